Context: an optimization exercise on an open-source flow, tuned for small area, a short achievable clock period and few clock cycles per item. The choices shown serve that exercise and are no tape-out recipe.
At most, simulation tests tie the RTL to the original design; equivalence was not proved.
Order is by start time. A run may have started before the one above it ended, and the first run may already hold edits.
Some runs may be left out. An edit can pass the tests and still lose a function that they never use.
No functional check of the RTL was part of runs 2 to 8, 10, 12 to 19, 21, 29 to 38, 40, 52, 55, 56 and 59 to 72.
No activity file was given, so power comes from the tool's default toggle rates.

==> design.v <==
module CordicAccelerator(
  input         clock,
  input         reset,
  input         cmd_valid,
  output        cmd_ready,
  input  [6:0]  cmd_funct,
  input  [4:0]  cmd_rd,
  input  [63:0] cmd_rs1,
  input  [63:0] cmd_rs2,
  output        resp_valid,
  input         resp_ready,
  output [4:0]  resp_rd,
  output [63:0] resp_data,
  output        busy
);
  reg  [1:0]  state;
  reg  [31:0] x_reg;
  reg  [31:0] y_reg;
  reg  [31:0] z_reg;
  reg  [5:0]  cnt_reg;
  reg  [4:0]  rd_reg;
  reg         funct_reg;    
  reg  [16:0] atan_entry;
  always @(*) begin
    case (cnt_reg[4:0])
      5'd0:  atan_entry = 17'hC910;
      5'd1:  atan_entry = 17'h76B2;
      5'd2:  atan_entry = 17'h3EB7;
      5'd3:  atan_entry = 17'h1FD6;
      5'd4:  atan_entry = 17'hFFB;
      5'd5:  atan_entry = 17'h7FF;
      5'd6:  atan_entry = 17'h400;
      5'd7:  atan_entry = 17'h200;
      5'd8:  atan_entry = 17'h100;
      5'd9:  atan_entry = 17'h80;
      5'd10: atan_entry = 17'h40;
      5'd11: atan_entry = 17'h20;
      5'd12: atan_entry = 17'h10;
      5'd13: atan_entry = 17'h8;
      5'd14: atan_entry = 17'h4;
      5'd15: atan_entry = 17'h2;
      5'd16: atan_entry = 17'h1;
      default: atan_entry = 17'h0;
    endcase
  end
  wire        cmd_fire = ~(|state) & cmd_valid;
  wire        computing = state == 2'h1;
  assign resp_valid = state == 2'h2;
  wire [31:0] shamt = {26'h0, cnt_reg};
  wire [31:0] x_shift = $signed($signed(x_reg) >>> shamt);
  wire [31:0] y_shift = $signed($signed(y_reg) >>> shamt);
  wire        sign = $signed(z_reg) < 32'sh0;
  wire [31:0] atan_val = {{15{atan_entry[16]}}, atan_entry};
  always @(posedge clock) begin
    if (reset)
      state <= 2'h0;
    else begin
      if (|state) begin
        if (computing) begin
          if (cnt_reg == 6'h1F)
            state <= 2'h2;
        end
        else if (state == 2'h2 & resp_ready & resp_valid)
          state <= 2'h0;
      end
      else if (cmd_fire)
        state <= 2'h1;
    end
    if (|state) begin
      if (computing) begin
        x_reg <= sign ? x_reg + y_shift : x_reg - y_shift;
        y_reg <= sign ? y_reg - x_shift : y_reg + x_shift;
        z_reg <= sign ? z_reg + atan_val : z_reg - atan_val;
        cnt_reg <= cnt_reg + 6'h1;
      end
    end
    else if (cmd_fire) begin
      x_reg <= cmd_rs1[31:0];
      y_reg <= 32'h0;
      z_reg <= cmd_rs2[31:0];
      cnt_reg <= 6'h0;
    end
    if (cmd_fire) begin
      rd_reg <= cmd_rd;
      funct_reg <= cmd_funct[0];
    end
  end
  assign cmd_ready = ~(|state);
  assign resp_rd = rd_reg;
  assign resp_data = {32'h0, funct_reg ? y_reg : x_reg};
  assign busy = |state;
endmodule
==> run.sh <==
#!/bin/bash
# synth_recipe.tcl (not shown) runs the flow's synth.tcl, then flattens the netlist and writes it again
# the make line also repeats each setting of config.mk as NAME=value (left out here)
make -C /OpenROAD-flow-scripts/flow DESIGN_CONFIG=/design/flow/config.mk WORK_HOME=/design/flow/orfs CLKGATE_MAP_FILE= SYNTH_SCRIPT=/design/flow/synth_recipe.tcl finish
==> config.mk <==
export PLATFORM = sky130hd
export DESIGN_NAME = CordicAccelerator
export DESIGN_NICKNAME = CordicAccelerator
export VERILOG_FILES = /design/flow/design.v
export SDC_FILE = /design/flow/constraint.sdc
export NUM_CORES = 8
export LEC_CHECK = 0
export CAP_MARGIN = 20
export CORE_MARGIN = 2
export CORE_UTILIZATION = 40
export SLEW_MARGIN = 20
==> constraint.sdc <==
create_clock -name core_clock -period 6.0 [get_ports {clock}]
set_input_delay 1.2000 -clock core_clock [delete_from_list [all_inputs] [get_ports {clock}]]
set_output_delay 1.2000 -clock core_clock [all_outputs]
set_load 0.01 [all_outputs]
==> run notes, run 1 <==
- TritonCTS clock tree: yes
- Final Skew: 0.0192 ns
- Routed vias/inst: 6.12
- Seq/Total Area, Yosys: 21.6%
- Max Buffers Root-to-Sink: 2
- Max_cap viols: 0
- H-tree level count: 4
- Die width: 208 µm
- Final worst path period share: 96.9%
- Share of cells above drive strength 1: 22.4%
- Most used cell, CP: buf_4
- Vias: 16,800
- CTS Hold Bufs: 0
- Clk sinks: 126
- Largest net degree at the start of global routing: 91
- Clock buffer count from CTS: 17
- Final count of hold timing violations: 0
- CTS root buf: clkbuf_16
- Remaining DRCs: 0
- Clk latency of the worst-skew pair: 0.51 ns
- Overall Global Routing Usage: 29.8%
- Max frequency: 0.172 GHz
- R2r setup slk: 0.19 ns
- Cell Rows: 74
- Hold Path Class: flip-flop to flip-flop
- Ys flop type: edfxtp_1
- Post-Place Cells: 2,698
- DP HPWL: 49,900 µm
- Final #Nets: 2,459
- Die Y: 208 µm
- Worst Tran Pin Value: 0.952 ns
- Initial Util: 40.6%
- Post-Route Utilization: 50.7%
- Startpoint types: flip-flop
- Outcome: complete, no violations
- Data arrival time of the worst path: 6.03 ns
- Non-filler cells, final: 2,746
- Commonest non-fill, non-tap cells in the layout: buf_4 (255), a21oi_1 (193), nor2_1 (183)
- Final setup vio count: 0
- Peak supply drop: 0.000246 V
- Mapped Area: 16,700 µm²
- Crit-path slowest cell: mux4_2
- Commonest non-fill, non-tap cell in the layout: buf_4
- CP Capture Type: flip-flop
- GPL Wtd Cong: 1.02
- Routed WL per cell: 24.0 µm
- Vias in the first global route: 16,100
- Post-synth EDFFs: 108
- Async set or reset register ratio after synthesis: 0%
- Critical Path RT: 6.21 ns
- First-pass GRT wire length: 97,800 µm
- Slew margin rel.: 36.5%
- I/O Buffers: 113
- Pleak: 8.62 nW
- # IOs: 216
- Die area: 43,300 µm²
- Ys Warns: 1
- GRT overflow: 0
- Library cells used by synthesis: 96
- RSZ-0062 raised after global routing: true
- P&R area growth vs syn: 24.8%
- Initial antenna violation count: 0
- DRT Pass-1 Iters: 6
- Power Density: 560 nW/µm²
- Max incr delay on CP: 0.60 ns
- Syn Area/Cell: 8.73 µm²
- Floorplan Core Area: 41,000 µm²
- Drt first-iter violations: 1,558
- CP max FO: 7
- Total inserted antenna cells: 0
- Routed Antenna Nets: 0
- DRT Wirelength: 65,800 µm
- CP Class: flip-flop to flip-flop
- Tmin final: 5.81 ns
- Synth Register Bits: 126
- Clock transition at path regs: 0.07 ns
- Max-slew violation count: 0
- Fillers: 3,938
- Post-Synthesis Cells: 1,910
==> through the flow <==
stage          hold slack, ns  setup WS, ns  cell area, µm²  power [mW]  setup TNS (ns)
3_5_place_dp            0.535        -0.179           19800        10.1          -0.403
2_1_floorplan           0.481         0.550           16800        6.94               0
3_3_place_gp            0.524        -0.161           19800        10.0          -0.238
4_1_cts                 0.546        0.0498           20500        11.4               0
6_report                0.545         0.185           20800        11.6               0
5_1_grt                 0.595       -0.0760           20800        12.5          -0.403
==> area by class of cell <==
type	instances	area, µm²	share of cell area (%)
Multi-Input combinational cell	1627	12400	59.5
Sequential cell	126	3600	17.3
Timing Repair Buffer	385	3370	16.2
Tap cell	532	666	3.20
Clock buffer	17	425	2.04
Clock inverter	15	198	0.950
Inverter	44	170	0.818
==> worst paths after layout <==
path,startpoint,to,cells past startpoint
hold reg to reg,state[0],state[0],2
setup / recovery,cnt_reg[0],y_reg[28],28
setup reg to reg,cnt_reg[0],y_reg[28],28
hold / removal,state[0],state[0],2
==> power breakdown <==
part,switching [mW],leakage (nW),internal [mW],total (mW)
Combinational,4.57,7.07,4.10,8.67
Clock,0.498,0.300,0.665,1.16
Sequential,0.503,1.25,1.31,1.81
==> cell families (layout without fill, tap and decap cells) <==
family / after synthesis / after routing / synth area share, %
compound gates: 579 / 579 / 22.1
simple gates: 559 / 559 / 16.0
mux: 196 / 196 / 17.9
buf+inv: 188 / 461 / 5.91
xor+xnor: 147 / 147 / 7.80
flops: 126 / 126 / 21.6
fa+ha+maj: 114 / 114 / 8.69
other cells: 1 / 32 / 0.0225
==> synthesized netlist by cell type (all sizes together) (11+ instances only) <==
library cell	n	area share (%)
and3	12	0.48
a21boi	13	0.59
o21ai	106	3.2
nor3	31	1.1
a211oi	22	1.0
o22ai	15	0.56
buf	89	3.7
nand2b	22	0.83
nand4	15	0.60
dfxtp	18	2.2
clkbuf	55	1.2
mux2	56	3.8
nand2	158	3.6
a21o	41	1.8
nor4	14	0.53
or3	13	0.49
a21oi	200	6.1
nand3	28	0.84
mux4	75	10
and2	27	1.0
o21bai	11	0.50
o21a	18	0.81
mux2i	65	3.9
o211ai	16	0.72
xnor2	70	3.7
edfxtp	108	19
a31oi	37	1.4
o31ai	12	0.54
ha	111	8.3
xor2	76	4.0
inv	42	0.95
nor2b	20	0.75
nor2	186	4.2
==> routing by layer <==
layer | up-vias | track usage (%) | routed length (µm)
met3 | 154 | 6.28 | 5480
met2 | 786 | 47.1 | 29600
met5 | - | 0 | 0
li1 | 7735 | - | -
met1 | 8138 | 38.9 | 27700
met4 | 0 | 13.8 | 3010
==> repair_timing <==
item	CTS	global route
hold endpoints to repair	0	0
buffers inserted	0	14
gates resized for setup	5	42
setup endpoints to repair	4	16
pin swaps	1	19
gates cloned	0	2
==> critical path, delay by kind of cell, from the launching register on <==
family                     cells  cell delay [ns]
buffers and inverters          8             1.29
muxes                          1             0.60
and+or+nand+nor               10             1.68
AOI/OAI and AO/OA              8             1.19
adders and majority gates      1             0.33
DFF                            1             0.43
Testbench counts, summed over its fixed seeds: cycles 54,400, items 1,600.
--- run 2: outline of the changes from run 1 ---
design.v: 92 -> 477 lines; modules unchanged: 0
  CordicAccelerator: edited, 92 -> 477 lines, shown in part
==> module CordicAccelerator as of run 2, first 46 of 477 lines <==
module CordicAccelerator(
  input         clock,
  input         reset,
  input         cmd_valid,
  output        cmd_ready,
  input  [6:0]  cmd_funct,
  input  [4:0]  cmd_rd,
  input  [63:0] cmd_rs1,
  input  [63:0] cmd_rs2,
  output        resp_valid,
  input         resp_ready,
  output [4:0]  resp_rd,
  output [63:0] resp_data,
  output        busy
);
  reg adv;   
  wire accept = cmd_valid & adv;
  wire [14:0] zh = cmd_rs2[31:17];
  wire [14:0] zh_p = zh + 15'd1;
  wire [14:0] zh_m = zh - 15'd1;
  wire s0_x_valid = accept;
  wire d_1;
  assign d_1 = zh[14];
  wire [31:0] x_2 = cmd_rs1[31:0];
  wire [31:0] y_3 = d_1 ? -cmd_rs1[31:0] : cmd_rs1[31:0];
  wire [18:0] w_4 = d_1 ? {2'b00, cmd_rs2[16:0]} + 19'd51472 : {2'b00, cmd_rs2[16:0]} - 19'd51472;
  wire d_5 = w_4[18] ? zh_m[14] : (w_4[17] ? zh_p[14] : zh[14]);
  wire [31:0] ys_8 = $signed(y_3) >>> 1;
  wire [31:0] xs_9 = $signed(x_2) >>> 1;
  wire [31:0] x_6 = x_2 + (ys_8 ^ {32{~d_5}}) + {31'd0, ~d_5};
  wire [31:0] y_7 = y_3 + (xs_9 ^ {32{d_5}}) + {31'd0, d_5};
  wire [18:0] w_10 = d_5 ? w_4 + 19'd30386 : w_4 - 19'd30386;
  reg [31:0] p1_x, p1_y;
  reg [4:0] p1_rd;
  reg p1_fn, p1_v;
  reg [18:0] p1_w;
  reg p1_fm, p1_f0, p1_fp;
  always @(posedge clock) begin
    if (reset) p1_v <= 1'b0;
    else if (adv) p1_v <= accept;
    if (adv) begin
      p1_x <= x_6;
      p1_y <= y_7;
      p1_rd <= cmd_rd;
      p1_fn <= cmd_funct[0];
      p1_w <= w_10;
==> run 2 against run 1 <==
Against the previous run: now fails the layout checks on setup timing; synthesized cell count grew to 8.6 times the previous value; global-route usage is 6.9 points lower; design area grew to 11 times the previous value; die area grew to 8.7 times the previous value; largest cell class unchanged.
==> run notes, run 2 <==
- Vias in the first global route: 145,000
- Final #Nets: 25,400
- Initial antenna violation count: 12
- Post-synth EDFFs: 1,307
- Max frequency: 0.138 GHz
- Initial Util: 40.1%
- SO Faults: setup timing
- Post-route setup TNS: -238.66 ns
- Non-CTS buffers: 6,785
- DRT Wirelength: 457,000 µm
- Clk sinks: 1,326
- Outcome: failed layout checks
- Tmin final: 7.22 ns
- Async set or reset register ratio after synthesis: 0%
- Synth Register Bits: 1,326
- Post-Synthesis Cells: 16,400
- Critical path's top delay family: compound AO/OA/AOI/OAI gates
- CTS Hold Bufs: 0
- Setup ws final: -1.22 ns
- # IOs: 216
- Multi-input gate share of total cell area: 52.1%
- Post-CTS Setup Bufs: 650
- Clock transition at path regs: 0.06 ns
- H-tree level count: 4
- Multi-input logic cell count: 14,200
- Clock network area share: 2.46%
- Multi-input logic area: 116,000 µm²
- Cell Rows: 224
- Slew margin rel.: 35.7%
- # clk buffers: 182
- Max Buffers Root-to-Sink: 4
- Overall Global Routing Usage: 22.9%
- Post-Route Utilization: 60.2%
- DRT Pass-1 Iters: 8
- Post-cts resize count: 1,564
- Startpoint types: flip-flop
- GPL Wtd Cong: 0.917
- DP HPWL: 355,000 µm
- Most common library cells after synthesis: xnor2_1 (2,107), ha_1 (2,013), a21oi_1 (1,598), edfxtp_1 (1,307), nor2_1 (1,132)
- Area-dominant class: multi-input gates
- Hold Path Class: flip-flop to flip-flop
- Layout Cell Area excl Fill: 224,000 µm²
- Seq/Total Area, Yosys: 26.6%
- Data arrival time of the worst path: 7.85 ns
- Critical Path RT: 6.63 ns
- CTS root buf: clkbuf_16
- Fillers: 31,100
- Final worst path period share: 120%
- Worst Tran Pin Value: 0.964 ns
- Final count of hold timing violations: 0
- Mapped Area: 149,000 µm²
- Largest cells by area after synthesis: edfxtp_1 (26%), ha_1 (17%), xnor2_1 (12%)
- Inverter count: 711
- Ys Warns: 1
- Max incr delay on CP: 0.48 ns
- Post-Place Cell Area: 199,000 µm²
- Library cells used by synthesis: 122
- Die area: 378,000 µm²
- Sequential cell area share: 17.7%
- Num sequential: 1,326
- Die width: 614 µm
- Final setup vio count: 532
- Clock buffer count from CTS: 164
- Final Skew: 0.0908 ns
- Final non-clock buffer share: 23.7%
- Clk latency of the worst-skew pair: 0.90 ns
- CP Class: flip-flop to flip-flop
- Floorplan Core Area: 372,000 µm²
- First-pass GRT wire length: 721,000 µm
- Crit-path slowest cell: edfxtp_1
- Total inserted antenna cells: 7
## run 2: stage by stage
stage | setup WS, ns | hold WS (ns) | std cells
after floorplan | -3.64 | 0.400 | 16400
after global placement | -2.14 | 0.400 | 27100
after detailed placement | -2.13 | 0.405 | 27100
after CTS | -1.14 | 0.405 | 28000
after global routing | -1.60 | 0.414 | 28300
final | -1.22 | 0.408 | 28300
## run 2: logic make-up (layout without fill, tap and decap cells)
| logic type | after synthesis | in the layout | synth area share (%) |
|---|---|---|---|
| AO/OA/AOI/OAI | 4980 | 4980 | 21.6 |
| XOR/XNOR | 2938 | 2938 | 17.3 |
| adder cells (fa/ha/maj) | 2094 | 2094 | 17.9 |
| multiplexers | 126 | 126 | 0.902 |
| AND/OR/NAND/NOR | 4005 | 4005 | 13.2 |
| other | 1 | 39 | 0.00252 |
| buffers and inverters | 947 | 7785 | 2.49 |
| flip-flops | 1326 | 1326 | 26.6 |
## run 2: final timing paths
check,start,to,cells past startpoint
worst max-delay path,p12_d,p13_x[30],36
worst min-delay path,p10_rd[3],p11_rd[3],0
worst max register to register,p12_d,p13_x[30],36
worst min register to register,p10_rd[3],p11_rd[3],0
## run 2: metal layers
layer | wire, µm | part of all wire, % | global-route usage (%)
met2 | 230000 | 50 | 42.4
met5 | 0 | 0 | 0
met4 | 19500 | 4.3 | 8.51
met1 | 195000 | 43 | 27.4
met3 | 11900 | 2.6 | 1.70
Power of run 2 is not shown: default switching activity piles up to over one toggle a cycle in this logic, so the estimate is an artifact.
==> run 3: too many edits to list; what changed since run 2 <==
design.v: 477 -> 753 lines; modules unchanged: 0
  CordicAccelerator: edited, 477 -> 753 lines, not shown
==> run 3 against run 2 <==
Against the previous run: the run now finishes clean; clock skew shrank 0.016 ns; sequential share of layout area rose by 20 points; register-to-register slack better by 1.9 ns; fmax rose by 36%; die area grew 26%; worst setup slack improved by 1.9 ns; via count shrank 9.3%; sequential cell count grew 1323; cell count shrank 14%; global-route usage shrank 5.0 points; critical path type unchanged.
==> run notes, run 3 <==
- Async set or reset register ratio after synthesis: 0%
- CP Class: flip-flop to flip-flop
- Commonest non-fill, non-tap cells in the layout: edfxtp_1 (2,614), ha_1 (2,078), xnor2_1 (1,832)
- DP HPWL: 340,000 µm
- Routed WL per cell: 18.0 µm
- Max_cap viols: 0
- Die area: 476,000 µm²
- GPL Wtd Cong: 0.877
- Mapped Area: 188,000 µm²
- DRT Pass-1 Iters: 6
- CTS root buf: clkbuf_16
- Tmin final: 5.30 ns
- HP Start: p11_rd[1]
- GRT overflow: 0
- Clk latency of the worst-skew pair: 0.98 ns
- Final #Nets: 20,200
- Fillers: 43,900
- Die width: 690 µm
- Syn Area/Cell: 10.8 µm²
- Routed vias/inst: 5.39
- Die Y: 690 µm
- Post-synthesis simple-gate area fraction: 9.45%
- Data arrival time of the worst path: 5.98 ns
- Floorplan Core Area: 468,000 µm²
- Yosys top cell by area: edfxtp_1
- Clock transition at path regs: 0.06 ns
- Max Buffers Root-to-Sink: 4
- Commonest non-fill, non-tap cell in the layout: edfxtp_1
- Largest net degree at the start of global routing: 187
- Hold Path Class: flip-flop to flip-flop
- Vias: 132,000
- H-tree level count: 5
- Most frequent cell after synthesis: edfxtp_1
- Top-area cell type share of the netlist area: 41.7%
- Critical path launch point: p6_w[17]
- Clock buffer count from CTS: 329
- CP max FO: 33
- Most common library cells after synthesis: edfxtp_1 (2,614), ha_1 (2,078), xnor2_1 (1,844), a21oi_1 (1,681), xor2_1 (1,088)
- Max-slew violation count: 0
- Final setup vio count: 0
- Largest cells by area after synthesis: edfxtp_1 (42%), ha_1 (14%), xnor2_1 (8.6%)
- Worst Tran Pin Value: 1.13 ns
- Post-synthesis mux area share: 0.691%
- Ys Warns: 1
- CP Capture Type: flip-flop
- Remaining DRCs: 0
- Final Skew: 0.0751 ns
- Initial Util: 40.2%
- Initial antenna violation count: 4
- Slew margin rel.: 24.1%
- Post-CTS Setup Bufs: 0
- Post-Route Utilization: 44.6%
- First-pass GRT wire length: 690,000 µm
- Post-Synthesis Cells: 17,500
- Outcome: complete, no violations
- Seq/Total Area, Yosys: 42.1%
- Critical Path RT: 6.68 ns
- Drt first-iter violations: 7,528
- Clk sinks: 2,649
- Cell Rows: 251
- Ys flop type: edfxtp_1
- CTS Hold Bufs: 0
- Routed Antenna Nets: 0
- Overall Global Routing Usage: 17.9%
- XOR/XNOR share of the synthesized area: 13.6%
- Post-synth EDFFs: 2,614
- TritonCTS clock tree: yes
- Synth Area in Compound Gates: 17.9%
- Min Hold Slack: 0.408 ns
- I/O Buffers: 113
- Adder-Cell Fraction of Synth Area: 14.6%
==> run 3: path summary, 6_finish.rpt <==
kind / to / slack [ns] / depth (start not counted)
min: p12_rd[1] / 0.41 / 0
max: p7_y[30] / 0.70 / 15
min reg2reg: p12_rd[1] / 0.41 / 0
max reg2reg: p7_y[30] / 0.70 / 15
==> run 3: stage by stage <==
stage,instance area [µm²],setup WS (ns),instances
5_1_grt,209000,0.302,24400
4_1_cts,209000,0.673,24400
3_5_place_dp,198000,0.696,23800
2_1_floorplan,188000,-12.31,17500
6_report,209000,0.701,24400
3_3_place_gp,198000,0.711,23800
==> run 3: critical path, cell delays in order, from the launching register on <==
cell and delay (ns):
edfxtp_1 0.36, mux2_2 0.39, mux2i_4 0.49, buf_4 0.38
buf_4 0.50, xnor2_1 0.22, ha_1 0.38, o211ai_1 0.13
o31ai_1 0.70, a21oi_1 0.32, o211ai_1 0.33, nand3_1 0.16
a31oi_1 0.30, a21o_1 0.16, a21oi_1 0.07, xnor2_1 0.13
==> run 3: layout make-up <==
cell class,count,area (µm²),area share (%)
Sequential cell,2649,79200,37.9
Clock inverter,216,1880,0.898
Antenna cell,3,7.51,0.00360
Tap cell,6198,7750,3.71
Multi-Input combinational cell,14100,106000,51.0
Inverter,541,2030,0.972
Clock buffer,390,8610,4.12
Timing Repair Buffer,315,2850,1.36
==> run 3: per-layer routing <==
metal  global-route usage (%)  share of wire, %
met5                        0                 0
met4                     5.61               3.3
met3                     1.89               3.5
met2                     32.3                50
met1                     22.2                44
Power of run 3 is left out for the same reason.
==> run 4: too many edits to list; what changed since run 3 <==
design.v: 753 -> 746 lines; modules unchanged: 0
  CordicAccelerator: edited, 753 -> 746 lines, not shown
--- a/config.mk
+++ b/config.mk
@@ -5,7 +5,9 @@
 export SDC_FILE = /design/flow/constraint.sdc
 export NUM_CORES = 8
 export LEC_CHECK = 0
+export ABC_CLOCK_PERIOD_IN_PS = 3000
 export CAP_MARGIN = 20
 export CORE_MARGIN = 2
 export CORE_UTILIZATION = 40
+export SETUP_SLACK_MARGIN = 3.0
 export SLEW_MARGIN = 20
==> run 4 against run 3 <==
Against the previous run: still clean on timing, DRC and antenna; core utilization grew 13 points; synthesized cell count shrank 5.6%; register-to-register slack gained 1.3 ns; critical path type unchanged; critical endpoint is now h_data[28]; largest cell class unchanged.
==> run notes, run 4 <==
- Cell Rows: 244
- Die area: 449,000 µm²
- TritonCTS clock tree: yes
- Critical path's top delay family: compound AO/OA/AOI/OAI gates
- DP HPWL: 318,000 µm
- Reg2Reg Depth: 15
- Post-Synthesis Cells: 16,500
- Most used cell, CP: o21ai_2
- Reg2reg start: p32_d
- Final #Nets: 22,100
- CTS Hold Bufs: 0
- CTS root buf: clkbuf_16
- Die width: 670 µm
- R2r setup slk: 2.02 ns
- Tmin final: 3.98 ns
- Max-slew violation count: 0
- DRT Pass-1 Iters: 8
- Fillers: 34,700
- CP max FO: 6
- Initial Util: 40.2%
- Max frequency: 0.251 GHz
- Ys Warns: 1
- Floorplan Core Area: 442,000 µm²
- Async set or reset register ratio after synthesis: 0%
- H-tree level count: 5
- Non-filler cells, final: 26,100
- Post-synth EDFFs: 2,466
- Clock transition at path regs: 0.06 ns
- Max Buffers Root-to-Sink: 4
- Routed vias/inst: 5.47
- Post-synthesis simple-gate area fraction: 9.36%
- Critical Path RT: 6.67 ns
- Remaining DRCs: 0
- Final Skew: 0.0644 ns
- Largest family of logic cells by synthesized area: compound AO/OA/AOI/OAI gates
- Max incr delay on CP: 0.41 ns
- Dpl ws: 1.30 ns
- Syn Area/Cell: 10.7 µm²
- Mapped Area: 177,000 µm²
- GRT overflow: 0
- Drt first-iter violations: 8,362
- Outcome: complete, no violations
- Final setup vio count: 0
- Critical path launch point: p32_d
- P&R area growth vs syn: 42.5%
- Share of cells above drive strength 1: 37.6%
- Post-CTS Setup Bufs: 2,048
- Overall Global Routing Usage: 20.4%
- Commonest non-fill, non-tap cells in the layout: edfxtp_1 (2,466), buf_4 (1,925), ha_1 (1,396)
- Setup ws final: 2.02 ns
- First-pass GRT wire length: 748,000 µm
- XOR/XNOR share of the synthesized area: 13.8%
- Vias in the first global route: 139,000
- GPL Wtd Cong: 0.882
- Clock buffer count from CTS: 298
- Seq/Total Area, Yosys: 42.2%
- Stages on the worst setup path: 15
- Die Y: 670 µm
- CP Class: flip-flop to flip-flop
- Most common library cells after synthesis: edfxtp_1 (2,466), ha_1 (1,936), xnor2_1 (1,681), a21oi_1 (1,680), xor2_1 (1,110)
- # IOs: 216
- Largest cells by area after synthesis: edfxtp_1 (42%), ha_1 (14%), xnor2_1 (8.3%)
- Final count of hold timing violations: 0
- Hold Path Class: flip-flop to flip-flop
- RSZ-0062 raised after global routing: true
- CP Capture Type: flip-flop
- Synth Register Bits: 2,502
- Post-synthesis mux area share: 0.648%
- Yosys top cell by area: edfxtp_1
- Synth Area in Compound Gates: 18.0%
- Adder-Cell Fraction of Synth Area: 14.4%
==> run 4: per-stage QoR <==
stage               hold slack [ns]  util (%)  cell area (µm²)
floorplan                     0.400         -           178000
global placement              0.400      42.2           186000
detailed placement            0.405      42.2           186000
CTS                           0.413      52.8           233000
global route                  0.419      57.2           253000
finish                        0.412      57.2           253000
==> run 4: worst min path at each step <==
stage,from,endpoint,slack [ns],cells past startpoint
detailed placement,p9_rd[4],p10_rd[4],0.40,0
global placement,p15_rd[2],p16_rd[2],0.40,0
floorplan,p9_fn,p10_fn,0.40,0
finish,p14_rd[3],p15_rd[3],0.41,0
global route,p8_rd[1],p9_rd[1],0.42,0
CTS,p26_rd[4],p27_rd[4],0.41,0
==> run 4: cell type report <==
| type | count | area (µm²) | area share, % |
|---|---|---|---|
| Antenna cell | 9 | 22.5 | 0.00891 |
| Inverter | 497 | 1890 | 0.748 |
| Sequential cell | 2502 | 74800 | 29.6 |
| Clock buffer | 354 | 7830 | 3.10 |
| Tap cell | 5904 | 7390 | 2.92 |
| Multi-Input combinational cell | 13300 | 127000 | 50.1 |
| Clock inverter | 183 | 1960 | 0.774 |
| Timing Repair Buffer | 3309 | 32300 | 12.8 |
==> run 4: metal layers <==
layer / vias up / routed length [µm] / share of wire [%] / GRT usage [%]
met5: - / 0 / 0 / 0
met4: 0 / 25200 / 4.9 / 8.75
met3: 1240 / 18600 / 3.6 / 2.11
met1: 69500 / 205000 / 40 / 24.2
li1: 68600 / - / - / -
met2: 3128 / 262000 / 51 / 37.4
Power of run 4 is left out for the same reason.
==> run 5, diff against run 4 <==
--- a/config.mk
+++ b/config.mk
@@ -5,7 +5,6 @@
 export SDC_FILE = /design/flow/constraint.sdc
 export NUM_CORES = 8
 export LEC_CHECK = 0
-export ABC_CLOCK_PERIOD_IN_PS = 3000
 export CAP_MARGIN = 20
 export CORE_MARGIN = 2
 export CORE_UTILIZATION = 40
==> run 5 against run 4 <==
Against the previous run: count of clock-buffer cells in the layout is the same; worst setup slack is the same; critical path type unchanged; synthesized cell count is the same; highest routed layer unchanged.
==> run notes, run 5 <==
- CP Capture Type: flip-flop
- Routed vias/inst: 5.47
- Adder-Cell Fraction of Synth Area: 14.4%
- Setup ws final: 2.02 ns
- GPL Wtd Cong: 0.882
- Final Skew: 0.0644 ns
- Ys Warns: 1
- Routed Antenna Nets: 0
- Top-area cell type share of the netlist area: 41.7%
- Largest net degree at the start of global routing: 171
- Most used cell, CP: o21ai_2
- # IOs: 216
- Cell Rows: 244
- Clk sinks: 2,502
- Post-Route Utilization: 57.2%
- Critical path's top delay family: compound AO/OA/AOI/OAI gates
- Overall Global Routing Usage: 20.4%
- Clock buffer count from CTS: 298
- Dpl ws: 1.30 ns
- Critical Path RT: 6.67 ns
- Post-synthesis simple-gate area fraction: 9.36%
- Most common library cells after synthesis: edfxtp_1 (2,466), ha_1 (1,936), xnor2_1 (1,681), a21oi_1 (1,680), xor2_1 (1,110)
- Share of cells above drive strength 1: 37.6%
- Synth Area in Compound Gates: 18.0%
- Ys flop type: edfxtp_1
- Most frequent cell after synthesis: edfxtp_1
- Vias: 142,000
- Final worst path period share: 66.3%
- TritonCTS clock tree: yes
- Final #Nets: 22,100
- Startpoint types: flip-flop
- Max incr delay on CP: 0.41 ns
- Max frequency: 0.251 GHz
- I/O Buffers: 113
- Crit-path slowest cell: edfxtp_1
- Routed WL per cell: 19.6 µm
- Fillers: 34,700
- Commonest non-fill, non-tap cells in the layout: edfxtp_1 (2,466), buf_4 (1,925), ha_1 (1,396)
- Post-Place Cell Area: 186,000 µm²
- Post-route setup TNS: 0 ns
- Min Hold Slack: 0.412 ns
- Max-slew violation count: 0
- CP Class: flip-flop to flip-flop
- Yosys top cell by area: edfxtp_1
- Max_cap viols: 0
- CTS root buf: clkbuf_16
- Outcome: complete, no violations
- Worst Tran Pin Value: 1.05 ns
- H-tree level count: 5
- Post-Place Cells: 22,400
- WP buf/inv: 2
- RSZ-0062 raised after global routing: true
- Drt first-iter violations: 8,362
- DRT Wirelength: 510,000 µm
- Syn Area/Cell: 10.7 µm²
- Final count of hold timing violations: 0
- GRT overflow: 0
- Vias in the first global route: 139,000
- Post-synthesis mux area share: 0.648%
- First-pass GRT wire length: 748,000 µm
- DRT Pass-1 Iters: 8
- Clk latency of the worst-skew pair: 0.96 ns
- XOR/XNOR share of the synthesized area: 13.8%
- Initial Util: 40.2%
- CTS Hold Bufs: 0
- CP max FO: 6
- DP HPWL: 318,000 µm
- Async set or reset register ratio after synthesis: 0%
- Synth Register Bits: 2,502
- Die width: 670 µm
- P&R area growth vs syn: 42.5%
-- run 5: what timing repair did --
action                      CTS  global route
pin swaps                  2236          2135
gates resized for setup    4234          2417
buffers inserted           2048           964
gates cloned                 55            10
setup endpoints to repair  1540          1591
-- run 5: layout make-up --
| class | instances | area share (%) |
|---|---|---|
| Antenna cell | 9 | 0.00891 |
| Clock buffer | 354 | 3.10 |
| Clock inverter | 183 | 0.774 |
| Inverter | 497 | 0.748 |
| Multi-Input combinational cell | 13300 | 50.1 |
| Sequential cell | 2502 | 29.6 |
| Tap cell | 5904 | 2.92 |
| Timing Repair Buffer | 3309 | 12.8 |
-- run 5: path summary, 6_finish.rpt --
check	from	endpoint	slack [ns]	cells after the start
min reg2reg	p14_rd[3]	p15_rd[3]	0.41	0
max	p32_d	h_data[28]	2.02	15
min	p14_rd[3]	p15_rd[3]	0.41	0
max reg2reg	p32_d	h_data[28]	2.02	15
-- run 5: routing by layer --
metal	up-vias	GRT usage, %	wire, µm
li1	68600	-	-
met1	69500	24.2	205000
met2	3128	37.4	262000
met3	1240	2.11	18600
met4	0	8.75	25200
met5	-	0	0
-- run 5: logic make-up (layout without fill, tap and decap cells) --
family / Yosys count / in the layout
mux: 106 / 106
simple gates: 3392 / 3399
flops: 2502 / 2502
compound gates: 4971 / 4972
buf+inv: 734 / 4343
xor+xnor: 2791 / 2791
other cells: 1 / 41
fa+ha+maj: 2005 / 2005
Power of run 5 is left out for the same reason.
--- run 6: outline of the changes from run 5 ---
design.v: 746 -> 770 lines; modules unchanged: 0
  CordicAccelerator: edited, 746 -> 770 lines, shown in part
==> module CordicAccelerator, changes in run 6, first 40 of 372 lines <==
@@ -13,6 +13,30 @@
   output [63:0] resp_data,
   output        busy
 );
+  function [31:0] addc(input [31:0] a, input [31:0] b, input c);
+    reg [31:0] g, p, gg, pp, gn, pn;
+    integer k, l;
+    begin
+      g = a & b;
+      p = a ^ b;
+      gg = g;
+      pp = p;
+      gg[0] = g[0] | (p[0] & c);
+      pp[0] = 1'b0;
+      for (l = 0; l < 5; l = l + 1) begin
+        gn = gg;
+        pn = pp;
+        for (k = 0; k < 32; k = k + 1)
+          if (k[l]) begin
+            gn[k] = gg[k] | (pp[k] & gg[((k >> l) << l) - 1]);
+            pn[k] = pp[k] & pp[((k >> l) << l) - 1];
+          end
+        gg = gn;
+        pp = pn;
+      end
+      addc = p ^ {gg[30:0], c};
+    end
+  endfunction
   reg adv;   
   wire accept = cmd_valid & adv;
   wire [31:0] z0 = cmd_rs2[31:0];
@@ -55,8 +79,8 @@
   wire d6 = p2_z[16];
   wire [31:0] ys9 = $signed(p2_y) >>> 1;
   wire [31:0] xs10 = $signed(p2_x) >>> 1;
-  wire [31:0] x7 = p2_x + (ys9 ^ {32{~d6}}) + {31'd0, ~d6};
-  wire [31:0] y8 = p2_y + (xs10 ^ {32{d6}}) + {31'd0, d6};
+  wire [31:0] x7 = addc(p2_x, ys9 ^ {32{~d6}}, ~d6);
+  wire [31:0] y8 = addc(p2_y, xs10 ^ {32{d6}}, d6);
   wire [16:0] zs11 = d6 ? p2_z + 17'd30386 : p2_z - 17'd30386;
--- a/config.mk
+++ b/config.mk
@@ -7,6 +7,5 @@
 export LEC_CHECK = 0
 export CAP_MARGIN = 20
 export CORE_MARGIN = 2
-export CORE_UTILIZATION = 40
-export SETUP_SLACK_MARGIN = 3.0
+export CORE_UTILIZATION = 60
 export SLEW_MARGIN = 20
==> run 6 against run 5 <==
Against the previous run: still clean; worst hold slack got worse by 0.013 ns; core utilization rose by 8.8 points; routed wire length fell by 32%; cell count fell by 31%; first-iteration DRC count fell by 22%; clock skew fell by 0.024 ns; via count fell by 27%; non-clock buffer count fell by 3070; critical path type unchanged; largest cell class unchanged.
==> run notes, run 6 <==
- Async set or reset register ratio after synthesis: 0%
- Routed WL per cell: 19.2 µm
- Library cells used by synthesis: 86
- First-pass GRT wire length: 553,000 µm
- Max Buffers Root-to-Sink: 4
- CP Class: flip-flop to flip-flop
- Clk latency of the worst-skew pair: 0.89 ns
- DRT Pass-1 Iters: 6
- Slew margin rel.: 22.4%
- Final Skew: 0.0404 ns
- Commonest non-fill, non-tap cell in the layout: edfxtp_1
- Initial Util: 60.3%
- CTS root buf: clkbuf_16
- Crit-path slowest cell: inv_1
- WP buf/inv: 1
- Largest cells by area after synthesis: edfxtp_1 (45%), ha_1 (14%), xnor2_1 (7.5%)
- Routed vias/inst: 5.76
- Post-cts resize count: 0
- Post-synthesis mux area share: 0.673%
- Final worst path period share: 85.1%
- Post-Place Cell Area: 170,000 µm²
- Crit-path cells: xor2_1, inv_1, ha_1, nand4_1, or2_2, a2111o_1, a21oi_1, o21ai_0, nor3_1, o21ai_0, a22oi_1, xor2_1, mux2_2
- Non-filler cells, final: 18,100
- Synth Register Bits: 2,502
- CP Capture Type: flip-flop
- DRT Wirelength: 346,000 µm
- Max frequency: 0.196 GHz
- Clock transition at path regs: 0.06 ns
- Post-Synthesis Cells: 13,900
- P&R area growth vs syn: 9.55%
- Commonest non-fill, non-tap cells in the layout: edfxtp_1 (2,466), ha_1 (1,874), xnor2_1 (1,378)
- Max incr delay on CP: 0.72 ns
- # IOs: 216
- Final count of hold timing violations: 0
- Die Y: 526 µm
- TritonCTS clock tree: yes
- Critical Path RT: 6.65 ns
- Post-synthesis simple-gate area fraction: 7.43%
- Yosys top cell by area: edfxtp_1
- Worst Tran Pin Value: 1.16 ns
- Mapped Area: 163,000 µm²
- Remaining DRCs: 0
- CTS Hold Bufs: 0
- XOR/XNOR share of the synthesized area: 13.5%
- Critical path's top delay family: compound AO/OA/AOI/OAI gates
- Syn Area/Cell: 11.8 µm²
- Final setup vio count: 0
- Top-area cell type share of the netlist area: 45.4%
- Outcome: complete, no violations
- Fillers: 20,400
- Share of cells above drive strength 1: 4.55%
- GRT overflow: 0
- CP max FO: 30
- Clk sinks: 2,502
- Synth Area in Compound Gates: 11.4%
- Initial antenna violation count: 2
- DP HPWL: 266,000 µm
- Dpl ws: 0.771 ns
- Seq/Total Area, Yosys: 45.8%
- Tmin final: 5.10 ns
- Vias: 104,000
- Vias in the first global route: 105,000
- Ys Warns: 1
- Setup ws final: 0.896 ns
- GPL Wtd Cong: 0.895
- I/O Buffers: 113
- Post-Route Utilization: 66.1%
- Cell Rows: 191
- Layout Cell Area excl Fill: 179,000 µm²
- Die width: 526 µm
- Data arrival time of the worst path: 5.75 ns
## run 6: final timing paths
kind | start | slack, ns | end | depth (start not counted)
setup reg to reg | p32_d | 0.90 | h_data[31] | 13
hold / removal | p5_rd[0] | 0.40 | p6_rd[0] | 0
setup / recovery | p32_d | 0.90 | h_data[31] | 13
hold reg to reg | p5_rd[0] | 0.40 | p6_rd[0] | 0
## run 6: layer usage
| layer | track usage [%] | vias up | routed length, µm |
|---|---|---|---|
| li1 | - | 51100 | - |
| met1 | 34.1 | 50500 | 158000 |
| met2 | 41.3 | 1859 | 164000 |
| met3 | 2.61 | 562 | 14000 |
| met4 | 7.43 | 0 | 10400 |
| met5 | 0 | - | 0 |
## run 6: cells by family (layout without fill, tap and decap cells)
family | count (synthesis) | in the layout
adder cells (fa/ha/maj) | 2193 | 2193
multiplexers | 105 | 105
AND/OR/NAND/NOR | 2476 | 2476
AO/OA/AOI/OAI | 2847 | 2847
buffers and inverters | 1230 | 1803
flip-flops | 2502 | 2502
other | 1 | 39
XOR/XNOR | 2521 | 2521
## run 6: layout make-up
| class | instances | area [µm²] | share of cell area [%] |
|---|---|---|---|
| well taps | 3570 | 4470 | 2.50 |
| repair buffers | 239 | 2290 | 1.28 |
| multi-input cells | 10200 | 84100 | 47.0 |
| clock buffers | 362 | 7680 | 4.29 |
| flip-flops and latches | 2502 | 74800 | 41.8 |
| diodes | 7 | 17.5 | 0.00979 |
| clock inverters | 156 | 1640 | 0.915 |
| inverters | 1046 | 3930 | 2.19 |
Power of run 6 is left out for the same reason.
==> run 7, diff against run 6 <==
--- a/config.mk
+++ b/config.mk
@@ -8,4 +8,5 @@
 export CAP_MARGIN = 20
 export CORE_MARGIN = 2
 export CORE_UTILIZATION = 60
+export SETUP_SLACK_MARGIN = 2.0
 export SLEW_MARGIN = 20
==> run 7 against run 6 <==
Against the previous run: global-route usage increased by 0.24 points; count of clock-buffer cells in the layout unchanged; sequential cell count unchanged; via count increased by 1.5%; non-clock buffer count increased by 241; worst setup slack improved by 1.1 ns; worst hold slack improved by 0.00085 ns.
==> run notes, run 7 <==
- Yosys top cell by area: edfxtp_1
- Fillers: 19,900
- Reg2Reg Depth: 16
- Reg2reg start: p24_d
- Post-Place Cell Area: 170,000 µm²
- Share of cells above drive strength 1: 8.05%
- Routed vias/inst: 5.77
- Drt first-iter violations: 6,559
- Slew margin rel.: 20.7%
- Layout Cell Area excl Fill: 184,000 µm²
- DP HPWL: 266,000 µm
- Ys Warns: 1
- Vias in the first global route: 106,000
- Initial antenna violation count: 2
- HP Start: p7_rd[4]
- Post-route setup TNS: 0 ns
- Cell Rows: 191
- Final worst path period share: 66.8%
- I/O Buffers: 113
- Reg2reg end: p25_x[31]
- DRT Wirelength: 356,000 µm
- Routed Antenna Nets: 0
- First-pass GRT wire length: 558,000 µm
- Mapped Area: 163,000 µm²
- Clk latency of the worst-skew pair: 0.89 ns
- Crit-path slowest cell: o41a_1
- WP buf/inv: 3
- Largest cells by area after synthesis: edfxtp_1 (45%), ha_1 (14%), xnor2_1 (7.5%)
- Startpoint types: flip-flop
- Setup ws final: 1.99 ns
- Max_cap viols: 0
- Floorplan Core Area: 271,000 µm²
- CP max FO: 12
- Routed WL per cell: 19.4 µm
- Library cells used by synthesis: 86
- Data arrival time of the worst path: 4.63 ns
- Final #Nets: 16,800
- Syn Area/Cell: 11.8 µm²
- CP endpoint: p25_x[31]
- R2r setup slk: 1.99 ns
- Non-filler cells, final: 18,300
- Outcome: complete, no violations
- Synth Register Bits: 2,502
- Max-slew violation count: 0
- GRT overflow: 0
- H-tree level count: 5
- Commonest non-fill, non-tap cells in the layout: edfxtp_1 (2,466), ha_1 (1,858), xnor2_1 (1,362)
- Hold Path Sink: p8_rd[4]
- Seq/Total Area, Yosys: 45.8%
- Max Buffers Root-to-Sink: 4
- Worst Tran Pin Value: 1.19 ns
- Critical Path RT: 6.63 ns
- Post-CTS Setup Bufs: 98
- Crit-path cells: buf_12, buf_12, xnor2_4, buf_6, ha_1, a21o_1, a21o_1, a21oi_1, o41a_1, o211ai_1, o41a_1, a41o_1, nor2_2, o21bai_1, a21oi_1, xnor2_1
- CTS Hold Bufs: 0
- Initial Util: 60.3%
- Die area: 276,000 µm²
- P&R area growth vs syn: 12.5%
- Clk sinks: 2,502
- Clock buffer count from CTS: 289
- RSZ-0062 raised after global routing: true
- CP Class: flip-flop to flip-flop
- Tmin final: 4.01 ns
- Post-Synthesis Cells: 13,900
- Largest net degree at the start of global routing: 181
- Post-Place Cells: 17,500
- Commonest non-fill, non-tap cell in the layout: edfxtp_1
- Post-cts resize count: 175
- Remaining DRCs: 0
- Most frequent cell after synthesis: edfxtp_1
- Max frequency: 0.250 GHz
-- run 7: changes by cell type in the layout (fill, tap and decap cells not counted), sizes merged --
cell and change:
buf +232, clkbuf +10, clkinvlp +4, diode -2, dlymetal6s2s -1, inv -3, nor2 +1, xor2 +1
-- run 7: worst register-to-register path, cell delays in order, from the launching register on --
cell	delay (ns)
edfxtp_1	0.44
buf_12	0.18
buf_12	0.14
xnor2_4	0.21
buf_6	0.19
ha_1	0.30
a21o_1	0.18
a21o_1	0.18
a21oi_1	0.20
o41a_1	0.19
o211ai_1	0.16
o41a_1	0.50
a41o_1	0.29
nor2_2	0.12
o21bai_1	0.11
a21oi_1	0.22
xnor2_1	0.12
-- run 7: logic make-up after synthesis --
kind of cell,Yosys count,synth area share (%)
mux,105,0.673
compound gates,2847,11.4
flops,2502,45.8
fa+ha+maj,2193,18.3
xor+xnor,2521,13.5
buf+inv,1230,2.90
other cells,1,0.00230
simple gates,2476,7.43
-- run 7: area by class of cell --
class                           instances  area, µm²  area share [%]
Multi-Input combinational cell      10200      86400            47.0
Clock inverter                        156       1640           0.891
Inverter                             1046       3940            2.14
Timing Repair inverter                  1       7.51         0.00409
Tap cell                             3570       4470            2.43
Timing Repair Buffer                  480       4800            2.61
Antenna cell                            5       12.5         0.00681
Clock buffer                          362       7680            4.18
Sequential cell                      2502      74800            40.7
-- run 7: per-layer routing --
metal	GRT usage, %	vias to the layer above	share of wire, %
met5	0	-	0
met4	7.60	0	3.1
met3	2.64	585	4.0
met2	41.8	1948	48
met1	34.4	51500	45
li1	-	51600	-
Power of run 7 is left out for the same reason.
==> run 8, diff against run 7 <==
--- a/config.mk
+++ b/config.mk
@@ -8,5 +8,5 @@
 export CAP_MARGIN = 20
 export CORE_MARGIN = 2
 export CORE_UTILIZATION = 60
-export SETUP_SLACK_MARGIN = 2.0
+export SETUP_SLACK_MARGIN = 3.0
 export SLEW_MARGIN = 20
==> run 8 against run 7 <==
Against the previous run: sequential cell count stayed put; design area up 24%; core utilization rose by 16 points; first-iteration DRC count is 33% higher; highest routed layer is now met5.
==> run notes, run 8 <==
- Outcome: complete, no violations
- Largest net degree at the start of global routing: 181
- Post-route setup TNS: 0 ns
- Fillers: 13,300
- Most frequent cell after synthesis: edfxtp_1
- DP HPWL: 266,000 µm
- Area-dominant class: multi-input gates
- CTS root buf: clkbuf_16
- Synth Register Bits: 2,502
- Drt first-iter violations: 8,754
- Seq/Total Area, Yosys: 45.8%
- CP max FO: 6
- Clock buffer count from CTS: 289
- Non-CTS buffers: 2,791
- Async set or reset register ratio after synthesis: 0%
- Worst Hold Depth: 0
- CTS Hold Bufs: 0
- Final setup vio count: 0
- Critical Path RT: 6.66 ns
- P&R area growth vs syn: 39.4%
- Clock network area share: 4.09%
- Max_cap viols: 0
- Worst Tran Pin Value: 1.10 ns
- First-pass GRT wire length: 652,000 µm
- Gr busiest metal: met2
- # clk buffers: 362
- GRT overflow: 0
- Non-filler cells, final: 20,600
- Commonest non-fill, non-tap cell in the layout: edfxtp_1
- Inverter count: 1,047
- Initial antenna violation count: 5
- Top-area cell type share of the netlist area: 45.4%
- WP buf/inv: 3
- Final worst path period share: 65.7%
- Vias in the first global route: 122,000
- Total inserted antenna cells: 5
- Initial Util: 60.3%
- Hold Path Class: flip-flop to flip-flop
- H-tree level count: 5
- Critical path's top delay family: compound AO/OA/AOI/OAI gates
- DRT Wirelength: 465,000 µm
- Reg2reg start: p26_d
- Crit-path slowest cell: o41a_1
- I/O Buffers: 113
- Crit-path cells: buf_6, buf_6, xor2_4, buf_12, ha_4, a21o_1, a21o_1, a21oi_2, o41a_1, o211ai_1, o41a_1, a41o_1, nor2_4, o21bai_2, a21oi_2, xor2_1
- Multi-input logic cell count: 10,200
- Max layer used: met5
- HP Start: p7_rd[4]
- Floorplan Core Area: 271,000 µm²
- Routed vias/inst: 5.92
- Tap cells: 3,570
- Multi-input logic area: 107,000 µm²
- Share of cells above drive strength 1: 37.3%
- DRT Pass-1 Iters: 6
- RSZ-0062 raised after global routing: true
- Met2 track demand over resource: 50.9%
- CP Class: flip-flop to flip-flop
- Die area: 276,000 µm²
- Routed WL per cell: 22.6 µm
- Largest cells by area after synthesis: edfxtp_1 (45%), ha_1 (14%), xnor2_1 (7.5%)
- Final count of hold timing violations: 0
- Ys Warns: 1
- Remaining DRCs: 0
- Yosys top cell by area: edfxtp_1
- Tmin final: 3.94 ns
- Clk latency of the worst-skew pair: 0.91 ns
- Routed Antenna Nets: 0
- Max Buffers Root-to-Sink: 4
- Commonest non-fill, non-tap cells in the layout: edfxtp_1 (2,466), buf_4 (1,538), ha_1 (1,413)
- Most common library cells after synthesis: edfxtp_1 (2,466), ha_1 (1,874), xnor2_1 (1,389), xor2_1 (1,132), inv_1 (1,046)
- Syn Area/Cell: 11.8 µm²
## run 8: cell counts after synthesis
Identical to the previous run, type by type.
## run 8: worst max-delay path by stage
| stage | cells after the start | slack (ns) | startpoint | to |
|---|---|---|---|---|
| after global routing | 16 | 1.98 | p32_d | h_data[30] |
| final | 16 | 2.06 | p26_d | p27_y[31] |
| after detailed placement | 14 | 0.77 | p32_d | h_data[31] |
| after CTS | 14 | 2.09 | p5_z[13] | p6_y[31] |
| after floorplan | 4 | -11.32 | adv | p10_v |
| after global placement | 14 | 0.84 | p32_d | h_data[31] |
## run 8: kinds of logic (layout without fill, tap and decap cells)
family / Yosys count / count (layout) / synth area share (%)
compound gates: 2847 / 2847 / 11.4
simple gates: 2476 / 2480 / 7.43
buf+inv: 1230 / 4356 / 2.90
mux: 105 / 105 / 0.673
xor+xnor: 2521 / 2522 / 13.5
flops: 2502 / 2502 / 45.8
fa+ha+maj: 2193 / 2193 / 18.3
other cells: 1 / 37 / 0.00230
## run 8: stage by stage
step           util [%]  instance area [µm²]  hold slack (ns)  setup slack [ns]
3_5_place_dp       62.6               170000            0.405             0.771
3_3_place_gp       62.6               170000            0.400             0.842
4_1_cts            77.2               209000            0.391              2.09
2_1_floorplan         -               163000            0.400            -11.32
6_report           84.1               228000            0.410              2.06
5_1_grt            84.1               228000            0.393              1.98
## run 8: what timing repair did
action | CTS | global route
pin swaps | 1579 | 1728
endpoints found under the setup margin | 1616 | 1690
buffers inserted | 1601 | 879
gates cloned | 66 | 13
gates resized for setup | 3432 | 2184
Power of run 8 is left out for the same reason.
--- run 9: outline of the changes from run 8 ---
design.v: 770 -> 787 lines; modules unchanged: 0
  CordicAccelerator: edited, 770 -> 787 lines, shown in part
==> module CordicAccelerator, changes in run 9, first 45 of 1287 lines <==
@@ -37,732 +37,749 @@
       addc = p ^ {gg[30:0], c};
     end
   endfunction
-  reg adv;   
-  wire accept = cmd_valid & adv;
+  wire recirc;    
+  wire [31:0] res;
+  wire [4:0] end_rd;
+  wire take;      
+  assign cmd_ready = take;
+  wire accept = cmd_valid & take;
   wire [31:0] z0 = cmd_rs2[31:0];
   wire z0_fits = (z0[31:17] == {15{z0[31]}});
   wire [17:0] zc0 = z0_fits ? z0[17:0] : {z0[31], {17{~z0[31]}}};
   reg [31:0] p1_x;
-  reg [4:0] p1_rd;
-  reg p1_fn, p1_v;
   reg [17:0] p1_z;
+  reg [4:0] p1_rd;
+  reg p1_fn, p1_dn, p1_v;
   always @(posedge clock) begin
     if (reset) p1_v <= 1'b0;
-    else if (adv) p1_v <= accept;
-    if (adv) begin
-      p1_x <= cmd_rs1[31:0];
-      p1_rd <= cmd_rd;
-      p1_fn <= cmd_funct[0];
-      p1_z <= zc0;
-    end
+    else p1_v <= accept | recirc;
+    p1_x <= recirc ? res : cmd_rs1[31:0];
+    p1_z <= zc0;
+    p1_rd <= recirc ? end_rd : cmd_rd;
+    p1_fn <= ~recirc & cmd_funct[0];
+    p1_dn <= recirc;
   end
   wire d1 = p1_z[17];
+  wire [31:0] xg4 = p1_x & {32{~p1_dn}};
   wire [31:0] x2 = p1_x;
-  wire [31:0] y3 = d1 ? -p1_x : p1_x;
-  wire [17:0] zs4 = d1 ? p1_z + 18'd51472 : p1_z - 18'd51472;
-  wire [16:0] z5 = (zs4[17:16] == {2{zs4[17]}}) ? zs4[16:0] : {zs4[17], {16{~zs4[17]}}};
+  wire [31:0] y3 = (xg4 ^ {32{d1}}) + {31'd0, d1};
+  wire [17:0] zs5 = d1 ? p1_z + 18'd51472 : p1_z - 18'd51472;
==> run 9 against run 8 <==
Against the previous run: design area shrank 11%; clock skew grew 0.062 ns; critical path type unchanged; critical endpoint is now blocked; still clean; routed wire length grew 0.77%; core utilization shrank 1.8 points; register-to-register slack gained 0.28 ns; worst setup slack gained 0.28 ns; area after synthesis shrank 9.2%; die area shrank 9.1%; non-clock buffer count shrank 760.
==> run notes, run 9 <==
- Outcome: complete, no violations
- Synth Register Bits: 2,540
- Mapped Area: 148,000 µm²
- Post-Route Utilization: 82.3%
- Max-slew violation count: 0
- Reg2reg end: blocked
- Layout Cell Area excl Fill: 202,000 µm²
- Most frequent cell after synthesis: dfxtp_1
- GRT overflow: 0
- Startpoint types: flip-flop
- Max_cap viols: 0
- DP HPWL: 301,000 µm
- Ys flop type: dfxtp_1
- Die width: 501 µm
- CP endpoint: blocked
- Commonest non-fill, non-tap cell in the layout: dfxtp_1
- CP Class: flip-flop to flip-flop
- Tmin final: 3.67 ns
- XOR/XNOR share of the synthesized area: 15.2%
- Initial antenna violation count: 25
- Floorplan Core Area: 246,000 µm²
- I/O Buffers: 113
- Largest net degree at the start of global routing: 48
- Library cells used by synthesis: 104
- Final setup vio count: 0
- Ys Warns: 1
- Slew margin rel.: 36.1%
- Initial Util: 60.3%
- Remaining DRCs: 0
- Routed WL per cell: 22.4 µm
- Vias: 124,000
- Async set or reset register ratio after synthesis: 0%
- Syn Area/Cell: 9.65 µm²
- Final count of hold timing violations: 0
- Max Buffers Root-to-Sink: 4
- Final #Nets: 19,900
- Cell Rows: 182
- Routed Antenna Nets: 0
- Most common library cells after synthesis: dfxtp_1 (2,466), ha_1 (1,877), xnor2_1 (1,868), nor2_1 (1,281), a21oi_1 (993)
- Final Skew: 0.103 ns
- Clk latency of the worst-skew pair: 0.98 ns
- Data arrival time of the worst path: 4.56 ns
- Worst Tran Pin Value: 0.955 ns
- Clock transition at path regs: 0.06 ns
- DRT Wirelength: 469,000 µm
- Vias in the first global route: 124,000
- Post-synthesis mux area share: 0.496%
- Final worst path period share: 61.1%
- Min Hold Slack: 0.325 ns
- TritonCTS clock tree: yes
- Post-route setup TNS: 0 ns
- RSZ-0062 raised after global routing: true
- Drt first-iter violations: 7,269
- GPL Wtd Cong: 0.933
- Max incr delay on CP: 0.35 ns
- CP Capture Type: flip-flop
- Yosys top cell by area: dfxtp_1
- H-tree level count: 5
- Hold Path Sink: p26_fn
- Top-area cell type share of the netlist area: 33.3%
- Largest family of logic cells by synthesized area: adder cells
- First-pass GRT wire length: 676,000 µm
- Seq/Total Area, Yosys: 34.8%
- Adder-Cell Fraction of Synth Area: 20.5%
- Clock buffer count from CTS: 293
- Die Y: 501 µm
- R2r setup slk: 2.33 ns
- Reg2reg start: wait_n[0]
- Post-synthesis simple-gate area fraction: 11.8%
- Max frequency: 0.273 GHz
- Post-Place Cell Area: 157,000 µm²
-- run 9: per-stage QoR --
stage / instances / worst slack [ns]
floorplan: 15400 / 2.19
global placement: 18500 / 1.42
detailed placement: 18500 / 1.36
CTS: 20300 / 2.39
global route: 20900 / 2.24
finish: 21000 / 2.33
-- run 9: area by class of cell --
class                      count  area (µm²)  area share [%]
timing repair inverter         9        68.8          0.0340
antenna                       14        35.0          0.0173
inverter                     876        3380            1.67
clock buffer                 398        8470            4.18
clock inverter               112        1380           0.680
sequential                  2540       51800            25.6
tap                         3220        4030            1.99
multi-input combinational  11800      113000            55.8
timing repair buffer        2031       20300            10.0
-- run 9: critical path, delay by kind of cell, from the launching register on --
family / cells / cell delay, ns
buf+inv: 23 / 2.74
flops: 1 / 0.35
simple gates: 2 / 0.23
fa+ha+maj: 1 / 0.19
compound gates: 2 / 0.12
-- run 9: cell families after synthesis --
group	after synthesis
other	1
muxes	67
DFF	2540
xor gates and xnor gates	2572
and+or+nand+nor	3607
buffers and inverters	1128
adders and majority gates	2226
AOI/OAI and AO/OA	3225
-- run 9: routing by layer --
metal  vias to the layer above  share of wire, %  track usage, %
li1                      57900                 -               -
met1                     60100                38            38.6
met2                      4007                50            60.0
met3                      1655               5.3            5.27
met4                        24               7.2            19.6
met5                         -             0.033               0
-- run 9: what timing repair did --
action,CTS,global route
resized for setup,2187,1743
endpoints found under the setup margin,1583,1218
endpoints found under the hold margin,0,0
pin swaps,1314,1418
setup buffers,1171,639
cloned,62,17
hold buffers,0,0
Testbench counts for the RTL of run 9, summed over its fixed seeds: cycles 1,864, items 1,600.
Power of run 9 is left out for the same reason.
==> run 10, diff against run 9 <==
--- a/design.v
+++ b/design.v
@@ -27,13 +27,21 @@
         gn = gg;
         pn = pp;
         for (k = 0; k < 32; k = k + 1)
-          if (k[l]) begin
-            gn[k] = gg[k] | (pp[k] & gg[((k >> l) << l) - 1]);
-            pn[k] = pp[k] & pp[((k >> l) << l) - 1];
+          if ((k % 2) == 1 && k >= (1 << l)) begin
+            gn[k] = gg[k] | (pp[k] & gg[k - (1 << l)]);
+            pn[k] = pp[k] & pp[k - (1 << l)];
           end
         gg = gn;
         pp = pn;
       end
+      gn = gg;
+      pn = pp;
+      for (k = 2; k < 32; k = k + 2) begin
+        gn[k] = gg[k] | (pp[k] & gg[k - 1]);
+        pn[k] = pp[k] & pp[k - 1];
+      end
+      gg = gn;
+      pp = pn;
       addc = p ^ {gg[30:0], c};
     end
   endfunction
--- a/config.mk
+++ b/config.mk
@@ -8,5 +8,5 @@
 export CAP_MARGIN = 20
 export CORE_MARGIN = 2
 export CORE_UTILIZATION = 60
-export SETUP_SLACK_MARGIN = 3.0
+export SETUP_SLACK_MARGIN = 2.0
 export SLEW_MARGIN = 20
==> run 10 against run 9 <==
Against the previous run: core utilization decreased by 13 points; non-clock buffer count decreased by 1435; critical path type unchanged; via count decreased by 17%; area after synthesis rose by 0.91%; critical path depth fell by 11; critical endpoint is now p11_y[31]; global-route usage shrank 4.7 points; design area decreased by 15%; worst hold slack got worse by 0.038 ns; worst setup slack lost 0.75 ns; still clean; die area increased by 0.90%.
==> run notes, run 10 <==
- Outcome: complete, no violations
- Max_cap viols: 0
- Initial Util: 60.3%
- Inverter count: 1,559
- DRT Pass-1 Iters: 6
- GPL Wtd Cong: 0.939
- P&R area growth vs syn: 15.2%
- Max Buffers Root-to-Sink: 4
- Reg2reg end: p11_y[31]
- Share of cells above drive strength 1: 10.7%
- Final count of hold timing violations: 0
- Non-CTS buffers: 596
- Vias in the first global route: 107,000
- Sequential cell area share: 30.0%
- Critical Path RT: 6.76 ns
- Clock network area share: 5.53%
- Crit-path cells: clkbuf_16, nand2b_4, fa_2, inv_2, fa_2, a21o_1, a21o_1, a21o_1, o31a_1, o41a_1, a21o_1, or4_4, a31o_4, a311o_1, fa_2, xnor2_2, xnor2_1
- Seq/Total Area, Yosys: 34.5%
- Largest cells by area after synthesis: dfxtp_1 (33%), ha_1 (15%), fa_1 (14%)
- Routed Antenna Nets: 0
- Tap cells: 3,330
- Max-slew violation count: 0
- CP endpoint: p11_y[31]
- Commonest non-fill, non-tap cells in the layout: dfxtp_1 (2,389), ha_1 (1,796), inv_1 (1,542)
- Die area: 253,000 µm²
- Crit-path slowest cell: or4_4
- Reg2reg start: p10_z[8]
- Most used cell, CP: a21o_1
- Tmin final: 4.42 ns
- Remaining DRCs: 0
- Vias: 103,000
- Hold Path Class: flip-flop to flip-flop
- Post-CTS Setup Bufs: 221
- Floorplan Core Area: 248,000 µm²
- Top-area cell type share of the netlist area: 33.0%
- Grt met1 use: 35.9%
- Multi-input logic area: 95,100 µm²
- CP Class: flip-flop to flip-flop
- Met3 Wirelength: 16,700 µm
- Cell Rows: 183
- Met2 routed WL: 183,000 µm
- Stages on the worst setup path: 17
- Clk latency of the worst-skew pair: 0.94 ns
- Syn Area/Cell: 10.3 µm²
- DRT Wirelength: 374,000 µm
- Ys flop type: dfxtp_1
- DP HPWL: 293,000 µm
- Post-Synthesis Cells: 14,600
- Initial antenna violation count: 19
- TritonCTS clock tree: yes
- Max layer used: met5
- Critical path launch point: p10_z[8]
- # clk buffers: 383
- Critical path's top delay family: compound AO/OA/AOI/OAI gates
- I/O Buffers: 113
- Clock buffer count from CTS: 290
- First-pass GRT wire length: 581,000 µm
- Final #Nets: 18,200
- Slew margin rel.: 16.7%
- Clk sinks: 2,540
- GRT overflow: 0
- Mapped Area: 150,000 µm²
- Overall Global Routing Usage: 29.2%
- Routed vias/inst: 5.49
- CP Capture Type: flip-flop
- Most common library cells after synthesis: dfxtp_1 (2,466), ha_1 (1,815), inv_1 (1,555), xnor2_1 (1,502), fa_1 (1,029)
- Final non-clock buffer share: 3.43%
- H-tree level count: 5
- Synth Register Bits: 2,540
- Worst Tran Pin Value: 1.24 ns
- Post-synth EDFFs: 74
-- run 10: changes by cell type after synthesis, moves of 131 or more --
cell	change
fa_1	+682
nor3_1	-141
or3_1	-131
inv_1	+680
a21oi_1	-289
nor2_1	-339
xnor2_1	-366
-- run 10: cells by family (layout without fill, tap and decap cells) --
logic type | Yosys count | in the layout | synth area share, %
XOR/XNOR | 2079 | 2082 | 12.2
multiplexers | 42 | 42 | 0.311
AND/OR/NAND/NOR | 2690 | 2698 | 8.34
flip-flops | 2540 | 2540 | 34.5
adder cells (fa/ha/maj) | 2846 | 2846 | 28.9
other | 1 | 39 | 0.00251
AO/OA/AOI/OAI | 2552 | 2552 | 11.1
buffers and inverters | 1816 | 2649 | 4.64
-- run 10: through the flow --
stage	instance area [µm²]	utilization [%]	std cells	setup WS [ns]	hold WS, ns
6_report	172000	69.4	18800	1.58	0.288
2_1_floorplan	151000	-	14600	1.17	0.310
3_3_place_gp	156000	62.8	17900	1.07	0.310
4_1_cts	170000	68.2	18600	1.62	0.289
5_1_grt	172000	69.4	18800	1.40	0.306
3_5_place_dp	156000	62.7	17900	1.02	0.312
-- run 10: how the worst min path moves through the flow --
| stage | start | to | cells after the start |
|---|---|---|---|
| floorplan | p9_fn | p10_fn | 0 |
| global placement | p10_fn | p11_fn | 0 |
| detailed placement | p12_rd[3] | p13_rd[3] | 0 |
| CTS | p7_z[5] | p8_z[5] | 0 |
| global route | p21_fn | p22_fn | 0 |
| finish | p7_z[5] | p8_z[5] | 0 |
Power of run 10 is left out for the same reason.
==> run 11, diff against run 10 <==
--- a/design.v
+++ b/design.v
@@ -27,21 +27,13 @@
         gn = gg;
         pn = pp;
         for (k = 0; k < 32; k = k + 1)
-          if ((k % 2) == 1 && k >= (1 << l)) begin
-            gn[k] = gg[k] | (pp[k] & gg[k - (1 << l)]);
-            pn[k] = pp[k] & pp[k - (1 << l)];
+          if (k[l]) begin
+            gn[k] = gg[k] | (pp[k] & gg[((k >> l) << l) - 1]);
+            pn[k] = pp[k] & pp[((k >> l) << l) - 1];
           end
         gg = gn;
         pp = pn;
       end
-      gn = gg;
-      pn = pp;
-      for (k = 2; k < 32; k = k + 2) begin
-        gn[k] = gg[k] | (pp[k] & gg[k - 1]);
-        pn[k] = pp[k] & pp[k - 1];
-      end
-      gg = gn;
-      pp = pn;
       addc = p ^ {gg[30:0], c};
     end
   endfunction
==> run 11 against run 10 <==
Against the previous run: still clean; first-iteration DRC count grew 11%; register-to-register slack gained 0.54 ns; sequential share of layout area grew 1.2 points; non-clock buffer count shrank 292; die area shrank 0.89%; core utilization shrank 2.2 points; critical path depth shrank 2; highest routed layer unchanged.
==> run notes, run 11 <==
- Outcome: complete, no violations
- RSZ-0062 raised after global routing: true
- Startpoint types: flip-flop
- Met2 routed WL: 189,000 µm
- Post-route setup TNS: 0 ns
- Initial antenna violation count: 14
- Crit-path slowest cell: a2111o_1
- P&R area growth vs syn: 11.4%
- Vias in the first global route: 111,000
- First-pass GRT wire length: 598,000 µm
- Routed Antenna Nets: 0
- Critical Path RT: 6.81 ns
- CTS root buf: clkbuf_16
- Post-synth EDFFs: 74
- Largest cells by area after synthesis: dfxtp_1 (33%), ha_1 (16%), xnor2_1 (11%)
- CTS Hold Bufs: 0
- Multi-input logic area: 93,800 µm²
- CP Class: flip-flop to flip-flop
- Cell Rows: 182
- Max Buffers Root-to-Sink: 4
- GRT overflow: 0
- Crit-path cells: buf_12, xor2_1, nand2b_1, fa_1, inv_1, fa_1, a21o_1, a21o_1, a2111o_1, a21oi_2, or3_1, a21oi_1, or3_1, a21oi_1, xnor2_1
- Final setup vio count: 0
- Vias: 110,000
- Max-slew violation count: 0
- TritonCTS clock tree: yes
- CP max FO: 22
- I/O Buffers: 113
- Layout Cell Area excl Fill: 165,000 µm²
- Dpl ws: 1.28 ns
- WP buf/inv: 2
- Remaining DRCs: 0
- Most common library cells after synthesis: dfxtp_1 (2,466), ha_1 (1,877), xnor2_1 (1,868), nor2_1 (1,281), a21oi_1 (993)
- # IOs: 216
- Largest family of logic cells by synthesized area: adder cells
- Die area: 251,000 µm²
- Hold Path Class: flip-flop to flip-flop
- Die Y: 501 µm
- Commonest non-fill, non-tap cells in the layout: dfxtp_1 (2,422), ha_1 (1,877), xnor2_1 (1,851)
- Drt first-iter violations: 6,018
- Non-filler cells, final: 19,200
- Max_cap viols: 0
- Final worst path period share: 64.6%
- Data arrival time of the worst path: 4.68 ns
- Clk latency of the worst-skew pair: 0.96 ns
- Post-Place Cell Area: 153,000 µm²
- Area occupied by registers: 51,700 µm²
- Share of cells above drive strength 1: 6.83%
- Initial Util: 60.3%
- Clk sinks: 2,540
- H-tree level count: 5
- Die width: 501 µm
- Max incr delay on CP: 0.49 ns
- DP HPWL: 304,000 µm
- Yosys top cell by area: dfxtp_1
- Adder-Cell Fraction of Synth Area: 20.5%
- XOR/XNOR share of the synthesized area: 15.2%
- Fillers: 19,400
- Synth Register Bits: 2,540
- Grt met1 use: 35.4%
- GPL Wtd Cong: 0.951
- Routed vias/inst: 5.75
- Max layer used: met5
- Post-Route Utilization: 67.2%
- Largest net degree at the start of global routing: 56
- CP Capture Type: flip-flop
- Mapped Area: 148,000 µm²
- Ys Warns: 1
- Syn Area/Cell: 9.65 µm²
- Clock buffer count from CTS: 287
- Met2 track demand over resource: 53.2%
[run 11: changes by cell type in the layout (fill, tap and decap cells not counted), moves of 107 or more]
cell | previous run | this run
inv_1 | 1542 | 868
fa_1 | 906 | 346
xnor2_1 | 1441 | 1851
nor2_1 | 915 | 1260
a21oi_1 | 668 | 969
buf_4 | 380 | 159
o21ai_0 | 315 | 449
nor3_1 | 198 | 331
or3_1 | 39 | 171
xor2_1 | 568 | 698
fa_2 | 123 | 1
nand3_1 | 143 | 253
a21o_1 | 556 | 449
[run 11: final timing paths]
| path | from | end | slack [ns] | cells past startpoint |
|---|---|---|---|---|
| hold reg to reg | p22_fn | p23_fn | 0.31 | 0 |
| setup / recovery | p11_z[7] | p12_y[28] | 2.13 | 15 |
| hold / removal | p22_fn | p23_fn | 0.31 | 0 |
| setup reg to reg | p11_z[7] | p12_y[28] | 2.13 | 15 |
[run 11: final cells by class]
class	instances	share of cell area (%)
multi-input cells	11700	56.8
flip-flops and latches	2540	31.3
clock buffers	364	4.83
well taps	3220	2.44
inverters	876	2.00
repair buffers	304	1.73
clock inverters	133	0.914
repair inverters	5	0.0212
diodes	2	0.00303
[run 11: timing repair]
item,4_1_cts,5_1_grt
endpoints found under the setup margin,448,373
resized for setup,134,156
cloned,6,1
pin swaps,6,26
setup buffers,34,57
[run 11: cells by family (layout without fill, tap and decap cells)]
kind of cell,count (synthesis),in the layout
buffers and inverters,1128,1682
and+or+nand+nor,3607,3607
xor gates and xnor gates,2572,2573
muxes,67,67
DFF,2540,2540
other,1,34
adders and majority gates,2226,2226
AOI/OAI and AO/OA,3225,3225
Testbench counts for the RTL of run 11, summed over its fixed seeds: cycles 1,864, items 1,600.
Power of run 11 is left out for the same reason.
==> run 12, diff against run 11 <==
--- a/design.v
+++ b/design.v
@@ -27,9 +27,20 @@
         gn = gg;
         pn = pp;
         for (k = 0; k < 32; k = k + 1)
-          if (k[l]) begin
-            gn[k] = gg[k] | (pp[k] & gg[((k >> l) << l) - 1]);
-            pn[k] = pp[k] & pp[((k >> l) << l) - 1];
+          if (((k + 1) % (2 << l)) == 0) begin
+            gn[k] = gg[k] | (pp[k] & gg[k - (1 << l)]);
+            pn[k] = pp[k] & pp[k - (1 << l)];
+          end
+        gg = gn;
+        pp = pn;
+      end
+      for (l = 3; l >= 0; l = l - 1) begin
+        gn = gg;
+        pn = pp;
+        for (k = 0; k < 32; k = k + 1)
+          if (((k + 1) % (2 << l)) == (1 << l) && k >= (2 << l)) begin
+            gn[k] = gg[k] | (pp[k] & gg[k - (1 << l)]);
+            pn[k] = pp[k] & pp[k - (1 << l)];
           end
         gg = gn;
         pp = pn;
==> run 12 against run 11 <==
Against the previous run: worst setup slack worse by 0.64 ns; design area up 4.2%; sequential cell count unchanged; still clean; worst hold slack better by 0.0066 ns; clock skew down 0.025 ns; fmax down 14%; non-clock buffer count up 185; synthesized cell count down 3.0%; via count down 5.6%.
==> run notes, run 12 <==
- CP Class: flip-flop to flip-flop
- Most frequent cell after synthesis: dfxtp_1
- Startpoint types: flip-flop
- Min Hold Slack: 0.313 ns
- Slew margin rel.: 31.8%
- Worst Hold Depth: 0
- Post-route setup TNS: 0 ns
- GR Util met3: 2.98%
- Library cells used by synthesis: 91
- DRT Pass-1 Iters: 8
- HP Start: p9_z[6]
- Max Buffers Root-to-Sink: 4
- Top-area cell type share of the netlist area: 32.6%
- Share of cells above drive strength 1: 9.36%
- Overall Global Routing Usage: 28.8%
- R2r setup slk: 1.48 ns
- Multi-input logic area: 95,400 µm²
- Largest net degree at the start of global routing: 65
- CTS Hold Bufs: 0
- Yosys top cell by area: dfxtp_1
- Floorplan Core Area: 251,000 µm²
- Die width: 506 µm
- Routed WL per cell: 19.6 µm
- Data arrival time of the worst path: 5.17 ns
- Gr busiest metal: met2
- Area occupied by registers: 51,800 µm²
- Routed Antenna Nets: 0
- First-pass GRT wire length: 587,000 µm
- Outcome: complete, no violations
- # IOs: 216
- Die Y: 506 µm
- Post-Route Utilization: 68.6%
- Commonest non-fill, non-tap cells in the layout: dfxtp_1 (2,398), ha_1 (1,798), inv_1 (1,670)
- Initial antenna violation count: 11
- I/O Buffers: 113
- Post-Place Cells: 18,200
- Met2 track demand over resource: 50.6%
- Critical path's top delay family: compound AO/OA/AOI/OAI gates
- Final setup vio count: 0
- Drt first-iter violations: 5,413
- Die area: 256,000 µm²
- Max layer used: met5
- Setup ws final: 1.48 ns
- Reg2Reg Depth: 19
- Vias in the first global route: 108,000
- Max-slew violation count: 0
- Largest cells by area after synthesis: dfxtp_1 (33%), ha_1 (15%), fa_1 (14%)
- Initial Util: 60.3%
- GPL Wtd Cong: 0.921
- P&R area growth vs syn: 13.8%
- Grt met1 use: 36.9%
- Max frequency: 0.221 GHz
- Routed vias/inst: 5.47
- Clk sinks: 2,540
- Seq/Total Area, Yosys: 34.1%
- Crit-path cells: xnor2_4, nor2_4, inv_2, fa_2, inv_2, fa_2, a211oi_4, o21ai_2, a211o_1, a41o_1, nand4_1, a2111oi_4, a211o_1, o41a_1, fa_2, xor2_2, a21oi_2, xnor2_2, mux2_2
- Max incr delay on CP: 0.37 ns
- Clock buffer count from CTS: 296
- Cell Rows: 184
- Max_cap viols: 0
- Post-Synthesis Cells: 14,900
- Non-filler cells, final: 19,000
- CP max FO: 5
- Most used cell, CP: fa_2
- Final Skew: 0.0796 ns
- Syn Area/Cell: 10.2 µm²
- Dpl ws: 1.03 ns
- Fillers: 19,300
- Reg2reg end: h_data[31]
- Met2 routed WL: 185,000 µm
- Final worst path period share: 75.3%
[run 12: changes by cell type after synthesis, sizes merged, moves of 92 or more]
cell,delta
nor2,-218
and3,-92
nand3,-92
a21oi,-260
a21o,+133
xor2,-127
inv,+799
nor2b,-116
xnor2,-361
fa,+682
or3,-124
nor3,-120
[run 12: layout make-up]
type / count / area share [%]
Antenna cell: 4 / 0.00581
Clock buffer: 384 / 4.83
Clock inverter: 119 / 0.804
Inverter: 1675 / 3.65
Multi-Input combinational cell: 10500 / 55.4
Sequential cell: 2540 / 30.1
Tap cell: 3348 / 2.43
Timing Repair Buffer: 489 / 2.83
[run 12: what timing repair did]
action	4_1_cts	5_1_grt
cloned	13	8
endpoints found under the setup margin	498	228
setup buffers	109	149
hold endpoints to repair	0	0
gates resized for setup	271	389
pin swaps	67	191
[run 12: logic make-up after synthesis]
logic type | after synthesis | share of synthesized area, %
DFF | 2540 | 34.1
AOI/OAI and AO/OA | 2713 | 11.7
xor gates and xnor gates | 2084 | 12.1
muxes | 44 | 0.325
buffers and inverters | 1930 | 4.88
other | 1 | 0.00248
and+or+nand+nor | 2742 | 8.40
adders and majority gates | 2846 | 28.6
[run 12: how the worst max path moves through the flow]
stage	slack, ns	from	cells past startpoint	to
after global placement	1.12	p32_d	14	h_data[31]
final	1.48	p32_d	19	h_data[31]
after global routing	1.29	p32_d	19	h_data[31]
after detailed placement	1.03	p26_d	13	p27_y[31]
after CTS	1.50	p32_d	19	h_data[31]
after floorplan	1.15	p32_d	16	h_data[31]
Power of run 12 is left out for the same reason.
==> run 13: too many edits to list; what changed since run 12 <==
design.v: 798 -> 773 lines; modules unchanged: 0
  CordicAccelerator: edited, 798 -> 773 lines, shown in part
==> module CordicAccelerator, changes in run 13, first 45 of 1151 lines <==
@@ -13,7 +13,7 @@
   output [63:0] resp_data,
   output        busy
 );
-  function [31:0] addc(input [31:0] a, input [31:0] b, input c);
+  function [31:0] add32(input [31:0] a, input [31:0] b, input c);
     reg [31:0] g, p, gg, pp, gn, pn;
     integer k, l;
     begin
@@ -27,25 +27,38 @@
         gn = gg;
         pn = pp;
         for (k = 0; k < 32; k = k + 1)
-          if (((k + 1) % (2 << l)) == 0) begin
-            gn[k] = gg[k] | (pp[k] & gg[k - (1 << l)]);
-            pn[k] = pp[k] & pp[k - (1 << l)];
+          if (k[l]) begin
+            gn[k] = gg[k] | (pp[k] & gg[((k >> l) << l) - 1]);
+            pn[k] = pp[k] & pp[((k >> l) << l) - 1];
           end
         gg = gn;
         pp = pn;
       end
-      for (l = 3; l >= 0; l = l - 1) begin
+      add32 = p ^ {gg[30:0], c};
+    end
+  endfunction
+  function [17:0] add18(input [17:0] a, input [17:0] b, input c);
+    reg [17:0] g, p, gg, pp, gn, pn;
+    integer k, l;
+    begin
+      g = a & b;
+      p = a ^ b;
+      gg = g;
+      pp = p;
+      gg[0] = g[0] | (p[0] & c);
+      pp[0] = 1'b0;
+      for (l = 0; l < 5; l = l + 1) begin
         gn = gg;
         pn = pp;
-        for (k = 0; k < 32; k = k + 1)
-          if (((k + 1) % (2 << l)) == (1 << l) && k >= (2 << l)) begin
-            gn[k] = gg[k] | (pp[k] & gg[k - (1 << l)]);
-            pn[k] = pp[k] & pp[k - (1 << l)];
+        for (k = 0; k < 18; k = k + 1)
==> run 13 against run 12 <==
Against the previous run: now fails the layout checks on setup timing; routed wire length shrank 6.7%; fmax shrank 61%; highest routed layer unchanged; synthesized cell count shrank 17%; global-route usage grew 5.0 points.
==> run notes, run 13 <==
- Max incr delay on CP: 0.54 ns
- Grt met1 use: 38.6%
- Most frequent cell after synthesis: dfxtp_1
- Post-Synthesis Cells: 12,400
- Largest cells by area after synthesis: dfxtp_1 (31%), ha_1 (15%), xnor2_1 (12%)
- Critical Path RT: 6.64 ns
- Post-synthesis mux area share: 1.05%
- Largest family of logic cells by synthesized area: adder cells
- CP Class: flip-flop to flip-flop
- Post-synthesis simple-gate area fraction: 12.6%
- Floorplan Core Area: 195,000 µm²
- Layout Cell Area excl Fill: 150,000 µm²
- WP buf/inv: 6
- CTS Hold Bufs: 0
- # IOs: 216
- Startpoint types: flip-flop
- Most common library cells after synthesis: dfxtp_1 (1,852), xnor2_1 (1,606), ha_1 (1,418), nor2_1 (1,248), inv_1 (762)
- DP HPWL: 267,000 µm
- HP Start: p9_z[2]
- Dpl ws: -5.70 ns
- Initial antenna violation count: 5
- Final setup vio count: 318
- SO Faults: setup timing
- Commonest non-fill, non-tap cells in the layout: buf_4 (2,040), dfxtp_1 (1,776), xnor2_1 (1,525)
- Remaining DRCs: 0
- P&R area growth vs syn: 27.1%
- Outcome: failed layout checks
- Hold Path Class: flip-flop to flip-flop
- Drt first-iter violations: 5,389
- Reg2reg start: p23_hx[2]
- Fillers: 13,300
- GR Util met3: 3.97%
- Non-filler cells, final: 17,500
- Max_cap viols: 0
- Critical path's top delay family: compound AO/OA/AOI/OAI gates
- Crit-path slowest cell: or4_4
- Reg2Reg Depth: 59
- Die area: 200,000 µm²
- DRT Pass-1 Iters: 8
- Data arrival time of the worst path: 12.17 ns
- Max Buffers Root-to-Sink: 3
- Worst Tran Pin Value: 0.995 ns
- Max-slew violation count: 0
- Multi-input logic area: 78,700 µm²
- CTS root buf: clkbuf_16
- Vias: 96,600
- Initial Util: 60.4%
- Tmin final: 11.53 ns
- Die Y: 447 µm
- Largest net degree at the start of global routing: 65
- R2r setup slk: -5.53 ns
- Final worst path period share: 192%
- Final #Nets: 16,600
- GPL Wtd Cong: 0.953
- Share of cells above drive strength 1: 23.7%
- I/O Buffers: 113
- Area occupied by registers: 39,500 µm²
- Most used cell, CP: o21a_1
- XOR/XNOR share of the synthesized area: 16.3%
- Clk latency of the worst-skew pair: 0.89 ns
- Adder-Cell Fraction of Synth Area: 20.8%
- Vias in the first global route: 98,300
- H-tree level count: 4
- Library cells used by synthesis: 102
- Clock transition at path regs: 0.06 ns
- Ys Warns: 1
- Hold Path Sink: p10_z[2]
- Gr busiest metal: met2
- Setup ws final: -5.53 ns
- GRT overflow: 0
- Post-synth EDFFs: 74
-- run 13: cell count changes after synthesis, moves of 79 or more --
cell	before	now
inv_1	1675	762
fa_1	1029	339
dfxtp_1	2466	1852
ha_1	1815	1418
a21o_1	583	338
nor2_1	1062	1248
a21oi_1	736	599
nand2_1	605	473
o21a_1	183	284
xnor2_1	1507	1606
o21ai_0	515	421
nor3_1	224	303
-- run 13: layout make-up --
type	count	share of cell area (%)
sequential	1926	26.3
timing repair buffer	2313	12.2
tap	2624	2.19
antenna	3	0.00501
clock buffer	266	3.81
multi-input combinational	9466	52.5
clock inverter	107	0.984
inverter	763	1.92
-- run 13: worst max-delay path by stage --
stage          depth (start not counted)          to  slack (ns)  startpoint
3_3_place_gp                          55  h_data[30]       -5.53   p23_hx[4]
2_1_floorplan                         56  h_data[31]       -5.54   p23_hx[1]
3_5_place_dp                          55  h_data[30]       -5.70   p23_hx[4]
5_1_grt                               60  h_data[29]       -6.19   p23_hx[2]
6_report                              59  h_data[31]       -5.53   p23_hx[2]
4_1_cts                               57  h_data[30]       -5.42   p23_hx[7]
-- run 13: what timing repair did --
| item | CTS | global route |
|---|---|---|
| buffers inserted | 382 | 144 |
| pin swaps | 380 | 272 |
| setup endpoints to repair | 779 | 905 |
| resized for setup | 336 | 419 |
-- run 13: worst reg2reg max path, delay by kind of cell, from the launching register on --
kind,cells,cell delay (ns)
AND/OR/NAND/NOR,12,2.71
adder cells (fa/ha/maj),5,1.36
buffers and inverters,6,0.83
AO/OA/AOI/OAI,32,5.52
flip-flops,1,0.32
XOR/XNOR,4,0.55
Power of run 13 is left out for the same reason.
==> run 14: too many edits to list; what changed since run 13 <==
design.v: 773 -> 774 lines; modules unchanged: 0
  CordicAccelerator: edited, 773 -> 774 lines, shown in part
==> module CordicAccelerator, changes in run 14, first 49 of 755 lines <==
@@ -13,7 +13,7 @@
   output [63:0] resp_data,
   output        busy
 );
-  function [31:0] add32(input [31:0] a, input [31:0] b, input c);
+  function [31:0] addc(input [31:0] a, input [31:0] b, input c);
     reg [31:0] g, p, gg, pp, gn, pn;
     integer k, l;
     begin
@@ -34,31 +34,7 @@
         gg = gn;
         pp = pn;
       end
-      add32 = p ^ {gg[30:0], c};
-    end
-  endfunction
-  function [17:0] add18(input [17:0] a, input [17:0] b, input c);
-    reg [17:0] g, p, gg, pp, gn, pn;
-    integer k, l;
-    begin
-      g = a & b;
-      p = a ^ b;
-      gg = g;
-      pp = p;
-      gg[0] = g[0] | (p[0] & c);
-      pp[0] = 1'b0;
-      for (l = 0; l < 5; l = l + 1) begin
-        gn = gg;
-        pn = pp;
-        for (k = 0; k < 18; k = k + 1)
-          if (k[l]) begin
-            gn[k] = gg[k] | (pp[k] & gg[((k >> l) << l) - 1]);
-            pn[k] = pp[k] & pp[((k >> l) << l) - 1];
-          end
-        gg = gn;
-        pp = pn;
-      end
-      add18 = p ^ {gg[16:0], c};
+      addc = p ^ {gg[30:0], c};
     end
   endfunction
   wire recirc;    
@@ -95,8 +71,8 @@
   wire [31:0] ys10 = $signed(p1_y) >>> 1;
   wire [31:0] xs11 = $signed(p1_x) >>> 1;
   wire ga12 = d7 & ~p1_dn;
-  wire [31:0] x8 = add32(p1_x, ys10 ^ {32{~d7}}, ~d7);
-  wire [31:0] y9 = add32(p1_y, (xs11 ^ {32{d7}}) & {32{~p1_dn}}, ga12);
+  wire [31:0] x8 = addc(p1_x, (ys10 ^ {32{~d7}}), ~d7);
==> run 14 against run 13 <==
Against the previous run: the run now finishes clean; design area is 6.5% higher; first-iteration DRC count is 9.7% lower; count of clock-buffer cells in the layout is 105 higher; global-route usage is 4.1 points lower; cell count is 5.0% higher; sequential cell count is 556 higher; worst hold slack worse by 0.00085 ns; core utilization is 8.9 points lower; synthesized cell count is 17% higher; worst setup slack better by 7.5 ns; clock skew is 0.0029 ns lower.
==> run notes, run 14 <==
- Outcome: complete, no violations
- Crit-path slowest cell: or4_4
- Mapped Area: 142,000 µm²
- Max_cap viols: 0
- Clk latency of the worst-skew pair: 0.93 ns
- Share of cells above drive strength 1: 7.83%
- Grt met1 use: 33.3%
- Ys Warns: 1
- Post-synth EDFFs: 74
- Library cells used by synthesis: 93
- Commonest non-fill, non-tap cell in the layout: dfxtp_1
- Final worst path period share: 68.0%
- CP endpoint: p1_z[9]
- Post-route setup TNS: 0 ns
- RSZ-0062 raised after global routing: true
- Routed vias/inst: 5.59
- Final #Nets: 17,400
- Clock buffer count from CTS: 284
- Remaining DRCs: 0
- XOR/XNOR share of the synthesized area: 15.4%
- Largest cells by area after synthesis: dfxtp_1 (34%), ha_1 (17%), xnor2_1 (11%)
- Drt first-iter violations: 4,867
- Clock transition at path regs: 0.06 ns
- CTS Hold Bufs: 0
- Floorplan Core Area: 235,000 µm²
- Max Buffers Root-to-Sink: 4
- CP Class: primary input to flip-flop
- # IOs: 216
- Final setup vio count: 0
- Worst Tran Pin Value: 1.00 ns
- I/O Buffers: 113
- CP Capture Type: flip-flop
- Most frequent cell after synthesis: dfxtp_1
- TritonCTS clock tree: yes
- Post-synthesis mux area share: 0.428%
- DRT Wirelength: 364,000 µm
- R2r setup slk: 2.04 ns
- Largest family of logic cells by synthesized area: adder cells
- Clk sinks: 2,482
- Final Skew: 0.0597 ns
- Overall Global Routing Usage: 29.7%
- Max frequency: 0.245 GHz
- Initial Util: 60.3%
- Yosys top cell by area: dfxtp_1
- DP HPWL: 285,000 µm
- Cell Rows: 178
- DRT Pass-1 Iters: 8
- Vias: 103,000
- Adder-Cell Fraction of Synth Area: 21.5%
- Met2 track demand over resource: 54.2%
- Die width: 490 µm
- Largest net degree at the start of global routing: 68
- Die Y: 490 µm
- First-pass GRT wire length: 562,000 µm
- Synth Area in Compound Gates: 13.0%
- GR Util met3: 3.80%
- Top-area cell type share of the netlist area: 34.0%
- Critical path launch point: cmd_rs2[22]
- Crit-path cells: buf_6, or4_4, nor3_4, a21oi_4, o21ai_4, nand2_2, fa_2, a21o_1, a21oi_2, o21ai_2, a41oi_2, o21ai_2, o21a_1, o21a_1, or2_4, a211oi_4, buf_4, buf_12, o21ai_1
- GPL Wtd Cong: 0.945
- Commonest non-fill, non-tap cells in the layout: dfxtp_1 (2,353), ha_1 (1,874), xnor2_1 (1,814)
- CP max FO: 5
- Startpoint types: primary input
- WP buf/inv: 3
- Gr busiest metal: met2
- Ys flop type: dfxtp_1
- Routed Antenna Nets: 0
- Final count of hold timing violations: 0
- Vias in the first global route: 104,000
- GRT overflow: 0
- Tmin final: 4.08 ns
run 14: per-stage QoR:
stage	area, µm²	hold slack (ns)	std cells	worst slack, ns	util [%]
after detailed placement	147000	0.312	17700	0.367	62.5
after CTS	158000	0.314	18200	1.95	67.2
final	160000	0.317	18300	1.92	67.9
after global routing	160000	0.326	18300	1.80	67.9
after global placement	147000	0.310	17700	0.343	62.5
after floorplan	142000	0.310	14600	1.26	-
run 14: worst min path at each step:
stage	from	to	slack, ns	depth (start not counted)
after global routing	p9_z[1]	p10_z[1]	0.33	0
after floorplan	p9_fn	p10_fn	0.31	0
after detailed placement	p7_rd[3]	p8_rd[3]	0.31	0
after global placement	p13_rd[4]	p14_rd[4]	0.31	0
final	p10_z[5]	p11_z[5]	0.32	0
after CTS	p10_z[5]	p11_z[5]	0.31	0
run 14: area by class of cell:
cell class                 instances  area [µm²]
antenna                           13        32.5
clock inverter                   116        1410
multi-input combinational      11000       88900
tap                             3150        3940
timing repair inverter             7        52.6
fill                           18200       75400
sequential                      2482       50600
inverter                         833        3160
timing repair buffer             372        3530
clock buffer                     371        7940
run 14: what timing repair did:
item	in CTS	in global routing
cloned	13	3
pin swaps	35	52
resized for setup	242	254
setup endpoints to repair	494	309
buffers inserted	74	83
run 14: metal layers:
layer	share of wire, %	routed length [µm]
met4	5.9	21600
met5	0.017	62
met2	51	185000
met1	40	145000
met3	3.4	12500
Power of run 14 is left out for the same reason.
## Run 15: large edit since run 14, in outline
design.v: 774 -> 949 lines; modules unchanged: 0
  CordicAccelerator: edited, 774 -> 949 lines, shown in part
==> module CordicAccelerator, changes in run 15, first 49 of 804 lines <==
@@ -13,7 +13,7 @@
   output [63:0] resp_data,
   output        busy
 );
-  function [31:0] addc(input [31:0] a, input [31:0] b, input c);
+  function [31:0] add32(input [31:0] a, input [31:0] b, input c);
     reg [31:0] g, p, gg, pp, gn, pn;
     integer k, l;
     begin
@@ -34,7 +34,31 @@
         gg = gn;
         pp = pn;
       end
-      addc = p ^ {gg[30:0], c};
+      add32 = p ^ {gg[30:0], c};
+    end
+  endfunction
+  function [17:0] add18(input [17:0] a, input [17:0] b, input c);
+    reg [17:0] g, p, gg, pp, gn, pn;
+    integer k, l;
+    begin
+      g = a & b;
+      p = a ^ b;
+      gg = g;
+      pp = p;
+      gg[0] = g[0] | (p[0] & c);
+      pp[0] = 1'b0;
+      for (l = 0; l < 5; l = l + 1) begin
+        gn = gg;
+        pn = pp;
+        for (k = 0; k < 18; k = k + 1)
+          if (k[l]) begin
+            gn[k] = gg[k] | (pp[k] & gg[((k >> l) << l) - 1]);
+            pn[k] = pp[k] & pp[((k >> l) << l) - 1];
+          end
+        gg = gn;
+        pp = pn;
+      end
+      add18 = p ^ {gg[16:0], c};
     end
   endfunction
   wire recirc;    
@@ -71,8 +95,8 @@
   wire [31:0] ys10 = $signed(p1_y) >>> 1;
   wire [31:0] xs11 = $signed(p1_x) >>> 1;
   wire ga12 = d7 & ~p1_dn;
-  wire [31:0] x8 = addc(p1_x, (ys10 ^ {32{~d7}}), ~d7);
-  wire [31:0] y9 = addc(p1_y, ((xs11 ^ {32{d7}}) & {32{~p1_dn}}), ga12);
+  wire [31:0] x8 = add32(p1_x, ys10 ^ {32{~d7}}, ~d7);
==> run 15 against run 14 <==
Against the previous run: now fails the layout checks on setup timing; count of clock-buffer cells in the layout grew 13; non-clock buffer count is 260 higher; critical endpoint is now h_data[30]; sequential share of layout area increased by 1.9 points; synthesized cell count fell by 7.3%; sequential cell count grew 60; critical path type is now flip-flop to flip-flop; first-iteration DRC count rose by 6.3%.
==> run notes, run 15 <==
- Final Skew: 0.0708 ns
- Worst Tran Pin Value: 1.05 ns
- Tmin final: 6.77 ns
- Crit-path slowest cell: fa_2
- Post-Place Cell Area: 139,000 µm²
- I/O Buffers: 113
- Clock buffer count from CTS: 286
- Most used cell, CP: buf_4
- Final setup vio count: 29
- Post-synth EDFFs: 74
- Routed vias/inst: 5.53
- Final count of hold timing violations: 0
- DRT Wirelength: 328,000 µm
- Max_cap viols: 0
- Setup ws final: -0.766 ns
- Max-slew violation count: 0
- R2r setup slk: -0.77 ns
- Outcome: failed layout checks
- Clock transition at path regs: 0.06 ns
- Post-Place Cells: 16,500
- Clk latency of the worst-skew pair: 0.93 ns
- Startpoint types: flip-flop
- Post-Synthesis Cells: 13,500
- Largest cells by area after synthesis: dfxtp_1 (37%), ha_1 (13%), xnor2_1 (11%)
- Commonest non-fill, non-tap cell in the layout: dfxtp_1
- Critical Path RT: 6.65 ns
- Vias: 95,700
- Max incr delay on CP: 0.41 ns
- Library cells used by synthesis: 104
- SO Faults: setup timing
- GPL Wtd Cong: 0.909
- Largest net degree at the start of global routing: 57
- Routed Antenna Nets: 0
- Initial Util: 60.4%
- Seq/Total Area, Yosys: 38.9%
- Share of cells above drive strength 1: 13.3%
- Vias in the first global route: 98,100
- Routed WL per cell: 19.0 µm
- Cell Rows: 172
- Clk sinks: 2,542
- Commonest non-fill, non-tap cells in the layout: dfxtp_1 (2,316), xnor2_1 (1,666), ha_1 (1,390)
- Ys flop type: dfxtp_1
- Post-route setup TNS: -16.13 ns
- TritonCTS clock tree: yes
- Die width: 475 µm
- Async set or reset register ratio after synthesis: 0%
- Non-filler cells, final: 17,300
- DP HPWL: 246,000 µm
- Dpl ws: -0.935 ns
- Drt first-iter violations: 5,175
- Min Hold Slack: 0.291 ns
- Ys Warns: 1
- H-tree level count: 5
- Slew margin rel.: 29.9%
- Post-Route Utilization: 70.3%
- Overall Global Routing Usage: 28.7%
- CP Class: flip-flop to flip-flop
- P&R area growth vs syn: 16.3%
- CP max FO: 8
- Max Buffers Root-to-Sink: 4
- Data arrival time of the worst path: 7.42 ns
- Final worst path period share: 113%
- CTS Hold Bufs: 0
- Max frequency: 0.148 GHz
- Hold Path Class: flip-flop to flip-flop
- Remaining DRCs: 0
- CP Capture Type: flip-flop
- Top-area cell type share of the netlist area: 37.2%
- Initial antenna violation count: 5
- Mapped Area: 133,000 µm²
- Die Y: 475 µm
## run 15: path summary, 6_finish.rpt
kind	start	end	cells past startpoint
max	p31_ly[17]	h_data[30]	33
min	p4_rd[4]	p5_rd[4]	0
min reg2reg	p4_rd[4]	p5_rd[4]	0
max reg2reg	p31_ly[17]	h_data[30]	33
## run 15: timing repair
action	CTS	global route
setup endpoints to repair	344	493
setup buffers	191	129
cloned	2	0
resized for setup	524	410
pin swaps	289	251
## run 15: critical path, delay by kind of cell (launching register included)
kind                       cells  cell delay (ns)
buffers and inverters          5             0.67
muxes                          1             0.26
xor gates and xnor gates       5             0.97
AOI/OAI and AO/OA             14             2.55
and+or+nand+nor                5             0.83
adders and majority gates      3             0.91
DFF                            1             0.31
## run 15: final cells by class
type	instances	area, µm²
Fill cell	16700	65400
Timing Repair Buffer	632	5320
Clock buffer	384	8180
Multi-Input combinational cell	9914	81400
Sequential cell	2542	52000
Inverter	765	2880
Clock inverter	96	1120
Antenna cell	4	10.0
Tap cell	2958	3700
## run 15: logic make-up after synthesis
logic type | share of synthesized area [%]
and+or+nand+nor | 12.6
xor gates and xnor gates | 15.1
muxes | 0.574
AOI/OAI and AO/OA | 11.3
buffers and inverters | 3.07
other | 0.00282
DFF | 38.9
adders and majority gates | 18.6
## run 15: metal layers
metal | GRT usage [%] | up-vias | part of all wire (%)
li1 | - | 47300 | -
met3 | 3.28 | 668 | 3.6
met4 | 9.67 | 2 | 3.4
met5 | 0 | - | 0.0040
met2 | 48.5 | 1840 | 47
met1 | 38.1 | 45900 | 46
Power of run 15 is left out for the same reason.
==> run 16: too many edits to list; what changed since run 15 <==
design.v: 949 -> 803 lines; modules unchanged: 0
  CordicAccelerator: edited, 949 -> 803 lines, shown in part
==> module CordicAccelerator, changes in run 16, first 45 of 1179 lines <==
@@ -13,7 +13,7 @@
   output [63:0] resp_data,
   output        busy
 );
-  function [31:0] add32(input [31:0] a, input [31:0] b, input c);
+  function [31:0] addc(input [31:0] a, input [31:0] b, input c);
     reg [31:0] g, p, gg, pp, gn, pn;
     integer k, l;
     begin
@@ -34,31 +34,7 @@
         gg = gn;
         pp = pn;
       end
-      add32 = p ^ {gg[30:0], c};
-    end
-  endfunction
-  function [17:0] add18(input [17:0] a, input [17:0] b, input c);
-    reg [17:0] g, p, gg, pp, gn, pn;
-    integer k, l;
-    begin
-      g = a & b;
-      p = a ^ b;
-      gg = g;
-      pp = p;
-      gg[0] = g[0] | (p[0] & c);
-      pp[0] = 1'b0;
-      for (l = 0; l < 5; l = l + 1) begin
-        gn = gg;
-        pn = pp;
-        for (k = 0; k < 18; k = k + 1)
-          if (k[l]) begin
-            gn[k] = gg[k] | (pp[k] & gg[((k >> l) << l) - 1]);
-            pn[k] = pp[k] & pp[((k >> l) << l) - 1];
-          end
-        gg = gn;
-        pp = pn;
-      end
-      add18 = p ^ {gg[16:0], c};
+      addc = p ^ {gg[30:0], c};
     end
   endfunction
   wire recirc;    
@@ -71,34 +47,33 @@
   wire z0_fits = (z0[31:17] == {15{z0[31]}});
   wire [17:0] zc0 = z0_fits ? z0[17:0] : {z0[31], {17{~z0[31]}}};
--- a/config.mk
+++ b/config.mk
@@ -8,5 +8,5 @@
 export CAP_MARGIN = 20
 export CORE_MARGIN = 2
 export CORE_UTILIZATION = 60
-export SETUP_SLACK_MARGIN = 2.0
+export SETUP_SLACK_MARGIN = 2.5
 export SLEW_MARGIN = 20
==> run 16 against run 15 <==
Against the previous run: the run now finishes clean; via count grew 3.4%; sequential share of layout area decreased by 2.2 points; area after synthesis grew 4.4%; critical path type is now primary input to flip-flop; register-to-register slack improved by 3.0 ns; first-iteration DRC count shrank 14%; non-clock buffer count decreased by 134; fmax is 63% higher; design area increased by 4.3%.
==> run notes, run 16 <==
- Outcome: complete, no violations
- Commonest non-fill, non-tap cells in the layout: dfxtp_1 (2,333), ha_1 (1,895), xnor2_1 (1,348)
- Initial antenna violation count: 9
- Crit-path slowest cell: or4_4
- Mapped Area: 139,000 µm²
- Share of cells above drive strength 1: 12.1%
- Commonest non-fill, non-tap cell in the layout: dfxtp_1
- Library cells used by synthesis: 107
- Reg2Reg Depth: 16
- CP Capture Type: flip-flop
- CP Class: primary input to flip-flop
- Startpoint types: primary input
- DP HPWL: 268,000 µm
- XOR/XNOR share of the synthesized area: 13.5%
- Routed vias/inst: 5.68
- Largest cells by area after synthesis: dfxtp_1 (35%), ha_1 (17%), xnor2_1 (9.2%)
- Die width: 485 µm
- Post-route setup TNS: 0 ns
- Min Hold Slack: 0.272 ns
- Most frequent cell after synthesis: dfxtp_1
- Final Skew: 0.0607 ns
- Die area: 235,000 µm²
- Clk sinks: 2,482
- TritonCTS clock tree: yes
- Layout Cell Area excl Fill: 161,000 µm²
- Synth Area in Compound Gates: 14.4%
- DRT met1 WL: 140,000 µm
- RSZ-0062 raised after global routing: true
- # IOs: 216
- Fillers: 17,000
- WP buf/inv: 4
- Ys Warns: 1
- Met2 routed WL: 179,000 µm
- Initial Util: 60.3%
- DRT Wirelength: 349,000 µm
- CP max FO: 8
- Clk latency of the worst-skew pair: 0.96 ns
- Final count of hold timing violations: 0
- Post-Synthesis Cells: 13,600
- Grt met1 use: 32.7%
- Critical path's top delay family: compound AO/OA/AOI/OAI gates
- Vias in the first global route: 103,000
- Hold Path Sink: p9_fn
- Async set or reset register ratio after synthesis: 0%
- Post-synthesis mux area share: 0.567%
- Reg2reg start: p31_d
- Max incr delay on CP: 0.57 ns
- Ys flop type: dfxtp_1
- CTS Hold Bufs: 0
- Met3 Wirelength: 9880 µm
- Worst Hold Depth: 0
- Largest family of logic cells by synthesized area: adder cells
- I/O Buffers: 113
- Floorplan Core Area: 230,000 µm²
- Multi-input logic area: 90,100 µm²
- Max-slew violation count: 0
- GR Util met3: 3.09%
- H-tree level count: 5
- Data arrival time of the worst path: 4.92 ns
- Worst Tran Pin Value: 1.09 ns
- Yosys top cell by area: dfxtp_1
- Syn Area/Cell: 10.2 µm²
- Reg2reg end: p1_x[25]
- Remaining DRCs: 0
- DRT Pass-1 Iters: 5
- Hold Path Class: flip-flop to flip-flop
- Most used cell, CP: a21o_1
- Post-synth EDFFs: 74
- Largest net degree at the start of global routing: 63
- Seq/Total Area, Yosys: 36.4%
- Max frequency: 0.241 GHz
==> run 16: changes by cell type after synthesis, sizes merged, moves of 101 or more <==
cell / change
nor2: -703
xnor2: -264
a21o: +281
nor3: -124
o21bai: +101
nand2b: +317
a21oi: +161
ha: +503
xor2: +108
==> run 16: stage by stage <==
step	std cells	setup WS [ns]	util [%]
6_report	17400	1.86	70.1
5_1_grt	17400	1.72	70.1
3_5_place_dp	16600	0.380	62.7
4_1_cts	17300	1.78	68.7
2_1_floorplan	13600	1.18	-
3_3_place_gp	16600	0.410	62.7
==> run 16: final cells by class <==
class	count	share of cell area, %
Sequential cell	2482	31.4
Clock inverter	124	0.971
Timing Repair Buffer	498	2.99
Tap cell	3026	2.35
Inverter	672	1.60
Antenna cell	4	0.00621
Clock buffer	354	4.80
Multi-Input combinational cell	10300	55.9
==> run 16: worst max path at each step <==
stage | startpoint | end | depth (start not counted)
floorplan | cmd_rs2[21] | p1_z[4] | 20
global placement | cmd_rs2[17] | p1_z[3] | 21
detailed placement | cmd_rs2[21] | p1_z[5] | 20
CTS | cmd_rs2[20] | p1_z[3] | 20
global route | cmd_rs2[28] | p1_z[3] | 22
finish | cmd_rs2[21] | p1_y[30] | 22
==> run 16: what timing repair did <==
| action | CTS | global route |
|---|---|---|
| buffers inserted | 192 | 129 |
| resized for setup | 578 | 459 |
| gates cloned | 14 | 6 |
| hold endpoints to repair | 0 | 0 |
| pin swaps | 281 | 338 |
| setup endpoints to repair | 760 | 565 |
Power of run 16 is left out for the same reason.
==> run 17, diff against run 16 <==
--- a/config.mk
+++ b/config.mk
@@ -8,5 +8,5 @@
 export CAP_MARGIN = 20
 export CORE_MARGIN = 2
 export CORE_UTILIZATION = 60
-export SETUP_SLACK_MARGIN = 2.5
+export SETUP_SLACK_MARGIN = 2.0
 export SLEW_MARGIN = 20
==> run 17 against run 16 <==
Against the previous run: still clean; sequential share of layout area rose by 1.1 points; routed wire length shrank 2.6%; critical path depth did not move; count of clock-buffer cells in the layout grew 36; cell count fell by 1.3%; synthesized cell count stayed put; via count decreased by 1.8%; fmax fell by 1.5%.
==> run notes, run 17 <==
- Largest net degree at the start of global routing: 63
- Critical path's top delay family: compound AO/OA/AOI/OAI gates
- Final worst path period share: 70.1%
- Clk latency of the worst-skew pair: 0.95 ns
- Startpoint types: primary input
- Post-synth EDFFs: 74
- Met3 Wirelength: 9830 µm
- Post-route setup TNS: 0 ns
- Multi-input logic area: 86,500 µm²
- Ys Warns: 1
- Routed Antenna Nets: 0
- Max_cap viols: 0
- DRT Pass-1 Iters: 6
- Max-slew violation count: 0
- Max frequency: 0.238 GHz
- Most used cell, CP: a21o_1
- WP buf/inv: 4
- Top-area cell type share of the netlist area: 34.8%
- RSZ-0062 raised after global routing: true
- Cell Rows: 176
- Die width: 485 µm
- Grt met1 use: 32.8%
- Final #Nets: 16,400
- CP max FO: 5
- Slew margin rel.: 25.9%
- Fillers: 17,800
- Hold Path Class: flip-flop to flip-flop
- Final count of hold timing violations: 0
- GPL Wtd Cong: 0.919
- Most frequent cell after synthesis: dfxtp_1
- Routed vias/inst: 5.65
- Clock transition at path regs: 0.06 ns
- Drt first-iter violations: 4,328
- P&R area growth vs syn: 12.0%
- Post-Place Cell Area: 144,000 µm²
- Vias in the first global route: 101,000
- Max incr delay on CP: 0.56 ns
- Async set or reset register ratio after synthesis: 0%
- DP HPWL: 270,000 µm
- Library cells used by synthesis: 107
- Largest cells by area after synthesis: dfxtp_1 (35%), ha_1 (17%), xnor2_1 (9.2%)
- CP Capture Type: flip-flop
- GR Util met3: 3.41%
- Commonest non-fill, non-tap cell in the layout: dfxtp_1
- Outcome: complete, no violations
- DRT met1 WL: 140,000 µm
- First-pass GRT wire length: 535,000 µm
- Seq/Total Area, Yosys: 36.4%
- CTS root buf: clkbuf_16
- Area occupied by registers: 50,500 µm²
- Remaining DRCs: 0
- Share of cells above drive strength 1: 6.93%
- Synth Register Bits: 2,482
- Clk sinks: 2,482
- Commonest non-fill, non-tap cells in the layout: dfxtp_1 (2,380), ha_1 (1,912), xnor2_1 (1,440)
- Initial antenna violation count: 8
- Die area: 235,000 µm²
- Mapped Area: 139,000 µm²
- R2r setup slk: 2.12 ns
- Worst Tran Pin Value: 1.10 ns
- Vias: 97,100
- Crit-path cells: buf_6, or4_4, a211oi_4, nor2_4, a21o_1, ha_4, nor2b_4, o21ai_2, nand2b_1, a21o_1, a21o_1, a31oi_4, o21ai_2, a21o_1, a21o_1, xor2_1, ha_2, nor2_4, clkinv_4, buf_12, buf_16, xnor2_2
- Setup ws final: 1.79 ns
- Tmin final: 4.21 ns
- Post-Synthesis Cells: 13,600
- Initial Util: 60.3%
- Routed WL per cell: 19.7 µm
- DRT Wirelength: 340,000 µm
- Clock buffer count from CTS: 287
- Gr busiest metal: met2
- Die Y: 485 µm
==> run 17: cell counts after synthesis <==
Identical to the previous run, type by type.
==> run 17: path summary, 6_finish.rpt <==
check | endpoint | start | cells past startpoint
setup / recovery | p1_y[28] | cmd_rs2[21] | 22
hold / removal | p18_rd[3] | p17_rd[3] | 0
setup reg to reg | h_data[17] | p31_dn | 17
hold reg to reg | p18_rd[3] | p17_rd[3] | 0
==> run 17: cell families (layout without fill, tap and decap cells) <==
group,Yosys count,in the layout,synth area share (%)
buffers and inverters,846,1423,2.38
other,1,40,0.00270
XOR/XNOR,2132,2134,13.5
flip-flops,2482,2482,36.4
AND/OR/NAND/NOR,2774,2774,10.5
adder cells (fa/ha/maj),2267,2267,22.3
AO/OA/AOI/OAI,2989,2990,14.4
multiplexers,72,72,0.567
==> run 17: layout make-up <==
| class | count | share of cell area (%) |
|---|---|---|
| repair buffers | 260 | 1.67 |
| clock inverters | 101 | 0.770 |
| clock buffers | 390 | 5.26 |
| flip-flops and latches | 2482 | 32.5 |
| inverters | 672 | 1.65 |
| well taps | 3026 | 2.44 |
| multi-input cells | 10300 | 55.7 |
| diodes | 8 | 0.0129 |
==> run 17: timing repair <==
| item | 4_1_cts | 5_1_grt |
|---|---|---|
| cloned | 10 | 2 |
| buffers inserted | 45 | 28 |
| pin swaps | 44 | 61 |
| endpoints found under the setup margin | 383 | 329 |
| resized for setup | 169 | 160 |
==> run 17: through the flow <==
stage                     cells  util (%)
after floorplan           13600         -
after global placement    16600      62.6
after detailed placement  16600      62.6
after CTS                 17200      67.1
after global routing      17200      67.6
final                     17200      67.6
Power of run 17 is left out for the same reason.
--- run 18: outline of the changes from run 17 ---
design.v: 803 -> 773 lines; modules unchanged: 0
  CordicAccelerator: edited, 803 -> 773 lines, not shown
==> run 18 against run 17 <==
Against the previous run: die area is 7.0% higher; highest routed layer unchanged; critical path depth down 3; clock skew shrank 0.0040 ns; area after synthesis up 7.0%; design area is 6.1% higher; count of clock-buffer cells in the layout is 14 lower; fmax grew 2.1%; synthesized cell count grew 16%; sequential cell count unchanged; sequential share of layout area is 1.9 points lower.
==> run notes, run 18 <==
- First-pass GRT wire length: 595,000 µm
- CP Class: flip-flop to flip-flop
- Crit-path cells: inv_2, fa_2, nor2b_1, o21ai_0, a21boi_1, o21ai_1, a21boi_1, o21ai_1, a21oi_2, o21ai_2, a21oi_2, nor2_2, ha_1, nor2_4, clkinvlp_4, or4_1, a21oi_1, a2111o_1, nor4_1
- Hold Path Class: flip-flop to flip-flop
- Overall Global Routing Usage: 29.4%
- Top-area cell type share of the netlist area: 32.5%
- I/O Buffers: 113
- Post-Place Cell Area: 153,000 µm²
- Setup ws final: 1.88 ns
- Non-filler cells, final: 19,500
- Syn Area/Cell: 9.42 µm²
- Data arrival time of the worst path: 4.91 ns
- Clock buffer count from CTS: 285
- DRT Pass-1 Iters: 6
- Drt first-iter violations: 5,586
- Ys Warns: 1
- Post-synth EDFFs: 74
- Final Skew: 0.0630 ns
- Floorplan Core Area: 246,000 µm²
- H-tree level count: 5
- Final count of hold timing violations: 0
- Worst Tran Pin Value: 1.02 ns
- Max Buffers Root-to-Sink: 4
- Mapped Area: 148,000 µm²
- GPL Wtd Cong: 0.963
- Synth Register Bits: 2,482
- Min Hold Slack: 0.303 ns
- Clk latency of the worst-skew pair: 0.91 ns
- Crit-path slowest cell: or4_1
- Post-Route Utilization: 67.0%
- Max incr delay on CP: 0.44 ns
- CP max FO: 8
- Tmin final: 4.12 ns
- Ys flop type: dfxtp_1
- Routed Antenna Nets: 0
- RSZ-0062 raised after global routing: true
- Clock transition at path regs: 0.06 ns
- Largest cells by area after synthesis: dfxtp_1 (32%), ha_1 (16%), xnor2_1 (11%)
- Remaining DRCs: 0
- Outcome: complete, no violations
- Largest net degree at the start of global routing: 58
- Critical path's top delay family: compound AO/OA/AOI/OAI gates
- Die width: 501 µm
- Yosys top cell by area: dfxtp_1
- Max_cap viols: 0
- Final setup vio count: 0
- GRT overflow: 0
- Vias: 109,000
- DRT Wirelength: 377,000 µm
- DP HPWL: 297,000 µm
- TritonCTS clock tree: yes
- Routed WL per cell: 19.3 µm
- Library cells used by synthesis: 94
- Seq/Total Area, Yosys: 34.0%
- Critical Path RT: 6.79 ns
- Die area: 251,000 µm²
- P&R area growth vs syn: 11.0%
- Die Y: 501 µm
- Final #Nets: 18,500
- Routed vias/inst: 5.61
- Commonest non-fill, non-tap cell in the layout: dfxtp_1
- CP Capture Type: flip-flop
- Commonest non-fill, non-tap cells in the layout: dfxtp_1 (2,385), ha_1 (1,912), xnor2_1 (1,813)
- Slew margin rel.: 31.8%
- # IOs: 216
- Max-slew violation count: 0
- Most common library cells after synthesis: dfxtp_1 (2,408), ha_1 (1,920), xnor2_1 (1,820), inv_1 (1,529), nor2_1 (1,209)
- Vias in the first global route: 113,000
- Share of cells above drive strength 1: 6.56%
- WP buf/inv: 2
- Final worst path period share: 68.7%
==> run 18: cells by family after synthesis <==
group	share of synthesized area, %
other cells	0.00253
mux	0.498
xor+xnor	15.2
fa+ha+maj	20.9
flops	34.0
simple gates	9.69
buf+inv	4.88
compound gates	14.9
==> run 18: worst paths after layout <==
kind,end,from,slack (ns),cells past startpoint
max,p6_y[31],p5_z[12],1.88,19
min,p20_rd[1],p19_rd[1],0.30,0
max reg2reg,p6_y[31],p5_z[12],1.88,19
min reg2reg,p20_rd[1],p19_rd[1],0.30,0
==> run 18: metal layers <==
metal | routed length (µm) | global-route usage [%] | up-vias
met3 | 11600 | 3.07 | 921
li1 | - | - | 54200
met5 | 41 | 0 | -
met4 | 21000 | 14.7 | 6
met2 | 192000 | 54.3 | 2045
met1 | 152000 | 33.5 | 52000
==> run 18: timing repair <==
action,CTS,global route
cloned,6,3
setup endpoints to repair,332,343
gates resized for setup,98,192
pin swaps,32,85
hold buffers,0,0
buffers inserted,57,42
==> run 18: layout make-up <==
type	count	area (µm²)
Multi-Input combinational cell	11400	92100
Inverter	1559	5900
Antenna cell	6	15.0
Tap cell	3220	4030
Sequential cell	2482	50500
Clock inverter	112	1450
Clock buffer	376	8120
Fill cell	19600	81100
Timing Repair Buffer	304	2780
Power of run 18 is left out for the same reason.
==> run 19, diff against run 18 <==
--- a/config.mk
+++ b/config.mk
@@ -8,5 +8,5 @@
 export CAP_MARGIN = 20
 export CORE_MARGIN = 2
 export CORE_UTILIZATION = 60
-export SETUP_SLACK_MARGIN = 2.0
+export SETUP_SLACK_MARGIN = 2.5
 export SLEW_MARGIN = 20
==> run 19 against run 18 <==
Against the previous run: global-route usage rose by 0.51 points; count of clock-buffer cells in the layout rose by 2; design area rose by 4.4%; critical path depth did not move; sequential share of layout area fell by 1.2 points; critical endpoint is now p5_y[31].
==> run notes, run 19 <==
- Async set or reset register ratio after synthesis: 0%
- Routed vias/inst: 5.63
- Critical Path RT: 6.78 ns
- Share of cells above drive strength 1: 12.3%
- Mapped Area: 148,000 µm²
- Routed WL per cell: 19.5 µm
- WP buf/inv: 4
- Commonest non-fill, non-tap cell in the layout: dfxtp_1
- Clk sinks: 2,482
- Largest net degree at the start of global routing: 58
- P&R area growth vs syn: 15.9%
- Multi-input logic area: 95,700 µm²
- Overall Global Routing Usage: 30.0%
- Final #Nets: 18,800
- First-pass GRT wire length: 606,000 µm
- XOR/XNOR share of the synthesized area: 15.2%
- Met2 routed WL: 195,000 µm
- H-tree level count: 5
- Initial antenna violation count: 9
- Die area: 251,000 µm²
- Post-Route Utilization: 70.0%
- CTS root buf: clkbuf_16
- Floorplan Core Area: 246,000 µm²
- Ys flop type: dfxtp_1
- # IOs: 216
- CP Capture Type: flip-flop
- Fillers: 18,700
- Max-slew violation count: 0
- Seq/Total Area, Yosys: 34.0%
- Post-synthesis simple-gate area fraction: 9.69%
- Ys Warns: 1
- Library cells used by synthesis: 94
- DRT met1 WL: 157,000 µm
- Synth Area in Compound Gates: 14.9%
- CP max FO: 5
- Most frequent cell after synthesis: dfxtp_1
- Crit-path cells: clkinvlp_4, ha_4, buf_4, a21oi_2, o21ai_1, a21oi_1, o21ai_1, a21oi_2, nor2b_1, o21ai_0, a211o_1, o21a_1, ha_2, nor2_4, inv_4, buf_6, or4_4, o21ai_4, nor4_2
- Syn Area/Cell: 9.42 µm²
- GR Util met3: 3.27%
- Clock buffer count from CTS: 287
- Tmin final: 3.86 ns
- Crit-path slowest cell: or4_4
- Grt met1 use: 34.1%
- DP HPWL: 295,000 µm
- Top-area cell type share of the netlist area: 32.5%
- Clock transition at path regs: 0.06 ns
- Post-Place Cells: 18,900
- DRT Pass-1 Iters: 8
- Most common library cells after synthesis: dfxtp_1 (2,408), ha_1 (1,920), xnor2_1 (1,820), inv_1 (1,529), nor2_1 (1,209)
- Largest cells by area after synthesis: dfxtp_1 (32%), ha_1 (16%), xnor2_1 (11%)
- Final Skew: 0.0725 ns
- Die width: 501 µm
- Vias: 112,000
- Max incr delay on CP: 0.49 ns
- Post-Synthesis Cells: 15,800
- Gr busiest metal: met2
- Outcome: complete, no violations
- CP Class: flip-flop to flip-flop
- Post-synthesis mux area share: 0.498%
- Worst Tran Pin Value: 1.00 ns
- Largest family of logic cells by synthesized area: adder cells
- Min Hold Slack: 0.306 ns
- Hold Path Class: flip-flop to flip-flop
- Max_cap viols: 0
- Post-route setup TNS: 0 ns
- Slew margin rel.: 33.3%
- GRT overflow: 0
- RSZ-0062 raised after global routing: true
- Remaining DRCs: 0
- Die Y: 501 µm
- Vias in the first global route: 115,000
-- run 19: cell counts after synthesis --
No cell type changed its count.
-- run 19: what timing repair did --
action	CTS	global route
pin swaps	300	402
setup buffers	299	182
setup endpoints to repair	792	636
gates cloned	16	6
gates resized for setup	625	575
hold endpoints to repair	0	0
-- run 19: final cells by class --
| class | count | area share (%) |
|---|---|---|
| tap | 3220 | 2.34 |
| antenna | 5 | 0.00727 |
| timing repair buffer | 682 | 3.63 |
| multi-input combinational | 11400 | 55.6 |
| sequential | 2482 | 29.4 |
| timing repair inverter | 6 | 0.0327 |
| clock inverter | 116 | 0.791 |
| clock buffer | 378 | 4.74 |
| inverter | 1559 | 3.44 |
-- run 19: through the flow --
step,worst slack (ns),cell area (µm²)
floorplan,1.45,149000
global placement,0.707,153000
detailed placement,0.731,153000
CTS,2.21,168000
global route,1.98,172000
finish,2.14,172000
-- run 19: worst register-to-register path, delay by kind of cell (launching register included) --
| kind | cells | cell delay (ns) |
|---|---|---|
| and+or+nand+nor | 4 | 0.89 |
| AOI/OAI and AO/OA | 9 | 1.40 |
| DFF | 1 | 0.38 |
| buffers and inverters | 4 | 0.50 |
| adders and majority gates | 2 | 0.56 |
-- run 19: path summary, 6_finish.rpt --
check | startpoint | end | slack [ns] | depth (start not counted)
max | p4_z[13] | p5_y[31] | 2.14 | 19
min | p14_z[0] | p15_z[0] | 0.31 | 0
max reg2reg | p4_z[13] | p5_y[31] | 2.14 | 19
min reg2reg | p14_z[0] | p15_z[0] | 0.31 | 0
Power of run 19 is left out for the same reason.
## Run 20: large edit since run 19, in outline
design.v: 773 -> 804 lines; modules unchanged: 0
  CordicAccelerator: edited, 773 -> 804 lines, not shown
--- a/config.mk
+++ b/config.mk
@@ -8,5 +8,5 @@
 export CAP_MARGIN = 20
 export CORE_MARGIN = 2
 export CORE_UTILIZATION = 60
-export SETUP_SLACK_MARGIN = 2.5
+export SETUP_SLACK_MARGIN = 2.0
 export SLEW_MARGIN = 20
==> run 20 against run 19 <==
Against the previous run: design area fell by 9.3%; worst hold slack got worse by 0.032 ns; area after synthesis fell by 5.7%; largest cell class unchanged; fmax fell by 1.3%; non-clock buffer count fell by 454; still clean; first-iteration DRC count rose by 4.3%; sequential share of layout area rose by 2.9 points; worst setup slack got worse by 0.051 ns; clock skew rose by 0.0045 ns; count of clock-buffer cells in the layout rose by 17; cell count fell by 12%; routed wire length fell by 16%.
==> run notes, run 20 <==
- Outcome: complete, no violations
- Post-synth EDFFs: 74
- Final #Nets: 16,700
- H-tree level count: 5
- Yosys top cell by area: dfxtp_1
- Post-CTS Setup Bufs: 14
- Max incr delay on CP: 0.51 ns
- Initial Util: 60.2%
- Hold Path Sink: p21_fn
- CTS root buf: clkbuf_16
- Max frequency: 0.256 GHz
- Library cells used by synthesis: 103
- GRT overflow: 0
- P&R area growth vs syn: 11.5%
- Overall Global Routing Usage: 26.8%
- Synth Register Bits: 2,482
- Largest cells by area after synthesis: dfxtp_1 (34%), ha_1 (17%), xnor2_1 (9.1%)
- Most frequent cell after synthesis: dfxtp_1
- Routed WL per cell: 18.5 µm
- Ys Warns: 1
- Final Skew: 0.0770 ns
- Reg2reg start: p31_x[0]
- Drt first-iter violations: 5,428
- Post-Place Cell Area: 145,000 µm²
- Data arrival time of the worst path: 4.59 ns
- RSZ-0062 raised after global routing: true
- Area occupied by registers: 50,500 µm²
- Max-slew violation count: 0
- CP Class: flip-flop to flip-flop
- Critical path launch point: p31_x[0]
- Tmin final: 3.91 ns
- Share of cells above drive strength 1: 6.15%
- Vias in the first global route: 101,000
- Clk latency of the worst-skew pair: 0.97 ns
- Critical Path RT: 6.68 ns
- Max_cap viols: 0
- First-pass GRT wire length: 519,000 µm
- Mapped Area: 140,000 µm²
- Ys flop type: dfxtp_1
- CP endpoint: h_data[18]
- Fillers: 18,100
- Post-route setup TNS: 0 ns
- Initial antenna violation count: 8
- Clk sinks: 2,482
- Dpl ws: 0.841 ns
- Reg2Reg Depth: 11
- Crit-path slowest cell: a311oi_1
- Reg2reg end: h_data[18]
- Worst Tran Pin Value: 1.29 ns
- Non-filler cells, final: 17,600
- Cell Rows: 177
- Crit-path cells: fa_1, fa_1, a211oi_1, o21ai_1, nand4_1, a21boi_2, a21bo_2, a21o_1, a311oi_1, o21ai_2, mux2_2
- Commonest non-fill, non-tap cell in the layout: dfxtp_1
- Startpoint types: flip-flop
- Post-Place Cells: 17,000
- Routed vias/inst: 5.66
- Vias: 99,300
- I/O Buffers: 113
- Most used cell, CP: fa_1
- Die Y: 487 µm
- Syn Area/Cell: 10.0 µm²
- Max Buffers Root-to-Sink: 4
- Die area: 237,000 µm²
- GPL Wtd Cong: 0.906
- Post-Synthesis Cells: 13,900
- Top-area cell type share of the netlist area: 34.4%
- CTS Hold Bufs: 0
- Routed Antenna Nets: 0
- CP max FO: 8
- DRT Wirelength: 325,000 µm
- Most common library cells after synthesis: dfxtp_1 (2,408), ha_1 (1,920), xnor2_1 (1,451), a21oi_1 (1,085), inv_1 (818)
run 20: cell types whose count changed in the layout (fill, tap and decap cells not counted), sizes merged, moves of 60 or more:
cell    delta
inv      -744
nor2b     -77
a21o     -134
or3       -69
xnor2    -369
nand2b   +457
buf      -465
a31oi     -65
nor2     -658
o21bai    +60
run 20: area by class of cell:
cell class                 instances  share of cell area (%)
multi-input combinational      10500                    55.8
sequential                      2482                    32.3
clock buffer                     395                    5.18
tap                             3043                    2.44
inverter                         819                    1.99
timing repair buffer             228                    1.45
clock inverter                    93                   0.770
antenna                            2                 0.00321
run 20: kinds of logic (layout without fill, tap and decap cells):
family	after synthesis	after routing	share of synthesized area (%)
compound gates	3239	3239	14.8
simple gates	2631	2632	9.65
flops	2482	2482	36.0
fa+ha+maj	2267	2267	22.1
xor+xnor	2250	2250	14.1
buf+inv	995	1535	2.79
mux	71	72	0.551
other cells	1	34	0.00268
run 20: layer usage:
| layer | routed length [µm] | vias to the layer above | track usage (%) |
|---|---|---|---|
| met5 | 10 | - | 0 |
| met4 | 7110 | 2 | 6.59 |
| met3 | 15900 | 461 | 4.32 |
| met2 | 149000 | 1730 | 44.3 |
| met1 | 153000 | 47700 | 36.4 |
| li1 | - | 49400 | - |
run 20: critical path, delay by kind of cell (launching register included):
kind,cells,cell delay (ns)
AND/OR/NAND/NOR,1,0.20
flip-flops,1,0.32
AO/OA/AOI/OAI,7,1.92
adder cells (fa/ha/maj),2,0.87
multiplexers,1,0.33
Testbench counts for the RTL of run 20, summed over its fixed seeds: cycles 1,856, items 1,600.
Power of run 20 is left out for the same reason.
==> run 21, diff against run 20 <==
--- a/design.v
+++ b/design.v
@@ -73,8 +73,8 @@
   wire [31:0] xs13 = $signed(p1_x) >>> 1;
   wire [31:0] x10 = addc(p1_x, ys12, ~d7);
   wire [31:0] xg15 = xs13 & {32{~p1_dn}};
-  wire [31:0] u14 = addc(p1_y, ~xg15, 1'b1);
-  wire [31:0] yt11 = u14 ^ {32{d7 ^ z9[15]}};
+  wire [31:0] u14 = addc(~p1_y, xg15, 1'b0);
+  wire [31:0] yt11 = u14 ^ {32{~(d7 ^ z9[15])}};
   reg [31:0] p2_x, p2_y;
   reg [4:0] p2_rd;
   reg p2_fn, p2_dn, p2_v;
@@ -96,8 +96,8 @@
   wire [31:0] xs22 = $signed(p2_x) >>> 2;
   wire [31:0] x19 = addc(p2_x, ys21, ~d16);
   wire [31:0] xg24 = xs22 & {32{~p2_dn}};
-  wire [31:0] u23 = addc(p2_y, ~xg24, 1'b1);
-  wire [31:0] yt20 = u23 ^ {32{d16 ^ z18[14]}};
+  wire [31:0] u23 = addc(~p2_y, xg24, 1'b0);
+  wire [31:0] yt20 = u23 ^ {32{~(d16 ^ z18[14])}};
   reg [31:0] p3_x, p3_y;
   reg [4:0] p3_rd;
   reg p3_fn, p3_dn, p3_v;
@@ -119,8 +119,8 @@
   wire [31:0] xs31 = $signed(p3_x) >>> 3;
   wire [31:0] x28 = addc(p3_x, ys30, ~d25);
   wire [31:0] xg33 = xs31 & {32{~p3_dn}};
-  wire [31:0] u32 = addc(p3_y, ~xg33, 1'b1);
-  wire [31:0] yt29 = u32 ^ {32{d25 ^ z27[13]}};
+  wire [31:0] u32 = addc(~p3_y, xg33, 1'b0);
+  wire [31:0] yt29 = u32 ^ {32{~(d25 ^ z27[13])}};
   reg [31:0] p4_x, p4_y;
   reg [4:0] p4_rd;
   reg p4_fn, p4_dn, p4_v;
@@ -142,8 +142,8 @@
   wire [31:0] xs40 = $signed(p4_x) >>> 4;
   wire [31:0] x37 = addc(p4_x, ys39, ~d34);
   wire [31:0] xg42 = xs40 & {32{~p4_dn}};
-  wire [31:0] u41 = addc(p4_y, ~xg42, 1'b1);
-  wire [31:0] yt38 = u41 ^ {32{d34 ^ z36[12]}};
+  wire [31:0] u41 = addc(~p4_y, xg42, 1'b0);
+  wire [31:0] yt38 = u41 ^ {32{~(d34 ^ z36[12])}};
   reg [31:0] p5_x, p5_y;
   reg [4:0] p5_rd;
   reg p5_fn, p5_dn, p5_v;
@@ -165,8 +165,8 @@
   wire [31:0] xs49 = $signed(p5_x) >>> 5;
   wire [31:0] x46 = addc(p5_x, ys48, ~d43);
   wire [31:0] xg51 = xs49 & {32{~p5_dn}};
-  wire [31:0] u50 = addc(p5_y, ~xg51, 1'b1);
-  wire [31:0] yt47 = u50 ^ {32{d43 ^ z45[11]}};
+  wire [31:0] u50 = addc(~p5_y, xg51, 1'b0);
+  wire [31:0] yt47 = u50 ^ {32{~(d43 ^ z45[11])}};
   reg [31:0] p6_x, p6_y;
   reg [4:0] p6_rd;
   reg p6_fn, p6_dn, p6_v;
@@ -188,8 +188,8 @@
   wire [31:0] xs58 = $signed(p6_x) >>> 6;
   wire [31:0] x55 = addc(p6_x, ys57, ~d52);
   wire [31:0] xg60 = xs58 & {32{~p6_dn}};
-  wire [31:0] u59 = addc(p6_y, ~xg60, 1'b1);
-  wire [31:0] yt56 = u59 ^ {32{d52 ^ z54[10]}};
+  wire [31:0] u59 = addc(~p6_y, xg60, 1'b0);
+  wire [31:0] yt56 = u59 ^ {32{~(d52 ^ z54[10])}};
   reg [31:0] p7_x, p7_y;
   reg [4:0] p7_rd;
   reg p7_fn, p7_dn, p7_v;
@@ -211,8 +211,8 @@
   wire [31:0] xs67 = $signed(p7_x) >>> 7;
   wire [31:0] x64 = addc(p7_x, ys66, ~d61);
   wire [31:0] xg69 = xs67 & {32{~p7_dn}};
-  wire [31:0] u68 = addc(p7_y, ~xg69, 1'b1);
-  wire [31:0] yt65 = u68 ^ {32{d61 ^ z63[9]}};
+  wire [31:0] u68 = addc(~p7_y, xg69, 1'b0);
+  wire [31:0] yt65 = u68 ^ {32{~(d61 ^ z63[9])}};
   reg [31:0] p8_x, p8_y;
   reg [4:0] p8_rd;
   reg p8_fn, p8_dn, p8_v;
@@ -234,8 +234,8 @@
   wire [31:0] xs76 = $signed(p8_x) >>> 8;
   wire [31:0] x73 = addc(p8_x, ys75, ~d70);
   wire [31:0] xg78 = xs76 & {32{~p8_dn}};
-  wire [31:0] u77 = addc(p8_y, ~xg78, 1'b1);
-  wire [31:0] yt74 = u77 ^ {32{d70 ^ z72[8]}};
+  wire [31:0] u77 = addc(~p8_y, xg78, 1'b0);
+  wire [31:0] yt74 = u77 ^ {32{~(d70 ^ z72[8])}};
   reg [31:0] p9_x, p9_y;
   reg [4:0] p9_rd;
   reg p9_fn, p9_dn, p9_v;
@@ -257,8 +257,8 @@
   wire [31:0] xs85 = $signed(p9_x) >>> 9;
   wire [31:0] x82 = addc(p9_x, ys84, ~d79);
   wire [31:0] xg87 = xs85 & {32{~p9_dn}};
-  wire [31:0] u86 = addc(p9_y, ~xg87, 1'b1);
-  wire [31:0] yt83 = u86 ^ {32{d79 ^ z81[7]}};
+  wire [31:0] u86 = addc(~p9_y, xg87, 1'b0);
+  wire [31:0] yt83 = u86 ^ {32{~(d79 ^ z81[7])}};
   reg [31:0] p10_x, p10_y;
   reg [4:0] p10_rd;
   reg p10_fn, p10_dn, p10_v;
@@ -280,8 +280,8 @@
   wire [31:0] xs94 = $signed(p10_x) >>> 10;
   wire [31:0] x91 = addc(p10_x, ys93, ~d88);
   wire [31:0] xg96 = xs94 & {32{~p10_dn}};
-  wire [31:0] u95 = addc(p10_y, ~xg96, 1'b1);
-  wire [31:0] yt92 = u95 ^ {32{d88 ^ z90[6]}};
+  wire [31:0] u95 = addc(~p10_y, xg96, 1'b0);
+  wire [31:0] yt92 = u95 ^ {32{~(d88 ^ z90[6])}};
   reg [31:0] p11_x, p11_y;
   reg [4:0] p11_rd;
   reg p11_fn, p11_dn, p11_v;
@@ -303,8 +303,8 @@
   wire [31:0] xs103 = $signed(p11_x) >>> 11;
   wire [31:0] x100 = addc(p11_x, ys102, ~d97);
   wire [31:0] xg105 = xs103 & {32{~p11_dn}};
-  wire [31:0] u104 = addc(p11_y, ~xg105, 1'b1);
-  wire [31:0] yt101 = u104 ^ {32{d97 ^ z99[5]}};
+  wire [31:0] u104 = addc(~p11_y, xg105, 1'b0);
+  wire [31:0] yt101 = u104 ^ {32{~(d97 ^ z99[5])}};
   reg [31:0] p12_x, p12_y;
   reg [4:0] p12_rd;
   reg p12_fn, p12_dn, p12_v;
@@ -326,8 +326,8 @@
   wire [31:0] xs112 = $signed(p12_x) >>> 12;
   wire [31:0] x109 = addc(p12_x, ys111, ~d106);
   wire [31:0] xg114 = xs112 & {32{~p12_dn}};
-  wire [31:0] u113 = addc(p12_y, ~xg114, 1'b1);
-  wire [31:0] yt110 = u113 ^ {32{d106 ^ z108[4]}};
+  wire [31:0] u113 = addc(~p12_y, xg114, 1'b0);
+  wire [31:0] yt110 = u113 ^ {32{~(d106 ^ z108[4])}};
   reg [31:0] p13_x, p13_y;
   reg [4:0] p13_rd;
   reg p13_fn, p13_dn, p13_v;
@@ -349,8 +349,8 @@
   wire [31:0] xs121 = $signed(p13_x) >>> 13;
   wire [31:0] x118 = addc(p13_x, ys120, ~d115);
   wire [31:0] xg123 = xs121 & {32{~p13_dn}};
-  wire [31:0] u122 = addc(p13_y, ~xg123, 1'b1);
-  wire [31:0] yt119 = u122 ^ {32{d115 ^ z117[3]}};
+  wire [31:0] u122 = addc(~p13_y, xg123, 1'b0);
+  wire [31:0] yt119 = u122 ^ {32{~(d115 ^ z117[3])}};
   reg [31:0] p14_x, p14_y;
   reg [4:0] p14_rd;
   reg p14_fn, p14_dn, p14_v;
@@ -372,8 +372,8 @@
   wire [31:0] xs130 = $signed(p14_x) >>> 14;
   wire [31:0] x127 = addc(p14_x, ys129, ~d124);
   wire [31:0] xg132 = xs130 & {32{~p14_dn}};
-  wire [31:0] u131 = addc(p14_y, ~xg132, 1'b1);
-  wire [31:0] yt128 = u131 ^ {32{d124 ^ z126[2]}};
+  wire [31:0] u131 = addc(~p14_y, xg132, 1'b0);
+  wire [31:0] yt128 = u131 ^ {32{~(d124 ^ z126[2])}};
   reg [31:0] p15_x, p15_y;
   reg [4:0] p15_rd;
   reg p15_fn, p15_dn, p15_v;
@@ -395,8 +395,8 @@
   wire [31:0] xs139 = $signed(p15_x) >>> 15;
   wire [31:0] x136 = addc(p15_x, ys138, ~d133);
   wire [31:0] xg141 = xs139 & {32{~p15_dn}};
-  wire [31:0] u140 = addc(p15_y, ~xg141, 1'b1);
-  wire [31:0] yt137 = u140 ^ {32{d133 ^ z135[1]}};
+  wire [31:0] u140 = addc(~p15_y, xg141, 1'b0);
+  wire [31:0] yt137 = u140 ^ {32{~(d133 ^ z135[1])}};
   reg [31:0] p16_x, p16_y;
   reg [4:0] p16_rd;
   reg p16_fn, p16_dn, p16_v;
@@ -418,8 +418,8 @@
   wire [31:0] xs148 = $signed(p16_x) >>> 16;
   wire [31:0] x145 = addc(p16_x, ys147, ~d142);
   wire [31:0] xg150 = xs148 & {32{~p16_dn}};
-  wire [31:0] u149 = addc(p16_y, ~xg150, 1'b1);
-  wire [31:0] yt146 = u149 ^ {32{d142 ^ z144}};
+  wire [31:0] u149 = addc(~p16_y, xg150, 1'b0);
+  wire [31:0] yt146 = u149 ^ {32{~(d142 ^ z144)}};
   reg [31:0] p17_x, p17_y;
   reg [4:0] p17_rd;
   reg p17_fn, p17_dn, p17_v;
@@ -439,8 +439,8 @@
   wire [31:0] xs155 = $signed(p17_x) >>> 17;
   wire [31:0] x152 = addc(p17_x, ys154, ~d151);
   wire [31:0] xg157 = xs155 & {32{~p17_dn}};
-  wire [31:0] u156 = addc(p17_y, ~xg157, 1'b1);
-  wire [31:0] yt153 = u156 ^ {32{d151 ^ d151}};
+  wire [31:0] u156 = addc(~p17_y, xg157, 1'b0);
+  wire [31:0] yt153 = u156 ^ {32{~(d151 ^ d151)}};
   reg [31:0] p18_x, p18_y;
   reg [4:0] p18_rd;
   reg p18_fn, p18_dn, p18_v;
@@ -459,8 +459,8 @@
   wire [31:0] xs161 = $signed(p18_x) >>> 18;
   wire [31:0] x158 = addc(p18_x, ys160, ~p18_d);
   wire [31:0] xg163 = xs161 & {32{~p18_dn}};
-  wire [31:0] u162 = addc(p18_y, ~xg163, 1'b1);
-  wire [31:0] yt159 = u162 ^ {32{p18_d ^ p18_d}};
+  wire [31:0] u162 = addc(~p18_y, xg163, 1'b0);
+  wire [31:0] yt159 = u162 ^ {32{~(p18_d ^ p18_d)}};
   reg [31:0] p19_x, p19_y;
   reg [4:0] p19_rd;
   reg p19_fn, p19_dn, p19_v;
@@ -479,8 +479,8 @@
   wire [31:0] xs167 = $signed(p19_x) >>> 19;
   wire [31:0] x164 = addc(p19_x, ys166, ~p19_d);
   wire [31:0] xg169 = xs167 & {32{~p19_dn}};
-  wire [31:0] u168 = addc(p19_y, ~xg169, 1'b1);
-  wire [31:0] yt165 = u168 ^ {32{p19_d ^ p19_d}};
+  wire [31:0] u168 = addc(~p19_y, xg169, 1'b0);
+  wire [31:0] yt165 = u168 ^ {32{~(p19_d ^ p19_d)}};
   reg [31:0] p20_x, p20_y;
   reg [4:0] p20_rd;
   reg p20_fn, p20_dn, p20_v;
@@ -499,8 +499,8 @@
   wire [31:0] xs173 = $signed(p20_x) >>> 20;
   wire [31:0] x170 = addc(p20_x, ys172, ~p20_d);
   wire [31:0] xg175 = xs173 & {32{~p20_dn}};
-  wire [31:0] u174 = addc(p20_y, ~xg175, 1'b1);
-  wire [31:0] yt171 = u174 ^ {32{p20_d ^ p20_d}};
+  wire [31:0] u174 = addc(~p20_y, xg175, 1'b0);
+  wire [31:0] yt171 = u174 ^ {32{~(p20_d ^ p20_d)}};
   reg [31:0] p21_x, p21_y;
   reg [4:0] p21_rd;
   reg p21_fn, p21_dn, p21_v;
@@ -519,8 +519,8 @@
   wire [31:0] xs179 = $signed(p21_x) >>> 21;
   wire [31:0] x176 = addc(p21_x, ys178, ~p21_d);
   wire [31:0] xg181 = xs179 & {32{~p21_dn}};
-  wire [31:0] u180 = addc(p21_y, ~xg181, 1'b1);
-  wire [31:0] yt177 = u180 ^ {32{p21_d ^ p21_d}};
+  wire [31:0] u180 = addc(~p21_y, xg181, 1'b0);
+  wire [31:0] yt177 = u180 ^ {32{~(p21_d ^ p21_d)}};
   reg [31:0] p22_x, p22_y;
   reg [4:0] p22_rd;
   reg p22_fn, p22_dn, p22_v;
@@ -539,8 +539,8 @@
   wire [31:0] xs185 = $signed(p22_x) >>> 22;
   wire [31:0] x182 = addc(p22_x, ys184, ~p22_d);
   wire [31:0] xg187 = xs185 & {32{~p22_dn}};
-  wire [31:0] u186 = addc(p22_y, ~xg187, 1'b1);
-  wire [31:0] yt183 = u186 ^ {32{p22_d ^ p22_d}};
+  wire [31:0] u186 = addc(~p22_y, xg187, 1'b0);
+  wire [31:0] yt183 = u186 ^ {32{~(p22_d ^ p22_d)}};
   reg [31:0] p23_x, p23_y;
   reg [4:0] p23_rd;
   reg p23_fn, p23_dn, p23_v;
@@ -559,8 +559,8 @@
   wire [31:0] xs191 = $signed(p23_x) >>> 23;
   wire [31:0] x188 = addc(p23_x, ys190, ~p23_d);
   wire [31:0] xg193 = xs191 & {32{~p23_dn}};
-  wire [31:0] u192 = addc(p23_y, ~xg193, 1'b1);
-  wire [31:0] yt189 = u192 ^ {32{p23_d ^ p23_d}};
+  wire [31:0] u192 = addc(~p23_y, xg193, 1'b0);
+  wire [31:0] yt189 = u192 ^ {32{~(p23_d ^ p23_d)}};
   reg [31:0] p24_x, p24_y;
   reg [4:0] p24_rd;
   reg p24_fn, p24_dn, p24_v;
@@ -579,8 +579,8 @@
   wire [31:0] xs197 = $signed(p24_x) >>> 24;
   wire [31:0] x194 = addc(p24_x, ys196, ~p24_d);
   wire [31:0] xg199 = xs197 & {32{~p24_dn}};
-  wire [31:0] u198 = addc(p24_y, ~xg199, 1'b1);
-  wire [31:0] yt195 = u198 ^ {32{p24_d ^ p24_d}};
+  wire [31:0] u198 = addc(~p24_y, xg199, 1'b0);
+  wire [31:0] yt195 = u198 ^ {32{~(p24_d ^ p24_d)}};
   reg [31:0] p25_x, p25_y;
   reg [4:0] p25_rd;
   reg p25_fn, p25_dn, p25_v;
@@ -599,8 +599,8 @@
   wire [31:0] xs203 = $signed(p25_x) >>> 25;
   wire [31:0] x200 = addc(p25_x, ys202, ~p25_d);
   wire [31:0] xg205 = xs203 & {32{~p25_dn}};
-  wire [31:0] u204 = addc(p25_y, ~xg205, 1'b1);
-  wire [31:0] yt201 = u204 ^ {32{p25_d ^ p25_d}};
+  wire [31:0] u204 = addc(~p25_y, xg205, 1'b0);
+  wire [31:0] yt201 = u204 ^ {32{~(p25_d ^ p25_d)}};
   reg [31:0] p26_x, p26_y;
   reg [4:0] p26_rd;
   reg p26_fn, p26_dn, p26_v;
@@ -619,8 +619,8 @@
   wire [31:0] xs209 = $signed(p26_x) >>> 26;
   wire [31:0] x206 = addc(p26_x, ys208, ~p26_d);
   wire [31:0] xg211 = xs209 & {32{~p26_dn}};
-  wire [31:0] u210 = addc(p26_y, ~xg211, 1'b1);
-  wire [31:0] yt207 = u210 ^ {32{p26_d ^ p26_d}};
+  wire [31:0] u210 = addc(~p26_y, xg211, 1'b0);
+  wire [31:0] yt207 = u210 ^ {32{~(p26_d ^ p26_d)}};
   reg [31:0] p27_x, p27_y;
   reg [4:0] p27_rd;
   reg p27_fn, p27_dn, p27_v;
@@ -639,8 +639,8 @@
   wire [31:0] xs215 = $signed(p27_x) >>> 27;
   wire [31:0] x212 = addc(p27_x, ys214, ~p27_d);
   wire [31:0] xg217 = xs215 & {32{~p27_dn}};
-  wire [31:0] u216 = addc(p27_y, ~xg217, 1'b1);
-  wire [31:0] yt213 = u216 ^ {32{p27_d ^ p27_d}};
+  wire [31:0] u216 = addc(~p27_y, xg217, 1'b0);
+  wire [31:0] yt213 = u216 ^ {32{~(p27_d ^ p27_d)}};
   reg [31:0] p28_x, p28_y;
   reg [4:0] p28_rd;
   reg p28_fn, p28_dn, p28_v;
@@ -659,8 +659,8 @@
   wire [31:0] xs221 = $signed(p28_x) >>> 28;
   wire [31:0] x218 = addc(p28_x, ys220, ~p28_d);
   wire [31:0] xg223 = xs221 & {32{~p28_dn}};
-  wire [31:0] u222 = addc(p28_y, ~xg223, 1'b1);
-  wire [31:0] yt219 = u222 ^ {32{p28_d ^ p28_d}};
+  wire [31:0] u222 = addc(~p28_y, xg223, 1'b0);
+  wire [31:0] yt219 = u222 ^ {32{~(p28_d ^ p28_d)}};
   reg [31:0] p29_x, p29_y;
   reg [4:0] p29_rd;
   reg p29_fn, p29_dn, p29_v;
@@ -679,8 +679,8 @@
   wire [31:0] xs227 = $signed(p29_x) >>> 29;
   wire [31:0] x224 = addc(p29_x, ys226, ~p29_d);
   wire [31:0] xg229 = xs227 & {32{~p29_dn}};
-  wire [31:0] u228 = addc(p29_y, ~xg229, 1'b1);
-  wire [31:0] yt225 = u228 ^ {32{p29_d ^ p29_d}};
+  wire [31:0] u228 = addc(~p29_y, xg229, 1'b0);
+  wire [31:0] yt225 = u228 ^ {32{~(p29_d ^ p29_d)}};
   reg [31:0] p30_x, p30_y;
   reg [4:0] p30_rd;
   reg p30_fn, p30_dn, p30_v;
@@ -699,8 +699,8 @@
   wire [31:0] xs233 = $signed(p30_x) >>> 30;
   wire [31:0] x230 = addc(p30_x, ys232, ~p30_d);
   wire [31:0] xg235 = xs233 & {32{~p30_dn}};
-  wire [31:0] u234 = addc(p30_y, ~xg235, 1'b1);
-  wire [31:0] yt231 = u234 ^ {32{p30_d ^ p30_d}};
+  wire [31:0] u234 = addc(~p30_y, xg235, 1'b0);
+  wire [31:0] yt231 = u234 ^ {32{~(p30_d ^ p30_d)}};
   reg [31:0] p31_x, p31_y;
   reg [4:0] p31_rd;
   reg p31_fn, p31_dn, p31_v;
@@ -719,8 +719,8 @@
   wire [31:0] xs239 = $signed(p31_x) >>> 31;
   wire [31:0] x236 = addc(p31_x, ys238, ~p31_d);
   wire [31:0] xg241 = xs239 & {32{~p31_dn}};
-  wire [31:0] u240 = addc(p31_y, ~xg241, 1'b1);
-  wire [31:0] yt237 = u240 ^ {32{p31_d ^ p31_d}};
+  wire [31:0] u240 = addc(~p31_y, xg241, 1'b0);
+  wire [31:0] yt237 = u240 ^ {32{~(p31_d ^ p31_d)}};
   assign res = p31_fn ? (yt237 ^ {32{~p31_d}}) : x236;
   assign end_rd = p31_rd;
   wire end_v = p31_v;
==> run 21 against run 20 <==
Against the previous run: area after synthesis increased by 2.3%; core utilization increased by 0.47 points; sequential cell count unchanged; via count increased by 2.6%; non-clock buffer count increased by 63; clock skew decreased by 0.0096 ns; first-iteration DRC count decreased by 20%; cell count increased by 5.4%; die area increased by 2.2%; worst hold slack improved by 0.028 ns; design area increased by 3.0%; sequential share of layout area decreased by 0.93 points; critical path type unchanged; largest cell class unchanged.
==> run notes, run 21 <==
- Cell Rows: 179
- Max-slew violation count: 0
- H-tree level count: 5
- Synth Register Bits: 2,482
- Met2 track demand over resource: 52.4%
- Library cells used by synthesis: 99
- Post-synthesis simple-gate area fraction: 11.0%
- DRT met1 WL: 141,000 µm
- Final count of hold timing violations: 0
- Syn Area/Cell: 9.74 µm²
- GRT overflow: 0
- Final setup vio count: 0
- Grt met1 use: 31.9%
- Worst Tran Pin Value: 0.977 ns
- Max Buffers Root-to-Sink: 4
- Seq/Total Area, Yosys: 35.2%
- Initial antenna violation count: 12
- DRT Pass-1 Iters: 7
- RSZ-0062 raised after global routing: true
- Startpoint types: flip-flop
- P&R area growth vs syn: 12.3%
- Post-cts resize count: 112
- DP HPWL: 277,000 µm
- GPL Wtd Cong: 0.960
- Overall Global Routing Usage: 28.3%
- Die width: 492 µm
- Routed WL per cell: 19.0 µm
- Gr busiest metal: met2
- Post-Synthesis Cells: 14,700
- I/O Buffers: 113
- Synth Area in Compound Gates: 13.9%
- Post-Place Cell Area: 148,000 µm²
- Tmin final: 3.96 ns
- Ys Warns: 1
- Outcome: complete, no violations
- HP Start: p19_fn
- Post-Route Utilization: 67.7%
- Min Hold Slack: 0.303 ns
- Max frequency: 0.253 GHz
- Routed Antenna Nets: 0
- CTS root buf: clkbuf_16
- Layout Cell Area excl Fill: 161,000 µm²
- Initial Util: 60.2%
- Mapped Area: 143,000 µm²
- Async set or reset register ratio after synthesis: 0%
- TritonCTS clock tree: yes
- Hold Path Sink: p20_fn
- Largest net degree at the start of global routing: 49
- XOR/XNOR share of the synthesized area: 13.2%
- Max_cap viols: 0
- Share of cells above drive strength 1: 7.09%
- Floorplan Core Area: 238,000 µm²
- Adder-Cell Fraction of Synth Area: 21.6%
- Post-Place Cells: 17,900
- DRT Wirelength: 351,000 µm
- Commonest non-fill, non-tap cell in the layout: dfxtp_1
- Post-CTS Setup Bufs: 34
- Post-synthesis mux area share: 0.534%
- Final #Nets: 17,500
- Hold Path Class: flip-flop to flip-flop
- Ys flop type: dfxtp_1
- CP max FO: 5
- Die area: 242,000 µm²
- Met2 routed WL: 180,000 µm
- First-pass GRT wire length: 552,000 µm
- Fillers: 18,700
- Top-area cell type share of the netlist area: 33.7%
- Worst Hold Depth: 0
- Final worst path period share: 66.0%
- Largest cells by area after synthesis: dfxtp_1 (34%), ha_1 (17%), xnor2_1 (8.8%)
- Most frequent cell after synthesis: dfxtp_1
==> run 21: cell type report <==
| type | count | area, µm² | share of cell area [%] |
|---|---|---|---|
| multi-input combinational | 10600 | 88200 | 54.9 |
| sequential | 2482 | 50500 | 31.4 |
| clock buffer | 375 | 8010 | 4.98 |
| inverter | 1509 | 5720 | 3.56 |
| tap | 3167 | 3960 | 2.46 |
| timing repair buffer | 291 | 2950 | 1.83 |
| clock inverter | 105 | 1380 | 0.859 |
| antenna | 11 | 27.5 | 0.0171 |
| timing repair inverter | 3 | 20.0 | 0.0125 |
==> run 21: worst max-delay path, cell delays in order, from the launching register on <==
cell and delay, ns:
dfxtp_4 0.37, inv_8 0.04, fa_2 0.34, a21o_1 0.21, a21oi_2 0.18, o21ai_2 0.11
a2111oi_4 0.36, o31ai_2 0.11, a21o_1 0.18, a21o_1 0.18, a21o_1 0.18, a21o_1 0.19
xnor2_2 0.14, ha_2 0.18, or2_4 0.28, buf_12 0.14, xnor2_4 0.23, buf_12 0.18
xor2_2 0.15, xnor2_1 0.13
==> run 21: worst max-delay path by stage <==
stage | startpoint | endpoint | slack [ns] | cells after the start
5_1_grt | p1_z[16] | p2_y[10] | 1.90 | 19
2_1_floorplan | cmd_rs2[31] | p1_z[10] | 1.62 | 20
3_3_place_gp | cmd_rs2[22] | p1_z[4] | 0.72 | 18
4_1_cts | wait_n[0] | cmd_ready | 2.00 | 11
3_5_place_dp | cmd_rs2[22] | p1_z[1] | 0.77 | 17
6_report | p1_z[16] | p2_y[24] | 2.04 | 19
Power of run 21 is left out for the same reason.
==> run 22, diff against run 21 <==
==> design.v: back to that of run 20 <==
--- a/config.mk
+++ b/config.mk
@@ -8,5 +8,5 @@
 export CAP_MARGIN = 20
 export CORE_MARGIN = 2
 export CORE_UTILIZATION = 60
-export SETUP_SLACK_MARGIN = 2.0
+export SETUP_SLACK_MARGIN = 2.2
 export SLEW_MARGIN = 20
==> run 22 against run 21 <==
Against the previous run: still clean on timing, DRC and antenna; first-iteration DRC count rose by 8.4%; area after synthesis down 2.2%; non-clock buffer count rose by 1; clock skew decreased by 0.020 ns; sequential cell count unchanged; critical endpoint is now p1_z[4]; worst setup slack improved by 0.24 ns; die area fell by 2.2%.
==> run notes, run 22 <==
- Most frequent cell after synthesis: dfxtp_1
- P&R area growth vs syn: 12.9%
- Adder-Cell Fraction of Synth Area: 22.1%
- Met2 track demand over resource: 52.3%
- Initial Util: 60.2%
- Startpoint types: primary input
- Max_cap viols: 0
- Post-synth EDFFs: 74
- DRT met1 WL: 142,000 µm
- CP Capture Type: flip-flop
- Post-Place Cell Area: 145,000 µm²
- Clk latency of the worst-skew pair: 0.93 ns
- CP Class: primary input to flip-flop
- Routed vias/inst: 5.68
- Largest family of logic cells by synthesized area: adder cells
- Async set or reset register ratio after synthesis: 0%
- Synth Area in Compound Gates: 14.8%
- Post-synthesis simple-gate area fraction: 9.65%
- Worst Tran Pin Value: 1.09 ns
- Post-cts resize count: 215
- H-tree level count: 5
- Data arrival time of the worst path: 4.60 ns
- Outcome: complete, no violations
- Library cells used by synthesis: 103
- Reg2reg end: p2_y[21]
- Final Skew: 0.0477 ns
- Die width: 487 µm
- First-pass GRT wire length: 555,000 µm
- Post-synthesis mux area share: 0.551%
- Critical Path RT: 6.87 ns
- GRT overflow: 0
- Share of cells above drive strength 1: 7.81%
- Reg2Reg Depth: 18
- Met2 routed WL: 177,000 µm
- Ys Warns: 1
- Vias in the first global route: 104,000
- Clk sinks: 2,482
- GR Util met3: 4.47%
- Max frequency: 0.269 GHz
- Routed Antenna Nets: 0
- DP HPWL: 281,000 µm
- Drt first-iter violations: 4,687
- Max-slew violation count: 0
- Top-area cell type share of the netlist area: 34.4%
- Remaining DRCs: 0
- I/O Buffers: 113
- Post-Place Cells: 17,000
- # IOs: 216
- CTS root buf: clkbuf_16
- Non-filler cells, final: 17,600
- Setup ws final: 2.28 ns
- Max Buffers Root-to-Sink: 4
- Min Hold Slack: 0.323 ns
- Overall Global Routing Usage: 29.5%
- Met3 Wirelength: 14,000 µm
- CTS Hold Bufs: 0
- Mapped Area: 140,000 µm²
- Final setup vio count: 0
- Dpl ws: 0.837 ns
- Most common library cells after synthesis: dfxtp_1 (2,408), ha_1 (1,920), xnor2_1 (1,451), a21oi_1 (1,085), inv_1 (818)
- Floorplan Core Area: 232,000 µm²
- XOR/XNOR share of the synthesized area: 14.1%
- Final #Nets: 16,800
- Synth Register Bits: 2,482
- Grt met1 use: 33.1%
- Hold Path Class: flip-flop to flip-flop
- Post-Route Utilization: 68.0%
- Commonest non-fill, non-tap cell in the layout: dfxtp_1
- Clock buffer count from CTS: 290
- Ys flop type: dfxtp_1
- Hold Path Sink: p8_z[3]
==> run 22: cells by family after synthesis <==
| family | after synthesis |
|---|---|
| DFF | 2482 |
| and+or+nand+nor | 2631 |
| adders and majority gates | 2267 |
| buffers and inverters | 995 |
| xor gates and xnor gates | 2250 |
| muxes | 71 |
| other | 1 |
| AOI/OAI and AO/OA | 3239 |
==> run 22: area by class of cell <==
type	instances	area (µm²)
antenna	16	40.0
clock inverter	112	1250
fill	18000	74300
sequential	2482	50500
clock buffer	386	8320
timing repair buffer	292	2830
inverter	819	3110
multi-input combinational	10500	88200
tap	3043	3810
timing repair inverter	1	8.76
==> run 22: worst max-delay path: stages <==
cell	delay (ns)
clkdlybuf4s50_1	0.50
inv_1	0.08
ha_4	0.28
inv_4	0.04
a31o_4	0.27
o31a_1	0.17
fa_2	0.39
a21o_1	0.19
a21oi_2	0.17
o21ai_2	0.10
a41o_1	0.25
a21oi_2	0.18
o21bai_4	0.11
o21bai_4	0.19
mux2_4	0.32
a21oi_2	0.14
==> run 22: worst max path at each step <==
stage | depth (start not counted) | startpoint | to | slack, ns
2_1_floorplan | 18 | cmd_rs2[31] | p1_z[10] | 1.59
3_3_place_gp | 15 | cmd_rs2[29] | p1_z[4] | 0.81
3_5_place_dp | 15 | cmd_rs2[29] | p1_z[4] | 0.84
4_1_cts | 19 | p4_z[13] | p5_y[13] | 2.20
5_1_grt | 17 | p1_z[16] | p2_y[6] | 2.09
6_report | 16 | cmd_rs2[30] | p1_z[4] | 2.28
Testbench counts for the RTL of run 22, summed over its fixed seeds: cycles 1,856, items 1,600.
Power of run 22 is left out for the same reason.
==> run 23, diff against run 22 <==
--- a/config.mk
+++ b/config.mk
@@ -8,5 +8,5 @@
 export CAP_MARGIN = 20
 export CORE_MARGIN = 2
 export CORE_UTILIZATION = 60
-export SETUP_SLACK_MARGIN = 2.2
+export SETUP_SLACK_MARGIN = 2.4
 export SLEW_MARGIN = 20
==> run 23 against run 22 <==
Against the previous run: core utilization up 1.1 points; cell count up 0.44%; routed wire length shrank 7.2%; sequential cell count stayed put; synthesized cell count stayed put; fmax rose by 2.1%; die area unchanged; critical path depth up 2; global-route usage fell by 2.3 points; critical endpoint is now p3_y[21]; largest cell class unchanged; highest routed layer unchanged.
==> run notes, run 23 <==
- Initial antenna violation count: 15
- Clock buffer count from CTS: 289
- Final count of hold timing violations: 0
- CP Capture Type: flip-flop
- Worst Tran Pin Value: 1.36 ns
- Routed Antenna Nets: 0
- Cell Rows: 177
- Post-route setup TNS: 0 ns
- Crit-path cells: buf_6, ha_4, nor2b_4, o21ai_2, a21boi_2, o211ai_1, a21oi_2, nor3_2, o31ai_2, a21oi_2, xnor2_1, ha_2, or2_4, buf_6, xnor2_4, clkbuf_16, xnor2_4, xnor2_1
- P&R area growth vs syn: 14.8%
- Max Buffers Root-to-Sink: 4
- Layout Cell Area excl Fill: 161,000 µm²
- Crit-path slowest cell: dfxtp_4
- Share of cells above drive strength 1: 10.2%
- Max-slew violation count: 0
- Most frequent cell after synthesis: dfxtp_1
- CTS root buf: clkbuf_16
- Reg2Reg Depth: 18
- Min Hold Slack: 0.312 ns
- Reg2reg end: p3_y[21]
- Final Skew: 0.0445 ns
- Clk latency of the worst-skew pair: 0.92 ns
- Mapped Area: 140,000 µm²
- Commonest non-fill, non-tap cell in the layout: dfxtp_1
- Drt first-iter violations: 5,174
- Largest net degree at the start of global routing: 62
- Non-filler cells, final: 17,700
- Initial Util: 60.2%
- Library cells used by synthesis: 103
- Die Y: 487 µm
- GRT overflow: 0
- DP HPWL: 254,000 µm
- Startpoint types: flip-flop
- Final setup vio count: 0
- Data arrival time of the worst path: 4.45 ns
- Max_cap viols: 0
- Fillers: 17,700
- Ys flop type: dfxtp_1
- DRT Pass-1 Iters: 6
- I/O Buffers: 113
- Ys Warns: 1
- Most common library cells after synthesis: dfxtp_1 (2,408), ha_1 (1,920), xnor2_1 (1,451), a21oi_1 (1,085), inv_1 (818)
- Routed WL per cell: 18.7 µm
- Largest cells by area after synthesis: dfxtp_1 (34%), ha_1 (17%), xnor2_1 (9.1%)
- Die width: 487 µm
- Clk sinks: 2,482
- Async set or reset register ratio after synthesis: 0%
- GPL Wtd Cong: 0.925
- First-pass GRT wire length: 528,000 µm
- DRT Wirelength: 331,000 µm
- # IOs: 216
- Remaining DRCs: 0
- Outcome: complete, no violations
- Area occupied by registers: 50,500 µm²
- Post-CTS Setup Bufs: 106
- Seq/Total Area, Yosys: 36.0%
- TritonCTS clock tree: yes
- Synth Register Bits: 2,482
- Post-cts resize count: 430
- Clock transition at path regs: 0.06 ns
- Hold Path Class: flip-flop to flip-flop
- Post-Synthesis Cells: 13,900
- Top-area cell type share of the netlist area: 34.4%
- Commonest non-fill, non-tap cells in the layout: dfxtp_1 (2,358), ha_1 (1,884), xnor2_1 (1,402)
- CP Class: flip-flop to flip-flop
- Final #Nets: 16,900
- Final worst path period share: 60.8%
- Max frequency: 0.274 GHz
- Dpl ws: 0.803 ns
- Hold Path Sink: p14_fn
- Floorplan Core Area: 232,000 µm²
-- run 23: cell counts after synthesis --
Identical to the previous run, type by type.
-- run 23: cells by family after synthesis --
logic type / after synthesis / synth area share, %
compound gates: 3239 / 14.8
buf+inv: 995 / 2.79
flops: 2482 / 36.0
other cells: 1 / 0.00268
fa+ha+maj: 2267 / 22.1
mux: 71 / 0.551
simple gates: 2631 / 9.65
xor+xnor: 2250 / 14.1
-- run 23: how the worst max path moves through the flow --
stage,endpoint
floorplan,p1_z[10]
global placement,p1_z[4]
detailed placement,p1_z[4]
CTS,p2_y[14]
global route,p3_y[18]
finish,p3_y[21]
-- run 23: cell type report --
class / count / share of cell area [%]
diodes: 6 / 0.00935
clock buffers: 383 / 5.09
clock inverters: 119 / 0.894
inverters: 819 / 1.96
multi-input cells: 10500 / 56.0
flip-flops and latches: 2482 / 31.5
well taps: 3043 / 2.37
repair buffers: 374 / 2.25
repair inverters: 1 / 0.00545
-- run 23: routing by layer --
| layer | part of all wire, % | track usage [%] |
|---|---|---|
| met5 | 0.017 | 0 |
| met1 | 47 | 37.4 |
| met2 | 46 | 44.8 |
| met3 | 4.8 | 3.75 |
| met4 | 2.7 | 7.58 |
-- run 23: critical path: cells and delay by family, from the launching register on --
family          cells  cell delay (ns)
fa+ha+maj           2             0.42
flops               1             0.38
buf+inv             3             0.51
compound gates      6             0.97
simple gates        3             0.67
xor+xnor            4             0.61
Power of run 23 is left out for the same reason.
==> run 24, diff against run 23 <==
--- a/config.mk
+++ b/config.mk
@@ -8,5 +8,5 @@
 export CAP_MARGIN = 20
 export CORE_MARGIN = 2
 export CORE_UTILIZATION = 60
-export SETUP_SLACK_MARGIN = 2.4
+export SETUP_SLACK_MARGIN = 2.8
 export SLEW_MARGIN = 20
==> run 24 against run 23 <==
Against the previous run: non-clock buffer count grew 356; still clean on timing, DRC and antenna; clock skew grew 0.0031 ns; largest cell class unchanged; register-to-register slack lost 0.14 ns; fmax shrank 3.8%; worst hold slack lost 0.018 ns; die area is the same; design area grew 5.2%.
==> run notes, run 24 <==
- Yosys top cell by area: dfxtp_1
- Routed vias/inst: 5.70
- Die width: 487 µm
- Post-synthesis mux area share: 0.551%
- Final worst path period share: 63.2%
- Top-area cell type share of the netlist area: 34.4%
- Clock network area share: 5.71%
- CTS Hold Bufs: 0
- Final non-clock buffer share: 4.20%
- H-tree level count: 5
- Fillers: 16,500
- Max layer used: met5
- GPL Wtd Cong: 0.924
- Library cells used by synthesis: 103
- Mapped Area: 140,000 µm²
- Async set or reset register ratio after synthesis: 0%
- Syn Area/Cell: 10.0 µm²
- Commonest non-fill, non-tap cell in the layout: dfxtp_1
- Startpoint types: flip-flop
- Critical Path RT: 6.81 ns
- Reg2reg end: wait_n[4]
- Post-route setup TNS: 0 ns
- Multi-input logic area: 94,500 µm²
- Max Buffers Root-to-Sink: 4
- Ys flop type: dfxtp_1
- Inverter count: 819
- Multi-input logic cell count: 10,500
- CP Class: flip-flop to flip-flop
- Area occupied by registers: 50,700 µm²
- Tmin final: 3.79 ns
- Adder-Cell Fraction of Synth Area: 22.1%
- Met2 routed WL: 163,000 µm
- Commonest non-fill, non-tap cells in the layout: dfxtp_1 (2,303), ha_1 (1,866), xnor2_1 (1,321)
- Outcome: complete, no violations
- Synth Register Bits: 2,482
- TritonCTS clock tree: yes
- R2r setup slk: 2.21 ns
- RSZ-0062 raised after global routing: true
- Floorplan Core Area: 232,000 µm²
- Max incr delay on CP: 0.38 ns
- CP max FO: 2
- Routed WL per cell: 19.3 µm
- Dpl ws: 0.818 ns
- # IOs: 216
- Num sequential: 2,482
- Final Skew: 0.0476 ns
- Worst Tran Pin Value: 1.07 ns
- Met2 track demand over resource: 46.8%
- Multi-input gate share of total cell area: 56.0%
- Reg2Reg Depth: 29
- Share of cells above drive strength 1: 16.3%
- Grt met1 use: 39.0%
- Synth Area in Compound Gates: 14.8%
- Post-synthesis simple-gate area fraction: 9.65%
- DRT Wirelength: 349,000 µm
- CTS root buf: clkbuf_16
- Vias in the first global route: 105,000
- Worst Hold Depth: 0
- Routed Antenna Nets: 0
- Clk sinks: 2,482
- XOR/XNOR share of the synthesized area: 14.1%
- # clk buffers: 410
- Most frequent cell after synthesis: dfxtp_1
- Area-dominant class: multi-input gates
- Reg2reg start: wait_n[1]
- DRT Pass-1 Iters: 5
- Max frequency: 0.264 GHz
- Gr busiest metal: met2
- Max_cap viols: 0
- Vias: 103,000
- Clock buffer count from CTS: 289
==> run 24: cells by family after synthesis <==
kind of cell,Yosys count
adders and majority gates,2267
muxes,71
xor gates and xnor gates,2250
buffers and inverters,995
DFF,2482
other,1
and+or+nand+nor,2631
AOI/OAI and AO/OA,3239
==> run 24: metrics by stage <==
stage               instances  util (%)  hold WS [ns]  area [µm²]
finish                  18100      72.7         0.294      169000
global route            18100      72.7         0.293      169000
CTS                     17900      70.2         0.287      163000
detailed placement      17000      62.7         0.312      146000
global placement        17000      62.7         0.310      146000
floorplan               14000         -         0.310      141000
==> run 24: repair_timing <==
action / 4_1_cts / 5_1_grt
gates cloned: 27 / 10
buffers inserted: 335 / 212
pin swaps: 409 / 576
setup endpoints to repair: 1189 / 725
gates resized for setup: 1048 / 813
==> run 24: worst max-delay path, delay by kind of cell, from the launching register on <==
family        cells  cell delay (ns)
xor+xnor          1             0.16
fa+ha+maj         1             0.17
buf+inv          25             2.80
flops             1             0.38
simple gates      2             0.15
==> run 24: worst max-delay path by stage <==
stage                      startpoint        end  slack, ns
after global routing         p2_z[15]   p3_y[24]       2.18
after global placement    cmd_rs2[29]    p1_z[4]       0.83
after detailed placement  cmd_rs2[29]    p1_z[4]       0.82
after floorplan           cmd_rs2[31]   p1_z[13]       1.60
final                       wait_n[1]  wait_n[4]       2.21
after CTS                   wait_n[1]  cmd_ready       2.30
Power of run 24 is left out for the same reason.
==> run 25, diff against run 24 <==
--- a/config.mk
+++ b/config.mk
@@ -8,5 +8,5 @@
 export CAP_MARGIN = 20
 export CORE_MARGIN = 2
 export CORE_UTILIZATION = 60
-export SETUP_SLACK_MARGIN = 2.8
+export SETUP_SLACK_MARGIN = 2.6
 export SLEW_MARGIN = 20
==> run 25 against run 24 <==
Against the previous run: still clean; worst hold slack got worse by 0.021 ns; first-iteration DRC count decreased by 2.8%; routed wire length decreased by 3.3%; global-route usage decreased by 0.74 points; fmax increased by 5.8%; count of clock-buffer cells in the layout decreased by 22; sequential cell count unchanged; worst setup slack improved by 0.21 ns; via count decreased by 1.4%; sequential share of layout area increased by 0.74 points; clock skew increased by 0.011 ns; highest routed layer unchanged.
==> run notes, run 25 <==
- Outcome: complete, no violations
- Clk sinks: 2,482
- Clock transition at path regs: 0.06 ns
- XOR/XNOR share of the synthesized area: 14.1%
- Met2 track demand over resource: 45.1%
- R2r setup slk: 2.42 ns
- CP Capture Type: flip-flop
- Largest family of logic cells by synthesized area: adder cells
- GPL Wtd Cong: 0.922
- Final worst path period share: 59.7%
- Crit-path slowest cell: dfxtp_4
- Share of cells above drive strength 1: 13.1%
- Worst Tran Pin Value: 1.34 ns
- Critical path launch point: p2_z[15]
- DRT Pass-1 Iters: 5
- H-tree level count: 5
- CP endpoint: p3_y[17]
- CTS root buf: clkbuf_16
- DP HPWL: 253,000 µm
- Reg2reg end: p3_y[17]
- Clk latency of the worst-skew pair: 0.94 ns
- Post-synthesis simple-gate area fraction: 9.65%
- GR Util met3: 3.97%
- Mapped Area: 140,000 µm²
- Final count of hold timing violations: 0
- Vias in the first global route: 103,000
- Yosys top cell by area: dfxtp_1
- Max incr delay on CP: 0.44 ns
- Max Buffers Root-to-Sink: 4
- GRT overflow: 0
- Syn Area/Cell: 10.0 µm²
- Library cells used by synthesis: 103
- Max frequency: 0.279 GHz
- Initial Util: 60.2%
- Remaining DRCs: 0
- Final Skew: 0.0591 ns
- Data arrival time of the worst path: 4.40 ns
- Max-slew violation count: 0
- Routed WL per cell: 18.9 µm
- Most frequent cell after synthesis: dfxtp_1
- Routed Antenna Nets: 0
- Die Y: 487 µm
- CP max FO: 6
- Reg2reg start: p2_z[15]
- Final setup vio count: 0
- Gr busiest metal: met2
- Max_cap viols: 0
- Post-route setup TNS: 0 ns
- Seq/Total Area, Yosys: 36.0%
- DRT met1 WL: 158,000 µm
- Most used cell, CP: o21ai_2
- Die area: 237,000 µm²
- Grt met1 use: 38.3%
- Startpoint types: flip-flop
- Tmin final: 3.58 ns
- TritonCTS clock tree: yes
- First-pass GRT wire length: 531,000 µm
- # IOs: 216
- Commonest non-fill, non-tap cell in the layout: dfxtp_1
- Post-Synthesis Cells: 13,900
- Top-area cell type share of the netlist area: 34.4%
- Overall Global Routing Usage: 27.4%
- Fillers: 17,200
- Critical Path RT: 6.82 ns
- WP buf/inv: 3
- Die width: 487 µm
- Hold Path Class: flip-flop to flip-flop
- Largest net degree at the start of global routing: 67
- Ys Warns: 1
- Initial antenna violation count: 9
- Synth Area in Compound Gates: 14.8%
-- run 25: what timing repair did --
action,4_1_cts,5_1_grt
cloned,15,7
gates resized for setup,729,684
hold buffers,0,0
setup endpoints to repair,947,634
pin swaps,237,398
setup buffers,206,130
endpoints found under the hold margin,0,0
-- run 25: kinds of logic after synthesis --
group	count (synthesis)
AO/OA/AOI/OAI	3239
AND/OR/NAND/NOR	2631
flip-flops	2482
adder cells (fa/ha/maj)	2267
XOR/XNOR	2250
buffers and inverters	995
multiplexers	71
other	1
-- run 25: stage by stage --
stage               util (%)  setup WS [ns]  std cells  area, µm²  hold WS (ns)
finish                  70.8           2.42      17900     165000         0.274
floorplan                  -           1.60      14000     141000         0.310
global route            70.8           2.25      17900     165000         0.273
global placement        62.5          0.895      17000     145000         0.310
CTS                     68.8           2.35      17700     160000         0.270
detailed placement      62.5          0.900      17000     145000         0.312
-- run 25: worst min path at each step --
stage / start / end / slack [ns] / cells after the start
floorplan: p9_fn / p10_fn / 0.31 / 0
global placement: p25_fn / p26_fn / 0.31 / 0
detailed placement: p15_fn / p16_fn / 0.31 / 0
CTS: p21_fn / p22_fn / 0.27 / 0
global route: p21_fn / p22_fn / 0.27 / 0
finish: p21_fn / p22_fn / 0.27 / 0
-- run 25: cell type report --
class	instances	area, µm²	share of cell area, %
multi-input cells	10500	92400	56.1
flip-flops and latches	2482	50600	30.7
clock buffers	388	8230	5.00
repair buffers	521	5120	3.11
well taps	3043	3810	2.31
inverters	819	3150	1.91
clock inverters	105	1270	0.770
diodes	5	12.5	0.00760
Power of run 25 is left out for the same reason.
==> run 26, diff against run 25 <==
--- a/config.mk
+++ b/config.mk
@@ -8,5 +8,7 @@
 export CAP_MARGIN = 20
 export CORE_MARGIN = 2
 export CORE_UTILIZATION = 60
-export SETUP_SLACK_MARGIN = 2.6
+export CTS_BUF_LIST = sky130_fd_sc_hd__clkbuf_8
+export CTS_CLUSTER_SIZE = 20
+export SETUP_SLACK_MARGIN = 2.5
 export SLEW_MARGIN = 20
==> run 26 against run 25 <==
Against the previous run: routed wire length decreased by 1.7%; global-route usage decreased by 0.24 points; via count decreased by 0.14%; clock skew increased by 0.035 ns; worst hold slack improved by 0.016 ns; fmax decreased by 3.1%; cell count increased by 0.70%; critical path type unchanged; largest cell class unchanged.
==> run notes, run 26 <==
- Vias: 101,000
- Critical path launch point: p2_z[15]
- Die Y: 487 µm
- Reg2reg end: p3_y[14]
- Commonest non-fill, non-tap cells in the layout: dfxtp_1 (2,353), ha_1 (1,884), xnor2_1 (1,360)
- Post-route setup TNS: 0 ns
- Floorplan Core Area: 232,000 µm²
- Library cells used by synthesis: 103
- Drt first-iter violations: 4,868
- Outcome: complete, no violations
- XOR/XNOR share of the synthesized area: 14.1%
- Largest cells by area after synthesis: dfxtp_1 (34%), ha_1 (17%), xnor2_1 (9.1%)
- Initial Util: 60.2%
- Largest net degree at the start of global routing: 67
- Ys flop type: dfxtp_1
- CP Class: flip-flop to flip-flop
- Startpoint types: flip-flop
- Post-synthesis simple-gate area fraction: 9.65%
- I/O Buffers: 113
- Critical Path RT: 6.93 ns
- Final setup vio count: 0
- Post-synthesis mux area share: 0.551%
- Max incr delay on CP: 0.43 ns
- Die width: 487 µm
- Most common library cells after synthesis: dfxtp_1 (2,408), ha_1 (1,920), xnor2_1 (1,451), a21oi_1 (1,085), inv_1 (818)
- CTS root buf: clkbuf_8
- CP Capture Type: flip-flop
- Non-filler cells, final: 18,000
- Final Skew: 0.0938 ns
- H-tree level count: 5
- First-pass GRT wire length: 528,000 µm
- CTS Hold Bufs: 0
- Cell Rows: 177
- Synth Area in Compound Gates: 14.8%
- WP buf/inv: 2
- Hold Path Sink: p20_fn
- Mapped Area: 140,000 µm²
- Worst Tran Pin Value: 1.14 ns
- Reg2reg start: p2_z[15]
- DRT Pass-1 Iters: 6
- Layout Cell Area excl Fill: 161,000 µm²
- Crit-path slowest cell: dfxtp_4
- Post-synth EDFFs: 74
- Dpl ws: 0.899 ns
- DRT Wirelength: 331,000 µm
- Async set or reset register ratio after synthesis: 0%
- Worst Hold Depth: 0
- GPL Wtd Cong: 0.917
- # IOs: 216
- Largest family of logic cells by synthesized area: adder cells
- Yosys top cell by area: dfxtp_1
- Min Hold Slack: 0.290 ns
- Post-Place Cells: 17,000
- CP max FO: 7
- Max_cap viols: 0
- CP endpoint: p3_y[14]
- Data arrival time of the worst path: 4.63 ns
- Clock transition at path regs: 0.06 ns
- Final count of hold timing violations: 0
- TritonCTS clock tree: yes
- Max-slew violation count: 0
- Syn Area/Cell: 10.0 µm²
- Post-Synthesis Cells: 13,900
- Final #Nets: 17,000
- HP Start: p19_fn
- Slew margin rel.: 23.1%
- Setup ws final: 2.30 ns
- Vias in the first global route: 103,000
- Reg2Reg Depth: 17
- Routed WL per cell: 18.4 µm
- Clk latency of the worst-skew pair: 1.10 ns
run 26: cell counts after synthesis:
No cell type changed its count.
run 26: cell type report:
cell class              instances  area, µm²
clock buffers                 520       7160
repair buffers                396       3830
diodes                          5       12.5
multi-input cells           10500      90700
inverters                     819       3140
clock inverters               222       1770
flip-flops and latches       2482      50500
fillers                     17800      71300
well taps                    3043       3810
run 26: layer usage:
metal  track usage [%]  up-vias  routed length (µm)
li1                  -    50100                   -
met1              37.9    48700              157000
met2              44.4     1907              151000
met3              3.68      582               16300
met4              6.71        8                7500
met5                 0        -                  48
run 26: worst reg2reg max path, stage by stage (launching register included):
cell and delay (ns):
dfxtp_4 0.43, inv_12 0.07, fa_2 0.38, nor2b_2 0.14, o21ai_2 0.08, a21boi_2 0.15
o211ai_1 0.16, a21oi_2 0.23, nor3_2 0.08, o31ai_2 0.29, a21oi_2 0.12, xnor2_1 0.14
ha_2 0.18, or2_4 0.29, xnor2_4 0.33, buf_12 0.22, xor2_2 0.17, xnor2_1 0.14
run 26: repair_timing:
action                     CTS  global route
resized for setup          542           513
setup endpoints to repair  809           540
pin swaps                  165           255
gates cloned                13             5
buffers inserted           121            96
run 26: cells by family after synthesis:
kind of cell / Yosys count
simple gates: 2631
compound gates: 3239
flops: 2482
fa+ha+maj: 2267
mux: 71
xor+xnor: 2250
buf+inv: 995
other cells: 1
Power of run 26 is left out for the same reason.
==> run 27, diff against run 26 <==
--- a/config.mk
+++ b/config.mk
@@ -8,7 +8,6 @@
 export CAP_MARGIN = 20
 export CORE_MARGIN = 2
 export CORE_UTILIZATION = 60
-export CTS_BUF_LIST = sky130_fd_sc_hd__clkbuf_8
-export CTS_CLUSTER_SIZE = 20
+export CTS_BUF_LIST = sky130_fd_sc_hd__clkbuf_4 sky130_fd_sc_hd__clkbuf_8
 export SETUP_SLACK_MARGIN = 2.5
 export SLEW_MARGIN = 20
==> run 27 against run 26 <==
Against the previous run: area after synthesis stayed put; fmax up 0.34%; routed wire length is essentially flat; cell count about the same; critical path depth shrank 6; sequential cell count is the same; global-route usage rose by 0.051 points.
==> run notes, run 27 <==
- Mapped Area: 140,000 µm²
- Clock transition at path regs: 0.06 ns
- Die area: 237,000 µm²
- Yosys top cell by area: dfxtp_1
- Setup ws final: 2.32 ns
- Max Buffers Root-to-Sink: 4
- Outcome: complete, no violations
- Crit-path slowest cell: dfxtp_2
- TritonCTS clock tree: yes
- Worst Hold Depth: 0
- Post-cts resize count: 535
- Routed WL per cell: 18.4 µm
- Seq/Total Area, Yosys: 36.0%
- DRT Pass-1 Iters: 6
- Area occupied by registers: 50,500 µm²
- Largest cells by area after synthesis: dfxtp_1 (34%), ha_1 (17%), xnor2_1 (9.1%)
- Post-Synthesis Cells: 13,900
- Non-filler cells, final: 18,000
- CP Capture Type: output pin
- Final setup vio count: 0
- Max_cap viols: 0
- I/O Buffers: 113
- Max-slew violation count: 0
- Final count of hold timing violations: 0
- Initial antenna violation count: 11
- Routed vias/inst: 5.63
- DRT Wirelength: 331,000 µm
- H-tree level count: 5
- Fillers: 17,700
- Top-area cell type share of the netlist area: 34.4%
- Hold Path Sink: p20_fn
- Reg2reg start: p2_z[15]
- CTS Hold Bufs: 0
- Critical path launch point: wait_n[1]
- Post-Place Cell Area: 145,000 µm²
- P&R area growth vs syn: 15.2%
- HP Start: p19_fn
- DP HPWL: 253,000 µm
- Synth Register Bits: 2,482
- Max frequency: 0.272 GHz
- Remaining DRCs: 0
- Post-synth EDFFs: 74
- Most frequent cell after synthesis: dfxtp_1
- R2r setup slk: 2.41 ns
- Dpl ws: 0.899 ns
- Reg2Reg Depth: 18
- Stages on the worst setup path: 11
- Crit-path cells: inv_2, ha_4, nand3b_1, nand2_1, nand2_2, a21oi_2, or2b_4, clkinv_4, buf_12, nor2_4, buf_6
- Post-route setup TNS: 0 ns
- Clock buffer count from CTS: 425
- Reg2reg end: p3_y[2]
- Share of cells above drive strength 1: 12.6%
- Post-Place Cells: 17,000
- Vias: 101,000
- Async set or reset register ratio after synthesis: 0%
- Most common library cells after synthesis: dfxtp_1 (2,408), ha_1 (1,920), xnor2_1 (1,451), a21oi_1 (1,085), inv_1 (818)
- Clk sinks: 2,482
- Clk latency of the worst-skew pair: 1.11 ns
- Startpoint types: flip-flop
- Ys flop type: dfxtp_1
- Layout Cell Area excl Fill: 161,000 µm²
- Syn Area/Cell: 10.0 µm²
- RSZ-0062 raised after global routing: true
- Die Y: 487 µm
- # IOs: 216
- Initial Util: 60.2%
- Largest net degree at the start of global routing: 67
- Worst Tran Pin Value: 1.14 ns
- CP max FO: 2
- CTS root buf: clkbuf_8
- CP Class: flip-flop to output pin
-- run 27: changes by cell type in the layout (fill, tap and decap cells not counted), moves of 3 or more --
| cell | change |
|---|---|
| o21ai_0 | -4 |
| xnor2_1 | +9 |
| o21ai_1 | +4 |
| xnor2_2 | -9 |
| buf_6 | -8 |
| xor2_2 | -4 |
| xor2_1 | +4 |
| clkbuf_4 | +99 |
| diode_2 | +3 |
| inv_1 | -99 |
-- run 27: cell type report --
cell class / count / share of cell area (%)
Timing Repair Buffer: 392 / 2.35
Multi-Input combinational cell: 10500 / 56.2
Inverter: 819 / 1.94
Antenna cell: 8 / 0.0124
Sequential cell: 2482 / 31.3
Clock buffer: 619 / 4.90
Tap cell: 3043 / 2.36
Clock inverter: 123 / 0.867
-- run 27: routing by layer --
metal	GRT usage, %	wire [µm]
met1	38.0	157000
met2	44.4	151000
met3	3.71	16000
met4	6.74	7480
met5	0	44
-- run 27: logic make-up (layout without fill, tap and decap cells) --
kind of cell | Yosys count | count (layout) | synth area share, %
compound gates | 3239 | 3239 | 14.8
fa+ha+maj | 2267 | 2267 | 22.1
simple gates | 2631 | 2635 | 9.65
buf+inv | 995 | 1953 | 2.79
xor+xnor | 2250 | 2254 | 14.1
flops | 2482 | 2482 | 36.0
mux | 71 | 72 | 0.551
other cells | 1 | 40 | 0.00268
-- run 27: metrics by stage --
stage	hold slack, ns	util (%)
after global placement	0.310	62.5
after global routing	0.289	69.4
after CTS	0.284	68.0
after detailed placement	0.312	62.5
after floorplan	0.310	-
final	0.292	69.4
Power of run 27 is left out for the same reason.
==> run 28, diff against run 27 <==
--- a/config.mk
+++ b/config.mk
@@ -5,6 +5,7 @@
 export SDC_FILE = /design/flow/constraint.sdc
 export NUM_CORES = 8
 export LEC_CHECK = 0
+export ABC_AREA = 1
 export CAP_MARGIN = 20
 export CORE_MARGIN = 2
 export CORE_UTILIZATION = 60
==> run 28 against run 27 <==
Against the previous run: sequential cell count unchanged; fmax up 4.1%; routed wire length up 5.9%; worst hold slack better by 0.012 ns; sequential share of layout area down 2.0 points; still clean; global-route usage down 1.2 points; highest routed layer unchanged; via count up 26%; critical path depth down 2; count of clock-buffer cells in the layout up 12; area after synthesis up 11%; largest cell class unchanged.
==> run notes, run 28 <==
- TritonCTS clock tree: yes
- RSZ-0062 raised after global routing: true
- Max frequency: 0.283 GHz
- Die width: 514 µm
- Final Skew: 0.106 ns
- I/O Buffers: 113
- Seq/Total Area, Yosys: 32.4%
- CP max FO: 2
- Hold Path Sink: p7_z[3]
- Final worst path period share: 58.9%
- Post-Place Cell Area: 161,000 µm²
- GR Util met3: 3.44%
- Final setup vio count: 0
- Multi-input logic area: 94,300 µm²
- Non-CTS buffers: 246
- Die Y: 514 µm
- Final count of hold timing violations: 0
- Clk sinks: 2,482
- GPL Wtd Cong: 0.914
- Clock buffer count from CTS: 422
- Data arrival time of the worst path: 2.34 ns
- Area-dominant class: multi-input gates
- CP Class: flip-flop to output pin
- Met3 Wirelength: 16,400 µm
- GRT overflow: 0
- Async set or reset register ratio after synthesis: 0%
- Tap cells: 3,402
- Syn Area/Cell: 7.56 µm²
- Initial antenna violation count: 12
- Clk latency of the worst-skew pair: 1.12 ns
- Routed vias/inst: 5.12
- Initial Util: 60.2%
- Routed WL per cell: 14.1 µm
- Commonest non-fill, non-tap cell in the layout: nand2_1
- Final non-clock buffer share: 1.35%
- Top-area cell type share of the netlist area: 30.9%
- Largest net degree at the start of global routing: 69
- Library cells used by synthesis: 52
- DRT met1 WL: 168,000 µm
- Slew margin rel.: 24.3%
- Worst Hold Depth: 0
- Multi-input gate share of total cell area: 54.9%
- Post-route setup TNS: 0 ns
- CP Capture Type: output pin
- Startpoint types: flip-flop
- Total inserted antenna cells: 5
- Max-slew violation count: 0
- Multi-input logic cell count: 15,100
- Grt met1 use: 35.7%
- Outcome: complete, no violations
- Floorplan Core Area: 259,000 µm²
- CTS root buf: clkbuf_8
- Clock transition at path regs: 0.07 ns
- Critical path launch point: wait_n[1]
- # clk buffers: 631
- Gr busiest metal: met2
- DRT Wirelength: 351,000 µm
- Mapped Area: 156,000 µm²
- Met2 track demand over resource: 43.1%
- Share of cells above drive strength 1: 5.15%
- Vias in the first global route: 118,000
- Max layer used: met5
- Die area: 264,000 µm²
- R2r setup slk: 2.49 ns
- Ys flop type: dfxtp_1
- Ys Warns: 1
- Yosys top cell by area: dfxtp_1
- H-tree level count: 5
- Met2 routed WL: 158,000 µm
- Post-Synthesis Cells: 20,600
- Most frequent cell after synthesis: nand2_1
## run 28: cell count changes in the layout (fill, tap and decap cells not counted), moves of 575 or more
cell | previous run | this run
xnor2_1 | 1369 | 443
nand3_1 | 194 | 1493
nor2_1 | 541 | 1201
inv_1 | 802 | 2824
nand2_1 | 503 | 5845
nand2b_1 | 575 | 0
## run 28: metrics by stage
stage	worst slack (ns)	cells	utilization, %
after floorplan	2.41	20600	-
after global placement	1.27	24000	62.1
after detailed placement	1.26	24000	62.1
after CTS	2.30	24800	66.0
after global routing	2.32	24800	66.4
final	2.46	24800	66.4
## run 28: worst max-delay path: stages, from the launching register on
cell and delay, ns:
dfxtp_2 0.33, inv_2 0.07, ha_4 0.13, nand3_2 0.07
a21oi_2 0.17, nand2_2 0.10, nand2_2 0.11, inv_4 0.05
nor2_4 0.09, buf_6 0.12
## run 28: cell families after synthesis
| family | count (synthesis) | synth area share [%] |
|---|---|---|
| AOI/OAI and AO/OA | 2395 | 8.51 |
| xor gates and xnor gates | 1338 | 8.04 |
| adders and majority gates | 2267 | 19.9 |
| buffers and inverters | 3083 | 7.60 |
| DFF | 2482 | 32.4 |
| other | 1 | 0.00241 |
| and+or+nand+nor | 9043 | 23.6 |
## run 28: repair_timing
item | CTS | global route
pin swaps | 5 | 21
setup endpoints to repair | 353 | 385
hold buffers | 0 | 0
setup buffers | 34 | 44
gates resized for setup | 81 | 135
cloned | 2 | 7
Power of run 28 is left out for the same reason.
==> run 29, diff against run 28 <==
--- a/design.v
+++ b/design.v
@@ -695,35 +695,19 @@
     p30_dn <= p29_dn;
     p30_d <= p29_d;
   end
-  wire [31:0] ys232 = $signed(p30_y) >>> 30;
-  wire [31:0] xs233 = $signed(p30_x) >>> 30;
-  wire [31:0] x230 = addc(p30_x, ys232, ~p30_d);
-  wire [31:0] xg235 = xs233 & {32{~p30_dn}};
-  wire [31:0] u234 = addc(p30_y, ~xg235, 1'b1);
-  wire [31:0] yt231 = u234 ^ {32{p30_d ^ p30_d}};
-  reg [31:0] p31_x, p31_y;
-  reg [4:0] p31_rd;
-  reg p31_fn, p31_dn, p31_v;
-  reg p31_d;
-  always @(posedge clock) begin
-    if (reset) p31_v <= 1'b0;
-    else p31_v <= p30_v;
-    p31_x <= x230;
-    p31_y <= yt231;
-    p31_rd <= p30_rd;
-    p31_fn <= p30_fn;
-    p31_dn <= p30_dn;
-    p31_d <= p30_d;
-  end
-  wire [31:0] ys238 = $signed(p31_y) >>> 31;
-  wire [31:0] xs239 = $signed(p31_x) >>> 31;
-  wire [31:0] x236 = addc(p31_x, ys238, ~p31_d);
-  wire [31:0] xg241 = xs239 & {32{~p31_dn}};
-  wire [31:0] u240 = addc(p31_y, ~xg241, 1'b1);
-  wire [31:0] yt237 = u240 ^ {32{p31_d ^ p31_d}};
-  assign res = p31_fn ? (yt237 ^ {32{~p31_d}}) : x236;
-  assign end_rd = p31_rd;
-  wire end_v = p31_v;
+  wire [31:0] y30 = p30_y ^ {32{~p30_d}};
+  wire [31:0] em = p30_fn ? y30 : p30_x;
+  wire [31:0] eo = p30_fn ? p30_x : y30;
+  wire etn = ~(p30_fn ^ p30_d);   
+  wire [3:0] etm = {{2{em[31]}}, em[31:30]};
+  wire [3:0] eto = {{2{eo[31]}}, eo[31:30]};
+  wire [3:0] ev = etn ? etm : -etm;
+  wire [31:0] eo31 = eo + {{28{ev[3]}}, ev};
+  wire [3:0] eq = eto - {3'b000, eo31[31]};
+  wire [3:0] edl = p30_dn ? 4'd0 : (etn ? -eq : eq);
+  assign res = em + {{28{edl[3]}}, edl};
+  assign end_rd = p30_rd;
+  wire end_v = p30_v;
   reg [31:0] h_data, k_data;
   reg [4:0] h_rd, k_rd;
   reg hv, kv, busy_r;
@@ -767,8 +751,7 @@
       p26_v |
       p27_v |
       p28_v |
-      p29_v |
-      p30_v;
+      p29_v;
   always @(posedge clock) begin
     if (reset) begin
       hv <= 1'b0;
@@ -785,7 +768,7 @@
         blocked <= 1'b0;
     end
     if (recirc & (~blocked | wait_0))
-      wait_n <= 5'd30;
+      wait_n <= 5'd29;
     else
       wait_n <= wait_n - 5'd1;
     if (h_load) begin
--- a/config.mk
+++ b/config.mk
@@ -5,7 +5,6 @@
 export SDC_FILE = /design/flow/constraint.sdc
 export NUM_CORES = 8
 export LEC_CHECK = 0
-export ABC_AREA = 1
 export CAP_MARGIN = 20
 export CORE_MARGIN = 2
 export CORE_UTILIZATION = 60
==> run 29 against run 28 <==
Against the previous run: now fails the layout checks on setup timing; routed wire length down 1.7%; clock skew decreased by 0.035 ns; sequential cell count down 73; area after synthesis fell by 13%; via count fell by 24%; worst setup slack worse by 2.8 ns; critical path depth grew 30; non-clock buffer count up 126.
==> run notes, run 29 <==
- Post-synth EDFFs: 74
- DRT met1 WL: 138,000 µm
- CTS root buf: clkbuf_8
- TritonCTS clock tree: yes
- Post-Place Cells: 16,400
- Worst Hold Depth: 0
- Critical Path RT: 6.83 ns
- WP buf/inv: 6
- Post-CTS Setup Bufs: 14
- CP max FO: 8
- Final Skew: 0.0701 ns
- DRT Wirelength: 345,000 µm
- DRT Pass-1 Iters: 6
- Layout Cell Area excl Fill: 153,000 µm²
- Stages on the worst setup path: 39
- Routed vias/inst: 5.62
- Share of cells above drive strength 1: 10.6%
- Yosys top cell by area: dfxtp_1
- R2r setup slk: -0.36 ns
- Library cells used by synthesis: 96
- Startpoint types: flip-flop
- Fillers: 17,300
- Post-Place Cell Area: 142,000 µm²
- Floorplan Core Area: 224,000 µm²
- Die width: 479 µm
- GR Util met3: 3.81%
- Final #Nets: 16,300
- Most frequent cell after synthesis: dfxtp_1
- Max_cap viols: 0
- DP HPWL: 275,000 µm
- Final count of hold timing violations: 0
- Vias in the first global route: 99,500
- Hold Path Class: flip-flop to flip-flop
- Initial Util: 60.3%
- Synth Register Bits: 2,409
- I/O Buffers: 113
- Reg2reg end: h_data[30]
- Post-Route Utilization: 68.1%
- Routed Antenna Nets: 0
- Met2 routed WL: 175,000 µm
- Tmin final: 6.36 ns
- Non-filler cells, final: 17,200
- Met2 track demand over resource: 53.8%
- Setup ws final: -0.360 ns
- Post-synthesis mux area share: 0.859%
- Initial antenna violation count: 11
- Clock transition at path regs: 0.06 ns
- Reg2reg start: p30_d
- Largest family of logic cells by synthesized area: adder cells
- Most used cell, CP: ha_4
- Crit-path slowest cell: dfxtp_4
- Critical path's top delay family: compound AO/OA/AOI/OAI gates
- Final setup vio count: 55
- Synth Area in Compound Gates: 14.6%
- Most common library cells after synthesis: dfxtp_1 (2,335), ha_1 (1,867), xnor2_1 (1,357), a21oi_1 (880), nor2_1 (751)
- Multi-input logic area: 85,200 µm²
- H-tree level count: 5
- P&R area growth vs syn: 13.0%
- Max Buffers Root-to-Sink: 4
- Mapped Area: 135,000 µm²
- Outcome: failed layout checks
- Reg2Reg Depth: 39
- # IOs: 216
- SO Faults: setup timing
- Cell Rows: 174
- XOR/XNOR share of the synthesized area: 13.5%
- Clk latency of the worst-skew pair: 1.11 ns
- Post-synthesis simple-gate area fraction: 10.3%
- CP endpoint: h_data[30]
- Post-Synthesis Cells: 13,300
- Area occupied by registers: 49,000 µm²
==> run 29: cell count changes in the layout (fill, tap and decap cells not counted), moves of 137 or more <==
cell,before,now
a21oi_1,1491,851
nor2b_1,0,164
nand2_1,5845,430
xnor2_1,443,1297
o21a_1,36,258
nor2_1,1201,744
nand2b_1,0,519
o21ai_0,318,455
a21o_1,122,534
nand3_1,1493,88
inv_1,2824,650
==> run 29: how the worst min path moves through the flow <==
stage,to,startpoint,slack (ns)
after floorplan,p30_fn,p29_fn,0.31
after global placement,p10_z[6],p9_z[6],0.31
after detailed placement,p11_z[0],p10_z[0],0.31
after CTS,p6_rd[1],p5_rd[1],0.25
after global routing,p6_rd[1],p5_rd[1],0.25
final,p6_rd[1],p5_rd[1],0.27
==> run 29: area by class of cell <==
class                           count  area share (%)
Tap cell                         2992            2.45
Clock inverter                    128            1.01
Sequential cell                  2409            32.1
Clock buffer                      584            4.88
Timing Repair Buffer              372            2.15
Antenna cell                       12          0.0196
Inverter                          674            1.68
Multi-Input combinational cell  10100            55.7
==> run 29: cell families (layout without fill, tap and decap cells) <==
logic type                 count (synthesis)  after routing
AOI/OAI and AO/OA                       2945           2946
xor gates and xnor gates                2089           2089
adders and majority gates               2193           2193
buffers and inverters                    856           1758
DFF                                     2409           2409
muxes                                    105            105
other                                      1             44
and+or+nand+nor                         2705           2706
Power of run 29 is left out for the same reason.
==> run 30, diff against run 29 <==
--- a/design.v
+++ b/design.v
@@ -675,39 +675,26 @@
     p29_dn <= p28_dn;
     p29_d <= p28_d;
   end
-  wire [31:0] ys226 = $signed(p29_y) >>> 29;
-  wire [31:0] xs227 = $signed(p29_x) >>> 29;
-  wire [31:0] x224 = addc(p29_x, ys226, ~p29_d);
-  wire [31:0] xg229 = xs227 & {32{~p29_dn}};
-  wire [31:0] u228 = addc(p29_y, ~xg229, 1'b1);
-  wire [31:0] yt225 = u228 ^ {32{p29_d ^ p29_d}};
-  reg [31:0] p30_x, p30_y;
-  reg [4:0] p30_rd;
-  reg p30_fn, p30_dn, p30_v;
-  reg p30_d;
-  always @(posedge clock) begin
-    if (reset) p30_v <= 1'b0;
-    else p30_v <= p29_v;
-    p30_x <= x224;
-    p30_y <= yt225;
-    p30_rd <= p29_rd;
-    p30_fn <= p29_fn;
-    p30_dn <= p29_dn;
-    p30_d <= p29_d;
-  end
-  wire [31:0] y30 = p30_y ^ {32{~p30_d}};
-  wire [31:0] em = p30_fn ? y30 : p30_x;
-  wire [31:0] eo = p30_fn ? p30_x : y30;
-  wire etn = ~(p30_fn ^ p30_d);   
-  wire [3:0] etm = {{2{em[31]}}, em[31:30]};
-  wire [3:0] eto = {{2{eo[31]}}, eo[31:30]};
-  wire [3:0] ev = etn ? etm : -etm;
-  wire [31:0] eo31 = eo + {{28{ev[3]}}, ev};
-  wire [3:0] eq = eto - {3'b000, eo31[31]};
-  wire [3:0] edl = p30_dn ? 4'd0 : (etn ? -eq : eq);
-  assign res = em + {{28{edl[3]}}, edl};
-  assign end_rd = p30_rd;
-  wire end_v = p30_v;
+  wire [31:0] y29 = p29_y ^ {32{~p29_d}};
+  wire [31:0] em = p29_fn ? y29 : p29_x;
+  wire [31:0] eo = p29_fn ? p29_x : y29;
+  wire etn = ~(p29_fn ^ p29_d);   
+  wire [4:0] em3 = {{2{em[31]}}, em[31:29]};
+  wire [4:0] eo3 = {{2{eo[31]}}, eo[31:29]};
+  wire [4:0] ea = etn ? -eo3 : eo3;
+  wire [4:0] eb = etn ? em3 : -em3;
+  wire [31:0] em30 = em + {{27{ea[4]}}, ea};
+  wire [31:0] eo30 = eo + {{27{eb[4]}}, eb};
+  wire [4:0] em2 = {{3{em30[31]}}, em30[31:30]};
+  wire [4:0] ev = etn ? em2 : -em2;
+  wire [4:0] ebv = eb + ev;
+  wire [31:0] eo31 = eo + {{27{ebv[4]}}, ebv};
+  wire [4:0] eq = {{3{eo30[31]}}, eo30[31:30]} - {4'b0000, eo31[31]};
+  wire [4:0] ee = p29_dn ? 5'd0 : (etn ? -eq : eq);
+  wire [4:0] eae = ea + ee;
+  assign res = em + {{27{eae[4]}}, eae};
+  assign end_rd = p29_rd;
+  wire end_v = p29_v;
   reg [31:0] h_data, k_data;
   reg [4:0] h_rd, k_rd;
   reg hv, kv, busy_r;
@@ -750,8 +737,7 @@
       p25_v |
       p26_v |
       p27_v |
-      p28_v |
-      p29_v;
+      p28_v;
   always @(posedge clock) begin
     if (reset) begin
       hv <= 1'b0;
@@ -768,7 +754,7 @@
         blocked <= 1'b0;
     end
     if (recirc & (~blocked | wait_0))
-      wait_n <= 5'd29;
+      wait_n <= 5'd28;
     else
       wait_n <= wait_n - 5'd1;
     if (h_load) begin
==> run 30 against run 29 <==
Against the previous run: still fails the layout checks on setup timing; first-iteration DRC count rose by 12%; global-route usage fell by 0.90 points; synthesized cell count rose by 1.0%; worst setup slack got worse by 5.8 ns; routed wire length fell by 4.5%; critical path depth rose by 28; design area rose by 0.77%; fmax fell by 47%; critical endpoint is now h_data[31].
==> run notes, run 30 <==
- Outcome: failed layout checks
- SO Faults: setup timing
- Most used cell, CP: buf_4
- Met2 track demand over resource: 47.1%
- Routed Antenna Nets: 0
- Final setup vio count: 96
- Dpl ws: -7.12 ns
- Slew margin rel.: 26.1%
- Async set or reset register ratio after synthesis: 0%
- Max layer used: met5
- Die area: 226,000 µm²
- P&R area growth vs syn: 15.3%
- Layout Cell Area excl Fill: 154,000 µm²
- Gr busiest metal: met2
- Floorplan Core Area: 222,000 µm²
- GR Util met3: 3.72%
- Initial Util: 60.2%
- Max Buffers Root-to-Sink: 4
- Clock transition at path regs: 0.07 ns
- Critical path's top delay family: compound AO/OA/AOI/OAI gates
- Max_cap viols: 0
- Drt first-iter violations: 4,975
- Grt met1 use: 39.5%
- Yosys top cell by area: dfxtp_1
- Post-Place Cells: 16,700
- Clock buffer count from CTS: 398
- Ys flop type: dfxtp_1
- CTS root buf: clkbuf_8
- Setup ws final: -6.11 ns
- Routed WL per cell: 18.7 µm
- GPL Wtd Cong: 0.904
- Vias in the first global route: 100,000
- Min Hold Slack: 0.310 ns
- Non-filler cells, final: 17,600
- Tmin final: 12.11 ns
- DRT Pass-1 Iters: 5
- Commonest non-fill, non-tap cell in the layout: dfxtp_1
- Share of cells above drive strength 1: 12.1%
- Seq/Total Area, Yosys: 35.6%
- HP Start: p23_rd[4]
- Max-slew violation count: 0
- Mapped Area: 134,000 µm²
- Critical Path RT: 6.80 ns
- Routed vias/inst: 5.60
- Largest net degree at the start of global routing: 71
- Ys Warns: 1
- Overall Global Routing Usage: 28.6%
- RSZ-0062 raised after global routing: true
- Library cells used by synthesis: 95
- Final count of hold timing violations: 0
- Commonest non-fill, non-tap cells in the layout: dfxtp_1 (2,243), ha_1 (1,813), xnor2_1 (1,340)
- CP max FO: 8
- Met3 Wirelength: 13,700 µm
- Met2 routed WL: 151,000 µm
- Post-Synthesis Cells: 13,400
- Remaining DRCs: 0
- Synth Register Bits: 2,336
- CP Class: flip-flop to flip-flop
- Data arrival time of the worst path: 12.91 ns
- Final worst path period share: 202%
- Hold Path Class: flip-flop to flip-flop
- TritonCTS clock tree: yes
- Max frequency: 0.0826 GHz
- Final #Nets: 16,600
- Most frequent cell after synthesis: dfxtp_1
- Initial antenna violation count: 13
- Startpoint types: flip-flop
- CP Capture Type: flip-flop
- Die width: 476 µm
- Final Skew: 0.112 ns
- Syn Area/Cell: 9.94 µm²
## run 30: cell count changes after synthesis, moves of 57 or more
cell      change
nand3_1     +119
and3_1       +57
xor2_1      -142
nor2_1       +88
dfxtp_1      -73
o21bai_1     -76
a21oi_1      -86
## run 30: cells by family (layout without fill, tap and decap cells)
| family | after synthesis | count (layout) | synth area share (%) |
|---|---|---|---|
| buffers and inverters | 854 | 1991 | 2.52 |
| AO/OA/AOI/OAI | 2889 | 2889 | 14.2 |
| AND/OR/NAND/NOR | 3136 | 3137 | 12.0 |
| flip-flops | 2336 | 2336 | 35.6 |
| other | 1 | 40 | 0.00281 |
| XOR/XNOR | 1982 | 1982 | 13.0 |
| multiplexers | 71 | 71 | 0.588 |
| adder cells (fa/ha/maj) | 2173 | 2173 | 22.1 |
## run 30: final timing paths
check          endpoint  slack [ns]  depth (start not counted)
max          h_data[31]       -6.11                         67
min           p24_rd[4]        0.31                          0
max reg2reg  h_data[31]       -6.11                         67
min reg2reg   p24_rd[4]        0.31                          0
## run 30: final cells by class
type                       instances  area (µm²)
antenna                            8        20.0
clock buffer                     590        7510
clock inverter                   106        1300
fill                           16900       67800
inverter                         660        2530
multi-input combinational      10300       85800
sequential                      2336       47600
tap                             2975        3720
timing repair buffer             635        5560
## run 30: what timing repair did
item,4_1_cts,5_1_grt
endpoints found under the setup margin,945,1107
cloned,7,2
setup buffers,107,50
pin swaps,156,161
gates resized for setup,329,241
hold buffers,0,0
Power of run 30 is left out for the same reason.
--- run 31: outline of the changes from run 30 ---
design.v: 773 -> 818 lines; modules unchanged: 0
  CordicAccelerator: edited, 773 -> 818 lines, not shown
==> run 31 against run 30 <==
Against the previous run: now clean on timing, DRC and antenna; clock skew decreased by 0.0067 ns; first-iteration DRC count increased by 0.12%; worst setup slack improved by 7.3 ns; count of clock-buffer cells in the layout increased by 35; highest routed layer is now met4.
==> run notes, run 31 <==
- Outcome: complete, no violations
- Post-Synthesis Cells: 13,700
- Largest cells by area after synthesis: dfxtp_1 (35%), ha_1 (17%), xnor2_1 (9.0%)
- Largest family of logic cells by synthesized area: adder cells
- Synth Register Bits: 2,482
- First-pass GRT wire length: 531,000 µm
- # IOs: 216
- Grt met1 use: 36.5%
- Drt first-iter violations: 4,981
- Dpl ws: 0.704 ns
- Post-Route Utilization: 71.4%
- CP Capture Type: flip-flop
- Mapped Area: 138,000 µm²
- DP HPWL: 246,000 µm
- Vias: 101,000
- Max-slew violation count: 0
- Initial Util: 60.2%
- Most common library cells after synthesis: dfxtp_1 (2,408), ha_1 (1,910), xnor2_1 (1,428), a21oi_1 (787), nor2_1 (746)
- Setup ws final: 1.19 ns
- Die width: 484 µm
- Layout Cell Area excl Fill: 164,000 µm²
- Non-filler cells, final: 18,100
- Post-synthesis mux area share: 0.445%
- Clk sinks: 2,482
- Clk latency of the worst-skew pair: 1.11 ns
- DRT Pass-1 Iters: 8
- CTS root buf: clkbuf_8
- Routed Antenna Nets: 0
- Final count of hold timing violations: 0
- Final Skew: 0.105 ns
- Commonest non-fill, non-tap cells in the layout: dfxtp_1 (2,297), ha_1 (1,881), xnor2_1 (1,377)
- Share of cells above drive strength 1: 17.2%
- Die Y: 484 µm
- Startpoint types: flip-flop
- Yosys top cell by area: dfxtp_1
- Met2 track demand over resource: 46.8%
- Clock transition at path regs: 0.06 ns
- H-tree level count: 5
- Fillers: 16,800
- Slew margin rel.: 28.4%
- Ys flop type: dfxtp_1
- CP Class: flip-flop to flip-flop
- DRT Wirelength: 334,000 µm
- Clock buffer count from CTS: 420
- TritonCTS clock tree: yes
- GRT overflow: 0
- Die area: 234,000 µm²
- Commonest non-fill, non-tap cell in the layout: dfxtp_1
- Tmin final: 4.81 ns
- GR Util met3: 3.68%
- Post-synthesis simple-gate area fraction: 11.1%
- Synth Area in Compound Gates: 13.9%
- Seq/Total Area, Yosys: 36.5%
- Syn Area/Cell: 10.1 µm²
- Overall Global Routing Usage: 27.5%
- Data arrival time of the worst path: 5.76 ns
- Routed vias/inst: 5.60
- Gr busiest metal: met2
- I/O Buffers: 113
- Adder-Cell Fraction of Synth Area: 22.3%
- Worst Tran Pin Value: 1.06 ns
- Largest net degree at the start of global routing: 69
- Final #Nets: 17,100
- CP max FO: 6
- Vias in the first global route: 105,000
- Remaining DRCs: 0
- Async set or reset register ratio after synthesis: 0%
- Most frequent cell after synthesis: dfxtp_1
- P&R area growth vs syn: 18.5%
- Hold Path Class: flip-flop to flip-flop
- Max_cap viols: 0
==> run 31: changes by cell type after synthesis, sizes merged, moves of 32 or more <==
cell    before   now
and2        86    54
dfxtp     2262  2408
ha        1855  1910
inv        660   697
nand3      208   162
nand4      130    75
nor2       839   746
nor2b      216   256
o21a       271   211
o21ai      520   585
o21bai      69   148
xnor2     1391  1428
xor2       590   678
==> run 31: layout make-up <==
type / count / share of cell area (%)
multi-input cells: 10400 / 55.7
flip-flops and latches: 2482 / 30.9
clock buffers: 625 / 4.86
repair buffers: 732 / 3.86
well taps: 3026 / 2.31
inverters: 697 / 1.62
clock inverters: 109 / 0.701
diodes: 7 / 0.0107
==> run 31: worst paths after layout <==
check	startpoint	end	cells after the start
min	p6_fn	p7_fn	0
min reg2reg	p6_fn	p7_fn	0
max	p1_z[16]	p2_z[13]	20
max reg2reg	p1_z[16]	p2_z[13]	20
==> run 31: worst max-delay path: stages, from the launching register on <==
cell	delay (ns)
dfxtp_4	0.43
buf_6	0.16
fa_2	0.21
nand2b_4	0.14
a21oi_4	0.05
o31a_1	0.33
o41a_1	0.37
or3_4	0.38
a31oi_4	0.30
buf_4	0.17
o21ai_0	0.08
ha_1	0.34
a21boi_2	0.18
o21ai_1	0.13
nand2b_1	0.09
a21o_1	0.20
a211o_1	0.29
a21bo_2	0.24
xnor2_4	0.15
or2_4	0.31
a41oi_1	0.17
==> run 31: layer usage <==
metal  wire length [µm]  share of wire (%)  up-vias
li1                   -                  -    49900
met1             152000                 46    48800
met2             159000                 48     1789
met3              14300                4.3      613
met4               8580                2.6        0
met5                  0                  0        -
Power of run 31 is left out for the same reason.
==> run 32, diff against run 31 <==
--- a/design.v
+++ b/design.v
@@ -689,55 +689,37 @@
     p29_dn <= p28_dn;
     p29_d <= p28_d;
   end
-  wire [31:0] ys210 = $signed(p29_y) >>> 29;
-  wire [31:0] xs211 = $signed(p29_x) >>> 29;
-  wire [31:0] x208 = addc(p29_x, ys210, ~p29_d);
-  wire [31:0] xg213 = xs211 & {32{~p29_dn}};
-  wire [31:0] u212 = addc(p29_y, ~xg213, 1'b1);
-  wire [31:0] yt209 = u212 ^ {32{p29_d ^ p29_d}};
-  reg [31:0] p30_x, p30_y;
-  reg [4:0] p30_rd;
-  reg p30_fn, p30_dn, p30_v;
-  reg p30_d;
-  always @(posedge clock) begin
-    if (reset) p30_v <= 1'b0;
-    else p30_v <= p29_v;
-    p30_x <= x208;
-    p30_y <= yt209;
-    p30_rd <= p29_rd;
-    p30_fn <= p29_fn;
-    p30_dn <= p29_dn;
-    p30_d <= p29_d;
-  end
-  wire [31:0] ys216 = $signed(p30_y) >>> 30;
-  wire [31:0] xs217 = $signed(p30_x) >>> 30;
-  wire [31:0] x214 = addc(p30_x, ys216, ~p30_d);
-  wire [31:0] xg219 = xs217 & {32{~p30_dn}};
-  wire [31:0] u218 = addc(p30_y, ~xg219, 1'b1);
-  wire [31:0] yt215 = u218 ^ {32{p30_d ^ p30_d}};
-  reg [31:0] p31_x, p31_y;
-  reg [4:0] p31_rd;
-  reg p31_fn, p31_dn, p31_v;
-  reg p31_d;
-  always @(posedge clock) begin
-    if (reset) p31_v <= 1'b0;
-    else p31_v <= p30_v;
-    p31_x <= x214;
-    p31_y <= yt215;
-    p31_rd <= p30_rd;
-    p31_fn <= p30_fn;
-    p31_dn <= p30_dn;
-    p31_d <= p30_d;
-  end
-  wire [31:0] ys222 = $signed(p31_y) >>> 31;
-  wire [31:0] xs223 = $signed(p31_x) >>> 31;
-  wire [31:0] x220 = addc(p31_x, ys222, ~p31_d);
-  wire [31:0] xg225 = xs223 & {32{~p31_dn}};
-  wire [31:0] u224 = addc(p31_y, ~xg225, 1'b1);
-  wire [31:0] yt221 = u224 ^ {32{p31_d ^ p31_d}};
-  assign res = p31_fn ? (yt221 ^ {32{~p31_d}}) : x220;
-  assign end_rd = p31_rd;
-  wire end_v = p31_v;
+  wire [31:0] y29 = p29_y ^ {32{~p29_d}};
+  wire [31:0] em = p29_fn ? y29 : p29_x;
+  wire [31:0] eo = p29_fn ? p29_x : y29;
+  wire etn = ~(p29_fn ^ p29_d);   
+  wire [4:0] em3 = {{2{em[31]}}, em[31:29]};
+  wire [4:0] eo3 = {{2{eo[31]}}, eo[31:29]};
+  wire [4:0] ea = etn ? -eo3 : eo3;
+  wire [4:0] eb = etn ? em3 : -em3;
+  wire [4:0] eml = {2'b00, em[2:0]};
+  wire [4:0] eol = {2'b00, eo[2:0]};
+  wire m_all1 = &em[29:3];
+  wire m_all0 = ~|em[29:3];
+  wire o_all1 = &eo[29:3];
+  wire o_all0 = ~|eo[29:3];
+  wire [4:0] es1 = eml + ea;
+  wire [1:0] et2m = em[31:30] + {1'b0, es1[4:3] == 2'b01 & m_all1} - {1'b0, es1[4:3] == 2'b11 & m_all0};
+  wire [4:0] em2 = {{3{et2m[1]}}, et2m};
+  wire [4:0] ev = etn ? em2 : -em2;
+  wire [4:0] es2 = eol + eb;
+  wire [1:0] et2o = eo[31:30] + {1'b0, es2[4:3] == 2'b01 & o_all1} - {1'b0, es2[4:3] == 2'b11 & o_all0};
+  wire [4:0] es3 = eol + eb + ev;
+  wire esgn = eo[31] ^ (es3[4:3] == 2'b01 & o_all1 & eo[30]) ^ (es3[4:3] == 2'b11 & o_all0 & ~eo[30]);
+  wire [4:0] eq = {{3{et2o[1]}}, et2o} - {4'b0000, esgn};
+  wire [4:0] ee = p29_dn ? 5'd0 : (etn ? -eq : eq);
+  wire [4:0] es4 = eml + ea + ee;
+  wire [28:0] emh = em[31:3];
+  wire [28:0] emhp = emh + 29'd1;
+  wire [28:0] emhm = emh - 29'd1;
+  assign res = {es4[4:3] == 2'b01 ? emhp : (es4[4:3] == 2'b11 ? emhm : emh), es4[2:0]};
+  assign end_rd = p29_rd;
+  wire end_v = p29_v;
   reg [31:0] h_data, k_data;
   reg [4:0] h_rd, k_rd;
   reg hv, kv, busy_r;
@@ -780,9 +762,7 @@
       p25_v |
       p26_v |
       p27_v |
-      p28_v |
-      p29_v |
-      p30_v;
+      p28_v;
   always @(posedge clock) begin
     if (reset) begin
       hv <= 1'b0;
@@ -799,7 +779,7 @@
         blocked <= 1'b0;
     end
     if (recirc & (~blocked | wait_0))
-      wait_n <= 5'd30;
+      wait_n <= 5'd28;
     else
       wait_n <= wait_n - 5'd1;
     if (h_load) begin
==> run 32 against run 31 <==
Against the previous run: critical endpoint is now h_data[18]; synthesized cell count is 5.3% lower; critical path depth rose by 23; clock skew fell by 0.026 ns; die area fell by 5.4%; design area is 7.3% lower; routed wire length fell by 4.2%; sequential share of layout area rose by 0.43 points; largest cell class unchanged; fmax down 44%; cell count down 6.0%; register-to-register slack got worse by 3.9 ns; now fails the layout checks on setup timing.
==> run notes, run 32 <==
- Outcome: failed layout checks
- SO Faults: setup timing
- Top-area cell type share of the netlist area: 34.6%
- Clk latency of the worst-skew pair: 1.09 ns
- # IOs: 216
- Critical Path RT: 6.79 ns
- Clk sinks: 2,336
- Largest cells by area after synthesis: dfxtp_1 (35%), ha_1 (17%), xnor2_1 (9.5%)
- Final #Nets: 16,000
- CP Capture Type: flip-flop
- Most frequent cell after synthesis: dfxtp_1
- Cell Rows: 171
- Post-CTS Setup Bufs: 120
- Tmin final: 8.66 ns
- Max-slew violation count: 0
- Yosys top cell by area: dfxtp_1
- Post-Place Cells: 16,000
- Initial antenna violation count: 27
- Setup ws final: -2.66 ns
- Max_cap viols: 0
- Stages on the worst setup path: 43
- Routed WL per cell: 18.9 µm
- Critical path launch point: p29_d
- Most common library cells after synthesis: dfxtp_1 (2,262), ha_1 (1,760), xnor2_1 (1,415), a21oi_1 (826), a21o_1 (723)
- Ys flop type: dfxtp_1
- Remaining DRCs: 0
- Library cells used by synthesis: 89
- DRT Pass-1 Iters: 5
- Post-cts resize count: 407
- Commonest non-fill, non-tap cell in the layout: dfxtp_1
- P&R area growth vs syn: 16.1%
- Mapped Area: 131,000 µm²
- Ys Warns: 1
- Post-Route Utilization: 70.0%
- Final count of hold timing violations: 0
- First-pass GRT wire length: 509,000 µm
- Reg2reg end: h_data[18]
- Post-synth EDFFs: 74
- CP max FO: 7
- CTS root buf: clkbuf_8
- Largest net degree at the start of global routing: 57
- Non-filler cells, final: 17,000
- Final worst path period share: 144%
- CTS Hold Bufs: 0
- Vias in the first global route: 96,800
- Slew margin rel.: 30.6%
- DP HPWL: 248,000 µm
- Clock buffer count from CTS: 403
- Drt first-iter violations: 4,796
- Die Y: 471 µm
- Routed Antenna Nets: 0
- TritonCTS clock tree: yes
- Max Buffers Root-to-Sink: 4
- Fillers: 16,200
- CP Class: flip-flop to flip-flop
- Min Hold Slack: 0.267 ns
- Vias: 94,400
- I/O Buffers: 113
- R2r setup slk: -2.66 ns
- WP buf/inv: 5
- GRT overflow: 0
- Final Skew: 0.0792 ns
- Crit-path slowest cell: fa_2
- Worst Tran Pin Value: 1.04 ns
- H-tree level count: 5
- Final setup vio count: 96
- CP endpoint: h_data[18]
- HP Start: p10_fn
- DRT Wirelength: 320,000 µm
- Routed vias/inst: 5.56
- Worst Hold Depth: 0
==> run 32: cell types whose count changed after synthesis, sizes merged, moves of 39 or more <==
| cell | change |
|---|---|
| a2111oi | +47 |
| a211oi | -52 |
| a21o | +132 |
| a21oi | +39 |
| dfxtp | -146 |
| ha | -150 |
| inv | -65 |
| nand4 | +42 |
| nor2b | -71 |
| nor3 | -43 |
| o21a | +52 |
| o21ai | -184 |
| o21bai | -89 |
==> run 32: kinds of logic (layout without fill, tap and decap cells) <==
kind of cell	count (synthesis)	in the layout	synth area share [%]
muxes	83	83	0.694
DFF	2336	2336	36.3
AOI/OAI and AO/OA	2809	2809	14.1
buffers and inverters	813	1913	2.45
and+or+nand+nor	2770	2773	10.8
xor gates and xnor gates	2078	2078	13.9
adders and majority gates	2078	2078	21.7
other	1	51	0.00287
==> run 32: area by class of cell <==
cell class	count	area [µm²]	share of cell area, %
multi-input combinational	9853	84200	55.4
sequential	2336	47600	31.4
clock buffer	607	7890	5.19
timing repair buffer	575	4860	3.20
tap	2854	3570	2.35
inverter	632	2390	1.57
clock inverter	99	1300	0.856
antenna	19	47.5	0.0313
==> run 32: per-stage QoR <==
step	area, µm²	TNS (ns)
floorplan	132000	-218.48
global placement	138000	-241.04
detailed placement	138000	-240.59
CTS	150000	-236.89
global route	152000	-264.48
finish	152000	-222.21
==> run 32: metal layers <==
layer | up-vias | track usage, % | routed length (µm)
met5 | - | 0 | 116
met4 | 18 | 7.56 | 7480
met3 | 548 | 4.26 | 14000
met2 | 1614 | 46.3 | 147000
met1 | 45300 | 38.7 | 151000
li1 | 46900 | - | -
Power of run 32 is left out for the same reason.
--- run 33: outline of the changes from run 32 ---
design.v: 798 -> 805 lines; modules unchanged: 0
  CordicAccelerator: edited, 798 -> 805 lines, not shown
==> run 33 against run 32 <==
Against the previous run: still fails the layout checks on setup timing; sequential share of layout area up 0.48 points; count of clock-buffer cells in the layout down 17; design area down 1.7%; routed wire length up 12%; clock skew up 0.045 ns; worst hold slack better by 0.025 ns; sequential cell count unchanged; largest cell class unchanged.
==> run notes, run 33 <==
- Post-Place Cells: 16,000
- Syn Area/Cell: 10.1 µm²
- DRT Pass-1 Iters: 6
- Initial Util: 60.4%
- Max frequency: 0.127 GHz
- Commonest non-fill, non-tap cell in the layout: dfxtp_1
- Post-route setup TNS: -145.57 ns
- Final #Nets: 15,900
- Top-area cell type share of the netlist area: 34.9%
- Routed WL per cell: 21.3 µm
- Most common library cells after synthesis: dfxtp_1 (2,262), ha_1 (1,752), xnor2_1 (1,497), a21oi_1 (846), inv_1 (685)
- Hold Path Class: flip-flop to flip-flop
- Yosys top cell by area: dfxtp_1
- SO Faults: setup timing
- DRT Wirelength: 358,000 µm
- CP Capture Type: flip-flop
- Outcome: failed layout checks
- Gr busiest metal: met2
- GPL Wtd Cong: 0.978
- Max layer used: met5
- Startpoint types: flip-flop
- DRT met1 WL: 149,000 µm
- # IOs: 216
- Ys Warns: 1
- Synth Area in Compound Gates: 12.6%
- Cell Rows: 170
- Met2 track demand over resource: 54.2%
- GR Util met3: 5.00%
- Share of cells above drive strength 1: 12.6%
- CTS root buf: clkbuf_8
- Final setup vio count: 93
- Ys flop type: dfxtp_1
- CP max FO: 6
- Post-synth EDFFs: 74
- Final worst path period share: 131%
- Post-synthesis simple-gate area fraction: 11.3%
- DP HPWL: 280,000 µm
- Clk sinks: 2,336
- Routed vias/inst: 5.66
- Largest cells by area after synthesis: dfxtp_1 (35%), ha_1 (17%), xnor2_1 (10%)
- Max Buffers Root-to-Sink: 4
- Floorplan Core Area: 215,000 µm²
- Initial antenna violation count: 29
- Commonest non-fill, non-tap cells in the layout: dfxtp_1 (2,241), ha_1 (1,742), xnor2_1 (1,475)
- CTS Hold Bufs: 0
- Setup ws final: -1.89 ns
- Non-filler cells, final: 16,800
- Data arrival time of the worst path: 8.67 ns
- Post-Place Cell Area: 137,000 µm²
- Crit-path slowest cell: a311oi_4
- Vias: 95,200
- Max-slew violation count: 0
- TritonCTS clock tree: yes
- Max incr delay on CP: 0.43 ns
- Die Y: 469 µm
- Critical path's top delay family: compound AO/OA/AOI/OAI gates
- Post-Synthesis Cells: 12,900
- Remaining DRCs: 0
- Layout Cell Area excl Fill: 149,000 µm²
- Synth Register Bits: 2,336
- Routed Antenna Nets: 0
- XOR/XNOR share of the synthesized area: 14.2%
- Die width: 469 µm
- RSZ-0062 raised after global routing: true
- H-tree level count: 5
- Clock transition at path regs: 0.06 ns
- Seq/Total Area, Yosys: 36.6%
- Clk latency of the worst-skew pair: 1.10 ns
- Largest family of logic cells by synthesized area: adder cells
- Mapped Area: 130,000 µm²
- Die area: 220,000 µm²
## run 33: changes by cell type after synthesis, sizes merged, moves of 53 or more
cell / delta
xnor2: +83
nor2: -66
xor2: -60
inv: +55
nor2b: +60
a21o: -206
o21a: -99
nand3: +53
o21bai: +67
## run 33: worst paths after layout
check,slack (ns),cells past startpoint,from,to
setup / recovery,-1.89,34,p29_d,h_data[23]
hold reg to reg,0.29,0,p16_rd[4],p17_rd[4]
hold / removal,0.29,0,p16_rd[4],p17_rd[4]
setup reg to reg,-1.89,34,p29_d,h_data[23]
## run 33: repair_timing
action                                  in CTS  in global routing
cloned                                       5                  1
endpoints found under the setup margin    1133               1274
pin swaps                                  148                166
buffers inserted                            97                 76
gates resized for setup                    324                295
## run 33: logic make-up (layout without fill, tap and decap cells)
family,Yosys count,after routing
AO/OA/AOI/OAI,2560,2560
XOR/XNOR,2103,2103
adder cells (fa/ha/maj),2068,2068
buffers and inverters,904,1993
flip-flops,2336,2336
multiplexers,82,82
other,1,40
AND/OR/NAND/NOR,2806,2807
## run 33: stage by stage
step                      utilization, %  worst slack, ns
after floorplan                        -            -2.32
after global placement              63.6            -1.94
after detailed placement            63.6            -2.03
after CTS                           68.6            -1.80
after global routing                69.5            -2.14
final                               69.5            -1.89
## run 33: final cells by class
class	count	area (µm²)
diodes	8	20.0
clock buffers	590	7540
clock inverters	95	1220
fillers	16300	65400
inverters	687	2580
multi-input cells	9652	81700
flip-flops and latches	2336	47600
well taps	2838	3550
repair buffers	621	5240
Power of run 33 is left out for the same reason.
==> run 34, diff against run 33 <==
--- a/config.mk
+++ b/config.mk
@@ -9,5 +9,5 @@
 export CORE_MARGIN = 2
 export CORE_UTILIZATION = 60
 export CTS_BUF_LIST = sky130_fd_sc_hd__clkbuf_4 sky130_fd_sc_hd__clkbuf_8
-export SETUP_SLACK_MARGIN = 2.5
+export SETUP_SLACK_MARGIN = 2.7
 export SLEW_MARGIN = 20
==> run 34 against run 33 <==
Against the previous run: the layout still fails its checks (setup timing); register-to-register slack about the same; fmax unchanged; first-iteration DRC count unchanged; sequential share of layout area unchanged; critical path type unchanged; core utilization unchanged; synthesized cell count unchanged.
==> run notes, run 34 <==
- Cell Rows: 170
- Setup ws final: -1.89 ns
- Post-Synthesis Cells: 12,900
- Vias in the first global route: 97,600
- Commonest non-fill, non-tap cell in the layout: dfxtp_1
- Drt first-iter violations: 5,286
- Min Hold Slack: 0.292 ns
- Tmin final: 7.89 ns
- Routed WL per cell: 21.3 µm
- Share of cells above drive strength 1: 12.6%
- Initial antenna violation count: 29
- Library cells used by synthesis: 107
- Critical path launch point: p29_d
- DRT Pass-1 Iters: 6
- Remaining DRCs: 0
- # clk buffers: 590
- CP max FO: 6
- Multi-input logic area: 81,700 µm²
- Num sequential: 2,336
- Worst Tran Pin Value: 1.09 ns
- Clk sinks: 2,336
- Commonest non-fill, non-tap cells in the layout: dfxtp_1 (2,241), ha_1 (1,742), xnor2_1 (1,475)
- Final count of hold timing violations: 0
- Non-filler cells, final: 16,800
- Final worst path period share: 131%
- Final #Nets: 15,900
- Max-slew violation count: 0
- Die Y: 469 µm
- Crit-path slowest cell: a311oi_4
- DP HPWL: 280,000 µm
- Routed Antenna Nets: 0
- Final setup vio count: 93
- Stages on the worst setup path: 34
- Layout Cell Area excl Fill: 149,000 µm²
- DRT Wirelength: 358,000 µm
- Outcome: failed layout checks
- Max layer used: met5
- Most common library cells after synthesis: dfxtp_1 (2,262), ha_1 (1,752), xnor2_1 (1,497), a21oi_1 (846), inv_1 (685)
- Vias: 95,200
- Data arrival time of the worst path: 8.67 ns
- SO Faults: setup timing
- Synth Register Bits: 2,336
- Initial Util: 60.4%
- Clock buffer count from CTS: 394
- Die area: 220,000 µm²
- Ys Warns: 1
- Clock transition at path regs: 0.06 ns
- Final Skew: 0.124 ns
- Startpoint types: flip-flop
- Total inserted antenna cells: 8
- Async set or reset register ratio after synthesis: 0%
- Overall Global Routing Usage: 32.0%
- Slew margin rel.: 27.6%
- Reg2reg start: p29_d
- CP endpoint: h_data[23]
- Die width: 469 µm
- Inverter count: 687
- Mapped Area: 130,000 µm²
- I/O Buffers: 113
- Fillers: 16,300
- Hold Path Class: flip-flop to flip-flop
- Largest net degree at the start of global routing: 60
- P&R area growth vs syn: 15.1%
- GPL Wtd Cong: 0.978
- Multi-input gate share of total cell area: 54.7%
- Top-area cell type share of the netlist area: 34.9%
- Post-synth EDFFs: 74
- Non-CTS buffers: 621
- Max_cap viols: 0
- RSZ-0062 raised after global routing: true
- Worst Hold Depth: 0
## run 34: cell counts after synthesis
Identical to the previous run, type by type.
## run 34: kinds of logic after synthesis
kind of cell	count (synthesis)	synth area share (%)
adder cells (fa/ha/maj)	2068	21.8
AND/OR/NAND/NOR	2806	11.3
buffers and inverters	904	2.76
multiplexers	82	0.721
flip-flops	2336	36.6
XOR/XNOR	2103	14.2
other	1	0.00289
AO/OA/AOI/OAI	2560	12.6
## run 34: timing repair
| action | 4_1_cts | 5_1_grt |
|---|---|---|
| hold buffers | 0 | 0 |
| pin swaps | 148 | 166 |
| setup endpoints to repair | 1301 | 1424 |
| gates cloned | 5 | 1 |
| gates resized for setup | 324 | 295 |
| setup buffers | 97 | 76 |
## run 34: worst register-to-register path: cells and delay by family, from the launching register on
family | cells | cell delay, ns
compound gates | 9 | 2.50
xor+xnor | 5 | 0.98
fa+ha+maj | 4 | 1.04
buf+inv | 4 | 0.48
flops | 1 | 0.39
mux | 4 | 1.02
simple gates | 8 | 1.25
## run 34: per-layer routing
metal  vias up  global-route usage, %
met5         -                      0
met4        20                   16.6
met3       879                   5.00
met2      2472                   54.2
met1     45700                   39.3
li1      46200                      -
## run 34: per-stage QoR
stage / setup slack, ns / TNS, ns
2_1_floorplan: -2.32 / -186.25
3_3_place_gp: -1.94 / -150.17
3_5_place_dp: -2.03 / -161.03
4_1_cts: -1.80 / -143.89
5_1_grt: -2.14 / -173.59
6_report: -1.89 / -145.57
Power of run 34 is left out for the same reason.
==> run 35, diff against run 34 <==
--- a/design.v
+++ b/design.v
@@ -691,42 +691,55 @@
     p29_dn <= p28_dn;
     p29_d <= p28_d;
   end
-  wire [31:0] y29 = p29_y ^ {32{~p29_d}};
-  wire [31:0] em = p29_fn ? y29 : p29_x;
-  wire [31:0] eo = p29_fn ? p29_x : y29;
-  wire etn = ~(p29_fn ^ p29_d);   
-  wire [4:0] em3 = {{2{em[31]}}, em[31:29]};
-  wire [4:0] eo3 = {{2{eo[31]}}, eo[31:29]};
-  wire [4:0] ea = etn ? -eo3 : eo3;
-  wire [4:0] eb = etn ? em3 : -em3;
-  wire [4:0] eml = {2'b00, em[2:0]};
-  wire [4:0] eol = {2'b00, eo[2:0]};
-  wire m_all1 = &em[29:3];
-  wire m_all0 = ~|em[29:3];
-  wire o_all1 = &eo[29:3];
-  wire o_all0 = ~|eo[29:3];
-  wire [4:0] es1 = eml + ea;
-  wire [1:0] et2m = em[31:30] + {1'b0, ~es1[4] & es1[3] & m_all1} - {1'b0, es1[4] & m_all0};
-  wire [4:0] eob = eol + eb;
-  wire [1:0] et2o = eo[31:30] + {1'b0, ~eob[4] & eob[3] & o_all1} - {1'b0, eob[4] & o_all0};
-  wire [4:0] es3_1 = etn ? eob + 5'd1 : eob - 5'd1;
-  wire [4:0] es3_2 = etn ? eob - 5'd2 : eob + 5'd2;
-  wire [4:0] es3_3 = etn ? eob - 5'd1 : eob + 5'd1;
-  wire [4:0] es3 = et2m[1] ? (et2m[0] ? es3_3 : es3_2) : (et2m[0] ? es3_1 : eob);
-  wire esgn = eo[31] ^ (~es3[4] & es3[3] & o_all1 & eo[30]) ^ (es3[4] & o_all0 & ~eo[30]);
-  wire [4:0] eq0 = {{3{et2o[1]}}, et2o};
-  wire [4:0] eq1 = eq0 - 5'd1;
-  wire [4:0] ee0 = p29_dn ? 5'd0 : (etn ? -eq0 : eq0);
-  wire [4:0] ee1 = p29_dn ? 5'd0 : (etn ? -eq1 : eq1);
-  wire [4:0] es4_0 = es1 + ee0;
-  wire [4:0] es4_1 = es1 + ee1;
-  wire [4:0] es4 = esgn ? es4_1 : es4_0;
-  wire [28:0] emh = em[31:3];
-  wire [28:0] emhp = emh + 29'd1;
-  wire [28:0] emhm = emh - 29'd1;
-  assign res = {es4[4] ? emhm : (es4[3] ? emhp : emh), es4[2:0]};
-  assign end_rd = p29_rd;
-  wire end_v = p29_v;
+  wire [31:0] ys212 = $signed(p29_y) >>> 29;
+  wire [31:0] xs213 = $signed(p29_x) >>> 29;
+  wire [31:0] x210 = addc(p29_x, ys212, ~p29_d);
+  wire [31:0] xg215 = xs213 & {32{~p29_dn}};
+  wire [31:0] u214 = addc(p29_y, ~xg215, 1'b1);
+  wire [31:0] yt211 = u214 ^ {32{p29_d ^ p29_d}};
+  reg [31:0] p30_x, p30_y;
+  reg [4:0] p30_rd;
+  reg p30_fn, p30_dn, p30_v;
+  reg p30_d;
+  always @(posedge clock) begin
+    if (reset) p30_v <= 1'b0;
+    else p30_v <= p29_v;
+    p30_x <= x210;
+    p30_y <= yt211;
+    p30_rd <= p29_rd;
+    p30_fn <= p29_fn;
+    p30_dn <= p29_dn;
+    p30_d <= p29_d;
+  end
+  wire [31:0] ys218 = $signed(p30_y) >>> 30;
+  wire [31:0] xs219 = $signed(p30_x) >>> 30;
+  wire [31:0] x216 = addc(p30_x, ys218, ~p30_d);
+  wire [31:0] xg221 = xs219 & {32{~p30_dn}};
+  wire [31:0] u220 = addc(p30_y, ~xg221, 1'b1);
+  wire [31:0] yt217 = u220 ^ {32{p30_d ^ p30_d}};
+  reg [31:0] p31_x, p31_y;
+  reg [4:0] p31_rd;
+  reg p31_fn, p31_dn, p31_v;
+  reg p31_d;
+  always @(posedge clock) begin
+    if (reset) p31_v <= 1'b0;
+    else p31_v <= p30_v;
+    p31_x <= x216;
+    p31_y <= yt217;
+    p31_rd <= p30_rd;
+    p31_fn <= p30_fn;
+    p31_dn <= p30_dn;
+    p31_d <= p30_d;
+  end
+  wire [31:0] ys224 = $signed(p31_y) >>> 31;
+  wire [31:0] xs225 = $signed(p31_x) >>> 31;
+  wire [31:0] x222 = addc(p31_x, ys224, ~p31_d);
+  wire [31:0] xg227 = xs225 & {32{~p31_dn}};
+  wire [31:0] u226 = addc(p31_y, ~xg227, 1'b1);
+  wire [31:0] yt223 = u226 ^ {32{p31_d ^ p31_d}};
+  assign res = p31_fn ? (yt223 ^ {32{~p31_d}}) : x222;
+  assign end_rd = p31_rd;
+  wire end_v = p31_v;
   reg [31:0] h_data, k_data;
   reg [4:0] h_rd, k_rd;
   reg hv, kv, busy_r;
@@ -769,7 +782,9 @@
       p25_v |
       p26_v |
       p27_v |
-      p28_v;
+      p28_v |
+      p29_v |
+      p30_v;
   always @(posedge clock) begin
     if (reset) begin
       hv <= 1'b0;
@@ -786,7 +801,7 @@
         blocked <= 1'b0;
     end
     if (recirc & (~blocked | wait_0))
-      wait_n <= 5'd28;
+      wait_n <= 5'd30;
     else
       wait_n <= wait_n - 5'd1;
     if (h_load) begin
--- a/config.mk
+++ b/config.mk
@@ -9,5 +9,5 @@
 export CORE_MARGIN = 2
 export CORE_UTILIZATION = 60
 export CTS_BUF_LIST = sky130_fd_sc_hd__clkbuf_4 sky130_fd_sc_hd__clkbuf_8
-export SETUP_SLACK_MARGIN = 2.7
+export SETUP_SLACK_MARGIN = 2.5
 export SLEW_MARGIN = 20
==> run 35 against run 34 <==
Against the previous run: now clean on timing, DRC and antenna; count of clock-buffer cells in the layout grew 35; first-iteration DRC count shrank 12%; synthesized cell count grew 7.9%; critical endpoint is now p2_z[0]; sequential share of layout area shrank 0.32 points; sequential cell count grew 146; register-to-register slack gained 3.4 ns; global-route usage shrank 5.5 points; worst hold slack lost 0.037 ns.
==> run notes, run 35 <==
- Outcome: complete, no violations
- Routed Antenna Nets: 0
- Largest net degree at the start of global routing: 61
- CTS Hold Bufs: 0
- Max frequency: 0.223 GHz
- Reg2reg start: p1_z[16]
- Critical path launch point: p1_z[16]
- Setup ws final: 1.51 ns
- Met3 Wirelength: 15,100 µm
- Hold Path Sink: p18_rd[0]
- Post-Synthesis Cells: 13,900
- Tmin final: 4.49 ns
- Library cells used by synthesis: 98
- Worst Hold Depth: 0
- CP Class: flip-flop to flip-flop
- Post-Route Utilization: 69.2%
- CP endpoint: p2_z[0]
- Final count of hold timing violations: 0
- Post-route setup TNS: 0 ns
- Drt first-iter violations: 4,637
- Met2 track demand over resource: 43.7%
- Die Y: 487 µm
- First-pass GRT wire length: 518,000 µm
- Largest cells by area after synthesis: dfxtp_1 (34%), ha_1 (17%), xnor2_1 (9.9%)
- Grt met1 use: 36.0%
- Min Hold Slack: 0.255 ns
- Reg2reg end: p2_z[0]
- Most frequent cell after synthesis: dfxtp_1
- # IOs: 216
- Gr busiest metal: met2
- Mapped Area: 140,000 µm²
- Max layer used: met5
- Share of cells above drive strength 1: 12.8%
- Data arrival time of the worst path: 5.51 ns
- DRT met1 WL: 151,000 µm
- Ys flop type: dfxtp_1
- Slew margin rel.: 19.5%
- Dpl ws: 0.342 ns
- Vias: 100,000
- DP HPWL: 245,000 µm
- Hold Path Class: flip-flop to flip-flop
- Startpoint types: flip-flop
- Clock buffer count from CTS: 422
- Worst Tran Pin Value: 1.20 ns
- TritonCTS clock tree: yes
- Top-area cell type share of the netlist area: 34.5%
- Non-filler cells, final: 18,000
- Post-Place Cell Area: 145,000 µm²
- GPL Wtd Cong: 0.906
- Clock transition at path regs: 0.06 ns
- RSZ-0062 raised after global routing: true
- Initial Util: 60.3%
- Synth Register Bits: 2,482
- Routed WL per cell: 17.9 µm
- H-tree level count: 5
- Most common library cells after synthesis: dfxtp_1 (2,408), ha_1 (1,905), xnor2_1 (1,573), a21oi_1 (852), inv_1 (775)
- DRT Wirelength: 322,000 µm
- Post-synth EDFFs: 74
- Critical Path RT: 7.03 ns
- I/O Buffers: 113
- Final setup vio count: 0
- Vias in the first global route: 103,000
- Yosys top cell by area: dfxtp_1
- Die area: 237,000 µm²
- Commonest non-fill, non-tap cells in the layout: dfxtp_1 (2,331), ha_1 (1,886), xnor2_1 (1,556)
- Die width: 487 µm
- CP Capture Type: flip-flop
- Layout Cell Area excl Fill: 161,000 µm²
- Clk latency of the worst-skew pair: 1.14 ns
- Final worst path period share: 74.8%
- Async set or reset register ratio after synthesis: 0%
-- run 35: final cells by class --
type                       instances  area [µm²]
sequential                      2482       50600
tap                             3043        3810
clock buffer                     625        8050
multi-input combinational      10500       90000
fill                           17700       71500
clock inverter                   112        1180
timing repair buffer             462        4020
antenna                            2        5.00
inverter                         777        2950
-- run 35: critical path, cell delays in order (launching register included) --
cell and delay [ns]:
dfxtp_4 0.39, inv_8 0.05, ha_4 0.21, a21o_1 0.17
a21o_1 0.16, a21o_1 0.15, a211o_1 0.26, a21oi_2 0.17
o41ai_2 0.09, a21oi_2 0.17, inv_2 0.09, fa_2 0.36
a21oi_2 0.16, o21bai_2 0.09, a311oi_2 0.31, or4b_4 0.20
a41oi_4 0.11, a31oi_4 0.26, mux2_4 0.32, a211o_1 0.34
a22o_4 0.27, a21oi_1 0.12
-- run 35: cell families (layout without fill, tap and decap cells) --
family | after synthesis | count (layout) | share of synthesized area, %
compound gates | 3068 | 3068 | 14.4
simple gates | 2869 | 2874 | 10.6
flops | 2482 | 2482 | 36.1
fa+ha+maj | 2255 | 2255 | 22.0
xor+xnor | 2187 | 2187 | 13.7
buf+inv | 953 | 1976 | 2.65
mux | 66 | 66 | 0.520
other cells | 1 | 34 | 0.00268
-- run 35: repair_timing --
item	in CTS	in global routing
pin swaps	160	339
endpoints found under the setup margin	814	546
resized for setup	469	487
gates cloned	4	4
setup buffers	122	169
Power of run 35 is left out for the same reason.
==> run 36, diff against run 35 <==
--- a/design.v
+++ b/design.v
@@ -731,13 +731,13 @@
     p31_dn <= p30_dn;
     p31_d <= p30_d;
   end
-  wire [31:0] ys224 = $signed(p31_y) >>> 31;
-  wire [31:0] xs225 = $signed(p31_x) >>> 31;
-  wire [31:0] x222 = addc(p31_x, ys224, ~p31_d);
-  wire [31:0] xg227 = xs225 & {32{~p31_dn}};
-  wire [31:0] u226 = addc(p31_y, ~xg227, 1'b1);
-  wire [31:0] yt223 = u226 ^ {32{p31_d ^ p31_d}};
-  assign res = p31_fn ? (yt223 ^ {32{~p31_d}}) : x222;
+  wire [31:0] y31 = p31_y ^ {32{~p31_d}};
+  wire [31:0] em = p31_fn ? y31 : p31_x;
+  wire eon = p31_fn ? p31_x[31] : y31[31];
+  wire etn = ~(p31_fn ^ p31_d);   
+  wire [31:0] emp = em + 32'd1;
+  wire [31:0] emm = em - 32'd1;
+  assign res = eon ? (etn ? emp : emm) : em;
   assign end_rd = p31_rd;
   wire end_v = p31_v;
   reg [31:0] h_data, k_data;
==> run 36 against run 35 <==
Against the previous run: via count rose by 0.81%; global-route usage rose by 0.46 points; clock skew rose by 0.0016 ns; sequential cell count fell by 1; still clean; core utilization rose by 0.53 points.
==> run notes, run 36 <==
- Cell Rows: 177
- CP max FO: 5
- CP Capture Type: flip-flop
- R2r setup slk: 1.93 ns
- Max frequency: 0.246 GHz
- Die width: 486 µm
- Remaining DRCs: 0
- I/O Buffers: 113
- Max_cap viols: 0
- Mapped Area: 140,000 µm²
- Slew margin rel.: 22.1%
- TritonCTS clock tree: yes
- Die Y: 486 µm
- Die area: 237,000 µm²
- Largest cells by area after synthesis: dfxtp_1 (35%), ha_1 (17%), xnor2_1 (9.1%)
- # IOs: 216
- Vias in the first global route: 104,000
- Worst Tran Pin Value: 1.16 ns
- Critical Path RT: 6.86 ns
- DRT Pass-1 Iters: 6
- Reg2reg end: h_data[24]
- Syn Area/Cell: 10.0 µm²
- Reg2Reg Depth: 16
- Clock transition at path regs: 0.07 ns
- Final setup vio count: 0
- HP Start: p11_rd[4]
- Crit-path cells: buf_12, buf_16, mux2i_4, inv_1, ha_2, a211o_1, or3_1, o21a_1, a41o_1, a21o_1, o31a_1, buf_4, o21ai_4, a21oi_2, o31a_4, mux2i_1
- Critical path's top delay family: compound AO/OA/AOI/OAI gates
- P&R area growth vs syn: 15.9%
- Largest net degree at the start of global routing: 69
- Commonest non-fill, non-tap cell in the layout: dfxtp_1
- Final worst path period share: 67.8%
- Final Skew: 0.0963 ns
- H-tree level count: 5
- DP HPWL: 251,000 µm
- Post-cts resize count: 559
- Routed Antenna Nets: 0
- Clock buffer count from CTS: 422
- Post-CTS Setup Bufs: 163
- Async set or reset register ratio after synthesis: 0%
- Max-slew violation count: 0
- GRT overflow: 0
- Commonest non-fill, non-tap cells in the layout: dfxtp_1 (2,336), ha_1 (1,834), xnor2_1 (1,440)
- Outcome: complete, no violations
- Initial Util: 60.2%
- Post-Synthesis Cells: 13,900
- Data arrival time of the worst path: 4.92 ns
- Worst Hold Depth: 0
- Final count of hold timing violations: 0
- CTS root buf: clkbuf_8
- Yosys top cell by area: dfxtp_1
- Most frequent cell after synthesis: dfxtp_1
- Final #Nets: 17,100
- Initial antenna violation count: 9
- Most common library cells after synthesis: dfxtp_1 (2,407), ha_1 (1,876), xnor2_1 (1,454), a21o_1 (786), a21oi_1 (783)
- Drt first-iter violations: 4,855
- Hold Path Sink: p12_rd[4]
- Vias: 101,000
- RSZ-0062 raised after global routing: true
- CP Class: flip-flop to flip-flop
- Crit-path slowest cell: dfxtp_4
- Startpoint types: flip-flop
- Hold Path Class: flip-flop to flip-flop
- Clk sinks: 2,481
- Synth Register Bits: 2,481
- First-pass GRT wire length: 523,000 µm
- DRT Wirelength: 330,000 µm
- GPL Wtd Cong: 0.910
- Post-synth EDFFs: 74
- WP buf/inv: 4
- Top-area cell type share of the netlist area: 34.5%
==> run 36: cells by family (layout without fill, tap and decap cells) <==
family	after synthesis	count (layout)	share of synthesized area, %
compound gates	2906	2907	14.0
xor+xnor	2125	2126	13.3
fa+ha+maj	2224	2224	21.7
buf+inv	959	2040	2.68
flops	2481	2481	36.1
mux	85	85	0.671
other cells	1	38	0.00269
simple gates	3121	3124	11.5
==> run 36: how the worst max path moves through the flow <==
stage | slack (ns) | end | cells after the start
after CTS | 2.04 | p2_z[13] | 20
final | 1.93 | h_data[24] | 16
after floorplan | 1.39 | p1_z[4] | 19
after detailed placement | 0.66 | p1_z[8] | 21
after global placement | 0.67 | p1_z[14] | 21
after global routing | 1.77 | p2_z[4] | 22
==> run 36: layer usage <==
metal	wire (µm)	up-vias	track usage [%]
met5	36	-	0
met4	9440	6	8.02
met3	14600	629	3.65
met2	158000	1910	46.5
met1	147000	48500	35.1
li1	-	50300	-
==> run 36: final cells by class <==
class,count,area [µm²]
well taps,3043,3810
inverters,768,2930
clock buffers,631,8020
fillers,17800,70300
clock inverters,114,1300
flip-flops and latches,2481,50600
multi-input cells,10500,90200
diodes,6,15.0
repair buffers,525,4960
repair inverters,2,15.0
==> run 36: stage by stage <==
stage	hold WS, ns	instance area [µm²]	setup WS [ns]	utilization [%]	cells
2_1_floorplan	0.310	140000	1.39	-	13900
3_3_place_gp	0.310	145000	0.665	62.5	17000
3_5_place_dp	0.312	145000	0.662	62.5	17000
4_1_cts	0.293	158000	2.04	68.2	17900
5_1_grt	0.315	162000	1.77	69.7	18100
6_report	0.308	162000	1.93	69.7	18100
Power of run 36 is left out for the same reason.
--- run 37: outline of the changes from run 36 ---
design.v: 820 -> 824 lines; modules unchanged: 0
  CordicAccelerator: edited, 820 -> 824 lines, not shown
==> run 37 against run 36 <==
Against the previous run: cell count is 2.8% lower; still clean on timing, DRC and antenna; fmax grew 10%; sequential cell count up 3; die area is 1.2% lower; count of clock-buffer cells in the layout down 1; routed wire length is 3.7% lower; sequential share of layout area is 0.56 points higher; first-iteration DRC count fell by 11%; core utilization decreased by 0.22 points; via count down 3.0%; highest routed layer is now met4; synthesized cell count shrank 3.5%; non-clock buffer count down 1.
==> run notes, run 37 <==
- Outcome: complete, no violations
- Commonest non-fill, non-tap cell in the layout: dfxtp_1
- Dpl ws: 1.48 ns
- Remaining DRCs: 0
- XOR/XNOR share of the synthesized area: 13.5%
- Initial antenna violation count: 3
- R2r setup slk: 2.31 ns
- Routed WL per cell: 18.1 µm
- Tmin final: 3.69 ns
- Slew margin rel.: 32.3%
- Stages on the worst setup path: 16
- Die area: 234,000 µm²
- Max Buffers Root-to-Sink: 4
- GPL Wtd Cong: 0.888
- Die Y: 484 µm
- Synth Register Bits: 2,484
- TritonCTS clock tree: yes
- Critical Path RT: 6.80 ns
- CTS Hold Bufs: 0
- Post-Place Cells: 16,500
- Max incr delay on CP: 0.40 ns
- RSZ-0062 raised after global routing: true
- Share of cells above drive strength 1: 13.3%
- Post-route setup TNS: 0 ns
- Final #Nets: 16,600
- Setup ws final: 2.31 ns
- Critical path's top delay family: compound AO/OA/AOI/OAI gates
- Yosys top cell by area: dfxtp_1
- Worst Hold Depth: 0
- First-pass GRT wire length: 513,000 µm
- Post-synthesis mux area share: 0.700%
- Largest family of logic cells by synthesized area: adder cells
- Vias in the first global route: 102,000
- Max frequency: 0.271 GHz
- Clock transition at path regs: 0.07 ns
- Top-area cell type share of the netlist area: 35.0%
- Post-synth EDFFs: 74
- WP buf/inv: 4
- Final count of hold timing violations: 0
- Clock buffer count from CTS: 422
- Final worst path period share: 61.5%
- Largest cells by area after synthesis: dfxtp_1 (35%), ha_1 (17%), xnor2_1 (9.3%)
- Routed vias/inst: 5.59
- GRT overflow: 0
- CP Class: flip-flop to flip-flop
- # IOs: 216
- Commonest non-fill, non-tap cells in the layout: dfxtp_1 (2,325), ha_1 (1,837), xnor2_1 (1,455)
- Syn Area/Cell: 10.3 µm²
- DRT Pass-1 Iters: 8
- Crit-path slowest cell: mux2i_4
- Most common library cells after synthesis: dfxtp_1 (2,410), ha_1 (1,863), xnor2_1 (1,465), a21oi_1 (774), a21o_1 (769)
- Library cells used by synthesis: 102
- Adder-Cell Fraction of Synth Area: 21.9%
- Data arrival time of the worst path: 4.49 ns
- Async set or reset register ratio after synthesis: 0%
- Synth Area in Compound Gates: 14.1%
- Drt first-iter violations: 4,334
- P&R area growth vs syn: 15.5%
- Most frequent cell after synthesis: dfxtp_1
- Startpoint types: flip-flop
- Die width: 484 µm
- Min Hold Slack: 0.288 ns
- Final setup vio count: 0
- Routed Antenna Nets: 0
- Floorplan Core Area: 229,000 µm²
- Initial Util: 60.2%
- Seq/Total Area, Yosys: 36.6%
- Mapped Area: 138,000 µm²
- Max_cap viols: 0
- Clk latency of the worst-skew pair: 1.14 ns
- Post-Place Cell Area: 143,000 µm²
==> run 37: cell types whose count changed after synthesis, sizes merged, moves of 27 or more <==
cell / change
nand3: -120
nand2b: -27
a31oi: +59
nor2: +32
inv: -142
and4: +52
a221oi: -34
a221o: +63
and3: -30
nor3: -75
nand2: -162
o21a: -48
o21ai: -29
==> run 37: routing by layer <==
| metal | track usage [%] | vias to the layer above | share of wire, % |
|---|---|---|---|
| li1 | - | 48900 | - |
| met3 | 3.30 | 545 | 3.7 |
| met1 | 34.6 | 47200 | 46 |
| met5 | 0 | - | 0 |
| met4 | 7.51 | 0 | 2.5 |
| met2 | 45.9 | 1574 | 48 |
==> run 37: final cells by class <==
| type | instances | area, µm² |
|---|---|---|
| Antenna cell | 5 | 12.5 |
| Clock buffer | 630 | 7980 |
| Clock inverter | 114 | 1420 |
| Fill cell | 17300 | 69900 |
| Inverter | 626 | 2370 |
| Multi-Input combinational cell | 10200 | 88500 |
| Sequential cell | 2484 | 50700 |
| Tap cell | 3026 | 3790 |
| Timing Repair Buffer | 524 | 4590 |
==> run 37: what timing repair did <==
action | in CTS | in global routing
cloned | 6 | 1
endpoints found under the setup margin | 674 | 365
resized for setup | 520 | 321
setup buffers | 217 | 131
pin swaps | 257 | 288
==> run 37: worst paths after layout <==
kind                               start         end
worst max register to register     p31_d  h_data[30]
worst max-delay path               p31_d  h_data[30]
worst min-delay path            p13_z[0]    p14_z[0]
worst min register to register  p13_z[0]    p14_z[0]
Power of run 37 is left out for the same reason.
==> run 38, diff against run 37 <==
--- a/design.v
+++ b/design.v
@@ -736,12 +736,9 @@
     p31_d <= p30_d;
   end
   wire [31:0] y31 = p31_y ^ {32{~p31_d}};
-  wire [31:0] em = p31_fn ? y31 : p31_x;
-  wire eon = p31_fn ? p31_x[31] : y31[31];
-  wire etn = ~(p31_fn ^ p31_d);   
-  wire [31:0] emp = em + 32'd1;
-  wire [31:0] emm = em - 32'd1;
-  assign res = eon ? (etn ? emp : emm) : em;
+  wire [31:0] exs = p31_x + (p31_d ? 32'hffffffff : 32'd1);
+  wire [31:0] eys = y31 + (p31_d ? 32'd1 : 32'hffffffff);
+  assign res = p31_fn ? (p31_x[31] ? eys : y31) : (y31[31] ? exs : p31_x);
   assign end_rd = p31_rd;
   wire end_v = p31_v;
   reg [31:0] h_data, k_data;
==> run 38 against run 37 <==
Against the previous run: critical endpoint is now wait_n[4]; via count up 5.3%; register-to-register slack got worse by 0.13 ns; non-clock buffer count down 51; synthesized cell count up 5.4%; cell count grew 4.3%; core utilization about the same; area after synthesis increased by 1.8%; first-iteration DRC count increased by 12%; still clean.
==> run notes, run 38 <==
- Share of cells above drive strength 1: 12.8%
- Floorplan Core Area: 233,000 µm²
- Crit-path slowest cell: dfxtp_2
- Die width: 488 µm
- R2r setup slk: 2.19 ns
- I/O Buffers: 113
- Initial Util: 60.4%
- Worst Tran Pin Value: 1.30 ns
- Ys flop type: dfxtp_1
- Reg2reg end: wait_n[4]
- Final count of hold timing violations: 0
- Largest net degree at the start of global routing: 62
- Critical path's top delay family: buffers and inverters
- Max_cap viols: 0
- Commonest non-fill, non-tap cell in the layout: dfxtp_1
- Most common library cells after synthesis: dfxtp_1 (2,410), ha_1 (1,892), xnor2_1 (1,501), nor2_1 (909), a21oi_1 (880)
- Grt met1 use: 34.8%
- Top-area cell type share of the netlist area: 34.3%
- CTS Hold Bufs: 0
- Initial antenna violation count: 27
- Synth Register Bits: 2,484
- Post-Place Cells: 17,300
- Max-slew violation count: 0
- Drt first-iter violations: 4,838
- Critical Path RT: 6.93 ns
- WP buf/inv: 24
- Slew margin rel.: 12.7%
- GPL Wtd Cong: 0.929
- Tmin final: 3.81 ns
- Setup ws final: 2.19 ns
- TritonCTS clock tree: yes
- Yosys top cell by area: dfxtp_1
- CP max FO: 2
- DP HPWL: 279,000 µm
- Hold Path Sink: p8_rd[1]
- RSZ-0062 raised after global routing: true
- H-tree level count: 5
- Max frequency: 0.262 GHz
- Post-Place Cell Area: 146,000 µm²
- Gr busiest metal: met2
- Final setup vio count: 0
- Min Hold Slack: 0.262 ns
- Routed Antenna Nets: 0
- CTS root buf: clkbuf_8
- DRT Wirelength: 367,000 µm
- HP Start: p7_rd[1]
- Largest cells by area after synthesis: dfxtp_1 (34%), ha_1 (17%), xnor2_1 (9.4%)
- Multi-input logic area: 90,900 µm²
- Seq/Total Area, Yosys: 35.9%
- Routed vias/inst: 5.65
- Area occupied by registers: 50,700 µm²
- Reg2reg start: wait_n[1]
- # IOs: 216
- CP Capture Type: flip-flop
- Met2 track demand over resource: 52.6%
- Startpoint types: flip-flop
- Non-filler cells, final: 18,300
- GR Util met3: 4.75%
- Reg2Reg Depth: 28
- Vias: 103,000
- Die area: 238,000 µm²
- Clk latency of the worst-skew pair: 1.12 ns
- Outcome: complete, no violations
- Worst Hold Depth: 0
- Final worst path period share: 63.6%
- Most frequent cell after synthesis: dfxtp_1
- Max layer used: met5
- Data arrival time of the worst path: 4.75 ns
- Post-Route Utilization: 69.5%
- Mapped Area: 140,000 µm²
- Remaining DRCs: 0
-- run 38: timing repair --
item,in CTS,in global routing
pin swaps,141,305
buffers inserted,158,137
setup endpoints to repair,879,460
cloned,10,1
resized for setup,512,507
-- run 38: worst reg2reg max path, delay by kind of cell (launching register included) --
| kind | cells | cell delay, ns |
|---|---|---|
| xor+xnor | 1 | 0.14 |
| fa+ha+maj | 1 | 0.17 |
| buf+inv | 24 | 2.92 |
| flops | 1 | 0.33 |
| simple gates | 2 | 0.13 |
-- run 38: layout make-up --
cell class | count | area share [%]
timing repair buffer | 473 | 2.56
tap | 3132 | 2.42
clock buffer | 613 | 4.82
multi-input combinational | 10700 | 56.2
antenna | 14 | 0.0217
timing repair inverter | 4 | 0.0271
clock inverter | 117 | 0.863
sequential | 2484 | 31.3
inverter | 758 | 1.79
-- run 38: logic make-up (layout without fill, tap and decap cells) --
logic type	after synthesis	count (layout)	synth area share [%]
AOI/OAI and AO/OA	3124	3125	14.5
xor gates and xnor gates	2150	2150	13.4
adders and majority gates	2227	2227	21.6
buffers and inverters	964	1965	2.70
DFF	2484	2484	35.9
muxes	75	76	0.583
other	1	46	0.00267
and+or+nand+nor	3109	3112	11.2
-- run 38: worst max-delay path by stage --
stage / to / cells after the start
2_1_floorplan: p2_z[3] / 17
3_3_place_gp: p30_y[31] / 12
3_5_place_dp: p30_y[31] / 12
4_1_cts: cmd_ready / 11
5_1_grt: wait_n[4] / 28
6_report: wait_n[4] / 28
Power of run 38 is left out for the same reason.
==> run 39, diff against run 38 <==
--- a/design.v
+++ b/design.v
@@ -736,8 +736,10 @@
     p31_d <= p30_d;
   end
   wire [31:0] y31 = p31_y ^ {32{~p31_d}};
-  wire [31:0] exs = p31_x + (p31_d ? 32'hffffffff : 32'd1);
-  wire [31:0] eys = y31 + (p31_d ? 32'd1 : 32'hffffffff);
+  wire [31:0] exi = p31_x + 32'd1;
+  wire [31:0] exd = p31_x - 32'd1;
+  wire [31:0] eys = (p31_y + 32'd1) ^ {32{~p31_d}};
+  wire [31:0] exs = p31_d ? exd : exi;
   assign res = p31_fn ? (p31_x[31] ? eys : y31) : (y31[31] ? exs : p31_x);
   assign end_rd = p31_rd;
   wire end_v = p31_v;
==> run 39 against run 38 <==
Against the previous run: still clean on timing, DRC and antenna; via count fell by 2.0%; first-iteration DRC count rose by 5.5%; register-to-register slack gained 0.19 ns; area after synthesis decreased by 1.6%; sequential share of layout area about the same; design area up 0.23%; clock skew is 0.028 ns higher; count of clock-buffer cells in the layout is 4 higher; critical endpoint is now p2_z[11].
==> run notes, run 39 <==
- Outcome: complete, no violations
- I/O Buffers: 113
- Die width: 484 µm
- Drt first-iter violations: 5,102
- Data arrival time of the worst path: 4.52 ns
- Largest net degree at the start of global routing: 63
- Remaining DRCs: 0
- Post-route setup TNS: 0 ns
- Crit-path cells: inv_6, ha_4, xor2_4, ha_4, o21a_1, o211ai_1, a31oi_2, o2111ai_2, a31oi_4, buf_4, a311oi_1, buf_4, or3_4, o221ai_4, o21ai_4, buf_12, mux2i_1
- Final #Nets: 16,900
- Post-Synthesis Cells: 13,600
- CP Capture Type: flip-flop
- Ys Warns: 1
- Critical path's top delay family: compound AO/OA/AOI/OAI gates
- Final worst path period share: 60.3%
- Largest cells by area after synthesis: dfxtp_1 (35%), ha_1 (17%), xnor2_1 (9.6%)
- TritonCTS clock tree: yes
- Post-synth EDFFs: 74
- Critical path launch point: p1_d1
- Initial Util: 60.2%
- DRT Pass-1 Iters: 5
- Routed Antenna Nets: 0
- Critical Path RT: 6.90 ns
- Mapped Area: 138,000 µm²
- Worst Tran Pin Value: 0.989 ns
- CP max FO: 14
- Yosys top cell by area: dfxtp_1
- CTS Hold Bufs: 0
- Slew margin rel.: 33.5%
- WP buf/inv: 4
- Post-CTS Setup Bufs: 302
- Cell Rows: 176
- Tmin final: 3.62 ns
- Max Buffers Root-to-Sink: 4
- Clock transition at path regs: 0.07 ns
- Clk sinks: 2,484
- Routed WL per cell: 20.7 µm
- Floorplan Core Area: 229,000 µm²
- Most frequent cell after synthesis: dfxtp_1
- # IOs: 216
- H-tree level count: 5
- Commonest non-fill, non-tap cells in the layout: dfxtp_1 (2,299), ha_1 (1,836), xnor2_1 (1,470)
- Overall Global Routing Usage: 30.5%
- Startpoint types: flip-flop
- P&R area growth vs syn: 17.4%
- DRT Wirelength: 370,000 µm
- Max_cap viols: 0
- Max incr delay on CP: 0.40 ns
- Vias in the first global route: 104,000
- Syn Area/Cell: 10.2 µm²
- Routed vias/inst: 5.66
- Max-slew violation count: 0
- Final setup vio count: 0
- Vias: 101,000
- Clk latency of the worst-skew pair: 1.14 ns
- Clock buffer count from CTS: 417
- Die Y: 484 µm
- CP Class: flip-flop to flip-flop
- GRT overflow: 0
- HP Start: p6_z[0]
- Final Skew: 0.132 ns
- Share of cells above drive strength 1: 16.4%
- Ys flop type: dfxtp_1
- Async set or reset register ratio after synthesis: 0%
- Die area: 234,000 µm²
- Commonest non-fill, non-tap cell in the layout: dfxtp_1
- GPL Wtd Cong: 0.932
- CTS root buf: clkbuf_8
- Max frequency: 0.276 GHz
- Initial antenna violation count: 35
- Hold Path Class: flip-flop to flip-flop
run 39: area by class of cell:
type                    instances  area (µm²)
diodes                         12        30.0
clock buffers                 617        7840
clock inverters               130        1740
fillers                     17100       67300
inverters                     719        2720
multi-input cells           10200       89000
flip-flops and latches       2484       50700
well taps                    3026        3790
repair buffers                735        6240
run 39: final timing paths:
check	endpoint	slack [ns]	depth (start not counted)
hold reg to reg	p7_z[0]	0.24	0
setup / recovery	p2_z[11]	2.38	17
setup reg to reg	p2_z[11]	2.38	17
hold / removal	p7_z[0]	0.24	0
run 39: logic make-up (layout without fill, tap and decap cells):
kind of cell    count (synthesis)  after routing  share of synthesized area, %
fa+ha+maj                    2214           2214                          21.8
other cells                     1             44                       0.00271
mux                            93             93                         0.733
simple gates                 2801           2808                          10.5
flops                        2484           2484                          36.5
xor+xnor                     2198           2198                          13.9
buf+inv                       908           2201                          2.56
compound gates               2859           2859                          13.9
run 39: per-stage QoR:
step / instance area [µm²] / instances / util [%] / worst slack (ns) / hold slack [ns]
after detailed placement: 143000 / 16600 / 62.4 / 1.53 / 0.312
after floorplan: 138000 / 13600 / - / 2.39 / 0.310
final: 162000 / 17900 / 70.7 / 2.38 / 0.238
after CTS: 158000 / 17700 / 68.8 / 2.30 / 0.246
after global placement: 143000 / 16600 / 62.4 / 1.59 / 0.310
after global routing: 162000 / 17900 / 70.7 / 1.89 / 0.247
run 39: per-layer routing:
layer | GRT usage, % | routed length (µm)
met5 | 0 | 61
met1 | 35.9 | 150000
met2 | 54.1 | 183000
met4 | 16.1 | 21700
met3 | 3.96 | 15800
Testbench counts for the RTL of run 39, summed over its fixed seeds: cycles 1,856, items 1,600.
Power of run 39 is left out for the same reason.
==> run 40, diff against run 39 <==
--- a/design.v
+++ b/design.v
@@ -27,9 +27,9 @@
         gn = gg;
         pn = pp;
         for (k = 0; k < 32; k = k + 1)
-          if (k[l]) begin
-            gn[k] = gg[k] | (pp[k] & gg[((k >> l) << l) - 1]);
-            pn[k] = pp[k] & pp[((k >> l) << l) - 1];
+          if (k >= (1 << l)) begin
+            gn[k] = gg[k] | (pp[k] & gg[k - (1 << l)]);
+            pn[k] = pp[k] & pp[k - (1 << l)];
           end
         gg = gn;
         pp = pn;
==> run 40 against run 39 <==
Against the previous run: still clean on timing, DRC and antenna; count of clock-buffer cells in the layout decreased by 22; sequential share of layout area is 2.1 points lower; die area increased by 7.8%; area after synthesis grew 7.9%; worst hold slack improved by 0.059 ns; clock skew down 0.0066 ns; design area increased by 7.3%; fmax shrank 5.6%; synthesized cell count up 18%; critical path type unchanged; highest routed layer unchanged.
==> run notes, run 40 <==
- Die Y: 502 µm
- Largest net degree at the start of global routing: 61
- Remaining DRCs: 0
- CTS root buf: clkbuf_8
- CTS Hold Bufs: 0
- Reg2reg start: p11_x[11]
- Largest cells by area after synthesis: dfxtp_1 (32%), ha_1 (16%), xnor2_1 (10%)
- Setup ws final: 2.17 ns
- Seq/Total Area, Yosys: 33.9%
- Final #Nets: 19,100
- Vias in the first global route: 119,000
- Critical path's top delay family: compound AO/OA/AOI/OAI gates
- # IOs: 216
- GPL Wtd Cong: 0.947
- Crit-path cells: nor2b_4, ha_4, inv_2, fa_2, a21o_1, a211oi_2, o211ai_1, a31o_1, a31o_1, a31o_4, a2111o_1, a31o_1, a21o_1, a21o_1, a21oi_2, xnor2_2
- DRT Pass-1 Iters: 6
- Vias: 121,000
- Startpoint types: flip-flop
- TritonCTS clock tree: yes
- Cell Rows: 182
- Max Buffers Root-to-Sink: 4
- Final worst path period share: 63.9%
- RSZ-0062 raised after global routing: true
- Clk sinks: 2,484
- Library cells used by synthesis: 92
- Synth Register Bits: 2,484
- First-pass GRT wire length: 634,000 µm
- Max incr delay on CP: 0.39 ns
- Initial antenna violation count: 15
- Post-Synthesis Cells: 16,000
- Worst Tran Pin Value: 1.13 ns
- Drt first-iter violations: 6,944
- Most common library cells after synthesis: dfxtp_1 (2,410), ha_1 (1,924), xnor2_1 (1,742), a21oi_1 (1,488), nor2_1 (890)
- Critical path launch point: p11_x[11]
- Clock buffer count from CTS: 415
- Slew margin rel.: 24.1%
- Max-slew violation count: 0
- Critical Path RT: 6.99 ns
- Clock transition at path regs: 0.06 ns
- I/O Buffers: 113
- Outcome: complete, no violations
- Routed WL per cell: 20.3 µm
- Routed Antenna Nets: 0
- Most frequent cell after synthesis: dfxtp_1
- CP Class: flip-flop to flip-flop
- Dpl ws: 1.41 ns
- DRT Wirelength: 417,000 µm
- Clk latency of the worst-skew pair: 1.12 ns
- Post-route setup TNS: 0 ns
- GRT overflow: 0
- Final setup vio count: 0
- Yosys top cell by area: dfxtp_1
- Data arrival time of the worst path: 4.82 ns
- Commonest non-fill, non-tap cells in the layout: dfxtp_1 (2,310), ha_1 (1,833), xnor2_1 (1,720)
- WP buf/inv: 1
- Die width: 502 µm
- DP HPWL: 313,000 µm
- Post-cts resize count: 673
- HP Start: p5_rd[3]
- Post-CTS Setup Bufs: 239
- Syn Area/Cell: 9.32 µm²
- Commonest non-fill, non-tap cell in the layout: dfxtp_1
- Die area: 252,000 µm²
- Ys flop type: dfxtp_1
- Initial Util: 60.5%
- Final count of hold timing violations: 0
- Hold Path Class: flip-flop to flip-flop
- Routed vias/inst: 5.86
- H-tree level count: 5
- Async set or reset register ratio after synthesis: 0%
- Tmin final: 3.83 ns
==> run 40: path summary, 6_finish.rpt <==
| path | end | slack [ns] | depth (start not counted) |
|---|---|---|---|
| max | p12_y[30] | 2.17 | 16 |
| min | p6_rd[3] | 0.30 | 0 |
| max reg2reg | p12_y[30] | 2.17 | 16 |
| min reg2reg | p6_rd[3] | 0.30 | 0 |
==> run 40: stage by stage <==
step	hold WS, ns	instance area (µm²)	utilization, %	cells
after global routing	0.292	174000	70.6	20600
final	0.297	174000	70.6	20600
after detailed placement	0.312	154000	62.7	19300
after global placement	0.310	154000	62.7	19300
after CTS	0.292	168000	68.4	20300
after floorplan	0.310	149000	-	16000
==> run 40: area by class of cell <==
cell class	instances	area [µm²]
inverters	598	2260
fillers	18600	72400
multi-input cells	12800	101000
well taps	3312	4140
clock buffers	595	7680
flip-flops and latches	2484	50700
repair buffers	681	5810
clock inverters	149	1870
diodes	12	30.0
==> run 40: cell families after synthesis <==
family,Yosys count,synth area share (%)
AO/OA/AOI/OAI,4543,19.5
XOR/XNOR,2456,14.4
adder cells (fa/ha/maj),2020,17.4
buffers and inverters,801,2.11
flip-flops,2484,33.9
multiplexers,61,0.446
other,1,0.00252
AND/OR/NAND/NOR,3628,12.2
==> run 40: routing by layer <==
layer / global-route usage (%) / routed length, µm / vias to the layer above
met5: 0 / 41 / -
met4: 16.9 / 25200 / 6
met1: 36.6 / 171000 / 57200
met3: 3.67 / 16800 / 1196
li1: - / - / 58900
met2: 55.5 / 205000 / 3227
Power of run 40 is left out for the same reason.
==> run 41, diff against run 40 <==
--- a/design.v
+++ b/design.v
@@ -27,9 +27,9 @@
         gn = gg;
         pn = pp;
         for (k = 0; k < 32; k = k + 1)
-          if (k >= (1 << l)) begin
-            gn[k] = gg[k] | (pp[k] & gg[k - (1 << l)]);
-            pn[k] = pp[k] & pp[k - (1 << l)];
+          if (k[l]) begin
+            gn[k] = gg[k] | (pp[k] & gg[((k >> l) << l) - 1]);
+            pn[k] = pp[k] & pp[((k >> l) << l) - 1];
           end
         gg = gn;
         pp = pn;
--- a/config.mk
+++ b/config.mk
@@ -7,7 +7,8 @@
 export LEC_CHECK = 0
 export CAP_MARGIN = 20
 export CORE_MARGIN = 2
-export CORE_UTILIZATION = 60
+export CORE_UTILIZATION = 70
 export CTS_BUF_LIST = sky130_fd_sc_hd__clkbuf_4 sky130_fd_sc_hd__clkbuf_8
+export PLACE_DENSITY = 0.75
 export SETUP_SLACK_MARGIN = 2.5
 export SLEW_MARGIN = 20
==> run 41 against run 40 <==
Against the previous run: still clean on timing, DRC and antenna; core utilization rose by 11 points; clock skew shrank 0.013 ns; non-clock buffer count is 98 higher; worst hold slack worse by 0.014 ns; routed wire length is 8.3% lower; register-to-register slack improved by 0.05 ns; synthesized cell count decreased by 15%; sequential share of layout area grew 2.3 points; global-route usage grew 4.7 points.
==> run notes, run 41 <==
- # IOs: 216
- Vias: 105,000
- CTS root buf: clkbuf_8
- Floorplan Core Area: 197,000 µm²
- Max layer used: met5
- Startpoint types: flip-flop
- Final setup vio count: 0
- Reg2Reg Depth: 14
- RSZ-0062 raised after global routing: true
- Post-cts resize count: 544
- Die Y: 448 µm
- Max-slew violation count: 0
- Critical path launch point: p22_d
- Max_cap viols: 0
- Max Buffers Root-to-Sink: 4
- Final Skew: 0.112 ns
- Vias in the first global route: 107,000
- Reg2reg end: p23_x[18]
- Cell Rows: 163
- Commonest non-fill, non-tap cell in the layout: dfxtp_1
- Ys Warns: 1
- Initial antenna violation count: 41
- Clk sinks: 2,484
- Die area: 201,000 µm²
- Clk latency of the worst-skew pair: 1.16 ns
- Routed vias/inst: 5.97
- Final count of hold timing violations: 0
- Outcome: complete, no violations
- Most frequent cell after synthesis: dfxtp_1
- Ys flop type: dfxtp_1
- Commonest non-fill, non-tap cells in the layout: dfxtp_1 (2,293), ha_1 (1,819), xnor2_1 (1,488)
- Met2 track demand over resource: 61.8%
- R2r setup slk: 2.22 ns
- DRT Pass-1 Iters: 8
- DRT met1 WL: 145,000 µm
- H-tree level count: 5
- Met2 routed WL: 186,000 µm
- DP HPWL: 272,000 µm
- Slew margin rel.: 17.7%
- Initial Util: 70.2%
- Syn Area/Cell: 10.2 µm²
- Hold Path Sink: p9_z[1]
- I/O Buffers: 113
- Final #Nets: 16,900
- Async set or reset register ratio after synthesis: 0%
- Clock buffer count from CTS: 402
- Remaining DRCs: 0
- TritonCTS clock tree: yes
- CP endpoint: p23_x[18]
- Final worst path period share: 63.0%
- Clock transition at path regs: 0.07 ns
- Met3 Wirelength: 22,200 µm
- Routed Antenna Nets: 0
- Tmin final: 3.78 ns
- Hold Path Class: flip-flop to flip-flop
- Mapped Area: 138,000 µm²
- CP max FO: 4
- Largest net degree at the start of global routing: 63
- Gr busiest metal: met2
- CTS Hold Bufs: 0
- Grt met1 use: 39.8%
- Synth Register Bits: 2,484
- Max frequency: 0.264 GHz
- Drt first-iter violations: 6,975
- Worst Tran Pin Value: 1.23 ns
- P&R area growth vs syn: 16.9%
- Routed WL per cell: 21.8 µm
- DRT Wirelength: 383,000 µm
- Overall Global Routing Usage: 35.9%
- Share of cells above drive strength 1: 16.6%
- GPL Wtd Cong: 0.934
-- run 41: worst max-delay path, cell delays in order, from the launching register on --
cell	delay, ns
dfxtp_2	0.33
inv_2	0.04
fa_2	0.39
fa_2	0.40
a21o_1	0.19
a21o_1	0.19
a21oi_2	0.22
o21ai_4	0.10
a221oi_4	0.43
nor2b_2	0.12
a311o_1	0.32
a31o_2	0.26
a21o_4	0.22
buf_4	0.15
xor2_4	0.33
-- run 41: metrics by stage --
| step | setup WS (ns) | instances | instance area, µm² | hold WS, ns | utilization, % |
|---|---|---|---|---|---|
| 6_report | 2.22 | 17500 | 162000 | 0.283 | 82.1 |
| 5_1_grt | 2.09 | 17500 | 162000 | 0.289 | 82.1 |
| 4_1_cts | 2.19 | 17200 | 156000 | 0.273 | 79.5 |
| 3_5_place_dp | 1.53 | 16200 | 143000 | 0.312 | 72.5 |
| 3_3_place_gp | 1.59 | 16200 | 143000 | 0.310 | 72.5 |
| 2_1_floorplan | 2.39 | 13600 | 138000 | 0.310 | - |
-- run 41: kinds of logic after synthesis --
group	Yosys count	synth area share [%]
flops	2484	36.5
compound gates	2859	13.9
other cells	1	0.00271
fa+ha+maj	2214	21.8
xor+xnor	2198	13.9
buf+inv	908	2.56
simple gates	2801	10.5
mux	93	0.733
-- run 41: final cells by class --
cell class                      count  area [µm²]
Clock buffer                      599        7700
Antenna cell                       21        52.6
Clock inverter                     93        1130
Fill cell                       11300       35300
Sequential cell                  2484       50800
Timing Repair Buffer              779        6550
Multi-Input combinational cell  10200       89300
Tap cell                         2640        3300
Inverter                          719        2720
Testbench counts for the RTL of run 41, summed over its fixed seeds: cycles 1,856, items 1,600.
Power of run 41 is left out for the same reason.
==> run 42, diff against run 41 <==
--- a/config.mk
+++ b/config.mk
@@ -7,8 +7,9 @@
 export LEC_CHECK = 0
 export CAP_MARGIN = 20
 export CORE_MARGIN = 2
-export CORE_UTILIZATION = 70
-export CTS_BUF_LIST = sky130_fd_sc_hd__clkbuf_4 sky130_fd_sc_hd__clkbuf_8
-export PLACE_DENSITY = 0.75
+export CORE_UTILIZATION = 60
+export CTS_BUF_LIST = sky130_fd_sc_hd__clkbuf_8 sky130_fd_sc_hd__clkbuf_16
+export CTS_CLUSTER_DIAMETER = 80
+export CTS_CLUSTER_SIZE = 30
 export SETUP_SLACK_MARGIN = 2.5
 export SLEW_MARGIN = 20
==> run 42 against run 41 <==
Against the previous run: die area rose by 17%; first-iteration DRC count fell by 24%; global-route usage fell by 5.9 points; core utilization fell by 13 points; critical path type unchanged; critical endpoint is now p16_x[6].
==> run notes, run 42 <==
- CP max FO: 2
- Ys flop type: dfxtp_1
- I/O Buffers: 113
- Reg2Reg Depth: 26
- Top-area cell type share of the netlist area: 34.9%
- Met3 Wirelength: 13,300 µm
- Multi-input logic area: 89,200 µm²
- Async set or reset register ratio after synthesis: 0%
- Max frequency: 0.270 GHz
- Commonest non-fill, non-tap cell in the layout: dfxtp_1
- Seq/Total Area, Yosys: 36.5%
- Tmin final: 3.71 ns
- CP Class: flip-flop to flip-flop
- Synth Area in Compound Gates: 13.9%
- Routed WL per cell: 20.8 µm
- GRT overflow: 0
- RSZ-0062 raised after global routing: true
- Worst Hold Depth: 0
- CP Capture Type: flip-flop
- Share of cells above drive strength 1: 14.0%
- Most common library cells after synthesis: dfxtp_1 (2,410), ha_1 (1,864), xnor2_1 (1,512), a21oi_1 (772), nor2_1 (742)
- GPL Wtd Cong: 0.932
- Cell Rows: 176
- First-pass GRT wire length: 554,000 µm
- P&R area growth vs syn: 14.4%
- H-tree level count: 4
- Met2 routed WL: 180,000 µm
- Overall Global Routing Usage: 30.0%
- Clock network area share: 3.28%
- Hold Path Sink: p8_z[3]
- Clk sinks: 2,484
- Floorplan Core Area: 229,000 µm²
- Data arrival time of the worst path: 4.46 ns
- Die Y: 484 µm
- DRT Pass-1 Iters: 5
- DRT Wirelength: 363,000 µm
- Clock buffer count from CTS: 143
- # clk buffers: 149
- Critical path launch point: p15_d
- Initial antenna violation count: 37
- R2r setup slk: 2.29 ns
- Max Buffers Root-to-Sink: 3
- Ys Warns: 1
- Outcome: complete, no violations
- DP HPWL: 282,000 µm
- Total inserted antenna cells: 17
- Final worst path period share: 61.8%
- Post-synth EDFFs: 74
- Remaining DRCs: 0
- Die area: 234,000 µm²
- Final #Nets: 16,600
- Final non-clock buffer share: 4.03%
- CP endpoint: p16_x[6]
- Library cells used by synthesis: 105
- Worst Tran Pin Value: 1.02 ns
- DRT met1 WL: 150,000 µm
- Post-Synthesis Cells: 13,600
- Max layer used: met5
- Final Skew: 0.0474 ns
- Routed Antenna Nets: 0
- Vias: 99,300
- Synth Register Bits: 2,484
- Syn Area/Cell: 10.2 µm²
- Multi-input gate share of total cell area: 56.4%
- Grt met1 use: 36.0%
- Num sequential: 2,484
- Critical Path RT: 6.76 ns
- Area occupied by registers: 50,800 µm²
- Non-CTS buffers: 752
- Largest family of logic cells by synthesized area: adder cells
- Initial Util: 60.2%
## run 42: cell counts after synthesis
No cell type changed its count.
## run 42: critical path: stages, from the launching register on
cell,delay (ns)
dfxtp_4,0.36
inv_2,0.05
fa_2,0.19
fa_2,0.23
a211oi_4,0.07
buf_4,0.13
buf_4,0.12
buf_4,0.12
buf_4,0.12
buf_4,0.12
buf_4,0.12
buf_4,0.13
buf_4,0.12
buf_4,0.12
buf_4,0.12
buf_4,0.12
buf_4,0.12
buf_4,0.12
buf_4,0.13
buf_4,0.13
buf_4,0.12
buf_4,0.12
buf_4,0.12
buf_4,0.13
o21bai_4,0.13
a21oi_2,0.08
xnor2_1,0.19
## run 42: logic make-up (layout without fill, tap and decap cells)
kind of cell | count (synthesis) | count (layout)
xor+xnor | 2198 | 2198
other cells | 1 | 49
compound gates | 2859 | 2859
fa+ha+maj | 2214 | 2214
mux | 93 | 93
flops | 2484 | 2484
buf+inv | 908 | 1732
simple gates | 2801 | 2807
## run 42: metrics by stage
stage	hold WS [ns]	worst slack, ns	utilization [%]	area [µm²]	instances
floorplan	0.310	2.39	-	138000	13600
detailed placement	0.312	1.53	62.4	143000	16600
finish	0.322	2.29	68.9	158000	17500
global placement	0.310	1.59	62.4	143000	16600
global route	0.317	2.21	68.9	158000	17400
CTS	0.321	2.31	66.9	154000	17200
## run 42: timing repair
action                                  in CTS  in global routing
gates resized for setup                    611                572
buffers inserted                           308                269
gates cloned                                 7                  1
endpoints found under the setup margin     811                466
pin swaps                                  335                555
Power of run 42 is left out for the same reason.
==> run 43, diff against run 42 <==
--- a/config.mk
+++ b/config.mk
@@ -11,5 +11,5 @@
 export CTS_BUF_LIST = sky130_fd_sc_hd__clkbuf_8 sky130_fd_sc_hd__clkbuf_16
 export CTS_CLUSTER_DIAMETER = 80
 export CTS_CLUSTER_SIZE = 30
-export SETUP_SLACK_MARGIN = 2.5
+export SETUP_SLACK_MARGIN = 2.6
 export SLEW_MARGIN = 20
==> run 43 against run 42 <==
Against the previous run: register-to-register slack improved by 0.03 ns; cell count is 0.95% higher; sequential share of layout area down 0.56 points; core utilization rose by 1.2 points; worst hold slack got worse by 0.0075 ns; critical endpoint is now h_data[31]; still clean on timing, DRC and antenna; critical path type unchanged; via count decreased by 0.96%.
==> run notes, run 43 <==
- Outcome: complete, no violations
- Tmin final: 3.68 ns
- Most common library cells after synthesis: dfxtp_1 (2,410), ha_1 (1,864), xnor2_1 (1,512), a21oi_1 (772), nor2_1 (742)
- CP Class: flip-flop to flip-flop
- Floorplan Core Area: 229,000 µm²
- Largest net degree at the start of global routing: 63
- Most frequent cell after synthesis: dfxtp_1
- Final #Nets: 16,800
- Routed vias/inst: 5.58
- Final setup vio count: 0
- GPL Wtd Cong: 0.902
- CTS root buf: clkbuf_16
- Vias: 98,400
- DRT met1 WL: 151,000 µm
- Max-slew violation count: 0
- Max_cap viols: 0
- Post-Synthesis Cells: 13,600
- I/O Buffers: 113
- Post-Route Utilization: 70.1%
- First-pass GRT wire length: 510,000 µm
- Max incr delay on CP: 0.42 ns
- Library cells used by synthesis: 105
- DRT Wirelength: 322,000 µm
- Clock buffer count from CTS: 142
- Post-route setup TNS: 0 ns
- CP max FO: 7
- Max layer used: met4
- Syn Area/Cell: 10.2 µm²
- Seq/Total Area, Yosys: 36.5%
- Max Buffers Root-to-Sink: 3
- Final worst path period share: 61.4%
- Min Hold Slack: 0.314 ns
- Post-Place Cell Area: 143,000 µm²
- Worst Tran Pin Value: 1.02 ns
- Yosys top cell by area: dfxtp_1
- Startpoint types: flip-flop
- DRT Pass-1 Iters: 6
- Commonest non-fill, non-tap cell in the layout: dfxtp_1
- Non-filler cells, final: 17,600
- Synth Register Bits: 2,484
- Largest cells by area after synthesis: dfxtp_1 (35%), ha_1 (17%), xnor2_1 (9.6%)
- Die area: 234,000 µm²
- Clk sinks: 2,484
- H-tree level count: 4
- Setup ws final: 2.32 ns
- Overall Global Routing Usage: 26.4%
- Hold Path Class: flip-flop to flip-flop
- Commonest non-fill, non-tap cells in the layout: dfxtp_1 (2,289), ha_1 (1,817), xnor2_1 (1,480)
- Routed Antenna Nets: 0
- Ys flop type: dfxtp_1
- Post-Place Cells: 16,600
- Layout Cell Area excl Fill: 161,000 µm²
- Slew margin rel.: 32.0%
- Crit-path cells: buf_8, ha_4, or3_4, a311oi_4, o31ai_4, a311oi_4, nor3_2, o21ai_2, o22ai_2, nor4_4, nor4b_4, buf_6, mux2_1
- Routed WL per cell: 18.3 µm
- Clk latency of the worst-skew pair: 0.84 ns
- Most used cell, CP: a311oi_4
- RSZ-0062 raised after global routing: true
- Critical path's top delay family: compound AO/OA/AOI/OAI gates
- Die Y: 484 µm
- Crit-path slowest cell: dfxtp_4
- GRT overflow: 0
- Mapped Area: 138,000 µm²
- Met2 routed WL: 153,000 µm
- Die width: 484 µm
- Top-area cell type share of the netlist area: 34.9%
- CP Capture Type: flip-flop
- Vias in the first global route: 99,800
- P&R area growth vs syn: 16.4%
- Met3 Wirelength: 11,300 µm
- Final count of hold timing violations: 0
-- run 43: cell counts after synthesis --
Identical to the previous run, type by type.
-- run 43: metal layers --
metal	vias up	global-route usage [%]
met3	369	2.31
met2	1451	44.9
met5	-	0
li1	49000	-
met4	0	5.83
met1	47600	36.6
-- run 43: cell type report --
cell class	count	area [µm²]	share of cell area, %
diodes	1	2.50	0.00156
clock buffers	156	3840	2.38
clock inverters	101	1330	0.828
inverters	719	2740	1.70
multi-input cells	10200	90200	56.1
flip-flops and latches	2484	50800	31.6
well taps	3026	3790	2.35
repair buffers	936	8200	5.09
-- run 43: what timing repair did --
item                                    CTS  global route
gates resized for setup                 776           716
pin swaps                               465           579
endpoints found under the setup margin  952           603
hold buffers                              0             0
gates cloned                             13             2
buffers inserted                        487           279
-- run 43: final timing paths --
| path | slack [ns] | start | end | cells past startpoint |
|---|---|---|---|---|
| worst max-delay path | 2.32 | p31_d | h_data[31] | 13 |
| worst min-delay path | 0.31 | p25_fn | p26_fn | 0 |
| worst max register to register | 2.32 | p31_d | h_data[31] | 13 |
| worst min register to register | 0.31 | p25_fn | p26_fn | 0 |
-- run 43: cell families after synthesis --
kind of cell    after synthesis  share of synthesized area [%]
xor+xnor                   2198                           13.9
flops                      2484                           36.5
other cells                   1                        0.00271
buf+inv                     908                           2.56
fa+ha+maj                  2214                           21.8
compound gates             2859                           13.9
simple gates               2801                           10.5
mux                          93                          0.733
Power of run 43 is left out for the same reason.
==> run 44, diff against run 43 <==
--- a/config.mk
+++ b/config.mk
@@ -11,5 +11,6 @@
 export CTS_BUF_LIST = sky130_fd_sc_hd__clkbuf_8 sky130_fd_sc_hd__clkbuf_16
 export CTS_CLUSTER_DIAMETER = 80
 export CTS_CLUSTER_SIZE = 30
-export SETUP_SLACK_MARGIN = 2.6
+export GPL_ROUTABILITY_DRIVEN = 0
+export SETUP_SLACK_MARGIN = 2.5
 export SLEW_MARGIN = 20
==> run 44 against run 43 <==
Against the previous run: area after synthesis unchanged; sequential share of layout area up 0.60 points; count of clock-buffer cells in the layout down 3; first-iteration DRC count up 9.9%; critical path type unchanged; largest cell class unchanged.
==> run notes, run 44 <==
- Tmin final: 3.62 ns
- Post-Place Cell Area: 143,000 µm²
- Remaining DRCs: 0
- HP Start: p17_rd[4]
- Gr busiest metal: met2
- H-tree level count: 4
- Seq/Total Area, Yosys: 36.5%
- Max layer used: met5
- Synth Register Bits: 2,484
- Routed vias/inst: 5.69
- DRT met1 WL: 148,000 µm
- Clock transition at path regs: 0.10 ns
- RSZ-0062 raised after global routing: true
- Max frequency: 0.277 GHz
- CP max FO: 3
- # IOs: 216
- Met2 track demand over resource: 52.3%
- Most common library cells after synthesis: dfxtp_1 (2,410), ha_1 (1,864), xnor2_1 (1,512), a21oi_1 (772), nor2_1 (742)
- Max_cap viols: 0
- Worst Tran Pin Value: 1.29 ns
- Hold Path Class: flip-flop to flip-flop
- Startpoint types: flip-flop
- Commonest non-fill, non-tap cells in the layout: dfxtp_1 (2,286), ha_1 (1,818), xnor2_1 (1,482)
- GRT overflow: 0
- Die area: 234,000 µm²
- Yosys top cell by area: dfxtp_1
- Fillers: 17,600
- Post-Route Utilization: 68.8%
- Clk latency of the worst-skew pair: 0.84 ns
- Slew margin rel.: 14.0%
- Post-synth EDFFs: 74
- Die width: 484 µm
- Max-slew violation count: 0
- Routed Antenna Nets: 0
- Share of cells above drive strength 1: 13.7%
- CP Class: flip-flop to flip-flop
- Multi-input logic area: 89,300 µm²
- Non-filler cells, final: 17,400
- Area occupied by registers: 50,800 µm²
- Min Hold Slack: 0.325 ns
- Data arrival time of the worst path: 4.35 ns
- First-pass GRT wire length: 547,000 µm
- Clk sinks: 2,484
- Routed WL per cell: 20.6 µm
- Commonest non-fill, non-tap cell in the layout: dfxtp_1
- CTS root buf: clkbuf_16
- Final worst path period share: 60.3%
- Setup ws final: 2.38 ns
- DRT Pass-1 Iters: 6
- Worst Hold Depth: 0
- Met2 routed WL: 177,000 µm
- Post-Place Cells: 16,600
- Grt met1 use: 35.4%
- Reg2reg start: p25_x[0]
- Critical path launch point: p25_x[0]
- Outcome: complete, no violations
- DP HPWL: 276,000 µm
- Critical Path RT: 6.74 ns
- GR Util met3: 3.28%
- Initial antenna violation count: 31
- CP Capture Type: flip-flop
- Syn Area/Cell: 10.2 µm²
- Max Buffers Root-to-Sink: 3
- Post-route setup TNS: 0 ns
- Largest net degree at the start of global routing: 47
- R2r setup slk: 2.38 ns
- Hold Path Sink: p18_rd[4]
- Library cells used by synthesis: 105
- DRT Wirelength: 358,000 µm
- Mapped Area: 138,000 µm²
- Vias in the first global route: 100,000
[run 44: cell counts after synthesis]
Identical to the previous run, type by type.
[run 44: critical path, stage by stage (launching register included)]
cell and delay (ns):
dfxtp_2 0.34, fa_2 0.39, fa_2 0.35, a21o_1 0.17, a21o_1 0.17, a2111o_1 0.46
a211o_1 0.30, o31a_1 0.29, buf_4 0.15, a31oi_4 0.18, o21a_1 0.22, nor2b_2 0.07
o21a_1 0.17, nor2_2 0.13, xnor2_2 0.14
[run 44: kinds of logic after synthesis]
family	count (synthesis)	share of synthesized area [%]
flops	2484	36.5
mux	93	0.733
compound gates	2859	13.9
buf+inv	908	2.56
simple gates	2801	10.5
other cells	1	0.00271
fa+ha+maj	2214	21.8
xor+xnor	2198	13.9
[run 44: how the worst max path moves through the flow]
| stage | slack (ns) | end |
|---|---|---|
| CTS | 2.32 | p26_x[31] |
| floorplan | 2.39 | p2_z[4] |
| finish | 2.38 | p26_x[22] |
| global route | 2.23 | p26_x[22] |
| detailed placement | 1.32 | h_data[28] |
| global placement | 1.50 | h_data[28] |
[run 44: timing repair]
action	4_1_cts	5_1_grt
resized for setup	579	592
pin swaps	317	560
setup endpoints to repair	813	520
setup buffers	273	277
hold buffers	0	0
cloned	9	7
[run 44: area by class of cell]
class | instances | share of cell area, %
diodes | 12 | 0.0190
well taps | 3026 | 2.40
multi-input cells | 10200 | 56.6
inverters | 719 | 1.73
clock inverters | 97 | 0.773
clock buffers | 153 | 2.38
flip-flops and latches | 2484 | 32.2
repair buffers | 727 | 3.95
Power of run 44 is left out for the same reason.
==> run 45, diff against run 44 <==
--- a/config.mk
+++ b/config.mk
@@ -12,5 +12,5 @@
 export CTS_CLUSTER_DIAMETER = 80
 export CTS_CLUSTER_SIZE = 30
 export GPL_ROUTABILITY_DRIVEN = 0
-export SETUP_SLACK_MARGIN = 2.5
+export SETUP_SLACK_MARGIN = 2.6
 export SLEW_MARGIN = 20
==> run 45 against run 44 <==
Against the previous run: still clean on timing, DRC and antenna; routed wire length down 11%; non-clock buffer count is 194 higher; worst hold slack better by 0.0016 ns; critical endpoint is now h_data[31]; largest cell class unchanged; highest routed layer is now met4.
==> run notes, run 45 <==
- Routed Antenna Nets: 0
- P&R area growth vs syn: 16.1%
- Max Buffers Root-to-Sink: 3
- Gr busiest metal: met2
- GR Util met3: 2.95%
- Remaining DRCs: 0
- Met2 routed WL: 151,000 µm
- CP endpoint: h_data[31]
- Synth Register Bits: 2,484
- Vias in the first global route: 100,000
- Clk sinks: 2,484
- Max incr delay on CP: 0.41 ns
- Async set or reset register ratio after synthesis: 0%
- Hold Path Class: flip-flop to flip-flop
- Vias: 98,400
- Met3 Wirelength: 12,500 µm
- Clock buffer count from CTS: 143
- DRT met1 WL: 150,000 µm
- Met2 track demand over resource: 44.6%
- Slew margin rel.: 35.2%
- WP buf/inv: 3
- Critical path launch point: p31_d
- Ys Warns: 1
- Most frequent cell after synthesis: dfxtp_1
- Post-synth EDFFs: 74
- Post-Route Utilization: 69.9%
- DP HPWL: 239,000 µm
- CP max FO: 5
- Final #Nets: 16,800
- Grt met1 use: 36.5%
- First-pass GRT wire length: 510,000 µm
- Crit-path slowest cell: or3_4
- Routed WL per cell: 18.2 µm
- Commonest non-fill, non-tap cell in the layout: dfxtp_1
- CP Class: flip-flop to flip-flop
- HP Start: p4_rd[0]
- Startpoint types: flip-flop
- Reg2reg end: h_data[31]
- Outcome: complete, no violations
- Library cells used by synthesis: 105
- GRT overflow: 0
- Final worst path period share: 62.0%
- CTS root buf: clkbuf_16
- Tmin final: 3.72 ns
- Overall Global Routing Usage: 26.5%
- Reg2Reg Depth: 14
- Max layer used: met4
- Die Y: 484 µm
- CP Capture Type: flip-flop
- Stages on the worst setup path: 14
- Cell Rows: 176
- Die width: 484 µm
- Final setup vio count: 0
- Crit-path cells: buf_8, ha_4, or3_4, a311oi_4, o31ai_4, a311oi_2, buf_4, nor3_4, o21ai_2, o22ai_2, nor4_4, nor4b_4, buf_12, mux2_4
- R2r setup slk: 2.28 ns
- Drt first-iter violations: 4,882
- TritonCTS clock tree: yes
- Initial antenna violation count: 7
- Reg2reg start: p31_d
- Ys flop type: dfxtp_1
- DRT Wirelength: 320,000 µm
- Most common library cells after synthesis: dfxtp_1 (2,410), ha_1 (1,864), xnor2_1 (1,512), a21oi_1 (772), nor2_1 (742)
- Seq/Total Area, Yosys: 36.5%
- Post-Synthesis Cells: 13,600
- Critical path's top delay family: compound AO/OA/AOI/OAI gates
- Largest cells by area after synthesis: dfxtp_1 (35%), ha_1 (17%), xnor2_1 (9.6%)
- Syn Area/Cell: 10.2 µm²
- Largest net degree at the start of global routing: 63
- Yosys top cell by area: dfxtp_1
- DRT Pass-1 Iters: 6
- Mapped Area: 138,000 µm²
==> run 45: cell count changes in the layout (fill, tap and decap cells not counted), sizes merged <==
cell           change
buf              +195
bufbuf             +3
bufinv             -1
clkbuf             -9
clkdlybuf4s50      -3
clkinv            +12
diode              -9
dlymetal6s2s       +3
inv                +7
nand2              -2
nand2b             +2
==> run 45: stage by stage <==
step,setup WS [ns],std cells,instance area [µm²],hold slack [ns]
floorplan,2.39,13600,139000,0.310
global placement,1.58,16600,143000,0.310
detailed placement,1.51,16600,143000,0.312
CTS,2.33,17300,155000,0.331
global route,2.23,17600,160000,0.333
finish,2.28,17600,160000,0.327
==> run 45: cell families after synthesis <==
kind of cell    Yosys count  synth area share, %
compound gates         2859                 13.9
fa+ha+maj              2214                 21.8
buf+inv                 908                 2.56
xor+xnor               2198                 13.9
other cells               1              0.00271
simple gates           2801                 10.5
flops                  2484                 36.5
mux                      93                0.733
==> run 45: repair_timing <==
action	4_1_cts	5_1_grt
pin swaps	470	611
hold endpoints to repair	0	0
setup buffers	465	286
resized for setup	749	661
gates cloned	13	4
setup endpoints to repair	957	612
hold buffers	0	0
==> run 45: area by class of cell <==
| type | count | area [µm²] |
|---|---|---|
| tap | 3026 | 3790 |
| clock buffer | 148 | 3660 |
| clock inverter | 115 | 1410 |
| timing repair buffer | 921 | 8050 |
| fill | 17400 | 69000 |
| multi-input combinational | 10200 | 90000 |
| inverter | 719 | 2730 |
| sequential | 2484 | 50800 |
| antenna | 3 | 7.51 |
Power of run 45 is left out for the same reason.
==> run 46, diff against run 45 <==
--- a/config.mk
+++ b/config.mk
@@ -7,10 +7,10 @@
 export LEC_CHECK = 0
 export CAP_MARGIN = 20
 export CORE_MARGIN = 2
-export CORE_UTILIZATION = 60
+export CORE_UTILIZATION = 55
 export CTS_BUF_LIST = sky130_fd_sc_hd__clkbuf_8 sky130_fd_sc_hd__clkbuf_16
 export CTS_CLUSTER_DIAMETER = 80
 export CTS_CLUSTER_SIZE = 30
 export GPL_ROUTABILITY_DRIVEN = 0
-export SETUP_SLACK_MARGIN = 2.6
+export SETUP_SLACK_MARGIN = 2.5
 export SLEW_MARGIN = 20
==> run 46 against run 45 <==
Against the previous run: still clean on timing, DRC and antenna; register-to-register slack better by 0.11 ns; global-route usage is 2.6 points lower; core utilization decreased by 6.8 points; fmax increased by 3.1%; critical path depth increased by 2; critical path type unchanged; highest routed layer unchanged.
==> run notes, run 46 <==
- DRT Pass-1 Iters: 7
- Critical path's top delay family: compound AO/OA/AOI/OAI gates
- Clk latency of the worst-skew pair: 0.83 ns
- Seq/Total Area, Yosys: 36.5%
- Largest cells by area after synthesis: dfxtp_1 (35%), ha_1 (17%), xnor2_1 (9.6%)
- Post-synthesis mux area share: 0.733%
- Worst Hold Depth: 0
- Adder-Cell Fraction of Synth Area: 21.8%
- TritonCTS clock tree: yes
- Tmin final: 3.61 ns
- Critical Path RT: 6.69 ns
- Drt first-iter violations: 4,776
- Vias: 96,500
- Die Y: 505 µm
- Crit-path cells: inv_8, ha_4, xor2_4, ha_4, o21a_1, o211ai_1, a31oi_2, o2111ai_2, a31oi_4, nor4_4, a311oi_4, or3_4, o221ai_4, o21ai_4, buf_12, mux2i_1
- Hold Path Sink: p7_rd[4]
- Post-route setup TNS: 0 ns
- Initial antenna violation count: 3
- Routed WL per cell: 17.8 µm
- CP max FO: 7
- Synth Register Bits: 2,484
- Final Skew: 0.0335 ns
- Startpoint types: flip-flop
- Clk sinks: 2,484
- Routed Antenna Nets: 0
- Yosys top cell by area: dfxtp_1
- Slew margin rel.: 32.6%
- CP Class: flip-flop to flip-flop
- Initial Util: 55.2%
- Critical path launch point: p1_d1
- Mapped Area: 138,000 µm²
- Post-synthesis simple-gate area fraction: 10.5%
- CP endpoint: p2_z[11]
- Largest net degree at the start of global routing: 63
- P&R area growth vs syn: 14.4%
- Commonest non-fill, non-tap cell in the layout: dfxtp_1
- Library cells used by synthesis: 105
- Met2 routed WL: 148,000 µm
- RSZ-0062 raised after global routing: true
- Outcome: complete, no violations
- Max frequency: 0.277 GHz
- Max incr delay on CP: 0.42 ns
- Ys Warns: 1
- R2r setup slk: 2.39 ns
- XOR/XNOR share of the synthesized area: 13.9%
- # IOs: 216
- Largest family of logic cells by synthesized area: adder cells
- Post-synth EDFFs: 74
- Floorplan Core Area: 250,000 µm²
- First-pass GRT wire length: 502,000 µm
- Crit-path slowest cell: or3_4
- Syn Area/Cell: 10.2 µm²
- I/O Buffers: 113
- Fillers: 20,700
- Most used cell, CP: ha_4
- Hold Path Class: flip-flop to flip-flop
- Most common library cells after synthesis: dfxtp_1 (2,410), ha_1 (1,864), xnor2_1 (1,512), a21oi_1 (772), nor2_1 (742)
- Stages on the worst setup path: 16
- DRT Wirelength: 316,000 µm
- Max_cap viols: 0
- Die area: 255,000 µm²
- Commonest non-fill, non-tap cells in the layout: dfxtp_1 (2,294), ha_1 (1,828), xnor2_1 (1,501)
- Cell Rows: 184
- Final setup vio count: 0
- Reg2Reg Depth: 16
- Most frequent cell after synthesis: dfxtp_1
- CP Capture Type: flip-flop
- Async set or reset register ratio after synthesis: 0%
- Routed vias/inst: 5.44
- CTS root buf: clkbuf_16
- WP buf/inv: 2
==> run 46: cell counts after synthesis <==
No cell type changed its count.
==> run 46: cell families (layout without fill, tap and decap cells) <==
kind of cell / count (synthesis) / count (layout)
other: 1 / 35
and+or+nand+nor: 2801 / 2805
AOI/OAI and AO/OA: 2859 / 2859
buffers and inverters: 908 / 1708
DFF: 2484 / 2484
adders and majority gates: 2214 / 2214
muxes: 93 / 93
xor gates and xnor gates: 2198 / 2198
==> run 46: metrics by stage <==
step	cells	cell area (µm²)	hold slack [ns]	setup slack, ns	util [%]
floorplan	13600	138000	0.310	2.39	-
global placement	16900	144000	0.310	1.61	57.3
detailed placement	16900	144000	0.312	1.50	57.3
CTS	17500	154000	0.315	2.31	61.5
global route	17700	158000	0.321	2.24	63.1
finish	17700	158000	0.315	2.39	63.1
==> run 46: area by class of cell <==
| cell class | count | area, µm² | area share, % |
|---|---|---|---|
| diodes | 3 | 7.51 | 0.00475 |
| clock buffers | 151 | 3720 | 2.35 |
| clock inverters | 103 | 1310 | 0.826 |
| inverters | 719 | 2730 | 1.72 |
| multi-input cells | 10200 | 89100 | 56.4 |
| flip-flops and latches | 2484 | 50700 | 32.1 |
| well taps | 3348 | 4190 | 2.65 |
| repair buffers | 735 | 6300 | 3.99 |
==> run 46: timing repair <==
action,CTS,global route
setup endpoints to repair,874,521
resized for setup,589,555
buffers inserted,331,230
gates cloned,7,1
pin swaps,342,513
==> run 46: per-layer routing <==
metal  GRT usage, %  vias up
met5              0        -
met4           4.95        0
met3           3.10      373
met2           40.1     1208
met1           33.0    46400
li1               -    48500
Power of run 46 is left out for the same reason.
==> run 47, diff against run 46 <==
--- a/config.mk
+++ b/config.mk
@@ -7,10 +7,11 @@
 export LEC_CHECK = 0
 export CAP_MARGIN = 20
 export CORE_MARGIN = 2
-export CORE_UTILIZATION = 55
+export CORE_UTILIZATION = 60
 export CTS_BUF_LIST = sky130_fd_sc_hd__clkbuf_8 sky130_fd_sc_hd__clkbuf_16
 export CTS_CLUSTER_DIAMETER = 80
 export CTS_CLUSTER_SIZE = 30
 export GPL_ROUTABILITY_DRIVEN = 0
+export PLACE_DENSITY = 0.66
 export SETUP_SLACK_MARGIN = 2.5
 export SLEW_MARGIN = 20
==> run 47 against run 46 <==
Against the previous run: non-clock buffer count rose by 5; die area fell by 8.3%; largest cell class unchanged; core utilization rose by 5.6 points; sequential cell count did not move.
==> run notes, run 47 <==
- Slew margin rel.: 16.8%
- P&R area growth vs syn: 14.1%
- First-pass GRT wire length: 538,000 µm
- Initial Util: 60.2%
- Clock transition at path regs: 0.11 ns
- DRT Pass-1 Iters: 6
- Routed vias/inst: 5.65
- # IOs: 216
- I/O Buffers: 113
- Met2 track demand over resource: 51.8%
- CP Capture Type: flip-flop
- Post-Synthesis Cells: 13,600
- XOR/XNOR share of the synthesized area: 13.9%
- Grt met1 use: 33.7%
- Max incr delay on CP: 0.45 ns
- Synth Area in Compound Gates: 13.9%
- Post-Place Cells: 16,600
- Share of cells above drive strength 1: 13.7%
- CTS root buf: clkbuf_16
- Post-route setup TNS: 0 ns
- Worst Tran Pin Value: 1.25 ns
- Syn Area/Cell: 10.2 µm²
- Overall Global Routing Usage: 28.8%
- Met3 Wirelength: 13,200 µm
- CP Class: flip-flop to flip-flop
- Largest net degree at the start of global routing: 63
- Hold Path Class: flip-flop to flip-flop
- Post-synth EDFFs: 74
- GR Util met3: 3.71%
- Die area: 234,000 µm²
- Synth Register Bits: 2,484
- WP buf/inv: 4
- CTS Hold Bufs: 0
- RSZ-0062 raised after global routing: true
- Crit-path slowest cell: or3_4
- Max layer used: met5
- Die Y: 484 µm
- Mapped Area: 138,000 µm²
- Remaining DRCs: 0
- Yosys top cell by area: dfxtp_1
- Max-slew violation count: 0
- Ys flop type: dfxtp_1
- Crit-path cells: buf_4, ha_1, inv_1, mux2i_4, ha_1, o21a_1, o211ai_1, a31oi_2, o2111ai_2, a31oi_2, buf_4, a311oi_2, or3_4, o221ai_4, o21ai_4, buf_12, mux2i_1
- Final Skew: 0.0380 ns
- Clk latency of the worst-skew pair: 0.87 ns
- Final count of hold timing violations: 0
- Initial antenna violation count: 32
- Met2 routed WL: 175,000 µm
- Commonest non-fill, non-tap cells in the layout: dfxtp_1 (2,284), ha_1 (1,838), xnor2_1 (1,488)
- Cell Rows: 176
- Vias: 98,600
- Critical Path RT: 6.72 ns
- Vias in the first global route: 100,000
- Seq/Total Area, Yosys: 36.5%
- Final #Nets: 16,600
- Routed Antenna Nets: 0
- Floorplan Core Area: 229,000 µm²
- Non-filler cells, final: 17,400
- Final worst path period share: 60.5%
- CP max FO: 14
- Routed WL per cell: 20.1 µm
- Adder-Cell Fraction of Synth Area: 21.8%
- Async set or reset register ratio after synthesis: 0%
- Post-synthesis mux area share: 0.733%
- Max frequency: 0.275 GHz
- Max_cap viols: 0
- Commonest non-fill, non-tap cell in the layout: dfxtp_1
- Multi-input logic area: 89,000 µm²
- Most common library cells after synthesis: dfxtp_1 (2,410), ha_1 (1,864), xnor2_1 (1,512), a21oi_1 (772), nor2_1 (742)
- Outcome: complete, no violations
- Max Buffers Root-to-Sink: 3
==> run 47: metrics by stage <==
step                      utilization, %  setup WS [ns]  instance area, µm²
after CTS                           66.7           2.30              153000
after global routing                68.7           2.21              158000
after detailed placement            62.4           1.35              143000
after global placement              62.4           1.42              143000
after floorplan                        -           2.39              138000
final                               68.7           2.37              158000
==> run 47: worst paths after layout <==
path         slack, ns       to  cells after the start  startpoint
min               0.31  p9_z[4]                      0     p8_z[4]
min reg2reg       0.31  p9_z[4]                      0     p8_z[4]
max reg2reg       2.37  p2_z[3]                     17       p1_d1
max               2.37  p2_z[3]                     17       p1_d1
==> run 47: timing repair <==
action | in CTS | in global routing
buffers inserted | 281 | 296
endpoints found under the setup margin | 838 | 482
pin swaps | 322 | 571
gates resized for setup | 561 | 565
cloned | 8 | 1
==> run 47: area by class of cell <==
type	count	share of cell area [%]
Clock buffer	144	2.26
Timing Repair Buffer	740	3.95
Inverter	719	1.73
Antenna cell	9	0.0143
Sequential cell	2484	32.2
Tap cell	3026	2.40
Clock inverter	108	1.02
Multi-Input combinational cell	10200	56.4
==> run 47: kinds of logic after synthesis <==
| logic type | Yosys count |
|---|---|
| DFF | 2484 |
| other | 1 |
| AOI/OAI and AO/OA | 2859 |
| adders and majority gates | 2214 |
| muxes | 93 |
| and+or+nand+nor | 2801 |
| xor gates and xnor gates | 2198 |
| buffers and inverters | 908 |
Power of run 47 is left out for the same reason.
==> run 48, diff against run 47 <==
--- a/config.mk
+++ b/config.mk
@@ -7,11 +7,11 @@
 export LEC_CHECK = 0
 export CAP_MARGIN = 20
 export CORE_MARGIN = 2
-export CORE_UTILIZATION = 60
+export CORE_UTILIZATION = 55
 export CTS_BUF_LIST = sky130_fd_sc_hd__clkbuf_8 sky130_fd_sc_hd__clkbuf_16
 export CTS_CLUSTER_DIAMETER = 80
 export CTS_CLUSTER_SIZE = 30
 export GPL_ROUTABILITY_DRIVEN = 0
-export PLACE_DENSITY = 0.66
+export PLACE_DENSITY = 0.55
 export SETUP_SLACK_MARGIN = 2.5
 export SLEW_MARGIN = 20
==> run 48 against run 47 <==
Against the previous run: still clean; sequential cell count is the same; die area grew 9.0%; worst hold slack gained 0.00075 ns; cell count grew 1.8%; worst setup slack gained 0.023 ns; register-to-register slack gained 0.02 ns; synthesized cell count is the same; core utilization shrank 5.6 points; area after synthesis is the same; count of clock-buffer cells in the layout grew 7; largest cell class unchanged.
==> run notes, run 48 <==
- Syn Area/Cell: 10.2 µm²
- Clock transition at path regs: 0.11 ns
- Remaining DRCs: 0
- Post-Place Cell Area: 144,000 µm²
- Commonest non-fill, non-tap cell in the layout: dfxtp_1
- Post-route setup TNS: 0 ns
- Drt first-iter violations: 4,776
- Routed Antenna Nets: 0
- Data arrival time of the worst path: 4.30 ns
- Cell Rows: 184
- Max Buffers Root-to-Sink: 3
- DP HPWL: 242,000 µm
- CTS Hold Bufs: 0
- Outcome: complete, no violations
- Post-Route Utilization: 63.1%
- Most common library cells after synthesis: dfxtp_1 (2,410), ha_1 (1,864), xnor2_1 (1,512), a21oi_1 (772), nor2_1 (742)
- Tmin final: 3.61 ns
- Ys Warns: 1
- CP max FO: 7
- Largest net degree at the start of global routing: 63
- Final setup vio count: 0
- P&R area growth vs syn: 14.4%
- Area occupied by registers: 50,700 µm²
- Synth Register Bits: 2,484
- H-tree level count: 4
- Crit-path slowest cell: or3_4
- Largest cells by area after synthesis: dfxtp_1 (35%), ha_1 (17%), xnor2_1 (9.6%)
- # IOs: 216
- Library cells used by synthesis: 105
- CP Class: flip-flop to flip-flop
- Top-area cell type share of the netlist area: 34.9%
- Reg2reg start: p1_d1
- Clock buffer count from CTS: 139
- First-pass GRT wire length: 502,000 µm
- Routed vias/inst: 5.44
- Critical path launch point: p1_d1
- DRT Pass-1 Iters: 7
- I/O Buffers: 113
- RSZ-0062 raised after global routing: true
- Layout Cell Area excl Fill: 158,000 µm²
- HP Start: p6_rd[4]
- Reg2reg end: p2_z[11]
- Vias: 96,500
- Post-Place Cells: 16,900
- Overall Global Routing Usage: 23.9%
- Reg2Reg Depth: 16
- Mapped Area: 138,000 µm²
- GRT overflow: 0
- Final count of hold timing violations: 0
- Most used cell, CP: ha_4
- Stages on the worst setup path: 16
- Share of cells above drive strength 1: 13.5%
- Fillers: 20,700
- Post-Synthesis Cells: 13,600
- Post-synth EDFFs: 74
- Final worst path period share: 60.2%
- Commonest non-fill, non-tap cells in the layout: dfxtp_1 (2,294), ha_1 (1,828), xnor2_1 (1,501)
- Floorplan Core Area: 250,000 µm²
- Startpoint types: flip-flop
- Most frequent cell after synthesis: dfxtp_1
- Die Y: 505 µm
- Final #Nets: 16,600
- Final Skew: 0.0335 ns
- Vias in the first global route: 98,000
- Seq/Total Area, Yosys: 36.5%
- Crit-path cells: inv_8, ha_4, xor2_4, ha_4, o21a_1, o211ai_1, a31oi_2, o2111ai_2, a31oi_4, nor4_4, a311oi_4, or3_4, o221ai_4, o21ai_4, buf_12, mux2i_1
- Initial Util: 55.2%
- Max frequency: 0.277 GHz
- Max_cap viols: 0
- Max incr delay on CP: 0.42 ns
- Max-slew violation count: 0
==> run 48: logic make-up (layout without fill, tap and decap cells) <==
logic type      Yosys count  in the layout  share of synthesized area (%)
compound gates         2859           2859                           13.9
simple gates           2801           2805                           10.5
flops                  2484           2484                           36.5
fa+ha+maj              2214           2214                           21.8
xor+xnor               2198           2198                           13.9
buf+inv                 908           1708                           2.56
mux                      93             93                          0.733
other cells               1             35                        0.00271
==> run 48: cell type report <==
cell class,count,area share [%]
Clock buffer,151,2.35
Multi-Input combinational cell,10200,56.4
Clock inverter,103,0.826
Sequential cell,2484,32.1
Timing Repair Buffer,735,3.99
Antenna cell,3,0.00475
Inverter,719,1.72
Tap cell,3348,2.65
==> run 48: through the flow <==
stage / setup WS [ns] / hold WS, ns
after detailed placement: 1.50 / 0.312
final: 2.39 / 0.315
after CTS: 2.31 / 0.315
after global placement: 1.61 / 0.310
after global routing: 2.24 / 0.321
after floorplan: 2.39 / 0.310
==> run 48: repair_timing <==
action                                  4_1_cts  5_1_grt
hold endpoints to repair                      0        0
endpoints found under the setup margin      874      521
resized for setup                           589      555
pin swaps                                   342      513
gates cloned                                  7        1
setup buffers                               331      230
==> run 48: layer usage <==
| metal | global-route usage (%) | share of wire [%] | routed length (µm) |
|---|---|---|---|
| met3 | 3.10 | 3.7 | 11700 |
| met2 | 40.1 | 47 | 148000 |
| met4 | 4.95 | 2.0 | 6320 |
| met5 | 0 | 0 | 0 |
| met1 | 33.0 | 48 | 150000 |
Power of run 48 is left out for the same reason.
==> run 49, diff against run 48 <==
--- a/design.v
+++ b/design.v
@@ -23,10 +23,12 @@
       pp = p;
       gg[0] = g[0] | (p[0] & c);
       pp[0] = 1'b0;
+      gg[1] = g[1] | (p[1] & ~(~a[0] | ~b[0])) | (p[1] & p[0] & c);
+      pp[1] = 1'b0;
       for (l = 0; l < 5; l = l + 1) begin
         gn = gg;
         pn = pp;
-        for (k = 0; k < 32; k = k + 1)
+        for (k = 2; k < 32; k = k + 1)
           if (k[l]) begin
             gn[k] = gg[k] | (pp[k] & gg[((k >> l) << l) - 1]);
             pn[k] = pp[k] & pp[((k >> l) << l) - 1];
--- a/config.mk
+++ b/config.mk
@@ -7,11 +7,10 @@
 export LEC_CHECK = 0
 export CAP_MARGIN = 20
 export CORE_MARGIN = 2
-export CORE_UTILIZATION = 55
+export CORE_UTILIZATION = 60
 export CTS_BUF_LIST = sky130_fd_sc_hd__clkbuf_8 sky130_fd_sc_hd__clkbuf_16
 export CTS_CLUSTER_DIAMETER = 80
 export CTS_CLUSTER_SIZE = 30
 export GPL_ROUTABILITY_DRIVEN = 0
-export PLACE_DENSITY = 0.55
-export SETUP_SLACK_MARGIN = 2.5
+export SETUP_SLACK_MARGIN = 2.7
 export SLEW_MARGIN = 20
==> run 49 against run 48 <==
Against the previous run: first-iteration DRC count rose by 15%; fmax up 2.1%; global-route usage is 6.0 points higher; still clean on timing, DRC and antenna; worst setup slack better by 0.074 ns.
==> run notes, run 49 <==
- Largest cells by area after synthesis: dfxtp_1 (34%), ha_1 (18%), xnor2_1 (9.5%)
- Routed vias/inst: 5.72
- Clock transition at path regs: 0.11 ns
- DRT Pass-1 Iters: 6
- I/O Buffers: 113
- Die area: 237,000 µm²
- Grt met1 use: 36.4%
- Drt first-iter violations: 5,489
- DP HPWL: 283,000 µm
- Share of cells above drive strength 1: 11.3%
- Die Y: 487 µm
- HP Start: p7_rd[3]
- Initial antenna violation count: 26
- Async set or reset register ratio after synthesis: 0%
- Most frequent cell after synthesis: dfxtp_1
- Max frequency: 0.283 GHz
- RSZ-0062 raised after global routing: true
- Fillers: 17,900
- Stages on the worst setup path: 14
- Crit-path cells: buf_12, buf_6, ha_4, and3_1, and3_4, a31oi_2, and3_4, a31oi_4, a31oi_4, o21ai_4, a2111o_2, o31ai_4, o41ai_4, mux2_4
- DRT Wirelength: 367,000 µm
- GR Util met3: 3.06%
- Cell Rows: 177
- Seq/Total Area, Yosys: 36.1%
- Final worst path period share: 58.9%
- Hold Path Class: flip-flop to flip-flop
- TritonCTS clock tree: yes
- Mapped Area: 140,000 µm²
- Most common library cells after synthesis: dfxtp_1 (2,410), ha_1 (1,984), xnor2_1 (1,516), a21oi_1 (921), xor2_1 (759)
- Yosys top cell by area: dfxtp_1
- Synth Register Bits: 2,484
- Overall Global Routing Usage: 29.9%
- Largest net degree at the start of global routing: 71
- Post-Place Cells: 16,900
- Worst Tran Pin Value: 0.985 ns
- Post-synth EDFFs: 74
- CTS Hold Bufs: 0
- Gr busiest metal: met2
- Clk sinks: 2,484
- Post-Synthesis Cells: 13,900
- Critical Path RT: 6.64 ns
- Worst Hold Depth: 0
- Top-area cell type share of the netlist area: 34.5%
- Vias in the first global route: 102,000
- Final setup vio count: 0
- Met2 track demand over resource: 53.5%
- Post-Place Cell Area: 145,000 µm²
- Crit-path slowest cell: a2111o_2
- First-pass GRT wire length: 559,000 µm
- Critical path's top delay family: compound AO/OA/AOI/OAI gates
- Commonest non-fill, non-tap cells in the layout: dfxtp_1 (2,311), ha_1 (1,888), xnor2_1 (1,498)
- # IOs: 216
- Routed Antenna Nets: 0
- Final Skew: 0.0409 ns
- Post-route setup TNS: 0 ns
- Final count of hold timing violations: 0
- Layout Cell Area excl Fill: 159,000 µm²
- Library cells used by synthesis: 95
- Ys flop type: dfxtp_1
- Min Hold Slack: 0.311 ns
- Dpl ws: 1.57 ns
- Commonest non-fill, non-tap cell in the layout: dfxtp_1
- Clock buffer count from CTS: 141
- Die width: 487 µm
- Outcome: complete, no violations
- Max Buffers Root-to-Sink: 3
- CTS root buf: clkbuf_16
- Data arrival time of the worst path: 4.18 ns
- Max-slew violation count: 0
- Ys Warns: 1
- Startpoint types: flip-flop
run 49: final timing paths:
kind,endpoint,slack (ns)
worst min-delay path,p8_rd[3],0.31
worst max-delay path,h_data[30],2.46
worst max register to register,h_data[30],2.46
worst min register to register,p8_rd[3],0.31
run 49: cell type report:
class	count	area [µm²]	area share (%)
diodes	12	30.0	0.0189
well taps	3043	3810	2.40
clock buffers	145	3580	2.26
repair buffers	554	4910	3.10
multi-input cells	10600	91500	57.6
clock inverters	113	1480	0.929
inverters	714	2710	1.70
flip-flops and latches	2484	50700	32.0
run 49: what timing repair did:
item / in CTS / in global routing
pin swaps: 163 / 295
setup endpoints to repair: 803 / 427
endpoints found under the hold margin: 0 / 0
cloned: 11 / 4
buffers inserted: 193 / 202
gates resized for setup: 535 / 555
run 49: kinds of logic after synthesis:
family	Yosys count	synth area share, %
XOR/XNOR	2275	14.2
AND/OR/NAND/NOR	2941	10.9
buffers and inverters	905	2.52
adder cells (fa/ha/maj)	2259	21.7
flip-flops	2484	36.1
AO/OA/AOI/OAI	2981	14.1
other	1	0.00268
multiplexers	57	0.444
run 49: layer usage:
layer / up-vias / part of all wire (%)
met2: 2179 / 50
met1: 48400 / 41
met3: 773 / 4.0
met5: - / 0.0084
li1: 49500 / -
met4: 6 / 4.8
Testbench counts for the RTL of run 49, summed over its fixed seeds: cycles 1,856, items 1,600.
Power of run 49 is left out for the same reason.
==> run 50, diff against run 49 <==
--- a/config.mk
+++ b/config.mk
@@ -12,5 +12,5 @@
 export CTS_CLUSTER_DIAMETER = 80
 export CTS_CLUSTER_SIZE = 30
 export GPL_ROUTABILITY_DRIVEN = 0
-export SETUP_SLACK_MARGIN = 2.7
+export SETUP_SLACK_MARGIN = 2.5
 export SLEW_MARGIN = 20
==> run 50 against run 49 <==
Against the previous run: worst setup slack lost 0.025 ns; count of clock-buffer cells in the layout up 3; clock skew decreased by 0.0031 ns; fmax down 0.69%; critical path depth shrank 1; routed wire length fell by 2.5%; synthesized cell count stayed put.
==> run notes, run 50 <==
- Slew margin rel.: 28.2%
- Post-synth EDFFs: 74
- Syn Area/Cell: 10.1 µm²
- Synth Register Bits: 2,484
- Die area: 237,000 µm²
- Hold Path Class: flip-flop to flip-flop
- CP max FO: 3
- Max-slew violation count: 0
- Fillers: 18,300
- Drt first-iter violations: 5,217
- Largest family of logic cells by synthesized area: adder cells
- Tmin final: 3.56 ns
- Largest net degree at the start of global routing: 71
- CP Capture Type: flip-flop
- Final Skew: 0.0378 ns
- I/O Buffers: 113
- Initial Util: 60.3%
- Remaining DRCs: 0
- Routed Antenna Nets: 0
- Initial antenna violation count: 23
- Dpl ws: 1.46 ns
- Post-Route Utilization: 66.6%
- CTS root buf: clkbuf_16
- TritonCTS clock tree: yes
- DRT Wirelength: 358,000 µm
- Floorplan Core Area: 232,000 µm²
- R2r setup slk: 2.44 ns
- Async set or reset register ratio after synthesis: 0%
- Clock transition at path regs: 0.11 ns
- Routed WL per cell: 20.6 µm
- Startpoint types: flip-flop
- Post-synthesis mux area share: 0.444%
- Ys flop type: dfxtp_1
- Share of cells above drive strength 1: 7.66%
- Reg2reg end: h_data[30]
- Final count of hold timing violations: 0
- Post-route setup TNS: 0 ns
- Adder-Cell Fraction of Synth Area: 21.7%
- HP Start: p4_fn
- First-pass GRT wire length: 549,000 µm
- Seq/Total Area, Yosys: 36.1%
- Data arrival time of the worst path: 4.18 ns
- Max frequency: 0.281 GHz
- DP HPWL: 281,000 µm
- Vias in the first global route: 100,000
- Non-filler cells, final: 17,400
- Post-Place Cells: 17,000
- Reg2reg start: p31_x[0]
- Cell Rows: 177
- Worst Tran Pin Value: 1.08 ns
- Overall Global Routing Usage: 29.3%
- Max Buffers Root-to-Sink: 3
- CP Class: flip-flop to flip-flop
- Min Hold Slack: 0.323 ns
- XOR/XNOR share of the synthesized area: 14.2%
- RSZ-0062 raised after global routing: true
- Top-area cell type share of the netlist area: 34.5%
- Die Y: 487 µm
- Outcome: complete, no violations
- Final setup vio count: 0
- Setup ws final: 2.44 ns
- Commonest non-fill, non-tap cells in the layout: dfxtp_1 (2,343), ha_1 (1,950), xnor2_1 (1,507)
- Max_cap viols: 0
- Library cells used by synthesis: 95
- Layout Cell Area excl Fill: 155,000 µm²
- Post-synthesis simple-gate area fraction: 10.9%
- Routed vias/inst: 5.69
- Hold Path Sink: p5_fn
- Die width: 487 µm
- Clk latency of the worst-skew pair: 0.85 ns
- Most frequent cell after synthesis: dfxtp_1
-- run 50: area by class of cell --
cell class,count,area share (%)
Inverter,714,1.74
Clock buffer,148,2.36
Antenna cell,2,0.00324
Multi-Input combinational cell,10600,57.7
Clock inverter,115,0.941
Sequential cell,2484,32.8
Tap cell,3043,2.46
Timing Repair Buffer,341,2.00
-- run 50: how the worst max path moves through the flow --
stage / slack (ns) / end / cells after the start
CTS: 2.45 / p11_x[28] / 12
detailed placement: 1.46 / p1_y[31] / 12
global placement: 1.54 / p1_y[31] / 12
global route: 2.35 / h_data[30] / 13
finish: 2.44 / h_data[30] / 13
floorplan: 2.32 / h_data[30] / 15
-- run 50: critical path, stage by stage, from the launching register on --
cell and delay, ns:
dfxtp_2 0.35, inv_1 0.06, fa_2 0.38, and2b_1 0.26, o2111ai_2 0.15, and3_4 0.20
or4b_4 0.52, a31oi_4 0.32, a31oi_4 0.15, o21ai_4 0.18, nand2_2 0.11, o31ai_4 0.23
o41ai_4 0.12, mux2_1 0.32
-- run 50: repair_timing --
item / in CTS / in global routing
gates resized for setup: 282 / 344
pin swaps: 60 / 152
setup endpoints to repair: 534 / 340
cloned: 7 / 7
buffers inserted: 59 / 110
-- run 50: layer usage --
metal | vias to the layer above | wire, µm | global-route usage [%]
li1 | 49000 | - | -
met1 | 47500 | 151000 | 35.7
met2 | 1812 | 178000 | 52.7
met3 | 682 | 12700 | 2.94
met4 | 6 | 16300 | 12.1
met5 | - | 44 | 0
Power of run 50 is left out for the same reason.
==> run 51, diff against run 50 <==
--- a/design.v
+++ b/design.v
@@ -39,6 +39,32 @@
       addc = p ^ {gg[30:0], c};
     end
   endfunction
+  function [31:0] suby(input [31:0] a, input [31:0] b, input m);
+    reg [31:0] g, p, gg, pp, gn, pn;
+    integer k, l;
+    begin
+      g = a & (~b | {32{m}});
+      p = ~(a ^ (b & ~{32{m}}));
+      gg = g;
+      pp = p;
+      gg[0] = g[0] | p[0];
+      pp[0] = 1'b0;
+      gg[1] = g[1] | (p[1] & a[0] & (~b[0] | m)) | (p[1] & p[0]);
+      pp[1] = 1'b0;
+      for (l = 0; l < 5; l = l + 1) begin
+        gn = gg;
+        pn = pp;
+        for (k = 2; k < 32; k = k + 1)
+          if (k[l]) begin
+            gn[k] = gg[k] | (pp[k] & gg[((k >> l) << l) - 1]);
+            pn[k] = pp[k] & pp[((k >> l) << l) - 1];
+          end
+        gg = gn;
+        pp = pn;
+      end
+      suby = p ^ {gg[30:0], 1'b1};
+    end
+  endfunction
   wire recirc;    
   wire [31:0] res;
   wire [4:0] end_rd;
@@ -83,7 +109,7 @@
   wire [31:0] xs18 = $signed(p1_x) >>> 1;
   wire [31:0] x15 = addc(p1_x, ys17, ~p1_d1);
   wire [31:0] xg20 = xs18 & {32{~p1_dn}};
-  wire [31:0] u19 = addc(p1_y, ~xg20, 1'b1);
+  wire [31:0] u19 = suby(p1_y, xs18, p1_dn);
   wire [31:0] yt16 = u19 ^ {32{p1_d1 ^ p1_d2}};
   reg [31:0] p2_x, p2_y;
   reg [4:0] p2_rd;
@@ -107,7 +133,7 @@
   wire [31:0] xs26 = $signed(p2_x) >>> 2;
   wire [31:0] x23 = addc(p2_x, ys25, ~p2_d);
   wire [31:0] xg28 = xs26 & {32{~p2_dn}};
-  wire [31:0] u27 = addc(p2_y, ~xg28, 1'b1);
+  wire [31:0] u27 = suby(p2_y, xs26, p2_dn);
   wire [31:0] yt24 = u27 ^ {32{p2_d ^ p2_z[14]}};
   reg [31:0] p3_x, p3_y;
   reg [4:0] p3_rd;
@@ -131,7 +157,7 @@
   wire [31:0] xs34 = $signed(p3_x) >>> 3;
   wire [31:0] x31 = addc(p3_x, ys33, ~p3_d);
   wire [31:0] xg36 = xs34 & {32{~p3_dn}};
-  wire [31:0] u35 = addc(p3_y, ~xg36, 1'b1);
+  wire [31:0] u35 = suby(p3_y, xs34, p3_dn);
   wire [31:0] yt32 = u35 ^ {32{p3_d ^ p3_z[13]}};
   reg [31:0] p4_x, p4_y;
   reg [4:0] p4_rd;
@@ -155,7 +181,7 @@
   wire [31:0] xs42 = $signed(p4_x) >>> 4;
   wire [31:0] x39 = addc(p4_x, ys41, ~p4_d);
   wire [31:0] xg44 = xs42 & {32{~p4_dn}};
-  wire [31:0] u43 = addc(p4_y, ~xg44, 1'b1);
+  wire [31:0] u43 = suby(p4_y, xs42, p4_dn);
   wire [31:0] yt40 = u43 ^ {32{p4_d ^ p4_z[12]}};
   reg [31:0] p5_x, p5_y;
   reg [4:0] p5_rd;
@@ -179,7 +205,7 @@
   wire [31:0] xs50 = $signed(p5_x) >>> 5;
   wire [31:0] x47 = addc(p5_x, ys49, ~p5_d);
   wire [31:0] xg52 = xs50 & {32{~p5_dn}};
-  wire [31:0] u51 = addc(p5_y, ~xg52, 1'b1);
+  wire [31:0] u51 = suby(p5_y, xs50, p5_dn);
   wire [31:0] yt48 = u51 ^ {32{p5_d ^ p5_z[11]}};
   reg [31:0] p6_x, p6_y;
   reg [4:0] p6_rd;
@@ -203,7 +229,7 @@
   wire [31:0] xs58 = $signed(p6_x) >>> 6;
   wire [31:0] x55 = addc(p6_x, ys57, ~p6_d);
   wire [31:0] xg60 = xs58 & {32{~p6_dn}};
-  wire [31:0] u59 = addc(p6_y, ~xg60, 1'b1);
+  wire [31:0] u59 = suby(p6_y, xs58, p6_dn);
   wire [31:0] yt56 = u59 ^ {32{p6_d ^ p6_z[10]}};
   reg [31:0] p7_x, p7_y;
   reg [4:0] p7_rd;
@@ -227,7 +253,7 @@
   wire [31:0] xs66 = $signed(p7_x) >>> 7;
   wire [31:0] x63 = addc(p7_x, ys65, ~p7_d);
   wire [31:0] xg68 = xs66 & {32{~p7_dn}};
-  wire [31:0] u67 = addc(p7_y, ~xg68, 1'b1);
+  wire [31:0] u67 = suby(p7_y, xs66, p7_dn);
   wire [31:0] yt64 = u67 ^ {32{p7_d ^ p7_z[9]}};
   reg [31:0] p8_x, p8_y;
   reg [4:0] p8_rd;
@@ -251,7 +277,7 @@
   wire [31:0] xs74 = $signed(p8_x) >>> 8;
   wire [31:0] x71 = addc(p8_x, ys73, ~p8_d);
   wire [31:0] xg76 = xs74 & {32{~p8_dn}};
-  wire [31:0] u75 = addc(p8_y, ~xg76, 1'b1);
+  wire [31:0] u75 = suby(p8_y, xs74, p8_dn);
   wire [31:0] yt72 = u75 ^ {32{p8_d ^ p8_z[8]}};
   reg [31:0] p9_x, p9_y;
   reg [4:0] p9_rd;
@@ -275,7 +301,7 @@
   wire [31:0] xs82 = $signed(p9_x) >>> 9;
   wire [31:0] x79 = addc(p9_x, ys81, ~p9_d);
   wire [31:0] xg84 = xs82 & {32{~p9_dn}};
-  wire [31:0] u83 = addc(p9_y, ~xg84, 1'b1);
+  wire [31:0] u83 = suby(p9_y, xs82, p9_dn);
   wire [31:0] yt80 = u83 ^ {32{p9_d ^ p9_z[7]}};
   reg [31:0] p10_x, p10_y;
   reg [4:0] p10_rd;
@@ -299,7 +325,7 @@
   wire [31:0] xs90 = $signed(p10_x) >>> 10;
   wire [31:0] x87 = addc(p10_x, ys89, ~p10_d);
   wire [31:0] xg92 = xs90 & {32{~p10_dn}};
-  wire [31:0] u91 = addc(p10_y, ~xg92, 1'b1);
+  wire [31:0] u91 = suby(p10_y, xs90, p10_dn);
   wire [31:0] yt88 = u91 ^ {32{p10_d ^ p10_z[6]}};
   reg [31:0] p11_x, p11_y;
   reg [4:0] p11_rd;
@@ -323,7 +349,7 @@
   wire [31:0] xs98 = $signed(p11_x) >>> 11;
   wire [31:0] x95 = addc(p11_x, ys97, ~p11_d);
   wire [31:0] xg100 = xs98 & {32{~p11_dn}};
-  wire [31:0] u99 = addc(p11_y, ~xg100, 1'b1);
+  wire [31:0] u99 = suby(p11_y, xs98, p11_dn);
   wire [31:0] yt96 = u99 ^ {32{p11_d ^ p11_z[5]}};
   reg [31:0] p12_x, p12_y;
   reg [4:0] p12_rd;
@@ -347,7 +373,7 @@
   wire [31:0] xs106 = $signed(p12_x) >>> 12;
   wire [31:0] x103 = addc(p12_x, ys105, ~p12_d);
   wire [31:0] xg108 = xs106 & {32{~p12_dn}};
-  wire [31:0] u107 = addc(p12_y, ~xg108, 1'b1);
+  wire [31:0] u107 = suby(p12_y, xs106, p12_dn);
   wire [31:0] yt104 = u107 ^ {32{p12_d ^ p12_z[4]}};
   reg [31:0] p13_x, p13_y;
   reg [4:0] p13_rd;
@@ -371,7 +397,7 @@
   wire [31:0] xs114 = $signed(p13_x) >>> 13;
   wire [31:0] x111 = addc(p13_x, ys113, ~p13_d);
   wire [31:0] xg116 = xs114 & {32{~p13_dn}};
-  wire [31:0] u115 = addc(p13_y, ~xg116, 1'b1);
+  wire [31:0] u115 = suby(p13_y, xs114, p13_dn);
   wire [31:0] yt112 = u115 ^ {32{p13_d ^ p13_z[3]}};
   reg [31:0] p14_x, p14_y;
   reg [4:0] p14_rd;
@@ -395,7 +421,7 @@
   wire [31:0] xs122 = $signed(p14_x) >>> 14;
   wire [31:0] x119 = addc(p14_x, ys121, ~p14_d);
   wire [31:0] xg124 = xs122 & {32{~p14_dn}};
-  wire [31:0] u123 = addc(p14_y, ~xg124, 1'b1);
+  wire [31:0] u123 = suby(p14_y, xs122, p14_dn);
   wire [31:0] yt120 = u123 ^ {32{p14_d ^ p14_z[2]}};
   reg [31:0] p15_x, p15_y;
   reg [4:0] p15_rd;
@@ -419,7 +445,7 @@
   wire [31:0] xs130 = $signed(p15_x) >>> 15;
   wire [31:0] x127 = addc(p15_x, ys129, ~p15_d);
   wire [31:0] xg132 = xs130 & {32{~p15_dn}};
-  wire [31:0] u131 = addc(p15_y, ~xg132, 1'b1);
+  wire [31:0] u131 = suby(p15_y, xs130, p15_dn);
   wire [31:0] yt128 = u131 ^ {32{p15_d ^ p15_z[1]}};
   reg [31:0] p16_x, p16_y;
   reg [4:0] p16_rd;
@@ -441,7 +467,7 @@
   wire [31:0] xs136 = $signed(p16_x) >>> 16;
   wire [31:0] x133 = addc(p16_x, ys135, ~p16_d);
   wire [31:0] xg138 = xs136 & {32{~p16_dn}};
-  wire [31:0] u137 = addc(p16_y, ~xg138, 1'b1);
+  wire [31:0] u137 = suby(p16_y, xs136, p16_dn);
   wire [31:0] yt134 = u137 ^ {32{p16_d ^ p16_z}};
   reg [31:0] p17_x, p17_y;
   reg [4:0] p17_rd;
@@ -461,7 +487,7 @@
   wire [31:0] xs142 = $signed(p17_x) >>> 17;
   wire [31:0] x139 = addc(p17_x, ys141, ~p17_d);
   wire [31:0] xg144 = xs142 & {32{~p17_dn}};
-  wire [31:0] u143 = addc(p17_y, ~xg144, 1'b1);
+  wire [31:0] u143 = suby(p17_y, xs142, p17_dn);
   wire [31:0] yt140 = u143 ^ {32{p17_d ^ p17_d}};
   reg [31:0] p18_x, p18_y;
   reg [4:0] p18_rd;
@@ -481,7 +507,7 @@
   wire [31:0] xs148 = $signed(p18_x) >>> 18;
   wire [31:0] x145 = addc(p18_x, ys147, ~p18_d);
   wire [31:0] xg150 = xs148 & {32{~p18_dn}};
-  wire [31:0] u149 = addc(p18_y, ~xg150, 1'b1);
+  wire [31:0] u149 = suby(p18_y, xs148, p18_dn);
   wire [31:0] yt146 = u149 ^ {32{p18_d ^ p18_d}};
   reg [31:0] p19_x, p19_y;
   reg [4:0] p19_rd;
@@ -501,7 +527,7 @@
   wire [31:0] xs154 = $signed(p19_x) >>> 19;
   wire [31:0] x151 = addc(p19_x, ys153, ~p19_d);
   wire [31:0] xg156 = xs154 & {32{~p19_dn}};
-  wire [31:0] u155 = addc(p19_y, ~xg156, 1'b1);
+  wire [31:0] u155 = suby(p19_y, xs154, p19_dn);
   wire [31:0] yt152 = u155 ^ {32{p19_d ^ p19_d}};
   reg [31:0] p20_x, p20_y;
   reg [4:0] p20_rd;
@@ -521,7 +547,7 @@
   wire [31:0] xs160 = $signed(p20_x) >>> 20;
   wire [31:0] x157 = addc(p20_x, ys159, ~p20_d);
   wire [31:0] xg162 = xs160 & {32{~p20_dn}};
-  wire [31:0] u161 = addc(p20_y, ~xg162, 1'b1);
+  wire [31:0] u161 = suby(p20_y, xs160, p20_dn);
   wire [31:0] yt158 = u161 ^ {32{p20_d ^ p20_d}};
   reg [31:0] p21_x, p21_y;
   reg [4:0] p21_rd;
@@ -541,7 +567,7 @@
   wire [31:0] xs166 = $signed(p21_x) >>> 21;
   wire [31:0] x163 = addc(p21_x, ys165, ~p21_d);
   wire [31:0] xg168 = xs166 & {32{~p21_dn}};
-  wire [31:0] u167 = addc(p21_y, ~xg168, 1'b1);
+  wire [31:0] u167 = suby(p21_y, xs166, p21_dn);
   wire [31:0] yt164 = u167 ^ {32{p21_d ^ p21_d}};
   reg [31:0] p22_x, p22_y;
   reg [4:0] p22_rd;
@@ -561,7 +587,7 @@
   wire [31:0] xs172 = $signed(p22_x) >>> 22;
   wire [31:0] x169 = addc(p22_x, ys171, ~p22_d);
   wire [31:0] xg174 = xs172 & {32{~p22_dn}};
-  wire [31:0] u173 = addc(p22_y, ~xg174, 1'b1);
+  wire [31:0] u173 = suby(p22_y, xs172, p22_dn);
   wire [31:0] yt170 = u173 ^ {32{p22_d ^ p22_d}};
   reg [31:0] p23_x, p23_y;
   reg [4:0] p23_rd;
@@ -581,7 +607,7 @@
   wire [31:0] xs178 = $signed(p23_x) >>> 23;
   wire [31:0] x175 = addc(p23_x, ys177, ~p23_d);
   wire [31:0] xg180 = xs178 & {32{~p23_dn}};
-  wire [31:0] u179 = addc(p23_y, ~xg180, 1'b1);
+  wire [31:0] u179 = suby(p23_y, xs178, p23_dn);
   wire [31:0] yt176 = u179 ^ {32{p23_d ^ p23_d}};
   reg [31:0] p24_x, p24_y;
   reg [4:0] p24_rd;
@@ -601,7 +627,7 @@
   wire [31:0] xs184 = $signed(p24_x) >>> 24;
   wire [31:0] x181 = addc(p24_x, ys183, ~p24_d);
   wire [31:0] xg186 = xs184 & {32{~p24_dn}};
-  wire [31:0] u185 = addc(p24_y, ~xg186, 1'b1);
+  wire [31:0] u185 = suby(p24_y, xs184, p24_dn);
   wire [31:0] yt182 = u185 ^ {32{p24_d ^ p24_d}};
   reg [31:0] p25_x, p25_y;
   reg [4:0] p25_rd;
@@ -621,7 +647,7 @@
   wire [31:0] xs190 = $signed(p25_x) >>> 25;
   wire [31:0] x187 = addc(p25_x, ys189, ~p25_d);
   wire [31:0] xg192 = xs190 & {32{~p25_dn}};
-  wire [31:0] u191 = addc(p25_y, ~xg192, 1'b1);
+  wire [31:0] u191 = suby(p25_y, xs190, p25_dn);
   wire [31:0] yt188 = u191 ^ {32{p25_d ^ p25_d}};
   reg [31:0] p26_x, p26_y;
   reg [4:0] p26_rd;
@@ -641,7 +667,7 @@
   wire [31:0] xs196 = $signed(p26_x) >>> 26;
   wire [31:0] x193 = addc(p26_x, ys195, ~p26_d);
   wire [31:0] xg198 = xs196 & {32{~p26_dn}};
-  wire [31:0] u197 = addc(p26_y, ~xg198, 1'b1);
+  wire [31:0] u197 = suby(p26_y, xs196, p26_dn);
   wire [31:0] yt194 = u197 ^ {32{p26_d ^ p26_d}};
   reg [31:0] p27_x, p27_y;
   reg [4:0] p27_rd;
@@ -661,7 +687,7 @@
   wire [31:0] xs202 = $signed(p27_x) >>> 27;
   wire [31:0] x199 = addc(p27_x, ys201, ~p27_d);
   wire [31:0] xg204 = xs202 & {32{~p27_dn}};
-  wire [31:0] u203 = addc(p27_y, ~xg204, 1'b1);
+  wire [31:0] u203 = suby(p27_y, xs202, p27_dn);
   wire [31:0] yt200 = u203 ^ {32{p27_d ^ p27_d}};
   reg [31:0] p28_x, p28_y;
   reg [4:0] p28_rd;
@@ -681,7 +707,7 @@
   wire [31:0] xs208 = $signed(p28_x) >>> 28;
   wire [31:0] x205 = addc(p28_x, ys207, ~p28_d);
   wire [31:0] xg210 = xs208 & {32{~p28_dn}};
-  wire [31:0] u209 = addc(p28_y, ~xg210, 1'b1);
+  wire [31:0] u209 = suby(p28_y, xs208, p28_dn);
   wire [31:0] yt206 = u209 ^ {32{p28_d ^ p28_d}};
   reg [31:0] p29_x, p29_y;
   reg [4:0] p29_rd;
@@ -701,7 +727,7 @@
   wire [31:0] xs214 = $signed(p29_x) >>> 29;
   wire [31:0] x211 = addc(p29_x, ys213, ~p29_d);
   wire [31:0] xg216 = xs214 & {32{~p29_dn}};
-  wire [31:0] u215 = addc(p29_y, ~xg216, 1'b1);
+  wire [31:0] u215 = suby(p29_y, xs214, p29_dn);
   wire [31:0] yt212 = u215 ^ {32{p29_d ^ p29_d}};
   reg [31:0] p30_x, p30_y;
   reg [4:0] p30_rd;
@@ -721,7 +747,7 @@
   wire [31:0] xs220 = $signed(p30_x) >>> 30;
   wire [31:0] x217 = addc(p30_x, ys219, ~p30_d);
   wire [31:0] xg222 = xs220 & {32{~p30_dn}};
-  wire [31:0] u221 = addc(p30_y, ~xg222, 1'b1);
+  wire [31:0] u221 = suby(p30_y, xs220, p30_dn);
   wire [31:0] yt218 = u221 ^ {32{p30_d ^ p30_d}};
   reg [31:0] p31_x, p31_y;
   reg [4:0] p31_rd;
==> run 51 against run 50 <==
Against the previous run: global-route usage fell by 3.4 points; core utilization down 0.47 points; non-clock buffer count is 48 lower; via count barely moved; routed wire length down 12%; worst setup slack gained 0.062 ns; fmax rose by 1.8%; die area is 0.24% higher.
==> run notes, run 51 <==
- Final worst path period share: 58.3%
- Met3 Wirelength: 12,100 µm
- Largest net degree at the start of global routing: 60
- Routed vias/inst: 5.67
- CTS Hold Bufs: 0
- Worst Tran Pin Value: 1.06 ns
- Startpoint types: flip-flop
- Post-Place Cell Area: 145,000 µm²
- Max_cap viols: 0
- First-pass GRT wire length: 507,000 µm
- CP Capture Type: flip-flop
- Commonest non-fill, non-tap cells in the layout: dfxtp_1 (2,350), ha_1 (1,932), xnor2_1 (1,542)
- Mapped Area: 140,000 µm²
- Post-synthesis simple-gate area fraction: 11.6%
- Share of cells above drive strength 1: 6.52%
- Critical path's top delay family: compound AO/OA/AOI/OAI gates
- Post-Synthesis Cells: 14,000
- # IOs: 216
- Crit-path cells: buf_12, ha_1, a21o_1, a21oi_4, o21a_1, o31a_1, nand3_1, o21ai_2, o21a_1, o21ai_0, or3_1, a32oi_4, buf_12, mux2_2
- Syn Area/Cell: 10.0 µm²
- Max-slew violation count: 0
- Final Skew: 0.0462 ns
- Largest family of logic cells by synthesized area: adder cells
- Top-area cell type share of the netlist area: 34.4%
- Clock buffer count from CTS: 144
- Met2 routed WL: 149,000 µm
- Async set or reset register ratio after synthesis: 0%
- Final setup vio count: 0
- DRT Pass-1 Iters: 6
- Hold Path Class: flip-flop to flip-flop
- GRT overflow: 0
- Clk latency of the worst-skew pair: 0.87 ns
- Outcome: complete, no violations
- Library cells used by synthesis: 91
- Gr busiest metal: met2
- H-tree level count: 4
- Clock transition at path regs: 0.10 ns
- Synth Register Bits: 2,484
- Vias: 99,000
- Post-synth EDFFs: 74
- CP Class: flip-flop to flip-flop
- CP max FO: 6
- Yosys top cell by area: dfxtp_1
- Fillers: 18,500
- TritonCTS clock tree: yes
- Post-route setup TNS: 0 ns
- XOR/XNOR share of the synthesized area: 13.8%
- Max incr delay on CP: 0.38 ns
- Non-filler cells, final: 17,500
- Floorplan Core Area: 233,000 µm²
- Vias in the first global route: 101,000
- Critical Path RT: 6.74 ns
- Routed WL per cell: 18.1 µm
- Ys Warns: 1
- GR Util met3: 3.03%
- Remaining DRCs: 0
- Seq/Total Area, Yosys: 36.0%
- Max frequency: 0.286 GHz
- Final #Nets: 16,700
- Ys flop type: dfxtp_1
- Synth Area in Compound Gates: 14.6%
- Max Buffers Root-to-Sink: 3
- Commonest non-fill, non-tap cell in the layout: dfxtp_1
- Met2 track demand over resource: 44.1%
- Overall Global Routing Usage: 26.0%
- Final count of hold timing violations: 0
- Crit-path slowest cell: dfxtp_4
- Max layer used: met4
- Most frequent cell after synthesis: dfxtp_1
- CTS root buf: clkbuf_16
- Die width: 487 µm
[run 51: cell families (layout without fill, tap and decap cells)]
kind of cell	after synthesis	in the layout
other	1	36
DFF	2484	2484
buffers and inverters	764	1130
xor gates and xnor gates	2213	2213
AOI/OAI and AO/OA	3100	3102
muxes	58	58
and+or+nand+nor	3170	3178
adders and majority gates	2229	2229
[run 51: worst paths after layout]
kind                            startpoint         end  cells after the start  slack [ns]
worst max-delay path                 p31_d  h_data[29]                     14        2.50
worst min-delay path               p8_z[1]     p9_z[1]                      0        0.31
worst max register to register       p31_d  h_data[29]                     14        2.50
worst min register to register     p8_z[1]     p9_z[1]                      0        0.31
[run 51: metrics by stage]
stage / util, % / hold WS, ns / setup slack (ns)
after floorplan: - / 0.310 / 2.46
after global placement: 62.5 / 0.309 / 1.51
after detailed placement: 62.5 / 0.312 / 1.41
after CTS: 65.3 / 0.309 / 2.49
after global routing: 66.1 / 0.310 / 2.36
final: 66.1 / 0.310 / 2.50
[run 51: layout make-up]
type                    count  share of cell area, %
multi-input cells       10800                   58.1
flip-flops and latches   2484                   32.9
well taps                3043                   2.48
clock buffers             151                   2.42
repair buffers            293                   1.73
inverters                 573                   1.40
clock inverters           113                  0.971
diodes                      4                0.00651
[run 51: timing repair]
action	in CTS	in global routing
cloned	5	5
gates resized for setup	228	294
hold endpoints to repair	0	0
pin swaps	36	104
buffers inserted	53	78
endpoints found under the setup margin	457	283
Testbench counts for the RTL of run 51, summed over its fixed seeds: cycles 1,856, items 1,600.
Power of run 51 is left out for the same reason.
==> run 52, diff against run 51 <==
--- a/design.v
+++ b/design.v
@@ -765,7 +765,8 @@
   end
   wire [31:0] y31 = p31_y ^ {32{~p31_d}};
   wire [31:0] exi = p31_x + 32'd1;
-  wire [31:0] exd = p31_x - 32'd1;
+  wire [31:0] exn = ~p31_x + 32'd1;
+  wire [31:0] exd = ~exn;   
   wire [31:0] eys = (p31_y + 32'd1) ^ {32{~p31_d}};
   wire [31:0] exs = p31_d ? exd : exi;
   assign res = p31_fn ? (p31_x[31] ? eys : y31) : (y31[31] ? exs : p31_x);
==> run 52 against run 51 <==
Against the previous run: worst setup slack worse by 0.11 ns; cell count down 0.11%; global-route usage up 0.24 points; worst hold slack better by 0.014 ns; highest routed layer is now met5; core utilization down 0.64 points; sequential cell count unchanged; non-clock buffer count down 59; still clean; die area about the same.
==> run notes, run 52 <==
- Mapped Area: 140,000 µm²
- Reg2reg end: p2_z[9]
- DP HPWL: 254,000 µm
- Ys Warns: 1
- Max layer used: met5
- Clk sinks: 2,484
- Drt first-iter violations: 5,428
- Post-Place Cell Area: 145,000 µm²
- TritonCTS clock tree: yes
- Most frequent cell after synthesis: dfxtp_1
- Vias: 99,700
- RSZ-0062 raised after global routing: true
- Post-route setup TNS: 0 ns
- Tmin final: 3.61 ns
- Outcome: complete, no violations
- Commonest non-fill, non-tap cells in the layout: dfxtp_1 (2,366), ha_1 (1,915), xnor2_1 (1,555)
- Met2 routed WL: 148,000 µm
- Post-Route Utilization: 65.5%
- Hold Path Sink: p30_rd[3]
- Max-slew violation count: 0
- DRT Pass-1 Iters: 6
- Max_cap viols: 0
- Floorplan Core Area: 232,000 µm²
- Gr busiest metal: met2
- Final count of hold timing violations: 0
- Reg2Reg Depth: 14
- Die Y: 487 µm
- Max Buffers Root-to-Sink: 3
- Clk latency of the worst-skew pair: 0.83 ns
- Final Skew: 0.0487 ns
- Max frequency: 0.277 GHz
- Syn Area/Cell: 9.95 µm²
- Hold Path Class: flip-flop to flip-flop
- Worst Hold Depth: 0
- # IOs: 216
- Cell Rows: 177
- CP Capture Type: flip-flop
- Dpl ws: 1.52 ns
- Post-Place Cells: 17,100
- Worst Tran Pin Value: 1.18 ns
- Largest cells by area after synthesis: dfxtp_1 (34%), ha_1 (17%), xnor2_1 (9.7%)
- Slew margin rel.: 20.5%
- Share of cells above drive strength 1: 5.23%
- CTS root buf: clkbuf_16
- Library cells used by synthesis: 94
- Commonest non-fill, non-tap cell in the layout: dfxtp_1
- Initial antenna violation count: 9
- Yosys top cell by area: dfxtp_1
- Clock transition at path regs: 0.11 ns
- CP max FO: 7
- Die area: 237,000 µm²
- GRT overflow: 0
- Startpoint types: flip-flop
- Routed vias/inst: 5.71
- Overall Global Routing Usage: 26.2%
- Routed Antenna Nets: 0
- Most common library cells after synthesis: dfxtp_1 (2,410), ha_1 (1,926), xnor2_1 (1,556), a21oi_1 (919), nor2_1 (733)
- Vias in the first global route: 100,000
- DRT Wirelength: 317,000 µm
- First-pass GRT wire length: 511,000 µm
- Crit-path cells: clkinvlp_4, buf_4, ha_1, o21ai_4, ha_2, o21a_4, o2111ai_4, buf_6, o311ai_4, a2111oi_4, o211ai_1, nor2_2, or2_4, o21ai_1
- Post-Synthesis Cells: 14,100
- Layout Cell Area excl Fill: 152,000 µm²
- Data arrival time of the worst path: 4.32 ns
- Setup ws final: 2.39 ns
- Remaining DRCs: 0
- Critical Path RT: 6.71 ns
- Met2 track demand over resource: 44.3%
- Crit-path slowest cell: dfxtp_4
- Met3 Wirelength: 14,400 µm
- HP Start: p29_rd[3]
## run 52: cell count changes after synthesis, sizes merged, moves of 25 or more
cell / delta
a211oi: +30
and2: -45
a221o: +26
xor2: +25
o21a: -27
nor3: +46
nand3: +101
a21o: -45
nor2: -115
and3: -31
ha: -28
a21oi: +50
nand2: +121
o211ai: +28
## run 52: timing repair
item | 4_1_cts | 5_1_grt
endpoints found under the setup margin | 344 | 304
setup buffers | 20 | 48
gates cloned | 1 | 3
gates resized for setup | 159 | 224
pin swaps | 12 | 64
## run 52: cell families after synthesis
logic type / Yosys count / share of synthesized area (%)
AOI/OAI and AO/OA: 3074 / 14.3
xor gates and xnor gates: 2247 / 14.0
adders and majority gates: 2200 / 21.1
buffers and inverters: 751 / 2.11
DFF: 2484 / 36.0
muxes: 51 / 0.396
other: 1 / 0.00268
and+or+nand+nor: 3271 / 12.0
## run 52: area by class of cell
class                           instances  area, µm²  area share, %
Multi-Input combinational cell      10900      88400           58.1
Sequential cell                      2484      50600           33.2
Tap cell                             3043       3810           2.50
Clock buffer                          152       3760           2.47
Timing Repair Buffer                  234       2190           1.44
Inverter                              557       2090           1.38
Clock inverter                        104       1260          0.827
Antenna cell                            3       7.51        0.00493
## run 52: how the worst max path moves through the flow
stage	startpoint	to	depth (start not counted)
6_report	p1_d1	p2_z[9]	14
3_5_place_dp	p1_d1	p2_z[10]	13
3_3_place_gp	cmd_rs2[31]	p1_y[31]	10
5_1_grt	p1_d1	p2_z[10]	15
2_1_floorplan	cmd_rs2[31]	p1_y[30]	15
4_1_cts	p30_y[31]	p31_x[30]	12
Power of run 52 is left out for the same reason.
==> run 53, diff against run 52 <==
--- a/design.v
+++ b/design.v
@@ -765,8 +765,7 @@
   end
   wire [31:0] y31 = p31_y ^ {32{~p31_d}};
   wire [31:0] exi = p31_x + 32'd1;
-  wire [31:0] exn = ~p31_x + 32'd1;
-  wire [31:0] exd = ~exn;   
+  wire [31:0] exd = p31_x - 32'd1;
   wire [31:0] eys = (p31_y + 32'd1) ^ {32{~p31_d}};
   wire [31:0] exs = p31_d ? exd : exi;
   assign res = p31_fn ? (p31_x[31] ? eys : y31) : (y31[31] ? exs : p31_x);
--- a/config.mk
+++ b/config.mk
@@ -7,7 +7,7 @@
 export LEC_CHECK = 0
 export CAP_MARGIN = 20
 export CORE_MARGIN = 2
-export CORE_UTILIZATION = 60
+export CORE_UTILIZATION = 55
 export CTS_BUF_LIST = sky130_fd_sc_hd__clkbuf_8 sky130_fd_sc_hd__clkbuf_16
 export CTS_CLUSTER_DIAMETER = 80
 export CTS_CLUSTER_SIZE = 30
==> run 53 against run 52 <==
Against the previous run: via count is 0.90% lower; critical path depth is 1 higher; worst hold slack worse by 0.0099 ns; register-to-register slack better by 0.08 ns; area after synthesis hardly changed; sequential cell count stayed put; routed wire length is 1.6% higher; critical endpoint is now p2_z[0].
==> run notes, run 53 <==
- Commonest non-fill, non-tap cell in the layout: dfxtp_1
- Post-Synthesis Cells: 14,000
- Worst Tran Pin Value: 1.03 ns
- Remaining DRCs: 0
- CP Class: flip-flop to flip-flop
- Slew margin rel.: 30.3%
- Most frequent cell after synthesis: dfxtp_1
- TritonCTS clock tree: yes
- Share of cells above drive strength 1: 6.87%
- Clk sinks: 2,484
- Die Y: 509 µm
- Final count of hold timing violations: 0
- Final setup vio count: 0
- Mapped Area: 140,000 µm²
- P&R area growth vs syn: 10.3%
- Commonest non-fill, non-tap cells in the layout: dfxtp_1 (2,347), ha_1 (1,925), xnor2_1 (1,543)
- Routed vias/inst: 5.54
- Initial antenna violation count: 6
- CP Capture Type: flip-flop
- Largest cells by area after synthesis: dfxtp_1 (34%), ha_1 (17%), xnor2_1 (9.7%)
- Routed Antenna Nets: 0
- DRT Pass-1 Iters: 6
- # IOs: 216
- RSZ-0062 raised after global routing: true
- Cell Rows: 185
- Library cells used by synthesis: 91
- Met2 track demand over resource: 41.5%
- DRT Wirelength: 322,000 µm
- Die width: 509 µm
- Final worst path period share: 58.9%
- First-pass GRT wire length: 514,000 µm
- Vias in the first global route: 101,000
- Ys Warns: 1
- Overall Global Routing Usage: 24.3%
- Vias: 98,800
- Max-slew violation count: 0
- Data arrival time of the worst path: 4.26 ns
- Post-Route Utilization: 61.0%
- Grt met1 use: 32.5%
- Final Skew: 0.0518 ns
- Initial Util: 55.3%
- Critical Path RT: 6.73 ns
- Clk latency of the worst-skew pair: 0.86 ns
- GR Util met3: 3.00%
- Post-synth EDFFs: 74
- Floorplan Core Area: 254,000 µm²
- Layout Cell Area excl Fill: 155,000 µm²
- Met3 Wirelength: 11,700 µm
- Drt first-iter violations: 5,259
- Hold Path Class: flip-flop to flip-flop
- CTS Hold Bufs: 0
- Dpl ws: 1.35 ns
- Max_cap viols: 0
- Synth Register Bits: 2,484
- Die area: 259,000 µm²
- I/O Buffers: 113
- Max layer used: met5
- H-tree level count: 4
- Gr busiest metal: met2
- Non-filler cells, final: 17,800
- Max frequency: 0.283 GHz
- Largest net degree at the start of global routing: 68
- Setup ws final: 2.47 ns
- Ys flop type: dfxtp_1
- Top-area cell type share of the netlist area: 34.4%
- CP max FO: 7
- DRT met1 WL: 150,000 µm
- Final #Nets: 16,700
- Startpoint types: flip-flop
- Outcome: complete, no violations
- Seq/Total Area, Yosys: 36.0%
-- run 53: cell count changes after synthesis, sizes merged, moves of 30 or more --
cell	change
nand3	-101
a21o	+45
nor3	-46
and2	+45
a21oi	-50
and3	+31
nand2	-121
a211oi	-30
nor2	+115
-- run 53: repair_timing --
item,CTS,global route
resized for setup,259,303
pin swaps,51,99
setup buffers,72,79
gates cloned,8,0
endpoints found under the setup margin,471,285
-- run 53: worst max-delay path: stages (launching register included) --
cell       delay [ns]
dfxtp_4          0.45
inv_8            0.07
ha_4             0.30
xor2_4           0.20
ha_4             0.23
o21ai_4          0.13
nand2_2          0.07
nand2_2          0.08
o21ba_4          0.16
a311o_1          0.30
a31o_4           0.25
a21oi_4          0.25
xnor2_4          0.14
nor4_4           0.35
a311o_2          0.27
o2111ai_1        0.13
-- run 53: worst paths after layout --
path         slack (ns)  cells after the start       from        end
max                2.47                     15      p1_d1    p2_z[0]
min                0.31                      0  p12_rd[1]  p13_rd[1]
max reg2reg        2.47                     15      p1_d1    p2_z[0]
min reg2reg        0.31                      0  p12_rd[1]  p13_rd[1]
-- run 53: logic make-up after synthesis --
kind of cell	synth area share (%)
buf+inv	2.14
compound gates	14.6
other cells	0.00267
xor+xnor	13.8
simple gates	11.6
fa+ha+maj	21.4
flops	36.0
mux	0.452
-- run 53: cell type report --
type                    count  area (µm²)
clock buffers             156        3840
well taps                3366        4210
fillers                 21300       99000
multi-input cells       10800       89400
clock inverters           115        1570
inverters                 573        2160
flip-flops and latches   2484       50600
repair buffers            317        2850
diodes                      5        12.5
Testbench counts for the RTL of run 53, summed over its fixed seeds: cycles 1,856, items 1,600.
Power of run 53 is left out for the same reason.
==> run 54, diff against run 53 <==
--- a/config.mk
+++ b/config.mk
@@ -7,10 +7,10 @@
 export LEC_CHECK = 0
 export CAP_MARGIN = 20
 export CORE_MARGIN = 2
-export CORE_UTILIZATION = 55
+export CORE_UTILIZATION = 60
 export CTS_BUF_LIST = sky130_fd_sc_hd__clkbuf_8 sky130_fd_sc_hd__clkbuf_16
 export CTS_CLUSTER_DIAMETER = 80
 export CTS_CLUSTER_SIZE = 30
 export GPL_ROUTABILITY_DRIVEN = 0
-export SETUP_SLACK_MARGIN = 2.5
+export SETUP_SLACK_MARGIN = 2.4
 export SLEW_MARGIN = 20
==> run 54 against run 53 <==
Against the previous run: still clean; routed wire length shrank 3.5%; via count shrank 0.26%; die area shrank 8.3%; synthesized cell count is the same; sequential cell count is the same; non-clock buffer count shrank 87; count of clock-buffer cells in the layout shrank 7; fmax shrank 3.3%; design area shrank 1.6%; critical endpoint is now h_data[30]; largest cell class unchanged; highest routed layer unchanged.
==> run notes, run 54 <==
- Remaining DRCs: 0
- Post-CTS Setup Bufs: 27
- Die area: 238,000 µm²
- Dpl ws: 1.26 ns
- Floorplan Core Area: 233,000 µm²
- Die width: 487 µm
- Die Y: 487 µm
- Largest cells by area after synthesis: dfxtp_1 (34%), ha_1 (17%), xnor2_1 (9.7%)
- RSZ-0062 raised after global routing: true
- WP buf/inv: 3
- Final Skew: 0.0452 ns
- Post-Synthesis Cells: 14,000
- Seq/Total Area, Yosys: 36.0%
- Tmin final: 3.65 ns
- CP Capture Type: flip-flop
- Async set or reset register ratio after synthesis: 0%
- Critical Path RT: 6.60 ns
- Met2 track demand over resource: 44.4%
- Final worst path period share: 60.9%
- Share of cells above drive strength 1: 5.30%
- Grt met1 use: 33.9%
- I/O Buffers: 113
- Overall Global Routing Usage: 25.7%
- P&R area growth vs syn: 8.59%
- Routed vias/inst: 5.66
- Most common library cells after synthesis: dfxtp_1 (2,410), ha_1 (1,954), xnor2_1 (1,547), a21oi_1 (867), nor2_1 (849)
- Drt first-iter violations: 5,240
- Synth Register Bits: 2,484
- H-tree level count: 4
- Post-Route Utilization: 65.5%
- Min Hold Slack: 0.305 ns
- Critical path's top delay family: compound AO/OA/AOI/OAI gates
- Worst Tran Pin Value: 1.16 ns
- DRT Pass-1 Iters: 6
- First-pass GRT wire length: 502,000 µm
- DRT Wirelength: 311,000 µm
- GRT overflow: 0
- Most frequent cell after synthesis: dfxtp_1
- Commonest non-fill, non-tap cell in the layout: dfxtp_1
- CTS root buf: clkbuf_16
- Routed Antenna Nets: 0
- Vias in the first global route: 99,600
- Max frequency: 0.274 GHz
- CTS Hold Bufs: 0
- Data arrival time of the worst path: 4.25 ns
- Clk latency of the worst-skew pair: 0.86 ns
- Post-Place Cell Area: 145,000 µm²
- Top-area cell type share of the netlist area: 34.4%
- Clock transition at path regs: 0.10 ns
- Slew margin rel.: 21.9%
- Library cells used by synthesis: 91
- Startpoint types: flip-flop
- TritonCTS clock tree: yes
- Gr busiest metal: met2
- CP max FO: 17
- Outcome: complete, no violations
- Mapped Area: 140,000 µm²
- Final #Nets: 16,600
- Yosys top cell by area: dfxtp_1
- Initial antenna violation count: 7
- Hold Path Class: flip-flop to flip-flop
- Post-cts resize count: 164
- Clk sinks: 2,484
- Initial Util: 60.3%
- Commonest non-fill, non-tap cells in the layout: dfxtp_1 (2,365), ha_1 (1,947), xnor2_1 (1,543)
- Routed WL per cell: 17.9 µm
- Crit-path cells: buf_4, buf_8, ha_1, nand4_1, nor3_1, o21ai_0, a31oi_2, o41a_1, a21oi_2, o31ai_1, mux2i_1, o21ai_1, buf_4, o21ai_0
- Final count of hold timing violations: 0
- Cell Rows: 177
- Final setup vio count: 0
- Post-synth EDFFs: 74
==> run 54: cell types whose count changed in the layout (fill, tap and decap cells not counted), moves of 9 or more <==
cell	delta
a21oi_1	+21
a21oi_2	-21
buf_4	-74
clkinv_4	-9
dfxtp_1	+18
dfxtp_4	-10
ha_1	+22
ha_4	-18
o21ai_0	+27
o21ai_1	-12
o21ai_2	-10
o41ai_1	+9
==> run 54: final timing paths <==
| kind | from | end | slack (ns) | cells past startpoint |
|---|---|---|---|---|
| max | p31_d | h_data[30] | 2.35 | 14 |
| min | p2_fn | p3_fn | 0.30 | 0 |
| max reg2reg | p31_d | h_data[30] | 2.35 | 14 |
| min reg2reg | p2_fn | p3_fn | 0.30 | 0 |
==> run 54: logic make-up (layout without fill, tap and decap cells) <==
logic type	after synthesis	count (layout)	share of synthesized area [%]
compound gates	3100	3101	14.6
xor+xnor	2213	2213	13.8
fa+ha+maj	2229	2229	21.4
buf+inv	764	1060	2.14
flops	2484	2484	36.0
mux	58	58	0.452
other cells	1	37	0.00267
simple gates	3170	3174	11.6
==> run 54: per-layer routing <==
metal	routed length (µm)	up-vias
li1	-	49600
met1	143000	47000
met2	148000	1516
met3	12100	441
met4	8160	2
met5	11	-
==> run 54: area by class of cell <==
class	instances	area, µm²
multi-input combinational	10800	88500
fill	18600	80300
sequential	2484	50600
tap	3043	3810
clock buffer	149	3650
inverter	573	2160
timing repair buffer	230	2130
clock inverter	108	1380
antenna	5	12.5
Power of run 54 is left out for the same reason.
## Run 55: large edit since run 54, in outline
design.v: 851 -> 921 lines; modules unchanged: 0
  CordicAccelerator: edited, 851 -> 859 lines, shown in part
  cordic_addc: new, 31 lines, not shown
  cordic_suby: new, 31 lines, not shown
==> module CordicAccelerator as of run 55, first 32 of 859 lines <==
module CordicAccelerator(
  input         clock,
  input         reset,
  input         cmd_valid,
  output        cmd_ready,
  input  [6:0]  cmd_funct,
  input  [4:0]  cmd_rd,
  input  [63:0] cmd_rs1,
  input  [63:0] cmd_rs2,
  output        resp_valid,
  input         resp_ready,
  output [4:0]  resp_rd,
  output [63:0] resp_data,
  output        busy
);
  wire recirc;    
  wire [31:0] res;
  wire [4:0] end_rd;
  wire take;      
  assign cmd_ready = take;
  wire accept = cmd_valid & take;
  wire [31:0] z0 = cmd_rs2[31:0];
  wire z0_fits = (z0[31:17] == {15{z0[31]}});
  wire [17:0] zc0 = z0_fits ? z0[17:0] : {z0[31], {17{~z0[31]}}};
  wire d1 = zc0[17];
  wire [17:0] zs2 = d1 ? zc0 + 18'd51472 : zc0 - 18'd51472;
  wire [16:0] z3 = (zs2[17:16] == {2{zs2[17]}}) ? zs2[16:0] : {zs2[17], {16{~zs2[17]}}};
  wire d6 = z0[31] ? ($signed(z0) < -32'sd51472) : ($signed(z0) < 32'sd51472);
  wire [31:0] x4 = cmd_rs1[31:0];
  wire [31:0] yt5 = ((cmd_rs1[31:0] ^ {32{d1}}) + {31'd0, d1}) ^ {32{~d6}};
  wire c2_7 = $signed(z0) < 32'sd81858;
  wire c2_8 = $signed(z0) < 32'sd21086;
--- a/config.mk
+++ b/config.mk
@@ -12,5 +12,6 @@
 export CTS_CLUSTER_DIAMETER = 80
 export CTS_CLUSTER_SIZE = 30
 export GPL_ROUTABILITY_DRIVEN = 0
-export SETUP_SLACK_MARGIN = 2.4
+export SETUP_SLACK_MARGIN = 2.5
 export SLEW_MARGIN = 20
+export SYNTH_HIERARCHICAL = 1
==> run 55 against run 54 <==
Against the previous run: critical endpoint is now h_data[10]; clock skew up 0.0098 ns; area after synthesis up 9.1%; worst hold slack gained 0.012 ns; critical path type unchanged; design area increased by 7.8%; sequential share of layout area shrank 2.4 points; still clean on timing, DRC and antenna; first-iteration DRC count increased by 23%; largest cell class unchanged; non-clock buffer count shrank 34.
==> run notes, run 55 <==
- Synth Register Bits: 2,484
- Async set or reset register ratio after synthesis: 0%
- Die width: 509 µm
- DRT Pass-1 Iters: 8
- Tap cells: 3,366
- Crit-path cells: buf_4, ha_1, a2111oi_2, a21oi_1, o21a_1, o21a_1, o31ai_1, a21boi_1, mux2_2
- Largest net degree at the start of global routing: 66
- Slew margin rel.: 29.4%
- Ys flop type: dfxtp_1
- Num sequential: 2,484
- Multi-input logic area: 98,700 µm²
- Synth Area in Compound Gates: 17.2%
- Clock buffer count from CTS: 147
- Total inserted antenna cells: 7
- Initial Util: 60.3%
- Seq/Total Area, Yosys: 33.0%
- Tmin final: 3.53 ns
- Sequential cell area share: 30.8%
- Post-CTS Setup Bufs: 9
- Commonest non-fill, non-tap cells in the layout: dfxtp_1 (2,369), ha_1 (1,946), xnor2_1 (1,412)
- Ys Warns: 9
- Die area: 259,000 µm²
- Hold Path Sink: p6_z[7]
- Overall Global Routing Usage: 26.5%
- Reg2reg end: h_data[10]
- Cell Rows: 185
- Outcome: complete, no violations
- Critical path's top delay family: compound AO/OA/AOI/OAI gates
- Final #Nets: 18,200
- Remaining DRCs: 0
- Routed vias/inst: 5.77
- H-tree level count: 4
- Die Y: 509 µm
- Most frequent cell after synthesis: dfxtp_1
- Most common library cells after synthesis: dfxtp_1 (2,410), ha_1 (1,954), xnor2_1 (1,429), nand2b_1 (971), inv_1 (924)
- # IOs: 216
- Mapped Area: 153,000 µm²
- XOR/XNOR share of the synthesized area: 12.1%
- Clock transition at path regs: 0.11 ns
- Dpl ws: 1.74 ns
- Reg2Reg Depth: 9
- Layout Cell Area excl Fill: 164,000 µm²
- WP buf/inv: 1
- Vias in the first global route: 112,000
- Vias: 112,000
- Fillers: 20,600
- CTS root buf: clkbuf_16
- Max Buffers Root-to-Sink: 3
- First-pass GRT wire length: 571,000 µm
- CP Capture Type: flip-flop
- Syn Area/Cell: 9.73 µm²
- Data arrival time of the worst path: 4.26 ns
- TritonCTS clock tree: yes
- Top-area cell type share of the netlist area: 31.5%
- Clock network area share: 3.25%
- Post-synth EDFFs: 74
- Library cells used by synthesis: 96
- RSZ-0062 raised after global routing: true
- Startpoint types: flip-flop
- DRT Wirelength: 351,000 µm
- Drt first-iter violations: 6,468
- R2r setup slk: 2.47 ns
- Post-synthesis mux area share: 0.886%
- I/O Buffers: 113
- Max-slew violation count: 0
- Area-dominant class: multi-input gates
- GRT overflow: 0
- Final non-clock buffer share: 1.09%
- Largest cells by area after synthesis: dfxtp_1 (32%), ha_1 (16%), xnor2_1 (8.2%)
- Hold Path Class: flip-flop to flip-flop
- Post-route setup TNS: 0 ns
-- run 55: changes by cell type after synthesis, moves of 75 or more --
cell	before	now
inv_1	571	924
nand2b_1	626	971
nor2_1	849	561
nor3_1	185	449
a21o_1	776	554
o21ai_0	462	248
nand3_1	163	371
o21bai_1	115	309
nand2_1	475	654
xnor2_1	1547	1429
a221oi_1	14	121
o21ai_2	0	90
a21oi_2	2	91
nor2b_1	242	317
-- run 55: metal layers --
| metal | up-vias | routed length [µm] | global-route usage, % |
|---|---|---|---|
| met2 | 1992 | 172000 | 47.6 |
| met5 | - | 50 | 0 |
| met4 | 8 | 10700 | 7.82 |
| li1 | 55800 | - | - |
| met3 | 577 | 12200 | 2.65 |
| met1 | 53300 | 156000 | 33.5 |
-- run 55: worst max-delay path by stage --
stage / depth (start not counted) / endpoint / from / slack, ns
4_1_cts: 11 / p24_y[31] / p23_dn / 2.50
3_5_place_dp: 8 / h_data[10] / p31_d / 1.74
5_1_grt: 15 / p2_z[5] / p1_d2 / 2.36
6_report: 9 / h_data[10] / p31_d / 2.47
3_3_place_gp: 10 / p1_y[24] / cmd_rs1[7] / 1.79
2_1_floorplan: 13 / h_data[28] / p31_d / 2.43
-- run 55: stage by stage --
stage / hold WS [ns] / instances
6_report: 0.317 / 19400
3_3_place_gp: 0.310 / 19100
3_5_place_dp: 0.312 / 19100
5_1_grt: 0.322 / 19400
2_1_floorplan: 0.310 / 15800
4_1_cts: 0.323 / 19300
Power of run 55 is left out for the same reason.
## Run 56: large edit since run 55, in outline
design.v: 921 -> 844 lines; modules unchanged: 0
  CordicAccelerator: edited, 859 -> 844 lines, shown in part
  removed: cordic_addc, cordic_suby
==> module CordicAccelerator, changes in run 56, first 45 of 545 lines <==
@@ -13,6 +13,58 @@
   output [63:0] resp_data,
   output        busy
 );
+  function [31:0] addc(input [31:0] a, input [31:0] b, input c);
+    reg [31:0] g, p, gg, pp, gn, pn;
+    integer k, l;
+    begin
+      g = a & b;
+      p = a ^ b;
+      gg = g;
+      pp = p;
+      gg[0] = g[0] | (p[0] & c);
+      pp[0] = 1'b0;
+      gg[1] = g[1] | (p[1] & ~(~a[0] | ~b[0])) | (p[1] & p[0] & c);
+      pp[1] = 1'b0;
+      for (l = 0; l < 5; l = l + 1) begin
+        gn = gg;
+        pn = pp;
+        for (k = 2; k < 32; k = k + 1)
+          if (k[l]) begin
+            gn[k] = gg[k] | (pp[k] & gg[((k >> l) << l) - 1]);
+            pn[k] = pp[k] & pp[((k >> l) << l) - 1];
+          end
+        gg = gn;
+        pp = pn;
+      end
+      addc = p ^ {gg[30:0], c};
+    end
+  endfunction
+  function [31:0] suby(input [31:0] a, input [31:0] b, input m);
+    reg [31:0] g, p, gg, pp, gn, pn;
+    integer k, l;
+    begin
+      g = a & (~b | {32{m}});
+      p = ~(a ^ (b & ~{32{m}}));
+      gg = g;
+      pp = p;
+      gg[0] = g[0] | p[0];
+      pp[0] = 1'b0;
+      gg[1] = g[1] | (p[1] & a[0] & (~b[0] | m)) | (p[1] & p[0]);
+      pp[1] = 1'b0;
+      for (l = 0; l < 5; l = l + 1) begin
+        gn = gg;
+        pn = pp;
--- a/config.mk
+++ b/config.mk
@@ -14,4 +14,3 @@
 export GPL_ROUTABILITY_DRIVEN = 0
 export SETUP_SLACK_MARGIN = 2.5
 export SLEW_MARGIN = 20
-export SYNTH_HIERARCHICAL = 1
==> run 56 against run 55 <==
Against the previous run: register-to-register slack barely moved; worst hold slack improved by 0.011 ns; critical path depth rose by 2; synthesized cell count fell by 12%; highest routed layer unchanged; still clean; via count fell by 12%; core utilization rose by 1.8 points; critical endpoint is now cmd_ready; sequential share of layout area rose by 1.9 points; fmax fell by 2.0%.
==> run notes, run 56 <==
- Outcome: complete, no violations
- WP buf/inv: 5
- Async set or reset register ratio after synthesis: 0%
- First-pass GRT wire length: 508,000 µm
- DRT Wirelength: 317,000 µm
- Floorplan Core Area: 228,000 µm²
- Die Y: 483 µm
- Multi-input logic area: 88,100 µm²
- H-tree level count: 4
- Overall Global Routing Usage: 26.4%
- Crit-path cells: inv_2, ha_4, inv_2, o41ai_4, nand2_2, a21oi_4, buf_12, nand2b_4, inv_4, nor2_4, buf_6
- Reg2Reg Depth: 16
- Routed vias/inst: 5.64
- Area occupied by registers: 49,500 µm²
- Library cells used by synthesis: 93
- Vias: 97,700
- CP endpoint: cmd_ready
- Final #Nets: 16,600
- Seq/Total Area, Yosys: 35.8%
- DP HPWL: 249,000 µm
- Commonest non-fill, non-tap cells in the layout: dfxtp_1 (2,348), ha_1 (1,897), xnor2_1 (1,505)
- Slew margin rel.: 25.4%
- Commonest non-fill, non-tap cell in the layout: dfxtp_1
- Die area: 234,000 µm²
- I/O Buffers: 113
- Critical path launch point: wait_n[0]
- Vias in the first global route: 98,900
- Most used cell, CP: inv_2
- Final worst path period share: 60.0%
- RSZ-0062 raised after global routing: true
- Largest net degree at the start of global routing: 57
- Clock buffer count from CTS: 137
- Stages on the worst setup path: 11
- CP Capture Type: output pin
- Drt first-iter violations: 4,940
- Largest cells by area after synthesis: dfxtp_1 (35%), ha_1 (17%), xnor2_1 (9.6%)
- # IOs: 216
- HP Start: p5_rd[0]
- Final setup vio count: 0
- Initial antenna violation count: 10
- Max incr delay on CP: 0.34 ns
- Critical path's top delay family: compound AO/OA/AOI/OAI gates
- Critical Path RT: 4.80 ns
- P&R area growth vs syn: 9.90%
- Clk latency of the worst-skew pair: 0.84 ns
- Synth Register Bits: 2,446
- Reg2reg end: p2_z[10]
- Max frequency: 0.278 GHz
- CP Class: flip-flop to output pin
- GRT overflow: 0
- DRT Pass-1 Iters: 5
- Die width: 483 µm
- R2r setup slk: 2.47 ns
- Ys Warns: 1
- Mapped Area: 138,000 µm²
- Max-slew violation count: 0
- Syn Area/Cell: 9.92 µm²
- Max_cap viols: 0
- Hold Path Sink: p6_rd[0]
- Most common library cells after synthesis: dfxtp_1 (2,409), ha_1 (1,926), xnor2_1 (1,508), a21oi_1 (898), nor2_1 (814)
- CTS root buf: clkbuf_16
- Post-Synthesis Cells: 13,900
- Fillers: 17,900
- Post-synth EDFFs: 37
- Clock transition at path regs: 0.11 ns
- CP max FO: 2
- Top-area cell type share of the netlist area: 35.0%
- Clk sinks: 2,446
- Routed WL per cell: 18.3 µm
- Routed Antenna Nets: 0
- Tmin final: 3.60 ns
[run 56: final cells by class]
class                   count  area share (%)
inverters                 576            1.45
multi-input cells       10700            58.2
clock inverters           104           0.850
well taps                3009            2.49
repair inverters            4          0.0182
clock buffers             148            2.42
repair buffers            321            1.95
flip-flops and latches   2446            32.7
diodes                      4         0.00661
[run 56: repair_timing]
action,CTS,global route
setup endpoints to repair,439,260
gates resized for setup,294,279
gates cloned,5,6
pin swaps,58,95
setup buffers,74,81
[run 56: stage by stage]
step	setup slack [ns]	instances	utilization [%]	hold slack, ns	instance area, µm²
detailed placement	1.39	16900	62.7	0.312	143000
global route	2.24	17300	66.4	0.329	151000
finish	2.40	17300	66.4	0.328	151000
CTS	2.24	17200	65.7	0.328	150000
floorplan	2.04	13900	-	0.310	138000
global placement	1.45	16900	62.7	0.310	143000
[run 56: routing by layer]
| metal | share of wire, % | GRT usage [%] |
|---|---|---|
| met3 | 3.5 | 2.90 |
| met2 | 47 | 45.3 |
| met4 | 2.8 | 7.02 |
| met5 | 0.0041 | 0 |
| met1 | 46 | 35.2 |
[run 56: cell families (layout without fill, tap and decap cells)]
family | Yosys count | in the layout | synth area share (%)
compound gates | 3020 | 3020 | 14.3
fa+ha+maj | 2200 | 2200 | 21.5
other cells | 1 | 36 | 0.00272
xor+xnor | 2198 | 2198 | 14.0
buf+inv | 759 | 1153 | 2.16
simple gates | 3222 | 3225 | 11.9
flops | 2446 | 2446 | 35.8
mux | 45 | 45 | 0.351
Power of run 56 is left out for the same reason.
==> run 57: too many edits to list; what changed since run 56 <==
design.v: 844 -> 843 lines; modules unchanged: 0
  CordicAccelerator: edited, 844 -> 843 lines, not shown
--- a/config.mk
+++ b/config.mk
@@ -12,5 +12,5 @@
 export CTS_CLUSTER_DIAMETER = 80
 export CTS_CLUSTER_SIZE = 30
 export GPL_ROUTABILITY_DRIVEN = 0
-export SETUP_SLACK_MARGIN = 2.5
+export SETUP_SLACK_MARGIN = 2.6
 export SLEW_MARGIN = 20
==> run 57 against run 56 <==
Against the previous run: core utilization grew 0.060 points; area after synthesis grew 0.26%; critical path depth is 3 higher; count of clock-buffer cells in the layout did not move; sequential cell count up 4; design area grew 0.76%; clock skew fell by 0.0051 ns; first-iteration DRC count up 2.1%; synthesized cell count fell by 0.37%; routed wire length up 2.1%; via count barely moved; non-clock buffer count grew 10; largest cell class unchanged.
==> run notes, run 57 <==
- Outcome: complete, no violations
- Tmin final: 3.43 ns
- Worst Hold Depth: 0
- Die Y: 484 µm
- Layout Cell Area excl Fill: 153,000 µm²
- Floorplan Core Area: 229,000 µm²
- TritonCTS clock tree: yes
- Largest net degree at the start of global routing: 56
- Initial Util: 60.2%
- Max-slew violation count: 0
- Inverter count: 516
- Worst Tran Pin Value: 1.11 ns
- Overall Global Routing Usage: 26.7%
- Dpl ws: 1.49 ns
- Clk latency of the worst-skew pair: 0.84 ns
- Share of cells above drive strength 1: 7.83%
- H-tree level count: 4
- Library cells used by synthesis: 120
- Final non-clock buffer share: 1.98%
- CTS root buf: clkbuf_16
- Synth Register Bits: 2,450
- CP Class: flip-flop to flip-flop
- Multi-input gate share of total cell area: 58.5%
- Die area: 234,000 µm²
- Final #Nets: 16,500
- Max frequency: 0.292 GHz
- Most common library cells after synthesis: dfxtp_1 (2,413), ha_1 (1,930), xnor2_1 (1,531), a21oi_1 (851), nor2_1 (820)
- Commonest non-fill, non-tap cell in the layout: dfxtp_1
- GRT overflow: 0
- Routed vias/inst: 5.65
- Setup ws final: 2.57 ns
- Num sequential: 2,450
- Critical path launch point: p5_dn
- CP max FO: 8
- Non-CTS buffers: 331
- Mapped Area: 138,000 µm²
- CP endpoint: p6_y[31]
- Hold Path Sink: p6_z[2]
- Post-route setup TNS: 0 ns
- Final setup vio count: 0
- Area-dominant class: multi-input gates
- Clock transition at path regs: 0.10 ns
- Post-Place Cell Area: 143,000 µm²
- CP Capture Type: flip-flop
- Post-Place Cells: 16,900
- Tap cells: 3,026
- Data arrival time of the worst path: 4.12 ns
- Vias: 97,800
- Clock network area share: 3.27%
- Post-Route Utilization: 66.5%
- DP HPWL: 253,000 µm
- P&R area growth vs syn: 10.4%
- Total inserted antenna cells: 6
- Async set or reset register ratio after synthesis: 0%
- Drt first-iter violations: 5,042
- Largest cells by area after synthesis: dfxtp_1 (35%), ha_1 (17%), xnor2_1 (9.7%)
- Initial antenna violation count: 10
- Syn Area/Cell: 9.98 µm²
- Reg2Reg Depth: 14
- Sequential cell area share: 32.5%
- Post-synth EDFFs: 37
- Area occupied by registers: 49,600 µm²
- Cell Rows: 176
- Most frequent cell after synthesis: dfxtp_1
- First-pass GRT wire length: 513,000 µm
- Slew margin rel.: 25.4%
- Multi-input logic area: 89,200 µm²
- Non-filler cells, final: 17,300
- HP Start: p5_z[2]
- DRT Wirelength: 323,000 µm
- Routed Antenna Nets: 0
-- run 57: changes by cell type in the layout (fill, tap and decap cells not counted), sizes merged, moves of 23 or more --
cell,before,now
nand2,531,559
xnor2,1508,1531
and3,90,124
a221oi,5,30
a221o,43,12
o31a,2,32
a21oi,898,875
a211oi,111,55
a31o,61,24
a21o,655,626
and2,101,63
o2111ai,45,3
inv,622,569
or3,59,89
-- run 57: what timing repair did --
action | in CTS | in global routing
setup buffers | 34 | 140
pin swaps | 34 | 142
gates resized for setup | 252 | 363
gates cloned | 7 | 6
endpoints found under the setup margin | 458 | 299
-- run 57: worst max-delay path: stages (launching register included) --
cell and delay (ns):
dfxtp_4 0.40, buf_12 0.14, nand2b_1 0.14, ha_1 0.33, and4_1 0.22, and2_1 0.17
o21bai_2 0.18, a21oi_2 0.10, or4b_4 0.55, a31o_1 0.24, a31o_1 0.24, a21o_1 0.21
a21oi_2 0.17, o21bai_1 0.09, xnor2_1 0.12
-- run 57: layer usage --
layer,wire [µm],GRT usage (%),vias to the layer above
li1,-,-,49100
met5,0,0,-
met1,157000,37.9,46700
met3,12100,2.69,415
met2,146000,43.9,1610
met4,7880,6.17,0
-- run 57: kinds of logic after synthesis --
| group | count (synthesis) | synth area share [%] |
|---|---|---|
| muxes | 40 | 0.311 |
| adders and majority gates | 2204 | 21.4 |
| and+or+nand+nor | 3327 | 12.3 |
| DFF | 2450 | 35.8 |
| other | 1 | 0.00271 |
| AOI/OAI and AO/OA | 2922 | 14.2 |
| xor gates and xnor gates | 2199 | 13.9 |
| buffers and inverters | 696 | 1.99 |
Testbench counts for the RTL of run 57, summed over its fixed seeds: cycles 1,856, items 1,600.
Power of run 57 is left out for the same reason.
==> run 58, diff against run 57 <==
--- a/config.mk
+++ b/config.mk
@@ -12,5 +12,5 @@
 export CTS_CLUSTER_DIAMETER = 80
 export CTS_CLUSTER_SIZE = 30
 export GPL_ROUTABILITY_DRIVEN = 0
-export SETUP_SLACK_MARGIN = 2.6
+export SETUP_SLACK_MARGIN = 2.5
 export SLEW_MARGIN = 20
==> run 58 against run 57 <==
Against the previous run: global-route usage hardly changed; routed wire length fell by 0.20%; synthesized cell count unchanged; first-iteration DRC count about the same; design area fell by 0.82%; cell count fell by 0.31%; register-to-register slack improved by 0.02 ns.
==> run notes, run 58 <==
- Most common library cells after synthesis: dfxtp_1 (2,413), ha_1 (1,930), xnor2_1 (1,531), a21oi_1 (851), nor2_1 (820)
- Min Hold Slack: 0.316 ns
- HP Start: p6_z[8]
- Reg2reg start: p5_dn
- Post-cts resize count: 162
- Final Skew: 0.0363 ns
- Met2 routed WL: 147,000 µm
- Largest cells by area after synthesis: dfxtp_1 (35%), ha_1 (17%), xnor2_1 (9.7%)
- WP buf/inv: 2
- Overall Global Routing Usage: 26.8%
- Vias: 97,700
- CTS root buf: clkbuf_16
- Share of cells above drive strength 1: 6.67%
- H-tree level count: 4
- Post-Synthesis Cells: 13,800
- Max incr delay on CP: 0.52 ns
- Top-area cell type share of the netlist area: 35.0%
- Remaining DRCs: 0
- Slew margin rel.: 26.1%
- Synth Register Bits: 2,450
- Max frequency: 0.291 GHz
- RSZ-0062 raised after global routing: true
- Die Y: 484 µm
- Initial antenna violation count: 9
- Critical path's top delay family: buffers and inverters
- Routed vias/inst: 5.66
- First-pass GRT wire length: 514,000 µm
- Die area: 234,000 µm²
- Max layer used: met5
- Post-route setup TNS: 0 ns
- Clock transition at path regs: 0.11 ns
- Final #Nets: 16,500
- Max Buffers Root-to-Sink: 3
- Mapped Area: 138,000 µm²
- Startpoint types: primary input
- P&R area growth vs syn: 9.54%
- Routed WL per cell: 18.7 µm
- # IOs: 216
- Met3 Wirelength: 12,100 µm
- Data arrival time of the worst path: 2.23 ns
- Final count of hold timing violations: 0
- Crit-path slowest cell: clkdlybuf4s50_1
- Reg2reg end: p6_y[31]
- Hold Path Sink: p7_z[8]
- Cell Rows: 176
- Ys Warns: 1
- Syn Area/Cell: 9.98 µm²
- CP Capture Type: output pin
- Reg2Reg Depth: 16
- Largest net degree at the start of global routing: 56
- I/O Buffers: 113
- Most frequent cell after synthesis: dfxtp_1
- DRT Wirelength: 323,000 µm
- DRT Pass-1 Iters: 5
- Worst Hold Depth: 0
- Clk latency of the worst-skew pair: 0.84 ns
- Async set or reset register ratio after synthesis: 0%
- DP HPWL: 254,000 µm
- Clock buffer count from CTS: 139
- Yosys top cell by area: dfxtp_1
- Crit-path cells: clkdlybuf4s50_1, nor2b_4, a21oi_1, clkdlybuf4s15_1
- Ys flop type: dfxtp_1
- CP Class: primary input to output pin
- Final setup vio count: 0
- Floorplan Core Area: 229,000 µm²
- Outcome: complete, no violations
- CP max FO: 2
- Fillers: 18,300
- CTS Hold Bufs: 0
- GRT overflow: 0
- Tmin final: 3.43 ns
-- run 58: kinds of logic (layout without fill, tap and decap cells) --
family	count (synthesis)	in the layout	synth area share, %
AND/OR/NAND/NOR	3327	3335	12.3
AO/OA/AOI/OAI	2922	2923	14.2
flip-flops	2450	2450	35.8
adder cells (fa/ha/maj)	2204	2204	21.4
XOR/XNOR	2199	2199	13.9
buffers and inverters	696	1052	1.99
multiplexers	40	40	0.311
other	1	34	0.00271
-- run 58: per-stage QoR --
step	std cells	setup WS [ns]	util [%]	area, µm²
6_report	17300	2.57	66.0	151000
2_1_floorplan	13900	2.47	-	138000
3_3_place_gp	16900	1.73	62.4	143000
3_5_place_dp	16900	1.60	62.4	143000
5_1_grt	17300	2.45	66.0	151000
4_1_cts	17100	2.33	64.9	149000
-- run 58: how the worst max path moves through the flow --
stage                     from  slack [ns]  depth (start not counted)        end
floorplan                p1_d1        2.47                         15   p2_z[16]
global placement        p15_dn        1.73                         13  p16_y[31]
detailed placement      p15_dn        1.60                         13  p16_y[31]
CTS                   p3_z[13]        2.33                         13    p4_z[8]
global route             p5_dn        2.45                         16   p6_y[31]
finish              resp_ready        2.57                          4  cmd_ready
-- run 58: area by class of cell --
class / instances / area (µm²) / share of cell area, %
Tap cell: 3026 / 3790 / 2.50
Multi-Input combinational cell: 10700 / 88600 / 58.5
Inverter: 516 / 1940 / 1.28
Sequential cell: 2450 / 49600 / 32.8
Clock inverter: 111 / 1380 / 0.914
Antenna cell: 2 / 5.00 / 0.00331
Timing Repair Buffer: 280 / 2540 / 1.68
Clock buffer: 145 / 3560 / 2.35
Power of run 58 is left out for the same reason.
==> run 59: too many edits to list; what changed since run 58 <==
design.v: 843 -> 844 lines; modules unchanged: 0
  CordicAccelerator: edited, 843 -> 844 lines, not shown
==> run 59 against run 58 <==
Against the previous run: design area fell by 0.46%; register-to-register slack worse by 0.11 ns; worst hold slack better by 0.0096 ns; routed wire length down 1.7%; synthesized cell count increased by 0.43%; die area decreased by 0.23%; non-clock buffer count fell by 19; clock skew up 0.0011 ns; highest routed layer unchanged; still clean on timing, DRC and antenna; core utilization rose by 0.14 points; critical path depth grew 9; largest cell class unchanged.
==> run notes, run 59 <==
- Post-CTS Setup Bufs: 26
- Routed vias/inst: 5.68
- Critical path's top delay family: compound AO/OA/AOI/OAI gates
- Crit-path cells: inv_1, fa_1, nor2b_1, o21ai_1, nand2_1, a21oi_1, o21bai_1, a21o_1, a21o_1, a31oi_1, o21ai_1, nand2_1, a21oi_1
- Largest cells by area after synthesis: dfxtp_1 (35%), ha_1 (18%), xnor2_1 (9.5%)
- Slew margin rel.: 20.1%
- Layout Cell Area excl Fill: 151,000 µm²
- RSZ-0062 raised after global routing: true
- Final worst path period share: 58.6%
- Hold Path Sink: p16_fn
- DRT Wirelength: 317,000 µm
- Outcome: complete, no violations
- Die width: 483 µm
- P&R area growth vs syn: 9.30%
- Post-Route Utilization: 66.1%
- Commonest non-fill, non-tap cells in the layout: dfxtp_1 (2,351), ha_1 (1,910), xnor2_1 (1,490)
- HP Start: p15_fn
- Final setup vio count: 0
- Largest net degree at the start of global routing: 59
- Vias in the first global route: 99,400
- Max frequency: 0.284 GHz
- Die Y: 483 µm
- Final #Nets: 16,500
- Top-area cell type share of the netlist area: 35.0%
- H-tree level count: 4
- Share of cells above drive strength 1: 5.89%
- Non-filler cells, final: 17,300
- I/O Buffers: 113
- Reg2reg end: p5_z[0]
- Mapped Area: 138,000 µm²
- Reg2Reg Depth: 13
- Most common library cells after synthesis: dfxtp_1 (2,413), ha_1 (1,929), xnor2_1 (1,491), a21oi_1 (897), nor2_1 (796)
- Fillers: 18,200
- Area occupied by registers: 49,600 µm²
- DRT Pass-1 Iters: 6
- Clock transition at path regs: 0.11 ns
- Remaining DRCs: 0
- Library cells used by synthesis: 101
- Routed WL per cell: 18.3 µm
- Worst Hold Depth: 0
- Hold Path Class: flip-flop to flip-flop
- First-pass GRT wire length: 509,000 µm
- Ys flop type: dfxtp_1
- Post-Synthesis Cells: 13,900
- Tmin final: 3.52 ns
- Max-slew violation count: 0
- Worst Tran Pin Value: 1.19 ns
- DP HPWL: 250,000 µm
- Final count of hold timing violations: 0
-- run 59: worst max-delay path by stage --
| stage | slack (ns) | cells past startpoint | start | end |
|---|---|---|---|---|
| after global routing | 2.34 | 13 | p4_z[12] | p5_z[2] |
| after global placement | 1.71 | 13 | p27_dn | p28_y[31] |
| after floorplan | 2.47 | 15 | p1_d1 | p2_z[16] |
| after detailed placement | 1.67 | 13 | p2_z[18] | p3_z[9] |
| final | 2.48 | 13 | p4_z[12] | p5_z[0] |
| after CTS | 2.50 | 14 | p22_dn | p23_y[31] |
-- run 59: area by class of cell --
type | count | area share [%]
Sequential cell | 2450 | 32.9
Clock inverter | 108 | 0.893
Clock buffer | 148 | 2.44
Antenna cell | 1 | 0.00166
Tap cell | 3009 | 2.50
Timing Repair Buffer | 261 | 1.61
Inverter | 533 | 1.33
Multi-Input combinational cell | 10800 | 58.3
-- run 59: cells by family after synthesis --
group	after synthesis	synth area share [%]
buf+inv	702	2.00
fa+ha+maj	2203	21.5
compound gates	2973	14.2
simple gates	3365	12.5
flops	2450	35.9
other cells	1	0.00272
mux	22	0.171
xor+xnor	2182	13.9
-- run 59: layer usage --
layer	global-route usage, %	routed length [µm]	vias to the layer above	share of wire [%]
met5	0	27	-	0.0085
met4	5.65	6470	4	2.0
met3	2.78	12300	393	3.9
met2	45.8	152000	1592	48
met1	35.5	147000	47000	46
li1	-	-	49200	-
-- run 59: worst reg2reg max path, delay by kind of cell (launching register included) --
kind	cells	cell delay, ns
compound gates	8	1.73
buf+inv	1	0.15
flops	1	0.54
fa+ha+maj	1	0.42
simple gates	3	0.49
Power of run 59 is left out for the same reason.
==> run 60, diff against run 59 <==
--- a/config.mk
+++ b/config.mk
@@ -12,5 +12,5 @@
 export CTS_CLUSTER_DIAMETER = 80
 export CTS_CLUSTER_SIZE = 30
 export GPL_ROUTABILITY_DRIVEN = 0
-export SETUP_SLACK_MARGIN = 2.5
+export SETUP_SLACK_MARGIN = 2.8
 export SLEW_MARGIN = 20
==> run 60 against run 59 <==
Against the previous run: still clean; sequential cell count is the same; global-route usage grew 0.66 points; core utilization grew 2.7 points; routed wire length grew 4.2%; die area is the same; register-to-register slack gained 0.16 ns; area after synthesis is the same; cell count grew 1.6%; critical path depth is the same; non-clock buffer count grew 261; clock skew shrank 0.0037 ns; fmax grew 4.6%; critical endpoint is now p23_y[31].
==> run notes, run 60 <==
- Outcome: complete, no violations
- Stages on the worst setup path: 13
- Clk sinks: 2,450
- TritonCTS clock tree: yes
- Commonest non-fill, non-tap cell in the layout: dfxtp_1
- DRT Pass-1 Iters: 5
- CTS Hold Bufs: 0
- Top-area cell type share of the netlist area: 35.0%
- Yosys top cell by area: dfxtp_1
- Slew margin rel.: 29.0%
- Tmin final: 3.36 ns
- Cell Rows: 175
- Routed vias/inst: 5.71
- Synth Register Bits: 2,450
- Most common library cells after synthesis: dfxtp_1 (2,413), ha_1 (1,929), xnor2_1 (1,491), a21oi_1 (897), nor2_1 (796)
- Reg2reg start: p22_dn
- CP max FO: 6
- Final #Nets: 16,800
- Seq/Total Area, Yosys: 35.9%
- Mapped Area: 138,000 µm²
- R2r setup slk: 2.64 ns
- # IOs: 216
- Initial antenna violation count: 10
- Library cells used by synthesis: 101
- Vias in the first global route: 102,000
- Post-route setup TNS: 0 ns
- CTS root buf: clkbuf_16
- Drt first-iter violations: 5,371
- Die Y: 483 µm
- Most frequent cell after synthesis: dfxtp_1
- Final worst path period share: 56.0%
- Hold Path Sink: p6_z[2]
- I/O Buffers: 113
- Final count of hold timing violations: 0
- Crit-path slowest cell: or4b_1
- H-tree level count: 4
- Clock buffer count from CTS: 139
- Post-cts resize count: 518
- Largest cells by area after synthesis: dfxtp_1 (35%), ha_1 (18%), xnor2_1 (9.5%)
- Critical path's top delay family: compound AO/OA/AOI/OAI gates
- Max_cap viols: 0
- Ys flop type: dfxtp_1
- First-pass GRT wire length: 522,000 µm
- Clk latency of the worst-skew pair: 0.85 ns
- Ys Warns: 1
- Data arrival time of the worst path: 4.09 ns
- CP Capture Type: flip-flop
- Max incr delay on CP: 0.48 ns
- Worst Hold Depth: 0
- Reg2reg end: p23_y[31]
- DRT Wirelength: 331,000 µm
- Remaining DRCs: 0
- Clock transition at path regs: 0.10 ns
- Final setup vio count: 0
- GRT overflow: 0
- Vias: 100,000
- Largest net degree at the start of global routing: 59
- Crit-path cells: nand2b_4, ha_4, a21o_1, a21o_1, a21oi_2, o21ai_2, or4b_1, a31o_1, o21a_1, o31a_1, o21a_1, nor2_1, xnor2_1
- CP Class: flip-flop to flip-flop
- Max frequency: 0.298 GHz
- Post-CTS Setup Bufs: 163
- DP HPWL: 249,000 µm
- P&R area growth vs syn: 13.7%
- RSZ-0062 raised after global routing: true
- Max-slew violation count: 0
- Critical path launch point: p22_dn
- Initial Util: 60.5%
- Fillers: 17,500
- Die width: 483 µm
- Async set or reset register ratio after synthesis: 0%
- WP buf/inv: 0
-- run 60: area by class of cell --
| class | count | area, µm² | share of cell area (%) |
|---|---|---|---|
| Antenna cell | 6 | 15.0 | 0.00958 |
| Clock buffer | 153 | 3760 | 2.40 |
| Clock inverter | 104 | 1250 | 0.796 |
| Inverter | 533 | 2010 | 1.28 |
| Multi-Input combinational cell | 10800 | 91600 | 58.5 |
| Sequential cell | 2450 | 49700 | 31.7 |
| Tap cell | 3009 | 3760 | 2.40 |
| Timing Repair Buffer | 522 | 4600 | 2.93 |
-- run 60: through the flow --
step	hold slack [ns]	cells	setup slack (ns)	utilization [%]	cell area, µm²
after global placement	0.310	16900	1.87	62.6	143000
after floorplan	0.310	13900	2.53	-	138000
final	0.306	17600	2.64	68.8	157000
after detailed placement	0.312	16900	1.81	62.6	143000
after CTS	0.305	17400	2.66	66.5	152000
after global routing	0.304	17600	2.55	68.8	157000
-- run 60: kinds of logic (layout without fill, tap and decap cells) --
group	after synthesis	count (layout)	share of synthesized area (%)
xor+xnor	2182	2182	13.9
other cells	1	38	0.00272
mux	22	22	0.171
buf+inv	702	1312	2.00
compound gates	2973	2975	14.2
simple gates	3365	3382	12.5
fa+ha+maj	2203	2203	21.5
flops	2450	2450	35.9
-- run 60: routing by layer --
layer / wire length (µm) / part of all wire (%) / global-route usage [%] / vias up
met5: 39 / 0.012 / 0 / -
met1: 151000 / 46 / 36.4 / 48300
met4: 6890 / 2.1 / 5.90 / 6
met3: 14600 / 4.4 / 3.05 / 429
li1: - / - / - / 49800
met2: 158000 / 48 / 46.7 / 1755
Power of run 60 is left out for the same reason.
==> run 61, diff against run 60 <==
--- a/design.v
+++ b/design.v
@@ -75,7 +75,7 @@
   wire z0_fits = (z0[31:17] == {15{z0[31]}});
   wire [17:0] zc0 = z0_fits ? z0[17:0] : {z0[31], {17{~z0[31]}}};
   wire d1 = z0[31];
-  wire [17:0] zs2 = d1 ? zc0 + 18'd51472 : zc0 - 18'd51472;
+  wire [17:0] zs2 = zc0 + (d1 ? 18'd51472 : -18'd51472);
   wire [16:0] z3 = (zs2[17:16] == {2{zs2[17]}}) ? zs2[16:0] : {zs2[17], {16{~zs2[17]}}};
   wire d6 = z0[31] ? ($signed(z0) < -32'sd51472) : ($signed(z0) < 32'sd51472);
   wire [31:0] x4 = cmd_rs1[31:0];
@@ -127,7 +127,7 @@
     p2_d <= p1_d2;
     p2_z <= zs14;
   end
-  wire [18:0] zs21 = p2_z[18] ? p2_z + 19'd8150 : p2_z - 19'd8150;
+  wire [18:0] zs21 = p2_z + (p2_z[18] ? 19'd8150 : -19'd8150);
   wire [13:0] z22 = (zs21[18:13] == {6{zs21[18]}}) ? zs21[13:0] : {zs21[18], {13{~zs21[18]}}};
   wire [31:0] ys25 = $signed(p2_y) >>> 2;
   wire [31:0] xs26 = $signed(p2_x) >>> 2;
@@ -151,7 +151,7 @@
     p3_d <= p2_z[18];
     p3_z <= z22;
   end
-  wire [13:0] zs29 = p3_z[13] ? p3_z + 14'd4091 : p3_z - 14'd4091;
+  wire [13:0] zs29 = p3_z + (p3_z[13] ? 14'd4091 : -14'd4091);
   wire [12:0] z30 = (zs29[13:12] == {2{zs29[13]}}) ? zs29[12:0] : {zs29[13], {12{~zs29[13]}}};
   wire [31:0] ys33 = $signed(p3_y) >>> 3;
   wire [31:0] xs34 = $signed(p3_x) >>> 3;
@@ -175,7 +175,7 @@
     p4_d <= p3_z[13];
     p4_z <= z30;
   end
-  wire [12:0] zs37 = p4_z[12] ? p4_z + 13'd2047 : p4_z - 13'd2047;
+  wire [12:0] zs37 = p4_z + (p4_z[12] ? 13'd2047 : -13'd2047);
   wire [11:0] z38 = (zs37[12:11] == {2{zs37[12]}}) ? zs37[11:0] : {zs37[12], {11{~zs37[12]}}};
   wire [31:0] ys41 = $signed(p4_y) >>> 4;
   wire [31:0] xs42 = $signed(p4_x) >>> 4;
@@ -199,7 +199,7 @@
     p5_d <= p4_z[12];
     p5_z <= z38;
   end
-  wire [11:0] zs45 = p5_z[11] ? p5_z + 12'd1024 : p5_z - 12'd1024;
+  wire [11:0] zs45 = p5_z + (p5_z[11] ? 12'd1024 : -12'd1024);
   wire [10:0] z46 = (zs45[11:10] == {2{zs45[11]}}) ? zs45[10:0] : {zs45[11], {10{~zs45[11]}}};
   wire [31:0] ys49 = $signed(p5_y) >>> 5;
   wire [31:0] xs50 = $signed(p5_x) >>> 5;
@@ -223,7 +223,7 @@
     p6_d <= p5_z[11];
     p6_z <= z46;
   end
-  wire [10:0] zs53 = p6_z[10] ? p6_z + 11'd512 : p6_z - 11'd512;
+  wire [10:0] zs53 = p6_z + (p6_z[10] ? 11'd512 : -11'd512);
   wire [9:0] z54 = (zs53[10:9] == {2{zs53[10]}}) ? zs53[9:0] : {zs53[10], {9{~zs53[10]}}};
   wire [31:0] ys57 = $signed(p6_y) >>> 6;
   wire [31:0] xs58 = $signed(p6_x) >>> 6;
@@ -247,7 +247,7 @@
     p7_d <= p6_z[10];
     p7_z <= z54;
   end
-  wire [9:0] zs61 = p7_z[9] ? p7_z + 10'd256 : p7_z - 10'd256;
+  wire [9:0] zs61 = p7_z + (p7_z[9] ? 10'd256 : -10'd256);
   wire [8:0] z62 = (zs61[9:8] == {2{zs61[9]}}) ? zs61[8:0] : {zs61[9], {8{~zs61[9]}}};
   wire [31:0] ys65 = $signed(p7_y) >>> 7;
   wire [31:0] xs66 = $signed(p7_x) >>> 7;
@@ -271,7 +271,7 @@
     p8_d <= p7_z[9];
     p8_z <= z62;
   end
-  wire [8:0] zs69 = p8_z[8] ? p8_z + 9'd128 : p8_z - 9'd128;
+  wire [8:0] zs69 = p8_z + (p8_z[8] ? 9'd128 : -9'd128);
   wire [7:0] z70 = (zs69[8:7] == {2{zs69[8]}}) ? zs69[7:0] : {zs69[8], {7{~zs69[8]}}};
   wire [31:0] ys73 = $signed(p8_y) >>> 8;
   wire [31:0] xs74 = $signed(p8_x) >>> 8;
@@ -295,7 +295,7 @@
     p9_d <= p8_z[8];
     p9_z <= z70;
   end
-  wire [7:0] zs77 = p9_z[7] ? p9_z + 8'd64 : p9_z - 8'd64;
+  wire [7:0] zs77 = p9_z + (p9_z[7] ? 8'd64 : -8'd64);
   wire [6:0] z78 = (zs77[7:6] == {2{zs77[7]}}) ? zs77[6:0] : {zs77[7], {6{~zs77[7]}}};
   wire [31:0] ys81 = $signed(p9_y) >>> 9;
   wire [31:0] xs82 = $signed(p9_x) >>> 9;
@@ -319,7 +319,7 @@
     p10_d <= p9_z[7];
     p10_z <= z78;
   end
-  wire [6:0] zs85 = p10_z[6] ? p10_z + 7'd32 : p10_z - 7'd32;
+  wire [6:0] zs85 = p10_z + (p10_z[6] ? 7'd32 : -7'd32);
   wire [5:0] z86 = (zs85[6:5] == {2{zs85[6]}}) ? zs85[5:0] : {zs85[6], {5{~zs85[6]}}};
   wire [31:0] ys89 = $signed(p10_y) >>> 10;
   wire [31:0] xs90 = $signed(p10_x) >>> 10;
@@ -343,7 +343,7 @@
     p11_d <= p10_z[6];
     p11_z <= z86;
   end
-  wire [5:0] zs93 = p11_z[5] ? p11_z + 6'd16 : p11_z - 6'd16;
+  wire [5:0] zs93 = p11_z + (p11_z[5] ? 6'd16 : -6'd16);
   wire [4:0] z94 = (zs93[5:4] == {2{zs93[5]}}) ? zs93[4:0] : {zs93[5], {4{~zs93[5]}}};
   wire [31:0] ys97 = $signed(p11_y) >>> 11;
   wire [31:0] xs98 = $signed(p11_x) >>> 11;
@@ -367,7 +367,7 @@
     p12_d <= p11_z[5];
     p12_z <= z94;
   end
-  wire [4:0] zs101 = p12_z[4] ? p12_z + 5'd8 : p12_z - 5'd8;
+  wire [4:0] zs101 = p12_z + (p12_z[4] ? 5'd8 : -5'd8);
   wire [3:0] z102 = (zs101[4:3] == {2{zs101[4]}}) ? zs101[3:0] : {zs101[4], {3{~zs101[4]}}};
   wire [31:0] ys105 = $signed(p12_y) >>> 12;
   wire [31:0] xs106 = $signed(p12_x) >>> 12;
@@ -391,7 +391,7 @@
     p13_d <= p12_z[4];
     p13_z <= z102;
   end
-  wire [3:0] zs109 = p13_z[3] ? p13_z + 4'd4 : p13_z - 4'd4;
+  wire [3:0] zs109 = p13_z + (p13_z[3] ? 4'd4 : -4'd4);
   wire [2:0] z110 = (zs109[3:2] == {2{zs109[3]}}) ? zs109[2:0] : {zs109[3], {2{~zs109[3]}}};
   wire [31:0] ys113 = $signed(p13_y) >>> 13;
   wire [31:0] xs114 = $signed(p13_x) >>> 13;
@@ -415,7 +415,7 @@
     p14_d <= p13_z[3];
     p14_z <= z110;
   end
-  wire [2:0] zs117 = p14_z[2] ? p14_z + 3'd2 : p14_z - 3'd2;
+  wire [2:0] zs117 = p14_z + (p14_z[2] ? 3'd2 : -3'd2);
   wire [1:0] z118 = (zs117[2:1] == {2{zs117[2]}}) ? zs117[1:0] : {zs117[2], {1{~zs117[2]}}};
   wire [31:0] ys121 = $signed(p14_y) >>> 14;
   wire [31:0] xs122 = $signed(p14_x) >>> 14;
@@ -439,7 +439,7 @@
     p15_d <= p14_z[2];
     p15_z <= z118;
   end
-  wire [1:0] zs125 = p15_z[1] ? p15_z + 2'd1 : p15_z - 2'd1;
+  wire [1:0] zs125 = p15_z + (p15_z[1] ? 2'd1 : -2'd1);
   wire z126 = zs125[1];
   wire [31:0] ys129 = $signed(p15_y) >>> 15;
   wire [31:0] xs130 = $signed(p15_x) >>> 15;
--- a/config.mk
+++ b/config.mk
@@ -12,5 +12,5 @@
 export CTS_CLUSTER_DIAMETER = 80
 export CTS_CLUSTER_SIZE = 30
 export GPL_ROUTABILITY_DRIVEN = 0
-export SETUP_SLACK_MARGIN = 2.8
+export SETUP_SLACK_MARGIN = 2.5
 export SLEW_MARGIN = 20
==> run 61 against run 60 <==
Against the previous run: first-iteration DRC count shrank 11%; worst hold slack better by 0.024 ns; non-clock buffer count fell by 142; sequential cell count unchanged; core utilization shrank 2.3 points; global-route usage down 0.45 points; critical path type is now primary input to flip-flop; critical endpoint is now p1_y[29]; highest routed layer unchanged.
==> run notes, run 61 <==
- Routed Antenna Nets: 0
- Seq/Total Area, Yosys: 36.2%
- Hold Path Class: flip-flop to flip-flop
- Post-Place Cell Area: 141,000 µm²
- Max incr delay on CP: 0.47 ns
- I/O Buffers: 113
- Hold Path Sink: p28_rd[0]
- Total inserted antenna cells: 4
- Final setup vio count: 0
- First-pass GRT wire length: 502,000 µm
- Min Hold Slack: 0.330 ns
- Reg2reg end: p5_y[30]
- Startpoint types: primary input
- Post-Synthesis Cells: 13,600
- Critical path's top delay family: simple AND/OR/NAND/NOR gates
- Post-synth EDFFs: 37
- Remaining DRCs: 0
- Post-Route Utilization: 66.5%
- Die area: 231,000 µm²
- Tap cells: 3,009
- # clk buffers: 144
- Vias in the first global route: 97,400
- Share of cells above drive strength 1: 7.66%
- Slew margin rel.: 38.8%
- CTS Hold Bufs: 0
- Non-CTS buffers: 380
- Sequential cell area share: 32.9%
- Post-Place Cells: 16,700
- Tmin final: 3.72 ns
- Crit-path cells: dlygate4sd2_1, nor2_2, nand2_2, or4_4, or3_4, or3_4, or3_4, or4_4, o41ai_4, xor2_1, nor2_2, xnor2_2
- Final Skew: 0.0483 ns
- Floorplan Core Area: 227,000 µm²
- Top-area cell type share of the netlist area: 35.4%
- Clock network area share: 3.20%
- Crit-path slowest cell: or4_4
- Most used cell, CP: or3_4
- GRT overflow: 0
- Num sequential: 2,450
- Worst Tran Pin Value: 0.918 ns
- Mapped Area: 136,000 µm²
- Reg2Reg Depth: 14
- CP Class: primary input to flip-flop
- Outcome: complete, no violations
- Die Y: 481 µm
- HP Start: p27_rd[0]
- Clock transition at path regs: 0.11 ns
- DP HPWL: 246,000 µm
- Final non-clock buffer share: 2.19%
- Area occupied by registers: 49,600 µm²
- Reg2reg start: p4_dn
- Area-dominant class: multi-input gates
- Most common library cells after synthesis: dfxtp_1 (2,413), ha_1 (1,929), xnor2_1 (1,520), a21oi_1 (851), nor2_1 (755)
- Largest cells by area after synthesis: dfxtp_1 (35%), ha_1 (18%), xnor2_1 (9.8%)
- CTS root buf: clkbuf_16
- Commonest non-fill, non-tap cell in the layout: dfxtp_1
- Yosys top cell by area: dfxtp_1
- Clock buffer count from CTS: 140
- Ys Warns: 1
- Stages on the worst setup path: 12
- RSZ-0062 raised after global routing: true
- DRT Wirelength: 315,000 µm
- R2r setup slk: 2.55 ns
- Cell Rows: 175
- Routed WL per cell: 18.4 µm
- CP endpoint: p1_y[29]
- Ys flop type: dfxtp_1
- CP max FO: 3
- Final #Nets: 16,400
- Post-route setup TNS: 0 ns
- Max frequency: 0.269 GHz
- Final count of hold timing violations: 0
## run 61: cell count changes after synthesis, moves of 24 or more
cell     change
o21ai_1    -104
o21ai_0     +85
nor2_1      -41
and3_1      -50
a21oi_1     -46
inv_1       +25
nor2b_1     +24
nand3_1     -63
nand2_1     -58
xnor2_1     +29
## run 61: what timing repair did
action                                  in CTS  in global routing
setup buffers                               89                137
pin swaps                                   83                159
resized for setup                          324                337
endpoints found under the setup margin     549                295
gates cloned                                 6                  5
## run 61: per-layer routing
| layer | part of all wire [%] | vias to the layer above | track usage, % |
|---|---|---|---|
| met3 | 3.4 | 432 | 2.76 |
| met1 | 47 | 45900 | 35.9 |
| met2 | 47 | 1491 | 45.4 |
| met5 | 0.025 | - | 0 |
| li1 | - | 48200 | - |
| met4 | 2.7 | 12 | 7.10 |
## run 61: worst register-to-register path: stages, from the launching register on
cell and delay (ns):
dfxtp_4 0.38, nor2b_4 0.17, ha_4 0.22, o21bai_4 0.17, o31a_1 0.31, a41o_1 0.23, o21a_2 0.26, a41o_1 0.29
a221o_1 0.36, a211oi_2 0.30, o21bai_2 0.11, a21oi_2 0.19, buf_4 0.15, o21bai_1 0.07, xnor2_1 0.12
## run 61: cell families after synthesis
group | after synthesis | share of synthesized area [%]
DFF | 2450 | 36.2
xor gates and xnor gates | 2223 | 14.3
other | 1 | 0.00275
and+or+nand+nor | 3136 | 11.8
buffers and inverters | 729 | 2.10
adders and majority gates | 2203 | 21.7
AOI/OAI and AO/OA | 2868 | 13.7
muxes | 21 | 0.164
Power of run 61 is left out for the same reason.
==> run 62, diff against run 61 <==
--- a/config.mk
+++ b/config.mk
@@ -12,5 +12,5 @@
 export CTS_CLUSTER_DIAMETER = 80
 export CTS_CLUSTER_SIZE = 30
 export GPL_ROUTABILITY_DRIVEN = 0
-export SETUP_SLACK_MARGIN = 2.5
+export SETUP_SLACK_MARGIN = 2.7
 export SLEW_MARGIN = 20
==> run 62 against run 61 <==
Against the previous run: critical path type unchanged; critical endpoint is now p1_y[31]; highest routed layer unchanged; register-to-register slack worse by 0.05 ns; global-route usage up 0.56 points; sequential share of layout area down 0.98 points; still clean on timing, DRC and antenna.
==> run notes, run 62 <==
- Reg2reg start: p3_dn
- Slew margin rel.: 37.0%
- Clock transition at path regs: 0.11 ns
- Cell Rows: 175
- Clk sinks: 2,450
- Worst Tran Pin Value: 0.935 ns
- Post-CTS Setup Bufs: 238
- Vias in the first global route: 98,400
- Vias: 97,600
- Drt first-iter violations: 4,756
- Floorplan Core Area: 227,000 µm²
- Startpoint types: primary input
- Clk latency of the worst-skew pair: 0.87 ns
- Max incr delay on CP: 0.48 ns
- Critical Path RT: 6.75 ns
- Final non-clock buffer share: 3.26%
- Crit-path cells: dlygate4sd2_1, nor2_2, nand2_2, or4_4, or3_4, or3_4, or3_4, or4_4, o31ai_4, xor2_1, nor2_1, xnor2_2
- Final setup vio count: 0
- Initial Util: 60.2%
- Largest cells by area after synthesis: dfxtp_1 (35%), ha_1 (18%), xnor2_1 (9.8%)
- CP Capture Type: flip-flop
- Library cells used by synthesis: 83
- Reg2Reg Depth: 15
- Multi-input logic cell count: 10,500
- DRT Pass-1 Iters: 5
- Most used cell, CP: or3_4
- Post-synth EDFFs: 37
- Post-route setup TNS: 0 ns
- Die area: 231,000 µm²
- GRT overflow: 0
- Max Buffers Root-to-Sink: 3
- CP max FO: 4
- Num sequential: 2,450
- Tap cells: 3,009
- Hold Path Sink: p7_z[1]
- Routed WL per cell: 18.8 µm
- Post-cts resize count: 579
- # IOs: 216
- R2r setup slk: 2.50 ns
- Yosys top cell by area: dfxtp_1
- CP Class: primary input to flip-flop
- Ys flop type: dfxtp_1
- Post-Route Utilization: 68.7%
- Final worst path period share: 62.1%
- Share of cells above drive strength 1: 12.0%
- Multi-input gate share of total cell area: 57.9%
- Non-CTS buffers: 600
- Clock network area share: 3.13%
- Reg2reg end: p4_y[31]
- Tmin final: 3.73 ns
- Post-Synthesis Cells: 13,600
- Commonest non-fill, non-tap cells in the layout: dfxtp_1 (2,284), ha_1 (1,791), xnor2_1 (1,502)
- Final count of hold timing violations: 0
- Final Skew: 0.0431 ns
- P&R area growth vs syn: 14.2%
- Outcome: complete, no violations
- Routed vias/inst: 5.62
- # clk buffers: 147
- Crit-path slowest cell: or4_4
- CTS Hold Bufs: 0
- Fillers: 17,500
- DP HPWL: 246,000 µm
- Commonest non-fill, non-tap cell in the layout: dfxtp_1
- CP endpoint: p1_y[31]
- Seq/Total Area, Yosys: 36.2%
- CTS root buf: clkbuf_16
- HP Start: p6_z[1]
- H-tree level count: 4
- Area-dominant class: multi-input gates
- Max frequency: 0.268 GHz
- Syn Area/Cell: 10.0 µm²
==> run 62: cell types whose count changed in the layout (fill, tap and decap cells not counted), moves of 35 or more <==
cell	delta
buf_4	+196
dfxtp_1	-53
nand2b_4	+40
a21oi_2	+56
a21oi_1	-64
ha_4	+92
ha_1	-108
o21ai_0	-35
==> run 62: worst max-delay path: cells and delay by family <==
kind | cells | cell delay, ns
AND/OR/NAND/NOR | 8 | 2.37
XOR/XNOR | 2 | 0.37
buffers and inverters | 1 | 0.30
AO/OA/AOI/OAI | 1 | 0.25
==> run 62: cells by family (layout without fill, tap and decap cells) <==
| family | count (synthesis) | count (layout) | share of synthesized area (%) |
|---|---|---|---|
| simple gates | 3136 | 3150 | 11.8 |
| mux | 21 | 21 | 0.164 |
| other cells | 1 | 35 | 0.00275 |
| flops | 2450 | 2450 | 36.2 |
| xor+xnor | 2223 | 2223 | 14.3 |
| compound gates | 2868 | 2868 | 13.7 |
| buf+inv | 729 | 1411 | 2.10 |
| fa+ha+maj | 2203 | 2203 | 21.7 |
==> run 62: stage by stage <==
step                      worst slack, ns  cells  hold slack (ns)  cell area [µm²]
after global placement              0.926  16700            0.310           141000
after detailed placement            0.895  16700            0.312           141000
after CTS                            2.33  17200            0.313           151000
after global routing                 2.22  17400            0.328           156000
final                                2.27  17400            0.314           156000
after floorplan                      1.86  13700            0.310           137000
==> run 62: routing by layer <==
metal  vias up  global-route usage, %  share of wire, %
met5         -                      0             0.032
met4        16                   6.82               2.5
met3       457                   2.99               3.7
met2      1614                   45.6                47
met1     46900                   37.3                47
li1      48700                      -                 -
Power of run 62 is left out for the same reason.
--- run 63: outline of the changes from run 62 ---
design.v: 844 -> 843 lines; modules unchanged: 0
  CordicAccelerator: edited, 844 -> 843 lines, not shown
--- a/config.mk
+++ b/config.mk
@@ -12,5 +12,5 @@
 export CTS_CLUSTER_DIAMETER = 80
 export CTS_CLUSTER_SIZE = 30
 export GPL_ROUTABILITY_DRIVEN = 0
-export SETUP_SLACK_MARGIN = 2.7
+export SETUP_SLACK_MARGIN = 2.5
 export SLEW_MARGIN = 20
==> run 63 against run 62 <==
Against the previous run: via count decreased by 1.9%; worst hold slack got worse by 0.0088 ns; cell count decreased by 2.2%; sequential cell count unchanged; critical path depth increased by 2; global-route usage decreased by 1.6 points; area after synthesis increased by 0.54%; still clean; count of clock-buffer cells in the layout increased by 1; highest routed layer unchanged; register-to-register slack about the same; worst setup slack improved by 0.22 ns.
==> run notes, run 63 <==
- Outcome: complete, no violations
- HP Start: p29_rd[0]
- Stages on the worst setup path: 14
- Worst Hold Depth: 0
- Critical path launch point: p22_dn
- First-pass GRT wire length: 488,000 µm
- Area occupied by registers: 49,600 µm²
- Initial antenna violation count: 16
- Non-filler cells, final: 17,000
- CP endpoint: p23_y[30]
- Yosys top cell by area: dfxtp_1
- Layout Cell Area excl Fill: 150,000 µm²
- Post-synth EDFFs: 37
- Reg2Reg Depth: 14
- Hold Path Class: flip-flop to flip-flop
- Startpoint types: flip-flop
- CTS Hold Bufs: 0
- Vias in the first global route: 97,300
- Library cells used by synthesis: 80
- Die width: 482 µm
- Post-Place Cell Area: 142,000 µm²
- DRT Pass-1 Iters: 6
- DP HPWL: 241,000 µm
- Clock transition at path regs: 0.11 ns
- R2r setup slk: 2.49 ns
- Final worst path period share: 58.5%
- CP max FO: 8
- Post-route setup TNS: 0 ns
- Data arrival time of the worst path: 4.22 ns
- Max Buffers Root-to-Sink: 3
- Vias: 95,800
- Most used cell, CP: a21o_1
- Cell Rows: 175
- Die Y: 482 µm
- Max frequency: 0.285 GHz
- Syn Area/Cell: 10.1 µm²
- Post-Place Cells: 16,600
- Share of cells above drive strength 1: 6.64%
- Floorplan Core Area: 227,000 µm²
- Overall Global Routing Usage: 25.6%
- Final Skew: 0.0373 ns
- Die area: 232,000 µm²
- Seq/Total Area, Yosys: 36.0%
- Drt first-iter violations: 4,891
- Clk latency of the worst-skew pair: 0.83 ns
- Crit-path slowest cell: or4_4
- Commonest non-fill, non-tap cells in the layout: dfxtp_1 (2,353), ha_1 (1,907), xnor2_1 (1,558)
- Crit-path cells: nand2b_4, ha_2, a21o_1, a21o_1, a21o_1, a221oi_2, o32ai_1, buf_4, o211a_1, o211a_1, a22o_1, or4_4, and2_4, xor2_1
- Most common library cells after synthesis: dfxtp_1 (2,413), ha_1 (1,930), xnor2_1 (1,560), a21oi_1 (936), a21o_1 (782)
- Critical Path RT: 6.71 ns
- Post-Route Utilization: 66.1%
- Reg2reg start: p22_dn
- Top-area cell type share of the netlist area: 35.2%
- CP Capture Type: flip-flop
- Remaining DRCs: 0
- CTS root buf: clkbuf_16
- Final setup vio count: 0
- Mapped Area: 137,000 µm²
- GRT overflow: 0
- Critical path's top delay family: compound AO/OA/AOI/OAI gates
- Largest net degree at the start of global routing: 57
- Commonest non-fill, non-tap cell in the layout: dfxtp_1
- Post-Synthesis Cells: 13,600
- Setup ws final: 2.49 ns
- Dpl ws: 1.27 ns
- I/O Buffers: 113
- Initial Util: 60.3%
- Ys flop type: dfxtp_1
- Async set or reset register ratio after synthesis: 0%
- Tmin final: 3.51 ns
- H-tree level count: 4
-- run 63: cell count changes in the layout (fill, tap and decap cells not counted), moves of 60 or more --
cell,change
buf_4,-294
a21oi_1,+171
nor2_1,-145
a21o_1,+130
ha_1,+116
ha_4,-99
a21oi_2,-84
nand2_1,-79
or3_1,+72
dfxtp_1,+69
inv_1,-64
nor3_1,-60
-- run 63: metal layers --
metal / GRT usage [%] / up-vias / wire, µm
li1: - / 48100 / -
met1: 33.9 / 46000 / 141000
met2: 44.3 / 1308 / 147000
met3: 2.96 / 410 / 11500
met4: 6.26 / 2 / 7460
met5: 0 / - / 13
-- run 63: what timing repair did --
action                                  CTS  global route
gates cloned                              8             6
endpoints found under the setup margin  465           232
resized for setup                       253           209
pin swaps                                40            60
hold endpoints to repair                  0             0
setup buffers                            56            69
-- run 63: logic make-up after synthesis --
| logic type | after synthesis | share of synthesized area [%] |
|---|---|---|
| XOR/XNOR | 2305 | 14.7 |
| buffers and inverters | 670 | 1.92 |
| flip-flops | 2450 | 36.0 |
| AND/OR/NAND/NOR | 2895 | 11.1 |
| multiplexers | 47 | 0.365 |
| adder cells (fa/ha/maj) | 2204 | 21.6 |
| AO/OA/AOI/OAI | 2994 | 14.2 |
| other | 1 | 0.00274 |
-- run 63: final cells by class --
| class | count | area share, % |
|---|---|---|
| multi-input combinational | 10500 | 58.3 |
| clock buffer | 148 | 2.43 |
| tap | 3009 | 2.50 |
| inverter | 490 | 1.23 |
| clock inverter | 115 | 0.917 |
| timing repair buffer | 277 | 1.64 |
| sequential | 2450 | 33.0 |
| antenna | 4 | 0.00666 |
Power of run 63 is left out for the same reason.
==> run 64, diff against run 63 <==
--- a/config.mk
+++ b/config.mk
@@ -12,5 +12,5 @@
 export CTS_CLUSTER_DIAMETER = 80
 export CTS_CLUSTER_SIZE = 30
 export GPL_ROUTABILITY_DRIVEN = 0
-export SETUP_SLACK_MARGIN = 2.5
+export SETUP_SLACK_MARGIN = 2.6
 export SLEW_MARGIN = 20
==> run 64 against run 63 <==
Against the previous run: core utilization rose by 0.75 points; critical path depth fell by 1; worst setup slack improved by 0.042 ns; global-route usage rose by 0.37 points; area after synthesis did not move; non-clock buffer count rose by 51; count of clock-buffer cells in the layout rose by 6; register-to-register slack improved by 0.04 ns; routed wire length rose by 1.3%; cell count rose by 0.27%; synthesized cell count did not move; sequential cell count did not move; critical path type unchanged; largest cell class unchanged.
==> run notes, run 64 <==
- Data arrival time of the worst path: 4.22 ns
- CTS Hold Bufs: 0
- WP buf/inv: 2
- Grt met1 use: 34.7%
- Final count of hold timing violations: 0
- Max layer used: met5
- Remaining DRCs: 0
- Most common library cells after synthesis: dfxtp_1 (2,413), ha_1 (1,930), xnor2_1 (1,560), a21oi_1 (936), a21o_1 (782)
- First-pass GRT wire length: 493,000 µm
- Clock buffer count from CTS: 139
- Largest cells by area after synthesis: dfxtp_1 (35%), ha_1 (18%), xnor2_1 (10%)
- Met2 routed WL: 148,000 µm
- Final setup vio count: 0
- CP Class: flip-flop to flip-flop
- Mapped Area: 137,000 µm²
- Synth Area in Compound Gates: 14.2%
- Clock transition at path regs: 0.10 ns
- Crit-path slowest cell: or4_4
- Commonest non-fill, non-tap cells in the layout: dfxtp_1 (2,347), ha_1 (1,885), xnor2_1 (1,557)
- Floorplan Core Area: 227,000 µm²
- H-tree level count: 4
- Max incr delay on CP: 0.44 ns
- Startpoint types: flip-flop
- Met2 track demand over resource: 44.5%
- Post-route setup TNS: 0 ns
- Post-synthesis simple-gate area fraction: 11.1%
- Commonest non-fill, non-tap cell in the layout: dfxtp_1
- Die width: 482 µm
- Routed Antenna Nets: 0
- Max Buffers Root-to-Sink: 3
- Slew margin rel.: 25.0%
- Routed vias/inst: 5.66
- Critical path's top delay family: compound AO/OA/AOI/OAI gates
- Most frequent cell after synthesis: dfxtp_1
- Synth Register Bits: 2,450
- Outcome: complete, no violations
- TritonCTS clock tree: yes
- Post-synthesis mux area share: 0.365%
- Post-Synthesis Cells: 13,600
- Tmin final: 3.47 ns
- Max frequency: 0.288 GHz
- DRT Pass-1 Iters: 6
- Syn Area/Cell: 10.1 µm²
- Max-slew violation count: 0
- CP max FO: 6
- Gr busiest metal: met2
- Final #Nets: 16,300
- Routed WL per cell: 18.2 µm
- I/O Buffers: 113
- P&R area growth vs syn: 10.9%
- Largest net degree at the start of global routing: 57
- XOR/XNOR share of the synthesized area: 14.7%
- GRT overflow: 0
- CTS root buf: clkbuf_16
- Crit-path cells: nand2b_4, buf_6, buf_4, ha_1, and3_4, a221oi_2, o32ai_2, o211a_1, o211a_4, a22o_4, or4_4, a31oi_4, xnor2_2
- Drt first-iter violations: 5,041
- Async set or reset register ratio after synthesis: 0%
- Cell Rows: 175
- Fillers: 17,900
- Die Y: 482 µm
- GR Util met3: 2.51%
- Vias: 96,400
- Clk sinks: 2,450
- Initial Util: 60.3%
- # IOs: 216
- Overall Global Routing Usage: 25.9%
- Vias in the first global route: 97,000
- Largest family of logic cells by synthesized area: adder cells
- RSZ-0062 raised after global routing: true
- Critical Path RT: 6.75 ns
- Post-Route Utilization: 66.9%
-- run 64: cell count changes in the layout (fill, tap and decap cells not counted), moves of 10 or more --
cell / before / now
buf_4: 143 / 187
ha_1: 1907 / 1885
o21ai_1: 15 / 29
a31oi_2: 14 / 27
o21ai_0: 356 / 338
a21oi_2: 43 / 66
ha_4: 18 / 35
clkinv_8: 19 / 9
a21oi_1: 883 / 851
nand2b_4: 26 / 40
a31oi_1: 94 / 76
dfxtp_4: 33 / 43
-- run 64: worst paths after layout --
kind,start,depth (start not counted),to
setup reg to reg,p22_dn,13,p23_y[31]
setup / recovery,p22_dn,13,p23_y[31]
hold reg to reg,p7_z[2],0,p8_z[2]
hold / removal,p7_z[2],0,p8_z[2]
-- run 64: what timing repair did --
item / 4_1_cts / 5_1_grt
pin swaps: 65 / 108
resized for setup: 337 / 353
setup buffers: 75 / 101
endpoints found under the setup margin: 514 / 268
gates cloned: 11 / 9
-- run 64: per-stage QoR --
step	std cells	instance area (µm²)	worst slack (ns)	hold WS (ns)
finish	17000	152000	2.53	0.327
global route	17000	152000	2.47	0.323
CTS	16900	149000	2.48	0.316
detailed placement	16600	142000	1.55	0.312
global placement	16600	142000	1.56	0.310
floorplan	13600	137000	2.56	0.310
-- run 64: cell type report --
type                    instances  area [µm²]  share of cell area (%)
diodes                          4        10.0                 0.00658
clock buffers                 154        3770                    2.48
clock inverters               100        1200                   0.790
inverters                     490        1850                    1.22
multi-input cells           10500       88900                    58.5
flip-flops and latches       2450       49600                    32.6
well taps                    3009        3760                    2.48
repair buffers                328        2940                    1.93
Power of run 64 is left out for the same reason.
==> run 65, diff against run 64 <==
--- a/config.mk
+++ b/config.mk
@@ -7,10 +7,10 @@
 export LEC_CHECK = 0
 export CAP_MARGIN = 20
 export CORE_MARGIN = 2
-export CORE_UTILIZATION = 60
+export CORE_UTILIZATION = 58
 export CTS_BUF_LIST = sky130_fd_sc_hd__clkbuf_8 sky130_fd_sc_hd__clkbuf_16
 export CTS_CLUSTER_DIAMETER = 80
 export CTS_CLUSTER_SIZE = 30
 export GPL_ROUTABILITY_DRIVEN = 0
-export SETUP_SLACK_MARGIN = 2.6
+export SETUP_SLACK_MARGIN = 2.5
 export SLEW_MARGIN = 20
==> run 65 against run 64 <==
Against the previous run: die area increased by 3.4%; fmax decreased by 0.82%; non-clock buffer count fell by 66; worst hold slack lost 0.0042 ns; highest routed layer is now met4; critical path depth did not move.
==> run notes, run 65 <==
- Outcome: complete, no violations
- Ys flop type: dfxtp_1
- P&R area growth vs syn: 10.0%
- Max incr delay on CP: 0.44 ns
- RSZ-0062 raised after global routing: true
- First-pass GRT wire length: 493,000 µm
- Post-synth EDFFs: 37
- # IOs: 216
- Ys Warns: 1
- Commonest non-fill, non-tap cell in the layout: dfxtp_1
- Max_cap viols: 0
- Final setup vio count: 0
- Seq/Total Area, Yosys: 36.0%
- Drt first-iter violations: 4,595
- Die width: 490 µm
- DP HPWL: 245,000 µm
- CTS Hold Bufs: 0
- Top-area cell type share of the netlist area: 35.2%
- Max Buffers Root-to-Sink: 3
- Commonest non-fill, non-tap cells in the layout: dfxtp_1 (2,356), ha_1 (1,902), xnor2_1 (1,558)
- Reg2Reg Depth: 13
- CP Capture Type: flip-flop
- Synth Register Bits: 2,450
- Crit-path slowest cell: o41ai_2
- Routed WL per cell: 18.1 µm
- Cell Rows: 178
- I/O Buffers: 113
- DRT Pass-1 Iters: 5
- Initial antenna violation count: 14
- CP max FO: 21
- DRT Wirelength: 309,000 µm
- Post-Synthesis Cells: 13,600
- Yosys top cell by area: dfxtp_1
- Data arrival time of the worst path: 4.24 ns
- Clock buffer count from CTS: 143
- Die Y: 490 µm
- Die area: 240,000 µm²
- GRT overflow: 0
- Max-slew violation count: 0
- Max frequency: 0.286 GHz
- Routed vias/inst: 5.57
- Largest net degree at the start of global routing: 57
- Worst Hold Depth: 0
- Hold Path Class: flip-flop to flip-flop
- WP buf/inv: 0
- Tmin final: 3.50 ns
- Share of cells above drive strength 1: 6.78%
- Critical path's top delay family: compound AO/OA/AOI/OAI gates
- Async set or reset register ratio after synthesis: 0%
- Mapped Area: 137,000 µm²
- Most common library cells after synthesis: dfxtp_1 (2,413), ha_1 (1,930), xnor2_1 (1,560), a21oi_1 (936), a21o_1 (782)
- Slew margin rel.: 19.8%
- Final worst path period share: 58.3%
- Min Hold Slack: 0.323 ns
- Largest cells by area after synthesis: dfxtp_1 (35%), ha_1 (18%), xnor2_1 (10%)
- Clk sinks: 2,450
- TritonCTS clock tree: yes
- Worst Tran Pin Value: 1.19 ns
- Vias in the first global route: 96,800
- Library cells used by synthesis: 80
- Overall Global Routing Usage: 24.9%
- Crit-path cells: nand2b_1, ha_1, nand2_1, o21a_1, o211ai_1, a31oi_4, o21ai_2, a221o_1, a2111oi_4, o41ai_2, a21oi_1, o21bai_1, xnor2_1
- Initial Util: 58.3%
- Vias: 95,300
- Critical Path RT: 6.74 ns
- Routed Antenna Nets: 0
- Floorplan Core Area: 235,000 µm²
- CP Class: flip-flop to flip-flop
- Clk latency of the worst-skew pair: 0.82 ns
- Clock transition at path regs: 0.10 ns
- CTS root buf: clkbuf_16
-- run 65: cell counts after synthesis --
Identical to the previous run, type by type.
-- run 65: what timing repair did --
action | CTS | global route
buffers inserted | 47 | 63
pin swaps | 44 | 72
setup endpoints to repair | 451 | 233
gates cloned | 9 | 7
resized for setup | 251 | 262
-- run 65: logic make-up after synthesis --
group | synth area share, %
mux | 0.365
other cells | 0.00274
simple gates | 11.1
compound gates | 14.2
flops | 36.0
xor+xnor | 14.7
buf+inv | 1.92
fa+ha+maj | 21.6
-- run 65: path summary, 6_finish.rpt --
kind	start	to	slack [ns]
worst max register to register	p12_dn	p13_y[31]	2.50
worst min register to register	p12_rd[1]	p13_rd[1]	0.32
worst max-delay path	p12_dn	p13_y[31]	2.50
worst min-delay path	p12_rd[1]	p13_rd[1]	0.32
-- run 65: metal layers --
layer | vias to the layer above | wire (µm) | track usage [%]
met2 | 1298 | 146000 | 42.8
met1 | 45400 | 143000 | 33.0
met3 | 442 | 11500 | 2.98
met5 | - | 0 | 0
met4 | 0 | 8260 | 6.51
li1 | 48100 | - | -
-- run 65: layout make-up --
type	instances	area, µm²
well taps	3150	3940
diodes	7	17.5
clock inverters	116	1500
clock buffers	147	3640
flip-flops and latches	2450	49600
multi-input cells	10500	87900
inverters	490	1850
repair buffers	262	2410
fillers	19200	84400
-- run 65: stage by stage --
stage          cells  worst slack (ns)  util, %
2_1_floorplan  13600              2.47        -
3_3_place_gp   16700              1.49     60.5
3_5_place_dp   16700              1.51     60.5
4_1_cts        17000              2.39     63.3
5_1_grt        17100              2.37     64.1
6_report       17100              2.50     64.1
Power of run 65 is left out for the same reason.
==> run 66, diff against run 65 <==
==> config.mk (replaced) <==
export PLATFORM = sky130hd
export DESIGN_NAME = CordicAccelerator
export DESIGN_NICKNAME = CordicAccelerator
export VERILOG_FILES = /design/flow/design.v
export SDC_FILE = /design/flow/constraint.sdc
export NUM_CORES = 8
export LEC_CHECK = 0
export CAP_MARGIN = 20
export CORE_MARGIN = 2
export CORE_UTILIZATION = 60
export CTS_BUF_LIST = sky130_fd_sc_hd__clkbuf_16
export CTS_CLUSTER_DIAMETER = 70
export CTS_CLUSTER_SIZE = 36
export GPL_ROUTABILITY_DRIVEN = 0
export SETUP_SLACK_MARGIN = 2.5
export SLEW_MARGIN = 20
==> run 66 against run 65 <==
Against the previous run: critical endpoint is now p1_x[20]; count of clock-buffer cells in the layout grew 13; first-iteration DRC count is 2.5% higher; fmax is 0.16% lower; non-clock buffer count grew 24; global-route usage is 0.70 points higher; clock skew grew 0.017 ns; design area increased by 0.27%; largest cell class unchanged; sequential cell count unchanged; die area is 3.3% lower; still clean; cell count is 0.58% lower; critical path depth decreased by 5; critical path type unchanged.
==> run notes, run 66 <==
- Post-route setup TNS: 0 ns
- Critical path launch point: p31_x[2]
- Met3 Wirelength: 12,300 µm
- Post-Place Cells: 16,600
- GR Util met3: 3.13%
- Clk latency of the worst-skew pair: 0.85 ns
- Stages on the worst setup path: 8
- Final worst path period share: 58.4%
- CTS Hold Bufs: 0
- Syn Area/Cell: 10.1 µm²
- Commonest non-fill, non-tap cell in the layout: dfxtp_1
- Worst Tran Pin Value: 1.11 ns
- Post-Synthesis Cells: 13,600
- Crit-path slowest cell: or4_4
- Gr busiest metal: met2
- Share of cells above drive strength 1: 6.97%
- Most frequent cell after synthesis: dfxtp_1
- Largest net degree at the start of global routing: 57
- Yosys top cell by area: dfxtp_1
- DRT Pass-1 Iters: 6
- P&R area growth vs syn: 10.3%
- Max-slew violation count: 0
- Max incr delay on CP: 0.45 ns
- Outcome: complete, no violations
- Synth Register Bits: 2,450
- Drt first-iter violations: 4,709
- HP Start: p5_rd[3]
- R2r setup slk: 2.50 ns
- DP HPWL: 241,000 µm
- Met2 track demand over resource: 44.2%
- Met2 routed WL: 146,000 µm
- Initial antenna violation count: 19
- Clk sinks: 2,450
- GRT overflow: 0
- Max layer used: met5
- Seq/Total Area, Yosys: 36.0%
- Reg2reg end: p1_x[20]
- Top-area cell type share of the netlist area: 35.2%
- I/O Buffers: 113
- Final count of hold timing violations: 0
- Largest cells by area after synthesis: dfxtp_1 (35%), ha_1 (18%), xnor2_1 (10%)
- Max_cap viols: 0
- RSZ-0062 raised after global routing: true
- First-pass GRT wire length: 488,000 µm
- Die area: 232,000 µm²
- Library cells used by synthesis: 80
- Overall Global Routing Usage: 25.6%
- Reg2reg start: p31_x[2]
- Remaining DRCs: 0
- Async set or reset register ratio after synthesis: 0%
- Vias: 96,100
- DRT Wirelength: 306,000 µm
- CP endpoint: p1_x[20]
- Max frequency: 0.285 GHz
- Tmin final: 3.50 ns
- Clock transition at path regs: 0.11 ns
- Data arrival time of the worst path: 4.20 ns
- TritonCTS clock tree: yes
- Slew margin rel.: 25.9%
- Critical Path RT: 6.70 ns
- CP Class: flip-flop to flip-flop
- Critical path's top delay family: simple AND/OR/NAND/NOR gates
- Ys flop type: dfxtp_1
- Routed WL per cell: 18.0 µm
- Hold Path Sink: p6_rd[3]
- Worst Hold Depth: 0
- Hold Path Class: flip-flop to flip-flop
- Floorplan Core Area: 227,000 µm²
- Final Skew: 0.0550 ns
- # IOs: 216
- Reg2Reg Depth: 8
[run 66: cell families (layout without fill, tap and decap cells)]
logic type               count (synthesis)  after routing  share of synthesized area, %
adder cells (fa/ha/maj)               2204           2204                          21.6
flip-flops                            2450           2450                          36.0
other                                    1             41                       0.00274
AND/OR/NAND/NOR                       2895           2909                          11.1
XOR/XNOR                              2305           2305                          14.7
buffers and inverters                  670           1056                          1.92
AO/OA/AOI/OAI                         2994           2995                          14.2
multiplexers                            47             47                         0.365
[run 66: stage by stage]
step                      worst slack, ns  area, µm²  util (%)  hold slack (ns)
after floorplan                      2.47     137000         -            0.310
after global placement               1.46     142000      62.5            0.309
after detailed placement             1.27     142000      62.5            0.312
after CTS                            2.40     149000      65.7            0.300
after global routing                 2.40     151000      66.5            0.304
final                                2.50     151000      66.5            0.303
[run 66: what timing repair did]
action                     4_1_cts  5_1_grt
setup buffers                   53       81
pin swaps                       47       67
setup endpoints to repair      468      233
gates cloned                     8        7
resized for setup              261      232
[run 66: cell type report]
type	count	area, µm²	area share (%)
Multi-Input combinational cell	10500	87800	58.0
Sequential cell	2450	49600	32.8
Clock buffer	160	4000	2.65
Tap cell	3009	3760	2.49
Timing Repair Buffer	286	2570	1.70
Inverter	490	1850	1.22
Clock inverter	120	1680	1.11
Antenna cell	9	22.5	0.0149
Power of run 66 is left out for the same reason.
==> run 67, diff against run 66 <==
--- a/config.mk
+++ b/config.mk
@@ -8,9 +8,10 @@
 export CAP_MARGIN = 20
 export CORE_MARGIN = 2
 export CORE_UTILIZATION = 60
-export CTS_BUF_LIST = sky130_fd_sc_hd__clkbuf_16
-export CTS_CLUSTER_DIAMETER = 70
-export CTS_CLUSTER_SIZE = 36
+export CTS_BUF_LIST = sky130_fd_sc_hd__clkbuf_8 sky130_fd_sc_hd__clkbuf_16
+export CTS_CLUSTER_DIAMETER = 80
+export CTS_CLUSTER_SIZE = 30
 export GPL_ROUTABILITY_DRIVEN = 0
+export PLACE_DENSITY = 0.63
 export SETUP_SLACK_MARGIN = 2.5
 export SLEW_MARGIN = 20
==> run 67 against run 66 <==
Against the previous run: still clean; routed wire length barely moved; fmax is 0.23% lower; die area did not move; register-to-register slack about the same; highest routed layer unchanged.
==> run notes, run 67 <==
- Slew margin rel.: 24.2%
- Final #Nets: 16,200
- Remaining DRCs: 0
- Die width: 482 µm
- Critical path launch point: p22_dn
- Min Hold Slack: 0.305 ns
- Share of cells above drive strength 1: 6.64%
- Reg2reg end: p23_y[30]
- CP Class: flip-flop to flip-flop
- CTS Hold Bufs: 0
- Routed Antenna Nets: 0
- Clk sinks: 2,450
- Overall Global Routing Usage: 25.6%
- Final count of hold timing violations: 0
- Final worst path period share: 58.5%
- Most common library cells after synthesis: dfxtp_1 (2,413), ha_1 (1,930), xnor2_1 (1,560), a21oi_1 (936), a21o_1 (782)
- Post-synth EDFFs: 37
- Clock transition at path regs: 0.11 ns
- Max frequency: 0.285 GHz
- Commonest non-fill, non-tap cells in the layout: dfxtp_1 (2,353), ha_1 (1,907), xnor2_1 (1,558)
- Setup ws final: 2.49 ns
- Layout Cell Area excl Fill: 150,000 µm²
- CP max FO: 8
- Routed vias/inst: 5.64
- Final setup vio count: 0
- I/O Buffers: 113
- CTS root buf: clkbuf_16
- Async set or reset register ratio after synthesis: 0%
- Die area: 232,000 µm²
- Post-Synthesis Cells: 13,600
- CP endpoint: p23_y[30]
- Ys flop type: dfxtp_1
- Post-Route Utilization: 66.1%
- Post-route setup TNS: 0 ns
- Vias in the first global route: 97,300
- Worst Tran Pin Value: 1.12 ns
- Synth Area in Compound Gates: 14.2%
- Commonest non-fill, non-tap cell in the layout: dfxtp_1
- Floorplan Core Area: 227,000 µm²
- P&R area growth vs syn: 9.62%
- Die Y: 482 µm
- Dpl ws: 1.27 ns
- Max incr delay on CP: 0.45 ns
- XOR/XNOR share of the synthesized area: 14.7%
- Largest family of logic cells by synthesized area: adder cells
- Initial antenna violation count: 16
- Vias: 95,800
- Post-synthesis simple-gate area fraction: 11.1%
- Post-synthesis mux area share: 0.365%
- DRT Wirelength: 306,000 µm
- Most used cell, CP: a21o_1
- HP Start: p29_rd[0]
- Max-slew violation count: 0
- Reg2Reg Depth: 14
- Tmin final: 3.51 ns
- Crit-path cells: nand2b_4, ha_2, a21o_1, a21o_1, a21o_1, a221oi_2, o32ai_1, buf_4, o211a_1, o211a_1, a22o_1, or4_4, and2_4, xor2_1
- GRT overflow: 0
- Largest net degree at the start of global routing: 57
- Post-Place Cells: 16,600
- Hold Path Sink: p30_rd[0]
- Largest cells by area after synthesis: dfxtp_1 (35%), ha_1 (18%), xnor2_1 (10%)
- Post-Place Cell Area: 142,000 µm²
- TritonCTS clock tree: yes
- Max_cap viols: 0
- DP HPWL: 241,000 µm
- Outcome: complete, no violations
- Seq/Total Area, Yosys: 36.0%
- Drt first-iter violations: 4,891
- RSZ-0062 raised after global routing: true
- Synth Register Bits: 2,450
- Data arrival time of the worst path: 4.22 ns
## run 67: layer usage
metal  vias up  share of wire [%]  global-route usage (%)
met5         -             0.0042                       0
met4         2                2.4                    6.26
met3       410                3.8                    2.96
met2      1308                 48                    44.3
met1     46000                 46                    33.9
li1      48100                  -                       -
## run 67: logic make-up (layout without fill, tap and decap cells)
logic type | count (synthesis) | after routing
compound gates | 2994 | 2994
xor+xnor | 2305 | 2305
fa+ha+maj | 2204 | 2204
buf+inv | 670 | 1030
flops | 2450 | 2450
mux | 47 | 47
other cells | 1 | 36
simple gates | 2895 | 2909
## run 67: final cells by class
| type | instances | area (µm²) | area share, % |
|---|---|---|---|
| flip-flops and latches | 2450 | 49600 | 33.0 |
| well taps | 3009 | 3760 | 2.50 |
| diodes | 4 | 10.0 | 0.00666 |
| repair buffers | 277 | 2470 | 1.64 |
| clock inverters | 115 | 1380 | 0.917 |
| inverters | 490 | 1850 | 1.23 |
| multi-input cells | 10500 | 87600 | 58.3 |
| clock buffers | 148 | 3650 | 2.43 |
## run 67: worst max-delay path: cells and delay by family, from the launching register on
| kind | cells | cell delay, ns |
|---|---|---|
| AO/OA/AOI/OAI | 8 | 1.69 |
| XOR/XNOR | 1 | 0.13 |
| adder cells (fa/ha/maj) | 1 | 0.22 |
| buffers and inverters | 1 | 0.18 |
| flip-flops | 1 | 0.38 |
| AND/OR/NAND/NOR | 3 | 0.82 |
## run 67: what timing repair did
item,in CTS,in global routing
cloned,8,6
gates resized for setup,253,209
pin swaps,40,60
endpoints found under the setup margin,465,232
setup buffers,56,69
Power of run 67 is left out for the same reason.
==> run 68, diff against run 67 <==
--- a/design.v
+++ b/design.v
@@ -742,35 +742,31 @@
     p30_dn <= p29_dn;
     p30_d <= p29_d;
   end
-  wire [31:0] ys218 = $signed(p30_y) >>> 30;
-  wire [31:0] xs219 = $signed(p30_x) >>> 30;
-  wire [31:0] x216 = addc(p30_x, ys218, ~p30_d);
-  wire [31:0] xg221 = xs219 & {32{~p30_dn}};
-  wire [31:0] u220 = suby(p30_y, xs219, p30_dn);
-  wire [31:0] yt217 = u220 ^ {32{p30_d ^ p30_d}};
-  reg [31:0] p31_x, p31_y;
-  reg [4:0] p31_rd;
-  reg p31_fn, p31_dn, p31_v;
-  reg p31_d;
-  always @(posedge clock) begin
-    if (reset) p31_v <= 1'b0;
-    else p31_v <= p30_v;
-    p31_x <= x216;
-    p31_y <= yt217;
-    p31_rd <= p30_rd;
-    p31_fn <= p30_fn;
-    p31_dn <= p30_dn;
-    p31_d <= p30_d;
-  end
-  wire [31:0] y31 = p31_y ^ {32{~p31_d}};
-  wire [31:0] exi = p31_x + 32'd1;
-  wire [31:0] exn = ~p31_x + 32'd1;
-  wire [31:0] exd = ~exn;   
-  wire [31:0] eys = (p31_y + 32'd1) ^ {32{~p31_d}};
-  wire [31:0] exs = p31_d ? exd : exi;
-  assign res = p31_fn ? (p31_x[31] ? eys : y31) : (y31[31] ? exs : p31_x);
-  assign end_rd = p31_rd;
-  wire end_v = p31_v;
+  wire [31:0] y30 = p30_y ^ {32{~p30_d}};
+  wire [31:0] em = p30_fn ? y30 : p30_x;
+  wire [31:0] eo = p30_fn ? p30_x : y30;
+  wire etn = ~(p30_fn ^ p30_d);   
+  wire [3:0] em2 = {{2{em[31]}}, em[31:30]};
+  wire [3:0] eo2 = {{2{eo[31]}}, eo[31:30]};
+  wire [3:0] ev = etn ? em2 : -em2;
+  wire [3:0] es3 = {2'b00, eo[1:0]} + ev;
+  wire o_all1 = &eo[30:2];
+  wire o_all0 = ~|eo[30:2];
+  wire esgn = eo[31] ^ (~es3[3] & es3[2] & o_all1) ^ (es3[3] & o_all0);
+  wire [3:0] eq0 = eo2;
+  wire [3:0] eq1 = eo2 - 4'd1;
+  wire [3:0] ee0 = p30_dn ? 4'd0 : (etn ? -eq0 : eq0);
+  wire [3:0] ee1 = p30_dn ? 4'd0 : (etn ? -eq1 : eq1);
+  wire [3:0] es4_0 = {2'b00, em[1:0]} + ee0;
+  wire [3:0] es4_1 = {2'b00, em[1:0]} + ee1;
+  wire [3:0] es4 = esgn ? es4_1 : es4_0;
+  wire [29:0] emh = em[31:2];
+  wire [29:0] emhp = emh + 30'd1;
+  wire [29:0] emhn = ~emh + 30'd1;
+  wire [29:0] emhm = ~emhn;   
+  assign res = {es4[3] ? emhm : (es4[2] ? emhp : emh), es4[1:0]};
+  assign end_rd = p30_rd;
+  wire end_v = p30_v;
   reg [31:0] h_data;
   reg [4:0] h_rd;
   reg hv, busy_r;
@@ -812,8 +808,7 @@
       p26_v |
       p27_v |
       p28_v |
-      p29_v |
-      p30_v;
+      p29_v;
   always @(posedge clock) begin
     if (reset) begin
       hv <= 1'b0;
@@ -828,7 +823,7 @@
         blocked <= 1'b0;
     end
     if (recirc & (~blocked | wait_0))
-      wait_n <= 5'd30;
+      wait_n <= 5'd29;
     else
       wait_n <= wait_n - 5'd1;
     if (push) begin
--- a/config.mk
+++ b/config.mk
@@ -12,6 +12,5 @@
 export CTS_CLUSTER_DIAMETER = 80
 export CTS_CLUSTER_SIZE = 30
 export GPL_ROUTABILITY_DRIVEN = 0
-export PLACE_DENSITY = 0.63
-export SETUP_SLACK_MARGIN = 2.5
+export SETUP_SLACK_MARGIN = 2.6
 export SLEW_MARGIN = 20
==> run 68 against run 67 <==
Against the previous run: still clean on timing, DRC and antenna; die area shrank 1.8%; cell count grew 0.87%; first-iteration DRC count grew 20%; core utilization grew 1.6 points; critical path depth grew 10; worst setup slack lost 1.9 ns; synthesized cell count grew 0.51%; sequential share of layout area shrank 1.0 points; non-clock buffer count grew 129; count of clock-buffer cells in the layout shrank 7; worst hold slack lost 0.0019 ns.
==> run notes, run 68 <==
- CP Capture Type: flip-flop
- Syn Area/Cell: 9.87 µm²
- Most frequent cell after synthesis: dfxtp_1
- Final count of hold timing violations: 0
- Non-CTS buffers: 406
- Multi-input logic cell count: 10,600
- TritonCTS clock tree: yes
- Cell Rows: 173
- Sequential cell area share: 32.0%
- Max incr delay on CP: 0.57 ns
- H-tree level count: 4
- # IOs: 216
- RSZ-0062 raised after global routing: true
- Vias: 98,200
- DP HPWL: 247,000 µm
- Final Skew: 0.0417 ns
- Initial Util: 60.4%
- Reg2reg start: p30_d
- Routed WL per cell: 18.6 µm
- Worst Tran Pin Value: 1.11 ns
- Reg2reg end: p1_x[28]
- Startpoint types: flip-flop
- DRT Wirelength: 319,000 µm
- Routed Antenna Nets: 0
- Die width: 478 µm
- Synth Register Bits: 2,378
- Library cells used by synthesis: 86
- CP max FO: 8
- Adder-Cell Fraction of Synth Area: 21.4%
- Hold Path Class: flip-flop to flip-flop
- Routed vias/inst: 5.73
- Outcome: complete, no violations
- Mapped Area: 135,000 µm²
- HP Start: p23_fn
- Final setup vio count: 0
- Inverter count: 499
- CTS Hold Bufs: 0
- Share of cells above drive strength 1: 9.36%
- Multi-input gate share of total cell area: 58.8%
- Post-synthesis mux area share: 0.525%
- Max-slew violation count: 0
- Async set or reset register ratio after synthesis: 0%
- Floorplan Core Area: 223,000 µm²
- Final non-clock buffer share: 2.32%
- Data arrival time of the worst path: 6.15 ns
- Ys Warns: 1
- First-pass GRT wire length: 507,000 µm
- Tap cells: 2,975
- Total inserted antenna cells: 6
- Crit-path cells: xor2_2, nor2_1, a21oi_2, ha_1, mux2i_1, ha_1, a31oi_2, or4_4, o22ai_4, nand2_1, o21ai_1, nand2_1, o21ai_1, nor2_1, ha_1, a21o_1, a211oi_2, and4_1, mux2_4, or2_4, or4_4, a32oi_2, xnor2_2, mux2_4
- Initial antenna violation count: 9
- Post-route setup TNS: 0 ns
- Die Y: 478 µm
- Worst Hold Depth: 0
- R2r setup slk: 0.60 ns
- Num sequential: 2,378
- Post-synthesis simple-gate area fraction: 13.3%
- Clock transition at path regs: 0.11 ns
- Max frequency: 0.185 GHz
- Post-Synthesis Cells: 13,600
- Clk latency of the worst-skew pair: 0.85 ns
- Hold Path Sink: p24_fn
- CP Class: flip-flop to flip-flop
- Overall Global Routing Usage: 27.0%
- Final worst path period share: 90.0%
- Largest net degree at the start of global routing: 59
- Ys flop type: dfxtp_1
- Most used cell, CP: ha_1
- Yosys top cell by area: dfxtp_1
- Final #Nets: 16,300
- Critical path's top delay family: simple AND/OR/NAND/NOR gates
-- run 68: cell types whose count changed after synthesis, sizes merged, moves of 72 or more --
cell,change
xnor2,-109
a21oi,-123
nand3,+82
nor3,+112
nor2,+314
a21o,-220
dfxtp,-72
xor2,-114
-- run 68: metal layers --
layer  vias up  global-route usage, %  routed length, µm
li1      48700                      -                  -
met1     47200                   38.1             152000
met2      1922                   44.7             146000
met3       393                   2.91              14400
met4         0                   5.75               6500
met5         -                      0                  0
-- run 68: worst max-delay path by stage --
stage,slack [ns],depth (start not counted),startpoint,endpoint
after floorplan,0.89,27,p30_d,p1_x[28]
after global placement,0.43,24,p30_fn,p1_x[18]
after detailed placement,0.41,24,p30_d,p1_x[18]
after CTS,0.78,24,p30_d,p1_x[25]
after global routing,0.46,25,p30_d,p1_x[28]
final,0.60,24,p30_d,p1_x[28]
-- run 68: repair_timing --
| item | 4_1_cts | 5_1_grt |
|---|---|---|
| gates cloned | 5 | 7 |
| endpoints found under the setup margin | 609 | 401 |
| buffers inserted | 120 | 122 |
| gates resized for setup | 507 | 413 |
| pin swaps | 124 | 210 |
-- run 68: through the flow --
stage                     setup WS (ns)  utilization, %  hold slack, ns  instance area [µm²]  instances
after detailed placement          0.413            62.7           0.312               140000      16600
after CTS                         0.783            66.4           0.298               148000      17000
after floorplan                   0.891               -           0.310               135000      13700
after global placement            0.429            62.7           0.310               140000      16600
final                             0.602            67.7           0.303               151000      17100
after global routing              0.457            67.7           0.307               151000      17100
Power of run 68 is left out for the same reason.
==> run 69, diff against run 68 <==
--- a/config.mk
+++ b/config.mk
@@ -12,5 +12,5 @@
 export CTS_CLUSTER_DIAMETER = 80
 export CTS_CLUSTER_SIZE = 30
 export GPL_ROUTABILITY_DRIVEN = 0
-export SETUP_SLACK_MARGIN = 2.6
+export SETUP_SLACK_MARGIN = 2.5
 export SLEW_MARGIN = 20
==> run 69 against run 68 <==
Against the previous run: still clean on timing, DRC and antenna; first-iteration DRC count decreased by 7.1%; cell count is 0.41% lower; global-route usage is 0.20 points lower; count of clock-buffer cells in the layout increased by 2; clock skew shrank 0.0012 ns; design area shrank 0.97%; worst hold slack improved by 0.014 ns; worst setup slack improved by 0.0046 ns; register-to-register slack about the same; via count fell by 0.65%; highest routed layer is now met5.
==> run notes, run 69 <==
- Max layer used: met5
- Final setup vio count: 0
- Vias: 97,500
- CTS Hold Bufs: 0
- Post-Route Utilization: 67.0%
- CP max FO: 6
- Drt first-iter violations: 5,428
- Ys flop type: dfxtp_1
- Reg2Reg Depth: 24
- DRT Pass-1 Iters: 6
- Clock buffer count from CTS: 137
- Remaining DRCs: 0
- GR Util met3: 3.35%
- Met2 routed WL: 148,000 µm
- Ys Warns: 1
- Grt met1 use: 36.4%
- XOR/XNOR share of the synthesized area: 13.6%
- Largest family of logic cells by synthesized area: adder cells
- Reg2reg start: p30_d
- Met2 track demand over resource: 45.3%
- Floorplan Core Area: 223,000 µm²
- Data arrival time of the worst path: 6.14 ns
- Synth Area in Compound Gates: 13.6%
- Max Buffers Root-to-Sink: 3
- Largest cells by area after synthesis: dfxtp_1 (35%), ha_1 (17%), xnor2_1 (9.4%)
- Clock transition at path regs: 0.11 ns
- DRT Wirelength: 316,000 µm
- Clk latency of the worst-skew pair: 0.84 ns
- Non-filler cells, final: 17,100
- DP HPWL: 247,000 µm
- Gr busiest metal: met2
- Initial antenna violation count: 9
- H-tree level count: 4
- Post-synthesis simple-gate area fraction: 13.3%
- Setup ws final: 0.607 ns
- Most common library cells after synthesis: dfxtp_1 (2,341), ha_1 (1,873), xnor2_1 (1,451), nor2_1 (908), a21oi_1 (813)
- P&R area growth vs syn: 10.9%
- Clk sinks: 2,378
- Reg2reg end: p1_x[28]
- Die Y: 478 µm
- Post-Synthesis Cells: 13,600
- Cell Rows: 173
- Critical Path RT: 6.74 ns
- Final Skew: 0.0405 ns
- Critical path's top delay family: compound AO/OA/AOI/OAI gates
- Largest net degree at the start of global routing: 48
- Worst Hold Depth: 0
- Final #Nets: 16,300
- Yosys top cell by area: dfxtp_1
- Die area: 228,000 µm²
- WP buf/inv: 1
- Vias in the first global route: 98,500
- Max_cap viols: 0
- Startpoint types: flip-flop
- Slew margin rel.: 20.5%
- Routed Antenna Nets: 0
- Die width: 478 µm
- CP Capture Type: flip-flop
- Worst Tran Pin Value: 1.16 ns
- Post-synth EDFFs: 37
- Post-route setup TNS: 0 ns
- Max frequency: 0.185 GHz
- Commonest non-fill, non-tap cell in the layout: dfxtp_1
- Library cells used by synthesis: 86
- Final worst path period share: 89.9%
- # IOs: 216
- CP Class: flip-flop to flip-flop
- Outcome: complete, no violations
- Synth Register Bits: 2,378
- TritonCTS clock tree: yes
- HP Start: p12_rd[2]
[run 69: cell count changes in the layout (fill, tap and decap cells not counted), sizes merged]
cell,before,now
buf,293,229
bufbuf,0,1
clkbuf,144,143
clkdlybuf4s50,103,110
clkinv,35,40
clkinvlp,9,10
diode,6,5
dlygate4sd2,0,1
dlymetal6s2s,7,0
inv,556,551
nand2,487,486
nand2b,621,616
nor2,909,908
[run 69: area by class of cell]
class / count / area, µm²
flip-flops and latches: 2378 / 48200
well taps: 2975 / 3720
inverters: 499 / 1880
fillers: 17500 / 73400
repair buffers: 341 / 3020
multi-input cells: 10600 / 87700
clock buffers: 143 / 3520
clock inverters: 108 / 1320
diodes: 5 / 12.5
[run 69: worst max-delay path by stage]
stage / startpoint / end / slack, ns / depth (start not counted)
after floorplan: p30_d / p1_x[28] / 0.89 / 27
after global placement: p30_fn / p1_x[18] / 0.48 / 24
after detailed placement: p30_d / p1_x[18] / 0.49 / 24
after CTS: p30_d / p1_x[25] / 0.79 / 24
after global routing: p30_d / h_data[15] / 0.47 / 26
final: p30_d / p1_x[28] / 0.61 / 24
[run 69: stage by stage]
stage	instance area [µm²]	hold WS, ns
5_1_grt	149000	0.328
3_5_place_dp	140000	0.312
4_1_cts	147000	0.322
3_3_place_gp	140000	0.310
2_1_floorplan	135000	0.310
6_report	149000	0.317
[run 69: repair_timing]
item | 4_1_cts | 5_1_grt
pin swaps | 121 | 135
resized for setup | 413 | 312
gates cloned | 5 | 0
setup endpoints to repair | 530 | 371
buffers inserted | 99 | 69
Power of run 69 is left out for the same reason.
==> run 70, diff against run 69 <==
==> design.v: back to that of run 63 <==
--- a/config.mk
+++ b/config.mk
@@ -12,5 +12,5 @@
 export CTS_CLUSTER_DIAMETER = 80
 export CTS_CLUSTER_SIZE = 30
 export GPL_ROUTABILITY_DRIVEN = 0
-export SETUP_SLACK_MARGIN = 2.5
+export SETUP_SLACK_MARGIN = 2.55
 export SLEW_MARGIN = 20
==> run 70 against run 69 <==
Against the previous run: still clean; count of clock-buffer cells in the layout up 9; cell count fell by 0.33%; via count fell by 1.4%; worst setup slack better by 1.9 ns; sequential cell count grew 72; global-route usage down 0.98 points; fmax rose by 54%; largest cell class unchanged; highest routed layer is now met4.
==> run notes, run 70 <==
- Met2 routed WL: 147,000 µm
- CP Class: flip-flop to flip-flop
- Clk latency of the worst-skew pair: 0.85 ns
- Initial Util: 60.3%
- Final setup vio count: 0
- Post-route setup TNS: 0 ns
- I/O Buffers: 113
- Die width: 482 µm
- Slew margin rel.: 21.9%
- Max incr delay on CP: 0.70 ns
- First-pass GRT wire length: 493,000 µm
- Final count of hold timing violations: 0
- RSZ-0062 raised after global routing: true
- Post-synthesis simple-gate area fraction: 11.1%
- Max Buffers Root-to-Sink: 3
- Vias in the first global route: 97,600
- Data arrival time of the worst path: 4.28 ns
- Crit-path cells: or2_2, or4_4, or2_2, o31ai_4, o21ai_0, nor2_1, xnor2_1, o21ai_1, mux2_2
- Met2 track demand over resource: 44.5%
- Vias: 96,200
- Final #Nets: 16,200
- Largest family of logic cells by synthesized area: adder cells
- DRT met1 WL: 142,000 µm
- Mapped Area: 137,000 µm²
- Share of cells above drive strength 1: 7.26%
- Gr busiest metal: met2
- Most frequent cell after synthesis: dfxtp_1
- Tmin final: 3.50 ns
- Min Hold Slack: 0.322 ns
- Clk sinks: 2,450
- Crit-path slowest cell: o21ai_1
- Ys Warns: 1
- CP max FO: 5
- H-tree level count: 4
- Max-slew violation count: 0
- Most common library cells after synthesis: dfxtp_1 (2,413), ha_1 (1,930), xnor2_1 (1,560), a21oi_1 (936), a21o_1 (782)
- Outcome: complete, no violations
- Async set or reset register ratio after synthesis: 0%
- Final Skew: 0.0304 ns
- Top-area cell type share of the netlist area: 35.2%
- Clock transition at path regs: 0.11 ns
- CTS root buf: clkbuf_16
- Remaining DRCs: 0
- Initial antenna violation count: 12
- Routed vias/inst: 5.66
- Final worst path period share: 58.4%
- Overall Global Routing Usage: 25.9%
- Post-CTS Setup Bufs: 55
- Max frequency: 0.285 GHz
- Grt met1 use: 34.5%
- Yosys top cell by area: dfxtp_1
- WP buf/inv: 0
- DRT Pass-1 Iters: 6
- Post-Synthesis Cells: 13,600
- Commonest non-fill, non-tap cell in the layout: dfxtp_1
- Floorplan Core Area: 227,000 µm²
- TritonCTS clock tree: yes
- Post-synthesis mux area share: 0.365%
- Adder-Cell Fraction of Synth Area: 21.6%
- GR Util met3: 2.48%
- Largest cells by area after synthesis: dfxtp_1 (35%), ha_1 (18%), xnor2_1 (10%)
- P&R area growth vs syn: 10.3%
- Cell Rows: 175
- Critical path's top delay family: simple AND/OR/NAND/NOR gates
- Largest net degree at the start of global routing: 57
- CTS Hold Bufs: 0
- Clock buffer count from CTS: 142
- Post-cts resize count: 291
- Critical Path RT: 6.78 ns
- Ys flop type: dfxtp_1
- Commonest non-fill, non-tap cells in the layout: dfxtp_1 (2,354), ha_1 (1,901), xnor2_1 (1,558)
-- run 70: cell types whose count changed in the layout (fill, tap and decap cells not counted), sizes merged, moves of 109 or more --
cell | before | now
xnor2 | 1451 | 1560
nor3 | 305 | 193
xor2 | 631 | 745
nor2 | 908 | 594
a21oi | 813 | 936
a21o | 562 | 782
-- run 70: kinds of logic (layout without fill, tap and decap cells) --
logic type	after synthesis	after routing
compound gates	2994	2996
xor+xnor	2305	2305
fa+ha+maj	2204	2204
buf+inv	670	1046
flops	2450	2450
mux	47	47
other cells	1	40
simple gates	2895	2908
-- run 70: final cells by class --
class,count,area (µm²)
repair buffers,296,2710
well taps,3009,3760
fillers,18000,76100
inverters,490,1850
clock buffers,152,3700
multi-input cells,10500,88200
diodes,8,20.0
clock inverters,108,1390
flip-flops and latches,2450,49600
-- run 70: metrics by stage --
step | instance area, µm² | instances | utilization, % | worst slack (ns)
after detailed placement | 142000 | 16600 | 62.5 | 1.43
after CTS | 149000 | 16900 | 65.5 | 2.46
final | 151000 | 17000 | 66.5 | 2.50
after floorplan | 137000 | 13600 | - | 2.47
after global placement | 142000 | 16600 | 62.5 | 1.48
after global routing | 151000 | 17000 | 66.5 | 2.34
-- run 70: path summary, 6_finish.rpt --
path / cells after the start / slack, ns / from / to
worst max-delay path: 9 / 2.50 / p31_x[2] / p1_x[24]
worst min-delay path: 0 / 0.32 / p28_rd[0] / p29_rd[0]
worst max register to register: 9 / 2.50 / p31_x[2] / p1_x[24]
worst min register to register: 0 / 0.32 / p28_rd[0] / p29_rd[0]
Power of run 70 is left out for the same reason.
==> run 71, diff against run 70 <==
--- a/config.mk
+++ b/config.mk
@@ -12,5 +12,5 @@
 export CTS_CLUSTER_DIAMETER = 80
 export CTS_CLUSTER_SIZE = 30
 export GPL_ROUTABILITY_DRIVEN = 0
-export SETUP_SLACK_MARGIN = 2.55
+export SETUP_SLACK_MARGIN = 2.45
 export SLEW_MARGIN = 20
==> run 71 against run 70 <==
Against the previous run: still clean; critical path depth is 6 higher; cell count decreased by 0.24%; register-to-register slack lost 0.04 ns; worst hold slack improved by 0.0019 ns; routed wire length is essentially flat; die area stayed put; via count down 0.35%; design area down 0.93%; fmax shrank 1.3%; core utilization down 0.62 points; critical endpoint is now p23_y[30]; highest routed layer unchanged.
==> run notes, run 71 <==
- Ys flop type: dfxtp_1
- DP HPWL: 244,000 µm
- Initial antenna violation count: 6
- Remaining DRCs: 0
- First-pass GRT wire length: 491,000 µm
- DRT Pass-1 Iters: 6
- Critical path's top delay family: compound AO/OA/AOI/OAI gates
- H-tree level count: 4
- Outcome: complete, no violations
- Most frequent cell after synthesis: dfxtp_1
- Drt first-iter violations: 4,578
- DRT Wirelength: 308,000 µm
- Max incr delay on CP: 0.45 ns
- Max frequency: 0.282 GHz
- CP Class: flip-flop to flip-flop
- Data arrival time of the worst path: 4.27 ns
- Max-slew violation count: 0
- Clk latency of the worst-skew pair: 0.84 ns
- Die Y: 482 µm
- Setup ws final: 2.45 ns
- Top-area cell type share of the netlist area: 35.2%
- Startpoint types: flip-flop
- Worst Tran Pin Value: 1.23 ns
- Tmin final: 3.55 ns
- Commonest non-fill, non-tap cells in the layout: dfxtp_1 (2,357), ha_1 (1,909), xnor2_1 (1,558)
- Library cells used by synthesis: 80
- Overall Global Routing Usage: 25.8%
- Final #Nets: 16,200
- Critical Path RT: 6.72 ns
- Clk sinks: 2,450
- Final count of hold timing violations: 0
- Routed Antenna Nets: 0
- CTS root buf: clkbuf_16
- HP Start: p10_rd[1]
- Max Buffers Root-to-Sink: 3
- Clock buffer count from CTS: 136
- Crit-path slowest cell: or4_4
- Final Skew: 0.0376 ns
- Commonest non-fill, non-tap cell in the layout: dfxtp_1
- Share of cells above drive strength 1: 6.40%
- Max_cap viols: 0
- Post-synth EDFFs: 37
- Dpl ws: 1.47 ns
- Synth Register Bits: 2,450
- TritonCTS clock tree: yes
- I/O Buffers: 113
- Slew margin rel.: 16.9%
- Cell Rows: 175
- Seq/Total Area, Yosys: 36.0%
- Post-Synthesis Cells: 13,600
- Largest cells by area after synthesis: dfxtp_1 (35%), ha_1 (18%), xnor2_1 (10%)
- RSZ-0062 raised after global routing: true
- Most common library cells after synthesis: dfxtp_1 (2,413), ha_1 (1,930), xnor2_1 (1,560), a21oi_1 (936), a21o_1 (782)
- CP max FO: 7
- Largest net degree at the start of global routing: 57
- Final setup vio count: 0
- # IOs: 216
- Post-route setup TNS: 0 ns
- Reg2reg start: p22_dn
- Vias in the first global route: 97,100
- Die width: 482 µm
- Floorplan Core Area: 227,000 µm²
- CP Capture Type: flip-flop
- Post-Route Utilization: 65.9%
- Initial Util: 60.3%
- Clock transition at path regs: 0.10 ns
- Yosys top cell by area: dfxtp_1
- Routed vias/inst: 5.65
- Routed WL per cell: 18.2 µm
- Final worst path period share: 59.2%
- Vias: 95,800
-- run 71: cell counts after synthesis --
Identical to the previous run, type by type.
-- run 71: layer usage --
metal	track usage, %	routed length, µm
met5	0	0
met4	7.22	8980
met3	2.86	11300
met2	44.6	147000
met1	34.1	141000
-- run 71: final cells by class --
cell class	instances	area (µm²)
Multi-Input combinational cell	10500	87400
Fill cell	18300	77500
Sequential cell	2450	49600
Tap cell	3009	3760
Clock buffer	143	3560
Timing Repair Buffer	278	2470
Inverter	490	1850
Clock inverter	99	1150
Antenna cell	9	22.5
-- run 71: cells by family after synthesis --
| kind of cell | synth area share, % |
|---|---|
| AOI/OAI and AO/OA | 14.2 |
| and+or+nand+nor | 11.1 |
| DFF | 36.0 |
| adders and majority gates | 21.6 |
| buffers and inverters | 1.92 |
| other | 0.00274 |
| xor gates and xnor gates | 14.7 |
| muxes | 0.365 |
-- run 71: worst paths after layout --
check,end,depth (start not counted),slack [ns]
worst min-delay path,p11_rd[1],0,0.32
worst min register to register,p11_rd[1],0,0.32
worst max-delay path,p23_y[30],15,2.45
worst max register to register,p23_y[30],15,2.45
-- run 71: through the flow --
step           cell area [µm²]  cells  hold WS [ns]
3_3_place_gp            142000  16600         0.310
5_1_grt                 150000  17000         0.316
4_1_cts                 148000  16900         0.321
3_5_place_dp            142000  16600         0.312
2_1_floorplan           137000  13600         0.310
6_report                150000  17000         0.324
-- run 71: repair_timing --
action | in CTS | in global routing
resized for setup | 204 | 242
buffers inserted | 35 | 86
pin swaps | 32 | 65
cloned | 9 | 2
endpoints found under the setup margin | 374 | 220
Power of run 71 is left out for the same reason.
## Run 72: large edit since run 71, in outline
design.v: 843 -> 816 lines; modules unchanged: 0
  CordicAccelerator: edited, 843 -> 816 lines, shown in part
==> module CordicAccelerator as of run 72, first 46 of 816 lines <==
module CordicAccelerator(
  input         clock,
  input         reset,
  input         cmd_valid,
  output        cmd_ready,
  input  [6:0]  cmd_funct,
  input  [4:0]  cmd_rd,
  input  [63:0] cmd_rs1,
  input  [63:0] cmd_rs2,
  output        resp_valid,
  input         resp_ready,
  output [4:0]  resp_rd,
  output [63:0] resp_data,
  output        busy
);
  function [31:0] addc(input [31:0] a, input [31:0] b, input c);
    reg [31:0] g, p, gg, pp, gn, pn;
    integer k, l;
    begin
      g = a & b;
      p = a ^ b;
      gg = g;
      pp = p;
      gg[0] = g[0] | (p[0] & c);
      pp[0] = 1'b0;
      gg[1] = g[1] | (p[1] & ~(~a[0] | ~b[0])) | (p[1] & p[0] & c);
      pp[1] = 1'b0;
      for (l = 0; l < 5; l = l + 1) begin
        gn = gg;
        pn = pp;
        for (k = 2; k < 32; k = k + 1)
          if (k[l]) begin
            gn[k] = gg[k] | (pp[k] & gg[((k >> l) << l) - 1]);
            pn[k] = pp[k] & pp[((k >> l) << l) - 1];
          end
        gg = gn;
        pp = pn;
      end
      addc = p ^ {gg[30:0], c};
    end
  endfunction
  wire recirc;    
  wire [31:0] res;
  wire [4:0] end_rd;
  wire take;      
  assign cmd_ready = take;
--- a/config.mk
+++ b/config.mk
@@ -12,5 +12,5 @@
 export CTS_CLUSTER_DIAMETER = 80
 export CTS_CLUSTER_SIZE = 30
 export GPL_ROUTABILITY_DRIVEN = 0
-export SETUP_SLACK_MARGIN = 2.45
+export SETUP_SLACK_MARGIN = 2.5
 export SLEW_MARGIN = 20
==> run 72 against run 71 <==
Against the previous run: non-clock buffer count grew 365; first-iteration DRC count up 18%; count of clock-buffer cells in the layout grew 8; worst hold slack got worse by 0.010 ns; fmax shrank 2.5%; area after synthesis increased by 0.37%; global-route usage is 1.5 points higher; via count is 5.3% higher; register-to-register slack got worse by 0.09 ns; die area increased by 0.37%; core utilization up 3.1 points; critical endpoint is now p23_y[31].
==> run notes, run 72 <==
- Outcome: complete, no violations
- Clk sinks: 2,450
- Library cells used by synthesis: 89
- Final Skew: 0.0354 ns
- Post-route setup TNS: 0 ns
- Initial Util: 60.4%
- Final #Nets: 16,900
- Max_cap viols: 0
- Final setup vio count: 0
- Vias: 101,000
- Vias in the first global route: 101,000
- Worst Tran Pin Value: 0.951 ns
- Die Y: 483 µm
- Post-Place Cell Area: 143,000 µm²
- Critical Path RT: 6.71 ns
- XOR/XNOR share of the synthesized area: 14.1%
- First-pass GRT wire length: 520,000 µm
- Clock transition at path regs: 0.10 ns
- Final count of hold timing violations: 0
- Slew margin rel.: 36.1%
- WP buf/inv: 3
- Async set or reset register ratio after synthesis: 0%
- Ys Warns: 1
- Data arrival time of the worst path: 4.35 ns
- Post-CTS Setup Bufs: 220
- Cell Rows: 175
- Post-synth EDFFs: 37
- Critical path's top delay family: compound AO/OA/AOI/OAI gates
- Crit-path cells: clkinvlp_4, nor2_4, buf_6, a21oi_4, ha_4, and3_4, a221o_1, a41oi_2, o31ai_2, buf_4, a31oi_4, o21ai_4, a21o_1, o41ai_4, o21bai_1, xnor2_1
- Final worst path period share: 60.6%
- Max frequency: 0.275 GHz
- Layout Cell Area excl Fill: 157,000 µm²
- Die width: 483 µm
- RSZ-0062 raised after global routing: true
- Max Buffers Root-to-Sink: 3
- Die area: 233,000 µm²
- Commonest non-fill, non-tap cell in the layout: dfxtp_1
- Hold Path Class: flip-flop to flip-flop
- CP Class: flip-flop to flip-flop
- Clock buffer count from CTS: 144
- GRT overflow: 0
- Syn Area/Cell: 9.89 µm²
- Initial antenna violation count: 22
- H-tree level count: 4
- Routed vias/inst: 5.71
- Mapped Area: 138,000 µm²
- DRT Wirelength: 330,000 µm
- Post-synthesis mux area share: 0.263%
- Most frequent cell after synthesis: dfxtp_1
-- run 72: logic make-up after synthesis --
family                   Yosys count
buffers and inverters           1029
AND/OR/NAND/NOR                 2426
XOR/XNOR                        2211
multiplexers                      36
AO/OA/AOI/OAI                   3530
flip-flops                      2450
other                              1
adder cells (fa/ha/maj)         2234
-- run 72: through the flow --
stage	util, %	hold WS (ns)	setup slack (ns)	std cells
2_1_floorplan	-	0.310	2.10	13900
3_3_place_gp	63.0	0.310	1.41	16900
3_5_place_dp	63.0	0.312	1.25	16900
4_1_cts	67.3	0.316	2.39	17400
5_1_grt	68.9	0.318	2.16	17700
6_report	69.0	0.314	2.36	17700
-- run 72: per-layer routing --
layer / global-route usage (%) / wire length [µm]
met1: 37.0 / 151000
met2: 45.8 / 154000
met3: 3.46 / 15300
met4: 7.35 / 9230
met5: 0 / 124
-- run 72: path summary, 6_finish.rpt --
| kind | cells after the start | endpoint | start |
|---|---|---|---|
| hold reg to reg | 0 | p31_fn | p30_fn |
| setup / recovery | 16 | p23_y[31] | p22_dn |
| hold / removal | 0 | p31_fn | p30_fn |
| setup reg to reg | 16 | p23_y[31] | p22_dn |
-- run 72: cell type report --
| class | count | area, µm² |
|---|---|---|
| inverters | 812 | 3180 |
| flip-flops and latches | 2450 | 49600 |
| well taps | 3009 | 3760 |
| multi-input cells | 10500 | 89100 |
| clock inverters | 115 | 1470 |
| repair inverters | 9 | 63.8 |
| diodes | 11 | 27.5 |
| clock buffers | 151 | 3740 |
| fillers | 17600 | 70700 |
| repair buffers | 643 | 6010 |
Power of run 72 is left out for the same reason.
==> run 73, diff against run 72 <==
==> design.v: back to that of run 57 <==
--- a/config.mk
+++ b/config.mk
@@ -7,7 +7,7 @@
 export LEC_CHECK = 0
 export CAP_MARGIN = 20
 export CORE_MARGIN = 2
-export CORE_UTILIZATION = 60
+export CORE_UTILIZATION = 50
 export CTS_BUF_LIST = sky130_fd_sc_hd__clkbuf_8 sky130_fd_sc_hd__clkbuf_16
 export CTS_CLUSTER_DIAMETER = 80
 export CTS_CLUSTER_SIZE = 30
==> run 73 against run 72 <==
Against the previous run: non-clock buffer count shrank 367; via count decreased by 3.7%; sequential share of layout area grew 1.1 points; highest routed layer unchanged; global-route usage is 4.8 points lower; routed wire length shrank 1.7%; synthesized cell count decreased by 0.56%; critical path type unchanged.
==> run notes, run 73 <==
- XOR/XNOR share of the synthesized area: 13.9%
- Routed vias/inst: 5.42
- DP HPWL: 256,000 µm
- Routed Antenna Nets: 0
- GRT overflow: 0
- Reg2reg end: h_data[13]
- Synth Register Bits: 2,450
- Final worst path period share: 58.2%
- Multi-input gate share of total cell area: 58.1%
- Initial antenna violation count: 25
- Die width: 530 µm
- Largest cells by area after synthesis: dfxtp_1 (35%), ha_1 (17%), xnor2_1 (9.7%)
- Overall Global Routing Usage: 22.5%
- First-pass GRT wire length: 516,000 µm
- Synth Area in Compound Gates: 14.2%
- Library cells used by synthesis: 120
- Num sequential: 2,450
- Post-synthesis simple-gate area fraction: 12.3%
- Top-area cell type share of the netlist area: 35.0%
- Critical path's top delay family: compound AO/OA/AOI/OAI gates
- Area-dominant class: multi-input gates
- Most frequent cell after synthesis: dfxtp_1
- Hold Path Sink: p23_fn
- DRT Pass-1 Iters: 8
- P&R area growth vs syn: 9.90%
- Grt met1 use: 31.6%
- Drt first-iter violations: 4,498
- Area occupied by registers: 49,600 µm²
- CTS root buf: clkbuf_16
- # IOs: 216
- Worst Hold Depth: 0
- Fillers: 24,100
- Inverter count: 516
- DRT Wirelength: 324,000 µm
- Clock network area share: 3.29%
- Stages on the worst setup path: 8
- Commonest non-fill, non-tap cell in the layout: dfxtp_1
- Cell Rows: 192
- Tmin final: 3.49 ns
- Adder-Cell Fraction of Synth Area: 21.4%
- Total inserted antenna cells: 13
- Gr busiest metal: met2
- Remaining DRCs: 0
- Vias in the first global route: 98,200
- Final non-clock buffer share: 1.62%
- Floorplan Core Area: 274,000 µm²
- # clk buffers: 159
- Initial Util: 50.4%
- Die area: 281,000 µm²
- Reg2reg start: p31_d
- Largest family of logic cells by synthesized area: adder cells
- Data arrival time of the worst path: 3.99 ns
- Final setup vio count: 0
- Max Buffers Root-to-Sink: 4
- Outcome: complete, no violations
- CP Class: flip-flop to flip-flop
- Sequential cell area share: 32.7%
- Multi-input logic cell count: 10,700
- Critical path launch point: p31_d
- Ys flop type: dfxtp_1
- Most common library cells after synthesis: dfxtp_1 (2,413), ha_1 (1,930), xnor2_1 (1,531), a21oi_1 (851), nor2_1 (820)
- R2r setup slk: 2.51 ns
- Final #Nets: 16,500
- Routed WL per cell: 18.1 µm
- Startpoint types: flip-flop
- HP Start: p22_fn
- Worst Tran Pin Value: 1.21 ns
- Vias: 97,200
- Reg2Reg Depth: 8
- CP Capture Type: flip-flop
- WP buf/inv: 1
run 73: changes by cell type after synthesis, moves of 42 or more:
cell and change:
a21oi_1 -542, o21ai_1 +67, nand2b_1 +466, nand2_1 +123
a41oi_1 -66, o21bai_1 -60, a211oi_1 -42, inv_1 -289
nor2b_1 +80, a21o_1 +58, nor3_1 +61, o21ai_0 -124
or3_1 +61
run 73: routing by layer:
| layer | share of wire (%) | vias to the layer above | wire (µm) |
|---|---|---|---|
| met2 | 45 | 1536 | 146000 |
| li1 | - | 48900 | - |
| met4 | 2.4 | 10 | 7930 |
| met1 | 49 | 46300 | 157000 |
| met3 | 4.0 | 435 | 12800 |
| met5 | 0.021 | - | 68 |
run 73: kinds of logic (layout without fill, tap and decap cells):
family,after synthesis,count (layout)
AOI/OAI and AO/OA,2922,2922
xor gates and xnor gates,2199,2199
adders and majority gates,2204,2204
buffers and inverters,696,1044
DFF,2450,2450
muxes,40,40
other,1,45
and+or+nand+nor,3327,3336
run 73: stage by stage:
step / cells / cell area (µm²) / setup slack, ns / utilization [%]
5_1_grt: 17900 / 152000 / 2.35 / 55.3
4_1_cts: 17800 / 150000 / 2.43 / 54.6
2_1_floorplan: 13900 / 138000 / 2.47 / -
6_report: 17900 / 152000 / 2.51 / 55.3
3_5_place_dp: 17500 / 144000 / 1.63 / 52.5
3_3_place_gp: 17500 / 144000 / 1.78 / 52.5
run 73: what timing repair did:
item	in CTS	in global routing
gates resized for setup	156	245
cloned	5	4
endpoints found under the setup margin	377	270
buffers inserted	11	107
pin swaps	14	71
Testbench counts for the RTL of run 73, summed over its fixed seeds: cycles 1,856, items 1,600.
Power of run 73 is left out for the same reason.
==> run 74, diff against run 73 <==
--- a/config.mk
+++ b/config.mk
@@ -7,7 +7,7 @@
 export LEC_CHECK = 0
 export CAP_MARGIN = 20
 export CORE_MARGIN = 2
-export CORE_UTILIZATION = 50
+export CORE_UTILIZATION = 65
 export CTS_BUF_LIST = sky130_fd_sc_hd__clkbuf_8 sky130_fd_sc_hd__clkbuf_16
 export CTS_CLUSTER_DIAMETER = 80
 export CTS_CLUSTER_SIZE = 30
==> run 74 against run 73 <==
Against the previous run: via count rose by 1.2%; fmax rose by 1.1%; worst setup slack improved by 0.039 ns.
==> run notes, run 74 <==
- Outcome: complete, no violations
- Reg2reg start: p7_dn
- Final count of hold timing violations: 0
- Worst Hold Depth: 0
- CP Capture Type: output pin
- Library cells used by synthesis: 120
- Max frequency: 0.290 GHz
- DRT met1 WL: 150,000 µm
- Data arrival time of the worst path: 2.25 ns
- Max layer used: met5
- Mapped Area: 138,000 µm²
- Synth Register Bits: 2,450
- Post-cts resize count: 152
- Crit-path cells: clkdlybuf4s50_1, nor2b_4, a21oi_1, dlygate4sd2_1
- DRT Pass-1 Iters: 5
- # IOs: 216
- Post-CTS Setup Bufs: 11
- TritonCTS clock tree: yes
- Final Skew: 0.0297 ns
- Critical Path RT: 4.80 ns
- Drt first-iter violations: 5,635
- Tmin final: 3.45 ns
- Hold Path Sink: p12_z[1]
- Post-Synthesis Cells: 13,800
- Top-area cell type share of the netlist area: 35.0%
- Max_cap viols: 0
- Vias in the first global route: 98,800
- Routed Antenna Nets: 0
- HP Start: p11_z[1]
- Critical path's top delay family: buffers and inverters
- Ys Warns: 1
- CTS Hold Bufs: 0
- Cell Rows: 169
- Post-Route Utilization: 71.1%
- Commonest non-fill, non-tap cell in the layout: dfxtp_1
- Routed vias/inst: 5.78
- WP buf/inv: 2
- Seq/Total Area, Yosys: 35.8%
- Max incr delay on CP: 0.52 ns
- Reg2Reg Depth: 13
- Ys flop type: dfxtp_1
- Non-filler cells, final: 17,000
- Clk sinks: 2,450
- Slew margin rel.: 24.6%
- Largest cells by area after synthesis: dfxtp_1 (35%), ha_1 (17%), xnor2_1 (9.7%)
- Share of cells above drive strength 1: 6.34%
- Clk latency of the worst-skew pair: 0.85 ns
- P&R area growth vs syn: 8.93%
- H-tree level count: 4
- CP Class: primary input to output pin
- Post-synth EDFFs: 37
- Dpl ws: 1.44 ns
- Yosys top cell by area: dfxtp_1
- Die width: 465 µm
- RSZ-0062 raised after global routing: true
- Crit-path slowest cell: clkdlybuf4s50_1
- Most frequent cell after synthesis: dfxtp_1
- Floorplan Core Area: 212,000 µm²
- Post-Place Cells: 16,700
- Critical path launch point: resp_ready
- Clock transition at path regs: 0.11 ns
- Layout Cell Area excl Fill: 151,000 µm²
- First-pass GRT wire length: 506,000 µm
- Fillers: 15,800
- R2r setup slk: 2.57 ns
- Overall Global Routing Usage: 28.4%
- GRT overflow: 0
- Reg2reg end: p8_y[31]
- Final worst path period share: 57.5%
- Final #Nets: 16,400
- Clock buffer count from CTS: 135
## run 74: changes by cell type in the layout (fill, tap and decap cells not counted), sizes merged, moves of 9 or more
cell    delta
clkinv    +15
diode      -9
buf       -19
clkbuf    -19
## run 74: layout make-up
cell class | count | area, µm² | share of cell area [%]
clock buffers | 138 | 3420 | 2.27
diodes | 4 | 10.0 | 0.00665
flip-flops and latches | 2450 | 49600 | 32.9
well taps | 2821 | 3530 | 2.35
repair buffers | 260 | 2410 | 1.60
inverters | 516 | 1940 | 1.29
clock inverters | 108 | 1430 | 0.948
multi-input cells | 10700 | 88200 | 58.6
## run 74: worst register-to-register path, cell delays in order, from the launching register on
cell and delay (ns):
dfxtp_4 0.41, nand2b_1 0.17, ha_1 0.34, a21oi_2 0.18, o21ai_1 0.09, a221o_1 0.37, a31oi_4 0.23, a211oi_2 0.16
o211ai_2 0.23, a311oi_2 0.18, or4_1 0.46, a31o_2 0.28, a21oi_2 0.17, xnor2_1 0.12
## run 74: routing by layer
metal / GRT usage, % / vias to the layer above
met2: 46.9 / 1869
met4: 6.85 / 4
met3: 2.95 / 445
met5: 0 / -
li1: - / 48900
met1: 40.0 / 47200
## run 74: kinds of logic after synthesis
logic type                 after synthesis  synth area share (%)
buffers and inverters                  696                  1.99
xor gates and xnor gates              2199                  13.9
and+or+nand+nor                       3327                  12.3
muxes                                   40                 0.311
DFF                                   2450                  35.8
adders and majority gates             2204                  21.4
other                                    1               0.00271
AOI/OAI and AO/OA                     2922                  14.2
Power of run 74 is left out for the same reason.

==> port drivers added, routing unchanged <==
How much do the figures lean on ideal ports? The routed layouts below were timed once more, with nothing changed but the port constraints. Step 1, drivers: a clkbuf_16 drives clock and a buf_2 each remaining input, both assumed. Step 2 adds t to the input delays and takes it off the output delays; t is the mean of the earliest and latest rising clock arrival at the registers after step 1. Input paths then give back, and output paths get back, about the clock's delay inside the block. Three values: ideal ports, drivers, drivers and shift; two values: the first two.
run | t (ns) | slack for setup (ns) | latest minus earliest clock arrival (ns)
run 1 | 0.552 | 0.185 / 0.185 / 0.185 | 0.019 / 0.019
run 2 | 0.960 | -1.222 / -1.222 / -1.233 | 0.092 / 0.091
run 3 | 1.052 | 0.701 / 0.701 / 0.701 | 0.091 / 0.091
run 4 | 1.042 | 2.019 / 2.019 / 2.019 | 0.071 / 0.070
run 5 | 1.042 | 2.019 / 2.019 / 2.019 | 0.071 / 0.070
run 6 | 0.984 | 0.896 / 0.896 / 0.896 | 0.062 / 0.062
run 7 | 0.982 | 1.994 / 1.994 / 1.994 | 0.063 / 0.063
run 8 | 1.013 | 2.060 / 2.060 / 2.060 | 0.067 / 0.068
run 9 | 1.022 | 2.335 / 2.297 / 2.335 | 0.113 / 0.113
run 10 | 1.002 | 1.584 / 1.584 / 1.584 | 0.086 / 0.087
run 11 | 1.006 | 2.127 / 2.054 / 2.127 | 0.119 / 0.119
run 12 | 1.008 | 1.482 / 1.482 / 1.482 | 0.099 / 0.098
run 13 | 0.956 | -5.534 / -5.534 / -5.534 | 0.084 / 0.083
run 14 | 0.988 | 1.918 / 1.978 / 0.990 | 0.061 / 0.061
run 15 | 0.995 | -0.766 / -0.766 / -0.766 | 0.087 / 0.088
run 16 | 1.007 | 1.859 / 1.908 / 0.901 | 0.066 / 0.066
run 17 | 0.994 | 1.795 / 1.838 / 0.844 | 0.070 / 0.070
run 18 | 0.981 | 1.880 / 1.880 / 1.192 | 0.076 / 0.075
run 19 | 1.018 | 2.141 / 2.141 / 1.356 | 0.081 / 0.081
run 20 | 1.021 | 2.090 / 2.090 / 1.165 | 0.080 / 0.080
run 21 | 1.014 | 2.041 / 2.041 / 1.208 | 0.070 / 0.071
run 22 | 1.006 | 2.277 / 2.254 / 1.306 | 0.053 / 0.054
run 23 | 0.985 | 2.355 / 2.338 / 1.424 | 0.047 / 0.047
run 24 | 1.016 | 2.211 / 2.172 / 1.403 | 0.049 / 0.049
run 25 | 0.996 | 2.418 / 2.343 / 1.527 | 0.065 / 0.065
run 26 | 1.147 | 2.305 / 2.235 / 1.464 | 0.101 / 0.101
run 27 | 1.151 | 2.317 / 2.228 / 1.469 | 0.100 / 0.100
run 28 | 1.168 | 2.464 / 2.365 / 1.623 | 0.108 / 0.108
run 29 | 1.157 | -0.360 / -0.360 / -0.360 | 0.086 / 0.086
run 30 | 1.133 | -6.112 / -6.112 / -6.112 | 0.116 / 0.116
run 31 | 1.145 | 1.187 / 1.187 / 1.187 | 0.112 / 0.112
run 32 | 1.146 | -2.663 / -2.663 / -2.663 | 0.099 / 0.099
run 33 | 1.139 | -1.885 / -1.885 / -1.885 | 0.132 / 0.131
run 34 | 1.139 | -1.885 / -1.885 / -1.885 | 0.132 / 0.131
run 35 | 1.177 | 1.515 / 1.515 / 1.486 | 0.109 / 0.109
run 36 | 1.137 | 1.934 / 1.934 / 1.243 | 0.101 / 0.101
run 37 | 1.171 | 2.312 / 2.312 / 1.686 | 0.123 / 0.123
run 38 | 1.151 | 2.187 / 2.187 / 1.582 | 0.108 / 0.109
run 39 | 1.171 | 2.381 / 2.327 / 1.622 | 0.140 / 0.139
run 40 | 1.177 | 2.166 / 2.166 / 1.536 | 0.170 / 0.170
run 41 | 1.188 | 2.218 / 2.218 / 1.470 | 0.126 / 0.125
run 42 | 0.932 | 2.292 / 2.292 / 1.786 | 0.050 / 0.050
run 43 | 0.907 | 2.318 / 2.312 / 1.853 | 0.037 / 0.037
run 44 | 0.919 | 2.384 / 2.384 / 1.797 | 0.045 / 0.046
run 45 | 0.923 | 2.278 / 2.278 / 1.915 | 0.034 / 0.034
run 46 | 0.895 | 2.390 / 2.390 / 1.791 | 0.047 / 0.047
run 47 | 0.941 | 2.368 / 2.368 / 1.626 | 0.039 / 0.039
run 48 | 0.895 | 2.390 / 2.390 / 1.791 | 0.047 / 0.047
run 49 | 0.936 | 2.465 / 2.465 / 1.861 | 0.046 / 0.046
run 50 | 0.929 | 2.440 / 2.440 / 1.703 | 0.044 / 0.044
run 51 | 0.931 | 2.502 / 2.501 / 1.757 | 0.054 / 0.054
run 52 | 0.898 | 2.391 / 2.391 / 1.766 | 0.056 / 0.056
run 53 | 0.928 | 2.467 / 2.467 / 1.711 | 0.061 / 0.061
run 54 | 0.924 | 2.346 / 2.346 / 1.604 | 0.048 / 0.048
run 55 | 0.952 | 2.473 / 2.473 / 1.765 | 0.056 / 0.056
run 56 | 0.908 | 2.400 / 2.307 / 1.690 | 0.048 / 0.048
run 57 | 0.907 | 2.575 / 2.575 / 1.825 | 0.052 / 0.051
run 58 | 0.919 | 2.569 / 2.537 / 1.802 | 0.038 / 0.037
run 59 | 0.924 | 2.483 / 2.483 / 1.685 | 0.046 / 0.046
run 60 | 0.922 | 2.639 / 2.639 / 1.968 | 0.035 / 0.035
run 61 | 0.924 | 2.278 / 2.335 / 1.411 | 0.050 / 0.049
run 62 | 0.940 | 2.271 / 2.324 / 1.384 | 0.052 / 0.052
run 63 | 0.895 | 2.487 / 2.487 / 1.770 | 0.041 / 0.041
run 64 | 0.912 | 2.530 / 2.530 / 1.888 | 0.042 / 0.042
run 65 | 0.891 | 2.501 / 2.501 / 1.801 | 0.048 / 0.048
run 66 | 0.907 | 2.496 / 2.496 / 1.763 | 0.060 / 0.061
run 67 | 0.895 | 2.487 / 2.487 / 1.770 | 0.041 / 0.041
run 68 | 0.914 | 0.602 / 0.602 / 0.602 | 0.049 / 0.049
run 69 | 0.919 | 0.607 / 0.607 / 0.607 | 0.041 / 0.041
run 70 | 0.921 | 2.496 / 2.496 / 1.838 | 0.032 / 0.033
run 71 | 0.918 | 2.451 / 2.451 / 1.753 | 0.039 / 0.039
run 72 | 0.918 | 2.362 / 2.362 / 1.757 | 0.048 / 0.048
run 73 | 0.918 | 2.510 / 2.510 / 1.806 | 0.092 / 0.093
run 74 | 0.922 | 2.549 / 2.526 / 1.678 | 0.045 / 0.045
For run 22, which loses most, drivers alone change the setup slack by -0.023 ns; drivers and shift together by -0.971 ns.
